This design comes from an exercise in tuning for small area and few clock cycles on the open sky130 flow, not from production work. In this exercise RTL edits were held to simulation tests only and were not proved equivalent to the original. Runs are listed by start time; runs that overlapped did not see each other's results, and the first one shown may already differ from the original design. Some runs may be left out. An edit can pass the tests and still lose a function that they never use.

--- design/flow/config.mk ---
export PLATFORM = sky130hd
export DESIGN_NAME = qdec_ctx_init
export DESIGN_NICKNAME = qdec_ctx_init
export VERILOG_FILES = /design/flow/design.v
export SDC_FILE = /design/flow/constraint.sdc
export NUM_CORES = 4
export LEC_CHECK = 0
export CAP_MARGIN = 20
export CORE_MARGIN = 2
export CORE_UTILIZATION = 25
export SLEW_MARGIN = 20
export SYNTH_MEMORY_MAX_BITS = 65536
--- design/flow/constraint.sdc ---
create_clock -name core_clock -period 10.0 [get_ports {clk}]
set_input_delay 2.0000 -clock core_clock [delete_from_list [all_inputs] [get_ports {clk}]]
set_output_delay 2.0000 -clock core_clock [all_outputs]
set_load 0.01 [all_outputs]
--- design/flow/design.v ---
module qdec_ctx_init (
    input clk,
    input rst_n,
    input  logic       ctx_init_start,
    input  logic [5:0] qp,
    output logic [9:0] ctx_init_addr,
    output logic [6:0] ctx_init_wdata,
    output logic       ctx_init_we,
    output logic       ctx_init_done_intr
);
logic [5:0] qp_r;
logic [9:0] counter_scan;
logic [9:0] counter_scan_d[2:0];
logic       scan_done;
logic [2:0] scan_done_d;
logic       scan_running;
logic [2:0] scan_running_d;
logic [7:0] init_value;
logic [5:0] init_value_shrink;  
function automatic logic [7:0] ctx_init_value_rom(input logic [9:0] i);
    case(i)
    10'd0: ctx_init_value_rom = 8'd153;
    10'd1: ctx_init_value_rom = 8'd153;
    10'd2: ctx_init_value_rom = 8'd153;
    10'd3: ctx_init_value_rom = 8'd153;
    10'd4: ctx_init_value_rom = 8'd153;
    10'd5: ctx_init_value_rom = 8'd153;
    10'd6: ctx_init_value_rom = 8'd200;
    10'd7: ctx_init_value_rom = 8'd185;
    10'd8: ctx_init_value_rom = 8'd160;
    10'd9: ctx_init_value_rom = 8'd200;
    10'd10: ctx_init_value_rom = 8'd185;
    10'd11: ctx_init_value_rom = 8'd160;
    10'd12: ctx_init_value_rom = 8'd139;
    10'd13: ctx_init_value_rom = 8'd141;
    10'd14: ctx_init_value_rom = 8'd157;
    10'd15: ctx_init_value_rom = 8'd107;
    10'd16: ctx_init_value_rom = 8'd139;
    10'd17: ctx_init_value_rom = 8'd126;
    10'd18: ctx_init_value_rom = 8'd107;
    10'd19: ctx_init_value_rom = 8'd139;
    10'd20: ctx_init_value_rom = 8'd126;
    10'd21: ctx_init_value_rom = 8'd154;
    10'd22: ctx_init_value_rom = 8'd154;
    10'd23: ctx_init_value_rom = 8'd154;
    10'd24: ctx_init_value_rom = 8'd197;
    10'd25: ctx_init_value_rom = 8'd185;
    10'd26: ctx_init_value_rom = 8'd201;
    10'd27: ctx_init_value_rom = 8'd197;
    10'd28: ctx_init_value_rom = 8'd185;
    10'd29: ctx_init_value_rom = 8'd201;
    10'd30: ctx_init_value_rom = 8'd149;
    10'd31: ctx_init_value_rom = 8'd134;
    10'd32: ctx_init_value_rom = 8'd184;
    10'd33: ctx_init_value_rom = 8'd154;
    10'd34: ctx_init_value_rom = 8'd139;
    10'd35: ctx_init_value_rom = 8'd154;
    10'd36: ctx_init_value_rom = 8'd154;
    10'd37: ctx_init_value_rom = 8'd154;
    10'd38: ctx_init_value_rom = 8'd139;
    10'd39: ctx_init_value_rom = 8'd154;
    10'd40: ctx_init_value_rom = 8'd154;
    10'd41: ctx_init_value_rom = 8'd184;
    10'd42: ctx_init_value_rom = 8'd154;
    10'd43: ctx_init_value_rom = 8'd183;
    10'd44: ctx_init_value_rom = 8'd63;
    10'd45: ctx_init_value_rom = 8'd152;
    10'd46: ctx_init_value_rom = 8'd152;
    10'd47: ctx_init_value_rom = 8'd79;
    10'd48: ctx_init_value_rom = 8'd79;
    10'd49: ctx_init_value_rom = 8'd110;
    10'd50: ctx_init_value_rom = 8'd154;
    10'd51: ctx_init_value_rom = 8'd122;
    10'd52: ctx_init_value_rom = 8'd137;
    10'd53: ctx_init_value_rom = 8'd95;
    10'd54: ctx_init_value_rom = 8'd79;
    10'd55: ctx_init_value_rom = 8'd63;
    10'd56: ctx_init_value_rom = 8'd31;
    10'd57: ctx_init_value_rom = 8'd31;
    10'd58: ctx_init_value_rom = 8'd95;
    10'd59: ctx_init_value_rom = 8'd79;
    10'd60: ctx_init_value_rom = 8'd63;
    10'd61: ctx_init_value_rom = 8'd31;
    10'd62: ctx_init_value_rom = 8'd31;
    10'd63: ctx_init_value_rom = 8'd153;
    10'd64: ctx_init_value_rom = 8'd153;
    10'd65: ctx_init_value_rom = 8'd153;
    10'd66: ctx_init_value_rom = 8'd153;
    10'd67: ctx_init_value_rom = 8'd153;
    10'd68: ctx_init_value_rom = 8'd153;
    10'd69: ctx_init_value_rom = 8'd153;
    10'd70: ctx_init_value_rom = 8'd153;
    10'd71: ctx_init_value_rom = 8'd168;
    10'd72: ctx_init_value_rom = 8'd168;
    10'd73: ctx_init_value_rom = 8'd168;
    10'd74: ctx_init_value_rom = 8'd168;
    10'd75: ctx_init_value_rom = 8'd153;
    10'd76: ctx_init_value_rom = 8'd138;
    10'd77: ctx_init_value_rom = 8'd138;
    10'd78: ctx_init_value_rom = 8'd124;
    10'd79: ctx_init_value_rom = 8'd138;
    10'd80: ctx_init_value_rom = 8'd94;
    10'd81: ctx_init_value_rom = 8'd224;
    10'd82: ctx_init_value_rom = 8'd167;
    10'd83: ctx_init_value_rom = 8'd122;
    10'd84: ctx_init_value_rom = 8'd111;
    10'd85: ctx_init_value_rom = 8'd141;
    10'd86: ctx_init_value_rom = 8'd153;
    10'd87: ctx_init_value_rom = 8'd111;
    10'd88: ctx_init_value_rom = 8'd153;
    10'd89: ctx_init_value_rom = 8'd111;
    10'd90: ctx_init_value_rom = 8'd94;
    10'd91: ctx_init_value_rom = 8'd138;
    10'd92: ctx_init_value_rom = 8'd182;
    10'd93: ctx_init_value_rom = 8'd154;
    10'd94: ctx_init_value_rom = 8'd149;
    10'd95: ctx_init_value_rom = 8'd107;
    10'd96: ctx_init_value_rom = 8'd167;
    10'd97: ctx_init_value_rom = 8'd154;
    10'd98: ctx_init_value_rom = 8'd149;
    10'd99: ctx_init_value_rom = 8'd92;
    10'd100: ctx_init_value_rom = 8'd167;
    10'd101: ctx_init_value_rom = 8'd154;
    10'd102: ctx_init_value_rom = 8'd154;
    10'd103: ctx_init_value_rom = 8'd154;
    10'd104: ctx_init_value_rom = 8'd154;
    10'd105: ctx_init_value_rom = 8'd94;
    10'd106: ctx_init_value_rom = 8'd138;
    10'd107: ctx_init_value_rom = 8'd182;
    10'd108: ctx_init_value_rom = 8'd154;
    10'd109: ctx_init_value_rom = 8'd149;
    10'd110: ctx_init_value_rom = 8'd107;
    10'd111: ctx_init_value_rom = 8'd167;
    10'd112: ctx_init_value_rom = 8'd154;
    10'd113: ctx_init_value_rom = 8'd149;
    10'd114: ctx_init_value_rom = 8'd92;
    10'd115: ctx_init_value_rom = 8'd167;
    10'd116: ctx_init_value_rom = 8'd154;
    10'd117: ctx_init_value_rom = 8'd154;
    10'd118: ctx_init_value_rom = 8'd154;
    10'd119: ctx_init_value_rom = 8'd154;
    10'd120: ctx_init_value_rom = 8'd140;
    10'd121: ctx_init_value_rom = 8'd198;
    10'd122: ctx_init_value_rom = 8'd169;
    10'd123: ctx_init_value_rom = 8'd198;
    10'd124: ctx_init_value_rom = 8'd140;
    10'd125: ctx_init_value_rom = 8'd198;
    10'd126: ctx_init_value_rom = 8'd169;
    10'd127: ctx_init_value_rom = 8'd198;
    10'd128: ctx_init_value_rom = 8'd154;
    10'd129: ctx_init_value_rom = 8'd154;
    10'd130: ctx_init_value_rom = 8'd154;
    10'd131: ctx_init_value_rom = 8'd154;
    10'd132: ctx_init_value_rom = 8'd154;
    10'd133: ctx_init_value_rom = 8'd154;
    10'd134: ctx_init_value_rom = 8'd139;
    10'd135: ctx_init_value_rom = 8'd139;
    10'd136: ctx_init_value_rom = 8'd139;
    10'd137: ctx_init_value_rom = 8'd139;
    10'd138: ctx_init_value_rom = 8'd139;
    10'd139: ctx_init_value_rom = 8'd139;
    10'd140: ctx_init_value_rom = 8'd110;
    10'd141: ctx_init_value_rom = 8'd110;
    10'd142: ctx_init_value_rom = 8'd124;
    10'd143: ctx_init_value_rom = 8'd125;
    10'd144: ctx_init_value_rom = 8'd140;
    10'd145: ctx_init_value_rom = 8'd153;
    10'd146: ctx_init_value_rom = 8'd125;
    10'd147: ctx_init_value_rom = 8'd127;
    10'd148: ctx_init_value_rom = 8'd140;
    10'd149: ctx_init_value_rom = 8'd109;
    10'd150: ctx_init_value_rom = 8'd111;
    10'd151: ctx_init_value_rom = 8'd143;
    10'd152: ctx_init_value_rom = 8'd127;
    10'd153: ctx_init_value_rom = 8'd111;
    10'd154: ctx_init_value_rom = 8'd79;
    10'd155: ctx_init_value_rom = 8'd108;
    10'd156: ctx_init_value_rom = 8'd123;
    10'd157: ctx_init_value_rom = 8'd63;
    10'd158: ctx_init_value_rom = 8'd125;
    10'd159: ctx_init_value_rom = 8'd110;
    10'd160: ctx_init_value_rom = 8'd94;
    10'd161: ctx_init_value_rom = 8'd110;
    10'd162: ctx_init_value_rom = 8'd95;
    10'd163: ctx_init_value_rom = 8'd79;
    10'd164: ctx_init_value_rom = 8'd125;
    10'd165: ctx_init_value_rom = 8'd111;
    10'd166: ctx_init_value_rom = 8'd110;
    10'd167: ctx_init_value_rom = 8'd78;
    10'd168: ctx_init_value_rom = 8'd110;
    10'd169: ctx_init_value_rom = 8'd111;
    10'd170: ctx_init_value_rom = 8'd111;
    10'd171: ctx_init_value_rom = 8'd95;
    10'd172: ctx_init_value_rom = 8'd94;
    10'd173: ctx_init_value_rom = 8'd108;
    10'd174: ctx_init_value_rom = 8'd123;
    10'd175: ctx_init_value_rom = 8'd108;
    10'd176: ctx_init_value_rom = 8'd125;
    10'd177: ctx_init_value_rom = 8'd110;
    10'd178: ctx_init_value_rom = 8'd124;
    10'd179: ctx_init_value_rom = 8'd110;
    10'd180: ctx_init_value_rom = 8'd95;
    10'd181: ctx_init_value_rom = 8'd94;
    10'd182: ctx_init_value_rom = 8'd125;
    10'd183: ctx_init_value_rom = 8'd111;
    10'd184: ctx_init_value_rom = 8'd111;
    10'd185: ctx_init_value_rom = 8'd79;
    10'd186: ctx_init_value_rom = 8'd125;
    10'd187: ctx_init_value_rom = 8'd126;
    10'd188: ctx_init_value_rom = 8'd111;
    10'd189: ctx_init_value_rom = 8'd111;
    10'd190: ctx_init_value_rom = 8'd79;
    10'd191: ctx_init_value_rom = 8'd108;
    10'd192: ctx_init_value_rom = 8'd123;
    10'd193: ctx_init_value_rom = 8'd93;
    10'd194: ctx_init_value_rom = 8'd110;
    10'd195: ctx_init_value_rom = 8'd110;
    10'd196: ctx_init_value_rom = 8'd124;
    10'd197: ctx_init_value_rom = 8'd125;
    10'd198: ctx_init_value_rom = 8'd140;
    10'd199: ctx_init_value_rom = 8'd153;
    10'd200: ctx_init_value_rom = 8'd125;
    10'd201: ctx_init_value_rom = 8'd127;
    10'd202: ctx_init_value_rom = 8'd140;
    10'd203: ctx_init_value_rom = 8'd109;
    10'd204: ctx_init_value_rom = 8'd111;
    10'd205: ctx_init_value_rom = 8'd143;
    10'd206: ctx_init_value_rom = 8'd127;
    10'd207: ctx_init_value_rom = 8'd111;
    10'd208: ctx_init_value_rom = 8'd79;
    10'd209: ctx_init_value_rom = 8'd108;
    10'd210: ctx_init_value_rom = 8'd123;
    10'd211: ctx_init_value_rom = 8'd63;
    10'd212: ctx_init_value_rom = 8'd125;
    10'd213: ctx_init_value_rom = 8'd110;
    10'd214: ctx_init_value_rom = 8'd94;
    10'd215: ctx_init_value_rom = 8'd110;
    10'd216: ctx_init_value_rom = 8'd95;
    10'd217: ctx_init_value_rom = 8'd79;
    10'd218: ctx_init_value_rom = 8'd125;
    10'd219: ctx_init_value_rom = 8'd111;
    10'd220: ctx_init_value_rom = 8'd110;
    10'd221: ctx_init_value_rom = 8'd78;
    10'd222: ctx_init_value_rom = 8'd110;
    10'd223: ctx_init_value_rom = 8'd111;
    10'd224: ctx_init_value_rom = 8'd111;
    10'd225: ctx_init_value_rom = 8'd95;
    10'd226: ctx_init_value_rom = 8'd94;
    10'd227: ctx_init_value_rom = 8'd108;
    10'd228: ctx_init_value_rom = 8'd123;
    10'd229: ctx_init_value_rom = 8'd108;
    10'd230: ctx_init_value_rom = 8'd125;
    10'd231: ctx_init_value_rom = 8'd110;
    10'd232: ctx_init_value_rom = 8'd124;
    10'd233: ctx_init_value_rom = 8'd110;
    10'd234: ctx_init_value_rom = 8'd95;
    10'd235: ctx_init_value_rom = 8'd94;
    10'd236: ctx_init_value_rom = 8'd125;
    10'd237: ctx_init_value_rom = 8'd111;
    10'd238: ctx_init_value_rom = 8'd111;
    10'd239: ctx_init_value_rom = 8'd79;
    10'd240: ctx_init_value_rom = 8'd125;
    10'd241: ctx_init_value_rom = 8'd126;
    10'd242: ctx_init_value_rom = 8'd111;
    10'd243: ctx_init_value_rom = 8'd111;
    10'd244: ctx_init_value_rom = 8'd79;
    10'd245: ctx_init_value_rom = 8'd108;
    10'd246: ctx_init_value_rom = 8'd123;
    10'd247: ctx_init_value_rom = 8'd93;
    10'd248: ctx_init_value_rom = 8'd91;
    10'd249: ctx_init_value_rom = 8'd171;
    10'd250: ctx_init_value_rom = 8'd134;
    10'd251: ctx_init_value_rom = 8'd141;
    10'd252: ctx_init_value_rom = 8'd121;
    10'd253: ctx_init_value_rom = 8'd140;
    10'd254: ctx_init_value_rom = 8'd61;
    10'd255: ctx_init_value_rom = 8'd154;
    10'd256: ctx_init_value_rom = 8'd121;
    10'd257: ctx_init_value_rom = 8'd140;
    10'd258: ctx_init_value_rom = 8'd61;
    10'd259: ctx_init_value_rom = 8'd154;
    10'd260: ctx_init_value_rom = 8'd111;
    10'd261: ctx_init_value_rom = 8'd111;
    10'd262: ctx_init_value_rom = 8'd125;
    10'd263: ctx_init_value_rom = 8'd110;
    10'd264: ctx_init_value_rom = 8'd110;
    10'd265: ctx_init_value_rom = 8'd94;
    10'd266: ctx_init_value_rom = 8'd124;
    10'd267: ctx_init_value_rom = 8'd108;
    10'd268: ctx_init_value_rom = 8'd124;
    10'd269: ctx_init_value_rom = 8'd107;
    10'd270: ctx_init_value_rom = 8'd125;
    10'd271: ctx_init_value_rom = 8'd141;
    10'd272: ctx_init_value_rom = 8'd179;
    10'd273: ctx_init_value_rom = 8'd153;
    10'd274: ctx_init_value_rom = 8'd125;
    10'd275: ctx_init_value_rom = 8'd107;
    10'd276: ctx_init_value_rom = 8'd125;
    10'd277: ctx_init_value_rom = 8'd141;
    10'd278: ctx_init_value_rom = 8'd179;
    10'd279: ctx_init_value_rom = 8'd153;
    10'd280: ctx_init_value_rom = 8'd125;
    10'd281: ctx_init_value_rom = 8'd107;
    10'd282: ctx_init_value_rom = 8'd125;
    10'd283: ctx_init_value_rom = 8'd141;
    10'd284: ctx_init_value_rom = 8'd179;
    10'd285: ctx_init_value_rom = 8'd153;
    10'd286: ctx_init_value_rom = 8'd125;
    10'd287: ctx_init_value_rom = 8'd140;
    10'd288: ctx_init_value_rom = 8'd139;
    10'd289: ctx_init_value_rom = 8'd182;
    10'd290: ctx_init_value_rom = 8'd182;
    10'd291: ctx_init_value_rom = 8'd152;
    10'd292: ctx_init_value_rom = 8'd136;
    10'd293: ctx_init_value_rom = 8'd152;
    10'd294: ctx_init_value_rom = 8'd136;
    10'd295: ctx_init_value_rom = 8'd153;
    10'd296: ctx_init_value_rom = 8'd136;
    10'd297: ctx_init_value_rom = 8'd139;
    10'd298: ctx_init_value_rom = 8'd111;
    10'd299: ctx_init_value_rom = 8'd136;
    10'd300: ctx_init_value_rom = 8'd139;
    10'd301: ctx_init_value_rom = 8'd111;
    10'd302: ctx_init_value_rom = 8'd155;
    10'd303: ctx_init_value_rom = 8'd154;
    10'd304: ctx_init_value_rom = 8'd139;
    10'd305: ctx_init_value_rom = 8'd153;
    10'd306: ctx_init_value_rom = 8'd139;
    10'd307: ctx_init_value_rom = 8'd123;
    10'd308: ctx_init_value_rom = 8'd123;
    10'd309: ctx_init_value_rom = 8'd63;
    10'd310: ctx_init_value_rom = 8'd153;
    10'd311: ctx_init_value_rom = 8'd166;
    10'd312: ctx_init_value_rom = 8'd183;
    10'd313: ctx_init_value_rom = 8'd140;
    10'd314: ctx_init_value_rom = 8'd136;
    10'd315: ctx_init_value_rom = 8'd153;
    10'd316: ctx_init_value_rom = 8'd154;
    10'd317: ctx_init_value_rom = 8'd166;
    10'd318: ctx_init_value_rom = 8'd183;
    10'd319: ctx_init_value_rom = 8'd140;
    10'd320: ctx_init_value_rom = 8'd136;
    10'd321: ctx_init_value_rom = 8'd153;
    10'd322: ctx_init_value_rom = 8'd154;
    10'd323: ctx_init_value_rom = 8'd166;
    10'd324: ctx_init_value_rom = 8'd183;
    10'd325: ctx_init_value_rom = 8'd140;
    10'd326: ctx_init_value_rom = 8'd136;
    10'd327: ctx_init_value_rom = 8'd153;
    10'd328: ctx_init_value_rom = 8'd154;
    10'd329: ctx_init_value_rom = 8'd170;
    10'd330: ctx_init_value_rom = 8'd153;
    10'd331: ctx_init_value_rom = 8'd123;
    10'd332: ctx_init_value_rom = 8'd123;
    10'd333: ctx_init_value_rom = 8'd107;
    10'd334: ctx_init_value_rom = 8'd121;
    10'd335: ctx_init_value_rom = 8'd107;
    10'd336: ctx_init_value_rom = 8'd121;
    10'd337: ctx_init_value_rom = 8'd167;
    10'd338: ctx_init_value_rom = 8'd151;
    10'd339: ctx_init_value_rom = 8'd183;
    10'd340: ctx_init_value_rom = 8'd140;
    10'd341: ctx_init_value_rom = 8'd151;
    10'd342: ctx_init_value_rom = 8'd183;
    10'd343: ctx_init_value_rom = 8'd140;
    10'd344: ctx_init_value_rom = 8'd170;
    10'd345: ctx_init_value_rom = 8'd154;
    10'd346: ctx_init_value_rom = 8'd139;
    10'd347: ctx_init_value_rom = 8'd153;
    10'd348: ctx_init_value_rom = 8'd139;
    10'd349: ctx_init_value_rom = 8'd123;
    10'd350: ctx_init_value_rom = 8'd123;
    10'd351: ctx_init_value_rom = 8'd63;
    10'd352: ctx_init_value_rom = 8'd124;
    10'd353: ctx_init_value_rom = 8'd166;
    10'd354: ctx_init_value_rom = 8'd183;
    10'd355: ctx_init_value_rom = 8'd140;
    10'd356: ctx_init_value_rom = 8'd136;
    10'd357: ctx_init_value_rom = 8'd153;
    10'd358: ctx_init_value_rom = 8'd154;
    10'd359: ctx_init_value_rom = 8'd166;
    10'd360: ctx_init_value_rom = 8'd183;
    10'd361: ctx_init_value_rom = 8'd140;
    10'd362: ctx_init_value_rom = 8'd136;
    10'd363: ctx_init_value_rom = 8'd153;
    10'd364: ctx_init_value_rom = 8'd154;
    10'd365: ctx_init_value_rom = 8'd166;
    10'd366: ctx_init_value_rom = 8'd183;
    10'd367: ctx_init_value_rom = 8'd140;
    10'd368: ctx_init_value_rom = 8'd136;
    10'd369: ctx_init_value_rom = 8'd153;
    10'd370: ctx_init_value_rom = 8'd154;
    10'd371: ctx_init_value_rom = 8'd170;
    10'd372: ctx_init_value_rom = 8'd153;
    10'd373: ctx_init_value_rom = 8'd138;
    10'd374: ctx_init_value_rom = 8'd138;
    10'd375: ctx_init_value_rom = 8'd122;
    10'd376: ctx_init_value_rom = 8'd121;
    10'd377: ctx_init_value_rom = 8'd122;
    10'd378: ctx_init_value_rom = 8'd121;
    10'd379: ctx_init_value_rom = 8'd167;
    10'd380: ctx_init_value_rom = 8'd151;
    10'd381: ctx_init_value_rom = 8'd183;
    10'd382: ctx_init_value_rom = 8'd140;
    10'd383: ctx_init_value_rom = 8'd151;
    10'd384: ctx_init_value_rom = 8'd183;
    10'd385: ctx_init_value_rom = 8'd140;
    10'd386: ctx_init_value_rom = 8'd141;
    10'd387: ctx_init_value_rom = 8'd111;
    10'd388: ctx_init_value_rom = 8'd140;
    10'd389: ctx_init_value_rom = 8'd140;
    10'd390: ctx_init_value_rom = 8'd140;
    10'd391: ctx_init_value_rom = 8'd140;
    10'd392: ctx_init_value_rom = 8'd140;
    10'd393: ctx_init_value_rom = 8'd92;
    10'd394: ctx_init_value_rom = 8'd137;
    10'd395: ctx_init_value_rom = 8'd138;
    10'd396: ctx_init_value_rom = 8'd140;
    10'd397: ctx_init_value_rom = 8'd152;
    10'd398: ctx_init_value_rom = 8'd138;
    10'd399: ctx_init_value_rom = 8'd139;
    10'd400: ctx_init_value_rom = 8'd153;
    10'd401: ctx_init_value_rom = 8'd74;
    10'd402: ctx_init_value_rom = 8'd149;
    10'd403: ctx_init_value_rom = 8'd92;
    10'd404: ctx_init_value_rom = 8'd139;
    10'd405: ctx_init_value_rom = 8'd107;
    10'd406: ctx_init_value_rom = 8'd122;
    10'd407: ctx_init_value_rom = 8'd152;
    10'd408: ctx_init_value_rom = 8'd140;
    10'd409: ctx_init_value_rom = 8'd179;
    10'd410: ctx_init_value_rom = 8'd166;
    10'd411: ctx_init_value_rom = 8'd182;
    10'd412: ctx_init_value_rom = 8'd140;
    10'd413: ctx_init_value_rom = 8'd227;
    10'd414: ctx_init_value_rom = 8'd122;
    10'd415: ctx_init_value_rom = 8'd197;
    10'd416: ctx_init_value_rom = 8'd154;
    10'd417: ctx_init_value_rom = 8'd196;
    10'd418: ctx_init_value_rom = 8'd196;
    10'd419: ctx_init_value_rom = 8'd167;
    10'd420: ctx_init_value_rom = 8'd154;
    10'd421: ctx_init_value_rom = 8'd152;
    10'd422: ctx_init_value_rom = 8'd167;
    10'd423: ctx_init_value_rom = 8'd182;
    10'd424: ctx_init_value_rom = 8'd182;
    10'd425: ctx_init_value_rom = 8'd134;
    10'd426: ctx_init_value_rom = 8'd149;
    10'd427: ctx_init_value_rom = 8'd136;
    10'd428: ctx_init_value_rom = 8'd153;
    10'd429: ctx_init_value_rom = 8'd121;
    10'd430: ctx_init_value_rom = 8'd136;
    10'd431: ctx_init_value_rom = 8'd137;
    10'd432: ctx_init_value_rom = 8'd169;
    10'd433: ctx_init_value_rom = 8'd194;
    10'd434: ctx_init_value_rom = 8'd166;
    10'd435: ctx_init_value_rom = 8'd167;
    10'd436: ctx_init_value_rom = 8'd154;
    10'd437: ctx_init_value_rom = 8'd167;
    10'd438: ctx_init_value_rom = 8'd137;
    10'd439: ctx_init_value_rom = 8'd182;
    10'd440: ctx_init_value_rom = 8'd154;
    10'd441: ctx_init_value_rom = 8'd196;
    10'd442: ctx_init_value_rom = 8'd167;
    10'd443: ctx_init_value_rom = 8'd167;
    10'd444: ctx_init_value_rom = 8'd154;
    10'd445: ctx_init_value_rom = 8'd152;
    10'd446: ctx_init_value_rom = 8'd167;
    10'd447: ctx_init_value_rom = 8'd182;
    10'd448: ctx_init_value_rom = 8'd182;
    10'd449: ctx_init_value_rom = 8'd134;
    10'd450: ctx_init_value_rom = 8'd149;
    10'd451: ctx_init_value_rom = 8'd136;
    10'd452: ctx_init_value_rom = 8'd153;
    10'd453: ctx_init_value_rom = 8'd121;
    10'd454: ctx_init_value_rom = 8'd136;
    10'd455: ctx_init_value_rom = 8'd122;
    10'd456: ctx_init_value_rom = 8'd169;
    10'd457: ctx_init_value_rom = 8'd208;
    10'd458: ctx_init_value_rom = 8'd166;
    10'd459: ctx_init_value_rom = 8'd167;
    10'd460: ctx_init_value_rom = 8'd154;
    10'd461: ctx_init_value_rom = 8'd152;
    10'd462: ctx_init_value_rom = 8'd167;
    10'd463: ctx_init_value_rom = 8'd182;
    10'd464: ctx_init_value_rom = 8'd138;
    10'd465: ctx_init_value_rom = 8'd153;
    10'd466: ctx_init_value_rom = 8'd136;
    10'd467: ctx_init_value_rom = 8'd167;
    10'd468: ctx_init_value_rom = 8'd152;
    10'd469: ctx_init_value_rom = 8'd152;
    10'd470: ctx_init_value_rom = 8'd107;
    10'd471: ctx_init_value_rom = 8'd167;
    10'd472: ctx_init_value_rom = 8'd91;
    10'd473: ctx_init_value_rom = 8'd122;
    10'd474: ctx_init_value_rom = 8'd107;
    10'd475: ctx_init_value_rom = 8'd167;
    10'd476: ctx_init_value_rom = 8'd107;
    10'd477: ctx_init_value_rom = 8'd167;
    10'd478: ctx_init_value_rom = 8'd91;
    10'd479: ctx_init_value_rom = 8'd107;
    10'd480: ctx_init_value_rom = 8'd107;
    10'd481: ctx_init_value_rom = 8'd167;
    10'd482: ctx_init_value_rom = 8'd139;
    10'd483: ctx_init_value_rom = 8'd139;
    10'd484: ctx_init_value_rom = 8'd139;
    10'd485: ctx_init_value_rom = 8'd139;
    10'd486: ctx_init_value_rom = 8'd139;
    10'd487: ctx_init_value_rom = 8'd139;
    10'd488: ctx_init_value_rom = 8'd139;
    10'd489: ctx_init_value_rom = 8'd139;
    10'd490: ctx_init_value_rom = 8'd154;
    10'd491: ctx_init_value_rom = 8'd154;
    10'd492: ctx_init_value_rom = 8'd154;
    10'd493: ctx_init_value_rom = 8'd154;
    10'd494: ctx_init_value_rom = 8'd154;
    10'd495: ctx_init_value_rom = 8'd154;
    10'd496: ctx_init_value_rom = 8'd154;
    10'd497: ctx_init_value_rom = 8'd154;
    10'd498: ctx_init_value_rom = 8'd154;
    10'd499: ctx_init_value_rom = 8'd154;
    10'd500: ctx_init_value_rom = 8'd154;
    10'd501: ctx_init_value_rom = 8'd154;
    10'd502: ctx_init_value_rom = 8'd154;
    10'd503: ctx_init_value_rom = 8'd154;
    10'd504: ctx_init_value_rom = 8'd154;
    10'd505: ctx_init_value_rom = 8'd154;
    10'd506: ctx_init_value_rom = 8'd154;
    10'd507: ctx_init_value_rom = 8'd154;
    10'd508: ctx_init_value_rom = 8'd154;
    10'd509: ctx_init_value_rom = 8'd154;
    10'd510: ctx_init_value_rom = 8'd154;
    10'd511: ctx_init_value_rom = 8'd154;
    10'd512: ctx_init_value_rom = 8'd154;
    10'd513: ctx_init_value_rom = 8'd154;
    10'd514: ctx_init_value_rom = 8'd154;
    10'd515: ctx_init_value_rom = 8'd154;
    10'd516: ctx_init_value_rom = 8'd154;
    10'd517: ctx_init_value_rom = 8'd154;
    10'd518: ctx_init_value_rom = 8'd154;
    10'd519: ctx_init_value_rom = 8'd154;
    10'd520: ctx_init_value_rom = 8'd154;
    10'd521: ctx_init_value_rom = 8'd154;
    10'd522: ctx_init_value_rom = 8'd154;
    10'd523: ctx_init_value_rom = 8'd154;
    10'd524: ctx_init_value_rom = 8'd154;
    10'd525: ctx_init_value_rom = 8'd154;
    10'd526: ctx_init_value_rom = 8'd154;
    10'd527: ctx_init_value_rom = 8'd154;
    10'd528: ctx_init_value_rom = 8'd154;
    10'd529: ctx_init_value_rom = 8'd154;
    10'd530: ctx_init_value_rom = 8'd154;
    10'd531: ctx_init_value_rom = 8'd154;
    10'd532: ctx_init_value_rom = 8'd154;
    10'd533: ctx_init_value_rom = 8'd154;
    10'd534: ctx_init_value_rom = 8'd154;
    10'd535: ctx_init_value_rom = 8'd154;
    10'd536: ctx_init_value_rom = 8'd154;
    10'd537: ctx_init_value_rom = 8'd154;
    10'd538: ctx_init_value_rom = 8'd154;
    10'd539: ctx_init_value_rom = 8'd154;
    10'd540: ctx_init_value_rom = 8'd154;
    10'd541: ctx_init_value_rom = 8'd154;
    10'd542: ctx_init_value_rom = 8'd154;
    10'd543: ctx_init_value_rom = 8'd154;
    10'd544: ctx_init_value_rom = 8'd154;
    10'd545: ctx_init_value_rom = 8'd154;
    10'd546: ctx_init_value_rom = 8'd154;
    10'd547: ctx_init_value_rom = 8'd154;
    10'd548: ctx_init_value_rom = 8'd154;
    10'd549: ctx_init_value_rom = 8'd154;
    10'd550: ctx_init_value_rom = 8'd154;
    10'd551: ctx_init_value_rom = 8'd154;
    10'd552: ctx_init_value_rom = 8'd154;
    10'd553: ctx_init_value_rom = 8'd154;
    10'd554: ctx_init_value_rom = 8'd154;
    10'd555: ctx_init_value_rom = 8'd154;
    10'd556: ctx_init_value_rom = 8'd154;
    10'd557: ctx_init_value_rom = 8'd154;
    10'd558: ctx_init_value_rom = 8'd154;
    10'd559: ctx_init_value_rom = 8'd154;
    10'd560: ctx_init_value_rom = 8'd154;
    10'd561: ctx_init_value_rom = 8'd154;
    10'd562: ctx_init_value_rom = 8'd154;
    10'd563: ctx_init_value_rom = 8'd154;
    10'd564: ctx_init_value_rom = 8'd154;
    10'd565: ctx_init_value_rom = 8'd154;
    10'd566: ctx_init_value_rom = 8'd154;
    default: ctx_init_value_rom = 8'd0;
    endcase
endfunction
function automatic logic [6:0] ctx_init_state_rom(input logic [11:0] i);
    case(i)
    12'd0: ctx_init_state_rom = 7'd81;
    12'd1: ctx_init_state_rom = 7'd49;
    12'd2: ctx_init_state_rom = 7'd81;
    12'd3: ctx_init_state_rom = 7'd1;
    12'd4: ctx_init_state_rom = 7'd65;
    12'd5: ctx_init_state_rom = 7'd81;
    12'd6: ctx_init_state_rom = 7'd17;
    12'd7: ctx_init_state_rom = 7'd33;
    12'd8: ctx_init_state_rom = 7'd49;
    12'd9: ctx_init_state_rom = 7'd65;
    12'd10: ctx_init_state_rom = 7'd81;
    12'd11: ctx_init_state_rom = 7'd17;
    12'd12: ctx_init_state_rom = 7'd33;
    12'd13: ctx_init_state_rom = 7'd49;
    12'd14: ctx_init_state_rom = 7'd65;
    12'd15: ctx_init_state_rom = 7'd81;
    12'd16: ctx_init_state_rom = 7'd14;
    12'd17: ctx_init_state_rom = 7'd1;
    12'd18: ctx_init_state_rom = 7'd17;
    12'd19: ctx_init_state_rom = 7'd33;
    12'd20: ctx_init_state_rom = 7'd49;
    12'd21: ctx_init_state_rom = 7'd65;
    12'd22: ctx_init_state_rom = 7'd81;
    12'd23: ctx_init_state_rom = 7'd62;
    12'd24: ctx_init_state_rom = 7'd30;
    12'd25: ctx_init_state_rom = 7'd14;
    12'd26: ctx_init_state_rom = 7'd1;
    12'd27: ctx_init_state_rom = 7'd17;
    12'd28: ctx_init_state_rom = 7'd33;
    12'd29: ctx_init_state_rom = 7'd49;
    12'd30: ctx_init_state_rom = 7'd81;
    12'd31: ctx_init_state_rom = 7'd78;
    12'd32: ctx_init_state_rom = 7'd46;
    12'd33: ctx_init_state_rom = 7'd30;
    12'd34: ctx_init_state_rom = 7'd14;
    12'd35: ctx_init_state_rom = 7'd1;
    12'd36: ctx_init_state_rom = 7'd17;
    12'd37: ctx_init_state_rom = 7'd49;
    12'd38: ctx_init_state_rom = 7'd124;
    12'd39: ctx_init_state_rom = 7'd62;
    12'd40: ctx_init_state_rom = 7'd46;
    12'd41: ctx_init_state_rom = 7'd30;
    12'd42: ctx_init_state_rom = 7'd14;
    12'd43: ctx_init_state_rom = 7'd1;
    12'd44: ctx_init_state_rom = 7'd17;
    12'd45: ctx_init_state_rom = 7'd110;
    12'd46: ctx_init_state_rom = 7'd62;
    12'd47: ctx_init_state_rom = 7'd46;
    12'd48: ctx_init_state_rom = 7'd30;
    12'd49: ctx_init_state_rom = 7'd14;
    12'd50: ctx_init_state_rom = 7'd124;
    12'd51: ctx_init_state_rom = 7'd94;
    12'd52: ctx_init_state_rom = 7'd78;
    12'd53: ctx_init_state_rom = 7'd62;
    12'd54: ctx_init_state_rom = 7'd30;
    12'd55: ctx_init_state_rom = 7'd14;
    12'd56: ctx_init_state_rom = 7'd124;
    12'd57: ctx_init_state_rom = 7'd124;
    12'd58: ctx_init_state_rom = 7'd110;
    12'd59: ctx_init_state_rom = 7'd0;
    12'd60: ctx_init_state_rom = 7'd0;
    12'd61: ctx_init_state_rom = 7'd0;
    12'd62: ctx_init_state_rom = 7'd0;
    12'd63: ctx_init_state_rom = 7'd0;
    12'd64: ctx_init_state_rom = 7'd75;
    12'd65: ctx_init_state_rom = 7'd45;
    12'd66: ctx_init_state_rom = 7'd77;
    12'd67: ctx_init_state_rom = 7'd2;
    12'd68: ctx_init_state_rom = 7'd61;
    12'd69: ctx_init_state_rom = 7'd77;
    12'd70: ctx_init_state_rom = 7'd13;
    12'd71: ctx_init_state_rom = 7'd29;
    12'd72: ctx_init_state_rom = 7'd45;
    12'd73: ctx_init_state_rom = 7'd61;
    12'd74: ctx_init_state_rom = 7'd77;
    12'd75: ctx_init_state_rom = 7'd15;
    12'd76: ctx_init_state_rom = 7'd31;
    12'd77: ctx_init_state_rom = 7'd47;
    12'd78: ctx_init_state_rom = 7'd63;
    12'd79: ctx_init_state_rom = 7'd79;
    12'd80: ctx_init_state_rom = 7'd16;
    12'd81: ctx_init_state_rom = 7'd0;
    12'd82: ctx_init_state_rom = 7'd15;
    12'd83: ctx_init_state_rom = 7'd31;
    12'd84: ctx_init_state_rom = 7'd47;
    12'd85: ctx_init_state_rom = 7'd63;
    12'd86: ctx_init_state_rom = 7'd79;
    12'd87: ctx_init_state_rom = 7'd64;
    12'd88: ctx_init_state_rom = 7'd32;
    12'd89: ctx_init_state_rom = 7'd16;
    12'd90: ctx_init_state_rom = 7'd0;
    12'd91: ctx_init_state_rom = 7'd15;
    12'd92: ctx_init_state_rom = 7'd31;
    12'd93: ctx_init_state_rom = 7'd47;
    12'd94: ctx_init_state_rom = 7'd79;
    12'd95: ctx_init_state_rom = 7'd78;
    12'd96: ctx_init_state_rom = 7'd46;
    12'd97: ctx_init_state_rom = 7'd30;
    12'd98: ctx_init_state_rom = 7'd14;
    12'd99: ctx_init_state_rom = 7'd1;
    12'd100: ctx_init_state_rom = 7'd17;
    12'd101: ctx_init_state_rom = 7'd49;
    12'd102: ctx_init_state_rom = 7'd124;
    12'd103: ctx_init_state_rom = 7'd62;
    12'd104: ctx_init_state_rom = 7'd46;
    12'd105: ctx_init_state_rom = 7'd30;
    12'd106: ctx_init_state_rom = 7'd14;
    12'd107: ctx_init_state_rom = 7'd1;
    12'd108: ctx_init_state_rom = 7'd17;
    12'd109: ctx_init_state_rom = 7'd110;
    12'd110: ctx_init_state_rom = 7'd62;
    12'd111: ctx_init_state_rom = 7'd46;
    12'd112: ctx_init_state_rom = 7'd30;
    12'd113: ctx_init_state_rom = 7'd14;
    12'd114: ctx_init_state_rom = 7'd124;
    12'd115: ctx_init_state_rom = 7'd94;
    12'd116: ctx_init_state_rom = 7'd78;
    12'd117: ctx_init_state_rom = 7'd62;
    12'd118: ctx_init_state_rom = 7'd30;
    12'd119: ctx_init_state_rom = 7'd14;
    12'd120: ctx_init_state_rom = 7'd124;
    12'd121: ctx_init_state_rom = 7'd124;
    12'd122: ctx_init_state_rom = 7'd108;
    12'd123: ctx_init_state_rom = 7'd0;
    12'd124: ctx_init_state_rom = 7'd0;
    12'd125: ctx_init_state_rom = 7'd0;
    12'd126: ctx_init_state_rom = 7'd0;
    12'd127: ctx_init_state_rom = 7'd0;
    12'd128: ctx_init_state_rom = 7'd71;
    12'd129: ctx_init_state_rom = 7'd41;
    12'd130: ctx_init_state_rom = 7'd73;
    12'd131: ctx_init_state_rom = 7'd6;
    12'd132: ctx_init_state_rom = 7'd57;
    12'd133: ctx_init_state_rom = 7'd73;
    12'd134: ctx_init_state_rom = 7'd11;
    12'd135: ctx_init_state_rom = 7'd27;
    12'd136: ctx_init_state_rom = 7'd43;
    12'd137: ctx_init_state_rom = 7'd59;
    12'd138: ctx_init_state_rom = 7'd75;
    12'd139: ctx_init_state_rom = 7'd13;
    12'd140: ctx_init_state_rom = 7'd29;
    12'd141: ctx_init_state_rom = 7'd45;
    12'd142: ctx_init_state_rom = 7'd61;
    12'd143: ctx_init_state_rom = 7'd77;
    12'd144: ctx_init_state_rom = 7'd18;
    12'd145: ctx_init_state_rom = 7'd2;
    12'd146: ctx_init_state_rom = 7'd13;
    12'd147: ctx_init_state_rom = 7'd29;
    12'd148: ctx_init_state_rom = 7'd45;
    12'd149: ctx_init_state_rom = 7'd61;
    12'd150: ctx_init_state_rom = 7'd77;
    12'd151: ctx_init_state_rom = 7'd64;
    12'd152: ctx_init_state_rom = 7'd32;
    12'd153: ctx_init_state_rom = 7'd16;
    12'd154: ctx_init_state_rom = 7'd0;
    12'd155: ctx_init_state_rom = 7'd15;
    12'd156: ctx_init_state_rom = 7'd31;
    12'd157: ctx_init_state_rom = 7'd47;
    12'd158: ctx_init_state_rom = 7'd79;
    12'd159: ctx_init_state_rom = 7'd78;
    12'd160: ctx_init_state_rom = 7'd46;
    12'd161: ctx_init_state_rom = 7'd30;
    12'd162: ctx_init_state_rom = 7'd14;
    12'd163: ctx_init_state_rom = 7'd1;
    12'd164: ctx_init_state_rom = 7'd17;
    12'd165: ctx_init_state_rom = 7'd49;
    12'd166: ctx_init_state_rom = 7'd124;
    12'd167: ctx_init_state_rom = 7'd62;
    12'd168: ctx_init_state_rom = 7'd46;
    12'd169: ctx_init_state_rom = 7'd30;
    12'd170: ctx_init_state_rom = 7'd14;
    12'd171: ctx_init_state_rom = 7'd1;
    12'd172: ctx_init_state_rom = 7'd17;
    12'd173: ctx_init_state_rom = 7'd108;
    12'd174: ctx_init_state_rom = 7'd60;
    12'd175: ctx_init_state_rom = 7'd44;
    12'd176: ctx_init_state_rom = 7'd28;
    12'd177: ctx_init_state_rom = 7'd12;
    12'd178: ctx_init_state_rom = 7'd124;
    12'd179: ctx_init_state_rom = 7'd92;
    12'd180: ctx_init_state_rom = 7'd76;
    12'd181: ctx_init_state_rom = 7'd60;
    12'd182: ctx_init_state_rom = 7'd28;
    12'd183: ctx_init_state_rom = 7'd12;
    12'd184: ctx_init_state_rom = 7'd124;
    12'd185: ctx_init_state_rom = 7'd124;
    12'd186: ctx_init_state_rom = 7'd104;
    12'd187: ctx_init_state_rom = 7'd0;
    12'd188: ctx_init_state_rom = 7'd0;
    12'd189: ctx_init_state_rom = 7'd0;
    12'd190: ctx_init_state_rom = 7'd0;
    12'd191: ctx_init_state_rom = 7'd0;
    12'd192: ctx_init_state_rom = 7'd65;
    12'd193: ctx_init_state_rom = 7'd37;
    12'd194: ctx_init_state_rom = 7'd69;
    12'd195: ctx_init_state_rom = 7'd8;
    12'd196: ctx_init_state_rom = 7'd55;
    12'd197: ctx_init_state_rom = 7'd71;
    12'd198: ctx_init_state_rom = 7'd9;
    12'd199: ctx_init_state_rom = 7'd25;
    12'd200: ctx_init_state_rom = 7'd41;
    12'd201: ctx_init_state_rom = 7'd57;
    12'd202: ctx_init_state_rom = 7'd73;
    12'd203: ctx_init_state_rom = 7'd11;
    12'd204: ctx_init_state_rom = 7'd27;
    12'd205: ctx_init_state_rom = 7'd43;
    12'd206: ctx_init_state_rom = 7'd59;
    12'd207: ctx_init_state_rom = 7'd75;
    12'd208: ctx_init_state_rom = 7'd18;
    12'd209: ctx_init_state_rom = 7'd2;
    12'd210: ctx_init_state_rom = 7'd13;
    12'd211: ctx_init_state_rom = 7'd29;
    12'd212: ctx_init_state_rom = 7'd45;
    12'd213: ctx_init_state_rom = 7'd61;
    12'd214: ctx_init_state_rom = 7'd77;
    12'd215: ctx_init_state_rom = 7'd64;
    12'd216: ctx_init_state_rom = 7'd32;
    12'd217: ctx_init_state_rom = 7'd16;
    12'd218: ctx_init_state_rom = 7'd0;
    12'd219: ctx_init_state_rom = 7'd15;
    12'd220: ctx_init_state_rom = 7'd31;
    12'd221: ctx_init_state_rom = 7'd47;
    12'd222: ctx_init_state_rom = 7'd79;
    12'd223: ctx_init_state_rom = 7'd78;
    12'd224: ctx_init_state_rom = 7'd46;
    12'd225: ctx_init_state_rom = 7'd30;
    12'd226: ctx_init_state_rom = 7'd14;
    12'd227: ctx_init_state_rom = 7'd1;
    12'd228: ctx_init_state_rom = 7'd17;
    12'd229: ctx_init_state_rom = 7'd49;
    12'd230: ctx_init_state_rom = 7'd124;
    12'd231: ctx_init_state_rom = 7'd62;
    12'd232: ctx_init_state_rom = 7'd46;
    12'd233: ctx_init_state_rom = 7'd30;
    12'd234: ctx_init_state_rom = 7'd14;
    12'd235: ctx_init_state_rom = 7'd1;
    12'd236: ctx_init_state_rom = 7'd17;
    12'd237: ctx_init_state_rom = 7'd108;
    12'd238: ctx_init_state_rom = 7'd60;
    12'd239: ctx_init_state_rom = 7'd44;
    12'd240: ctx_init_state_rom = 7'd28;
    12'd241: ctx_init_state_rom = 7'd12;
    12'd242: ctx_init_state_rom = 7'd122;
    12'd243: ctx_init_state_rom = 7'd90;
    12'd244: ctx_init_state_rom = 7'd74;
    12'd245: ctx_init_state_rom = 7'd58;
    12'd246: ctx_init_state_rom = 7'd26;
    12'd247: ctx_init_state_rom = 7'd10;
    12'd248: ctx_init_state_rom = 7'd124;
    12'd249: ctx_init_state_rom = 7'd124;
    12'd250: ctx_init_state_rom = 7'd102;
    12'd251: ctx_init_state_rom = 7'd0;
    12'd252: ctx_init_state_rom = 7'd0;
    12'd253: ctx_init_state_rom = 7'd0;
    12'd254: ctx_init_state_rom = 7'd0;
    12'd255: ctx_init_state_rom = 7'd0;
    12'd256: ctx_init_state_rom = 7'd61;
    12'd257: ctx_init_state_rom = 7'd33;
    12'd258: ctx_init_state_rom = 7'd65;
    12'd259: ctx_init_state_rom = 7'd12;
    12'd260: ctx_init_state_rom = 7'd51;
    12'd261: ctx_init_state_rom = 7'd67;
    12'd262: ctx_init_state_rom = 7'd7;
    12'd263: ctx_init_state_rom = 7'd23;
    12'd264: ctx_init_state_rom = 7'd39;
    12'd265: ctx_init_state_rom = 7'd55;
    12'd266: ctx_init_state_rom = 7'd71;
    12'd267: ctx_init_state_rom = 7'd9;
    12'd268: ctx_init_state_rom = 7'd25;
    12'd269: ctx_init_state_rom = 7'd41;
    12'd270: ctx_init_state_rom = 7'd57;
    12'd271: ctx_init_state_rom = 7'd73;
    12'd272: ctx_init_state_rom = 7'd20;
    12'd273: ctx_init_state_rom = 7'd4;
    12'd274: ctx_init_state_rom = 7'd11;
    12'd275: ctx_init_state_rom = 7'd27;
    12'd276: ctx_init_state_rom = 7'd43;
    12'd277: ctx_init_state_rom = 7'd59;
    12'd278: ctx_init_state_rom = 7'd75;
    12'd279: ctx_init_state_rom = 7'd66;
    12'd280: ctx_init_state_rom = 7'd34;
    12'd281: ctx_init_state_rom = 7'd18;
    12'd282: ctx_init_state_rom = 7'd2;
    12'd283: ctx_init_state_rom = 7'd13;
    12'd284: ctx_init_state_rom = 7'd29;
    12'd285: ctx_init_state_rom = 7'd45;
    12'd286: ctx_init_state_rom = 7'd77;
    12'd287: ctx_init_state_rom = 7'd78;
    12'd288: ctx_init_state_rom = 7'd46;
    12'd289: ctx_init_state_rom = 7'd30;
    12'd290: ctx_init_state_rom = 7'd14;
    12'd291: ctx_init_state_rom = 7'd1;
    12'd292: ctx_init_state_rom = 7'd17;
    12'd293: ctx_init_state_rom = 7'd49;
    12'd294: ctx_init_state_rom = 7'd124;
    12'd295: ctx_init_state_rom = 7'd60;
    12'd296: ctx_init_state_rom = 7'd44;
    12'd297: ctx_init_state_rom = 7'd28;
    12'd298: ctx_init_state_rom = 7'd12;
    12'd299: ctx_init_state_rom = 7'd3;
    12'd300: ctx_init_state_rom = 7'd19;
    12'd301: ctx_init_state_rom = 7'd106;
    12'd302: ctx_init_state_rom = 7'd58;
    12'd303: ctx_init_state_rom = 7'd42;
    12'd304: ctx_init_state_rom = 7'd26;
    12'd305: ctx_init_state_rom = 7'd10;
    12'd306: ctx_init_state_rom = 7'd120;
    12'd307: ctx_init_state_rom = 7'd88;
    12'd308: ctx_init_state_rom = 7'd72;
    12'd309: ctx_init_state_rom = 7'd56;
    12'd310: ctx_init_state_rom = 7'd24;
    12'd311: ctx_init_state_rom = 7'd8;
    12'd312: ctx_init_state_rom = 7'd124;
    12'd313: ctx_init_state_rom = 7'd124;
    12'd314: ctx_init_state_rom = 7'd98;
    12'd315: ctx_init_state_rom = 7'd0;
    12'd316: ctx_init_state_rom = 7'd0;
    12'd317: ctx_init_state_rom = 7'd0;
    12'd318: ctx_init_state_rom = 7'd0;
    12'd319: ctx_init_state_rom = 7'd0;
    12'd320: ctx_init_state_rom = 7'd55;
    12'd321: ctx_init_state_rom = 7'd29;
    12'd322: ctx_init_state_rom = 7'd61;
    12'd323: ctx_init_state_rom = 7'd14;
    12'd324: ctx_init_state_rom = 7'd49;
    12'd325: ctx_init_state_rom = 7'd65;
    12'd326: ctx_init_state_rom = 7'd3;
    12'd327: ctx_init_state_rom = 7'd19;
    12'd328: ctx_init_state_rom = 7'd35;
    12'd329: ctx_init_state_rom = 7'd51;
    12'd330: ctx_init_state_rom = 7'd67;
    12'd331: ctx_init_state_rom = 7'd7;
    12'd332: ctx_init_state_rom = 7'd23;
    12'd333: ctx_init_state_rom = 7'd39;
    12'd334: ctx_init_state_rom = 7'd55;
    12'd335: ctx_init_state_rom = 7'd71;
    12'd336: ctx_init_state_rom = 7'd22;
    12'd337: ctx_init_state_rom = 7'd6;
    12'd338: ctx_init_state_rom = 7'd9;
    12'd339: ctx_init_state_rom = 7'd25;
    12'd340: ctx_init_state_rom = 7'd41;
    12'd341: ctx_init_state_rom = 7'd57;
    12'd342: ctx_init_state_rom = 7'd73;
    12'd343: ctx_init_state_rom = 7'd66;
    12'd344: ctx_init_state_rom = 7'd34;
    12'd345: ctx_init_state_rom = 7'd18;
    12'd346: ctx_init_state_rom = 7'd2;
    12'd347: ctx_init_state_rom = 7'd13;
    12'd348: ctx_init_state_rom = 7'd29;
    12'd349: ctx_init_state_rom = 7'd45;
    12'd350: ctx_init_state_rom = 7'd77;
    12'd351: ctx_init_state_rom = 7'd78;
    12'd352: ctx_init_state_rom = 7'd46;
    12'd353: ctx_init_state_rom = 7'd30;
    12'd354: ctx_init_state_rom = 7'd14;
    12'd355: ctx_init_state_rom = 7'd1;
    12'd356: ctx_init_state_rom = 7'd17;
    12'd357: ctx_init_state_rom = 7'd49;
    12'd358: ctx_init_state_rom = 7'd124;
    12'd359: ctx_init_state_rom = 7'd60;
    12'd360: ctx_init_state_rom = 7'd44;
    12'd361: ctx_init_state_rom = 7'd28;
    12'd362: ctx_init_state_rom = 7'd12;
    12'd363: ctx_init_state_rom = 7'd3;
    12'd364: ctx_init_state_rom = 7'd19;
    12'd365: ctx_init_state_rom = 7'd104;
    12'd366: ctx_init_state_rom = 7'd56;
    12'd367: ctx_init_state_rom = 7'd40;
    12'd368: ctx_init_state_rom = 7'd24;
    12'd369: ctx_init_state_rom = 7'd8;
    12'd370: ctx_init_state_rom = 7'd118;
    12'd371: ctx_init_state_rom = 7'd86;
    12'd372: ctx_init_state_rom = 7'd70;
    12'd373: ctx_init_state_rom = 7'd54;
    12'd374: ctx_init_state_rom = 7'd22;
    12'd375: ctx_init_state_rom = 7'd6;
    12'd376: ctx_init_state_rom = 7'd124;
    12'd377: ctx_init_state_rom = 7'd124;
    12'd378: ctx_init_state_rom = 7'd96;
    12'd379: ctx_init_state_rom = 7'd0;
    12'd380: ctx_init_state_rom = 7'd0;
    12'd381: ctx_init_state_rom = 7'd0;
    12'd382: ctx_init_state_rom = 7'd0;
    12'd383: ctx_init_state_rom = 7'd0;
    12'd384: ctx_init_state_rom = 7'd51;
    12'd385: ctx_init_state_rom = 7'd25;
    12'd386: ctx_init_state_rom = 7'd57;
    12'd387: ctx_init_state_rom = 7'd18;
    12'd388: ctx_init_state_rom = 7'd45;
    12'd389: ctx_init_state_rom = 7'd61;
    12'd390: ctx_init_state_rom = 7'd1;
    12'd391: ctx_init_state_rom = 7'd17;
    12'd392: ctx_init_state_rom = 7'd33;
    12'd393: ctx_init_state_rom = 7'd49;
    12'd394: ctx_init_state_rom = 7'd65;
    12'd395: ctx_init_state_rom = 7'd5;
    12'd396: ctx_init_state_rom = 7'd21;
    12'd397: ctx_init_state_rom = 7'd37;
    12'd398: ctx_init_state_rom = 7'd53;
    12'd399: ctx_init_state_rom = 7'd69;
    12'd400: ctx_init_state_rom = 7'd22;
    12'd401: ctx_init_state_rom = 7'd6;
    12'd402: ctx_init_state_rom = 7'd9;
    12'd403: ctx_init_state_rom = 7'd25;
    12'd404: ctx_init_state_rom = 7'd41;
    12'd405: ctx_init_state_rom = 7'd57;
    12'd406: ctx_init_state_rom = 7'd73;
    12'd407: ctx_init_state_rom = 7'd66;
    12'd408: ctx_init_state_rom = 7'd34;
    12'd409: ctx_init_state_rom = 7'd18;
    12'd410: ctx_init_state_rom = 7'd2;
    12'd411: ctx_init_state_rom = 7'd13;
    12'd412: ctx_init_state_rom = 7'd29;
    12'd413: ctx_init_state_rom = 7'd45;
    12'd414: ctx_init_state_rom = 7'd77;
    12'd415: ctx_init_state_rom = 7'd78;
    12'd416: ctx_init_state_rom = 7'd46;
    12'd417: ctx_init_state_rom = 7'd30;
    12'd418: ctx_init_state_rom = 7'd14;
    12'd419: ctx_init_state_rom = 7'd1;
    12'd420: ctx_init_state_rom = 7'd17;
    12'd421: ctx_init_state_rom = 7'd49;
    12'd422: ctx_init_state_rom = 7'd124;
    12'd423: ctx_init_state_rom = 7'd60;
    12'd424: ctx_init_state_rom = 7'd44;
    12'd425: ctx_init_state_rom = 7'd28;
    12'd426: ctx_init_state_rom = 7'd12;
    12'd427: ctx_init_state_rom = 7'd3;
    12'd428: ctx_init_state_rom = 7'd19;
    12'd429: ctx_init_state_rom = 7'd104;
    12'd430: ctx_init_state_rom = 7'd56;
    12'd431: ctx_init_state_rom = 7'd40;
    12'd432: ctx_init_state_rom = 7'd24;
    12'd433: ctx_init_state_rom = 7'd8;
    12'd434: ctx_init_state_rom = 7'd116;
    12'd435: ctx_init_state_rom = 7'd84;
    12'd436: ctx_init_state_rom = 7'd68;
    12'd437: ctx_init_state_rom = 7'd52;
    12'd438: ctx_init_state_rom = 7'd20;
    12'd439: ctx_init_state_rom = 7'd4;
    12'd440: ctx_init_state_rom = 7'd124;
    12'd441: ctx_init_state_rom = 7'd124;
    12'd442: ctx_init_state_rom = 7'd92;
    12'd443: ctx_init_state_rom = 7'd0;
    12'd444: ctx_init_state_rom = 7'd0;
    12'd445: ctx_init_state_rom = 7'd0;
    12'd446: ctx_init_state_rom = 7'd0;
    12'd447: ctx_init_state_rom = 7'd0;
    12'd448: ctx_init_state_rom = 7'd45;
    12'd449: ctx_init_state_rom = 7'd21;
    12'd450: ctx_init_state_rom = 7'd53;
    12'd451: ctx_init_state_rom = 7'd20;
    12'd452: ctx_init_state_rom = 7'd43;
    12'd453: ctx_init_state_rom = 7'd59;
    12'd454: ctx_init_state_rom = 7'd0;
    12'd455: ctx_init_state_rom = 7'd15;
    12'd456: ctx_init_state_rom = 7'd31;
    12'd457: ctx_init_state_rom = 7'd47;
    12'd458: ctx_init_state_rom = 7'd63;
    12'd459: ctx_init_state_rom = 7'd3;
    12'd460: ctx_init_state_rom = 7'd19;
    12'd461: ctx_init_state_rom = 7'd35;
    12'd462: ctx_init_state_rom = 7'd51;
    12'd463: ctx_init_state_rom = 7'd67;
    12'd464: ctx_init_state_rom = 7'd24;
    12'd465: ctx_init_state_rom = 7'd8;
    12'd466: ctx_init_state_rom = 7'd7;
    12'd467: ctx_init_state_rom = 7'd23;
    12'd468: ctx_init_state_rom = 7'd39;
    12'd469: ctx_init_state_rom = 7'd55;
    12'd470: ctx_init_state_rom = 7'd71;
    12'd471: ctx_init_state_rom = 7'd68;
    12'd472: ctx_init_state_rom = 7'd36;
    12'd473: ctx_init_state_rom = 7'd20;
    12'd474: ctx_init_state_rom = 7'd4;
    12'd475: ctx_init_state_rom = 7'd11;
    12'd476: ctx_init_state_rom = 7'd27;
    12'd477: ctx_init_state_rom = 7'd43;
    12'd478: ctx_init_state_rom = 7'd75;
    12'd479: ctx_init_state_rom = 7'd78;
    12'd480: ctx_init_state_rom = 7'd46;
    12'd481: ctx_init_state_rom = 7'd30;
    12'd482: ctx_init_state_rom = 7'd14;
    12'd483: ctx_init_state_rom = 7'd1;
    12'd484: ctx_init_state_rom = 7'd17;
    12'd485: ctx_init_state_rom = 7'd49;
    12'd486: ctx_init_state_rom = 7'd124;
    12'd487: ctx_init_state_rom = 7'd58;
    12'd488: ctx_init_state_rom = 7'd42;
    12'd489: ctx_init_state_rom = 7'd26;
    12'd490: ctx_init_state_rom = 7'd10;
    12'd491: ctx_init_state_rom = 7'd5;
    12'd492: ctx_init_state_rom = 7'd21;
    12'd493: ctx_init_state_rom = 7'd102;
    12'd494: ctx_init_state_rom = 7'd54;
    12'd495: ctx_init_state_rom = 7'd38;
    12'd496: ctx_init_state_rom = 7'd22;
    12'd497: ctx_init_state_rom = 7'd6;
    12'd498: ctx_init_state_rom = 7'd114;
    12'd499: ctx_init_state_rom = 7'd82;
    12'd500: ctx_init_state_rom = 7'd66;
    12'd501: ctx_init_state_rom = 7'd50;
    12'd502: ctx_init_state_rom = 7'd18;
    12'd503: ctx_init_state_rom = 7'd2;
    12'd504: ctx_init_state_rom = 7'd124;
    12'd505: ctx_init_state_rom = 7'd124;
    12'd506: ctx_init_state_rom = 7'd90;
    12'd507: ctx_init_state_rom = 7'd0;
    12'd508: ctx_init_state_rom = 7'd0;
    12'd509: ctx_init_state_rom = 7'd0;
    12'd510: ctx_init_state_rom = 7'd0;
    12'd511: ctx_init_state_rom = 7'd0;
    12'd512: ctx_init_state_rom = 7'd41;
    12'd513: ctx_init_state_rom = 7'd19;
    12'd514: ctx_init_state_rom = 7'd51;
    12'd515: ctx_init_state_rom = 7'd24;
    12'd516: ctx_init_state_rom = 7'd39;
    12'd517: ctx_init_state_rom = 7'd55;
    12'd518: ctx_init_state_rom = 7'd2;
    12'd519: ctx_init_state_rom = 7'd13;
    12'd520: ctx_init_state_rom = 7'd29;
    12'd521: ctx_init_state_rom = 7'd45;
    12'd522: ctx_init_state_rom = 7'd61;
    12'd523: ctx_init_state_rom = 7'd1;
    12'd524: ctx_init_state_rom = 7'd17;
    12'd525: ctx_init_state_rom = 7'd33;
    12'd526: ctx_init_state_rom = 7'd49;
    12'd527: ctx_init_state_rom = 7'd65;
    12'd528: ctx_init_state_rom = 7'd24;
    12'd529: ctx_init_state_rom = 7'd8;
    12'd530: ctx_init_state_rom = 7'd7;
    12'd531: ctx_init_state_rom = 7'd23;
    12'd532: ctx_init_state_rom = 7'd39;
    12'd533: ctx_init_state_rom = 7'd55;
    12'd534: ctx_init_state_rom = 7'd71;
    12'd535: ctx_init_state_rom = 7'd68;
    12'd536: ctx_init_state_rom = 7'd36;
    12'd537: ctx_init_state_rom = 7'd20;
    12'd538: ctx_init_state_rom = 7'd4;
    12'd539: ctx_init_state_rom = 7'd11;
    12'd540: ctx_init_state_rom = 7'd27;
    12'd541: ctx_init_state_rom = 7'd43;
    12'd542: ctx_init_state_rom = 7'd75;
    12'd543: ctx_init_state_rom = 7'd78;
    12'd544: ctx_init_state_rom = 7'd46;
    12'd545: ctx_init_state_rom = 7'd30;
    12'd546: ctx_init_state_rom = 7'd14;
    12'd547: ctx_init_state_rom = 7'd1;
    12'd548: ctx_init_state_rom = 7'd17;
    12'd549: ctx_init_state_rom = 7'd49;
    12'd550: ctx_init_state_rom = 7'd124;
    12'd551: ctx_init_state_rom = 7'd58;
    12'd552: ctx_init_state_rom = 7'd42;
    12'd553: ctx_init_state_rom = 7'd26;
    12'd554: ctx_init_state_rom = 7'd10;
    12'd555: ctx_init_state_rom = 7'd5;
    12'd556: ctx_init_state_rom = 7'd21;
    12'd557: ctx_init_state_rom = 7'd100;
    12'd558: ctx_init_state_rom = 7'd52;
    12'd559: ctx_init_state_rom = 7'd36;
    12'd560: ctx_init_state_rom = 7'd20;
    12'd561: ctx_init_state_rom = 7'd4;
    12'd562: ctx_init_state_rom = 7'd112;
    12'd563: ctx_init_state_rom = 7'd80;
    12'd564: ctx_init_state_rom = 7'd64;
    12'd565: ctx_init_state_rom = 7'd48;
    12'd566: ctx_init_state_rom = 7'd16;
    12'd567: ctx_init_state_rom = 7'd0;
    12'd568: ctx_init_state_rom = 7'd124;
    12'd569: ctx_init_state_rom = 7'd124;
    12'd570: ctx_init_state_rom = 7'd86;
    12'd571: ctx_init_state_rom = 7'd0;
    12'd572: ctx_init_state_rom = 7'd0;
    12'd573: ctx_init_state_rom = 7'd0;
    12'd574: ctx_init_state_rom = 7'd0;
    12'd575: ctx_init_state_rom = 7'd0;
    12'd576: ctx_init_state_rom = 7'd35;
    12'd577: ctx_init_state_rom = 7'd15;
    12'd578: ctx_init_state_rom = 7'd47;
    12'd579: ctx_init_state_rom = 7'd28;
    12'd580: ctx_init_state_rom = 7'd35;
    12'd581: ctx_init_state_rom = 7'd51;
    12'd582: ctx_init_state_rom = 7'd6;
    12'd583: ctx_init_state_rom = 7'd9;
    12'd584: ctx_init_state_rom = 7'd25;
    12'd585: ctx_init_state_rom = 7'd41;
    12'd586: ctx_init_state_rom = 7'd57;
    12'd587: ctx_init_state_rom = 7'd0;
    12'd588: ctx_init_state_rom = 7'd15;
    12'd589: ctx_init_state_rom = 7'd31;
    12'd590: ctx_init_state_rom = 7'd47;
    12'd591: ctx_init_state_rom = 7'd63;
    12'd592: ctx_init_state_rom = 7'd26;
    12'd593: ctx_init_state_rom = 7'd10;
    12'd594: ctx_init_state_rom = 7'd5;
    12'd595: ctx_init_state_rom = 7'd21;
    12'd596: ctx_init_state_rom = 7'd37;
    12'd597: ctx_init_state_rom = 7'd53;
    12'd598: ctx_init_state_rom = 7'd69;
    12'd599: ctx_init_state_rom = 7'd68;
    12'd600: ctx_init_state_rom = 7'd36;
    12'd601: ctx_init_state_rom = 7'd20;
    12'd602: ctx_init_state_rom = 7'd4;
    12'd603: ctx_init_state_rom = 7'd11;
    12'd604: ctx_init_state_rom = 7'd27;
    12'd605: ctx_init_state_rom = 7'd43;
    12'd606: ctx_init_state_rom = 7'd75;
    12'd607: ctx_init_state_rom = 7'd78;
    12'd608: ctx_init_state_rom = 7'd46;
    12'd609: ctx_init_state_rom = 7'd30;
    12'd610: ctx_init_state_rom = 7'd14;
    12'd611: ctx_init_state_rom = 7'd1;
    12'd612: ctx_init_state_rom = 7'd17;
    12'd613: ctx_init_state_rom = 7'd49;
    12'd614: ctx_init_state_rom = 7'd124;
    12'd615: ctx_init_state_rom = 7'd58;
    12'd616: ctx_init_state_rom = 7'd42;
    12'd617: ctx_init_state_rom = 7'd26;
    12'd618: ctx_init_state_rom = 7'd10;
    12'd619: ctx_init_state_rom = 7'd5;
    12'd620: ctx_init_state_rom = 7'd21;
    12'd621: ctx_init_state_rom = 7'd100;
    12'd622: ctx_init_state_rom = 7'd52;
    12'd623: ctx_init_state_rom = 7'd36;
    12'd624: ctx_init_state_rom = 7'd20;
    12'd625: ctx_init_state_rom = 7'd4;
    12'd626: ctx_init_state_rom = 7'd110;
    12'd627: ctx_init_state_rom = 7'd78;
    12'd628: ctx_init_state_rom = 7'd62;
    12'd629: ctx_init_state_rom = 7'd46;
    12'd630: ctx_init_state_rom = 7'd14;
    12'd631: ctx_init_state_rom = 7'd1;
    12'd632: ctx_init_state_rom = 7'd124;
    12'd633: ctx_init_state_rom = 7'd124;
    12'd634: ctx_init_state_rom = 7'd82;
    12'd635: ctx_init_state_rom = 7'd0;
    12'd636: ctx_init_state_rom = 7'd0;
    12'd637: ctx_init_state_rom = 7'd0;
    12'd638: ctx_init_state_rom = 7'd0;
    12'd639: ctx_init_state_rom = 7'd0;
    12'd640: ctx_init_state_rom = 7'd31;
    12'd641: ctx_init_state_rom = 7'd11;
    12'd642: ctx_init_state_rom = 7'd43;
    12'd643: ctx_init_state_rom = 7'd30;
    12'd644: ctx_init_state_rom = 7'd33;
    12'd645: ctx_init_state_rom = 7'd49;
    12'd646: ctx_init_state_rom = 7'd8;
    12'd647: ctx_init_state_rom = 7'd7;
    12'd648: ctx_init_state_rom = 7'd23;
    12'd649: ctx_init_state_rom = 7'd39;
    12'd650: ctx_init_state_rom = 7'd55;
    12'd651: ctx_init_state_rom = 7'd2;
    12'd652: ctx_init_state_rom = 7'd13;
    12'd653: ctx_init_state_rom = 7'd29;
    12'd654: ctx_init_state_rom = 7'd45;
    12'd655: ctx_init_state_rom = 7'd61;
    12'd656: ctx_init_state_rom = 7'd28;
    12'd657: ctx_init_state_rom = 7'd12;
    12'd658: ctx_init_state_rom = 7'd3;
    12'd659: ctx_init_state_rom = 7'd19;
    12'd660: ctx_init_state_rom = 7'd35;
    12'd661: ctx_init_state_rom = 7'd51;
    12'd662: ctx_init_state_rom = 7'd67;
    12'd663: ctx_init_state_rom = 7'd70;
    12'd664: ctx_init_state_rom = 7'd38;
    12'd665: ctx_init_state_rom = 7'd22;
    12'd666: ctx_init_state_rom = 7'd6;
    12'd667: ctx_init_state_rom = 7'd9;
    12'd668: ctx_init_state_rom = 7'd25;
    12'd669: ctx_init_state_rom = 7'd41;
    12'd670: ctx_init_state_rom = 7'd73;
    12'd671: ctx_init_state_rom = 7'd78;
    12'd672: ctx_init_state_rom = 7'd46;
    12'd673: ctx_init_state_rom = 7'd30;
    12'd674: ctx_init_state_rom = 7'd14;
    12'd675: ctx_init_state_rom = 7'd1;
    12'd676: ctx_init_state_rom = 7'd17;
    12'd677: ctx_init_state_rom = 7'd49;
    12'd678: ctx_init_state_rom = 7'd124;
    12'd679: ctx_init_state_rom = 7'd56;
    12'd680: ctx_init_state_rom = 7'd40;
    12'd681: ctx_init_state_rom = 7'd24;
    12'd682: ctx_init_state_rom = 7'd8;
    12'd683: ctx_init_state_rom = 7'd7;
    12'd684: ctx_init_state_rom = 7'd23;
    12'd685: ctx_init_state_rom = 7'd98;
    12'd686: ctx_init_state_rom = 7'd50;
    12'd687: ctx_init_state_rom = 7'd34;
    12'd688: ctx_init_state_rom = 7'd18;
    12'd689: ctx_init_state_rom = 7'd2;
    12'd690: ctx_init_state_rom = 7'd108;
    12'd691: ctx_init_state_rom = 7'd76;
    12'd692: ctx_init_state_rom = 7'd60;
    12'd693: ctx_init_state_rom = 7'd44;
    12'd694: ctx_init_state_rom = 7'd12;
    12'd695: ctx_init_state_rom = 7'd3;
    12'd696: ctx_init_state_rom = 7'd124;
    12'd697: ctx_init_state_rom = 7'd124;
    12'd698: ctx_init_state_rom = 7'd80;
    12'd699: ctx_init_state_rom = 7'd0;
    12'd700: ctx_init_state_rom = 7'd0;
    12'd701: ctx_init_state_rom = 7'd0;
    12'd702: ctx_init_state_rom = 7'd0;
    12'd703: ctx_init_state_rom = 7'd0;
    12'd704: ctx_init_state_rom = 7'd25;
    12'd705: ctx_init_state_rom = 7'd7;
    12'd706: ctx_init_state_rom = 7'd39;
    12'd707: ctx_init_state_rom = 7'd34;
    12'd708: ctx_init_state_rom = 7'd29;
    12'd709: ctx_init_state_rom = 7'd45;
    12'd710: ctx_init_state_rom = 7'd10;
    12'd711: ctx_init_state_rom = 7'd5;
    12'd712: ctx_init_state_rom = 7'd21;
    12'd713: ctx_init_state_rom = 7'd37;
    12'd714: ctx_init_state_rom = 7'd53;
    12'd715: ctx_init_state_rom = 7'd4;
    12'd716: ctx_init_state_rom = 7'd11;
    12'd717: ctx_init_state_rom = 7'd27;
    12'd718: ctx_init_state_rom = 7'd43;
    12'd719: ctx_init_state_rom = 7'd59;
    12'd720: ctx_init_state_rom = 7'd28;
    12'd721: ctx_init_state_rom = 7'd12;
    12'd722: ctx_init_state_rom = 7'd3;
    12'd723: ctx_init_state_rom = 7'd19;
    12'd724: ctx_init_state_rom = 7'd35;
    12'd725: ctx_init_state_rom = 7'd51;
    12'd726: ctx_init_state_rom = 7'd67;
    12'd727: ctx_init_state_rom = 7'd70;
    12'd728: ctx_init_state_rom = 7'd38;
    12'd729: ctx_init_state_rom = 7'd22;
    12'd730: ctx_init_state_rom = 7'd6;
    12'd731: ctx_init_state_rom = 7'd9;
    12'd732: ctx_init_state_rom = 7'd25;
    12'd733: ctx_init_state_rom = 7'd41;
    12'd734: ctx_init_state_rom = 7'd73;
    12'd735: ctx_init_state_rom = 7'd78;
    12'd736: ctx_init_state_rom = 7'd46;
    12'd737: ctx_init_state_rom = 7'd30;
    12'd738: ctx_init_state_rom = 7'd14;
    12'd739: ctx_init_state_rom = 7'd1;
    12'd740: ctx_init_state_rom = 7'd17;
    12'd741: ctx_init_state_rom = 7'd49;
    12'd742: ctx_init_state_rom = 7'd124;
    12'd743: ctx_init_state_rom = 7'd56;
    12'd744: ctx_init_state_rom = 7'd40;
    12'd745: ctx_init_state_rom = 7'd24;
    12'd746: ctx_init_state_rom = 7'd8;
    12'd747: ctx_init_state_rom = 7'd7;
    12'd748: ctx_init_state_rom = 7'd23;
    12'd749: ctx_init_state_rom = 7'd98;
    12'd750: ctx_init_state_rom = 7'd50;
    12'd751: ctx_init_state_rom = 7'd34;
    12'd752: ctx_init_state_rom = 7'd18;
    12'd753: ctx_init_state_rom = 7'd2;
    12'd754: ctx_init_state_rom = 7'd106;
    12'd755: ctx_init_state_rom = 7'd74;
    12'd756: ctx_init_state_rom = 7'd58;
    12'd757: ctx_init_state_rom = 7'd42;
    12'd758: ctx_init_state_rom = 7'd10;
    12'd759: ctx_init_state_rom = 7'd5;
    12'd760: ctx_init_state_rom = 7'd124;
    12'd761: ctx_init_state_rom = 7'd124;
    12'd762: ctx_init_state_rom = 7'd76;
    12'd763: ctx_init_state_rom = 7'd0;
    12'd764: ctx_init_state_rom = 7'd0;
    12'd765: ctx_init_state_rom = 7'd0;
    12'd766: ctx_init_state_rom = 7'd0;
    12'd767: ctx_init_state_rom = 7'd0;
    12'd768: ctx_init_state_rom = 7'd21;
    12'd769: ctx_init_state_rom = 7'd3;
    12'd770: ctx_init_state_rom = 7'd35;
    12'd771: ctx_init_state_rom = 7'd36;
    12'd772: ctx_init_state_rom = 7'd27;
    12'd773: ctx_init_state_rom = 7'd43;
    12'd774: ctx_init_state_rom = 7'd12;
    12'd775: ctx_init_state_rom = 7'd3;
    12'd776: ctx_init_state_rom = 7'd19;
    12'd777: ctx_init_state_rom = 7'd35;
    12'd778: ctx_init_state_rom = 7'd51;
    12'd779: ctx_init_state_rom = 7'd6;
    12'd780: ctx_init_state_rom = 7'd9;
    12'd781: ctx_init_state_rom = 7'd25;
    12'd782: ctx_init_state_rom = 7'd41;
    12'd783: ctx_init_state_rom = 7'd57;
    12'd784: ctx_init_state_rom = 7'd30;
    12'd785: ctx_init_state_rom = 7'd14;
    12'd786: ctx_init_state_rom = 7'd1;
    12'd787: ctx_init_state_rom = 7'd17;
    12'd788: ctx_init_state_rom = 7'd33;
    12'd789: ctx_init_state_rom = 7'd49;
    12'd790: ctx_init_state_rom = 7'd65;
    12'd791: ctx_init_state_rom = 7'd70;
    12'd792: ctx_init_state_rom = 7'd38;
    12'd793: ctx_init_state_rom = 7'd22;
    12'd794: ctx_init_state_rom = 7'd6;
    12'd795: ctx_init_state_rom = 7'd9;
    12'd796: ctx_init_state_rom = 7'd25;
    12'd797: ctx_init_state_rom = 7'd41;
    12'd798: ctx_init_state_rom = 7'd73;
    12'd799: ctx_init_state_rom = 7'd78;
    12'd800: ctx_init_state_rom = 7'd46;
    12'd801: ctx_init_state_rom = 7'd30;
    12'd802: ctx_init_state_rom = 7'd14;
    12'd803: ctx_init_state_rom = 7'd1;
    12'd804: ctx_init_state_rom = 7'd17;
    12'd805: ctx_init_state_rom = 7'd49;
    12'd806: ctx_init_state_rom = 7'd124;
    12'd807: ctx_init_state_rom = 7'd56;
    12'd808: ctx_init_state_rom = 7'd40;
    12'd809: ctx_init_state_rom = 7'd24;
    12'd810: ctx_init_state_rom = 7'd8;
    12'd811: ctx_init_state_rom = 7'd7;
    12'd812: ctx_init_state_rom = 7'd23;
    12'd813: ctx_init_state_rom = 7'd96;
    12'd814: ctx_init_state_rom = 7'd48;
    12'd815: ctx_init_state_rom = 7'd32;
    12'd816: ctx_init_state_rom = 7'd16;
    12'd817: ctx_init_state_rom = 7'd0;
    12'd818: ctx_init_state_rom = 7'd104;
    12'd819: ctx_init_state_rom = 7'd72;
    12'd820: ctx_init_state_rom = 7'd56;
    12'd821: ctx_init_state_rom = 7'd40;
    12'd822: ctx_init_state_rom = 7'd8;
    12'd823: ctx_init_state_rom = 7'd7;
    12'd824: ctx_init_state_rom = 7'd124;
    12'd825: ctx_init_state_rom = 7'd122;
    12'd826: ctx_init_state_rom = 7'd74;
    12'd827: ctx_init_state_rom = 7'd0;
    12'd828: ctx_init_state_rom = 7'd0;
    12'd829: ctx_init_state_rom = 7'd0;
    12'd830: ctx_init_state_rom = 7'd0;
    12'd831: ctx_init_state_rom = 7'd0;
    12'd832: ctx_init_state_rom = 7'd15;
    12'd833: ctx_init_state_rom = 7'd0;
    12'd834: ctx_init_state_rom = 7'd31;
    12'd835: ctx_init_state_rom = 7'd40;
    12'd836: ctx_init_state_rom = 7'd23;
    12'd837: ctx_init_state_rom = 7'd39;
    12'd838: ctx_init_state_rom = 7'd16;
    12'd839: ctx_init_state_rom = 7'd0;
    12'd840: ctx_init_state_rom = 7'd15;
    12'd841: ctx_init_state_rom = 7'd31;
    12'd842: ctx_init_state_rom = 7'd47;
    12'd843: ctx_init_state_rom = 7'd8;
    12'd844: ctx_init_state_rom = 7'd7;
    12'd845: ctx_init_state_rom = 7'd23;
    12'd846: ctx_init_state_rom = 7'd39;
    12'd847: ctx_init_state_rom = 7'd55;
    12'd848: ctx_init_state_rom = 7'd32;
    12'd849: ctx_init_state_rom = 7'd16;
    12'd850: ctx_init_state_rom = 7'd0;
    12'd851: ctx_init_state_rom = 7'd15;
    12'd852: ctx_init_state_rom = 7'd31;
    12'd853: ctx_init_state_rom = 7'd47;
    12'd854: ctx_init_state_rom = 7'd63;
    12'd855: ctx_init_state_rom = 7'd72;
    12'd856: ctx_init_state_rom = 7'd40;
    12'd857: ctx_init_state_rom = 7'd24;
    12'd858: ctx_init_state_rom = 7'd8;
    12'd859: ctx_init_state_rom = 7'd7;
    12'd860: ctx_init_state_rom = 7'd23;
    12'd861: ctx_init_state_rom = 7'd39;
    12'd862: ctx_init_state_rom = 7'd71;
    12'd863: ctx_init_state_rom = 7'd78;
    12'd864: ctx_init_state_rom = 7'd46;
    12'd865: ctx_init_state_rom = 7'd30;
    12'd866: ctx_init_state_rom = 7'd14;
    12'd867: ctx_init_state_rom = 7'd1;
    12'd868: ctx_init_state_rom = 7'd17;
    12'd869: ctx_init_state_rom = 7'd49;
    12'd870: ctx_init_state_rom = 7'd124;
    12'd871: ctx_init_state_rom = 7'd54;
    12'd872: ctx_init_state_rom = 7'd38;
    12'd873: ctx_init_state_rom = 7'd22;
    12'd874: ctx_init_state_rom = 7'd6;
    12'd875: ctx_init_state_rom = 7'd9;
    12'd876: ctx_init_state_rom = 7'd25;
    12'd877: ctx_init_state_rom = 7'd94;
    12'd878: ctx_init_state_rom = 7'd46;
    12'd879: ctx_init_state_rom = 7'd30;
    12'd880: ctx_init_state_rom = 7'd14;
    12'd881: ctx_init_state_rom = 7'd1;
    12'd882: ctx_init_state_rom = 7'd102;
    12'd883: ctx_init_state_rom = 7'd70;
    12'd884: ctx_init_state_rom = 7'd54;
    12'd885: ctx_init_state_rom = 7'd38;
    12'd886: ctx_init_state_rom = 7'd6;
    12'd887: ctx_init_state_rom = 7'd9;
    12'd888: ctx_init_state_rom = 7'd124;
    12'd889: ctx_init_state_rom = 7'd118;
    12'd890: ctx_init_state_rom = 7'd70;
    12'd891: ctx_init_state_rom = 7'd0;
    12'd892: ctx_init_state_rom = 7'd0;
    12'd893: ctx_init_state_rom = 7'd0;
    12'd894: ctx_init_state_rom = 7'd0;
    12'd895: ctx_init_state_rom = 7'd0;
    12'd896: ctx_init_state_rom = 7'd11;
    12'd897: ctx_init_state_rom = 7'd4;
    12'd898: ctx_init_state_rom = 7'd27;
    12'd899: ctx_init_state_rom = 7'd42;
    12'd900: ctx_init_state_rom = 7'd21;
    12'd901: ctx_init_state_rom = 7'd37;
    12'd902: ctx_init_state_rom = 7'd18;
    12'd903: ctx_init_state_rom = 7'd2;
    12'd904: ctx_init_state_rom = 7'd13;
    12'd905: ctx_init_state_rom = 7'd29;
    12'd906: ctx_init_state_rom = 7'd45;
    12'd907: ctx_init_state_rom = 7'd10;
    12'd908: ctx_init_state_rom = 7'd5;
    12'd909: ctx_init_state_rom = 7'd21;
    12'd910: ctx_init_state_rom = 7'd37;
    12'd911: ctx_init_state_rom = 7'd53;
    12'd912: ctx_init_state_rom = 7'd32;
    12'd913: ctx_init_state_rom = 7'd16;
    12'd914: ctx_init_state_rom = 7'd0;
    12'd915: ctx_init_state_rom = 7'd15;
    12'd916: ctx_init_state_rom = 7'd31;
    12'd917: ctx_init_state_rom = 7'd47;
    12'd918: ctx_init_state_rom = 7'd63;
    12'd919: ctx_init_state_rom = 7'd72;
    12'd920: ctx_init_state_rom = 7'd40;
    12'd921: ctx_init_state_rom = 7'd24;
    12'd922: ctx_init_state_rom = 7'd8;
    12'd923: ctx_init_state_rom = 7'd7;
    12'd924: ctx_init_state_rom = 7'd23;
    12'd925: ctx_init_state_rom = 7'd39;
    12'd926: ctx_init_state_rom = 7'd71;
    12'd927: ctx_init_state_rom = 7'd78;
    12'd928: ctx_init_state_rom = 7'd46;
    12'd929: ctx_init_state_rom = 7'd30;
    12'd930: ctx_init_state_rom = 7'd14;
    12'd931: ctx_init_state_rom = 7'd1;
    12'd932: ctx_init_state_rom = 7'd17;
    12'd933: ctx_init_state_rom = 7'd49;
    12'd934: ctx_init_state_rom = 7'd124;
    12'd935: ctx_init_state_rom = 7'd54;
    12'd936: ctx_init_state_rom = 7'd38;
    12'd937: ctx_init_state_rom = 7'd22;
    12'd938: ctx_init_state_rom = 7'd6;
    12'd939: ctx_init_state_rom = 7'd9;
    12'd940: ctx_init_state_rom = 7'd25;
    12'd941: ctx_init_state_rom = 7'd94;
    12'd942: ctx_init_state_rom = 7'd46;
    12'd943: ctx_init_state_rom = 7'd30;
    12'd944: ctx_init_state_rom = 7'd14;
    12'd945: ctx_init_state_rom = 7'd1;
    12'd946: ctx_init_state_rom = 7'd100;
    12'd947: ctx_init_state_rom = 7'd68;
    12'd948: ctx_init_state_rom = 7'd52;
    12'd949: ctx_init_state_rom = 7'd36;
    12'd950: ctx_init_state_rom = 7'd4;
    12'd951: ctx_init_state_rom = 7'd11;
    12'd952: ctx_init_state_rom = 7'd124;
    12'd953: ctx_init_state_rom = 7'd116;
    12'd954: ctx_init_state_rom = 7'd68;
    12'd955: ctx_init_state_rom = 7'd0;
    12'd956: ctx_init_state_rom = 7'd0;
    12'd957: ctx_init_state_rom = 7'd0;
    12'd958: ctx_init_state_rom = 7'd0;
    12'd959: ctx_init_state_rom = 7'd0;
    12'd960: ctx_init_state_rom = 7'd5;
    12'd961: ctx_init_state_rom = 7'd8;
    12'd962: ctx_init_state_rom = 7'd23;
    12'd963: ctx_init_state_rom = 7'd46;
    12'd964: ctx_init_state_rom = 7'd17;
    12'd965: ctx_init_state_rom = 7'd33;
    12'd966: ctx_init_state_rom = 7'd20;
    12'd967: ctx_init_state_rom = 7'd4;
    12'd968: ctx_init_state_rom = 7'd11;
    12'd969: ctx_init_state_rom = 7'd27;
    12'd970: ctx_init_state_rom = 7'd43;
    12'd971: ctx_init_state_rom = 7'd12;
    12'd972: ctx_init_state_rom = 7'd3;
    12'd973: ctx_init_state_rom = 7'd19;
    12'd974: ctx_init_state_rom = 7'd35;
    12'd975: ctx_init_state_rom = 7'd51;
    12'd976: ctx_init_state_rom = 7'd34;
    12'd977: ctx_init_state_rom = 7'd18;
    12'd978: ctx_init_state_rom = 7'd2;
    12'd979: ctx_init_state_rom = 7'd13;
    12'd980: ctx_init_state_rom = 7'd29;
    12'd981: ctx_init_state_rom = 7'd45;
    12'd982: ctx_init_state_rom = 7'd61;
    12'd983: ctx_init_state_rom = 7'd72;
    12'd984: ctx_init_state_rom = 7'd40;
    12'd985: ctx_init_state_rom = 7'd24;
    12'd986: ctx_init_state_rom = 7'd8;
    12'd987: ctx_init_state_rom = 7'd7;
    12'd988: ctx_init_state_rom = 7'd23;
    12'd989: ctx_init_state_rom = 7'd39;
    12'd990: ctx_init_state_rom = 7'd71;
    12'd991: ctx_init_state_rom = 7'd78;
    12'd992: ctx_init_state_rom = 7'd46;
    12'd993: ctx_init_state_rom = 7'd30;
    12'd994: ctx_init_state_rom = 7'd14;
    12'd995: ctx_init_state_rom = 7'd1;
    12'd996: ctx_init_state_rom = 7'd17;
    12'd997: ctx_init_state_rom = 7'd49;
    12'd998: ctx_init_state_rom = 7'd124;
    12'd999: ctx_init_state_rom = 7'd54;
    12'd1000: ctx_init_state_rom = 7'd38;
    12'd1001: ctx_init_state_rom = 7'd22;
    12'd1002: ctx_init_state_rom = 7'd6;
    12'd1003: ctx_init_state_rom = 7'd9;
    12'd1004: ctx_init_state_rom = 7'd25;
    12'd1005: ctx_init_state_rom = 7'd92;
    12'd1006: ctx_init_state_rom = 7'd44;
    12'd1007: ctx_init_state_rom = 7'd28;
    12'd1008: ctx_init_state_rom = 7'd12;
    12'd1009: ctx_init_state_rom = 7'd3;
    12'd1010: ctx_init_state_rom = 7'd98;
    12'd1011: ctx_init_state_rom = 7'd66;
    12'd1012: ctx_init_state_rom = 7'd50;
    12'd1013: ctx_init_state_rom = 7'd34;
    12'd1014: ctx_init_state_rom = 7'd2;
    12'd1015: ctx_init_state_rom = 7'd13;
    12'd1016: ctx_init_state_rom = 7'd122;
    12'd1017: ctx_init_state_rom = 7'd112;
    12'd1018: ctx_init_state_rom = 7'd64;
    12'd1019: ctx_init_state_rom = 7'd0;
    12'd1020: ctx_init_state_rom = 7'd0;
    12'd1021: ctx_init_state_rom = 7'd0;
    12'd1022: ctx_init_state_rom = 7'd0;
    12'd1023: ctx_init_state_rom = 7'd0;
    12'd1024: ctx_init_state_rom = 7'd1;
    12'd1025: ctx_init_state_rom = 7'd10;
    12'd1026: ctx_init_state_rom = 7'd21;
    12'd1027: ctx_init_state_rom = 7'd48;
    12'd1028: ctx_init_state_rom = 7'd15;
    12'd1029: ctx_init_state_rom = 7'd31;
    12'd1030: ctx_init_state_rom = 7'd22;
    12'd1031: ctx_init_state_rom = 7'd6;
    12'd1032: ctx_init_state_rom = 7'd9;
    12'd1033: ctx_init_state_rom = 7'd25;
    12'd1034: ctx_init_state_rom = 7'd41;
    12'd1035: ctx_init_state_rom = 7'd12;
    12'd1036: ctx_init_state_rom = 7'd3;
    12'd1037: ctx_init_state_rom = 7'd19;
    12'd1038: ctx_init_state_rom = 7'd35;
    12'd1039: ctx_init_state_rom = 7'd51;
    12'd1040: ctx_init_state_rom = 7'd34;
    12'd1041: ctx_init_state_rom = 7'd18;
    12'd1042: ctx_init_state_rom = 7'd2;
    12'd1043: ctx_init_state_rom = 7'd13;
    12'd1044: ctx_init_state_rom = 7'd29;
    12'd1045: ctx_init_state_rom = 7'd45;
    12'd1046: ctx_init_state_rom = 7'd61;
    12'd1047: ctx_init_state_rom = 7'd72;
    12'd1048: ctx_init_state_rom = 7'd40;
    12'd1049: ctx_init_state_rom = 7'd24;
    12'd1050: ctx_init_state_rom = 7'd8;
    12'd1051: ctx_init_state_rom = 7'd7;
    12'd1052: ctx_init_state_rom = 7'd23;
    12'd1053: ctx_init_state_rom = 7'd39;
    12'd1054: ctx_init_state_rom = 7'd71;
    12'd1055: ctx_init_state_rom = 7'd78;
    12'd1056: ctx_init_state_rom = 7'd46;
    12'd1057: ctx_init_state_rom = 7'd30;
    12'd1058: ctx_init_state_rom = 7'd14;
    12'd1059: ctx_init_state_rom = 7'd1;
    12'd1060: ctx_init_state_rom = 7'd17;
    12'd1061: ctx_init_state_rom = 7'd49;
    12'd1062: ctx_init_state_rom = 7'd124;
    12'd1063: ctx_init_state_rom = 7'd52;
    12'd1064: ctx_init_state_rom = 7'd36;
    12'd1065: ctx_init_state_rom = 7'd20;
    12'd1066: ctx_init_state_rom = 7'd4;
    12'd1067: ctx_init_state_rom = 7'd11;
    12'd1068: ctx_init_state_rom = 7'd27;
    12'd1069: ctx_init_state_rom = 7'd90;
    12'd1070: ctx_init_state_rom = 7'd42;
    12'd1071: ctx_init_state_rom = 7'd26;
    12'd1072: ctx_init_state_rom = 7'd10;
    12'd1073: ctx_init_state_rom = 7'd5;
    12'd1074: ctx_init_state_rom = 7'd96;
    12'd1075: ctx_init_state_rom = 7'd64;
    12'd1076: ctx_init_state_rom = 7'd48;
    12'd1077: ctx_init_state_rom = 7'd32;
    12'd1078: ctx_init_state_rom = 7'd0;
    12'd1079: ctx_init_state_rom = 7'd15;
    12'd1080: ctx_init_state_rom = 7'd118;
    12'd1081: ctx_init_state_rom = 7'd108;
    12'd1082: ctx_init_state_rom = 7'd60;
    12'd1083: ctx_init_state_rom = 7'd0;
    12'd1084: ctx_init_state_rom = 7'd0;
    12'd1085: ctx_init_state_rom = 7'd0;
    12'd1086: ctx_init_state_rom = 7'd0;
    12'd1087: ctx_init_state_rom = 7'd0;
    12'd1088: ctx_init_state_rom = 7'd4;
    12'd1089: ctx_init_state_rom = 7'd14;
    12'd1090: ctx_init_state_rom = 7'd17;
    12'd1091: ctx_init_state_rom = 7'd52;
    12'd1092: ctx_init_state_rom = 7'd11;
    12'd1093: ctx_init_state_rom = 7'd27;
    12'd1094: ctx_init_state_rom = 7'd26;
    12'd1095: ctx_init_state_rom = 7'd10;
    12'd1096: ctx_init_state_rom = 7'd5;
    12'd1097: ctx_init_state_rom = 7'd21;
    12'd1098: ctx_init_state_rom = 7'd37;
    12'd1099: ctx_init_state_rom = 7'd14;
    12'd1100: ctx_init_state_rom = 7'd1;
    12'd1101: ctx_init_state_rom = 7'd17;
    12'd1102: ctx_init_state_rom = 7'd33;
    12'd1103: ctx_init_state_rom = 7'd49;
    12'd1104: ctx_init_state_rom = 7'd36;
    12'd1105: ctx_init_state_rom = 7'd20;
    12'd1106: ctx_init_state_rom = 7'd4;
    12'd1107: ctx_init_state_rom = 7'd11;
    12'd1108: ctx_init_state_rom = 7'd27;
    12'd1109: ctx_init_state_rom = 7'd43;
    12'd1110: ctx_init_state_rom = 7'd59;
    12'd1111: ctx_init_state_rom = 7'd74;
    12'd1112: ctx_init_state_rom = 7'd42;
    12'd1113: ctx_init_state_rom = 7'd26;
    12'd1114: ctx_init_state_rom = 7'd10;
    12'd1115: ctx_init_state_rom = 7'd5;
    12'd1116: ctx_init_state_rom = 7'd21;
    12'd1117: ctx_init_state_rom = 7'd37;
    12'd1118: ctx_init_state_rom = 7'd69;
    12'd1119: ctx_init_state_rom = 7'd78;
    12'd1120: ctx_init_state_rom = 7'd46;
    12'd1121: ctx_init_state_rom = 7'd30;
    12'd1122: ctx_init_state_rom = 7'd14;
    12'd1123: ctx_init_state_rom = 7'd1;
    12'd1124: ctx_init_state_rom = 7'd17;
    12'd1125: ctx_init_state_rom = 7'd49;
    12'd1126: ctx_init_state_rom = 7'd124;
    12'd1127: ctx_init_state_rom = 7'd52;
    12'd1128: ctx_init_state_rom = 7'd36;
    12'd1129: ctx_init_state_rom = 7'd20;
    12'd1130: ctx_init_state_rom = 7'd4;
    12'd1131: ctx_init_state_rom = 7'd11;
    12'd1132: ctx_init_state_rom = 7'd27;
    12'd1133: ctx_init_state_rom = 7'd90;
    12'd1134: ctx_init_state_rom = 7'd42;
    12'd1135: ctx_init_state_rom = 7'd26;
    12'd1136: ctx_init_state_rom = 7'd10;
    12'd1137: ctx_init_state_rom = 7'd5;
    12'd1138: ctx_init_state_rom = 7'd96;
    12'd1139: ctx_init_state_rom = 7'd64;
    12'd1140: ctx_init_state_rom = 7'd48;
    12'd1141: ctx_init_state_rom = 7'd32;
    12'd1142: ctx_init_state_rom = 7'd0;
    12'd1143: ctx_init_state_rom = 7'd15;
    12'd1144: ctx_init_state_rom = 7'd116;
    12'd1145: ctx_init_state_rom = 7'd106;
    12'd1146: ctx_init_state_rom = 7'd58;
    12'd1147: ctx_init_state_rom = 7'd0;
    12'd1148: ctx_init_state_rom = 7'd0;
    12'd1149: ctx_init_state_rom = 7'd0;
    12'd1150: ctx_init_state_rom = 7'd0;
    12'd1151: ctx_init_state_rom = 7'd0;
    12'd1152: ctx_init_state_rom = 7'd8;
    12'd1153: ctx_init_state_rom = 7'd18;
    12'd1154: ctx_init_state_rom = 7'd13;
    12'd1155: ctx_init_state_rom = 7'd56;
    12'd1156: ctx_init_state_rom = 7'd7;
    12'd1157: ctx_init_state_rom = 7'd23;
    12'd1158: ctx_init_state_rom = 7'd28;
    12'd1159: ctx_init_state_rom = 7'd12;
    12'd1160: ctx_init_state_rom = 7'd3;
    12'd1161: ctx_init_state_rom = 7'd19;
    12'd1162: ctx_init_state_rom = 7'd35;
    12'd1163: ctx_init_state_rom = 7'd16;
    12'd1164: ctx_init_state_rom = 7'd0;
    12'd1165: ctx_init_state_rom = 7'd15;
    12'd1166: ctx_init_state_rom = 7'd31;
    12'd1167: ctx_init_state_rom = 7'd47;
    12'd1168: ctx_init_state_rom = 7'd38;
    12'd1169: ctx_init_state_rom = 7'd22;
    12'd1170: ctx_init_state_rom = 7'd6;
    12'd1171: ctx_init_state_rom = 7'd9;
    12'd1172: ctx_init_state_rom = 7'd25;
    12'd1173: ctx_init_state_rom = 7'd41;
    12'd1174: ctx_init_state_rom = 7'd57;
    12'd1175: ctx_init_state_rom = 7'd74;
    12'd1176: ctx_init_state_rom = 7'd42;
    12'd1177: ctx_init_state_rom = 7'd26;
    12'd1178: ctx_init_state_rom = 7'd10;
    12'd1179: ctx_init_state_rom = 7'd5;
    12'd1180: ctx_init_state_rom = 7'd21;
    12'd1181: ctx_init_state_rom = 7'd37;
    12'd1182: ctx_init_state_rom = 7'd69;
    12'd1183: ctx_init_state_rom = 7'd78;
    12'd1184: ctx_init_state_rom = 7'd46;
    12'd1185: ctx_init_state_rom = 7'd30;
    12'd1186: ctx_init_state_rom = 7'd14;
    12'd1187: ctx_init_state_rom = 7'd1;
    12'd1188: ctx_init_state_rom = 7'd17;
    12'd1189: ctx_init_state_rom = 7'd49;
    12'd1190: ctx_init_state_rom = 7'd124;
    12'd1191: ctx_init_state_rom = 7'd52;
    12'd1192: ctx_init_state_rom = 7'd36;
    12'd1193: ctx_init_state_rom = 7'd20;
    12'd1194: ctx_init_state_rom = 7'd4;
    12'd1195: ctx_init_state_rom = 7'd11;
    12'd1196: ctx_init_state_rom = 7'd27;
    12'd1197: ctx_init_state_rom = 7'd88;
    12'd1198: ctx_init_state_rom = 7'd40;
    12'd1199: ctx_init_state_rom = 7'd24;
    12'd1200: ctx_init_state_rom = 7'd8;
    12'd1201: ctx_init_state_rom = 7'd7;
    12'd1202: ctx_init_state_rom = 7'd94;
    12'd1203: ctx_init_state_rom = 7'd62;
    12'd1204: ctx_init_state_rom = 7'd46;
    12'd1205: ctx_init_state_rom = 7'd30;
    12'd1206: ctx_init_state_rom = 7'd1;
    12'd1207: ctx_init_state_rom = 7'd17;
    12'd1208: ctx_init_state_rom = 7'd114;
    12'd1209: ctx_init_state_rom = 7'd102;
    12'd1210: ctx_init_state_rom = 7'd54;
    12'd1211: ctx_init_state_rom = 7'd0;
    12'd1212: ctx_init_state_rom = 7'd0;
    12'd1213: ctx_init_state_rom = 7'd0;
    12'd1214: ctx_init_state_rom = 7'd0;
    12'd1215: ctx_init_state_rom = 7'd0;
    12'd1216: ctx_init_state_rom = 7'd14;
    12'd1217: ctx_init_state_rom = 7'd22;
    12'd1218: ctx_init_state_rom = 7'd9;
    12'd1219: ctx_init_state_rom = 7'd58;
    12'd1220: ctx_init_state_rom = 7'd5;
    12'd1221: ctx_init_state_rom = 7'd21;
    12'd1222: ctx_init_state_rom = 7'd30;
    12'd1223: ctx_init_state_rom = 7'd14;
    12'd1224: ctx_init_state_rom = 7'd1;
    12'd1225: ctx_init_state_rom = 7'd17;
    12'd1226: ctx_init_state_rom = 7'd33;
    12'd1227: ctx_init_state_rom = 7'd18;
    12'd1228: ctx_init_state_rom = 7'd2;
    12'd1229: ctx_init_state_rom = 7'd13;
    12'd1230: ctx_init_state_rom = 7'd29;
    12'd1231: ctx_init_state_rom = 7'd45;
    12'd1232: ctx_init_state_rom = 7'd38;
    12'd1233: ctx_init_state_rom = 7'd22;
    12'd1234: ctx_init_state_rom = 7'd6;
    12'd1235: ctx_init_state_rom = 7'd9;
    12'd1236: ctx_init_state_rom = 7'd25;
    12'd1237: ctx_init_state_rom = 7'd41;
    12'd1238: ctx_init_state_rom = 7'd57;
    12'd1239: ctx_init_state_rom = 7'd74;
    12'd1240: ctx_init_state_rom = 7'd42;
    12'd1241: ctx_init_state_rom = 7'd26;
    12'd1242: ctx_init_state_rom = 7'd10;
    12'd1243: ctx_init_state_rom = 7'd5;
    12'd1244: ctx_init_state_rom = 7'd21;
    12'd1245: ctx_init_state_rom = 7'd37;
    12'd1246: ctx_init_state_rom = 7'd69;
    12'd1247: ctx_init_state_rom = 7'd78;
    12'd1248: ctx_init_state_rom = 7'd46;
    12'd1249: ctx_init_state_rom = 7'd30;
    12'd1250: ctx_init_state_rom = 7'd14;
    12'd1251: ctx_init_state_rom = 7'd1;
    12'd1252: ctx_init_state_rom = 7'd17;
    12'd1253: ctx_init_state_rom = 7'd49;
    12'd1254: ctx_init_state_rom = 7'd124;
    12'd1255: ctx_init_state_rom = 7'd52;
    12'd1256: ctx_init_state_rom = 7'd36;
    12'd1257: ctx_init_state_rom = 7'd20;
    12'd1258: ctx_init_state_rom = 7'd4;
    12'd1259: ctx_init_state_rom = 7'd11;
    12'd1260: ctx_init_state_rom = 7'd27;
    12'd1261: ctx_init_state_rom = 7'd88;
    12'd1262: ctx_init_state_rom = 7'd40;
    12'd1263: ctx_init_state_rom = 7'd24;
    12'd1264: ctx_init_state_rom = 7'd8;
    12'd1265: ctx_init_state_rom = 7'd7;
    12'd1266: ctx_init_state_rom = 7'd92;
    12'd1267: ctx_init_state_rom = 7'd60;
    12'd1268: ctx_init_state_rom = 7'd44;
    12'd1269: ctx_init_state_rom = 7'd28;
    12'd1270: ctx_init_state_rom = 7'd3;
    12'd1271: ctx_init_state_rom = 7'd19;
    12'd1272: ctx_init_state_rom = 7'd112;
    12'd1273: ctx_init_state_rom = 7'd100;
    12'd1274: ctx_init_state_rom = 7'd52;
    12'd1275: ctx_init_state_rom = 7'd0;
    12'd1276: ctx_init_state_rom = 7'd0;
    12'd1277: ctx_init_state_rom = 7'd0;
    12'd1278: ctx_init_state_rom = 7'd0;
    12'd1279: ctx_init_state_rom = 7'd0;
    12'd1280: ctx_init_state_rom = 7'd18;
    12'd1281: ctx_init_state_rom = 7'd26;
    12'd1282: ctx_init_state_rom = 7'd5;
    12'd1283: ctx_init_state_rom = 7'd62;
    12'd1284: ctx_init_state_rom = 7'd1;
    12'd1285: ctx_init_state_rom = 7'd17;
    12'd1286: ctx_init_state_rom = 7'd32;
    12'd1287: ctx_init_state_rom = 7'd16;
    12'd1288: ctx_init_state_rom = 7'd0;
    12'd1289: ctx_init_state_rom = 7'd15;
    12'd1290: ctx_init_state_rom = 7'd31;
    12'd1291: ctx_init_state_rom = 7'd20;
    12'd1292: ctx_init_state_rom = 7'd4;
    12'd1293: ctx_init_state_rom = 7'd11;
    12'd1294: ctx_init_state_rom = 7'd27;
    12'd1295: ctx_init_state_rom = 7'd43;
    12'd1296: ctx_init_state_rom = 7'd40;
    12'd1297: ctx_init_state_rom = 7'd24;
    12'd1298: ctx_init_state_rom = 7'd8;
    12'd1299: ctx_init_state_rom = 7'd7;
    12'd1300: ctx_init_state_rom = 7'd23;
    12'd1301: ctx_init_state_rom = 7'd39;
    12'd1302: ctx_init_state_rom = 7'd55;
    12'd1303: ctx_init_state_rom = 7'd76;
    12'd1304: ctx_init_state_rom = 7'd44;
    12'd1305: ctx_init_state_rom = 7'd28;
    12'd1306: ctx_init_state_rom = 7'd12;
    12'd1307: ctx_init_state_rom = 7'd3;
    12'd1308: ctx_init_state_rom = 7'd19;
    12'd1309: ctx_init_state_rom = 7'd35;
    12'd1310: ctx_init_state_rom = 7'd67;
    12'd1311: ctx_init_state_rom = 7'd78;
    12'd1312: ctx_init_state_rom = 7'd46;
    12'd1313: ctx_init_state_rom = 7'd30;
    12'd1314: ctx_init_state_rom = 7'd14;
    12'd1315: ctx_init_state_rom = 7'd1;
    12'd1316: ctx_init_state_rom = 7'd17;
    12'd1317: ctx_init_state_rom = 7'd49;
    12'd1318: ctx_init_state_rom = 7'd124;
    12'd1319: ctx_init_state_rom = 7'd50;
    12'd1320: ctx_init_state_rom = 7'd34;
    12'd1321: ctx_init_state_rom = 7'd18;
    12'd1322: ctx_init_state_rom = 7'd2;
    12'd1323: ctx_init_state_rom = 7'd13;
    12'd1324: ctx_init_state_rom = 7'd29;
    12'd1325: ctx_init_state_rom = 7'd86;
    12'd1326: ctx_init_state_rom = 7'd38;
    12'd1327: ctx_init_state_rom = 7'd22;
    12'd1328: ctx_init_state_rom = 7'd6;
    12'd1329: ctx_init_state_rom = 7'd9;
    12'd1330: ctx_init_state_rom = 7'd90;
    12'd1331: ctx_init_state_rom = 7'd58;
    12'd1332: ctx_init_state_rom = 7'd42;
    12'd1333: ctx_init_state_rom = 7'd26;
    12'd1334: ctx_init_state_rom = 7'd5;
    12'd1335: ctx_init_state_rom = 7'd21;
    12'd1336: ctx_init_state_rom = 7'd108;
    12'd1337: ctx_init_state_rom = 7'd96;
    12'd1338: ctx_init_state_rom = 7'd48;
    12'd1339: ctx_init_state_rom = 7'd0;
    12'd1340: ctx_init_state_rom = 7'd0;
    12'd1341: ctx_init_state_rom = 7'd0;
    12'd1342: ctx_init_state_rom = 7'd0;
    12'd1343: ctx_init_state_rom = 7'd0;
    12'd1344: ctx_init_state_rom = 7'd24;
    12'd1345: ctx_init_state_rom = 7'd30;
    12'd1346: ctx_init_state_rom = 7'd1;
    12'd1347: ctx_init_state_rom = 7'd64;
    12'd1348: ctx_init_state_rom = 7'd0;
    12'd1349: ctx_init_state_rom = 7'd15;
    12'd1350: ctx_init_state_rom = 7'd36;
    12'd1351: ctx_init_state_rom = 7'd20;
    12'd1352: ctx_init_state_rom = 7'd4;
    12'd1353: ctx_init_state_rom = 7'd11;
    12'd1354: ctx_init_state_rom = 7'd27;
    12'd1355: ctx_init_state_rom = 7'd22;
    12'd1356: ctx_init_state_rom = 7'd6;
    12'd1357: ctx_init_state_rom = 7'd9;
    12'd1358: ctx_init_state_rom = 7'd25;
    12'd1359: ctx_init_state_rom = 7'd41;
    12'd1360: ctx_init_state_rom = 7'd42;
    12'd1361: ctx_init_state_rom = 7'd26;
    12'd1362: ctx_init_state_rom = 7'd10;
    12'd1363: ctx_init_state_rom = 7'd5;
    12'd1364: ctx_init_state_rom = 7'd21;
    12'd1365: ctx_init_state_rom = 7'd37;
    12'd1366: ctx_init_state_rom = 7'd53;
    12'd1367: ctx_init_state_rom = 7'd76;
    12'd1368: ctx_init_state_rom = 7'd44;
    12'd1369: ctx_init_state_rom = 7'd28;
    12'd1370: ctx_init_state_rom = 7'd12;
    12'd1371: ctx_init_state_rom = 7'd3;
    12'd1372: ctx_init_state_rom = 7'd19;
    12'd1373: ctx_init_state_rom = 7'd35;
    12'd1374: ctx_init_state_rom = 7'd67;
    12'd1375: ctx_init_state_rom = 7'd78;
    12'd1376: ctx_init_state_rom = 7'd46;
    12'd1377: ctx_init_state_rom = 7'd30;
    12'd1378: ctx_init_state_rom = 7'd14;
    12'd1379: ctx_init_state_rom = 7'd1;
    12'd1380: ctx_init_state_rom = 7'd17;
    12'd1381: ctx_init_state_rom = 7'd49;
    12'd1382: ctx_init_state_rom = 7'd124;
    12'd1383: ctx_init_state_rom = 7'd50;
    12'd1384: ctx_init_state_rom = 7'd34;
    12'd1385: ctx_init_state_rom = 7'd18;
    12'd1386: ctx_init_state_rom = 7'd2;
    12'd1387: ctx_init_state_rom = 7'd13;
    12'd1388: ctx_init_state_rom = 7'd29;
    12'd1389: ctx_init_state_rom = 7'd84;
    12'd1390: ctx_init_state_rom = 7'd36;
    12'd1391: ctx_init_state_rom = 7'd20;
    12'd1392: ctx_init_state_rom = 7'd4;
    12'd1393: ctx_init_state_rom = 7'd11;
    12'd1394: ctx_init_state_rom = 7'd88;
    12'd1395: ctx_init_state_rom = 7'd56;
    12'd1396: ctx_init_state_rom = 7'd40;
    12'd1397: ctx_init_state_rom = 7'd24;
    12'd1398: ctx_init_state_rom = 7'd7;
    12'd1399: ctx_init_state_rom = 7'd23;
    12'd1400: ctx_init_state_rom = 7'd106;
    12'd1401: ctx_init_state_rom = 7'd94;
    12'd1402: ctx_init_state_rom = 7'd46;
    12'd1403: ctx_init_state_rom = 7'd0;
    12'd1404: ctx_init_state_rom = 7'd0;
    12'd1405: ctx_init_state_rom = 7'd0;
    12'd1406: ctx_init_state_rom = 7'd0;
    12'd1407: ctx_init_state_rom = 7'd0;
    12'd1408: ctx_init_state_rom = 7'd28;
    12'd1409: ctx_init_state_rom = 7'd34;
    12'd1410: ctx_init_state_rom = 7'd2;
    12'd1411: ctx_init_state_rom = 7'd68;
    12'd1412: ctx_init_state_rom = 7'd4;
    12'd1413: ctx_init_state_rom = 7'd11;
    12'd1414: ctx_init_state_rom = 7'd38;
    12'd1415: ctx_init_state_rom = 7'd22;
    12'd1416: ctx_init_state_rom = 7'd6;
    12'd1417: ctx_init_state_rom = 7'd9;
    12'd1418: ctx_init_state_rom = 7'd25;
    12'd1419: ctx_init_state_rom = 7'd24;
    12'd1420: ctx_init_state_rom = 7'd8;
    12'd1421: ctx_init_state_rom = 7'd7;
    12'd1422: ctx_init_state_rom = 7'd23;
    12'd1423: ctx_init_state_rom = 7'd39;
    12'd1424: ctx_init_state_rom = 7'd42;
    12'd1425: ctx_init_state_rom = 7'd26;
    12'd1426: ctx_init_state_rom = 7'd10;
    12'd1427: ctx_init_state_rom = 7'd5;
    12'd1428: ctx_init_state_rom = 7'd21;
    12'd1429: ctx_init_state_rom = 7'd37;
    12'd1430: ctx_init_state_rom = 7'd53;
    12'd1431: ctx_init_state_rom = 7'd76;
    12'd1432: ctx_init_state_rom = 7'd44;
    12'd1433: ctx_init_state_rom = 7'd28;
    12'd1434: ctx_init_state_rom = 7'd12;
    12'd1435: ctx_init_state_rom = 7'd3;
    12'd1436: ctx_init_state_rom = 7'd19;
    12'd1437: ctx_init_state_rom = 7'd35;
    12'd1438: ctx_init_state_rom = 7'd67;
    12'd1439: ctx_init_state_rom = 7'd78;
    12'd1440: ctx_init_state_rom = 7'd46;
    12'd1441: ctx_init_state_rom = 7'd30;
    12'd1442: ctx_init_state_rom = 7'd14;
    12'd1443: ctx_init_state_rom = 7'd1;
    12'd1444: ctx_init_state_rom = 7'd17;
    12'd1445: ctx_init_state_rom = 7'd49;
    12'd1446: ctx_init_state_rom = 7'd124;
    12'd1447: ctx_init_state_rom = 7'd50;
    12'd1448: ctx_init_state_rom = 7'd34;
    12'd1449: ctx_init_state_rom = 7'd18;
    12'd1450: ctx_init_state_rom = 7'd2;
    12'd1451: ctx_init_state_rom = 7'd13;
    12'd1452: ctx_init_state_rom = 7'd29;
    12'd1453: ctx_init_state_rom = 7'd84;
    12'd1454: ctx_init_state_rom = 7'd36;
    12'd1455: ctx_init_state_rom = 7'd20;
    12'd1456: ctx_init_state_rom = 7'd4;
    12'd1457: ctx_init_state_rom = 7'd11;
    12'd1458: ctx_init_state_rom = 7'd86;
    12'd1459: ctx_init_state_rom = 7'd54;
    12'd1460: ctx_init_state_rom = 7'd38;
    12'd1461: ctx_init_state_rom = 7'd22;
    12'd1462: ctx_init_state_rom = 7'd9;
    12'd1463: ctx_init_state_rom = 7'd25;
    12'd1464: ctx_init_state_rom = 7'd104;
    12'd1465: ctx_init_state_rom = 7'd90;
    12'd1466: ctx_init_state_rom = 7'd42;
    12'd1467: ctx_init_state_rom = 7'd0;
    12'd1468: ctx_init_state_rom = 7'd0;
    12'd1469: ctx_init_state_rom = 7'd0;
    12'd1470: ctx_init_state_rom = 7'd0;
    12'd1471: ctx_init_state_rom = 7'd0;
    12'd1472: ctx_init_state_rom = 7'd34;
    12'd1473: ctx_init_state_rom = 7'd38;
    12'd1474: ctx_init_state_rom = 7'd6;
    12'd1475: ctx_init_state_rom = 7'd70;
    12'd1476: ctx_init_state_rom = 7'd6;
    12'd1477: ctx_init_state_rom = 7'd9;
    12'd1478: ctx_init_state_rom = 7'd40;
    12'd1479: ctx_init_state_rom = 7'd24;
    12'd1480: ctx_init_state_rom = 7'd8;
    12'd1481: ctx_init_state_rom = 7'd7;
    12'd1482: ctx_init_state_rom = 7'd23;
    12'd1483: ctx_init_state_rom = 7'd26;
    12'd1484: ctx_init_state_rom = 7'd10;
    12'd1485: ctx_init_state_rom = 7'd5;
    12'd1486: ctx_init_state_rom = 7'd21;
    12'd1487: ctx_init_state_rom = 7'd37;
    12'd1488: ctx_init_state_rom = 7'd44;
    12'd1489: ctx_init_state_rom = 7'd28;
    12'd1490: ctx_init_state_rom = 7'd12;
    12'd1491: ctx_init_state_rom = 7'd3;
    12'd1492: ctx_init_state_rom = 7'd19;
    12'd1493: ctx_init_state_rom = 7'd35;
    12'd1494: ctx_init_state_rom = 7'd51;
    12'd1495: ctx_init_state_rom = 7'd78;
    12'd1496: ctx_init_state_rom = 7'd46;
    12'd1497: ctx_init_state_rom = 7'd30;
    12'd1498: ctx_init_state_rom = 7'd14;
    12'd1499: ctx_init_state_rom = 7'd1;
    12'd1500: ctx_init_state_rom = 7'd17;
    12'd1501: ctx_init_state_rom = 7'd33;
    12'd1502: ctx_init_state_rom = 7'd65;
    12'd1503: ctx_init_state_rom = 7'd78;
    12'd1504: ctx_init_state_rom = 7'd46;
    12'd1505: ctx_init_state_rom = 7'd30;
    12'd1506: ctx_init_state_rom = 7'd14;
    12'd1507: ctx_init_state_rom = 7'd1;
    12'd1508: ctx_init_state_rom = 7'd17;
    12'd1509: ctx_init_state_rom = 7'd49;
    12'd1510: ctx_init_state_rom = 7'd124;
    12'd1511: ctx_init_state_rom = 7'd48;
    12'd1512: ctx_init_state_rom = 7'd32;
    12'd1513: ctx_init_state_rom = 7'd16;
    12'd1514: ctx_init_state_rom = 7'd0;
    12'd1515: ctx_init_state_rom = 7'd15;
    12'd1516: ctx_init_state_rom = 7'd31;
    12'd1517: ctx_init_state_rom = 7'd82;
    12'd1518: ctx_init_state_rom = 7'd34;
    12'd1519: ctx_init_state_rom = 7'd18;
    12'd1520: ctx_init_state_rom = 7'd2;
    12'd1521: ctx_init_state_rom = 7'd13;
    12'd1522: ctx_init_state_rom = 7'd84;
    12'd1523: ctx_init_state_rom = 7'd52;
    12'd1524: ctx_init_state_rom = 7'd36;
    12'd1525: ctx_init_state_rom = 7'd20;
    12'd1526: ctx_init_state_rom = 7'd11;
    12'd1527: ctx_init_state_rom = 7'd27;
    12'd1528: ctx_init_state_rom = 7'd102;
    12'd1529: ctx_init_state_rom = 7'd88;
    12'd1530: ctx_init_state_rom = 7'd40;
    12'd1531: ctx_init_state_rom = 7'd0;
    12'd1532: ctx_init_state_rom = 7'd0;
    12'd1533: ctx_init_state_rom = 7'd0;
    12'd1534: ctx_init_state_rom = 7'd0;
    12'd1535: ctx_init_state_rom = 7'd0;
    12'd1536: ctx_init_state_rom = 7'd38;
    12'd1537: ctx_init_state_rom = 7'd40;
    12'd1538: ctx_init_state_rom = 7'd8;
    12'd1539: ctx_init_state_rom = 7'd74;
    12'd1540: ctx_init_state_rom = 7'd10;
    12'd1541: ctx_init_state_rom = 7'd5;
    12'd1542: ctx_init_state_rom = 7'd42;
    12'd1543: ctx_init_state_rom = 7'd26;
    12'd1544: ctx_init_state_rom = 7'd10;
    12'd1545: ctx_init_state_rom = 7'd5;
    12'd1546: ctx_init_state_rom = 7'd21;
    12'd1547: ctx_init_state_rom = 7'd28;
    12'd1548: ctx_init_state_rom = 7'd12;
    12'd1549: ctx_init_state_rom = 7'd3;
    12'd1550: ctx_init_state_rom = 7'd19;
    12'd1551: ctx_init_state_rom = 7'd35;
    12'd1552: ctx_init_state_rom = 7'd44;
    12'd1553: ctx_init_state_rom = 7'd28;
    12'd1554: ctx_init_state_rom = 7'd12;
    12'd1555: ctx_init_state_rom = 7'd3;
    12'd1556: ctx_init_state_rom = 7'd19;
    12'd1557: ctx_init_state_rom = 7'd35;
    12'd1558: ctx_init_state_rom = 7'd51;
    12'd1559: ctx_init_state_rom = 7'd78;
    12'd1560: ctx_init_state_rom = 7'd46;
    12'd1561: ctx_init_state_rom = 7'd30;
    12'd1562: ctx_init_state_rom = 7'd14;
    12'd1563: ctx_init_state_rom = 7'd1;
    12'd1564: ctx_init_state_rom = 7'd17;
    12'd1565: ctx_init_state_rom = 7'd33;
    12'd1566: ctx_init_state_rom = 7'd65;
    12'd1567: ctx_init_state_rom = 7'd78;
    12'd1568: ctx_init_state_rom = 7'd46;
    12'd1569: ctx_init_state_rom = 7'd30;
    12'd1570: ctx_init_state_rom = 7'd14;
    12'd1571: ctx_init_state_rom = 7'd1;
    12'd1572: ctx_init_state_rom = 7'd17;
    12'd1573: ctx_init_state_rom = 7'd49;
    12'd1574: ctx_init_state_rom = 7'd124;
    12'd1575: ctx_init_state_rom = 7'd48;
    12'd1576: ctx_init_state_rom = 7'd32;
    12'd1577: ctx_init_state_rom = 7'd16;
    12'd1578: ctx_init_state_rom = 7'd0;
    12'd1579: ctx_init_state_rom = 7'd15;
    12'd1580: ctx_init_state_rom = 7'd31;
    12'd1581: ctx_init_state_rom = 7'd80;
    12'd1582: ctx_init_state_rom = 7'd32;
    12'd1583: ctx_init_state_rom = 7'd16;
    12'd1584: ctx_init_state_rom = 7'd0;
    12'd1585: ctx_init_state_rom = 7'd15;
    12'd1586: ctx_init_state_rom = 7'd82;
    12'd1587: ctx_init_state_rom = 7'd50;
    12'd1588: ctx_init_state_rom = 7'd34;
    12'd1589: ctx_init_state_rom = 7'd18;
    12'd1590: ctx_init_state_rom = 7'd13;
    12'd1591: ctx_init_state_rom = 7'd29;
    12'd1592: ctx_init_state_rom = 7'd98;
    12'd1593: ctx_init_state_rom = 7'd84;
    12'd1594: ctx_init_state_rom = 7'd36;
    12'd1595: ctx_init_state_rom = 7'd0;
    12'd1596: ctx_init_state_rom = 7'd0;
    12'd1597: ctx_init_state_rom = 7'd0;
    12'd1598: ctx_init_state_rom = 7'd0;
    12'd1599: ctx_init_state_rom = 7'd0;
    12'd1600: ctx_init_state_rom = 7'd44;
    12'd1601: ctx_init_state_rom = 7'd44;
    12'd1602: ctx_init_state_rom = 7'd12;
    12'd1603: ctx_init_state_rom = 7'd78;
    12'd1604: ctx_init_state_rom = 7'd14;
    12'd1605: ctx_init_state_rom = 7'd1;
    12'd1606: ctx_init_state_rom = 7'd46;
    12'd1607: ctx_init_state_rom = 7'd30;
    12'd1608: ctx_init_state_rom = 7'd14;
    12'd1609: ctx_init_state_rom = 7'd1;
    12'd1610: ctx_init_state_rom = 7'd17;
    12'd1611: ctx_init_state_rom = 7'd30;
    12'd1612: ctx_init_state_rom = 7'd14;
    12'd1613: ctx_init_state_rom = 7'd1;
    12'd1614: ctx_init_state_rom = 7'd17;
    12'd1615: ctx_init_state_rom = 7'd33;
    12'd1616: ctx_init_state_rom = 7'd46;
    12'd1617: ctx_init_state_rom = 7'd30;
    12'd1618: ctx_init_state_rom = 7'd14;
    12'd1619: ctx_init_state_rom = 7'd1;
    12'd1620: ctx_init_state_rom = 7'd17;
    12'd1621: ctx_init_state_rom = 7'd33;
    12'd1622: ctx_init_state_rom = 7'd49;
    12'd1623: ctx_init_state_rom = 7'd78;
    12'd1624: ctx_init_state_rom = 7'd46;
    12'd1625: ctx_init_state_rom = 7'd30;
    12'd1626: ctx_init_state_rom = 7'd14;
    12'd1627: ctx_init_state_rom = 7'd1;
    12'd1628: ctx_init_state_rom = 7'd17;
    12'd1629: ctx_init_state_rom = 7'd33;
    12'd1630: ctx_init_state_rom = 7'd65;
    12'd1631: ctx_init_state_rom = 7'd78;
    12'd1632: ctx_init_state_rom = 7'd46;
    12'd1633: ctx_init_state_rom = 7'd30;
    12'd1634: ctx_init_state_rom = 7'd14;
    12'd1635: ctx_init_state_rom = 7'd1;
    12'd1636: ctx_init_state_rom = 7'd17;
    12'd1637: ctx_init_state_rom = 7'd49;
    12'd1638: ctx_init_state_rom = 7'd124;
    12'd1639: ctx_init_state_rom = 7'd48;
    12'd1640: ctx_init_state_rom = 7'd32;
    12'd1641: ctx_init_state_rom = 7'd16;
    12'd1642: ctx_init_state_rom = 7'd0;
    12'd1643: ctx_init_state_rom = 7'd15;
    12'd1644: ctx_init_state_rom = 7'd31;
    12'd1645: ctx_init_state_rom = 7'd80;
    12'd1646: ctx_init_state_rom = 7'd32;
    12'd1647: ctx_init_state_rom = 7'd16;
    12'd1648: ctx_init_state_rom = 7'd0;
    12'd1649: ctx_init_state_rom = 7'd15;
    12'd1650: ctx_init_state_rom = 7'd80;
    12'd1651: ctx_init_state_rom = 7'd48;
    12'd1652: ctx_init_state_rom = 7'd32;
    12'd1653: ctx_init_state_rom = 7'd16;
    12'd1654: ctx_init_state_rom = 7'd15;
    12'd1655: ctx_init_state_rom = 7'd31;
    12'd1656: ctx_init_state_rom = 7'd96;
    12'd1657: ctx_init_state_rom = 7'd80;
    12'd1658: ctx_init_state_rom = 7'd32;
    12'd1659: ctx_init_state_rom = 7'd0;
    12'd1660: ctx_init_state_rom = 7'd0;
    12'd1661: ctx_init_state_rom = 7'd0;
    12'd1662: ctx_init_state_rom = 7'd0;
    12'd1663: ctx_init_state_rom = 7'd0;
    12'd1664: ctx_init_state_rom = 7'd48;
    12'd1665: ctx_init_state_rom = 7'd48;
    12'd1666: ctx_init_state_rom = 7'd16;
    12'd1667: ctx_init_state_rom = 7'd80;
    12'd1668: ctx_init_state_rom = 7'd16;
    12'd1669: ctx_init_state_rom = 7'd0;
    12'd1670: ctx_init_state_rom = 7'd48;
    12'd1671: ctx_init_state_rom = 7'd32;
    12'd1672: ctx_init_state_rom = 7'd16;
    12'd1673: ctx_init_state_rom = 7'd0;
    12'd1674: ctx_init_state_rom = 7'd15;
    12'd1675: ctx_init_state_rom = 7'd32;
    12'd1676: ctx_init_state_rom = 7'd16;
    12'd1677: ctx_init_state_rom = 7'd0;
    12'd1678: ctx_init_state_rom = 7'd15;
    12'd1679: ctx_init_state_rom = 7'd31;
    12'd1680: ctx_init_state_rom = 7'd48;
    12'd1681: ctx_init_state_rom = 7'd32;
    12'd1682: ctx_init_state_rom = 7'd16;
    12'd1683: ctx_init_state_rom = 7'd0;
    12'd1684: ctx_init_state_rom = 7'd15;
    12'd1685: ctx_init_state_rom = 7'd31;
    12'd1686: ctx_init_state_rom = 7'd47;
    12'd1687: ctx_init_state_rom = 7'd80;
    12'd1688: ctx_init_state_rom = 7'd48;
    12'd1689: ctx_init_state_rom = 7'd32;
    12'd1690: ctx_init_state_rom = 7'd16;
    12'd1691: ctx_init_state_rom = 7'd0;
    12'd1692: ctx_init_state_rom = 7'd15;
    12'd1693: ctx_init_state_rom = 7'd31;
    12'd1694: ctx_init_state_rom = 7'd63;
    12'd1695: ctx_init_state_rom = 7'd78;
    12'd1696: ctx_init_state_rom = 7'd46;
    12'd1697: ctx_init_state_rom = 7'd30;
    12'd1698: ctx_init_state_rom = 7'd14;
    12'd1699: ctx_init_state_rom = 7'd1;
    12'd1700: ctx_init_state_rom = 7'd17;
    12'd1701: ctx_init_state_rom = 7'd49;
    12'd1702: ctx_init_state_rom = 7'd124;
    12'd1703: ctx_init_state_rom = 7'd46;
    12'd1704: ctx_init_state_rom = 7'd30;
    12'd1705: ctx_init_state_rom = 7'd14;
    12'd1706: ctx_init_state_rom = 7'd1;
    12'd1707: ctx_init_state_rom = 7'd17;
    12'd1708: ctx_init_state_rom = 7'd33;
    12'd1709: ctx_init_state_rom = 7'd78;
    12'd1710: ctx_init_state_rom = 7'd30;
    12'd1711: ctx_init_state_rom = 7'd14;
    12'd1712: ctx_init_state_rom = 7'd1;
    12'd1713: ctx_init_state_rom = 7'd17;
    12'd1714: ctx_init_state_rom = 7'd78;
    12'd1715: ctx_init_state_rom = 7'd46;
    12'd1716: ctx_init_state_rom = 7'd30;
    12'd1717: ctx_init_state_rom = 7'd14;
    12'd1718: ctx_init_state_rom = 7'd17;
    12'd1719: ctx_init_state_rom = 7'd33;
    12'd1720: ctx_init_state_rom = 7'd94;
    12'd1721: ctx_init_state_rom = 7'd78;
    12'd1722: ctx_init_state_rom = 7'd30;
    12'd1723: ctx_init_state_rom = 7'd0;
    12'd1724: ctx_init_state_rom = 7'd0;
    12'd1725: ctx_init_state_rom = 7'd0;
    12'd1726: ctx_init_state_rom = 7'd0;
    12'd1727: ctx_init_state_rom = 7'd0;
    12'd1728: ctx_init_state_rom = 7'd54;
    12'd1729: ctx_init_state_rom = 7'd52;
    12'd1730: ctx_init_state_rom = 7'd20;
    12'd1731: ctx_init_state_rom = 7'd84;
    12'd1732: ctx_init_state_rom = 7'd20;
    12'd1733: ctx_init_state_rom = 7'd4;
    12'd1734: ctx_init_state_rom = 7'd50;
    12'd1735: ctx_init_state_rom = 7'd34;
    12'd1736: ctx_init_state_rom = 7'd18;
    12'd1737: ctx_init_state_rom = 7'd2;
    12'd1738: ctx_init_state_rom = 7'd13;
    12'd1739: ctx_init_state_rom = 7'd34;
    12'd1740: ctx_init_state_rom = 7'd18;
    12'd1741: ctx_init_state_rom = 7'd2;
    12'd1742: ctx_init_state_rom = 7'd13;
    12'd1743: ctx_init_state_rom = 7'd29;
    12'd1744: ctx_init_state_rom = 7'd48;
    12'd1745: ctx_init_state_rom = 7'd32;
    12'd1746: ctx_init_state_rom = 7'd16;
    12'd1747: ctx_init_state_rom = 7'd0;
    12'd1748: ctx_init_state_rom = 7'd15;
    12'd1749: ctx_init_state_rom = 7'd31;
    12'd1750: ctx_init_state_rom = 7'd47;
    12'd1751: ctx_init_state_rom = 7'd80;
    12'd1752: ctx_init_state_rom = 7'd48;
    12'd1753: ctx_init_state_rom = 7'd32;
    12'd1754: ctx_init_state_rom = 7'd16;
    12'd1755: ctx_init_state_rom = 7'd0;
    12'd1756: ctx_init_state_rom = 7'd15;
    12'd1757: ctx_init_state_rom = 7'd31;
    12'd1758: ctx_init_state_rom = 7'd63;
    12'd1759: ctx_init_state_rom = 7'd78;
    12'd1760: ctx_init_state_rom = 7'd46;
    12'd1761: ctx_init_state_rom = 7'd30;
    12'd1762: ctx_init_state_rom = 7'd14;
    12'd1763: ctx_init_state_rom = 7'd1;
    12'd1764: ctx_init_state_rom = 7'd17;
    12'd1765: ctx_init_state_rom = 7'd49;
    12'd1766: ctx_init_state_rom = 7'd124;
    12'd1767: ctx_init_state_rom = 7'd46;
    12'd1768: ctx_init_state_rom = 7'd30;
    12'd1769: ctx_init_state_rom = 7'd14;
    12'd1770: ctx_init_state_rom = 7'd1;
    12'd1771: ctx_init_state_rom = 7'd17;
    12'd1772: ctx_init_state_rom = 7'd33;
    12'd1773: ctx_init_state_rom = 7'd78;
    12'd1774: ctx_init_state_rom = 7'd30;
    12'd1775: ctx_init_state_rom = 7'd14;
    12'd1776: ctx_init_state_rom = 7'd1;
    12'd1777: ctx_init_state_rom = 7'd17;
    12'd1778: ctx_init_state_rom = 7'd76;
    12'd1779: ctx_init_state_rom = 7'd44;
    12'd1780: ctx_init_state_rom = 7'd28;
    12'd1781: ctx_init_state_rom = 7'd12;
    12'd1782: ctx_init_state_rom = 7'd19;
    12'd1783: ctx_init_state_rom = 7'd35;
    12'd1784: ctx_init_state_rom = 7'd92;
    12'd1785: ctx_init_state_rom = 7'd74;
    12'd1786: ctx_init_state_rom = 7'd26;
    12'd1787: ctx_init_state_rom = 7'd0;
    12'd1788: ctx_init_state_rom = 7'd0;
    12'd1789: ctx_init_state_rom = 7'd0;
    12'd1790: ctx_init_state_rom = 7'd0;
    12'd1791: ctx_init_state_rom = 7'd0;
    12'd1792: ctx_init_state_rom = 7'd58;
    12'd1793: ctx_init_state_rom = 7'd56;
    12'd1794: ctx_init_state_rom = 7'd24;
    12'd1795: ctx_init_state_rom = 7'd86;
    12'd1796: ctx_init_state_rom = 7'd22;
    12'd1797: ctx_init_state_rom = 7'd6;
    12'd1798: ctx_init_state_rom = 7'd52;
    12'd1799: ctx_init_state_rom = 7'd36;
    12'd1800: ctx_init_state_rom = 7'd20;
    12'd1801: ctx_init_state_rom = 7'd4;
    12'd1802: ctx_init_state_rom = 7'd11;
    12'd1803: ctx_init_state_rom = 7'd36;
    12'd1804: ctx_init_state_rom = 7'd20;
    12'd1805: ctx_init_state_rom = 7'd4;
    12'd1806: ctx_init_state_rom = 7'd11;
    12'd1807: ctx_init_state_rom = 7'd27;
    12'd1808: ctx_init_state_rom = 7'd50;
    12'd1809: ctx_init_state_rom = 7'd34;
    12'd1810: ctx_init_state_rom = 7'd18;
    12'd1811: ctx_init_state_rom = 7'd2;
    12'd1812: ctx_init_state_rom = 7'd13;
    12'd1813: ctx_init_state_rom = 7'd29;
    12'd1814: ctx_init_state_rom = 7'd45;
    12'd1815: ctx_init_state_rom = 7'd80;
    12'd1816: ctx_init_state_rom = 7'd48;
    12'd1817: ctx_init_state_rom = 7'd32;
    12'd1818: ctx_init_state_rom = 7'd16;
    12'd1819: ctx_init_state_rom = 7'd0;
    12'd1820: ctx_init_state_rom = 7'd15;
    12'd1821: ctx_init_state_rom = 7'd31;
    12'd1822: ctx_init_state_rom = 7'd63;
    12'd1823: ctx_init_state_rom = 7'd78;
    12'd1824: ctx_init_state_rom = 7'd46;
    12'd1825: ctx_init_state_rom = 7'd30;
    12'd1826: ctx_init_state_rom = 7'd14;
    12'd1827: ctx_init_state_rom = 7'd1;
    12'd1828: ctx_init_state_rom = 7'd17;
    12'd1829: ctx_init_state_rom = 7'd49;
    12'd1830: ctx_init_state_rom = 7'd124;
    12'd1831: ctx_init_state_rom = 7'd46;
    12'd1832: ctx_init_state_rom = 7'd30;
    12'd1833: ctx_init_state_rom = 7'd14;
    12'd1834: ctx_init_state_rom = 7'd1;
    12'd1835: ctx_init_state_rom = 7'd17;
    12'd1836: ctx_init_state_rom = 7'd33;
    12'd1837: ctx_init_state_rom = 7'd76;
    12'd1838: ctx_init_state_rom = 7'd28;
    12'd1839: ctx_init_state_rom = 7'd12;
    12'd1840: ctx_init_state_rom = 7'd3;
    12'd1841: ctx_init_state_rom = 7'd19;
    12'd1842: ctx_init_state_rom = 7'd74;
    12'd1843: ctx_init_state_rom = 7'd42;
    12'd1844: ctx_init_state_rom = 7'd26;
    12'd1845: ctx_init_state_rom = 7'd10;
    12'd1846: ctx_init_state_rom = 7'd21;
    12'd1847: ctx_init_state_rom = 7'd37;
    12'd1848: ctx_init_state_rom = 7'd88;
    12'd1849: ctx_init_state_rom = 7'd72;
    12'd1850: ctx_init_state_rom = 7'd24;
    12'd1851: ctx_init_state_rom = 7'd0;
    12'd1852: ctx_init_state_rom = 7'd0;
    12'd1853: ctx_init_state_rom = 7'd0;
    12'd1854: ctx_init_state_rom = 7'd0;
    12'd1855: ctx_init_state_rom = 7'd0;
    12'd1856: ctx_init_state_rom = 7'd64;
    12'd1857: ctx_init_state_rom = 7'd60;
    12'd1858: ctx_init_state_rom = 7'd28;
    12'd1859: ctx_init_state_rom = 7'd90;
    12'd1860: ctx_init_state_rom = 7'd26;
    12'd1861: ctx_init_state_rom = 7'd10;
    12'd1862: ctx_init_state_rom = 7'd56;
    12'd1863: ctx_init_state_rom = 7'd40;
    12'd1864: ctx_init_state_rom = 7'd24;
    12'd1865: ctx_init_state_rom = 7'd8;
    12'd1866: ctx_init_state_rom = 7'd7;
    12'd1867: ctx_init_state_rom = 7'd38;
    12'd1868: ctx_init_state_rom = 7'd22;
    12'd1869: ctx_init_state_rom = 7'd6;
    12'd1870: ctx_init_state_rom = 7'd9;
    12'd1871: ctx_init_state_rom = 7'd25;
    12'd1872: ctx_init_state_rom = 7'd52;
    12'd1873: ctx_init_state_rom = 7'd36;
    12'd1874: ctx_init_state_rom = 7'd20;
    12'd1875: ctx_init_state_rom = 7'd4;
    12'd1876: ctx_init_state_rom = 7'd11;
    12'd1877: ctx_init_state_rom = 7'd27;
    12'd1878: ctx_init_state_rom = 7'd43;
    12'd1879: ctx_init_state_rom = 7'd82;
    12'd1880: ctx_init_state_rom = 7'd50;
    12'd1881: ctx_init_state_rom = 7'd34;
    12'd1882: ctx_init_state_rom = 7'd18;
    12'd1883: ctx_init_state_rom = 7'd2;
    12'd1884: ctx_init_state_rom = 7'd13;
    12'd1885: ctx_init_state_rom = 7'd29;
    12'd1886: ctx_init_state_rom = 7'd61;
    12'd1887: ctx_init_state_rom = 7'd78;
    12'd1888: ctx_init_state_rom = 7'd46;
    12'd1889: ctx_init_state_rom = 7'd30;
    12'd1890: ctx_init_state_rom = 7'd14;
    12'd1891: ctx_init_state_rom = 7'd1;
    12'd1892: ctx_init_state_rom = 7'd17;
    12'd1893: ctx_init_state_rom = 7'd49;
    12'd1894: ctx_init_state_rom = 7'd124;
    12'd1895: ctx_init_state_rom = 7'd44;
    12'd1896: ctx_init_state_rom = 7'd28;
    12'd1897: ctx_init_state_rom = 7'd12;
    12'd1898: ctx_init_state_rom = 7'd3;
    12'd1899: ctx_init_state_rom = 7'd19;
    12'd1900: ctx_init_state_rom = 7'd35;
    12'd1901: ctx_init_state_rom = 7'd74;
    12'd1902: ctx_init_state_rom = 7'd26;
    12'd1903: ctx_init_state_rom = 7'd10;
    12'd1904: ctx_init_state_rom = 7'd5;
    12'd1905: ctx_init_state_rom = 7'd21;
    12'd1906: ctx_init_state_rom = 7'd72;
    12'd1907: ctx_init_state_rom = 7'd40;
    12'd1908: ctx_init_state_rom = 7'd24;
    12'd1909: ctx_init_state_rom = 7'd8;
    12'd1910: ctx_init_state_rom = 7'd23;
    12'd1911: ctx_init_state_rom = 7'd39;
    12'd1912: ctx_init_state_rom = 7'd86;
    12'd1913: ctx_init_state_rom = 7'd68;
    12'd1914: ctx_init_state_rom = 7'd20;
    12'd1915: ctx_init_state_rom = 7'd0;
    12'd1916: ctx_init_state_rom = 7'd0;
    12'd1917: ctx_init_state_rom = 7'd0;
    12'd1918: ctx_init_state_rom = 7'd0;
    12'd1919: ctx_init_state_rom = 7'd0;
    12'd1920: ctx_init_state_rom = 7'd68;
    12'd1921: ctx_init_state_rom = 7'd64;
    12'd1922: ctx_init_state_rom = 7'd32;
    12'd1923: ctx_init_state_rom = 7'd92;
    12'd1924: ctx_init_state_rom = 7'd28;
    12'd1925: ctx_init_state_rom = 7'd12;
    12'd1926: ctx_init_state_rom = 7'd58;
    12'd1927: ctx_init_state_rom = 7'd42;
    12'd1928: ctx_init_state_rom = 7'd26;
    12'd1929: ctx_init_state_rom = 7'd10;
    12'd1930: ctx_init_state_rom = 7'd5;
    12'd1931: ctx_init_state_rom = 7'd40;
    12'd1932: ctx_init_state_rom = 7'd24;
    12'd1933: ctx_init_state_rom = 7'd8;
    12'd1934: ctx_init_state_rom = 7'd7;
    12'd1935: ctx_init_state_rom = 7'd23;
    12'd1936: ctx_init_state_rom = 7'd52;
    12'd1937: ctx_init_state_rom = 7'd36;
    12'd1938: ctx_init_state_rom = 7'd20;
    12'd1939: ctx_init_state_rom = 7'd4;
    12'd1940: ctx_init_state_rom = 7'd11;
    12'd1941: ctx_init_state_rom = 7'd27;
    12'd1942: ctx_init_state_rom = 7'd43;
    12'd1943: ctx_init_state_rom = 7'd82;
    12'd1944: ctx_init_state_rom = 7'd50;
    12'd1945: ctx_init_state_rom = 7'd34;
    12'd1946: ctx_init_state_rom = 7'd18;
    12'd1947: ctx_init_state_rom = 7'd2;
    12'd1948: ctx_init_state_rom = 7'd13;
    12'd1949: ctx_init_state_rom = 7'd29;
    12'd1950: ctx_init_state_rom = 7'd61;
    12'd1951: ctx_init_state_rom = 7'd78;
    12'd1952: ctx_init_state_rom = 7'd46;
    12'd1953: ctx_init_state_rom = 7'd30;
    12'd1954: ctx_init_state_rom = 7'd14;
    12'd1955: ctx_init_state_rom = 7'd1;
    12'd1956: ctx_init_state_rom = 7'd17;
    12'd1957: ctx_init_state_rom = 7'd49;
    12'd1958: ctx_init_state_rom = 7'd124;
    12'd1959: ctx_init_state_rom = 7'd44;
    12'd1960: ctx_init_state_rom = 7'd28;
    12'd1961: ctx_init_state_rom = 7'd12;
    12'd1962: ctx_init_state_rom = 7'd3;
    12'd1963: ctx_init_state_rom = 7'd19;
    12'd1964: ctx_init_state_rom = 7'd35;
    12'd1965: ctx_init_state_rom = 7'd74;
    12'd1966: ctx_init_state_rom = 7'd26;
    12'd1967: ctx_init_state_rom = 7'd10;
    12'd1968: ctx_init_state_rom = 7'd5;
    12'd1969: ctx_init_state_rom = 7'd21;
    12'd1970: ctx_init_state_rom = 7'd70;
    12'd1971: ctx_init_state_rom = 7'd38;
    12'd1972: ctx_init_state_rom = 7'd22;
    12'd1973: ctx_init_state_rom = 7'd6;
    12'd1974: ctx_init_state_rom = 7'd25;
    12'd1975: ctx_init_state_rom = 7'd41;
    12'd1976: ctx_init_state_rom = 7'd84;
    12'd1977: ctx_init_state_rom = 7'd66;
    12'd1978: ctx_init_state_rom = 7'd18;
    12'd1979: ctx_init_state_rom = 7'd0;
    12'd1980: ctx_init_state_rom = 7'd0;
    12'd1981: ctx_init_state_rom = 7'd0;
    12'd1982: ctx_init_state_rom = 7'd0;
    12'd1983: ctx_init_state_rom = 7'd0;
    12'd1984: ctx_init_state_rom = 7'd74;
    12'd1985: ctx_init_state_rom = 7'd68;
    12'd1986: ctx_init_state_rom = 7'd36;
    12'd1987: ctx_init_state_rom = 7'd96;
    12'd1988: ctx_init_state_rom = 7'd32;
    12'd1989: ctx_init_state_rom = 7'd16;
    12'd1990: ctx_init_state_rom = 7'd60;
    12'd1991: ctx_init_state_rom = 7'd44;
    12'd1992: ctx_init_state_rom = 7'd28;
    12'd1993: ctx_init_state_rom = 7'd12;
    12'd1994: ctx_init_state_rom = 7'd3;
    12'd1995: ctx_init_state_rom = 7'd42;
    12'd1996: ctx_init_state_rom = 7'd26;
    12'd1997: ctx_init_state_rom = 7'd10;
    12'd1998: ctx_init_state_rom = 7'd5;
    12'd1999: ctx_init_state_rom = 7'd21;
    12'd2000: ctx_init_state_rom = 7'd54;
    12'd2001: ctx_init_state_rom = 7'd38;
    12'd2002: ctx_init_state_rom = 7'd22;
    12'd2003: ctx_init_state_rom = 7'd6;
    12'd2004: ctx_init_state_rom = 7'd9;
    12'd2005: ctx_init_state_rom = 7'd25;
    12'd2006: ctx_init_state_rom = 7'd41;
    12'd2007: ctx_init_state_rom = 7'd82;
    12'd2008: ctx_init_state_rom = 7'd50;
    12'd2009: ctx_init_state_rom = 7'd34;
    12'd2010: ctx_init_state_rom = 7'd18;
    12'd2011: ctx_init_state_rom = 7'd2;
    12'd2012: ctx_init_state_rom = 7'd13;
    12'd2013: ctx_init_state_rom = 7'd29;
    12'd2014: ctx_init_state_rom = 7'd61;
    12'd2015: ctx_init_state_rom = 7'd78;
    12'd2016: ctx_init_state_rom = 7'd46;
    12'd2017: ctx_init_state_rom = 7'd30;
    12'd2018: ctx_init_state_rom = 7'd14;
    12'd2019: ctx_init_state_rom = 7'd1;
    12'd2020: ctx_init_state_rom = 7'd17;
    12'd2021: ctx_init_state_rom = 7'd49;
    12'd2022: ctx_init_state_rom = 7'd124;
    12'd2023: ctx_init_state_rom = 7'd44;
    12'd2024: ctx_init_state_rom = 7'd28;
    12'd2025: ctx_init_state_rom = 7'd12;
    12'd2026: ctx_init_state_rom = 7'd3;
    12'd2027: ctx_init_state_rom = 7'd19;
    12'd2028: ctx_init_state_rom = 7'd35;
    12'd2029: ctx_init_state_rom = 7'd72;
    12'd2030: ctx_init_state_rom = 7'd24;
    12'd2031: ctx_init_state_rom = 7'd8;
    12'd2032: ctx_init_state_rom = 7'd7;
    12'd2033: ctx_init_state_rom = 7'd23;
    12'd2034: ctx_init_state_rom = 7'd68;
    12'd2035: ctx_init_state_rom = 7'd36;
    12'd2036: ctx_init_state_rom = 7'd20;
    12'd2037: ctx_init_state_rom = 7'd4;
    12'd2038: ctx_init_state_rom = 7'd27;
    12'd2039: ctx_init_state_rom = 7'd43;
    12'd2040: ctx_init_state_rom = 7'd82;
    12'd2041: ctx_init_state_rom = 7'd62;
    12'd2042: ctx_init_state_rom = 7'd14;
    12'd2043: ctx_init_state_rom = 7'd0;
    12'd2044: ctx_init_state_rom = 7'd0;
    12'd2045: ctx_init_state_rom = 7'd0;
    12'd2046: ctx_init_state_rom = 7'd0;
    12'd2047: ctx_init_state_rom = 7'd0;
    12'd2048: ctx_init_state_rom = 7'd78;
    12'd2049: ctx_init_state_rom = 7'd70;
    12'd2050: ctx_init_state_rom = 7'd38;
    12'd2051: ctx_init_state_rom = 7'd98;
    12'd2052: ctx_init_state_rom = 7'd34;
    12'd2053: ctx_init_state_rom = 7'd18;
    12'd2054: ctx_init_state_rom = 7'd62;
    12'd2055: ctx_init_state_rom = 7'd46;
    12'd2056: ctx_init_state_rom = 7'd30;
    12'd2057: ctx_init_state_rom = 7'd14;
    12'd2058: ctx_init_state_rom = 7'd1;
    12'd2059: ctx_init_state_rom = 7'd42;
    12'd2060: ctx_init_state_rom = 7'd26;
    12'd2061: ctx_init_state_rom = 7'd10;
    12'd2062: ctx_init_state_rom = 7'd5;
    12'd2063: ctx_init_state_rom = 7'd21;
    12'd2064: ctx_init_state_rom = 7'd54;
    12'd2065: ctx_init_state_rom = 7'd38;
    12'd2066: ctx_init_state_rom = 7'd22;
    12'd2067: ctx_init_state_rom = 7'd6;
    12'd2068: ctx_init_state_rom = 7'd9;
    12'd2069: ctx_init_state_rom = 7'd25;
    12'd2070: ctx_init_state_rom = 7'd41;
    12'd2071: ctx_init_state_rom = 7'd82;
    12'd2072: ctx_init_state_rom = 7'd50;
    12'd2073: ctx_init_state_rom = 7'd34;
    12'd2074: ctx_init_state_rom = 7'd18;
    12'd2075: ctx_init_state_rom = 7'd2;
    12'd2076: ctx_init_state_rom = 7'd13;
    12'd2077: ctx_init_state_rom = 7'd29;
    12'd2078: ctx_init_state_rom = 7'd61;
    12'd2079: ctx_init_state_rom = 7'd78;
    12'd2080: ctx_init_state_rom = 7'd46;
    12'd2081: ctx_init_state_rom = 7'd30;
    12'd2082: ctx_init_state_rom = 7'd14;
    12'd2083: ctx_init_state_rom = 7'd1;
    12'd2084: ctx_init_state_rom = 7'd17;
    12'd2085: ctx_init_state_rom = 7'd49;
    12'd2086: ctx_init_state_rom = 7'd124;
    12'd2087: ctx_init_state_rom = 7'd42;
    12'd2088: ctx_init_state_rom = 7'd26;
    12'd2089: ctx_init_state_rom = 7'd10;
    12'd2090: ctx_init_state_rom = 7'd5;
    12'd2091: ctx_init_state_rom = 7'd21;
    12'd2092: ctx_init_state_rom = 7'd37;
    12'd2093: ctx_init_state_rom = 7'd70;
    12'd2094: ctx_init_state_rom = 7'd22;
    12'd2095: ctx_init_state_rom = 7'd6;
    12'd2096: ctx_init_state_rom = 7'd9;
    12'd2097: ctx_init_state_rom = 7'd25;
    12'd2098: ctx_init_state_rom = 7'd66;
    12'd2099: ctx_init_state_rom = 7'd34;
    12'd2100: ctx_init_state_rom = 7'd18;
    12'd2101: ctx_init_state_rom = 7'd2;
    12'd2102: ctx_init_state_rom = 7'd29;
    12'd2103: ctx_init_state_rom = 7'd45;
    12'd2104: ctx_init_state_rom = 7'd78;
    12'd2105: ctx_init_state_rom = 7'd58;
    12'd2106: ctx_init_state_rom = 7'd10;
    12'd2107: ctx_init_state_rom = 7'd0;
    12'd2108: ctx_init_state_rom = 7'd0;
    12'd2109: ctx_init_state_rom = 7'd0;
    12'd2110: ctx_init_state_rom = 7'd0;
    12'd2111: ctx_init_state_rom = 7'd0;
    12'd2112: ctx_init_state_rom = 7'd84;
    12'd2113: ctx_init_state_rom = 7'd74;
    12'd2114: ctx_init_state_rom = 7'd42;
    12'd2115: ctx_init_state_rom = 7'd102;
    12'd2116: ctx_init_state_rom = 7'd38;
    12'd2117: ctx_init_state_rom = 7'd22;
    12'd2118: ctx_init_state_rom = 7'd66;
    12'd2119: ctx_init_state_rom = 7'd50;
    12'd2120: ctx_init_state_rom = 7'd34;
    12'd2121: ctx_init_state_rom = 7'd18;
    12'd2122: ctx_init_state_rom = 7'd2;
    12'd2123: ctx_init_state_rom = 7'd44;
    12'd2124: ctx_init_state_rom = 7'd28;
    12'd2125: ctx_init_state_rom = 7'd12;
    12'd2126: ctx_init_state_rom = 7'd3;
    12'd2127: ctx_init_state_rom = 7'd19;
    12'd2128: ctx_init_state_rom = 7'd56;
    12'd2129: ctx_init_state_rom = 7'd40;
    12'd2130: ctx_init_state_rom = 7'd24;
    12'd2131: ctx_init_state_rom = 7'd8;
    12'd2132: ctx_init_state_rom = 7'd7;
    12'd2133: ctx_init_state_rom = 7'd23;
    12'd2134: ctx_init_state_rom = 7'd39;
    12'd2135: ctx_init_state_rom = 7'd84;
    12'd2136: ctx_init_state_rom = 7'd52;
    12'd2137: ctx_init_state_rom = 7'd36;
    12'd2138: ctx_init_state_rom = 7'd20;
    12'd2139: ctx_init_state_rom = 7'd4;
    12'd2140: ctx_init_state_rom = 7'd11;
    12'd2141: ctx_init_state_rom = 7'd27;
    12'd2142: ctx_init_state_rom = 7'd59;
    12'd2143: ctx_init_state_rom = 7'd78;
    12'd2144: ctx_init_state_rom = 7'd46;
    12'd2145: ctx_init_state_rom = 7'd30;
    12'd2146: ctx_init_state_rom = 7'd14;
    12'd2147: ctx_init_state_rom = 7'd1;
    12'd2148: ctx_init_state_rom = 7'd17;
    12'd2149: ctx_init_state_rom = 7'd49;
    12'd2150: ctx_init_state_rom = 7'd124;
    12'd2151: ctx_init_state_rom = 7'd42;
    12'd2152: ctx_init_state_rom = 7'd26;
    12'd2153: ctx_init_state_rom = 7'd10;
    12'd2154: ctx_init_state_rom = 7'd5;
    12'd2155: ctx_init_state_rom = 7'd21;
    12'd2156: ctx_init_state_rom = 7'd37;
    12'd2157: ctx_init_state_rom = 7'd70;
    12'd2158: ctx_init_state_rom = 7'd22;
    12'd2159: ctx_init_state_rom = 7'd6;
    12'd2160: ctx_init_state_rom = 7'd9;
    12'd2161: ctx_init_state_rom = 7'd25;
    12'd2162: ctx_init_state_rom = 7'd66;
    12'd2163: ctx_init_state_rom = 7'd34;
    12'd2164: ctx_init_state_rom = 7'd18;
    12'd2165: ctx_init_state_rom = 7'd2;
    12'd2166: ctx_init_state_rom = 7'd29;
    12'd2167: ctx_init_state_rom = 7'd45;
    12'd2168: ctx_init_state_rom = 7'd76;
    12'd2169: ctx_init_state_rom = 7'd56;
    12'd2170: ctx_init_state_rom = 7'd8;
    12'd2171: ctx_init_state_rom = 7'd0;
    12'd2172: ctx_init_state_rom = 7'd0;
    12'd2173: ctx_init_state_rom = 7'd0;
    12'd2174: ctx_init_state_rom = 7'd0;
    12'd2175: ctx_init_state_rom = 7'd0;
    12'd2176: ctx_init_state_rom = 7'd88;
    12'd2177: ctx_init_state_rom = 7'd78;
    12'd2178: ctx_init_state_rom = 7'd46;
    12'd2179: ctx_init_state_rom = 7'd106;
    12'd2180: ctx_init_state_rom = 7'd42;
    12'd2181: ctx_init_state_rom = 7'd26;
    12'd2182: ctx_init_state_rom = 7'd68;
    12'd2183: ctx_init_state_rom = 7'd52;
    12'd2184: ctx_init_state_rom = 7'd36;
    12'd2185: ctx_init_state_rom = 7'd20;
    12'd2186: ctx_init_state_rom = 7'd4;
    12'd2187: ctx_init_state_rom = 7'd46;
    12'd2188: ctx_init_state_rom = 7'd30;
    12'd2189: ctx_init_state_rom = 7'd14;
    12'd2190: ctx_init_state_rom = 7'd1;
    12'd2191: ctx_init_state_rom = 7'd17;
    12'd2192: ctx_init_state_rom = 7'd58;
    12'd2193: ctx_init_state_rom = 7'd42;
    12'd2194: ctx_init_state_rom = 7'd26;
    12'd2195: ctx_init_state_rom = 7'd10;
    12'd2196: ctx_init_state_rom = 7'd5;
    12'd2197: ctx_init_state_rom = 7'd21;
    12'd2198: ctx_init_state_rom = 7'd37;
    12'd2199: ctx_init_state_rom = 7'd84;
    12'd2200: ctx_init_state_rom = 7'd52;
    12'd2201: ctx_init_state_rom = 7'd36;
    12'd2202: ctx_init_state_rom = 7'd20;
    12'd2203: ctx_init_state_rom = 7'd4;
    12'd2204: ctx_init_state_rom = 7'd11;
    12'd2205: ctx_init_state_rom = 7'd27;
    12'd2206: ctx_init_state_rom = 7'd59;
    12'd2207: ctx_init_state_rom = 7'd78;
    12'd2208: ctx_init_state_rom = 7'd46;
    12'd2209: ctx_init_state_rom = 7'd30;
    12'd2210: ctx_init_state_rom = 7'd14;
    12'd2211: ctx_init_state_rom = 7'd1;
    12'd2212: ctx_init_state_rom = 7'd17;
    12'd2213: ctx_init_state_rom = 7'd49;
    12'd2214: ctx_init_state_rom = 7'd124;
    12'd2215: ctx_init_state_rom = 7'd42;
    12'd2216: ctx_init_state_rom = 7'd26;
    12'd2217: ctx_init_state_rom = 7'd10;
    12'd2218: ctx_init_state_rom = 7'd5;
    12'd2219: ctx_init_state_rom = 7'd21;
    12'd2220: ctx_init_state_rom = 7'd37;
    12'd2221: ctx_init_state_rom = 7'd68;
    12'd2222: ctx_init_state_rom = 7'd20;
    12'd2223: ctx_init_state_rom = 7'd4;
    12'd2224: ctx_init_state_rom = 7'd11;
    12'd2225: ctx_init_state_rom = 7'd27;
    12'd2226: ctx_init_state_rom = 7'd64;
    12'd2227: ctx_init_state_rom = 7'd32;
    12'd2228: ctx_init_state_rom = 7'd16;
    12'd2229: ctx_init_state_rom = 7'd0;
    12'd2230: ctx_init_state_rom = 7'd31;
    12'd2231: ctx_init_state_rom = 7'd47;
    12'd2232: ctx_init_state_rom = 7'd74;
    12'd2233: ctx_init_state_rom = 7'd52;
    12'd2234: ctx_init_state_rom = 7'd4;
    12'd2235: ctx_init_state_rom = 7'd0;
    12'd2236: ctx_init_state_rom = 7'd0;
    12'd2237: ctx_init_state_rom = 7'd0;
    12'd2238: ctx_init_state_rom = 7'd0;
    12'd2239: ctx_init_state_rom = 7'd0;
    12'd2240: ctx_init_state_rom = 7'd94;
    12'd2241: ctx_init_state_rom = 7'd82;
    12'd2242: ctx_init_state_rom = 7'd50;
    12'd2243: ctx_init_state_rom = 7'd108;
    12'd2244: ctx_init_state_rom = 7'd44;
    12'd2245: ctx_init_state_rom = 7'd28;
    12'd2246: ctx_init_state_rom = 7'd70;
    12'd2247: ctx_init_state_rom = 7'd54;
    12'd2248: ctx_init_state_rom = 7'd38;
    12'd2249: ctx_init_state_rom = 7'd22;
    12'd2250: ctx_init_state_rom = 7'd6;
    12'd2251: ctx_init_state_rom = 7'd48;
    12'd2252: ctx_init_state_rom = 7'd32;
    12'd2253: ctx_init_state_rom = 7'd16;
    12'd2254: ctx_init_state_rom = 7'd0;
    12'd2255: ctx_init_state_rom = 7'd15;
    12'd2256: ctx_init_state_rom = 7'd58;
    12'd2257: ctx_init_state_rom = 7'd42;
    12'd2258: ctx_init_state_rom = 7'd26;
    12'd2259: ctx_init_state_rom = 7'd10;
    12'd2260: ctx_init_state_rom = 7'd5;
    12'd2261: ctx_init_state_rom = 7'd21;
    12'd2262: ctx_init_state_rom = 7'd37;
    12'd2263: ctx_init_state_rom = 7'd84;
    12'd2264: ctx_init_state_rom = 7'd52;
    12'd2265: ctx_init_state_rom = 7'd36;
    12'd2266: ctx_init_state_rom = 7'd20;
    12'd2267: ctx_init_state_rom = 7'd4;
    12'd2268: ctx_init_state_rom = 7'd11;
    12'd2269: ctx_init_state_rom = 7'd27;
    12'd2270: ctx_init_state_rom = 7'd59;
    12'd2271: ctx_init_state_rom = 7'd78;
    12'd2272: ctx_init_state_rom = 7'd46;
    12'd2273: ctx_init_state_rom = 7'd30;
    12'd2274: ctx_init_state_rom = 7'd14;
    12'd2275: ctx_init_state_rom = 7'd1;
    12'd2276: ctx_init_state_rom = 7'd17;
    12'd2277: ctx_init_state_rom = 7'd49;
    12'd2278: ctx_init_state_rom = 7'd124;
    12'd2279: ctx_init_state_rom = 7'd42;
    12'd2280: ctx_init_state_rom = 7'd26;
    12'd2281: ctx_init_state_rom = 7'd10;
    12'd2282: ctx_init_state_rom = 7'd5;
    12'd2283: ctx_init_state_rom = 7'd21;
    12'd2284: ctx_init_state_rom = 7'd37;
    12'd2285: ctx_init_state_rom = 7'd68;
    12'd2286: ctx_init_state_rom = 7'd20;
    12'd2287: ctx_init_state_rom = 7'd4;
    12'd2288: ctx_init_state_rom = 7'd11;
    12'd2289: ctx_init_state_rom = 7'd27;
    12'd2290: ctx_init_state_rom = 7'd62;
    12'd2291: ctx_init_state_rom = 7'd30;
    12'd2292: ctx_init_state_rom = 7'd14;
    12'd2293: ctx_init_state_rom = 7'd1;
    12'd2294: ctx_init_state_rom = 7'd33;
    12'd2295: ctx_init_state_rom = 7'd49;
    12'd2296: ctx_init_state_rom = 7'd72;
    12'd2297: ctx_init_state_rom = 7'd50;
    12'd2298: ctx_init_state_rom = 7'd2;
    12'd2299: ctx_init_state_rom = 7'd0;
    12'd2300: ctx_init_state_rom = 7'd0;
    12'd2301: ctx_init_state_rom = 7'd0;
    12'd2302: ctx_init_state_rom = 7'd0;
    12'd2303: ctx_init_state_rom = 7'd0;
    12'd2304: ctx_init_state_rom = 7'd98;
    12'd2305: ctx_init_state_rom = 7'd86;
    12'd2306: ctx_init_state_rom = 7'd54;
    12'd2307: ctx_init_state_rom = 7'd112;
    12'd2308: ctx_init_state_rom = 7'd48;
    12'd2309: ctx_init_state_rom = 7'd32;
    12'd2310: ctx_init_state_rom = 7'd72;
    12'd2311: ctx_init_state_rom = 7'd56;
    12'd2312: ctx_init_state_rom = 7'd40;
    12'd2313: ctx_init_state_rom = 7'd24;
    12'd2314: ctx_init_state_rom = 7'd8;
    12'd2315: ctx_init_state_rom = 7'd50;
    12'd2316: ctx_init_state_rom = 7'd34;
    12'd2317: ctx_init_state_rom = 7'd18;
    12'd2318: ctx_init_state_rom = 7'd2;
    12'd2319: ctx_init_state_rom = 7'd13;
    12'd2320: ctx_init_state_rom = 7'd60;
    12'd2321: ctx_init_state_rom = 7'd44;
    12'd2322: ctx_init_state_rom = 7'd28;
    12'd2323: ctx_init_state_rom = 7'd12;
    12'd2324: ctx_init_state_rom = 7'd3;
    12'd2325: ctx_init_state_rom = 7'd19;
    12'd2326: ctx_init_state_rom = 7'd35;
    12'd2327: ctx_init_state_rom = 7'd86;
    12'd2328: ctx_init_state_rom = 7'd54;
    12'd2329: ctx_init_state_rom = 7'd38;
    12'd2330: ctx_init_state_rom = 7'd22;
    12'd2331: ctx_init_state_rom = 7'd6;
    12'd2332: ctx_init_state_rom = 7'd9;
    12'd2333: ctx_init_state_rom = 7'd25;
    12'd2334: ctx_init_state_rom = 7'd57;
    12'd2335: ctx_init_state_rom = 7'd78;
    12'd2336: ctx_init_state_rom = 7'd46;
    12'd2337: ctx_init_state_rom = 7'd30;
    12'd2338: ctx_init_state_rom = 7'd14;
    12'd2339: ctx_init_state_rom = 7'd1;
    12'd2340: ctx_init_state_rom = 7'd17;
    12'd2341: ctx_init_state_rom = 7'd49;
    12'd2342: ctx_init_state_rom = 7'd124;
    12'd2343: ctx_init_state_rom = 7'd40;
    12'd2344: ctx_init_state_rom = 7'd24;
    12'd2345: ctx_init_state_rom = 7'd8;
    12'd2346: ctx_init_state_rom = 7'd7;
    12'd2347: ctx_init_state_rom = 7'd23;
    12'd2348: ctx_init_state_rom = 7'd39;
    12'd2349: ctx_init_state_rom = 7'd66;
    12'd2350: ctx_init_state_rom = 7'd18;
    12'd2351: ctx_init_state_rom = 7'd2;
    12'd2352: ctx_init_state_rom = 7'd13;
    12'd2353: ctx_init_state_rom = 7'd29;
    12'd2354: ctx_init_state_rom = 7'd60;
    12'd2355: ctx_init_state_rom = 7'd28;
    12'd2356: ctx_init_state_rom = 7'd12;
    12'd2357: ctx_init_state_rom = 7'd3;
    12'd2358: ctx_init_state_rom = 7'd35;
    12'd2359: ctx_init_state_rom = 7'd51;
    12'd2360: ctx_init_state_rom = 7'd68;
    12'd2361: ctx_init_state_rom = 7'd46;
    12'd2362: ctx_init_state_rom = 7'd1;
    12'd2363: ctx_init_state_rom = 7'd0;
    12'd2364: ctx_init_state_rom = 7'd0;
    12'd2365: ctx_init_state_rom = 7'd0;
    12'd2366: ctx_init_state_rom = 7'd0;
    12'd2367: ctx_init_state_rom = 7'd0;
    12'd2368: ctx_init_state_rom = 7'd104;
    12'd2369: ctx_init_state_rom = 7'd90;
    12'd2370: ctx_init_state_rom = 7'd58;
    12'd2371: ctx_init_state_rom = 7'd114;
    12'd2372: ctx_init_state_rom = 7'd50;
    12'd2373: ctx_init_state_rom = 7'd34;
    12'd2374: ctx_init_state_rom = 7'd76;
    12'd2375: ctx_init_state_rom = 7'd60;
    12'd2376: ctx_init_state_rom = 7'd44;
    12'd2377: ctx_init_state_rom = 7'd28;
    12'd2378: ctx_init_state_rom = 7'd12;
    12'd2379: ctx_init_state_rom = 7'd52;
    12'd2380: ctx_init_state_rom = 7'd36;
    12'd2381: ctx_init_state_rom = 7'd20;
    12'd2382: ctx_init_state_rom = 7'd4;
    12'd2383: ctx_init_state_rom = 7'd11;
    12'd2384: ctx_init_state_rom = 7'd62;
    12'd2385: ctx_init_state_rom = 7'd46;
    12'd2386: ctx_init_state_rom = 7'd30;
    12'd2387: ctx_init_state_rom = 7'd14;
    12'd2388: ctx_init_state_rom = 7'd1;
    12'd2389: ctx_init_state_rom = 7'd17;
    12'd2390: ctx_init_state_rom = 7'd33;
    12'd2391: ctx_init_state_rom = 7'd86;
    12'd2392: ctx_init_state_rom = 7'd54;
    12'd2393: ctx_init_state_rom = 7'd38;
    12'd2394: ctx_init_state_rom = 7'd22;
    12'd2395: ctx_init_state_rom = 7'd6;
    12'd2396: ctx_init_state_rom = 7'd9;
    12'd2397: ctx_init_state_rom = 7'd25;
    12'd2398: ctx_init_state_rom = 7'd57;
    12'd2399: ctx_init_state_rom = 7'd78;
    12'd2400: ctx_init_state_rom = 7'd46;
    12'd2401: ctx_init_state_rom = 7'd30;
    12'd2402: ctx_init_state_rom = 7'd14;
    12'd2403: ctx_init_state_rom = 7'd1;
    12'd2404: ctx_init_state_rom = 7'd17;
    12'd2405: ctx_init_state_rom = 7'd49;
    12'd2406: ctx_init_state_rom = 7'd124;
    12'd2407: ctx_init_state_rom = 7'd40;
    12'd2408: ctx_init_state_rom = 7'd24;
    12'd2409: ctx_init_state_rom = 7'd8;
    12'd2410: ctx_init_state_rom = 7'd7;
    12'd2411: ctx_init_state_rom = 7'd23;
    12'd2412: ctx_init_state_rom = 7'd39;
    12'd2413: ctx_init_state_rom = 7'd64;
    12'd2414: ctx_init_state_rom = 7'd16;
    12'd2415: ctx_init_state_rom = 7'd0;
    12'd2416: ctx_init_state_rom = 7'd15;
    12'd2417: ctx_init_state_rom = 7'd31;
    12'd2418: ctx_init_state_rom = 7'd58;
    12'd2419: ctx_init_state_rom = 7'd26;
    12'd2420: ctx_init_state_rom = 7'd10;
    12'd2421: ctx_init_state_rom = 7'd5;
    12'd2422: ctx_init_state_rom = 7'd37;
    12'd2423: ctx_init_state_rom = 7'd53;
    12'd2424: ctx_init_state_rom = 7'd66;
    12'd2425: ctx_init_state_rom = 7'd44;
    12'd2426: ctx_init_state_rom = 7'd3;
    12'd2427: ctx_init_state_rom = 7'd0;
    12'd2428: ctx_init_state_rom = 7'd0;
    12'd2429: ctx_init_state_rom = 7'd0;
    12'd2430: ctx_init_state_rom = 7'd0;
    12'd2431: ctx_init_state_rom = 7'd0;
    12'd2432: ctx_init_state_rom = 7'd108;
    12'd2433: ctx_init_state_rom = 7'd94;
    12'd2434: ctx_init_state_rom = 7'd62;
    12'd2435: ctx_init_state_rom = 7'd118;
    12'd2436: ctx_init_state_rom = 7'd54;
    12'd2437: ctx_init_state_rom = 7'd38;
    12'd2438: ctx_init_state_rom = 7'd78;
    12'd2439: ctx_init_state_rom = 7'd62;
    12'd2440: ctx_init_state_rom = 7'd46;
    12'd2441: ctx_init_state_rom = 7'd30;
    12'd2442: ctx_init_state_rom = 7'd14;
    12'd2443: ctx_init_state_rom = 7'd54;
    12'd2444: ctx_init_state_rom = 7'd38;
    12'd2445: ctx_init_state_rom = 7'd22;
    12'd2446: ctx_init_state_rom = 7'd6;
    12'd2447: ctx_init_state_rom = 7'd9;
    12'd2448: ctx_init_state_rom = 7'd62;
    12'd2449: ctx_init_state_rom = 7'd46;
    12'd2450: ctx_init_state_rom = 7'd30;
    12'd2451: ctx_init_state_rom = 7'd14;
    12'd2452: ctx_init_state_rom = 7'd1;
    12'd2453: ctx_init_state_rom = 7'd17;
    12'd2454: ctx_init_state_rom = 7'd33;
    12'd2455: ctx_init_state_rom = 7'd86;
    12'd2456: ctx_init_state_rom = 7'd54;
    12'd2457: ctx_init_state_rom = 7'd38;
    12'd2458: ctx_init_state_rom = 7'd22;
    12'd2459: ctx_init_state_rom = 7'd6;
    12'd2460: ctx_init_state_rom = 7'd9;
    12'd2461: ctx_init_state_rom = 7'd25;
    12'd2462: ctx_init_state_rom = 7'd57;
    12'd2463: ctx_init_state_rom = 7'd78;
    12'd2464: ctx_init_state_rom = 7'd46;
    12'd2465: ctx_init_state_rom = 7'd30;
    12'd2466: ctx_init_state_rom = 7'd14;
    12'd2467: ctx_init_state_rom = 7'd1;
    12'd2468: ctx_init_state_rom = 7'd17;
    12'd2469: ctx_init_state_rom = 7'd49;
    12'd2470: ctx_init_state_rom = 7'd124;
    12'd2471: ctx_init_state_rom = 7'd40;
    12'd2472: ctx_init_state_rom = 7'd24;
    12'd2473: ctx_init_state_rom = 7'd8;
    12'd2474: ctx_init_state_rom = 7'd7;
    12'd2475: ctx_init_state_rom = 7'd23;
    12'd2476: ctx_init_state_rom = 7'd39;
    12'd2477: ctx_init_state_rom = 7'd64;
    12'd2478: ctx_init_state_rom = 7'd16;
    12'd2479: ctx_init_state_rom = 7'd0;
    12'd2480: ctx_init_state_rom = 7'd15;
    12'd2481: ctx_init_state_rom = 7'd31;
    12'd2482: ctx_init_state_rom = 7'd56;
    12'd2483: ctx_init_state_rom = 7'd24;
    12'd2484: ctx_init_state_rom = 7'd8;
    12'd2485: ctx_init_state_rom = 7'd7;
    12'd2486: ctx_init_state_rom = 7'd39;
    12'd2487: ctx_init_state_rom = 7'd55;
    12'd2488: ctx_init_state_rom = 7'd64;
    12'd2489: ctx_init_state_rom = 7'd40;
    12'd2490: ctx_init_state_rom = 7'd7;
    12'd2491: ctx_init_state_rom = 7'd0;
    12'd2492: ctx_init_state_rom = 7'd0;
    12'd2493: ctx_init_state_rom = 7'd0;
    12'd2494: ctx_init_state_rom = 7'd0;
    12'd2495: ctx_init_state_rom = 7'd0;
    12'd2496: ctx_init_state_rom = 7'd114;
    12'd2497: ctx_init_state_rom = 7'd98;
    12'd2498: ctx_init_state_rom = 7'd66;
    12'd2499: ctx_init_state_rom = 7'd120;
    12'd2500: ctx_init_state_rom = 7'd56;
    12'd2501: ctx_init_state_rom = 7'd40;
    12'd2502: ctx_init_state_rom = 7'd80;
    12'd2503: ctx_init_state_rom = 7'd64;
    12'd2504: ctx_init_state_rom = 7'd48;
    12'd2505: ctx_init_state_rom = 7'd32;
    12'd2506: ctx_init_state_rom = 7'd16;
    12'd2507: ctx_init_state_rom = 7'd56;
    12'd2508: ctx_init_state_rom = 7'd40;
    12'd2509: ctx_init_state_rom = 7'd24;
    12'd2510: ctx_init_state_rom = 7'd8;
    12'd2511: ctx_init_state_rom = 7'd7;
    12'd2512: ctx_init_state_rom = 7'd64;
    12'd2513: ctx_init_state_rom = 7'd48;
    12'd2514: ctx_init_state_rom = 7'd32;
    12'd2515: ctx_init_state_rom = 7'd16;
    12'd2516: ctx_init_state_rom = 7'd0;
    12'd2517: ctx_init_state_rom = 7'd15;
    12'd2518: ctx_init_state_rom = 7'd31;
    12'd2519: ctx_init_state_rom = 7'd88;
    12'd2520: ctx_init_state_rom = 7'd56;
    12'd2521: ctx_init_state_rom = 7'd40;
    12'd2522: ctx_init_state_rom = 7'd24;
    12'd2523: ctx_init_state_rom = 7'd8;
    12'd2524: ctx_init_state_rom = 7'd7;
    12'd2525: ctx_init_state_rom = 7'd23;
    12'd2526: ctx_init_state_rom = 7'd55;
    12'd2527: ctx_init_state_rom = 7'd78;
    12'd2528: ctx_init_state_rom = 7'd46;
    12'd2529: ctx_init_state_rom = 7'd30;
    12'd2530: ctx_init_state_rom = 7'd14;
    12'd2531: ctx_init_state_rom = 7'd1;
    12'd2532: ctx_init_state_rom = 7'd17;
    12'd2533: ctx_init_state_rom = 7'd49;
    12'd2534: ctx_init_state_rom = 7'd124;
    12'd2535: ctx_init_state_rom = 7'd38;
    12'd2536: ctx_init_state_rom = 7'd22;
    12'd2537: ctx_init_state_rom = 7'd6;
    12'd2538: ctx_init_state_rom = 7'd9;
    12'd2539: ctx_init_state_rom = 7'd25;
    12'd2540: ctx_init_state_rom = 7'd41;
    12'd2541: ctx_init_state_rom = 7'd62;
    12'd2542: ctx_init_state_rom = 7'd14;
    12'd2543: ctx_init_state_rom = 7'd1;
    12'd2544: ctx_init_state_rom = 7'd17;
    12'd2545: ctx_init_state_rom = 7'd33;
    12'd2546: ctx_init_state_rom = 7'd54;
    12'd2547: ctx_init_state_rom = 7'd22;
    12'd2548: ctx_init_state_rom = 7'd6;
    12'd2549: ctx_init_state_rom = 7'd9;
    12'd2550: ctx_init_state_rom = 7'd41;
    12'd2551: ctx_init_state_rom = 7'd57;
    12'd2552: ctx_init_state_rom = 7'd62;
    12'd2553: ctx_init_state_rom = 7'd38;
    12'd2554: ctx_init_state_rom = 7'd9;
    12'd2555: ctx_init_state_rom = 7'd0;
    12'd2556: ctx_init_state_rom = 7'd0;
    12'd2557: ctx_init_state_rom = 7'd0;
    12'd2558: ctx_init_state_rom = 7'd0;
    12'd2559: ctx_init_state_rom = 7'd0;
    12'd2560: ctx_init_state_rom = 7'd118;
    12'd2561: ctx_init_state_rom = 7'd100;
    12'd2562: ctx_init_state_rom = 7'd68;
    12'd2563: ctx_init_state_rom = 7'd124;
    12'd2564: ctx_init_state_rom = 7'd60;
    12'd2565: ctx_init_state_rom = 7'd44;
    12'd2566: ctx_init_state_rom = 7'd82;
    12'd2567: ctx_init_state_rom = 7'd66;
    12'd2568: ctx_init_state_rom = 7'd50;
    12'd2569: ctx_init_state_rom = 7'd34;
    12'd2570: ctx_init_state_rom = 7'd18;
    12'd2571: ctx_init_state_rom = 7'd58;
    12'd2572: ctx_init_state_rom = 7'd42;
    12'd2573: ctx_init_state_rom = 7'd26;
    12'd2574: ctx_init_state_rom = 7'd10;
    12'd2575: ctx_init_state_rom = 7'd5;
    12'd2576: ctx_init_state_rom = 7'd64;
    12'd2577: ctx_init_state_rom = 7'd48;
    12'd2578: ctx_init_state_rom = 7'd32;
    12'd2579: ctx_init_state_rom = 7'd16;
    12'd2580: ctx_init_state_rom = 7'd0;
    12'd2581: ctx_init_state_rom = 7'd15;
    12'd2582: ctx_init_state_rom = 7'd31;
    12'd2583: ctx_init_state_rom = 7'd88;
    12'd2584: ctx_init_state_rom = 7'd56;
    12'd2585: ctx_init_state_rom = 7'd40;
    12'd2586: ctx_init_state_rom = 7'd24;
    12'd2587: ctx_init_state_rom = 7'd8;
    12'd2588: ctx_init_state_rom = 7'd7;
    12'd2589: ctx_init_state_rom = 7'd23;
    12'd2590: ctx_init_state_rom = 7'd55;
    12'd2591: ctx_init_state_rom = 7'd78;
    12'd2592: ctx_init_state_rom = 7'd46;
    12'd2593: ctx_init_state_rom = 7'd30;
    12'd2594: ctx_init_state_rom = 7'd14;
    12'd2595: ctx_init_state_rom = 7'd1;
    12'd2596: ctx_init_state_rom = 7'd17;
    12'd2597: ctx_init_state_rom = 7'd49;
    12'd2598: ctx_init_state_rom = 7'd124;
    12'd2599: ctx_init_state_rom = 7'd38;
    12'd2600: ctx_init_state_rom = 7'd22;
    12'd2601: ctx_init_state_rom = 7'd6;
    12'd2602: ctx_init_state_rom = 7'd9;
    12'd2603: ctx_init_state_rom = 7'd25;
    12'd2604: ctx_init_state_rom = 7'd41;
    12'd2605: ctx_init_state_rom = 7'd60;
    12'd2606: ctx_init_state_rom = 7'd12;
    12'd2607: ctx_init_state_rom = 7'd3;
    12'd2608: ctx_init_state_rom = 7'd19;
    12'd2609: ctx_init_state_rom = 7'd35;
    12'd2610: ctx_init_state_rom = 7'd52;
    12'd2611: ctx_init_state_rom = 7'd20;
    12'd2612: ctx_init_state_rom = 7'd4;
    12'd2613: ctx_init_state_rom = 7'd11;
    12'd2614: ctx_init_state_rom = 7'd43;
    12'd2615: ctx_init_state_rom = 7'd59;
    12'd2616: ctx_init_state_rom = 7'd58;
    12'd2617: ctx_init_state_rom = 7'd34;
    12'd2618: ctx_init_state_rom = 7'd13;
    12'd2619: ctx_init_state_rom = 7'd0;
    12'd2620: ctx_init_state_rom = 7'd0;
    12'd2621: ctx_init_state_rom = 7'd0;
    12'd2622: ctx_init_state_rom = 7'd0;
    12'd2623: ctx_init_state_rom = 7'd0;
    12'd2624: ctx_init_state_rom = 7'd124;
    12'd2625: ctx_init_state_rom = 7'd104;
    12'd2626: ctx_init_state_rom = 7'd72;
    12'd2627: ctx_init_state_rom = 7'd124;
    12'd2628: ctx_init_state_rom = 7'd64;
    12'd2629: ctx_init_state_rom = 7'd48;
    12'd2630: ctx_init_state_rom = 7'd86;
    12'd2631: ctx_init_state_rom = 7'd70;
    12'd2632: ctx_init_state_rom = 7'd54;
    12'd2633: ctx_init_state_rom = 7'd38;
    12'd2634: ctx_init_state_rom = 7'd22;
    12'd2635: ctx_init_state_rom = 7'd60;
    12'd2636: ctx_init_state_rom = 7'd44;
    12'd2637: ctx_init_state_rom = 7'd28;
    12'd2638: ctx_init_state_rom = 7'd12;
    12'd2639: ctx_init_state_rom = 7'd3;
    12'd2640: ctx_init_state_rom = 7'd66;
    12'd2641: ctx_init_state_rom = 7'd50;
    12'd2642: ctx_init_state_rom = 7'd34;
    12'd2643: ctx_init_state_rom = 7'd18;
    12'd2644: ctx_init_state_rom = 7'd2;
    12'd2645: ctx_init_state_rom = 7'd13;
    12'd2646: ctx_init_state_rom = 7'd29;
    12'd2647: ctx_init_state_rom = 7'd88;
    12'd2648: ctx_init_state_rom = 7'd56;
    12'd2649: ctx_init_state_rom = 7'd40;
    12'd2650: ctx_init_state_rom = 7'd24;
    12'd2651: ctx_init_state_rom = 7'd8;
    12'd2652: ctx_init_state_rom = 7'd7;
    12'd2653: ctx_init_state_rom = 7'd23;
    12'd2654: ctx_init_state_rom = 7'd55;
    12'd2655: ctx_init_state_rom = 7'd78;
    12'd2656: ctx_init_state_rom = 7'd46;
    12'd2657: ctx_init_state_rom = 7'd30;
    12'd2658: ctx_init_state_rom = 7'd14;
    12'd2659: ctx_init_state_rom = 7'd1;
    12'd2660: ctx_init_state_rom = 7'd17;
    12'd2661: ctx_init_state_rom = 7'd49;
    12'd2662: ctx_init_state_rom = 7'd124;
    12'd2663: ctx_init_state_rom = 7'd38;
    12'd2664: ctx_init_state_rom = 7'd22;
    12'd2665: ctx_init_state_rom = 7'd6;
    12'd2666: ctx_init_state_rom = 7'd9;
    12'd2667: ctx_init_state_rom = 7'd25;
    12'd2668: ctx_init_state_rom = 7'd41;
    12'd2669: ctx_init_state_rom = 7'd60;
    12'd2670: ctx_init_state_rom = 7'd12;
    12'd2671: ctx_init_state_rom = 7'd3;
    12'd2672: ctx_init_state_rom = 7'd19;
    12'd2673: ctx_init_state_rom = 7'd35;
    12'd2674: ctx_init_state_rom = 7'd50;
    12'd2675: ctx_init_state_rom = 7'd18;
    12'd2676: ctx_init_state_rom = 7'd2;
    12'd2677: ctx_init_state_rom = 7'd13;
    12'd2678: ctx_init_state_rom = 7'd45;
    12'd2679: ctx_init_state_rom = 7'd61;
    12'd2680: ctx_init_state_rom = 7'd56;
    12'd2681: ctx_init_state_rom = 7'd30;
    12'd2682: ctx_init_state_rom = 7'd17;
    12'd2683: ctx_init_state_rom = 7'd0;
    12'd2684: ctx_init_state_rom = 7'd0;
    12'd2685: ctx_init_state_rom = 7'd0;
    12'd2686: ctx_init_state_rom = 7'd0;
    12'd2687: ctx_init_state_rom = 7'd0;
    12'd2688: ctx_init_state_rom = 7'd124;
    12'd2689: ctx_init_state_rom = 7'd108;
    12'd2690: ctx_init_state_rom = 7'd76;
    12'd2691: ctx_init_state_rom = 7'd124;
    12'd2692: ctx_init_state_rom = 7'd66;
    12'd2693: ctx_init_state_rom = 7'd50;
    12'd2694: ctx_init_state_rom = 7'd88;
    12'd2695: ctx_init_state_rom = 7'd72;
    12'd2696: ctx_init_state_rom = 7'd56;
    12'd2697: ctx_init_state_rom = 7'd40;
    12'd2698: ctx_init_state_rom = 7'd24;
    12'd2699: ctx_init_state_rom = 7'd62;
    12'd2700: ctx_init_state_rom = 7'd46;
    12'd2701: ctx_init_state_rom = 7'd30;
    12'd2702: ctx_init_state_rom = 7'd14;
    12'd2703: ctx_init_state_rom = 7'd1;
    12'd2704: ctx_init_state_rom = 7'd68;
    12'd2705: ctx_init_state_rom = 7'd52;
    12'd2706: ctx_init_state_rom = 7'd36;
    12'd2707: ctx_init_state_rom = 7'd20;
    12'd2708: ctx_init_state_rom = 7'd4;
    12'd2709: ctx_init_state_rom = 7'd11;
    12'd2710: ctx_init_state_rom = 7'd27;
    12'd2711: ctx_init_state_rom = 7'd90;
    12'd2712: ctx_init_state_rom = 7'd58;
    12'd2713: ctx_init_state_rom = 7'd42;
    12'd2714: ctx_init_state_rom = 7'd26;
    12'd2715: ctx_init_state_rom = 7'd10;
    12'd2716: ctx_init_state_rom = 7'd5;
    12'd2717: ctx_init_state_rom = 7'd21;
    12'd2718: ctx_init_state_rom = 7'd53;
    12'd2719: ctx_init_state_rom = 7'd78;
    12'd2720: ctx_init_state_rom = 7'd46;
    12'd2721: ctx_init_state_rom = 7'd30;
    12'd2722: ctx_init_state_rom = 7'd14;
    12'd2723: ctx_init_state_rom = 7'd1;
    12'd2724: ctx_init_state_rom = 7'd17;
    12'd2725: ctx_init_state_rom = 7'd49;
    12'd2726: ctx_init_state_rom = 7'd124;
    12'd2727: ctx_init_state_rom = 7'd36;
    12'd2728: ctx_init_state_rom = 7'd20;
    12'd2729: ctx_init_state_rom = 7'd4;
    12'd2730: ctx_init_state_rom = 7'd11;
    12'd2731: ctx_init_state_rom = 7'd27;
    12'd2732: ctx_init_state_rom = 7'd43;
    12'd2733: ctx_init_state_rom = 7'd58;
    12'd2734: ctx_init_state_rom = 7'd10;
    12'd2735: ctx_init_state_rom = 7'd5;
    12'd2736: ctx_init_state_rom = 7'd21;
    12'd2737: ctx_init_state_rom = 7'd37;
    12'd2738: ctx_init_state_rom = 7'd48;
    12'd2739: ctx_init_state_rom = 7'd16;
    12'd2740: ctx_init_state_rom = 7'd0;
    12'd2741: ctx_init_state_rom = 7'd15;
    12'd2742: ctx_init_state_rom = 7'd47;
    12'd2743: ctx_init_state_rom = 7'd63;
    12'd2744: ctx_init_state_rom = 7'd54;
    12'd2745: ctx_init_state_rom = 7'd28;
    12'd2746: ctx_init_state_rom = 7'd19;
    12'd2747: ctx_init_state_rom = 7'd0;
    12'd2748: ctx_init_state_rom = 7'd0;
    12'd2749: ctx_init_state_rom = 7'd0;
    12'd2750: ctx_init_state_rom = 7'd0;
    12'd2751: ctx_init_state_rom = 7'd0;
    12'd2752: ctx_init_state_rom = 7'd124;
    12'd2753: ctx_init_state_rom = 7'd112;
    12'd2754: ctx_init_state_rom = 7'd80;
    12'd2755: ctx_init_state_rom = 7'd124;
    12'd2756: ctx_init_state_rom = 7'd70;
    12'd2757: ctx_init_state_rom = 7'd54;
    12'd2758: ctx_init_state_rom = 7'd90;
    12'd2759: ctx_init_state_rom = 7'd74;
    12'd2760: ctx_init_state_rom = 7'd58;
    12'd2761: ctx_init_state_rom = 7'd42;
    12'd2762: ctx_init_state_rom = 7'd26;
    12'd2763: ctx_init_state_rom = 7'd64;
    12'd2764: ctx_init_state_rom = 7'd48;
    12'd2765: ctx_init_state_rom = 7'd32;
    12'd2766: ctx_init_state_rom = 7'd16;
    12'd2767: ctx_init_state_rom = 7'd0;
    12'd2768: ctx_init_state_rom = 7'd68;
    12'd2769: ctx_init_state_rom = 7'd52;
    12'd2770: ctx_init_state_rom = 7'd36;
    12'd2771: ctx_init_state_rom = 7'd20;
    12'd2772: ctx_init_state_rom = 7'd4;
    12'd2773: ctx_init_state_rom = 7'd11;
    12'd2774: ctx_init_state_rom = 7'd27;
    12'd2775: ctx_init_state_rom = 7'd90;
    12'd2776: ctx_init_state_rom = 7'd58;
    12'd2777: ctx_init_state_rom = 7'd42;
    12'd2778: ctx_init_state_rom = 7'd26;
    12'd2779: ctx_init_state_rom = 7'd10;
    12'd2780: ctx_init_state_rom = 7'd5;
    12'd2781: ctx_init_state_rom = 7'd21;
    12'd2782: ctx_init_state_rom = 7'd53;
    12'd2783: ctx_init_state_rom = 7'd78;
    12'd2784: ctx_init_state_rom = 7'd46;
    12'd2785: ctx_init_state_rom = 7'd30;
    12'd2786: ctx_init_state_rom = 7'd14;
    12'd2787: ctx_init_state_rom = 7'd1;
    12'd2788: ctx_init_state_rom = 7'd17;
    12'd2789: ctx_init_state_rom = 7'd49;
    12'd2790: ctx_init_state_rom = 7'd124;
    12'd2791: ctx_init_state_rom = 7'd36;
    12'd2792: ctx_init_state_rom = 7'd20;
    12'd2793: ctx_init_state_rom = 7'd4;
    12'd2794: ctx_init_state_rom = 7'd11;
    12'd2795: ctx_init_state_rom = 7'd27;
    12'd2796: ctx_init_state_rom = 7'd43;
    12'd2797: ctx_init_state_rom = 7'd58;
    12'd2798: ctx_init_state_rom = 7'd10;
    12'd2799: ctx_init_state_rom = 7'd5;
    12'd2800: ctx_init_state_rom = 7'd21;
    12'd2801: ctx_init_state_rom = 7'd37;
    12'd2802: ctx_init_state_rom = 7'd46;
    12'd2803: ctx_init_state_rom = 7'd14;
    12'd2804: ctx_init_state_rom = 7'd1;
    12'd2805: ctx_init_state_rom = 7'd17;
    12'd2806: ctx_init_state_rom = 7'd49;
    12'd2807: ctx_init_state_rom = 7'd65;
    12'd2808: ctx_init_state_rom = 7'd52;
    12'd2809: ctx_init_state_rom = 7'd24;
    12'd2810: ctx_init_state_rom = 7'd23;
    12'd2811: ctx_init_state_rom = 7'd0;
    12'd2812: ctx_init_state_rom = 7'd0;
    12'd2813: ctx_init_state_rom = 7'd0;
    12'd2814: ctx_init_state_rom = 7'd0;
    12'd2815: ctx_init_state_rom = 7'd0;
    12'd2816: ctx_init_state_rom = 7'd124;
    12'd2817: ctx_init_state_rom = 7'd116;
    12'd2818: ctx_init_state_rom = 7'd84;
    12'd2819: ctx_init_state_rom = 7'd124;
    12'd2820: ctx_init_state_rom = 7'd72;
    12'd2821: ctx_init_state_rom = 7'd56;
    12'd2822: ctx_init_state_rom = 7'd92;
    12'd2823: ctx_init_state_rom = 7'd76;
    12'd2824: ctx_init_state_rom = 7'd60;
    12'd2825: ctx_init_state_rom = 7'd44;
    12'd2826: ctx_init_state_rom = 7'd28;
    12'd2827: ctx_init_state_rom = 7'd66;
    12'd2828: ctx_init_state_rom = 7'd50;
    12'd2829: ctx_init_state_rom = 7'd34;
    12'd2830: ctx_init_state_rom = 7'd18;
    12'd2831: ctx_init_state_rom = 7'd2;
    12'd2832: ctx_init_state_rom = 7'd70;
    12'd2833: ctx_init_state_rom = 7'd54;
    12'd2834: ctx_init_state_rom = 7'd38;
    12'd2835: ctx_init_state_rom = 7'd22;
    12'd2836: ctx_init_state_rom = 7'd6;
    12'd2837: ctx_init_state_rom = 7'd9;
    12'd2838: ctx_init_state_rom = 7'd25;
    12'd2839: ctx_init_state_rom = 7'd90;
    12'd2840: ctx_init_state_rom = 7'd58;
    12'd2841: ctx_init_state_rom = 7'd42;
    12'd2842: ctx_init_state_rom = 7'd26;
    12'd2843: ctx_init_state_rom = 7'd10;
    12'd2844: ctx_init_state_rom = 7'd5;
    12'd2845: ctx_init_state_rom = 7'd21;
    12'd2846: ctx_init_state_rom = 7'd53;
    12'd2847: ctx_init_state_rom = 7'd78;
    12'd2848: ctx_init_state_rom = 7'd46;
    12'd2849: ctx_init_state_rom = 7'd30;
    12'd2850: ctx_init_state_rom = 7'd14;
    12'd2851: ctx_init_state_rom = 7'd1;
    12'd2852: ctx_init_state_rom = 7'd17;
    12'd2853: ctx_init_state_rom = 7'd49;
    12'd2854: ctx_init_state_rom = 7'd124;
    12'd2855: ctx_init_state_rom = 7'd36;
    12'd2856: ctx_init_state_rom = 7'd20;
    12'd2857: ctx_init_state_rom = 7'd4;
    12'd2858: ctx_init_state_rom = 7'd11;
    12'd2859: ctx_init_state_rom = 7'd27;
    12'd2860: ctx_init_state_rom = 7'd43;
    12'd2861: ctx_init_state_rom = 7'd56;
    12'd2862: ctx_init_state_rom = 7'd8;
    12'd2863: ctx_init_state_rom = 7'd7;
    12'd2864: ctx_init_state_rom = 7'd23;
    12'd2865: ctx_init_state_rom = 7'd39;
    12'd2866: ctx_init_state_rom = 7'd44;
    12'd2867: ctx_init_state_rom = 7'd12;
    12'd2868: ctx_init_state_rom = 7'd3;
    12'd2869: ctx_init_state_rom = 7'd19;
    12'd2870: ctx_init_state_rom = 7'd51;
    12'd2871: ctx_init_state_rom = 7'd67;
    12'd2872: ctx_init_state_rom = 7'd48;
    12'd2873: ctx_init_state_rom = 7'd22;
    12'd2874: ctx_init_state_rom = 7'd25;
    12'd2875: ctx_init_state_rom = 7'd0;
    12'd2876: ctx_init_state_rom = 7'd0;
    12'd2877: ctx_init_state_rom = 7'd0;
    12'd2878: ctx_init_state_rom = 7'd0;
    12'd2879: ctx_init_state_rom = 7'd0;
    12'd2880: ctx_init_state_rom = 7'd124;
    12'd2881: ctx_init_state_rom = 7'd120;
    12'd2882: ctx_init_state_rom = 7'd88;
    12'd2883: ctx_init_state_rom = 7'd124;
    12'd2884: ctx_init_state_rom = 7'd76;
    12'd2885: ctx_init_state_rom = 7'd60;
    12'd2886: ctx_init_state_rom = 7'd96;
    12'd2887: ctx_init_state_rom = 7'd80;
    12'd2888: ctx_init_state_rom = 7'd64;
    12'd2889: ctx_init_state_rom = 7'd48;
    12'd2890: ctx_init_state_rom = 7'd32;
    12'd2891: ctx_init_state_rom = 7'd68;
    12'd2892: ctx_init_state_rom = 7'd52;
    12'd2893: ctx_init_state_rom = 7'd36;
    12'd2894: ctx_init_state_rom = 7'd20;
    12'd2895: ctx_init_state_rom = 7'd4;
    12'd2896: ctx_init_state_rom = 7'd72;
    12'd2897: ctx_init_state_rom = 7'd56;
    12'd2898: ctx_init_state_rom = 7'd40;
    12'd2899: ctx_init_state_rom = 7'd24;
    12'd2900: ctx_init_state_rom = 7'd8;
    12'd2901: ctx_init_state_rom = 7'd7;
    12'd2902: ctx_init_state_rom = 7'd23;
    12'd2903: ctx_init_state_rom = 7'd92;
    12'd2904: ctx_init_state_rom = 7'd60;
    12'd2905: ctx_init_state_rom = 7'd44;
    12'd2906: ctx_init_state_rom = 7'd28;
    12'd2907: ctx_init_state_rom = 7'd12;
    12'd2908: ctx_init_state_rom = 7'd3;
    12'd2909: ctx_init_state_rom = 7'd19;
    12'd2910: ctx_init_state_rom = 7'd51;
    12'd2911: ctx_init_state_rom = 7'd78;
    12'd2912: ctx_init_state_rom = 7'd46;
    12'd2913: ctx_init_state_rom = 7'd30;
    12'd2914: ctx_init_state_rom = 7'd14;
    12'd2915: ctx_init_state_rom = 7'd1;
    12'd2916: ctx_init_state_rom = 7'd17;
    12'd2917: ctx_init_state_rom = 7'd49;
    12'd2918: ctx_init_state_rom = 7'd124;
    12'd2919: ctx_init_state_rom = 7'd34;
    12'd2920: ctx_init_state_rom = 7'd18;
    12'd2921: ctx_init_state_rom = 7'd2;
    12'd2922: ctx_init_state_rom = 7'd13;
    12'd2923: ctx_init_state_rom = 7'd29;
    12'd2924: ctx_init_state_rom = 7'd45;
    12'd2925: ctx_init_state_rom = 7'd54;
    12'd2926: ctx_init_state_rom = 7'd6;
    12'd2927: ctx_init_state_rom = 7'd9;
    12'd2928: ctx_init_state_rom = 7'd25;
    12'd2929: ctx_init_state_rom = 7'd41;
    12'd2930: ctx_init_state_rom = 7'd42;
    12'd2931: ctx_init_state_rom = 7'd10;
    12'd2932: ctx_init_state_rom = 7'd5;
    12'd2933: ctx_init_state_rom = 7'd21;
    12'd2934: ctx_init_state_rom = 7'd53;
    12'd2935: ctx_init_state_rom = 7'd69;
    12'd2936: ctx_init_state_rom = 7'd46;
    12'd2937: ctx_init_state_rom = 7'd18;
    12'd2938: ctx_init_state_rom = 7'd29;
    12'd2939: ctx_init_state_rom = 7'd0;
    12'd2940: ctx_init_state_rom = 7'd0;
    12'd2941: ctx_init_state_rom = 7'd0;
    12'd2942: ctx_init_state_rom = 7'd0;
    12'd2943: ctx_init_state_rom = 7'd0;
    12'd2944: ctx_init_state_rom = 7'd124;
    12'd2945: ctx_init_state_rom = 7'd124;
    12'd2946: ctx_init_state_rom = 7'd92;
    12'd2947: ctx_init_state_rom = 7'd124;
    12'd2948: ctx_init_state_rom = 7'd78;
    12'd2949: ctx_init_state_rom = 7'd62;
    12'd2950: ctx_init_state_rom = 7'd98;
    12'd2951: ctx_init_state_rom = 7'd82;
    12'd2952: ctx_init_state_rom = 7'd66;
    12'd2953: ctx_init_state_rom = 7'd50;
    12'd2954: ctx_init_state_rom = 7'd34;
    12'd2955: ctx_init_state_rom = 7'd70;
    12'd2956: ctx_init_state_rom = 7'd54;
    12'd2957: ctx_init_state_rom = 7'd38;
    12'd2958: ctx_init_state_rom = 7'd22;
    12'd2959: ctx_init_state_rom = 7'd6;
    12'd2960: ctx_init_state_rom = 7'd72;
    12'd2961: ctx_init_state_rom = 7'd56;
    12'd2962: ctx_init_state_rom = 7'd40;
    12'd2963: ctx_init_state_rom = 7'd24;
    12'd2964: ctx_init_state_rom = 7'd8;
    12'd2965: ctx_init_state_rom = 7'd7;
    12'd2966: ctx_init_state_rom = 7'd23;
    12'd2967: ctx_init_state_rom = 7'd92;
    12'd2968: ctx_init_state_rom = 7'd60;
    12'd2969: ctx_init_state_rom = 7'd44;
    12'd2970: ctx_init_state_rom = 7'd28;
    12'd2971: ctx_init_state_rom = 7'd12;
    12'd2972: ctx_init_state_rom = 7'd3;
    12'd2973: ctx_init_state_rom = 7'd19;
    12'd2974: ctx_init_state_rom = 7'd51;
    12'd2975: ctx_init_state_rom = 7'd78;
    12'd2976: ctx_init_state_rom = 7'd46;
    12'd2977: ctx_init_state_rom = 7'd30;
    12'd2978: ctx_init_state_rom = 7'd14;
    12'd2979: ctx_init_state_rom = 7'd1;
    12'd2980: ctx_init_state_rom = 7'd17;
    12'd2981: ctx_init_state_rom = 7'd49;
    12'd2982: ctx_init_state_rom = 7'd124;
    12'd2983: ctx_init_state_rom = 7'd34;
    12'd2984: ctx_init_state_rom = 7'd18;
    12'd2985: ctx_init_state_rom = 7'd2;
    12'd2986: ctx_init_state_rom = 7'd13;
    12'd2987: ctx_init_state_rom = 7'd29;
    12'd2988: ctx_init_state_rom = 7'd45;
    12'd2989: ctx_init_state_rom = 7'd54;
    12'd2990: ctx_init_state_rom = 7'd6;
    12'd2991: ctx_init_state_rom = 7'd9;
    12'd2992: ctx_init_state_rom = 7'd25;
    12'd2993: ctx_init_state_rom = 7'd41;
    12'd2994: ctx_init_state_rom = 7'd40;
    12'd2995: ctx_init_state_rom = 7'd8;
    12'd2996: ctx_init_state_rom = 7'd7;
    12'd2997: ctx_init_state_rom = 7'd23;
    12'd2998: ctx_init_state_rom = 7'd55;
    12'd2999: ctx_init_state_rom = 7'd71;
    12'd3000: ctx_init_state_rom = 7'd44;
    12'd3001: ctx_init_state_rom = 7'd16;
    12'd3002: ctx_init_state_rom = 7'd31;
    12'd3003: ctx_init_state_rom = 7'd0;
    12'd3004: ctx_init_state_rom = 7'd0;
    12'd3005: ctx_init_state_rom = 7'd0;
    12'd3006: ctx_init_state_rom = 7'd0;
    12'd3007: ctx_init_state_rom = 7'd0;
    12'd3008: ctx_init_state_rom = 7'd124;
    12'd3009: ctx_init_state_rom = 7'd124;
    12'd3010: ctx_init_state_rom = 7'd96;
    12'd3011: ctx_init_state_rom = 7'd124;
    12'd3012: ctx_init_state_rom = 7'd82;
    12'd3013: ctx_init_state_rom = 7'd66;
    12'd3014: ctx_init_state_rom = 7'd100;
    12'd3015: ctx_init_state_rom = 7'd84;
    12'd3016: ctx_init_state_rom = 7'd68;
    12'd3017: ctx_init_state_rom = 7'd52;
    12'd3018: ctx_init_state_rom = 7'd36;
    12'd3019: ctx_init_state_rom = 7'd72;
    12'd3020: ctx_init_state_rom = 7'd56;
    12'd3021: ctx_init_state_rom = 7'd40;
    12'd3022: ctx_init_state_rom = 7'd24;
    12'd3023: ctx_init_state_rom = 7'd8;
    12'd3024: ctx_init_state_rom = 7'd74;
    12'd3025: ctx_init_state_rom = 7'd58;
    12'd3026: ctx_init_state_rom = 7'd42;
    12'd3027: ctx_init_state_rom = 7'd26;
    12'd3028: ctx_init_state_rom = 7'd10;
    12'd3029: ctx_init_state_rom = 7'd5;
    12'd3030: ctx_init_state_rom = 7'd21;
    12'd3031: ctx_init_state_rom = 7'd92;
    12'd3032: ctx_init_state_rom = 7'd60;
    12'd3033: ctx_init_state_rom = 7'd44;
    12'd3034: ctx_init_state_rom = 7'd28;
    12'd3035: ctx_init_state_rom = 7'd12;
    12'd3036: ctx_init_state_rom = 7'd3;
    12'd3037: ctx_init_state_rom = 7'd19;
    12'd3038: ctx_init_state_rom = 7'd51;
    12'd3039: ctx_init_state_rom = 7'd78;
    12'd3040: ctx_init_state_rom = 7'd46;
    12'd3041: ctx_init_state_rom = 7'd30;
    12'd3042: ctx_init_state_rom = 7'd14;
    12'd3043: ctx_init_state_rom = 7'd1;
    12'd3044: ctx_init_state_rom = 7'd17;
    12'd3045: ctx_init_state_rom = 7'd49;
    12'd3046: ctx_init_state_rom = 7'd124;
    12'd3047: ctx_init_state_rom = 7'd34;
    12'd3048: ctx_init_state_rom = 7'd18;
    12'd3049: ctx_init_state_rom = 7'd2;
    12'd3050: ctx_init_state_rom = 7'd13;
    12'd3051: ctx_init_state_rom = 7'd29;
    12'd3052: ctx_init_state_rom = 7'd45;
    12'd3053: ctx_init_state_rom = 7'd52;
    12'd3054: ctx_init_state_rom = 7'd4;
    12'd3055: ctx_init_state_rom = 7'd11;
    12'd3056: ctx_init_state_rom = 7'd27;
    12'd3057: ctx_init_state_rom = 7'd43;
    12'd3058: ctx_init_state_rom = 7'd38;
    12'd3059: ctx_init_state_rom = 7'd6;
    12'd3060: ctx_init_state_rom = 7'd9;
    12'd3061: ctx_init_state_rom = 7'd25;
    12'd3062: ctx_init_state_rom = 7'd57;
    12'd3063: ctx_init_state_rom = 7'd73;
    12'd3064: ctx_init_state_rom = 7'd42;
    12'd3065: ctx_init_state_rom = 7'd12;
    12'd3066: ctx_init_state_rom = 7'd35;
    12'd3067: ctx_init_state_rom = 7'd0;
    12'd3068: ctx_init_state_rom = 7'd0;
    12'd3069: ctx_init_state_rom = 7'd0;
    12'd3070: ctx_init_state_rom = 7'd0;
    12'd3071: ctx_init_state_rom = 7'd0;
    12'd3072: ctx_init_state_rom = 7'd124;
    12'd3073: ctx_init_state_rom = 7'd124;
    12'd3074: ctx_init_state_rom = 7'd98;
    12'd3075: ctx_init_state_rom = 7'd124;
    12'd3076: ctx_init_state_rom = 7'd84;
    12'd3077: ctx_init_state_rom = 7'd68;
    12'd3078: ctx_init_state_rom = 7'd102;
    12'd3079: ctx_init_state_rom = 7'd86;
    12'd3080: ctx_init_state_rom = 7'd70;
    12'd3081: ctx_init_state_rom = 7'd54;
    12'd3082: ctx_init_state_rom = 7'd38;
    12'd3083: ctx_init_state_rom = 7'd72;
    12'd3084: ctx_init_state_rom = 7'd56;
    12'd3085: ctx_init_state_rom = 7'd40;
    12'd3086: ctx_init_state_rom = 7'd24;
    12'd3087: ctx_init_state_rom = 7'd8;
    12'd3088: ctx_init_state_rom = 7'd74;
    12'd3089: ctx_init_state_rom = 7'd58;
    12'd3090: ctx_init_state_rom = 7'd42;
    12'd3091: ctx_init_state_rom = 7'd26;
    12'd3092: ctx_init_state_rom = 7'd10;
    12'd3093: ctx_init_state_rom = 7'd5;
    12'd3094: ctx_init_state_rom = 7'd21;
    12'd3095: ctx_init_state_rom = 7'd92;
    12'd3096: ctx_init_state_rom = 7'd60;
    12'd3097: ctx_init_state_rom = 7'd44;
    12'd3098: ctx_init_state_rom = 7'd28;
    12'd3099: ctx_init_state_rom = 7'd12;
    12'd3100: ctx_init_state_rom = 7'd3;
    12'd3101: ctx_init_state_rom = 7'd19;
    12'd3102: ctx_init_state_rom = 7'd51;
    12'd3103: ctx_init_state_rom = 7'd78;
    12'd3104: ctx_init_state_rom = 7'd46;
    12'd3105: ctx_init_state_rom = 7'd30;
    12'd3106: ctx_init_state_rom = 7'd14;
    12'd3107: ctx_init_state_rom = 7'd1;
    12'd3108: ctx_init_state_rom = 7'd17;
    12'd3109: ctx_init_state_rom = 7'd49;
    12'd3110: ctx_init_state_rom = 7'd124;
    12'd3111: ctx_init_state_rom = 7'd32;
    12'd3112: ctx_init_state_rom = 7'd16;
    12'd3113: ctx_init_state_rom = 7'd0;
    12'd3114: ctx_init_state_rom = 7'd15;
    12'd3115: ctx_init_state_rom = 7'd31;
    12'd3116: ctx_init_state_rom = 7'd47;
    12'd3117: ctx_init_state_rom = 7'd50;
    12'd3118: ctx_init_state_rom = 7'd2;
    12'd3119: ctx_init_state_rom = 7'd13;
    12'd3120: ctx_init_state_rom = 7'd29;
    12'd3121: ctx_init_state_rom = 7'd45;
    12'd3122: ctx_init_state_rom = 7'd36;
    12'd3123: ctx_init_state_rom = 7'd4;
    12'd3124: ctx_init_state_rom = 7'd11;
    12'd3125: ctx_init_state_rom = 7'd27;
    12'd3126: ctx_init_state_rom = 7'd59;
    12'd3127: ctx_init_state_rom = 7'd75;
    12'd3128: ctx_init_state_rom = 7'd38;
    12'd3129: ctx_init_state_rom = 7'd8;
    12'd3130: ctx_init_state_rom = 7'd39;
    12'd3131: ctx_init_state_rom = 7'd0;
    12'd3132: ctx_init_state_rom = 7'd0;
    12'd3133: ctx_init_state_rom = 7'd0;
    12'd3134: ctx_init_state_rom = 7'd0;
    12'd3135: ctx_init_state_rom = 7'd0;
    12'd3136: ctx_init_state_rom = 7'd124;
    12'd3137: ctx_init_state_rom = 7'd124;
    12'd3138: ctx_init_state_rom = 7'd102;
    12'd3139: ctx_init_state_rom = 7'd124;
    12'd3140: ctx_init_state_rom = 7'd88;
    12'd3141: ctx_init_state_rom = 7'd72;
    12'd3142: ctx_init_state_rom = 7'd106;
    12'd3143: ctx_init_state_rom = 7'd90;
    12'd3144: ctx_init_state_rom = 7'd74;
    12'd3145: ctx_init_state_rom = 7'd58;
    12'd3146: ctx_init_state_rom = 7'd42;
    12'd3147: ctx_init_state_rom = 7'd74;
    12'd3148: ctx_init_state_rom = 7'd58;
    12'd3149: ctx_init_state_rom = 7'd42;
    12'd3150: ctx_init_state_rom = 7'd26;
    12'd3151: ctx_init_state_rom = 7'd10;
    12'd3152: ctx_init_state_rom = 7'd76;
    12'd3153: ctx_init_state_rom = 7'd60;
    12'd3154: ctx_init_state_rom = 7'd44;
    12'd3155: ctx_init_state_rom = 7'd28;
    12'd3156: ctx_init_state_rom = 7'd12;
    12'd3157: ctx_init_state_rom = 7'd3;
    12'd3158: ctx_init_state_rom = 7'd19;
    12'd3159: ctx_init_state_rom = 7'd94;
    12'd3160: ctx_init_state_rom = 7'd62;
    12'd3161: ctx_init_state_rom = 7'd46;
    12'd3162: ctx_init_state_rom = 7'd30;
    12'd3163: ctx_init_state_rom = 7'd14;
    12'd3164: ctx_init_state_rom = 7'd1;
    12'd3165: ctx_init_state_rom = 7'd17;
    12'd3166: ctx_init_state_rom = 7'd49;
    12'd3167: ctx_init_state_rom = 7'd78;
    12'd3168: ctx_init_state_rom = 7'd46;
    12'd3169: ctx_init_state_rom = 7'd30;
    12'd3170: ctx_init_state_rom = 7'd14;
    12'd3171: ctx_init_state_rom = 7'd1;
    12'd3172: ctx_init_state_rom = 7'd17;
    12'd3173: ctx_init_state_rom = 7'd49;
    12'd3174: ctx_init_state_rom = 7'd124;
    12'd3175: ctx_init_state_rom = 7'd32;
    12'd3176: ctx_init_state_rom = 7'd16;
    12'd3177: ctx_init_state_rom = 7'd0;
    12'd3178: ctx_init_state_rom = 7'd15;
    12'd3179: ctx_init_state_rom = 7'd31;
    12'd3180: ctx_init_state_rom = 7'd47;
    12'd3181: ctx_init_state_rom = 7'd50;
    12'd3182: ctx_init_state_rom = 7'd2;
    12'd3183: ctx_init_state_rom = 7'd13;
    12'd3184: ctx_init_state_rom = 7'd29;
    12'd3185: ctx_init_state_rom = 7'd45;
    12'd3186: ctx_init_state_rom = 7'd36;
    12'd3187: ctx_init_state_rom = 7'd4;
    12'd3188: ctx_init_state_rom = 7'd11;
    12'd3189: ctx_init_state_rom = 7'd27;
    12'd3190: ctx_init_state_rom = 7'd59;
    12'd3191: ctx_init_state_rom = 7'd75;
    12'd3192: ctx_init_state_rom = 7'd36;
    12'd3193: ctx_init_state_rom = 7'd6;
    12'd3194: ctx_init_state_rom = 7'd41;
    12'd3195: ctx_init_state_rom = 7'd0;
    12'd3196: ctx_init_state_rom = 7'd0;
    12'd3197: ctx_init_state_rom = 7'd0;
    12'd3198: ctx_init_state_rom = 7'd0;
    12'd3199: ctx_init_state_rom = 7'd0;
    12'd3200: ctx_init_state_rom = 7'd124;
    12'd3201: ctx_init_state_rom = 7'd124;
    12'd3202: ctx_init_state_rom = 7'd106;
    12'd3203: ctx_init_state_rom = 7'd124;
    12'd3204: ctx_init_state_rom = 7'd92;
    12'd3205: ctx_init_state_rom = 7'd76;
    12'd3206: ctx_init_state_rom = 7'd108;
    12'd3207: ctx_init_state_rom = 7'd92;
    12'd3208: ctx_init_state_rom = 7'd76;
    12'd3209: ctx_init_state_rom = 7'd60;
    12'd3210: ctx_init_state_rom = 7'd44;
    12'd3211: ctx_init_state_rom = 7'd76;
    12'd3212: ctx_init_state_rom = 7'd60;
    12'd3213: ctx_init_state_rom = 7'd44;
    12'd3214: ctx_init_state_rom = 7'd28;
    12'd3215: ctx_init_state_rom = 7'd12;
    12'd3216: ctx_init_state_rom = 7'd78;
    12'd3217: ctx_init_state_rom = 7'd62;
    12'd3218: ctx_init_state_rom = 7'd46;
    12'd3219: ctx_init_state_rom = 7'd30;
    12'd3220: ctx_init_state_rom = 7'd14;
    12'd3221: ctx_init_state_rom = 7'd1;
    12'd3222: ctx_init_state_rom = 7'd17;
    12'd3223: ctx_init_state_rom = 7'd94;
    12'd3224: ctx_init_state_rom = 7'd62;
    12'd3225: ctx_init_state_rom = 7'd46;
    12'd3226: ctx_init_state_rom = 7'd30;
    12'd3227: ctx_init_state_rom = 7'd14;
    12'd3228: ctx_init_state_rom = 7'd1;
    12'd3229: ctx_init_state_rom = 7'd17;
    12'd3230: ctx_init_state_rom = 7'd49;
    12'd3231: ctx_init_state_rom = 7'd78;
    12'd3232: ctx_init_state_rom = 7'd46;
    12'd3233: ctx_init_state_rom = 7'd30;
    12'd3234: ctx_init_state_rom = 7'd14;
    12'd3235: ctx_init_state_rom = 7'd1;
    12'd3236: ctx_init_state_rom = 7'd17;
    12'd3237: ctx_init_state_rom = 7'd49;
    12'd3238: ctx_init_state_rom = 7'd124;
    12'd3239: ctx_init_state_rom = 7'd32;
    12'd3240: ctx_init_state_rom = 7'd16;
    12'd3241: ctx_init_state_rom = 7'd0;
    12'd3242: ctx_init_state_rom = 7'd15;
    12'd3243: ctx_init_state_rom = 7'd31;
    12'd3244: ctx_init_state_rom = 7'd47;
    12'd3245: ctx_init_state_rom = 7'd48;
    12'd3246: ctx_init_state_rom = 7'd0;
    12'd3247: ctx_init_state_rom = 7'd15;
    12'd3248: ctx_init_state_rom = 7'd31;
    12'd3249: ctx_init_state_rom = 7'd47;
    12'd3250: ctx_init_state_rom = 7'd34;
    12'd3251: ctx_init_state_rom = 7'd2;
    12'd3252: ctx_init_state_rom = 7'd13;
    12'd3253: ctx_init_state_rom = 7'd29;
    12'd3254: ctx_init_state_rom = 7'd61;
    12'd3255: ctx_init_state_rom = 7'd77;
    12'd3256: ctx_init_state_rom = 7'd34;
    12'd3257: ctx_init_state_rom = 7'd2;
    12'd3258: ctx_init_state_rom = 7'd45;
    12'd3259: ctx_init_state_rom = 7'd0;
    12'd3260: ctx_init_state_rom = 7'd0;
    12'd3261: ctx_init_state_rom = 7'd0;
    12'd3262: ctx_init_state_rom = 7'd0;
    12'd3263: ctx_init_state_rom = 7'd0;
    12'd3264: ctx_init_state_rom = 7'd124;
    12'd3265: ctx_init_state_rom = 7'd124;
    12'd3266: ctx_init_state_rom = 7'd110;
    12'd3267: ctx_init_state_rom = 7'd124;
    12'd3268: ctx_init_state_rom = 7'd94;
    12'd3269: ctx_init_state_rom = 7'd78;
    12'd3270: ctx_init_state_rom = 7'd110;
    12'd3271: ctx_init_state_rom = 7'd94;
    12'd3272: ctx_init_state_rom = 7'd78;
    12'd3273: ctx_init_state_rom = 7'd62;
    12'd3274: ctx_init_state_rom = 7'd46;
    12'd3275: ctx_init_state_rom = 7'd78;
    12'd3276: ctx_init_state_rom = 7'd62;
    12'd3277: ctx_init_state_rom = 7'd46;
    12'd3278: ctx_init_state_rom = 7'd30;
    12'd3279: ctx_init_state_rom = 7'd14;
    12'd3280: ctx_init_state_rom = 7'd78;
    12'd3281: ctx_init_state_rom = 7'd62;
    12'd3282: ctx_init_state_rom = 7'd46;
    12'd3283: ctx_init_state_rom = 7'd30;
    12'd3284: ctx_init_state_rom = 7'd14;
    12'd3285: ctx_init_state_rom = 7'd1;
    12'd3286: ctx_init_state_rom = 7'd17;
    12'd3287: ctx_init_state_rom = 7'd94;
    12'd3288: ctx_init_state_rom = 7'd62;
    12'd3289: ctx_init_state_rom = 7'd46;
    12'd3290: ctx_init_state_rom = 7'd30;
    12'd3291: ctx_init_state_rom = 7'd14;
    12'd3292: ctx_init_state_rom = 7'd1;
    12'd3293: ctx_init_state_rom = 7'd17;
    12'd3294: ctx_init_state_rom = 7'd49;
    12'd3295: ctx_init_state_rom = 7'd78;
    12'd3296: ctx_init_state_rom = 7'd46;
    12'd3297: ctx_init_state_rom = 7'd30;
    12'd3298: ctx_init_state_rom = 7'd14;
    12'd3299: ctx_init_state_rom = 7'd1;
    12'd3300: ctx_init_state_rom = 7'd17;
    12'd3301: ctx_init_state_rom = 7'd49;
    12'd3302: ctx_init_state_rom = 7'd124;
    12'd3303: ctx_init_state_rom = 7'd32;
    12'd3304: ctx_init_state_rom = 7'd16;
    12'd3305: ctx_init_state_rom = 7'd0;
    12'd3306: ctx_init_state_rom = 7'd15;
    12'd3307: ctx_init_state_rom = 7'd31;
    12'd3308: ctx_init_state_rom = 7'd47;
    12'd3309: ctx_init_state_rom = 7'd48;
    12'd3310: ctx_init_state_rom = 7'd0;
    12'd3311: ctx_init_state_rom = 7'd15;
    12'd3312: ctx_init_state_rom = 7'd31;
    12'd3313: ctx_init_state_rom = 7'd47;
    12'd3314: ctx_init_state_rom = 7'd32;
    12'd3315: ctx_init_state_rom = 7'd0;
    12'd3316: ctx_init_state_rom = 7'd15;
    12'd3317: ctx_init_state_rom = 7'd31;
    12'd3318: ctx_init_state_rom = 7'd63;
    12'd3319: ctx_init_state_rom = 7'd79;
    12'd3320: ctx_init_state_rom = 7'd32;
    12'd3321: ctx_init_state_rom = 7'd0;
    12'd3322: ctx_init_state_rom = 7'd47;
    12'd3323: ctx_init_state_rom = 7'd0;
    12'd3324: ctx_init_state_rom = 7'd0;
    12'd3325: ctx_init_state_rom = 7'd0;
    12'd3326: ctx_init_state_rom = 7'd0;
    12'd3327: ctx_init_state_rom = 7'd0;
    default: ctx_init_state_rom = 7'd0;
    endcase
endfunction
localparam logic [1:0] IDLE_INIT = 2'd0;
localparam logic [1:0] SCAN_INIT = 2'd1;
localparam logic [1:0] ENDING_INIT = 2'd2;
logic [1:0] state, nxt_state;
always_comb
    case(state)
    IDLE_INIT:                nxt_state = ctx_init_start ? SCAN_INIT : IDLE_INIT;
    SCAN_INIT:                nxt_state = scan_done ? ENDING_INIT : SCAN_INIT;
    ENDING_INIT:              nxt_state = IDLE_INIT;
    default:                  nxt_state = IDLE_INIT;
    endcase
always_ff @(posedge clk)
    if(!rst_n) state <= IDLE_INIT;
    else state <= nxt_state;
always_ff @(posedge clk)
    if(!rst_n) ctx_init_done_intr <= 0;
    else ctx_init_done_intr <= scan_done_d[1];
always_ff @(posedge clk)
    if(state == SCAN_INIT) counter_scan <= (counter_scan == 10'd566) ? counter_scan : counter_scan + 1;
    else counter_scan <= 0;
always_ff @(posedge clk) begin
    counter_scan_d[0] <= counter_scan;
    counter_scan_d[1] <= counter_scan_d[0];
    counter_scan_d[2] <= counter_scan_d[1];
end
assign scan_done = (state == SCAN_INIT) && (counter_scan == 10'd566);  
assign scan_running = (state == SCAN_INIT);
always_ff @(posedge clk)
    if(!rst_n) scan_running_d <= 3'b000;
    else scan_running_d <= {scan_running_d[1:0], scan_running};
always_ff @(posedge clk)
    if(!rst_n) scan_done_d <= 3'b000;
    else scan_done_d <= {scan_done_d[1:0], scan_done};
always_ff @(posedge clk) init_value <= ctx_init_value_rom(counter_scan);
always_ff @(posedge clk)
    case(init_value)
    8'd31 : init_value_shrink <= 6'd0;
    8'd61 : init_value_shrink <= 6'd1;
    8'd63 : init_value_shrink <= 6'd2;
    8'd74 : init_value_shrink <= 6'd3;
    8'd78 : init_value_shrink <= 6'd4;
    8'd79 : init_value_shrink <= 6'd5;
    8'd91 : init_value_shrink <= 6'd6;
    8'd92 : init_value_shrink <= 6'd7;
    8'd93 : init_value_shrink <= 6'd8;
    8'd94 : init_value_shrink <= 6'd9;
    8'd95 : init_value_shrink <= 6'd10;
    8'd107: init_value_shrink <= 6'd11;
    8'd108: init_value_shrink <= 6'd12;
    8'd109: init_value_shrink <= 6'd13;
    8'd110: init_value_shrink <= 6'd14;
    8'd111: init_value_shrink <= 6'd15;
    8'd121: init_value_shrink <= 6'd16;
    8'd122: init_value_shrink <= 6'd17;
    8'd123: init_value_shrink <= 6'd18;
    8'd124: init_value_shrink <= 6'd19;
    8'd125: init_value_shrink <= 6'd20;
    8'd126: init_value_shrink <= 6'd21;
    8'd127: init_value_shrink <= 6'd22;
    8'd134: init_value_shrink <= 6'd23;
    8'd136: init_value_shrink <= 6'd24;
    8'd137: init_value_shrink <= 6'd25;
    8'd138: init_value_shrink <= 6'd26;
    8'd139: init_value_shrink <= 6'd27;
    8'd140: init_value_shrink <= 6'd28;
    8'd141: init_value_shrink <= 6'd29;
    8'd143: init_value_shrink <= 6'd30;
    8'd149: init_value_shrink <= 6'd31;
    8'd151: init_value_shrink <= 6'd32;
    8'd152: init_value_shrink <= 6'd33;
    8'd153: init_value_shrink <= 6'd34;
    8'd154: init_value_shrink <= 6'd35;
    8'd155: init_value_shrink <= 6'd36;
    8'd157: init_value_shrink <= 6'd37;
    8'd160: init_value_shrink <= 6'd38;
    8'd166: init_value_shrink <= 6'd39;
    8'd167: init_value_shrink <= 6'd40;
    8'd168: init_value_shrink <= 6'd41;
    8'd169: init_value_shrink <= 6'd42;
    8'd170: init_value_shrink <= 6'd43;
    8'd171: init_value_shrink <= 6'd44;
    8'd179: init_value_shrink <= 6'd45;
    8'd182: init_value_shrink <= 6'd46;
    8'd183: init_value_shrink <= 6'd47;
    8'd184: init_value_shrink <= 6'd48;
    8'd185: init_value_shrink <= 6'd49;
    8'd194: init_value_shrink <= 6'd50;
    8'd196: init_value_shrink <= 6'd51;
    8'd197: init_value_shrink <= 6'd52;
    8'd198: init_value_shrink <= 6'd53;
    8'd200: init_value_shrink <= 6'd54;
    8'd201: init_value_shrink <= 6'd55;
    8'd208: init_value_shrink <= 6'd56;
    8'd224: init_value_shrink <= 6'd57;
    8'd227: init_value_shrink <= 6'd58;
    default:init_value_shrink <= 6'd59;
    endcase
always_ff @(posedge clk) qp_r <= qp;
always_ff @(posedge clk) ctx_init_addr <= counter_scan_d[1];
always_ff @(posedge clk) ctx_init_wdata <= ctx_init_state_rom({qp_r, init_value_shrink});
always_ff @(posedge clk)
    if(!rst_n) ctx_init_we <= 0;
    else ctx_init_we <= scan_running_d[1];
endmodule
--- design/flow/run.sh ---
#!/bin/bash
# synth_recipe.tcl (not shown) runs the flow's synth.tcl, then flattens the netlist and writes it again
# the make line also repeats each setting of config.mk as NAME=value (left out here)
make -C /OpenROAD-flow-scripts/flow DESIGN_CONFIG=/design/flow/config.mk WORK_HOME=/design/flow/orfs CLKGATE_MAP_FILE= SYNTH_SCRIPT=/design/flow/synth_recipe.tcl finish
==> impl_summary.log, run 1 <==
INFO  metric outcome = finished clean
INFO  metric rsz0062_at_grt = no
INFO  metric fillCellCount = 7,997
INFO  metric synth_ff_type = dfxtp_1
INFO  metric maxCapViolations = 0
INFO  metric timing.critical_path.fanout_max = 22
INFO  metric grt_pass1_wl = 186,000 um
INFO  metric max_freq = 198 MHz
INFO  metric globalRoute.totalOverflow = 0
INFO  metric ys_seq_elements = 74
INFO  metric synthMuxAreaShare = 0.0333
INFO  metric timing.critical_path.slowest_stage_cell = dfxtp_1
INFO  metric portBuffers = 27
INFO  metric h-tree-depth = 3
INFO  metric slowest_delay = 0.86 ns
INFO  metric netlist_area = 17,800 sq um
INFO  metric groute.usage.overall = 0.349
INFO  metric synthCells = 2,826
INFO  metric worst_skew_pair.late_latency = 0.42 ns
INFO  metric timing.critical_path.cells = inv_1 > ha_1 > buf_4 > nand2b_1 > a32oi_1 > o21a_1 > a31oi_1 > nor3_1 > o21ai_0 > a221oi_1 > a211oi_1
INFO  metric parity_gate_share_of_the_synthesized_area_counting_xor_and_xnor_cells = 0.00590
INFO  metric layout-drive-gt1-share = 0.0797
INFO  metric ctsRootBufferMaster = clkbuf_16
INFO  metric finalCriticalPeriod = 5.06 ns
INFO  metric synthDominantCellAreaShare = 0.0837
INFO  metric tns = 0 ns
INFO  metric ys_top_cells_by_area = o21ai_0 (8.4%), dfxtp_1 (8.3%), a21oi_1 (7.7%), nor2_1 (5.3%), nand2_1 (5.1%)
INFO  metric yosys.cell_count.top_type = o21ai_0
INFO  metric endpoint_kind = register
INFO  metric seq_total_area_yosys = 0.0831
INFO  metric clkSinkCount = 74
INFO  metric post_synthesis_cell_type_count = 102
INFO  metric cts.reportedPaths.clkPinSlew = 0.12 ns
INFO  metric floorplan.initialDensity = 0.254
INFO  metric postRouteAntennaNets = 0
INFO  metric first_global_vias = 23,599
INFO  metric die_area = 73,500 sq um
INFO  metric grt_start_max_net_pins = 120
INFO  metric core = 70,300 sq um
INFO  metric hold_viol_final = 0
INFO  metric detail_routed_net_length_per_standard_cell = 37.5 um
INFO  metric crit_type = reg2reg
INFO  metric synth_commonest_cells = o21ai_0 (298), a21oi_1 (275), nor2_1 (252)
INFO  metric detail_route.iter0.violations = 5,533
INFO  metric cp-start-kind = register
INFO  metric cpLargestDelayFamily = compound AO/OA/AOI/OAI gates
INFO  metric layout.nets = 2,679
INFO  metric gp_routability_congestion = 1.11
INFO  metric tritoncts.num_buffers = 9
INFO  metric cts_resized = 0
INFO  metric synth_nets = 2,888
INFO  metric drc_errors_left = 0
INFO  metric final_number_of_max_transition_violations = 0
INFO  metric drt-vias-per-instance = 7.31
INFO  metric finalCritPeriodShare = 0.506
INFO  metric tritoncts = built
INFO  metric ctsHoldBuffers = 0
INFO  metric finalSetupViolations = 0
INFO  metric area.sequential = 1520 sq um
INFO  metric synth-edff-count = 0
INFO  metric floorplan.die.height = 271 um
INFO  metric post_synth_and_or_nand_nor_area_fraction = 0.278
INFO  metric asyncSetResetFlopFracSynth = 0
INFO  metric detail_route.first_pass.iterations = 8
INFO  metric largest_family_of_logic_cells_by_synthesized_area = compound AO/OA/AOI/OAI gates
INFO  metric yosys_warnings = 2
INFO  metric areaGrowthSynthToFinish = 5.71%
INFO  metric number_of_primary_i_o_pins = 28
INFO  metric tightestPinTransition = 1.22 ns
INFO  metric maxSlewHeadroom = 0.167
INFO  metric cp_data_required_time = 10.25 ns
INFO  metric syn-mean-instance-area = 6.31 sq um
INFO  metric grt_antenna_before_repair = 7
INFO  metric buf_inv_on_cp = 2
INFO  metric dpl.hpwl = 90,600 um
INFO  metric via_count = 26,053
INFO  metric fraction_of_the_mapped_netlist_area_in_adder_cells = 0.0378
INFO  metric synth_compound_area_frac = 0.468
INFO  metric core.rowCount = 97
INFO  metric min_path_type = reg2reg
INFO  metric dieWidth = 271 um
INFO  metric crit_arrival = 5.31 ns
INFO  metric multi_input_area = 14,700 sq um
INFO  metric yosys.area.top_type = o21ai_0
INFO  metric clock_skew = 0.0470 ns
INFO  metric postCtsSetupRepairBufs = 0
INFO  metric finalWirelength = 134,000 um
INFO  metric clock_tree.buffer_depth = 2
-- layout make-up --
class                           instances  share of cell area
Antenna cell                            4            0.000531
Tap cell                              940              0.0624
Clock buffer                           11              0.0146
Multi-Input combinational cell       2374               0.780
Sequential cell                        74              0.0806
Timing Repair Buffer                  118              0.0519
Inverter                               40             0.00797
Clock inverter                          4             0.00153
-- final timing paths --
check | start | end | slack [ns] | cells after the start
worst min register to register | counter_scan_d[0][3] | counter_scan_d[1][3] | 0.31 | 0
worst min-delay path | counter_scan_d[0][3] | counter_scan_d[1][3] | 0.31 | 0
worst max-delay path | init_value_shrink[0] | ctx_init_wdata[1] | 4.94 | 11
worst max register to register | init_value_shrink[0] | ctx_init_wdata[1] | 4.94 | 11
-- cells in the final DEF (no fill, tap or decap), drive strengths merged, types with 14 or more instances in the layout --
master	Yosys	routed
buf	144	91
o31ai	28	28
nor2	254	254
a211oi	76	76
o2111ai	20	20
nor2b	65	65
o211ai	62	62
inv	32	34
a221oi	32	32
o21a	19	19
a211o	19	19
a2111oi	18	18
a21o	21	21
o311ai	37	37
nor3	98	98
o22ai	35	35
nor3b	18	18
nand2	242	242
or3	22	22
and3	18	18
nor4	14	14
dfxtp	74	74
o221ai	24	24
ha	53	53
a311oi	31	31
nand2b	64	64
a31oi	73	73
a21oi	277	277
o32ai	15	15
clkdlybuf4s50	0	27
or2	27	27
nand3	105	105
o21ai	306	306
mux2i	29	29
and2	30	30
a22oi	21	21
-- metal layers --
metal	vias up	share of wire	global-route usage
li1	10367	-	-
met1	12188	0.36	0.425
met2	2680	0.39	0.487
met3	810	0.15	0.143
met4	8	0.097	0.256
met5	-	0.0011	0.0105
-- through the flow --
step / cell area (sq um) / cells / worst slack (ns) / hold slack (ns) / utilization
finish: 18800 / 3565 / 4.94 / 0.314 / 0.268
global placement: 18500 / 3545 / 5.26 / 0.311 / 0.263
global route: 18800 / 3561 / 5.02 / 0.323 / 0.268
floorplan: 17800 / 2826 / 6.34 / 0.310 / -
detailed placement: 18500 / 3545 / 5.26 / 0.312 / 0.263
CTS: 18800 / 3560 / 5.23 / 0.314 / 0.268
-- registers in the layout, indices dropped and copies added, names as in the netlist, 2 cells and up --
register	cells
counter_scan_d	20
counter_scan	10
ctx_init_addr	10
qp_r	6
state	2
init_value_shrink	6
scan_running_d	2
init_value	8
ctx_init_wdata	7
-- kinds of logic after synthesis --
group           count (synthesis)
compound gates               1253
flops                          74
buf+inv                       378
fa+ha+maj                      54
mux                            46
xor+xnor                       12
simple gates                 1009
Testbench counts, summed over its fixed seeds: cycles 36,488.
Power of run 1 is not shown: the default activity estimate is doubtful for this run.
==> run 2: changes to the inputs <==
==> design/flow/design.v (replaced) <==
module qdec_ctx_init (
    input clk,
    input rst_n,
    input  logic       ctx_init_start,
    input  logic [5:0] qp,
    output logic [9:0] ctx_init_addr,
    output logic [6:0] ctx_init_wdata,
    output logic       ctx_init_we,
    output logic       ctx_init_done_intr
);
function automatic logic [7:0] ctx_init_value_rom(input logic [9:0] i);
    case(i)
    10'd0: ctx_init_value_rom = 8'd153;
    10'd1: ctx_init_value_rom = 8'd153;
    10'd2: ctx_init_value_rom = 8'd153;
    10'd3: ctx_init_value_rom = 8'd153;
    10'd4: ctx_init_value_rom = 8'd153;
    10'd5: ctx_init_value_rom = 8'd153;
    10'd6: ctx_init_value_rom = 8'd200;
    10'd7: ctx_init_value_rom = 8'd185;
    10'd8: ctx_init_value_rom = 8'd160;
    10'd9: ctx_init_value_rom = 8'd200;
    10'd10: ctx_init_value_rom = 8'd185;
    10'd11: ctx_init_value_rom = 8'd160;
    10'd12: ctx_init_value_rom = 8'd139;
    10'd13: ctx_init_value_rom = 8'd141;
    10'd14: ctx_init_value_rom = 8'd157;
    10'd15: ctx_init_value_rom = 8'd107;
    10'd16: ctx_init_value_rom = 8'd139;
    10'd17: ctx_init_value_rom = 8'd126;
    10'd18: ctx_init_value_rom = 8'd107;
    10'd19: ctx_init_value_rom = 8'd139;
    10'd20: ctx_init_value_rom = 8'd126;
    10'd21: ctx_init_value_rom = 8'd154;
    10'd22: ctx_init_value_rom = 8'd154;
    10'd23: ctx_init_value_rom = 8'd154;
    10'd24: ctx_init_value_rom = 8'd197;
    10'd25: ctx_init_value_rom = 8'd185;
    10'd26: ctx_init_value_rom = 8'd201;
    10'd27: ctx_init_value_rom = 8'd197;
    10'd28: ctx_init_value_rom = 8'd185;
    10'd29: ctx_init_value_rom = 8'd201;
    10'd30: ctx_init_value_rom = 8'd149;
    10'd31: ctx_init_value_rom = 8'd134;
    10'd32: ctx_init_value_rom = 8'd184;
    10'd33: ctx_init_value_rom = 8'd154;
    10'd34: ctx_init_value_rom = 8'd139;
    10'd35: ctx_init_value_rom = 8'd154;
    10'd36: ctx_init_value_rom = 8'd154;
    10'd37: ctx_init_value_rom = 8'd154;
    10'd38: ctx_init_value_rom = 8'd139;
    10'd39: ctx_init_value_rom = 8'd154;
    10'd40: ctx_init_value_rom = 8'd154;
    10'd41: ctx_init_value_rom = 8'd184;
    10'd42: ctx_init_value_rom = 8'd154;
    10'd43: ctx_init_value_rom = 8'd183;
    10'd44: ctx_init_value_rom = 8'd63;
    10'd45: ctx_init_value_rom = 8'd152;
    10'd46: ctx_init_value_rom = 8'd152;
    10'd47: ctx_init_value_rom = 8'd79;
    10'd48: ctx_init_value_rom = 8'd79;
    10'd49: ctx_init_value_rom = 8'd110;
    10'd50: ctx_init_value_rom = 8'd154;
    10'd51: ctx_init_value_rom = 8'd122;
    10'd52: ctx_init_value_rom = 8'd137;
    10'd53: ctx_init_value_rom = 8'd95;
    10'd54: ctx_init_value_rom = 8'd79;
    10'd55: ctx_init_value_rom = 8'd63;
    10'd56: ctx_init_value_rom = 8'd31;
    10'd57: ctx_init_value_rom = 8'd31;
    10'd58: ctx_init_value_rom = 8'd95;
    10'd59: ctx_init_value_rom = 8'd79;
    10'd60: ctx_init_value_rom = 8'd63;
    10'd61: ctx_init_value_rom = 8'd31;
    10'd62: ctx_init_value_rom = 8'd31;
    10'd63: ctx_init_value_rom = 8'd153;
    10'd64: ctx_init_value_rom = 8'd153;
    10'd65: ctx_init_value_rom = 8'd153;
    10'd66: ctx_init_value_rom = 8'd153;
    10'd67: ctx_init_value_rom = 8'd153;
    10'd68: ctx_init_value_rom = 8'd153;
    10'd69: ctx_init_value_rom = 8'd153;
    10'd70: ctx_init_value_rom = 8'd153;
    10'd71: ctx_init_value_rom = 8'd168;
    10'd72: ctx_init_value_rom = 8'd168;
    10'd73: ctx_init_value_rom = 8'd168;
    10'd74: ctx_init_value_rom = 8'd168;
    10'd75: ctx_init_value_rom = 8'd153;
    10'd76: ctx_init_value_rom = 8'd138;
    10'd77: ctx_init_value_rom = 8'd138;
    10'd78: ctx_init_value_rom = 8'd124;
    10'd79: ctx_init_value_rom = 8'd138;
    10'd80: ctx_init_value_rom = 8'd94;
    10'd81: ctx_init_value_rom = 8'd224;
    10'd82: ctx_init_value_rom = 8'd167;
    10'd83: ctx_init_value_rom = 8'd122;
    10'd84: ctx_init_value_rom = 8'd111;
    10'd85: ctx_init_value_rom = 8'd141;
    10'd86: ctx_init_value_rom = 8'd153;
    10'd87: ctx_init_value_rom = 8'd111;
    10'd88: ctx_init_value_rom = 8'd153;
    10'd89: ctx_init_value_rom = 8'd111;
    10'd90: ctx_init_value_rom = 8'd94;
    10'd91: ctx_init_value_rom = 8'd138;
    10'd92: ctx_init_value_rom = 8'd182;
    10'd93: ctx_init_value_rom = 8'd154;
    10'd94: ctx_init_value_rom = 8'd149;
    10'd95: ctx_init_value_rom = 8'd107;
    10'd96: ctx_init_value_rom = 8'd167;
    10'd97: ctx_init_value_rom = 8'd154;
    10'd98: ctx_init_value_rom = 8'd149;
    10'd99: ctx_init_value_rom = 8'd92;
    10'd100: ctx_init_value_rom = 8'd167;
    10'd101: ctx_init_value_rom = 8'd154;
    10'd102: ctx_init_value_rom = 8'd154;
    10'd103: ctx_init_value_rom = 8'd154;
    10'd104: ctx_init_value_rom = 8'd154;
    10'd105: ctx_init_value_rom = 8'd94;
    10'd106: ctx_init_value_rom = 8'd138;
    10'd107: ctx_init_value_rom = 8'd182;
    10'd108: ctx_init_value_rom = 8'd154;
    10'd109: ctx_init_value_rom = 8'd149;
    10'd110: ctx_init_value_rom = 8'd107;
    10'd111: ctx_init_value_rom = 8'd167;
    10'd112: ctx_init_value_rom = 8'd154;
    10'd113: ctx_init_value_rom = 8'd149;
    10'd114: ctx_init_value_rom = 8'd92;
    10'd115: ctx_init_value_rom = 8'd167;
    10'd116: ctx_init_value_rom = 8'd154;
    10'd117: ctx_init_value_rom = 8'd154;
    10'd118: ctx_init_value_rom = 8'd154;
    10'd119: ctx_init_value_rom = 8'd154;
    10'd120: ctx_init_value_rom = 8'd140;
    10'd121: ctx_init_value_rom = 8'd198;
    10'd122: ctx_init_value_rom = 8'd169;
    10'd123: ctx_init_value_rom = 8'd198;
    10'd124: ctx_init_value_rom = 8'd140;
    10'd125: ctx_init_value_rom = 8'd198;
    10'd126: ctx_init_value_rom = 8'd169;
    10'd127: ctx_init_value_rom = 8'd198;
    10'd128: ctx_init_value_rom = 8'd154;
    10'd129: ctx_init_value_rom = 8'd154;
    10'd130: ctx_init_value_rom = 8'd154;
    10'd131: ctx_init_value_rom = 8'd154;
    10'd132: ctx_init_value_rom = 8'd154;
    10'd133: ctx_init_value_rom = 8'd154;
    10'd134: ctx_init_value_rom = 8'd139;
    10'd135: ctx_init_value_rom = 8'd139;
    10'd136: ctx_init_value_rom = 8'd139;
    10'd137: ctx_init_value_rom = 8'd139;
    10'd138: ctx_init_value_rom = 8'd139;
    10'd139: ctx_init_value_rom = 8'd139;
    10'd140: ctx_init_value_rom = 8'd110;
    10'd141: ctx_init_value_rom = 8'd110;
    10'd142: ctx_init_value_rom = 8'd124;
    10'd143: ctx_init_value_rom = 8'd125;
    10'd144: ctx_init_value_rom = 8'd140;
    10'd145: ctx_init_value_rom = 8'd153;
    10'd146: ctx_init_value_rom = 8'd125;
    10'd147: ctx_init_value_rom = 8'd127;
    10'd148: ctx_init_value_rom = 8'd140;
    10'd149: ctx_init_value_rom = 8'd109;
    10'd150: ctx_init_value_rom = 8'd111;
    10'd151: ctx_init_value_rom = 8'd143;
    10'd152: ctx_init_value_rom = 8'd127;
    10'd153: ctx_init_value_rom = 8'd111;
    10'd154: ctx_init_value_rom = 8'd79;
    10'd155: ctx_init_value_rom = 8'd108;
    10'd156: ctx_init_value_rom = 8'd123;
    10'd157: ctx_init_value_rom = 8'd63;
    10'd158: ctx_init_value_rom = 8'd125;
    10'd159: ctx_init_value_rom = 8'd110;
    10'd160: ctx_init_value_rom = 8'd94;
    10'd161: ctx_init_value_rom = 8'd110;
    10'd162: ctx_init_value_rom = 8'd95;
    10'd163: ctx_init_value_rom = 8'd79;
    10'd164: ctx_init_value_rom = 8'd125;
    10'd165: ctx_init_value_rom = 8'd111;
    10'd166: ctx_init_value_rom = 8'd110;
    10'd167: ctx_init_value_rom = 8'd78;
    10'd168: ctx_init_value_rom = 8'd110;
    10'd169: ctx_init_value_rom = 8'd111;
    10'd170: ctx_init_value_rom = 8'd111;
    10'd171: ctx_init_value_rom = 8'd95;
    10'd172: ctx_init_value_rom = 8'd94;
    10'd173: ctx_init_value_rom = 8'd108;
    10'd174: ctx_init_value_rom = 8'd123;
    10'd175: ctx_init_value_rom = 8'd108;
    10'd176: ctx_init_value_rom = 8'd125;
    10'd177: ctx_init_value_rom = 8'd110;
    10'd178: ctx_init_value_rom = 8'd124;
    10'd179: ctx_init_value_rom = 8'd110;
    10'd180: ctx_init_value_rom = 8'd95;
    10'd181: ctx_init_value_rom = 8'd94;
    10'd182: ctx_init_value_rom = 8'd125;
    10'd183: ctx_init_value_rom = 8'd111;
    10'd184: ctx_init_value_rom = 8'd111;
    10'd185: ctx_init_value_rom = 8'd79;
    10'd186: ctx_init_value_rom = 8'd125;
    10'd187: ctx_init_value_rom = 8'd126;
    10'd188: ctx_init_value_rom = 8'd111;
    10'd189: ctx_init_value_rom = 8'd111;
    10'd190: ctx_init_value_rom = 8'd79;
    10'd191: ctx_init_value_rom = 8'd108;
    10'd192: ctx_init_value_rom = 8'd123;
    10'd193: ctx_init_value_rom = 8'd93;
    10'd194: ctx_init_value_rom = 8'd110;
    10'd195: ctx_init_value_rom = 8'd110;
    10'd196: ctx_init_value_rom = 8'd124;
    10'd197: ctx_init_value_rom = 8'd125;
    10'd198: ctx_init_value_rom = 8'd140;
    10'd199: ctx_init_value_rom = 8'd153;
    10'd200: ctx_init_value_rom = 8'd125;
    10'd201: ctx_init_value_rom = 8'd127;
    10'd202: ctx_init_value_rom = 8'd140;
    10'd203: ctx_init_value_rom = 8'd109;
    10'd204: ctx_init_value_rom = 8'd111;
    10'd205: ctx_init_value_rom = 8'd143;
    10'd206: ctx_init_value_rom = 8'd127;
    10'd207: ctx_init_value_rom = 8'd111;
    10'd208: ctx_init_value_rom = 8'd79;
    10'd209: ctx_init_value_rom = 8'd108;
    10'd210: ctx_init_value_rom = 8'd123;
    10'd211: ctx_init_value_rom = 8'd63;
    10'd212: ctx_init_value_rom = 8'd125;
    10'd213: ctx_init_value_rom = 8'd110;
    10'd214: ctx_init_value_rom = 8'd94;
    10'd215: ctx_init_value_rom = 8'd110;
    10'd216: ctx_init_value_rom = 8'd95;
    10'd217: ctx_init_value_rom = 8'd79;
    10'd218: ctx_init_value_rom = 8'd125;
    10'd219: ctx_init_value_rom = 8'd111;
    10'd220: ctx_init_value_rom = 8'd110;
    10'd221: ctx_init_value_rom = 8'd78;
    10'd222: ctx_init_value_rom = 8'd110;
    10'd223: ctx_init_value_rom = 8'd111;
    10'd224: ctx_init_value_rom = 8'd111;
    10'd225: ctx_init_value_rom = 8'd95;
    10'd226: ctx_init_value_rom = 8'd94;
    10'd227: ctx_init_value_rom = 8'd108;
    10'd228: ctx_init_value_rom = 8'd123;
    10'd229: ctx_init_value_rom = 8'd108;
    10'd230: ctx_init_value_rom = 8'd125;
    10'd231: ctx_init_value_rom = 8'd110;
    10'd232: ctx_init_value_rom = 8'd124;
    10'd233: ctx_init_value_rom = 8'd110;
    10'd234: ctx_init_value_rom = 8'd95;
    10'd235: ctx_init_value_rom = 8'd94;
    10'd236: ctx_init_value_rom = 8'd125;
    10'd237: ctx_init_value_rom = 8'd111;
    10'd238: ctx_init_value_rom = 8'd111;
    10'd239: ctx_init_value_rom = 8'd79;
    10'd240: ctx_init_value_rom = 8'd125;
    10'd241: ctx_init_value_rom = 8'd126;
    10'd242: ctx_init_value_rom = 8'd111;
    10'd243: ctx_init_value_rom = 8'd111;
    10'd244: ctx_init_value_rom = 8'd79;
    10'd245: ctx_init_value_rom = 8'd108;
    10'd246: ctx_init_value_rom = 8'd123;
    10'd247: ctx_init_value_rom = 8'd93;
    10'd248: ctx_init_value_rom = 8'd91;
    10'd249: ctx_init_value_rom = 8'd171;
    10'd250: ctx_init_value_rom = 8'd134;
    10'd251: ctx_init_value_rom = 8'd141;
    10'd252: ctx_init_value_rom = 8'd121;
    10'd253: ctx_init_value_rom = 8'd140;
    10'd254: ctx_init_value_rom = 8'd61;
    10'd255: ctx_init_value_rom = 8'd154;
    10'd256: ctx_init_value_rom = 8'd121;
    10'd257: ctx_init_value_rom = 8'd140;
    10'd258: ctx_init_value_rom = 8'd61;
    10'd259: ctx_init_value_rom = 8'd154;
    10'd260: ctx_init_value_rom = 8'd111;
    10'd261: ctx_init_value_rom = 8'd111;
    10'd262: ctx_init_value_rom = 8'd125;
    10'd263: ctx_init_value_rom = 8'd110;
    10'd264: ctx_init_value_rom = 8'd110;
    10'd265: ctx_init_value_rom = 8'd94;
    10'd266: ctx_init_value_rom = 8'd124;
    10'd267: ctx_init_value_rom = 8'd108;
    10'd268: ctx_init_value_rom = 8'd124;
    10'd269: ctx_init_value_rom = 8'd107;
    10'd270: ctx_init_value_rom = 8'd125;
    10'd271: ctx_init_value_rom = 8'd141;
    10'd272: ctx_init_value_rom = 8'd179;
    10'd273: ctx_init_value_rom = 8'd153;
    10'd274: ctx_init_value_rom = 8'd125;
    10'd275: ctx_init_value_rom = 8'd107;
    10'd276: ctx_init_value_rom = 8'd125;
    10'd277: ctx_init_value_rom = 8'd141;
    10'd278: ctx_init_value_rom = 8'd179;
    10'd279: ctx_init_value_rom = 8'd153;
    10'd280: ctx_init_value_rom = 8'd125;
    10'd281: ctx_init_value_rom = 8'd107;
    10'd282: ctx_init_value_rom = 8'd125;
    10'd283: ctx_init_value_rom = 8'd141;
    10'd284: ctx_init_value_rom = 8'd179;
    10'd285: ctx_init_value_rom = 8'd153;
    10'd286: ctx_init_value_rom = 8'd125;
    10'd287: ctx_init_value_rom = 8'd140;
    10'd288: ctx_init_value_rom = 8'd139;
    10'd289: ctx_init_value_rom = 8'd182;
    10'd290: ctx_init_value_rom = 8'd182;
    10'd291: ctx_init_value_rom = 8'd152;
    10'd292: ctx_init_value_rom = 8'd136;
    10'd293: ctx_init_value_rom = 8'd152;
    10'd294: ctx_init_value_rom = 8'd136;
    10'd295: ctx_init_value_rom = 8'd153;
    10'd296: ctx_init_value_rom = 8'd136;
    10'd297: ctx_init_value_rom = 8'd139;
    10'd298: ctx_init_value_rom = 8'd111;
    10'd299: ctx_init_value_rom = 8'd136;
    10'd300: ctx_init_value_rom = 8'd139;
    10'd301: ctx_init_value_rom = 8'd111;
    10'd302: ctx_init_value_rom = 8'd155;
    10'd303: ctx_init_value_rom = 8'd154;
    10'd304: ctx_init_value_rom = 8'd139;
    10'd305: ctx_init_value_rom = 8'd153;
    10'd306: ctx_init_value_rom = 8'd139;
    10'd307: ctx_init_value_rom = 8'd123;
    10'd308: ctx_init_value_rom = 8'd123;
    10'd309: ctx_init_value_rom = 8'd63;
    10'd310: ctx_init_value_rom = 8'd153;
    10'd311: ctx_init_value_rom = 8'd166;
    10'd312: ctx_init_value_rom = 8'd183;
    10'd313: ctx_init_value_rom = 8'd140;
    10'd314: ctx_init_value_rom = 8'd136;
    10'd315: ctx_init_value_rom = 8'd153;
    10'd316: ctx_init_value_rom = 8'd154;
    10'd317: ctx_init_value_rom = 8'd166;
    10'd318: ctx_init_value_rom = 8'd183;
    10'd319: ctx_init_value_rom = 8'd140;
    10'd320: ctx_init_value_rom = 8'd136;
    10'd321: ctx_init_value_rom = 8'd153;
    10'd322: ctx_init_value_rom = 8'd154;
    10'd323: ctx_init_value_rom = 8'd166;
    10'd324: ctx_init_value_rom = 8'd183;
    10'd325: ctx_init_value_rom = 8'd140;
    10'd326: ctx_init_value_rom = 8'd136;
    10'd327: ctx_init_value_rom = 8'd153;
    10'd328: ctx_init_value_rom = 8'd154;
    10'd329: ctx_init_value_rom = 8'd170;
    10'd330: ctx_init_value_rom = 8'd153;
    10'd331: ctx_init_value_rom = 8'd123;
    10'd332: ctx_init_value_rom = 8'd123;
    10'd333: ctx_init_value_rom = 8'd107;
    10'd334: ctx_init_value_rom = 8'd121;
    10'd335: ctx_init_value_rom = 8'd107;
    10'd336: ctx_init_value_rom = 8'd121;
    10'd337: ctx_init_value_rom = 8'd167;
    10'd338: ctx_init_value_rom = 8'd151;
    10'd339: ctx_init_value_rom = 8'd183;
    10'd340: ctx_init_value_rom = 8'd140;
    10'd341: ctx_init_value_rom = 8'd151;
    10'd342: ctx_init_value_rom = 8'd183;
    10'd343: ctx_init_value_rom = 8'd140;
    10'd344: ctx_init_value_rom = 8'd170;
    10'd345: ctx_init_value_rom = 8'd154;
    10'd346: ctx_init_value_rom = 8'd139;
    10'd347: ctx_init_value_rom = 8'd153;
    10'd348: ctx_init_value_rom = 8'd139;
    10'd349: ctx_init_value_rom = 8'd123;
    10'd350: ctx_init_value_rom = 8'd123;
    10'd351: ctx_init_value_rom = 8'd63;
    10'd352: ctx_init_value_rom = 8'd124;
    10'd353: ctx_init_value_rom = 8'd166;
    10'd354: ctx_init_value_rom = 8'd183;
    10'd355: ctx_init_value_rom = 8'd140;
    10'd356: ctx_init_value_rom = 8'd136;
    10'd357: ctx_init_value_rom = 8'd153;
    10'd358: ctx_init_value_rom = 8'd154;
    10'd359: ctx_init_value_rom = 8'd166;
    10'd360: ctx_init_value_rom = 8'd183;
    10'd361: ctx_init_value_rom = 8'd140;
    10'd362: ctx_init_value_rom = 8'd136;
    10'd363: ctx_init_value_rom = 8'd153;
    10'd364: ctx_init_value_rom = 8'd154;
    10'd365: ctx_init_value_rom = 8'd166;
    10'd366: ctx_init_value_rom = 8'd183;
    10'd367: ctx_init_value_rom = 8'd140;
    10'd368: ctx_init_value_rom = 8'd136;
    10'd369: ctx_init_value_rom = 8'd153;
    10'd370: ctx_init_value_rom = 8'd154;
    10'd371: ctx_init_value_rom = 8'd170;
    10'd372: ctx_init_value_rom = 8'd153;
    10'd373: ctx_init_value_rom = 8'd138;
    10'd374: ctx_init_value_rom = 8'd138;
    10'd375: ctx_init_value_rom = 8'd122;
    10'd376: ctx_init_value_rom = 8'd121;
    10'd377: ctx_init_value_rom = 8'd122;
    10'd378: ctx_init_value_rom = 8'd121;
    10'd379: ctx_init_value_rom = 8'd167;
    10'd380: ctx_init_value_rom = 8'd151;
    10'd381: ctx_init_value_rom = 8'd183;
    10'd382: ctx_init_value_rom = 8'd140;
    10'd383: ctx_init_value_rom = 8'd151;
    10'd384: ctx_init_value_rom = 8'd183;
    10'd385: ctx_init_value_rom = 8'd140;
    10'd386: ctx_init_value_rom = 8'd141;
    10'd387: ctx_init_value_rom = 8'd111;
    10'd388: ctx_init_value_rom = 8'd140;
    10'd389: ctx_init_value_rom = 8'd140;
    10'd390: ctx_init_value_rom = 8'd140;
    10'd391: ctx_init_value_rom = 8'd140;
    10'd392: ctx_init_value_rom = 8'd140;
    10'd393: ctx_init_value_rom = 8'd92;
    10'd394: ctx_init_value_rom = 8'd137;
    10'd395: ctx_init_value_rom = 8'd138;
    10'd396: ctx_init_value_rom = 8'd140;
    10'd397: ctx_init_value_rom = 8'd152;
    10'd398: ctx_init_value_rom = 8'd138;
    10'd399: ctx_init_value_rom = 8'd139;
    10'd400: ctx_init_value_rom = 8'd153;
    10'd401: ctx_init_value_rom = 8'd74;
    10'd402: ctx_init_value_rom = 8'd149;
    10'd403: ctx_init_value_rom = 8'd92;
    10'd404: ctx_init_value_rom = 8'd139;
    10'd405: ctx_init_value_rom = 8'd107;
    10'd406: ctx_init_value_rom = 8'd122;
    10'd407: ctx_init_value_rom = 8'd152;
    10'd408: ctx_init_value_rom = 8'd140;
    10'd409: ctx_init_value_rom = 8'd179;
    10'd410: ctx_init_value_rom = 8'd166;
    10'd411: ctx_init_value_rom = 8'd182;
    10'd412: ctx_init_value_rom = 8'd140;
    10'd413: ctx_init_value_rom = 8'd227;
    10'd414: ctx_init_value_rom = 8'd122;
    10'd415: ctx_init_value_rom = 8'd197;
    10'd416: ctx_init_value_rom = 8'd154;
    10'd417: ctx_init_value_rom = 8'd196;
    10'd418: ctx_init_value_rom = 8'd196;
    10'd419: ctx_init_value_rom = 8'd167;
    10'd420: ctx_init_value_rom = 8'd154;
    10'd421: ctx_init_value_rom = 8'd152;
    10'd422: ctx_init_value_rom = 8'd167;
    10'd423: ctx_init_value_rom = 8'd182;
    10'd424: ctx_init_value_rom = 8'd182;
    10'd425: ctx_init_value_rom = 8'd134;
    10'd426: ctx_init_value_rom = 8'd149;
    10'd427: ctx_init_value_rom = 8'd136;
    10'd428: ctx_init_value_rom = 8'd153;
    10'd429: ctx_init_value_rom = 8'd121;
    10'd430: ctx_init_value_rom = 8'd136;
    10'd431: ctx_init_value_rom = 8'd137;
    10'd432: ctx_init_value_rom = 8'd169;
    10'd433: ctx_init_value_rom = 8'd194;
    10'd434: ctx_init_value_rom = 8'd166;
    10'd435: ctx_init_value_rom = 8'd167;
    10'd436: ctx_init_value_rom = 8'd154;
    10'd437: ctx_init_value_rom = 8'd167;
    10'd438: ctx_init_value_rom = 8'd137;
    10'd439: ctx_init_value_rom = 8'd182;
    10'd440: ctx_init_value_rom = 8'd154;
    10'd441: ctx_init_value_rom = 8'd196;
    10'd442: ctx_init_value_rom = 8'd167;
    10'd443: ctx_init_value_rom = 8'd167;
    10'd444: ctx_init_value_rom = 8'd154;
    10'd445: ctx_init_value_rom = 8'd152;
    10'd446: ctx_init_value_rom = 8'd167;
    10'd447: ctx_init_value_rom = 8'd182;
    10'd448: ctx_init_value_rom = 8'd182;
    10'd449: ctx_init_value_rom = 8'd134;
    10'd450: ctx_init_value_rom = 8'd149;
    10'd451: ctx_init_value_rom = 8'd136;
    10'd452: ctx_init_value_rom = 8'd153;
    10'd453: ctx_init_value_rom = 8'd121;
    10'd454: ctx_init_value_rom = 8'd136;
    10'd455: ctx_init_value_rom = 8'd122;
    10'd456: ctx_init_value_rom = 8'd169;
    10'd457: ctx_init_value_rom = 8'd208;
    10'd458: ctx_init_value_rom = 8'd166;
    10'd459: ctx_init_value_rom = 8'd167;
    10'd460: ctx_init_value_rom = 8'd154;
    10'd461: ctx_init_value_rom = 8'd152;
    10'd462: ctx_init_value_rom = 8'd167;
    10'd463: ctx_init_value_rom = 8'd182;
    10'd464: ctx_init_value_rom = 8'd138;
    10'd465: ctx_init_value_rom = 8'd153;
    10'd466: ctx_init_value_rom = 8'd136;
    10'd467: ctx_init_value_rom = 8'd167;
    10'd468: ctx_init_value_rom = 8'd152;
    10'd469: ctx_init_value_rom = 8'd152;
    10'd470: ctx_init_value_rom = 8'd107;
    10'd471: ctx_init_value_rom = 8'd167;
    10'd472: ctx_init_value_rom = 8'd91;
    10'd473: ctx_init_value_rom = 8'd122;
    10'd474: ctx_init_value_rom = 8'd107;
    10'd475: ctx_init_value_rom = 8'd167;
    10'd476: ctx_init_value_rom = 8'd107;
    10'd477: ctx_init_value_rom = 8'd167;
    10'd478: ctx_init_value_rom = 8'd91;
    10'd479: ctx_init_value_rom = 8'd107;
    10'd480: ctx_init_value_rom = 8'd107;
    10'd481: ctx_init_value_rom = 8'd167;
    10'd482: ctx_init_value_rom = 8'd139;
    10'd483: ctx_init_value_rom = 8'd139;
    10'd484: ctx_init_value_rom = 8'd139;
    10'd485: ctx_init_value_rom = 8'd139;
    10'd486: ctx_init_value_rom = 8'd139;
    10'd487: ctx_init_value_rom = 8'd139;
    10'd488: ctx_init_value_rom = 8'd139;
    10'd489: ctx_init_value_rom = 8'd139;
    10'd490: ctx_init_value_rom = 8'd154;
    10'd491: ctx_init_value_rom = 8'd154;
    10'd492: ctx_init_value_rom = 8'd154;
    10'd493: ctx_init_value_rom = 8'd154;
    10'd494: ctx_init_value_rom = 8'd154;
    10'd495: ctx_init_value_rom = 8'd154;
    10'd496: ctx_init_value_rom = 8'd154;
    10'd497: ctx_init_value_rom = 8'd154;
    10'd498: ctx_init_value_rom = 8'd154;
    10'd499: ctx_init_value_rom = 8'd154;
    10'd500: ctx_init_value_rom = 8'd154;
    10'd501: ctx_init_value_rom = 8'd154;
    10'd502: ctx_init_value_rom = 8'd154;
    10'd503: ctx_init_value_rom = 8'd154;
    10'd504: ctx_init_value_rom = 8'd154;
    10'd505: ctx_init_value_rom = 8'd154;
    10'd506: ctx_init_value_rom = 8'd154;
    10'd507: ctx_init_value_rom = 8'd154;
    10'd508: ctx_init_value_rom = 8'd154;
    10'd509: ctx_init_value_rom = 8'd154;
    10'd510: ctx_init_value_rom = 8'd154;
    10'd511: ctx_init_value_rom = 8'd154;
    10'd512: ctx_init_value_rom = 8'd154;
    10'd513: ctx_init_value_rom = 8'd154;
    10'd514: ctx_init_value_rom = 8'd154;
    10'd515: ctx_init_value_rom = 8'd154;
    10'd516: ctx_init_value_rom = 8'd154;
    10'd517: ctx_init_value_rom = 8'd154;
    10'd518: ctx_init_value_rom = 8'd154;
    10'd519: ctx_init_value_rom = 8'd154;
    10'd520: ctx_init_value_rom = 8'd154;
    10'd521: ctx_init_value_rom = 8'd154;
    10'd522: ctx_init_value_rom = 8'd154;
    10'd523: ctx_init_value_rom = 8'd154;
    10'd524: ctx_init_value_rom = 8'd154;
    10'd525: ctx_init_value_rom = 8'd154;
    10'd526: ctx_init_value_rom = 8'd154;
    10'd527: ctx_init_value_rom = 8'd154;
    10'd528: ctx_init_value_rom = 8'd154;
    10'd529: ctx_init_value_rom = 8'd154;
    10'd530: ctx_init_value_rom = 8'd154;
    10'd531: ctx_init_value_rom = 8'd154;
    10'd532: ctx_init_value_rom = 8'd154;
    10'd533: ctx_init_value_rom = 8'd154;
    10'd534: ctx_init_value_rom = 8'd154;
    10'd535: ctx_init_value_rom = 8'd154;
    10'd536: ctx_init_value_rom = 8'd154;
    10'd537: ctx_init_value_rom = 8'd154;
    10'd538: ctx_init_value_rom = 8'd154;
    10'd539: ctx_init_value_rom = 8'd154;
    10'd540: ctx_init_value_rom = 8'd154;
    10'd541: ctx_init_value_rom = 8'd154;
    10'd542: ctx_init_value_rom = 8'd154;
    10'd543: ctx_init_value_rom = 8'd154;
    10'd544: ctx_init_value_rom = 8'd154;
    10'd545: ctx_init_value_rom = 8'd154;
    10'd546: ctx_init_value_rom = 8'd154;
    10'd547: ctx_init_value_rom = 8'd154;
    10'd548: ctx_init_value_rom = 8'd154;
    10'd549: ctx_init_value_rom = 8'd154;
    10'd550: ctx_init_value_rom = 8'd154;
    10'd551: ctx_init_value_rom = 8'd154;
    10'd552: ctx_init_value_rom = 8'd154;
    10'd553: ctx_init_value_rom = 8'd154;
    10'd554: ctx_init_value_rom = 8'd154;
    10'd555: ctx_init_value_rom = 8'd154;
    10'd556: ctx_init_value_rom = 8'd154;
    10'd557: ctx_init_value_rom = 8'd154;
    10'd558: ctx_init_value_rom = 8'd154;
    10'd559: ctx_init_value_rom = 8'd154;
    10'd560: ctx_init_value_rom = 8'd154;
    10'd561: ctx_init_value_rom = 8'd154;
    10'd562: ctx_init_value_rom = 8'd154;
    10'd563: ctx_init_value_rom = 8'd154;
    10'd564: ctx_init_value_rom = 8'd154;
    10'd565: ctx_init_value_rom = 8'd154;
    10'd566: ctx_init_value_rom = 8'd154;
    default: ctx_init_value_rom = 8'd0;
    endcase
endfunction
logic [9:0] cnt, cnt_next;
logic       run;
logic       last;
assign last     = (cnt == 10'd566);
assign cnt_next = ctx_init_start ? 10'd0 : cnt + 10'd1;
always_ff @(posedge clk) cnt <= cnt_next;
always_ff @(posedge clk)
    if (!rst_n) run <= 1'b0;
    else run <= ctx_init_start | (run & ~last);
logic [7:0] init_value_next;
logic [3:0] slope_u, offset_r;
assign init_value_next = ctx_init_value_rom(cnt_next);
always_ff @(posedge clk) begin
    slope_u  <= init_value_next[7:4] + 4'd7;
    offset_r <= init_value_next[3:0];
end
logic [7:0]  qp5;
logic [12:0] y;
logic [8:0]  yq;
logic [6:0]  pre_c;
assign qp5   = {2'd0, qp} + {qp, 2'b00};
assign y     = {10'd0, slope_u[2:0]} * {5'd0, qp5} - (slope_u[3] ? {2'b0, qp5, 3'b000} : 13'd0)
             + {2'd0, offset_r, 7'd0} + 13'd4096;
assign yq    = y[12:4];
assign pre_c = (yq < 9'd273) ? 7'd1 : (yq > 9'd398) ? 7'd126 : (yq[6:0] - 7'd16);
assign ctx_init_addr      = cnt;
assign ctx_init_wdata     = {pre_c[5:0] ^ {6{~pre_c[6]}}, pre_c[6]};
assign ctx_init_we        = run;
assign ctx_init_done_intr = run & last;
endmodule
--- a/design/flow/config.mk
+++ b/design/flow/config.mk
@@ -7,5 +7,6 @@
 export LEC_CHECK = 0
+export ABC_AREA = 1
 export CAP_MARGIN = 20
 export CORE_MARGIN = 2
-export CORE_UTILIZATION = 25
+export CORE_UTILIZATION = 50
 export SLEW_MARGIN = 20
==> run 2 against run 1 <==
Still clean on timing, DRC and antenna; register-to-register slack better by 0.02 ns; cell area shrank 63%; via count down 66%; non-clock buffer count is 77 lower; synthesized cell count fell by 57%; clock skew down 0.039 ns; die area fell by 81%; count of clock-buffer cells in the layout fell by 8.
==> impl_summary.log, run 2 <==
INFO  metric cts.reportedPaths.clkPinSlew = 0.06 ns
INFO  metric final_number_of_max_transition_violations = 0
INFO  metric tightestPinTransition = 1.03 ns
INFO  metric seq_total_area_yosys = 0.0573
INFO  metric core.rowCount = 42
INFO  metric ys_top_cells_by_area = nand2_1 (23%), nand3_1 (13%), ha_1 (9.0%), inv_1 (7.2%), dfxtp_1 (5.7%)
INFO  metric synth-edff-count = 0
INFO  metric core = 13,100 sq um
INFO  metric synthCells = 1,210
INFO  metric timing.critical_path.fanout_max = 5
INFO  metric first_global_vias = 7,940
INFO  metric tritoncts = built
INFO  metric clock_tree.buffer_depth = 2
INFO  metric crit_type = in2out
INFO  metric grt_pass1_wl = 47,200 um
INFO  metric synthDominantCellAreaShare = 0.231
INFO  metric top_usage_layer_grt = met2
INFO  metric dpl.hpwl = 22,800 um
INFO  metric finalWirelength = 31,800 um
INFO  metric worst_skew_pair.late_latency = 0.26 ns
INFO  metric grt_util_met2 = 0.659
INFO  metric finalCritPeriodShare = 0.961
INFO  metric largest_family_of_logic_cells_by_synthesized_area = simple AND/OR/NAND/NOR gates
INFO  metric drc_errors_left = 0
INFO  metric ctsRootBufferMaster = clkbuf_16
INFO  metric ys_seq_elements = 19
INFO  metric drt-vias-per-instance = 6.45
INFO  metric groute.usage.overall = 0.439
INFO  metric tns = 0 ns
INFO  metric post_synth_and_or_nand_nor_area_fraction = 0.475
INFO  metric reg.largest.list = cnt x10, offset_r x4, slope_u x4
INFO  metric maxSlewHeadroom = 0.315
INFO  metric parity_gate_share_of_the_synthesized_area_counting_xor_and_xnor_cells = 0.0237
INFO  metric syn-mean-instance-area = 5.49 sq um
INFO  metric floorplan.die.height = 119 um
INFO  metric crit_arrival = 7.61 ns
INFO  metric cp-start-kind = primary input
INFO  metric mostFrequentLayoutCell = nand2_1
INFO  metric outcome = finished clean
INFO  metric portBuffers = 27
INFO  metric gp_routability_congestion = 1.13
INFO  metric synth_ff_type = dfxtp_1
INFO  metric dieWidth = 119 um
INFO  metric clkSinkCount = 19
INFO  metric areaGrowthSynthToFinish = 4.94%
INFO  metric hold_viol_final = 0
INFO  metric maxCapViolations = 0
INFO  metric max_freq = 104 MHz
INFO  metric preCtsSetupSlack = -0.128 ns
INFO  metric groute.layer.met1.usage = 0.526
INFO  metric post_synthesis_cell_type_count = 49
INFO  metric grt_antenna_before_repair = 0
INFO  metric asyncSetResetFlopFracSynth = 0
INFO  metric postRouteAntennaNets = 0
INFO  metric synthMuxAreaShare = 0
INFO  metric layout-drive-gt1-share = 0.0551
INFO  metric h-tree-depth = 1
INFO  metric synth_commonest_cells = nand2_1 (408), nand3_1 (169), inv_1 (127)
INFO  metric setup_ws = 0.386 ns
INFO  metric cp_data_required_time = 8.00 ns
INFO  metric floorplan.initialDensity = 0.508
INFO  metric globalRoute.totalOverflow = 0
INFO  metric crit_top_cell = inv_1
INFO  metric rsz0062_at_grt = no
INFO  metric grt_start_max_net_pins = 73
INFO  metric fraction_of_the_mapped_netlist_area_in_adder_cells = 0.139
INFO  metric endpoint_kind = output pin
INFO  metric detail_routed_net_length_per_standard_cell = 23.1 um
INFO  metric yosys_warnings = 1
INFO  metric clock_skew = 0.00808 ns
INFO  metric yosys.cell_count.top_type = nand2_1
INFO  metric finalCriticalPeriod = 9.61 ns
INFO  metric layout.nets = 1,272
INFO  metric regMostFlops = cnt
INFO  metric number_of_primary_i_o_pins = 28
INFO  metric fin_cells = 1,374
INFO  metric flip_flop_count_of_the_largest_register_all_copies_and_words_added = 10
INFO  metric insertedDiodeCount = 0
INFO  metric placed_cells_incl_taps = 1,369
INFO  metric synth_compound_area_frac = 0.169
INFO  metric global_route.usage.met3 = 0.145
INFO  metric yosys.area.top_type = nand2_1
INFO  metric detail_route.iter0.violations = 1,734
INFO  metric finalSetupViolations = 0
INFO  metric min_path_type = reg2reg
INFO  metric synth_nets = 1,283
INFO  metric mostFrequentLayoutCells = nand2_1 (407), nand3_1 (169), inv_1 (127)
INFO  metric via_count = 8,869
INFO  metric timing.critical_path.slowest_stage_cell = fa_1
INFO  metric detail_route.first_pass.iterations = 9
INFO  metric tritoncts.num_buffers = 3
INFO  metric die_area = 14,200 sq um
INFO  metric slowest_delay = 0.53 ns
INFO  metric netlist_area = 6640 sq um
run 2: cells by family after synthesis:
| group | Yosys count |
|---|---|
| adder cells (fa/ha/maj) | 64 |
| AND/OR/NAND/NOR | 725 |
| flip-flops | 19 |
| AO/OA/AOI/OAI | 194 |
| buffers and inverters | 190 |
| XOR/XNOR | 18 |
run 2: what timing repair did:
item / 4_1_cts / 5_1_grt
hold buffers: 0 / 0
pin swaps: 0 / 2
endpoints found under the setup margin: 6 / 7
resized for setup: 1 / 13
endpoints found under the hold margin: 0 / 0
setup buffers: 0 / 1
run 2: area by class of cell:
class / instances / area (sq um)
repair buffers: 41 / 393
fillers: 1444 / 6120
inverters: 133 / 499
clock inverters: 1 / 7.51
clock buffers: 3 / 75.1
multi-input cells: 1001 / 5390
flip-flops and latches: 19 / 380
well taps: 176 / 220
run 2: per-stage QoR:
stage	area (sq um)	util	hold WS (ns)
finish	6970	0.533	0.486
global route	6970	0.533	0.520
CTS	6920	0.529	0.489
detailed placement	6830	0.522	0.480
global placement	6830	0.522	0.475
floorplan	6640	-	0.506
run 2: worst paths after layout:
check | from | endpoint | slack (ns) | cells after the start
setup / recovery | qp[0] | ctx_init_wdata[5] | 0.39 | 27
hold / removal | run | run | 0.49 | 2
setup reg to reg | cnt[0] | slope_u[2] | 4.96 | 23
hold reg to reg | run | run | 0.49 | 2
run 2: worst max-delay path: cells and delay by family:
kind,cells,cell delay (ns)
buf+inv,7,1.07
simple gates,7,0.99
compound gates,5,0.74
fa+ha+maj,7,2.65
xor+xnor,1,0.17
run 2: layer usage:
layer | share of wire | wire length, um
met1 | 0.34 | 10900
met5 | 0.0017 | 55
met2 | 0.41 | 13200
met4 | 0.092 | 2930
met3 | 0.15 | 4720
Testbench counts for the RTL of run 2, summed over its fixed seeds: cycles 36,296.
Power of run 2 is not shown: the default activity estimate is doubtful for this run.
==> run 3: changes to the inputs <==
--- a/design/flow/design.v
+++ b/design/flow/design.v
@@ -594,6 +594,4 @@
 assign init_value_next = ctx_init_value_rom(cnt_next);
-always_ff @(posedge clk) begin
-    slope_u  <= init_value_next[7:4] + 4'd7;
-    offset_r <= init_value_next[3:0];
-end
+assign slope_u  = init_value_next[7:4] + 4'd7;
+assign offset_r = init_value_next[3:0];
 logic [7:0]  qp5;
@@ -607,4 +605,6 @@
 assign pre_c = (yq < 9'd273) ? 7'd1 : (yq > 9'd398) ? 7'd126 : (yq[6:0] - 7'd16);
+logic [6:0] wdata_r;
+always_ff @(posedge clk) wdata_r <= {pre_c[5:0] ^ {6{~pre_c[6]}}, pre_c[6]};
 assign ctx_init_addr      = cnt;
-assign ctx_init_wdata     = {pre_c[5:0] ^ {6{~pre_c[6]}}, pre_c[6]};
+assign ctx_init_wdata     = wdata_r;
 assign ctx_init_we        = run;
==> design/flow/flow/run.sh (new file) <==
#!/bin/bash
# Own flow: the standard ORFS flow, but synthesis maps logic with an area-oriented ABC script
# (flow/abc_area.script) and leaves adders to ABC instead of mapping them to full/half-adder
# cells. Everything else (registers, their names, floorplan, place, CTS, route) is standard.
set -euo pipefail
W=$(pwd)
cp -r "$FLOW_HOME/scripts" "$W/scripts_own"
cp "$W/flow/abc_area.script" "$W/scripts_own/abc_area.script"
bash "$W/standard.sh" SCRIPTS_DIR="$W/scripts_own" ADDER_MAP_FILE= synth > "$W/own_synth.log" 2>&1
bash "$W/standard.sh" finish > "$W/own_finish.log" 2>&1
==> design/flow/flow/abc_area.script (new file) <==
strash
&get -n
&deepsyn -T 30
&put
dch
amap
topo
==> design/flow/standard.sh (new file) <==
#!/bin/bash
# synth_recipe.tcl (not shown) runs the flow's synth.tcl, then flattens the netlist and writes it again
# the make line also repeats each setting of config.mk as NAME=value (left out here)
make -C /OpenROAD-flow-scripts/flow DESIGN_CONFIG=/design/flow/config.mk WORK_HOME=/design/flow/orfs CLKGATE_MAP_FILE= SYNTH_SCRIPT=/design/flow/synth_recipe.tcl "${@:-finish}"
--- a/design/flow/config.mk
+++ b/design/flow/config.mk
@@ -10,3 +10,3 @@
 export CORE_MARGIN = 2
-export CORE_UTILIZATION = 50
+export CORE_UTILIZATION = 40
 export SLEW_MARGIN = 20
removed: design/flow/run.sh
==> run 3 against run 2 <==
Still clean; cell area shrank 17%; global-route usage grew 5.1 points; setup slack gained 0.20 ns; critical path type is now in2reg; critical endpoint is now wdata_r[2].
==> impl_summary.log, run 3 <==
INFO  metric outcome = finished clean
INFO  metric synthDominantCellAreaShare = 0.252
INFO  metric endpoint_kind = register
INFO  metric timing.critical_path.fanout_max = 14
INFO  metric post_synth_and_or_nand_nor_area_fraction = 0.404
INFO  metric groute.usage.overall = 0.490
INFO  metric grt_start_max_net_pins = 34
INFO  metric dieWidth = 110 um
INFO  metric core.rowCount = 38
INFO  metric mostFrequentLayoutCells = nor2_1 (296), o21ai_0 (102), clkinv_1 (93)
INFO  metric clkSinkCount = 18
INFO  metric portBuffers = 27
INFO  metric core = 10,900 sq um
INFO  metric clock_tree.buffer_depth = 2
INFO  metric detail_routed_net_length_per_standard_cell = 26.0 um
INFO  metric synthMuxAreaShare = 0
INFO  metric maxCapViolations = 0
INFO  metric min_path_type = reg2reg
INFO  metric cp-start-kind = primary input
INFO  metric cp_data_required_time = 10.12 ns
INFO  metric tns = 0 ns
INFO  metric netlist_area = 4520 sq um
INFO  metric ctsRootBufferMaster = clkbuf_16
INFO  metric die_area = 12,200 sq um
INFO  metric floorplan.die.height = 110 um
INFO  metric gp_routability_congestion = 1.25
INFO  metric syn-mean-instance-area = 5.16 sq um
INFO  metric synth_ff_type = dfxtp_1
INFO  metric final_number_of_max_transition_violations = 0
INFO  metric mostFrequentLayoutCell = nor2_1
INFO  metric flip_flop_count_of_the_largest_register_all_copies_and_words_added = 10
INFO  metric clock_skew = 0.00667 ns
INFO  metric largest_family_of_logic_cells_by_synthesized_area = compound AO/OA/AOI/OAI gates
INFO  metric finalCritPeriodShare = 0.941
INFO  metric ys_seq_elements = 18
INFO  metric globalRoute.totalOverflow = 0
INFO  metric drt-vias-per-instance = 7.07
INFO  metric h-tree-depth = 1
INFO  metric ys_top_cells_by_area = nor2_1 (25%), o21ai_0 (12%), dfxtp_1 (8.0%), clkinv_1 (7.9%), a21oi_1 (7.1%)
INFO  metric number_of_primary_i_o_pins = 28
INFO  metric post_synthesis_cell_type_count = 42
INFO  metric areaGrowthSynthToFinish = 27.6%
INFO  metric max_freq = 106 MHz
INFO  metric fraction_of_the_mapped_netlist_area_in_adder_cells = 0
INFO  metric multi_input_area = 3870 sq um
INFO  metric asyncSetResetFlopFracSynth = 0
INFO  metric drc_errors_left = 0
INFO  metric synth-edff-count = 0
INFO  metric cts.reportedPaths.clkPinSlew = 0.06 ns
INFO  metric first_global_vias = 6,999
INFO  metric synthCells = 876
INFO  metric tritoncts.num_buffers = 3
INFO  metric crit_type = in2reg
INFO  metric yosys.area.top_type = nor2_1
INFO  metric synth_commonest_cells = nor2_1 (303), o21ai_0 (112), clkinv_1 (95)
INFO  metric floorplan.initialDensity = 0.413
INFO  metric layout-drive-gt1-share = 0.108
INFO  metric synth_compound_area_frac = 0.438
INFO  metric parity_gate_share_of_the_synthesized_area_counting_xor_and_xnor_cells = 0
INFO  metric timing.critical_path.slowest_stage_cell = o21ai_0
INFO  metric worst_skew_pair.late_latency = 0.26 ns
INFO  metric finalCriticalPeriod = 9.41 ns
INFO  metric slowest_delay = 0.50 ns
INFO  metric tritoncts = built
INFO  metric yosys_warnings = 1
INFO  metric yosys.cell_count.top_type = nor2_1
INFO  metric via_count = 7,987
INFO  metric detail_route.iter0.violations = 1,914
INFO  metric layout.nets = 999
INFO  metric grt_antenna_before_repair = 0
INFO  metric reg.largest.list = cnt x10, wdata_r x7, run x1
INFO  metric maxSlewHeadroom = 0.353
INFO  metric grt_pass1_wl = 42,800 um
INFO  metric regMostFlops = cnt
INFO  metric crit_arrival = 9.53 ns
INFO  metric postRouteAntennaNets = 0
INFO  metric seq_total_area_yosys = 0.0797
INFO  metric detail_route.first_pass.iterations = 13
INFO  metric dpl.hpwl = 22,300 um
INFO  metric crit_top_cell = nor2_1
INFO  metric finalSetupViolations = 0
INFO  metric finalWirelength = 29,400 um
INFO  metric tightestPinTransition = 0.963 ns
INFO  metric hold_viol_final = 0
INFO  metric fillCellCount = 1,177
INFO  metric synth_nets = 885
INFO  metric area.sequential = 360 sq um
==> run 3: cell types whose count changed after synthesis, sizes merged, moves of 28 or more <==
| cell | previous run | this run |
|---|---|---|
| buf | 54 | 0 |
| clkinv | 0 | 95 |
| ha | 48 | 0 |
| inv | 133 | 0 |
| nand2 | 418 | 67 |
| nand3 | 177 | 8 |
| nor2 | 98 | 303 |
| nor3 | 4 | 41 |
| o21ai | 84 | 112 |
==> run 3: layout make-up <==
type,count,area share
Sequential cell,18,0.0625
Multi-Input combinational cell,763,0.672
Tap cell,140,0.0304
Timing Repair Buffer,109,0.158
Inverter,95,0.0618
Clock buffer,4,0.0154
Antenna cell,1,0.000434
==> run 3: per-layer routing <==
metal	global-route usage	share of wire	wire, um	vias up
li1	-	-	-	3378
met1	0.608	0.36	10700	3427
met3	0.290	0.19	5490	307
met2	0.629	0.35	10300	875
met5	0.0179	0	0	-
met4	0.309	0.098	2870	0
==> run 3: cells by family (layout without fill, tap and decap cells) <==
kind of cell / Yosys count / after routing
buffers and inverters: 95 / 208
DFF: 18 / 18
and+or+nand+nor: 449 / 449
other: 0 / 1
AOI/OAI and AO/OA: 314 / 314
==> run 3: critical path, delay by kind of cell <==
family | cells | cell delay (ns)
simple gates | 22 | 3.13
compound gates | 14 | 2.64
buf+inv | 9 | 1.76
==> run 3: path summary, 6_finish.rpt <==
path,slack (ns),end,from,depth (start not counted)
min,0.60,run,run,3
min reg2reg,0.60,run,run,3
max,0.59,wdata_r[2],ctx_init_start,45
max reg2reg,1.03,wdata_r[2],cnt[1],53
==> run 3: per-stage QoR <==
| stage | utilization | setup slack (ns) | instance area [sq um] | hold slack [ns] | std cells |
|---|---|---|---|---|---|
| after floorplan | - | 0.115 | 4520 | 0.610 | 876 |
| after global placement | 0.511 | 0.355 | 5580 | 0.588 | 1121 |
| after detailed placement | 0.511 | 0.223 | 5590 | 0.594 | 1122 |
| after CTS | 0.519 | 0.445 | 5680 | 0.604 | 1126 |
| after global routing | 0.527 | -0.00915 | 5760 | 0.657 | 1129 |
| final | 0.527 | 0.589 | 5770 | 0.603 | 1130 |
==> run 3: repair_timing <==
item | 4_1_cts | 5_1_grt
buffers inserted | 0 | 3
gates resized for setup | 0 | 28
hold buffers | 0 | 0
endpoints found under the setup margin | 0 | 7
Testbench counts for the RTL of run 3, summed over its fixed seeds: cycles 36,296.
Power of run 3 is not shown: the default activity estimate is doubtful for this run.
==> run 4: changes to the inputs <==
==> design/flow/flow/abc_area.script (replaced) <==
strash
&get -n
&deepsyn -T 30
&put
dch
amap
topo
strash
dch
amap
topo
--- a/design/flow/config.mk
+++ b/design/flow/config.mk
@@ -10,3 +10,3 @@
 export CORE_MARGIN = 2
-export CORE_UTILIZATION = 40
+export CORE_UTILIZATION = 30
 export SLEW_MARGIN = 20
==> run 4 against run 3 <==
First-iteration DRC count shrank 15%; via count increased by 2.2%; register-to-register slack gained 0.40 ns; synthesized cell count fell by 0.91%; count of clock-buffer cells in the layout stayed put; critical endpoint is now wdata_r[1]; largest cell class unchanged; highest routed layer unchanged.
==> impl_summary.log, run 4 <==
INFO  metric flip_flop_count_of_the_largest_register_all_copies_and_words_added = 10
INFO  metric tightestPinTransition = 0.998 ns
INFO  metric synth-edff-count = 0
INFO  metric preCtsSetupSlack = -0.0491 ns
INFO  metric grt_antenna_before_repair = 3
INFO  metric setup_ws = 0.658 ns
INFO  metric yosys_warnings = 1
INFO  metric crit_type = in2reg
INFO  metric groute.usage.overall = 0.414
INFO  metric first_global_vias = 7,597
INFO  metric wl_met1 = 12,300 um
INFO  metric synth_nets = 877
INFO  metric layout-drive-gt1-share = 0.197
INFO  metric tritoncts = built
INFO  metric buf_inv_on_cp = 11
INFO  metric drt-vias-per-instance = 6.44
INFO  metric seq_total_area_yosys = 0.0803
INFO  metric post_synthesis_cell_type_count = 42
INFO  metric grt_start_max_net_pins = 34
INFO  metric cp.depth = 47
INFO  metric core.rowCount = 44
INFO  metric final_number_of_max_transition_violations = 0
INFO  metric ys_top_cells_by_area = nor2_1 (26%), o21ai_0 (10%), dfxtp_1 (8.0%), clkinv_1 (7.7%), a21oi_1 (7.0%)
INFO  metric number_of_primary_i_o_pins = 28
INFO  metric clock_skew = 0.00268 ns
INFO  metric cpLargestDelayFamily = compound AO/OA/AOI/OAI gates
INFO  metric postCtsSetupRepairBufs = 0
INFO  metric dpl.hpwl = 26,400 um
INFO  metric core = 14,600 sq um
INFO  metric max_freq = 107 MHz
INFO  metric cp_data_required_time = 10.18 ns
INFO  metric cp-start-kind = primary input
INFO  metric maxCapViolations = 0
INFO  metric cts.reportedPaths.clkPinSlew = 0.07 ns
INFO  metric floorplan.die.height = 126 um
INFO  metric slowest_delay = 0.51 ns
INFO  metric hold-path-cell-count = 3
INFO  metric areaGrowthSynthToFinish = 46.4%
INFO  metric min_path_type = reg2reg
INFO  metric mostFrequentLayoutCells = nor2_1 (294), buf_4 (178), clkinv_1 (87)
INFO  metric hold_viol_final = 0
INFO  metric yosys.area.top_type = nor2_1
INFO  metric clkSinkCount = 18
INFO  metric maxSlewHeadroom = 0.326
INFO  metric gp_routability_congestion = 1.17
INFO  metric timing.critical_path.slowest_stage_cell = clkdlybuf4s50_1
INFO  metric crit_arrival = 9.52 ns
INFO  metric mostFrequentLayoutCell = nor2_1
INFO  metric globalRoute.totalOverflow = 0
INFO  metric finalSetupViolations = 0
INFO  metric worst_skew_pair.late_latency = 0.26 ns
INFO  metric regMostFlops = cnt
INFO  metric portBuffers = 27
INFO  metric timing.reg2reg.worst_path_depth = 57
INFO  metric synthDominantCellAreaShare = 0.256
INFO  metric grt_pass1_wl = 49,200 um
INFO  metric finalWirelength = 33,800 um
INFO  metric floorplan.initialDensity = 0.308
INFO  metric endpoint_kind = register
INFO  metric ctsRootBufferMaster = clkbuf_16
INFO  metric detail_route.iter0.violations = 1,634
INFO  metric fillCellCount = 1,611
INFO  metric crit_top_cell = nor2_1
INFO  metric layout.nets = 1,090
INFO  metric finalCritPeriodShare = 0.934
INFO  metric outcome = finished clean
INFO  metric detail_routed_net_length_per_standard_cell = 26.7 um
INFO  metric synth_commonest_cells = nor2_1 (306), clkinv_1 (92), o21ai_0 (90)
INFO  metric netlist_area = 4490 sq um
INFO  metric tritoncts.num_buffers = 3
INFO  metric clock_tree.buffer_depth = 2
INFO  metric dieWidth = 126 um
INFO  metric timing.critical_path.fanout_max = 9
INFO  metric postRouteAntennaNets = 0
INFO  metric ys_seq_elements = 18
INFO  metric met2RoutedLength = 13,400 um
INFO  metric h-tree-depth = 1
INFO  metric detail_route.first_pass.iterations = 8
INFO  metric synthCells = 868
INFO  metric yosys.cell_count.top_type = nor2_1
INFO  metric reg.largest.list = cnt x10, wdata_r x7, run x1
INFO  metric drc_errors_left = 0
INFO  metric highest_signal_layer = met4
INFO  metric met3_length = 5150 um
INFO  metric die_area = 16,000 sq um
INFO  metric asyncSetResetFlopFracSynth = 0
INFO  metric syn-mean-instance-area = 5.17 sq um
INFO  metric synth_ff_type = dfxtp_1
INFO  metric via_count = 8,161
INFO  metric finalCriticalPeriod = 9.34 ns
==> run 4: cells by family (layout without fill, tap and decap cells) <==
logic type             Yosys count  in the layout  share of synthesized area
buffers and inverters           92            304                     0.0769
and+or+nand+nor                454            454                      0.412
other                            0              3                          0
AOI/OAI and AO/OA              304            304                      0.431
DFF                             18             18                     0.0803
==> run 4: path summary, 6_finish.rpt <==
kind	startpoint	end	slack, ns
setup reg to reg	cnt[0]	wdata_r[1]	1.43
setup / recovery	ctx_init_start	wdata_r[1]	0.66
hold reg to reg	run	run	0.66
hold / removal	run	run	0.66
==> run 4: metal layers <==
metal	vias to the layer above	global-route usage
met4	0	0.256
met5	-	0
met3	231	0.159
met1	3625	0.517
met2	757	0.600
li1	3548	-
==> run 4: per-stage QoR <==
stage / cells / util / cell area, sq um / hold slack (ns) / TNS, ns
after floorplan: 868 / - / 4490 / 0.608 / 0
after global placement: 1260 / 0.438 / 6390 / 0.637 / -0.00674
after detailed placement: 1260 / 0.438 / 6390 / 0.656 / -0.0940
after CTS: 1264 / 0.444 / 6480 / 0.666 / 0
after global routing: 1264 / 0.450 / 6570 / 0.681 / -0.109
final: 1267 / 0.451 / 6570 / 0.665 / 0
==> run 4: what timing repair did <==
item | in CTS | in global routing
gates resized for setup | 0 | 37
setup endpoints to repair | 0 | 7
hold buffers | 0 | 0
==> run 4: tightest hold or removal path, delay by kind of cell (launching register included) <==
family,cells,cell delay [ns]
AND/OR/NAND/NOR,1,0.04
flip-flops,1,0.35
buffers and inverters,1,0.07
AO/OA/AOI/OAI,1,0.15
==> run 4: area by class of cell <==
type	count	area, sq um	share of cell area
antenna	3	7.51	0.00114
clock buffer	4	88.8	0.0135
inverter	92	352	0.0535
multi-input combinational	758	3870	0.589
sequential	18	360	0.0548
tap	184	230	0.0350
timing repair buffer	208	1670	0.254
Power of run 4 is not shown: the default activity estimate is doubtful for this run.
==> run 5: changes to the inputs <==
--- a/design/flow/design.v
+++ b/design/flow/design.v
@@ -582,8 +582,10 @@
 endfunction
-logic [9:0] cnt, cnt_next;
+logic [9:0] cnt, cnt_dec;
 logic       run;
 logic       last;
-assign last     = (cnt == 10'd566);
-assign cnt_next = ctx_init_start ? 10'd0 : cnt + 10'd1;
-always_ff @(posedge clk) cnt <= cnt_next;
+assign last    = (cnt == 10'd0);
+assign cnt_dec = cnt - 10'd1;
+always_ff @(posedge clk)
+    if (ctx_init_start) cnt <= 10'd566;
+    else cnt <= cnt_dec;
 always_ff @(posedge clk)
@@ -593,3 +595,3 @@
 logic [3:0] slope_u, offset_r;
-assign init_value_next = ctx_init_value_rom(cnt_next);
+assign init_value_next = ctx_init_value_rom(cnt_dec);
 assign slope_u  = init_value_next[7:4] + 4'd7;
@@ -606,3 +608,5 @@
 logic [6:0] wdata_r;
-always_ff @(posedge clk) wdata_r <= {pre_c[5:0] ^ {6{~pre_c[6]}}, pre_c[6]};
+always_ff @(posedge clk)
+    if (ctx_init_start) wdata_r <= 7'd1;
+    else wdata_r <= {pre_c[5:0] ^ {6{~pre_c[6]}}, pre_c[6]};
 assign ctx_init_addr      = cnt;
--- a/design/flow/config.mk
+++ b/design/flow/config.mk
@@ -10,3 +10,3 @@
 export CORE_MARGIN = 2
-export CORE_UTILIZATION = 30
+export CORE_UTILIZATION = 35
 export SLEW_MARGIN = 20
==> run 5 against run 4 <==
Count of clock-buffer cells in the layout unchanged; die area decreased by 14%; non-clock buffer count decreased by 110; cell count decreased by 11%; synthesized cell count decreased by 1.6%; clock skew increased by 0.013 ns; wire length increased by 1.1%; hold slack got worse by 0.069 ns; critical path type is now reg2reg; largest cell class unchanged; highest routed layer is now met5.
==> impl_summary.log, run 5 <==
INFO  metric synth_nets = 863
INFO  metric outcome = finished clean
INFO  metric min_path_type = reg2reg
INFO  metric maxSlewHeadroom = 0.0493
INFO  metric tightestPinTransition = 1.42 ns
INFO  metric preCtsSetupSlack = 1.24 ns
INFO  metric core.rowCount = 41
INFO  metric fillCellCount = 1,431
INFO  metric drt-vias-per-instance = 7.17
INFO  metric groute.usage.overall = 0.499
INFO  metric tns = 0 ns
INFO  metric reg.largest.list = cnt x10, wdata_r x7, run x1
INFO  metric rsz0062_at_grt = no
INFO  metric number_of_primary_i_o_pins = 28
INFO  metric maxCapViolations = 0
INFO  metric floorplan.initialDensity = 0.356
INFO  metric crit_type = reg2reg
INFO  metric postCtsSetupRepairBufs = 0
INFO  metric synth_commonest_cells = nor2_1 (286), clkinv_1 (80), o21ai_0 (77)
INFO  metric setup_ws = 0.658 ns
INFO  metric regMostFlops = cnt
INFO  metric layout-drive-gt1-share = 0.0858
INFO  metric timing.critical_path.slowest_stage_cell = o31ai_1
INFO  metric finalCoreUtilization = 0.448
INFO  metric die_area = 13,700 sq um
INFO  metric max_freq = 107 MHz
INFO  metric final_number_of_max_transition_violations = 0
INFO  metric dieWidth = 117 um
INFO  metric portBuffers = 27
INFO  metric clkSinkCount = 18
INFO  metric met3_length = 6210 um
INFO  metric mostFrequentLayoutCells = nor2_1 (284), clkinv_1 (79), o21ai_0 (75)
INFO  metric finalWirelength = 34,100 um
INFO  metric wl_met1 = 11,400 um
INFO  metric cts.reportedPaths.clkPinSlew = 0.08 ns
INFO  metric synthCells = 854
INFO  metric netlist_area = 4460 sq um
INFO  metric finalSetupViolations = 0
INFO  metric worst_skew_pair.late_latency = 0.28 ns
INFO  metric dpl.hpwl = 25,200 um
INFO  metric highest_signal_layer = met5
INFO  metric postRouteAntennaNets = 0
INFO  metric yosys.area.top_type = nor2_1
INFO  metric grt_pass1_wl = 48,400 um
INFO  metric core = 12,500 sq um
INFO  metric post_synthesis_cell_type_count = 42
INFO  metric slowest_delay = 1.11 ns
INFO  metric hold-path-cell-count = 3
INFO  metric gp_routability_congestion = 1.20
INFO  metric finalCriticalPeriod = 9.34 ns
INFO  metric ys_seq_elements = 18
INFO  metric cp-start-kind = register
INFO  metric endpoint_kind = register
INFO  metric drc_errors_left = 0
INFO  metric hold_viol_final = 0
INFO  metric ys_top_cells_by_area = nor2_1 (24%), o21ai_0 (8.6%), nor3_1 (8.3%), dfxtp_1 (8.1%), clkinv_1 (6.7%)
INFO  metric timing.critical_path.fanout_max = 13
INFO  metric synth-edff-count = 0
INFO  metric cp_data_required_time = 10.11 ns
INFO  metric grt_start_max_net_pins = 33
INFO  metric detail_routed_net_length_per_standard_cell = 30.3 um
INFO  metric syn-mean-instance-area = 5.22 sq um
INFO  metric clock_tree.buffer_depth = 2
INFO  metric asyncSetResetFlopFracSynth = 0
INFO  metric timing.reg2reg.worst_path_depth = 49
INFO  metric synth_ff_type = dfxtp_1
INFO  metric yosys.cell_count.top_type = nor2_1
INFO  metric reg2reg_from = cnt[0]
INFO  metric tritoncts = built
INFO  metric insertedDiodeCount = 0
INFO  metric clock_skew = 0.0153 ns
INFO  metric synthDominantCellAreaShare = 0.241
INFO  metric detail_route.first_pass.iterations = 11
INFO  metric seq_total_area_yosys = 0.0808
INFO  metric first_global_vias = 7,349
INFO  metric ctsRootBufferMaster = clkbuf_16
INFO  metric holdCritStartpoint = run
INFO  metric tritoncts.num_buffers = 3
INFO  metric crit_arrival = 9.46 ns
INFO  metric globalRoute.totalOverflow = 0
INFO  metric finalCritPeriodShare = 0.934
INFO  metric floorplan.die.height = 117 um
INFO  metric h-tree-depth = 1
INFO  metric start_point_of_the_critical_path = cnt[0]
INFO  metric detail_route.iter0.violations = 1,677
INFO  metric fin_hold_ws = 0.596 ns
INFO  metric yosys_warnings = 1
INFO  metric layout.nets = 966
INFO  metric areaGrowthSynthToFinish = 25.8%
INFO  metric mostFrequentLayoutCell = nor2_1
INFO  metric flip_flop_count_of_the_largest_register_all_copies_and_words_added = 10
INFO  metric crit_top_cell = nor2_1
INFO  metric grt_antenna_before_repair = 3
INFO  metric via_count = 8,084
INFO  metric met2RoutedLength = 12,900 um
run 5: cell count changes in the layout (fill, tap and decap cells not counted), sizes merged, moves of 11 or more:
| cell | before | now |
|---|---|---|
| nor2 | 306 | 286 |
| nor3 | 51 | 74 |
| o21ai | 90 | 77 |
| buf | 181 | 71 |
| o221ai | 14 | 3 |
| nor4 | 4 | 15 |
run 5: metrics by stage:
| step | area [sq um] | std cells |
|---|---|---|
| 3_3_place_gp | 5510 | 1124 |
| 3_5_place_dp | 5510 | 1124 |
| 2_1_floorplan | 4470 | 854 |
| 6_report | 5610 | 1128 |
| 5_1_grt | 5610 | 1128 |
| 4_1_cts | 5590 | 1128 |
run 5: worst max-delay path: cells and delay by family (launching register included):
family	cells	cell delay, ns
compound gates	17	4.23
simple gates	27	3.65
buf+inv	5	0.83
flops	1	0.45
run 5: kinds of logic (layout without fill, tap and decap cells):
kind of cell	count (synthesis)	count (layout)	share of synthesized area
AND/OR/NAND/NOR	474	474	0.444
AO/OA/AOI/OAI	282	282	0.407
buffers and inverters	80	182	0.0673
flip-flops	18	18	0.0808
run 5: repair_timing:
item | 4_1_cts | 5_1_grt
endpoints found under the setup margin | 0 | 6
hold buffers | 0 | 0
gates resized for setup | 0 | 2
run 5: layout make-up:
type                            count  area (sq um)  share of cell area
Clock buffer                        4          88.8              0.0158
Inverter                           80           302              0.0537
Multi-Input combinational cell    756          3830               0.682
Sequential cell                    18           360              0.0642
Tap cell                          172           215              0.0383
Timing Repair Buffer               98           816               0.145
run 5: per-layer routing:
layer | vias up | track usage
met5 | - | 0
met4 | 6 | 0.373
met3 | 318 | 0.304
met2 | 834 | 0.684
met1 | 3611 | 0.559
li1 | 3315 | -
run 5: final timing paths:
path                end  slack, ns
max          wdata_r[6]       0.66
min reg2reg         run       0.60
min                 run       0.60
max reg2reg  wdata_r[6]       0.66
Testbench counts for the RTL of run 5, summed over its fixed seeds: cycles 36,296.
Power of run 5 is not shown: the default activity estimate is doubtful for this run.
==> run 6: changes to the inputs <==
==> design/flow/flow/run.sh (replaced) <==
#!/bin/bash
# Own flow: the standard ORFS flow (standard.sh), with two changes:
#  - synthesis maps the logic with an area-oriented ABC script (flow/abc_area.script) and leaves
#    adders to ABC instead of mapping them to full/half-adder cells; the registers, their
#    names and cells are as in the standard synthesis;
#  - the port buffers are sky130_fd_sc_hd__buf_1 (every input and output port still gets one).
# Each step's full output goes to its own log here (own_synth.log, own_finish.log) and to
# ORFS's logs under orfs/logs.
set -euo pipefail
W=$(pwd)
cp -r "$FLOW_HOME/scripts" "$W/scripts_own"
cp "$W/flow/abc_area.script" "$W/scripts_own/abc_area.script"
bash "$W/standard.sh" SCRIPTS_DIR="$W/scripts_own" ADDER_MAP_FILE= synth > "$W/own_synth.log" 2>&1
bash "$W/standard.sh" "BUFFER_PORTS_ARGS=-buffer_cell sky130_fd_sc_hd__buf_1" finish > "$W/own_finish.log" 2>&1
--- a/design/flow/config.mk
+++ b/design/flow/config.mk
@@ -11,2 +11,3 @@
 export CORE_UTILIZATION = 35
+export GPL_TIMING_DRIVEN = 0
 export SLEW_MARGIN = 20
==> run 6 against run 5 <==
Still clean on timing, DRC and antenna; register-to-register slack worse by 0.21 ns; cell area down 5.6%; area after synthesis unchanged; clock skew down 0.013 ns; count of clock-buffer cells in the layout unchanged; synthesized cell count unchanged; critical path type unchanged.
==> impl_summary.log, run 6 <==
INFO  metric dieWidth = 117 um
INFO  metric finalCritPeriodShare = 0.955
INFO  metric setup_ws = 0.453 ns
INFO  metric holdCritStartpoint = run
INFO  metric synth_commonest_cells = nor2_1 (286), clkinv_1 (80), o21ai_0 (77)
INFO  metric detail_routed_net_length_per_standard_cell = 28.6 um
INFO  metric ctsRootBufferMaster = clkbuf_16
INFO  metric fillCellCount = 1,460
INFO  metric first_global_vias = 6,608
INFO  metric clock_tree.buffer_depth = 2
INFO  metric layout.nets = 909
INFO  metric timing.critical_path.slowest_stage_cell = o21ai_0
INFO  metric placed_cells_incl_taps = 1,058
INFO  metric preCtsSetupSlack = -1.63 ns
INFO  metric endpoint_kind = register
INFO  metric yosys_warnings = 1
INFO  metric groute.usage.overall = 0.437
INFO  metric worst_skew_pair.late_latency = 0.25 ns
INFO  metric synth_nets = 863
INFO  metric cpLargestDelayFamily = compound AO/OA/AOI/OAI gates
INFO  metric portBuffers = 27
INFO  metric grt_antenna_before_repair = 2
INFO  metric timing.critical_path.fanout_max = 15
INFO  metric drt-vias-per-instance = 7.18
INFO  metric dpl.hpwl = 22,300 um
INFO  metric netlist_area = 4460 sq um
INFO  metric cts.reportedPaths.clkPinSlew = 0.05 ns
INFO  metric seq_total_area_yosys = 0.0808
INFO  metric asyncSetResetFlopFracSynth = 0
INFO  metric hold_viol_final = 0
INFO  metric cp_data_required_time = 10.11 ns
INFO  metric stdcell_area = 5300 sq um
INFO  metric rsz0062_at_grt = no
INFO  metric detail_route.iter0.violations = 1,589
INFO  metric syn-mean-instance-area = 5.22 sq um
INFO  metric slowest_delay = 0.65 ns
INFO  metric synth_ff_type = dfxtp_1
INFO  metric tightestPinTransition = 1.05 ns
INFO  metric finalWirelength = 30,700 um
INFO  metric regMostFlops = cnt
INFO  metric core = 12,500 sq um
INFO  metric min_path_type = reg2reg
INFO  metric floorplan.initialDensity = 0.356
INFO  metric synthCells = 854
INFO  metric crit_top_cell = nor2_1
INFO  metric tritoncts = built
INFO  metric yosys.cell_count.top_type = nor2_1
INFO  metric postRouteAntennaNets = 0
INFO  metric maxCapViolations = 0
INFO  metric mostFrequentLayoutCell = nor2_1
INFO  metric max_freq = 105 MHz
INFO  metric drc_errors_left = 0
INFO  metric final_number_of_max_transition_violations = 0
INFO  metric flip_flop_count_of_the_largest_register_all_copies_and_words_added = 10
INFO  metric buf_inv_on_cp = 4
INFO  metric grt_start_max_net_pins = 45
INFO  metric instance_area_after_placement = 4940 sq um
INFO  metric h-tree-depth = 1
INFO  metric crit_arrival = 9.66 ns
INFO  metric floorplan.die.height = 117 um
INFO  metric gp_routability_congestion = 1.12
INFO  metric layout-drive-gt1-share = 0.0823
INFO  metric detail_route.first_pass.iterations = 8
INFO  metric clkSinkCount = 18
INFO  metric maxSlewHeadroom = 0.297
INFO  metric cp-start-kind = register
INFO  metric fin_hold_ws = 0.621 ns
INFO  metric areaGrowthSynthToFinish = 18.8%
INFO  metric reg.largest.list = cnt x10, wdata_r x7, run x1
INFO  metric start_point_of_the_critical_path = cnt[1]
INFO  metric core.rowCount = 41
INFO  metric via_count = 7,707
INFO  metric number_of_primary_i_o_pins = 28
INFO  metric post_synthesis_cell_type_count = 42
INFO  metric area.sequential = 370 sq um
INFO  metric clock_skew = 0.00249 ns
INFO  metric globalRoute.totalOverflow = 0
INFO  metric grt_pass1_wl = 43,500 um
INFO  metric crit_type = reg2reg
INFO  metric yosys.area.top_type = nor2_1
INFO  metric finalCriticalPeriod = 9.55 ns
INFO  metric finalSetupViolations = 0
INFO  metric outcome = finished clean
INFO  metric ys_seq_elements = 18
INFO  metric synth-edff-count = 0
INFO  metric ys_top_cells_by_area = nor2_1 (24%), o21ai_0 (8.6%), nor3_1 (8.3%), dfxtp_1 (8.1%), clkinv_1 (6.7%)
INFO  metric fin_cells = 1,073
INFO  metric die_area = 13,700 sq um
INFO  metric reg2reg_from = cnt[1]
INFO  metric tritoncts.num_buffers = 3
INFO  metric multi_input_area = 3990 sq um
INFO  metric mostFrequentLayoutCells = nor2_1 (263), nor3_1 (72), o21ai_0 (72)
INFO  metric synthDominantCellAreaShare = 0.241
==> run 6: cell count changes in the layout (fill, tap and decap cells not counted), moves of 5 or more <==
cell,previous run,this run
nor2_4,1,8
buf_4,70,9
clkinvlp_4,0,5
clkinv_1,79,64
nor2_1,284,263
buf_1,0,27
inv_4,0,5
nor2_2,1,15
clkdlybuf4s50_1,27,0
==> run 6: routing by layer <==
metal / track usage / up-vias / share of wire
met1: 0.541 / 3433 / 0.34
met5: 0 / - / 0
met3: 0.165 / 282 / 0.16
met2: 0.632 / 772 / 0.39
li1: - / 3220 / -
met4: 0.288 / 0 / 0.11
==> run 6: layout make-up <==
| cell class | instances | share of cell area |
|---|---|---|
| inverters | 80 | 0.0659 |
| flip-flops and latches | 18 | 0.0699 |
| repair buffers | 40 | 0.0527 |
| multi-input cells | 757 | 0.753 |
| well taps | 172 | 0.0406 |
| clock buffers | 4 | 0.0168 |
| diodes | 2 | 0.000945 |
==> run 6: final timing paths <==
kind	endpoint	depth (start not counted)	slack [ns]
hold / removal	run	3	0.62
hold reg to reg	run	3	0.62
setup / recovery	wdata_r[6]	44	0.45
setup reg to reg	wdata_r[6]	44	0.45
==> run 6: what timing repair did <==
| item | 4_1_cts | 5_1_grt |
|---|---|---|
| pin swaps | 0 | 4 |
| hold buffers | 0 | 0 |
| buffers inserted | 0 | 8 |
| cloned | 0 | 1 |
| gates resized for setup | 22 | 46 |
| setup endpoints to repair | 7 | 7 |
| endpoints found under the hold margin | 0 | 0 |
==> run 6: through the flow <==
step / setup TNS (ns) / utilization
2_1_floorplan: 0 / -
3_3_place_gp: -36.41 / 0.382
3_5_place_dp: -9.94 / 0.395
4_1_cts: 0 / 0.406
5_1_grt: 0 / 0.423
6_report: 0 / 0.423
==> run 6: cells by family after synthesis <==
logic type,count (synthesis),share of synthesized area
flip-flops,18,0.0808
AO/OA/AOI/OAI,282,0.407
AND/OR/NAND/NOR,474,0.444
buffers and inverters,80,0.0673
==> run 6: worst min-delay path, stage by stage (launching register included) <==
cell	delay, ns
dfxtp_1	0.32
clkinv_1	0.06
nor2_1	0.04
o21a_1	0.16
Power of run 6 is not shown: the default activity estimate is doubtful for this run.
==> run 7: changes to the inputs <==
--- a/design/flow/config.mk
+++ b/design/flow/config.mk
@@ -11,2 +11,3 @@
 export CORE_UTILIZATION = 35
+export CTS_BUF_LIST = sky130_fd_sc_hd__clkbuf_2 sky130_fd_sc_hd__clkbuf_4
 export GPL_TIMING_DRIVEN = 0
==> run 7 against run 6 <==
Fmax is 0.12% lower; non-clock buffer count is 1 higher; critical path depth is 1 higher; register-to-register slack hardly changed; clock skew is 0.0032 ns higher; area after synthesis stayed put; critical endpoint unchanged; critical path type unchanged; wire length is 0.27% lower; via count is 0.42% lower.
==> impl_summary.log, run 7 <==
INFO  metric gp_routability_congestion = 1.12
INFO  metric worst_skew_pair.late_latency = 0.30 ns
INFO  metric reg2reg_from = cnt[2]
INFO  metric die_area = 13,700 sq um
INFO  metric finalWirelength = 30,600 um
INFO  metric finalCritPeriodShare = 0.956
INFO  metric mostFrequentLayoutCell = nor2_1
INFO  metric seq_total_area_yosys = 0.0808
INFO  metric grt_start_max_net_pins = 45
INFO  metric portBuffers = 27
INFO  metric post_synth_and_or_nand_nor_area_fraction = 0.444
INFO  metric crit_top_cell = nor2_1
INFO  metric cp-start-kind = register
INFO  metric post_synthesis_cell_type_count = 42
INFO  metric tns = 0 ns
INFO  metric number_of_primary_i_o_pins = 28
INFO  metric largest_family_of_logic_cells_by_synthesized_area = simple AND/OR/NAND/NOR gates
INFO  metric clock_tree.buffer_depth = 2
INFO  metric slowest_delay = 0.92 ns
INFO  metric tightestPinTransition = 1.05 ns
INFO  metric parity_gate_share_of_the_synthesized_area_counting_xor_and_xnor_cells = 0
INFO  metric detail_route.first_pass.iterations = 7
INFO  metric yosys.area.top_type = nor2_1
INFO  metric yosys.cell_count.top_type = nor2_1
INFO  metric placed_cells_incl_taps = 1,058
INFO  metric ys_seq_elements = 18
INFO  metric yosys_warnings = 1
INFO  metric h-tree-depth = 1
INFO  metric timing.critical_path.slowest_stage_cell = nor2_1
INFO  metric cts.reportedPaths.clkPinSlew = 0.11 ns
INFO  metric setup_ws = 0.441 ns
INFO  metric dpl.hpwl = 22,300 um
INFO  metric instance_area_after_placement = 4940 sq um
INFO  metric postRouteAntennaNets = 0
INFO  metric globalRoute.totalOverflow = 0
INFO  metric core = 12,500 sq um
INFO  metric syn-mean-instance-area = 5.22 sq um
INFO  metric groute.usage.overall = 0.435
INFO  metric hold-path-cell-count = 3
INFO  metric setup.reg_to_reg.worst_slack = 0.44 ns
INFO  metric crit_arrival = 9.73 ns
INFO  metric ctsRootBufferMaster = clkbuf_4
INFO  metric min_path_type = reg2reg
INFO  metric maxCapViolations = 0
INFO  metric tritoncts = built
INFO  metric drt-vias-per-instance = 7.15
INFO  metric layout-drive-gt1-share = 0.0767
INFO  metric synthCells = 854
INFO  metric synth_ff_type = dfxtp_1
INFO  metric clock_skew = 0.00573 ns
INFO  metric multi_input_area = 3970 sq um
INFO  metric fraction_of_the_mapped_netlist_area_in_adder_cells = 0
INFO  metric preCtsSetupSlack = -1.63 ns
INFO  metric detail_routed_net_length_per_standard_cell = 28.5 um
INFO  metric flip_flop_count_of_the_largest_register_all_copies_and_words_added = 10
INFO  metric stdcell_area = 5220 sq um
INFO  metric synthMuxAreaShare = 0
INFO  metric timing.critical_path.fanout_max = 10
INFO  metric regMostFlops = cnt
INFO  metric synth_nets = 863
INFO  metric fin_cells = 1,074
INFO  metric ctsHoldBuffers = 0
INFO  metric grt_antenna_before_repair = 2
INFO  metric floorplan.initialDensity = 0.356
INFO  metric first_global_vias = 6,602
INFO  metric drc_errors_left = 0
INFO  metric finalCriticalPeriod = 9.56 ns
INFO  metric final_number_of_max_transition_violations = 0
INFO  metric reg.largest.list = cnt x10, wdata_r x7, run x1
INFO  metric mostFrequentLayoutCells = nor2_1 (265), nor3_1 (72), o21ai_0 (72)
INFO  metric areaGrowthSynthToFinish = 17.0%
INFO  metric detail_route.iter0.violations = 1,320
INFO  metric core.rowCount = 41
INFO  metric synthDominantCellAreaShare = 0.241
INFO  metric clkSinkCount = 18
INFO  metric finalSetupViolations = 0
INFO  metric tritoncts.num_buffers = 3
INFO  metric ys_top_cells_by_area = nor2_1 (24%), o21ai_0 (8.6%), nor3_1 (8.3%), dfxtp_1 (8.1%), clkinv_1 (6.7%)
INFO  metric grt_pass1_wl = 43,400 um
INFO  metric synth-edff-count = 0
INFO  metric via_count = 7,675
INFO  metric rsz0062_at_grt = no
INFO  metric max_freq = 105 MHz
INFO  metric crit_type = reg2reg
INFO  metric cp_data_required_time = 10.17 ns
INFO  metric synth_compound_area_frac = 0.407
INFO  metric crit-reg2reg-capture = wdata_r[6]
INFO  metric outcome = finished clean
INFO  metric fillCellCount = 1,475
INFO  metric maxSlewHeadroom = 0.297
INFO  metric timing.reg2reg.worst_path_depth = 45
INFO  metric endpoint_kind = register
INFO  metric floorplan.die.height = 117 um
INFO  metric layout.nets = 910
INFO  metric synth_commonest_cells = nor2_1 (286), clkinv_1 (80), o21ai_0 (77)
INFO  metric netlist_area = 4460 sq um
INFO  metric hold_viol_final = 0
INFO  metric dieWidth = 117 um
INFO  metric holdCritStartpoint = run
INFO  metric area.sequential = 373 sq um
INFO  metric min_delay_worst_endpoint = run
INFO  metric asyncSetResetFlopFracSynth = 0
-- run 7: cell counts after synthesis --
No cell type changed its count.
-- run 7: per-layer routing --
layer,up-vias,part of all wire,track usage
met5,-,0,0
met4,0,0.099,0.300
met3,274,0.16,0.170
met2,746,0.40,0.629
met1,3424,0.34,0.530
li1,3231,-,-
-- run 7: cells by family after synthesis --
kind of cell    after synthesis
simple gates                474
compound gates              282
buf+inv                      80
flops                        18
-- run 7: how the worst max path moves through the flow --
stage                 from  slack, ns          to  cells past startpoint
floorplan           cnt[3]       0.16  wdata_r[5]                     48
global placement    cnt[3]      -5.41  wdata_r[6]                     49
detailed placement  cnt[3]      -1.63  wdata_r[6]                     50
CTS                 cnt[3]       0.07  wdata_r[6]                     48
global route        cnt[3]       0.01  wdata_r[6]                     55
finish              cnt[2]       0.44  wdata_r[6]                     45
-- run 7: through the flow --
stage | hold WS, ns | utilization
global route | 0.637 | 0.417
global placement | 0.576 | 0.382
finish | 0.622 | 0.417
detailed placement | 0.612 | 0.395
floorplan | 0.613 | -
CTS | 0.625 | 0.401
-- run 7: cell type report --
class                      instances  share of cell area
clock inverter                     1            0.000719
tap                              172              0.0412
timing repair buffer              41              0.0549
antenna                            2            0.000959
multi-input combinational        757               0.761
sequential                        18              0.0714
clock buffer                       3             0.00431
inverter                          80              0.0654
-- run 7: what timing repair did --
| action | in CTS | in global routing |
|---|---|---|
| gates resized for setup | 22 | 41 |
| setup endpoints to repair | 7 | 7 |
| gates cloned | 0 | 1 |
| setup buffers | 0 | 9 |
| pin swaps | 0 | 3 |
-- run 7: critical path, delay by kind of cell, from the launching register on --
kind | cells | cell delay [ns]
buf+inv | 4 | 0.86
flops | 1 | 0.57
compound gates | 17 | 4.25
simple gates | 24 | 3.70
Power of run 7 is not shown: the default activity estimate is doubtful for this run.
==> run 8: changes to the inputs <==
--- a/design/flow/design.v
+++ b/design/flow/design.v
@@ -598,3 +598,3 @@
 assign offset_r = init_value_next[3:0];
-logic [7:0]  qp5;
+logic [12:0] uq;
 logic [12:0] y;
@@ -602,5 +602,4 @@
 logic [6:0]  pre_c;
-assign qp5   = {2'd0, qp} + {qp, 2'b00};
-assign y     = {10'd0, slope_u[2:0]} * {5'd0, qp5} - (slope_u[3] ? {2'b0, qp5, 3'b000} : 13'd0)
-             + {2'd0, offset_r, 7'd0} + 13'd4096;
+assign uq    = {10'd0, slope_u[2:0]} * {7'd0, qp} - (slope_u[3] ? {4'b0, qp, 3'b000} : 13'd0);
+assign y     = uq + {uq[10:0], 2'b00} + {2'd0, offset_r, 7'd0} + 13'd4096;
 assign yq    = y[12:4];
==> run 8 against run 7 <==
Critical endpoint is now wdata_r[2]; hold slack got worse by 0.020 ns; cell count shrank 1.1%; count of clock-buffer cells in the layout is the same; critical path type unchanged; non-clock buffer count grew 1; highest routed layer is now met5.
==> impl_summary.log, run 8 <==
INFO  metric reg2reg_from = cnt[0]
INFO  metric synthDominantCellAreaShare = 0.228
INFO  metric cp_data_required_time = 10.15 ns
INFO  metric crit-reg2reg-capture = wdata_r[2]
INFO  metric setup.worst_path.end = wdata_r[2]
INFO  metric netlist_area = 4370 sq um
INFO  metric number_of_primary_i_o_pins = 28
INFO  metric floorplan.die.height = 116 um
INFO  metric worst_skew_pair.late_latency = 0.30 ns
INFO  metric maxSlewHeadroom = 0.134
INFO  metric ctsHoldBuffers = 0
INFO  metric outcome = finished clean
INFO  metric mostFrequentLayoutCell = nor2_1
INFO  metric crit_arrival = 9.37 ns
INFO  metric tritoncts.num_buffers = 3
INFO  metric clock_skew = 0.00865 ns
INFO  metric timing.reg2reg.worst_path_depth = 42
INFO  metric postRouteAntennaNets = 0
INFO  metric fin_hold_ws = 0.602 ns
INFO  metric finalWirelength = 28,300 um
INFO  metric reg.largest.list = cnt x10, wdata_r x7, run x1
INFO  metric grt_antenna_before_repair = 3
INFO  metric slowest_delay = 1.03 ns
INFO  metric layout-drive-gt1-share = 0.0738
INFO  metric insertedDiodeCount = 0
INFO  metric detail_routed_net_length_per_standard_cell = 26.7 um
INFO  metric synth_ff_type = dfxtp_1
INFO  metric syn-mean-instance-area = 5.17 sq um
INFO  metric finalSetupViolations = 0
INFO  metric core.rowCount = 40
INFO  metric finalCritPeriodShare = 0.922
INFO  metric tightestPinTransition = 1.29 ns
INFO  metric h-tree-depth = 1
INFO  metric asyncSetResetFlopFracSynth = 0
INFO  metric drt-vias-per-instance = 6.92
INFO  metric die_area = 13,400 sq um
INFO  metric dieWidth = 116 um
INFO  metric final_number_of_max_transition_violations = 0
INFO  metric synth-edff-count = 0
INFO  metric gp_routability_congestion = 1.18
INFO  metric hold_viol_final = 0
INFO  metric floorplan.initialDensity = 0.361
INFO  metric mostFrequentLayoutCells = nor2_1 (245), o21ai_0 (105), clkinv_1 (81)
INFO  metric layout.nets = 904
INFO  metric endpoint_kind = register
INFO  metric crit_top_cell = nor2_1
INFO  metric timing.critical_path.slowest_stage_cell = nor3_1
INFO  metric yosys.area.top_type = nor2_1
INFO  metric dpl.hpwl = 20,700 um
INFO  metric fin_cells = 1,062
INFO  metric cp-start-kind = register
INFO  metric start_point_of_the_critical_path = cnt[0]
INFO  metric min_path_type = reg2reg
INFO  metric post_synthesis_cell_type_count = 41
INFO  metric timing.critical_path.fanout_max = 21
INFO  metric synthCells = 846
INFO  metric tns = 0 ns
INFO  metric clkSinkCount = 18
INFO  metric cts.reportedPaths.clkPinSlew = 0.11 ns
INFO  metric drc_errors_left = 0
INFO  metric regMostFlops = cnt
INFO  metric maxCapViolations = 0
INFO  metric setup.reg_to_reg.worst_slack = 0.78 ns
INFO  metric ctsRootBufferMaster = clkbuf_4
INFO  metric clock_tree.buffer_depth = 2
INFO  metric crit_type = reg2reg
INFO  metric tritoncts = built
INFO  metric ys_top_cells_by_area = nor2_1 (23%), o21ai_0 (12%), dfxtp_1 (8.2%), a21oi_1 (8.0%), clkinv_1 (8.0%)
INFO  metric grt_start_max_net_pins = 33
INFO  metric globalRoute.totalOverflow = 0
INFO  metric seq_total_area_yosys = 0.0824
INFO  metric yosys.cell_count.top_type = nor2_1
INFO  metric groute.usage.overall = 0.412
INFO  metric synth_commonest_cells = nor2_1 (265), o21ai_0 (107), clkinv_1 (93)
INFO  metric portBuffers = 27
INFO  metric yosys_warnings = 1
INFO  metric core = 12,100 sq um
INFO  metric grt_pass1_wl = 40,900 um
INFO  metric synth_nets = 855
INFO  metric detail_route.iter0.violations = 1,361
INFO  metric finalCriticalPeriod = 9.22 ns
INFO  metric flip_flop_count_of_the_largest_register_all_copies_and_words_added = 10
INFO  metric ys_seq_elements = 18
INFO  metric first_global_vias = 6,461
INFO  metric via_count = 7,344
INFO  metric areaGrowthSynthToFinish = 17.1%
INFO  metric max_freq = 109 MHz
INFO  metric placed_cells_incl_taps = 1,046
INFO  metric detail_route.first_pass.iterations = 7
run 8: cell types whose count changed after synthesis, sizes merged, moves of 7 or more:
cell,change
o21a,-8
nand3,+10
o22ai,-15
nor2,-21
a21oi,+16
nor4,-10
clkinv,+13
or2,-7
o21ai,+30
o311ai,+10
nor3,-23
run 8: worst min path at each step:
stage	from	end	slack, ns	cells past startpoint
finish	run	run	0.60	3
global route	run	run	0.62	3
CTS	run	run	0.60	3
detailed placement	run	run	0.58	3
global placement	run	run	0.58	3
floorplan	run	run	0.61	3
run 8: logic make-up after synthesis:
logic type / after synthesis / synth area share
buffers and inverters: 93 / 0.0799
AOI/OAI and AO/OA: 306 / 0.436
and+or+nand+nor: 429 / 0.402
DFF: 18 / 0.0824
run 8: timing repair:
action,in CTS,in global routing
endpoints found under the setup margin,7,7
gates cloned,0,2
buffers inserted,0,10
pin swaps,0,3
resized for setup,14,39
run 8: worst max-delay path, delay by kind of cell (launching register included):
kind                   cells  cell delay [ns]
DFF                        1             0.47
and+or+nand+nor           19             3.82
AOI/OAI and AO/OA         18             3.76
buffers and inverters      5             0.97
run 8: cell type report:
class / instances / area, sq um
well taps: 168 / 210
fillers: 1420 / 6990
repair buffers: 42 / 289
flip-flops and latches: 18 / 372
repair inverters: 1 / 5.00
inverters: 93 / 390
clock buffers: 3 / 22.5
clock inverters: 1 / 3.75
multi-input cells: 736 / 3820
run 8: metrics by stage:
stage,util,worst slack [ns],cell area (sq um)
final,0.423,0.785,5120
after global routing,0.423,-0.0310,5120
after CTS,0.403,0.00440,4880
after detailed placement,0.397,-1.20,4810
after global placement,0.387,-4.85,4680
after floorplan,-,0.517,4370
run 8: layer usage:
| layer | wire length, um | up-vias | GRT usage |
|---|---|---|---|
| met5 | 12 | - | 0 |
| met4 | 2710 | 2 | 0.252 |
| met3 | 4790 | 267 | 0.209 |
| met2 | 10700 | 749 | 0.568 |
| met1 | 10100 | 3148 | 0.509 |
| li1 | - | 3178 | - |
Testbench counts for the RTL of run 8, summed over its fixed seeds: cycles 36,296.
Power of run 8 is not shown: the default activity estimate is doubtful for this run.
==> run 9: changes to the inputs <==
--- a/design/flow/config.mk
+++ b/design/flow/config.mk
@@ -10,3 +10,3 @@
 export CORE_MARGIN = 2
-export CORE_UTILIZATION = 35
+export CORE_UTILIZATION = 40
 export CTS_BUF_LIST = sky130_fd_sc_hd__clkbuf_2 sky130_fd_sc_hd__clkbuf_4
==> run 9 against run 8 <==
Area after synthesis unchanged; critical path depth increased by 3; highest routed layer unchanged; cell count decreased by 1.1%; synthesized cell count unchanged; non-clock buffer count increased by 16; die area decreased by 12%; cell area increased by 2.0%; flip-flop and latch count unchanged.
==> impl_summary.log, run 9 <==
INFO  metric yosys_warnings = 1
INFO  metric areaGrowthSynthToFinish = 19.4%
INFO  metric start_point_of_the_critical_path = cnt[2]
INFO  metric h-tree-depth = 1
INFO  metric top_usage_layer_grt = met2
INFO  metric portBuffers = 27
INFO  metric synthCells = 846
INFO  metric via_count = 7,760
INFO  metric postRouteAntennaNets = 0
INFO  metric detail_routed_net_length_per_standard_cell = 27.6 um
INFO  metric max_freq = 104 MHz
INFO  metric ctsRootBufferMaster = clkbuf_4
INFO  metric slowest_delay = 0.64 ns
INFO  metric die_area = 11,800 sq um
INFO  metric ctsHoldBuffers = 0
INFO  metric grt_start_max_net_pins = 33
INFO  metric ys_top_cells_by_area = nor2_1 (23%), o21ai_0 (12%), dfxtp_1 (8.2%), a21oi_1 (8.0%), clkinv_1 (8.0%)
INFO  metric synth_commonest_cells = nor2_1 (265), o21ai_0 (107), clkinv_1 (93)
INFO  metric ys_seq_elements = 18
INFO  metric crit_type = reg2reg
INFO  metric endpoint_kind = register
INFO  metric detail_route.first_pass.iterations = 14
INFO  metric floorplan.initialDensity = 0.407
INFO  metric layout.nets = 920
INFO  metric first_global_vias = 6,638
INFO  metric drc_errors_left = 0
INFO  metric clock_skew = 0.00158 ns
INFO  metric globalRoute.totalOverflow = 0
INFO  metric outcome = finished clean
INFO  metric cts.reportedPaths.clkPinSlew = 0.11 ns
INFO  metric global_route.usage.met3 = 0.241
INFO  metric min_path_type = reg2reg
INFO  metric finalCoreUtilization = 0.486
INFO  metric floorplan.die.height = 109 um
INFO  metric reg2reg_from = cnt[2]
INFO  metric cp-start-kind = register
INFO  metric finalCriticalPeriod = 9.63 ns
INFO  metric number_of_primary_i_o_pins = 28
INFO  metric insertedDiodeCount = 0
INFO  metric crit_top_cell = nor2_1
INFO  metric maxCapViolations = 0
INFO  metric synth_ff_type = dfxtp_1
INFO  metric dpl.hpwl = 20,600 um
INFO  metric flip_flop_count_of_the_largest_register_all_copies_and_words_added = 10
INFO  metric layout-drive-gt1-share = 0.0967
INFO  metric gp_routability_congestion = 1.15
INFO  metric post_synthesis_cell_type_count = 41
INFO  metric placed_cells_incl_taps = 1,017
INFO  metric finalCritPeriodShare = 0.963
INFO  metric grt_antenna_before_repair = 1
INFO  metric tritoncts.num_buffers = 3
INFO  metric groute.usage.overall = 0.472
INFO  metric rsz0062_at_grt = no
INFO  metric detail_route.iter0.violations = 1,552
INFO  metric core.rowCount = 38
INFO  metric tightestPinTransition = 0.964 ns
INFO  metric crit_arrival = 9.82 ns
INFO  metric fin_cells = 1,050
INFO  metric timing.critical_path.fanout_max = 31
INFO  metric clock_tree.buffer_depth = 2
INFO  metric fillCellCount = 1,188
INFO  metric maxSlewHeadroom = 0.355
INFO  metric regMostFlops = cnt
INFO  metric grt_util_met2 = 0.667
INFO  metric mostFrequentLayoutCell = nor2_1
INFO  metric reg.largest.list = cnt x10, wdata_r x7, run x1
INFO  metric dieWidth = 109 um
INFO  metric synth-edff-count = 0
INFO  metric grt_pass1_wl = 41,000 um
INFO  metric area.sequential = 372 sq um
INFO  metric hold_viol_final = 0
INFO  metric mostFrequentLayoutCells = nor2_1 (245), o21ai_0 (104), clkinv_1 (77)
INFO  metric yosys.area.top_type = nor2_1
INFO  metric multi_input_area = 3840 sq um
INFO  metric holdCritStartpoint = run
INFO  metric cp_data_required_time = 10.19 ns
INFO  metric timing.critical_path.slowest_stage_cell = o311ai_0
INFO  metric synth_nets = 855
INFO  metric final_number_of_max_transition_violations = 0
INFO  metric groute.layer.met1.usage = 0.572
INFO  metric finalSetupViolations = 0
INFO  metric synthDominantCellAreaShare = 0.228
INFO  metric finalWirelength = 29,000 um
INFO  metric clkSinkCount = 18
INFO  metric drt-vias-per-instance = 7.39
INFO  metric syn-mean-instance-area = 5.17 sq um
INFO  metric asyncSetResetFlopFracSynth = 0
INFO  metric core = 10,700 sq um
INFO  metric worst_skew_pair.late_latency = 0.30 ns
INFO  metric seq_total_area_yosys = 0.0824
INFO  metric netlist_area = 4370 sq um
INFO  metric yosys.cell_count.top_type = nor2_1
INFO  metric tritoncts = built
[run 9: cell types whose count changed in the layout (fill, tap and decap cells not counted), sizes merged]
cell and change:
buf +16, clkinv -1, clkinvlp +3, inv -2
[run 9: routing by layer]
metal	part of all wire	vias to the layer above
met5	0.0011	-
met4	0.10	2
met3	0.19	314
met2	0.38	896
met1	0.33	3340
li1	-	3208
[run 9: final timing paths]
| check | endpoint | slack (ns) | cells after the start |
|---|---|---|---|
| setup / recovery | wdata_r[5] | 0.37 | 45 |
| hold / removal | run | 0.61 | 3 |
| setup reg to reg | wdata_r[5] | 0.37 | 45 |
| hold reg to reg | run | 0.61 | 3 |
[run 9: what timing repair did]
item / CTS / global route
pin swaps: 0 / 6
endpoints found under the setup margin: 7 / 7
buffers inserted: 0 / 27
resized for setup: 17 / 47
cloned: 0 / 2
[run 9: final cells by class]
| type | instances | area share |
|---|---|---|
| multi-input cells | 736 | 0.737 |
| clock inverters | 1 | 0.000719 |
| clock buffers | 3 | 0.00432 |
| inverters | 93 | 0.0782 |
| repair inverters | 1 | 0.000959 |
| well taps | 140 | 0.0336 |
| flip-flops and latches | 18 | 0.0712 |
| repair buffers | 58 | 0.0746 |
[run 9: through the flow]
| stage | hold slack [ns] | setup WS, ns | area [sq um] | TNS, ns |
|---|---|---|---|---|
| final | 0.607 | 0.371 | 5220 | 0 |
| after global routing | 0.643 | 0.000401 | 5220 | 0 |
| after CTS | 0.610 | 0.0307 | 4850 | 0 |
| after detailed placement | 0.595 | -1.24 | 4760 | -7.34 |
| after global placement | 0.572 | -4.40 | 4650 | -30.10 |
| after floorplan | 0.613 | 0.517 | 4370 | 0 |
[run 9: critical path, delay by kind of cell (launching register included)]
family          cells  cell delay [ns]
compound gates     22             4.68
buf+inv             4             1.14
simple gates       19             3.16
flops               1             0.47
[run 9: cell families after synthesis]
| kind of cell | after synthesis | synth area share |
|---|---|---|
| AO/OA/AOI/OAI | 306 | 0.436 |
| buffers and inverters | 93 | 0.0799 |
| flip-flops | 18 | 0.0824 |
| AND/OR/NAND/NOR | 429 | 0.402 |
Power of run 9 is not shown: the default activity estimate is doubtful for this run.
==> run 10: changes to the inputs <==
--- a/design/flow/design.v
+++ b/design/flow/design.v
@@ -598,2 +598,4 @@
 assign offset_r = init_value_next[3:0];
+logic [12:0] qp3;
+logic [12:0] ua, ub;
 logic [12:0] uq;
@@ -602,3 +604,18 @@
 logic [6:0]  pre_c;
-assign uq    = {10'd0, slope_u[2:0]} * {7'd0, qp} - (slope_u[3] ? {4'b0, qp, 3'b000} : 13'd0);
+assign qp3 = {7'd0, qp} + {6'd0, qp, 1'b0};
+always_comb
+    case (slope_u[1:0])
+    2'd0: ua = 13'd0;
+    2'd1: ua = {7'd0, qp};
+    2'd2: ua = {6'd0, qp, 1'b0};
+    default: ua = qp3;
+    endcase
+always_comb
+    case (slope_u[3:2])
+    2'd0: ub = 13'd0;
+    2'd1: ub = {5'd0, qp, 2'b00};
+    2'd2: ub = 13'd0 - {4'd0, qp, 3'b000};
+    default: ub = 13'd0 - {5'd0, qp, 2'b00};
+    endcase
+assign uq    = ua + ub;
 assign y     = uq + {uq[10:0], 2'b00} + {2'd0, offset_r, 7'd0} + 13'd4096;
--- a/design/flow/config.mk
+++ b/design/flow/config.mk
@@ -10,3 +10,3 @@
 export CORE_MARGIN = 2
-export CORE_UTILIZATION = 40
+export CORE_UTILIZATION = 30
 export CTS_BUF_LIST = sky130_fd_sc_hd__clkbuf_2 sky130_fd_sc_hd__clkbuf_4
==> run 10 against run 9 <==
Still clean on timing, DRC and antenna; sequential share of layout area up 0.099 points; synthesized cell count down 1.5%; wire length up 10%; highest routed layer is now met4.
==> impl_summary.log, run 10 <==
INFO  metric tritoncts = built
INFO  metric portBuffers = 27
INFO  metric buf_inv_on_cp = 5
INFO  metric synth_ff_type = dfxtp_1
INFO  metric synthCells = 833
INFO  metric mostFrequentLayoutCell = nor2_1
INFO  metric detail_routed_net_length_per_standard_cell = 29.8 um
INFO  metric slowest_delay = 0.58 ns
INFO  metric flip_flop_count_of_the_largest_register_all_copies_and_words_added = 10
INFO  metric regMostFlops = cnt
INFO  metric max_freq = 112 MHz
INFO  metric finalWirelength = 31,900 um
INFO  metric ctsHoldBuffers = 0
INFO  metric clock_skew = 0.00126 ns
INFO  metric yosys_warnings = 1
INFO  metric syn-mean-instance-area = 5.22 sq um
INFO  metric grt_start_max_net_pins = 39
INFO  metric asyncSetResetFlopFracSynth = 0
INFO  metric die_area = 15,500 sq um
INFO  metric maxCapViolations = 0
INFO  metric clock_tree.buffer_depth = 2
INFO  metric clkSinkCount = 18
INFO  metric gp_routability_congestion = 1.12
INFO  metric setup_ws = 1.04 ns
INFO  metric groute.usage.overall = 0.380
INFO  metric finalCriticalPeriod = 8.96 ns
INFO  metric endpoint_kind = register
INFO  metric h-tree-depth = 1
INFO  metric maxSlewHeadroom = 0.203
INFO  metric finalCritPeriodShare = 0.896
INFO  metric cts.reportedPaths.clkPinSlew = 0.09 ns
INFO  metric yosys.cell_count.top_type = nor2_1
INFO  metric core.rowCount = 44
INFO  metric preCtsSetupSlack = -2.28 ns
INFO  metric cpLargestDelayFamily = simple AND/OR/NAND/NOR gates
INFO  metric finalSetupViolations = 0
INFO  metric final_number_of_max_transition_violations = 0
INFO  metric layout-drive-gt1-share = 0.100
INFO  metric insertedDiodeCount = 0
INFO  metric netlist_area = 4350 sq um
INFO  metric detail_route.first_pass.iterations = 6
INFO  metric rsz0062_at_grt = no
INFO  metric synth_commonest_cells = nor2_1 (266), clkinv_1 (90), o21ai_0 (75)
INFO  metric reg.largest.list = cnt x10, wdata_r x7, run x1
INFO  metric hold_viol_final = 0
INFO  metric synth_nets = 842
INFO  metric tightestPinTransition = 1.17 ns
INFO  metric drt-vias-per-instance = 6.81
INFO  metric dpl.hpwl = 23,200 um
INFO  metric dieWidth = 124 um
INFO  metric timing.critical_path.slowest_stage_cell = dfxtp_4
INFO  metric first_global_vias = 6,710
INFO  metric tritoncts.num_buffers = 3
INFO  metric postRouteAntennaNets = 0
INFO  metric areaGrowthSynthToFinish = 19.9%
INFO  metric yosys.area.top_type = nor2_1
INFO  metric grt_pass1_wl = 44,500 um
INFO  metric floorplan.die.height = 124 um
INFO  metric number_of_primary_i_o_pins = 28
INFO  metric drc_errors_left = 0
INFO  metric grt_antenna_before_repair = 0
INFO  metric mostFrequentLayoutCells = nor2_1 (241), clkinv_1 (73), o21ai_0 (68)
INFO  metric cp_data_required_time = 10.20 ns
INFO  metric timing.critical_path.fanout_max = 16
INFO  metric via_count = 7,287
INFO  metric worst_skew_pair.late_latency = 0.28 ns
INFO  metric ctsRootBufferMaster = clkbuf_4
INFO  metric seq_total_area_yosys = 0.0828
INFO  metric crit_top_cell = nor2_1
INFO  metric ys_seq_elements = 18
INFO  metric detail_route.iter0.violations = 1,234
INFO  metric cp-start-kind = register
INFO  metric synthDominantCellAreaShare = 0.230
INFO  metric synth-edff-count = 0
INFO  metric layout.nets = 896
INFO  metric globalRoute.totalOverflow = 0
INFO  metric ys_top_cells_by_area = nor2_1 (23%), o21ai_0 (8.6%), dfxtp_1 (8.3%), clkinv_1 (7.8%), a21oi_1 (7.7%)
INFO  metric post_synthesis_cell_type_count = 39
INFO  metric min_path_type = reg2reg
INFO  metric outcome = finished clean
INFO  metric floorplan.initialDensity = 0.303
INFO  metric crit_arrival = 9.16 ns
INFO  metric core = 14,400 sq um
INFO  metric crit_type = reg2reg
## run 10: worst register-to-register path, delay by kind of cell, from the launching register on
kind	cells	cell delay [ns]
buffers and inverters	5	0.91
and+or+nand+nor	28	4.37
AOI/OAI and AO/OA	15	3.01
DFF	1	0.58
## run 10: cell families (layout without fill, tap and decap cells)
logic type | Yosys count | after routing | share of synthesized area
compound gates | 287 | 287 | 0.421
xor+xnor | 1 | 1 | 0.00201
buf+inv | 90 | 142 | 0.0777
flops | 18 | 18 | 0.0828
simple gates | 437 | 438 | 0.417
## run 10: worst paths after layout
kind         cells past startpoint  startpoint          to  slack (ns)
max                             48      cnt[2]  wdata_r[1]        1.04
min reg2reg                      3         run         run        0.61
max reg2reg                     48      cnt[2]  wdata_r[1]        1.04
min                              3         run         run        0.61
## run 10: routing by layer
metal  up-vias  track usage  routed length (um)
met1      3287        0.461               11300
met4         0        0.251                3060
met5         -            0                   0
li1       3158            -                   -
met3       207       0.0962                4250
met2       635        0.591               13300
## run 10: per-stage QoR
stage          std cells  utilization  hold WS (ns)  cell area (sq um)  TNS, ns
2_1_floorplan        833            -         0.613               4350        0
3_3_place_gp        1044        0.326         0.582               4680   -36.42
3_5_place_dp        1047        0.331         0.587               4760   -15.06
4_1_cts             1053        0.341         0.601               4900        0
5_1_grt             1070        0.363         0.663               5220        0
6_report            1070        0.363         0.608               5220        0
## run 10: what timing repair did
item                                    4_1_cts  5_1_grt
buffers inserted                              2       16
gates resized for setup                      32       58
pin swaps                                     2        6
endpoints found under the setup margin        7        7
cloned                                        0        1
## run 10: layout make-up
class,count,area (sq um)
fillers,1705,9150
multi-input cells,726,3890
inverters,90,379
flip-flops and latches,18,377
repair buffers,48,310
well taps,184,230
clock buffers,3,22.5
clock inverters,1,3.75
Testbench counts for the RTL of run 10, summed over its fixed seeds: cycles 36,296.
Power of run 10 is not shown: the default activity estimate is doubtful for this run.
==> run 11: changes to the inputs <==
--- a/design/flow/config.mk
+++ b/design/flow/config.mk
@@ -11,3 +11,3 @@
 export CORE_UTILIZATION = 30
-export CTS_BUF_LIST = sky130_fd_sc_hd__clkbuf_2 sky130_fd_sc_hd__clkbuf_4
+export CTS_BUF_LIST = sky130_fd_sc_hd__clkbuf_4
 export GPL_TIMING_DRIVEN = 0
==> run 11 against run 10 <==
Still clean on timing, DRC and antenna; critical path depth unchanged; first-iteration DRC count unchanged; global-route usage unchanged; setup slack unchanged; die area unchanged; fmax unchanged; non-clock buffer count unchanged; core utilization unchanged; via count unchanged; cell area unchanged; highest routed layer unchanged.
==> impl_summary.log, run 11 <==
INFO  metric reg2reg_from = cnt[2]
INFO  metric hold_viol_final = 0
INFO  metric seq_total_area_yosys = 0.0828
INFO  metric synth_commonest_cells = nor2_1 (266), clkinv_1 (90), o21ai_0 (75)
INFO  metric crit_arrival = 9.16 ns
INFO  metric ys_seq_elements = 18
INFO  metric drc_errors_left = 0
INFO  metric cp-start-kind = register
INFO  metric die_area = 15,500 sq um
INFO  metric detail_routed_net_length_per_standard_cell = 29.8 um
INFO  metric detail_route.first_pass.iterations = 6
INFO  metric cts.reportedPaths.clkPinSlew = 0.09 ns
INFO  metric portBuffers = 27
INFO  metric final_number_of_max_transition_violations = 0
INFO  metric postRouteAntennaNets = 0
INFO  metric finalCriticalPeriod = 8.96 ns
INFO  metric holdCritStartpoint = run
INFO  metric number_of_primary_i_o_pins = 28
INFO  metric first_global_vias = 6,710
INFO  metric maxSlewHeadroom = 0.203
INFO  metric h-tree-depth = 1
INFO  metric mostFrequentLayoutCell = nor2_1
INFO  metric globalRoute.totalOverflow = 0
INFO  metric synth_ff_type = dfxtp_1
INFO  metric tritoncts.num_buffers = 3
INFO  metric met2RoutedLength = 13,300 um
INFO  metric synth-edff-count = 0
INFO  metric met3_length = 4250 um
INFO  metric dieWidth = 124 um
INFO  metric reg.largest.list = cnt x10, wdata_r x7, run x1
INFO  metric timing.critical_path.fanout_max = 16
INFO  metric timing.critical_path.slowest_stage_cell = dfxtp_4
INFO  metric clock_skew = 0.00126 ns
INFO  metric groute.usage.overall = 0.380
INFO  metric core.rowCount = 44
INFO  metric cp_data_required_time = 10.20 ns
INFO  metric clock_tree.buffer_depth = 2
INFO  metric gp_routability_congestion = 1.12
INFO  metric tightestPinTransition = 1.17 ns
INFO  metric wl_met1 = 11,300 um
INFO  metric finalCritPeriodShare = 0.896
INFO  metric slowest_delay = 0.58 ns
INFO  metric regMostFlops = cnt
INFO  metric tritoncts = built
INFO  metric grt_start_max_net_pins = 39
INFO  metric min_path_type = reg2reg
INFO  metric flip_flop_count_of_the_largest_register_all_copies_and_words_added = 10
INFO  metric ctsHoldBuffers = 0
INFO  metric floorplan.initialDensity = 0.303
INFO  metric timing.reg2reg.worst_path_depth = 48
INFO  metric core = 14,400 sq um
INFO  metric outcome = finished clean
INFO  metric detail_route.iter0.violations = 1,234
INFO  metric yosys.area.top_type = nor2_1
INFO  metric crit_type = reg2reg
INFO  metric hold-path-cell-count = 3
INFO  metric tns = 0 ns
INFO  metric insertedDiodeCount = 0
INFO  metric grt_pass1_wl = 44,500 um
INFO  metric ys_top_cells_by_area = nor2_1 (23%), o21ai_0 (8.6%), dfxtp_1 (8.3%), clkinv_1 (7.8%), a21oi_1 (7.7%)
INFO  metric max_freq = 112 MHz
INFO  metric areaGrowthSynthToFinish = 19.9%
INFO  metric highest_signal_layer = met4
INFO  metric maxCapViolations = 0
INFO  metric min_delay_worst_endpoint = run
INFO  metric ctsRootBufferMaster = clkbuf_4
INFO  metric start_point_of_the_critical_path = cnt[2]
INFO  metric yosys.cell_count.top_type = nor2_1
INFO  metric rsz0062_at_grt = no
INFO  metric setup.reg_to_reg.worst_slack = 1.04 ns
INFO  metric synth_nets = 842
INFO  metric synthDominantCellAreaShare = 0.230
INFO  metric crit_top_cell = nor2_1
INFO  metric drt-vias-per-instance = 6.81
INFO  metric mostFrequentLayoutCells = nor2_1 (241), clkinv_1 (73), o21ai_0 (68)
INFO  metric worst_skew_pair.late_latency = 0.28 ns
INFO  metric layout.nets = 896
INFO  metric floorplan.die.height = 124 um
INFO  metric finalWirelength = 31,900 um
INFO  metric endpoint_kind = register
INFO  metric asyncSetResetFlopFracSynth = 0
INFO  metric via_count = 7,287
INFO  metric syn-mean-instance-area = 5.22 sq um
INFO  metric crit-reg2reg-capture = wdata_r[1]
INFO  metric dpl.hpwl = 23,200 um
INFO  metric layout-drive-gt1-share = 0.100
INFO  metric netlist_area = 4350 sq um
INFO  metric clkSinkCount = 18
INFO  metric post_synthesis_cell_type_count = 39
INFO  metric grt_antenna_before_repair = 0
INFO  metric yosys_warnings = 1
INFO  metric synthCells = 833
INFO  metric fin_hold_ws = 0.608 ns
INFO  metric finalSetupViolations = 0
-- run 11: critical path, delay by kind of cell, from the launching register on --
kind,cells,cell delay (ns)
and+or+nand+nor,28,4.36
buffers and inverters,5,0.88
DFF,1,0.58
AOI/OAI and AO/OA,15,3.00
-- run 11: cell type report --
| class | count | area, sq um |
|---|---|---|
| fill | 1705 | 9150 |
| multi-input combinational | 726 | 3890 |
| inverter | 90 | 379 |
| sequential | 18 | 377 |
| timing repair buffer | 48 | 310 |
| tap | 184 | 230 |
| clock buffer | 3 | 22.5 |
| clock inverter | 1 | 3.75 |
-- run 11: cells by family (layout without fill, tap and decap cells) --
group,Yosys count,in the layout,synth area share
buffers and inverters,90,142,0.0777
AO/OA/AOI/OAI,287,287,0.421
AND/OR/NAND/NOR,437,438,0.417
flip-flops,18,18,0.0828
XOR/XNOR,1,1,0.00201
-- run 11: worst max path at each step --
stage,slack (ns),cells past startpoint,end
after floorplan,0.47,49,wdata_r[6]
after global placement,-5.33,46,wdata_r[6]
after detailed placement,-2.28,47,wdata_r[1]
after CTS,0.004,52,wdata_r[1]
after global routing,0.03,51,wdata_r[1]
final,1.04,48,wdata_r[1]
-- run 11: timing repair --
action                     CTS  global route
gates resized for setup     32            58
buffers inserted             2            16
setup endpoints to repair    7             7
cloned                       0             1
pin swaps                    2             6
-- run 11: layer usage --
metal / up-vias / GRT usage
met5: - / 0
met4: 0 / 0.251
met3: 207 / 0.0962
met2: 635 / 0.591
met1: 3287 / 0.461
li1: 3158 / -
-- run 11: stage by stage --
| step | util | setup WS (ns) | cells | cell area [sq um] |
|---|---|---|---|---|
| 2_1_floorplan | - | 0.471 | 833 | 4350 |
| 3_5_place_dp | 0.331 | -2.28 | 1047 | 4760 |
| 5_1_grt | 0.363 | 0.0262 | 1070 | 5220 |
| 3_3_place_gp | 0.326 | -5.33 | 1044 | 4680 |
| 6_report | 0.363 | 1.04 | 1070 | 5220 |
| 4_1_cts | 0.341 | 0.00367 | 1053 | 4900 |
Power of run 11 is not shown: the default activity estimate is doubtful for this run.
==> run 12: changes to the inputs <==
--- a/design/flow/config.mk
+++ b/design/flow/config.mk
@@ -10,4 +10,3 @@
 export CORE_MARGIN = 2
-export CORE_UTILIZATION = 30
-export CTS_BUF_LIST = sky130_fd_sc_hd__clkbuf_4
+export CORE_UTILIZATION = 35
 export GPL_TIMING_DRIVEN = 0
==> run 12 against run 11 <==
Die area fell by 14%; still clean; setup slack got worse by 0.57 ns; critical endpoint is now wdata_r[6]; global-route usage rose by 5.6 points; non-clock buffer count decreased by 8; largest cell class unchanged; count of clock-buffer cells in the layout up 1; clock skew grew 0.0012 ns; synthesized cell count did not move; critical path type unchanged.
==> impl_summary.log, run 12 <==
INFO  metric outcome = finished clean
INFO  metric reg.largest.list = cnt x10, wdata_r x7, run x1
INFO  metric crit_top_cell = nor2_1
INFO  metric via_count = 7,480
INFO  metric post_synth_and_or_nand_nor_area_fraction = 0.417
INFO  metric largest_family_of_logic_cells_by_synthesized_area = compound AO/OA/AOI/OAI gates
INFO  metric finalCritPeriodShare = 0.953
INFO  metric globalRoute.totalOverflow = 0
INFO  metric regMostFlops = cnt
INFO  metric timing.critical_path.fanout_max = 29
INFO  metric number_of_primary_i_o_pins = 28
INFO  metric layout.nets = 888
INFO  metric drc_errors_left = 0
INFO  metric grt_pass1_wl = 42,500 um
INFO  metric detail_routed_net_length_per_standard_cell = 28.0 um
INFO  metric tritoncts = built
INFO  metric drt-vias-per-instance = 7.14
INFO  metric synth_compound_area_frac = 0.421
INFO  metric flip_flop_count_of_the_largest_register_all_copies_and_words_added = 10
INFO  metric layout-drive-gt1-share = 0.0831
INFO  metric yosys.cell_count.top_type = nor2_1
INFO  metric placed_cells_incl_taps = 1,031
INFO  metric setup.reg_to_reg.worst_slack = 0.47 ns
INFO  metric synthMuxAreaShare = 0
INFO  metric instance_area_after_placement = 4730 sq um
INFO  metric timing.critical_path.slowest_stage_cell = dfxtp_4
INFO  metric synth_nets = 842
INFO  metric finalWirelength = 29,400 um
INFO  metric clock_skew = 0.00248 ns
INFO  metric multi_input_area = 3840 sq um
INFO  metric clkSinkCount = 18
INFO  metric synth_commonest_cells = nor2_1 (266), clkinv_1 (90), o21ai_0 (75)
INFO  metric maxCapViolations = 0
INFO  metric cts.reportedPaths.clkPinSlew = 0.06 ns
INFO  metric gp_routability_congestion = 1.15
INFO  metric mostFrequentLayoutCells = nor2_1 (248), clkinv_1 (72), o21ai_0 (69)
INFO  metric yosys_warnings = 1
INFO  metric crit-reg2reg-capture = wdata_r[6]
INFO  metric portBuffers = 27
INFO  metric seq_total_area_yosys = 0.0828
INFO  metric detail_route.first_pass.iterations = 14
INFO  metric ctsRootBufferMaster = clkbuf_16
INFO  metric final_number_of_max_transition_violations = 0
INFO  metric area.sequential = 377 sq um
INFO  metric synthCells = 833
INFO  metric setup.worst_path.end = wdata_r[6]
INFO  metric dieWidth = 115 um
INFO  metric finalCriticalPeriod = 9.53 ns
INFO  metric die_area = 13,300 sq um
INFO  metric maxSlewHeadroom = 0.241
INFO  metric h-tree-depth = 1
INFO  metric ctsHoldBuffers = 0
INFO  metric syn-mean-instance-area = 5.22 sq um
INFO  metric tightestPinTransition = 1.13 ns
INFO  metric detail_route.iter0.violations = 1,361
INFO  metric stdcell_area = 5120 sq um
INFO  metric hold_viol_final = 0
INFO  metric crit_arrival = 9.64 ns
INFO  metric ys_top_cells_by_area = nor2_1 (23%), o21ai_0 (8.6%), dfxtp_1 (8.3%), clkinv_1 (7.8%), a21oi_1 (7.7%)
INFO  metric reg2reg_from = cnt[3]
INFO  metric synthDominantCellAreaShare = 0.230
INFO  metric synth_ff_type = dfxtp_1
INFO  metric floorplan.initialDensity = 0.361
INFO  metric areaGrowthSynthToFinish = 17.8%
INFO  metric dpl.hpwl = 21,300 um
INFO  metric clock_tree.buffer_depth = 2
INFO  metric max_freq = 105 MHz
INFO  metric cp-start-kind = register
INFO  metric fillCellCount = 1,400
INFO  metric ys_seq_elements = 18
INFO  metric tritoncts.num_buffers = 3
INFO  metric slowest_delay = 0.48 ns
INFO  metric first_global_vias = 6,630
INFO  metric grt_start_max_net_pins = 39
INFO  metric core.rowCount = 40
INFO  metric start_point_of_the_critical_path = cnt[3]
INFO  metric parity_gate_share_of_the_synthesized_area_counting_xor_and_xnor_cells = 0.00201
INFO  metric endpoint_kind = register
INFO  metric min_path_type = reg2reg
INFO  metric crit_type = reg2reg
INFO  metric timing.reg2reg.worst_path_depth = 53
INFO  metric post_synthesis_cell_type_count = 39
INFO  metric netlist_area = 4350 sq um
INFO  metric asyncSetResetFlopFracSynth = 0
INFO  metric core = 12,100 sq um
INFO  metric hold-path-cell-count = 3
INFO  metric cp_data_required_time = 10.10 ns
INFO  metric tns = 0 ns
INFO  metric grt_antenna_before_repair = 1
INFO  metric finalCoreUtilization = 0.425
INFO  metric yosys.area.top_type = nor2_1
INFO  metric groute.usage.overall = 0.436
INFO  metric fin_cells = 1,047
INFO  metric synth-edff-count = 0
INFO  metric floorplan.die.height = 115 um
INFO  metric fraction_of_the_mapped_netlist_area_in_adder_cells = 0
INFO  metric mostFrequentLayoutCell = nor2_1
INFO  metric postRouteAntennaNets = 0
INFO  metric finalSetupViolations = 0
INFO  metric worst_skew_pair.late_latency = 0.26 ns
## run 12: cell counts after synthesis
No cell type changed its count.
## run 12: cell families after synthesis
| group | Yosys count |
|---|---|
| AND/OR/NAND/NOR | 437 |
| AO/OA/AOI/OAI | 287 |
| flip-flops | 18 |
| XOR/XNOR | 1 |
| buffers and inverters | 90 |
## run 12: metal layers
layer | wire length (um) | vias up | track usage
met2 | 11200 | 814 | 0.615
li1 | - | 3150 | -
met1 | 10400 | 3266 | 0.559
met3 | 4870 | 250 | 0.167
met5 | 0 | - | 0
met4 | 2820 | 0 | 0.259
## run 12: area by class of cell
cell class	count	area share
inverters	90	0.0740
repair buffers	40	0.0449
multi-input cells	726	0.749
diodes	1	0.000488
flip-flops and latches	18	0.0735
well taps	168	0.0410
clock buffers	4	0.0173
## run 12: per-stage QoR
| stage | worst slack (ns) | hold slack, ns |
|---|---|---|
| global placement | -4.77 | 0.592 |
| CTS | 0.0387 | 0.609 |
| finish | 0.467 | 0.615 |
| global route | -0.0362 | 0.627 |
| detailed placement | -1.89 | 0.594 |
| floorplan | 0.471 | 0.613 |
## run 12: critical path: cells and delay by family (launching register included)
kind | cells | cell delay (ns)
simple gates | 31 | 4.65
compound gates | 13 | 2.41
flops | 1 | 0.48
buf+inv | 9 | 1.82
## run 12: worst min-delay path by stage
stage | from | end | slack (ns)
global placement | run | run | 0.59
CTS | run | run | 0.61
global route | run | run | 0.63
finish | run | run | 0.61
floorplan | run | run | 0.61
detailed placement | run | run | 0.59
## run 12: what timing repair did
action / CTS / global route
setup buffers: 0 / 10
gates resized for setup: 30 / 42
pin swaps: 0 / 7
cloned: 0 / 1
setup endpoints to repair: 7 / 7
Power of run 12 is not shown: the default activity estimate is doubtful for this run.

## afterwards: timing with drivers on the ports
In the flow no input, the clock included, has a driving cell. The finished layouts below were timed again as built, in two steps. Step 1 sets driving cells, clkbuf_16 on the clock port and buf_2 on the other inputs (assumed; they add their load-dependent delay and slew). Step 2 also shifts input and output timing later by t, the mid clock arrival at the registers, as if the neighbouring blocks saw the same clock. Three values: ideal ports, drivers, drivers and shift; two values: the first two.
run	shift t [ns]	slack for setup (ns)	pins driven straight from the clock port
run 1	0.456	4.937 / 4.937 / 4.937	1
run 2	0.302	0.386 / 0.364 / 0.364	1
run 3	0.287	0.589 / 0.596 / 0.308	1
run 4	0.301	0.658 / 0.673 / 0.371	1
run 5	0.311	0.658 / 0.658 / 0.658	1
run 6	0.284	0.453 / 0.452 / 0.452	1
run 7	0.322	0.441 / 0.441 / 0.441	1
run 8	0.315	0.785 / 0.785 / 0.785	1
run 9	0.324	0.371 / 0.371 / 0.371	1
run 10	0.297	1.036 / 1.036 / 1.036	1
run 11	0.297	1.036 / 1.036 / 1.036	1
run 12	0.281	0.467 / 0.466 / 0.466	1
After both steps setup and hold are still met in every run listed. For run 4, which loses most, drivers alone change the setup slack by +0.015 ns; drivers and shift together by -0.287 ns.
